Source: an optimization exercise on an open RTL-to-GDS flow (aim: small area and a short achievable clock period). Production flows keep margins and buffers that such runs may drop.
At most, simulation tests tie the RTL to the original design; equivalence was not proved.
Order is by start time. A run may have started before the one above it ended, and the first run may already hold edits.
Not every run is shown, and edits may drop behaviour that the tests do not exercise.
Function not checked in runs 4, 14 to 16, 20, 33 and 36 to 40: the RTL went through the layout flow alone.
Power is estimated from default activity; no workload was simulated.

[design/flow/design.v]
module top_module (
    input wire clk,
    input wire reset,
    input wire signed [15:0] x_in,
    input wire signed [15:0] d_in,
    output wire signed [15:0] y_out
);
    reg [15:0] d0;                  
    reg [15:0] dl [1:15];           
    reg        p16, n16;            
    reg [15:0] rz, rp, rn;
    reg [15:0] y;
    reg [15:0] dr, yo;              
    reg        kp, kn;              
    reg [3:0]  cnt;                 
    integer i;
    wire        v15 = &cnt;
    wire [15:0] d15 = v15 ? dl[15] : 16'd0;
    wire [15:0] d1  = dl[1];
    wire        p1  = (|d1) & ~d1[15];
    wire        n1  = d1[15];
    wire        p15 = (|d15) & ~d15[15];
    wire        n15 = d15[15];
    wire [15:0] sp = p1 ? rp + d0 : rp - d0;
    wire [15:0] sn = n1 ? rn + d0 : rn - d0;
    wire [15:0] sz = rz - d0;
    wire [15:0] e  = dr - yo;
    wire        first = ~|cnt;
    always @(posedge clk or posedge reset) begin
        if (reset) begin
            d0  <= 16'd0;
            p16 <= 1'b0;
            n16 <= 1'b0;
            rz  <= 16'd0;
            rp  <= 16'd0;
            rn  <= 16'd0;
            y   <= 16'd0;
            kp  <= 1'b0;
            kn  <= 1'b0;
            cnt <= 4'd0;
        end else begin
            d0  <= x_in;
            p16 <= p15;
            n16 <= n15;
            rz  <= sz + d15;
            rp  <= p16 ? sp - d15 : sp + d15;
            rn  <= n16 ? sn - d15 : sn + d15;
            y   <= kp ? sp : (kn ? sn : sz);
            kp  <= ~first & (|e) & ~e[15];
            kn  <= ~first & e[15];
            if (!v15) cnt <= cnt + 4'd1;
        end
    end
    always @(posedge clk) begin
        dl[1] <= d0;
        for (i = 2; i < 16; i = i + 1)
            dl[i] <= dl[i-1];
        dr <= d_in;
        yo <= y;
    end
    assign y_out = y;
endmodule
[design/flow/run.sh]
#!/bin/bash
# synth_recipe.tcl (not shown) runs the flow's synth.tcl, then flattens the netlist and writes it again
# the make line also repeats each setting of config.mk as NAME=value (left out here)
make -C /OpenROAD-flow-scripts/flow DESIGN_CONFIG=/design/flow/config.mk WORK_HOME=/design/flow/orfs CLKGATE_MAP_FILE= SYNTH_SCRIPT=/design/flow/synth_recipe.tcl finish
[design/flow/config.mk]
export PLATFORM = sky130hd
export DESIGN_NAME = top_module
export DESIGN_NICKNAME = top_module
export VERILOG_FILES = /design/flow/design.v
export SDC_FILE = /design/flow/constraint.sdc
export NUM_CORES = 4
export LEC_CHECK = 0
export CAP_MARGIN = 20
export CORE_MARGIN = 2
export CORE_UTILIZATION = 45
export SLEW_MARGIN = 20
[design/flow/constraint.sdc]
create_clock -name core_clock -period 12.5 [get_ports {clk}]
set_input_delay 2.5000 -clock core_clock [delete_from_list [all_inputs] [get_ports {clk}]]
set_output_delay 2.5000 -clock core_clock [all_outputs]
set_load 0.01 [all_outputs]
==> metrics.yaml, run 1 <==
critical_path:
  path_delay_family: "compound AO/OA/AOI/OAI gates"
  worstPathCellList: "a41oi_1 > buf_4 > mux2_2 > inv_1 > fa_1 > nor2b_1 > o21ai_1 > a21boi_1 > o31ai_1 > a2111o_1 > nor2b_1 > xnor2_1 > ha_1 > or3_1 > o31ai_1 > o21bai_1 > a21oi_1 > xnor2_1"
  startpoint_type: "flip-flop"
  reg2regPathDepth: 18
  path_class: "reg2reg"
  r2r-end: "rp[14]$_DFF_PP0_"
  crit_buf_inv: 2
  slowest_stage: "dfxtp_1"
  cpPeakStageDelay_ns: 0.77
  path_depth: 18
  regToRegStartpoint: "dl[1][15]$_DFF_P_"
  startpoint: "dl[1][15]$_DFF_P_"
  path_max_fanout: 17
  regToRegSetupSlack_ns: 7.80
  cp.required_ns: 12.94
  crit_path_end: "rp[14]$_DFF_PP0_"
  setup.worst_path.end_class: "flip-flop"
  worstPathArrival_ns: 5.14
routing:
  drt_wl_total_um: 28200
  viasPerCell: 4.97
  drt-initial-drc-count: 623
  first_pass_iters: 7
  post-route-drc-count: 0
  wl_per_cell_um: 15.7
  via_count: 8939
  drtAntennaViolNets: 0
grt:
  antenna_found_initial: 0
  grt_max_degree: 58
  use_met2_pct: 27.8
  grt_pass1_vias: 9084
  overflow: 0
  grt_pass1_wl_um: 45600
  use_met3_pct: 2.83
  grt_use_total_pct: 17.5
  use_met1_pct: 24.5
  grt_busiest_layer: "met2"
floorplanning:
  io_pins: 50
  die_h_um: 181
  core-area_mm2: 0.0307
  num_rows: 64
  initial_utilization_pct: 45.8
  die_w_um: 181
  dieArea_mm2: 0.0326
layout:
  layout-drive-gt1-share_pct: 6.13
  fin_util_pct: 53.0
  final_net_count: 1526
  final_cell_mix: "dfxtp_1, xnor2_1, ha_1"
  antenna_cells: 0
  final_common_cell: "dfxtp_1"
  synthToLayoutAreaGrowth_pct: 15.8
synth:
  synth_top_cell_by_area: "dfxtp_1"
  synthCells: 1300
  synth-seq-cells: 360
  yosys-top-cells-area: "dfxtp_1, dfrtp_1, ha_1"
  synth_top_area_share_pct: 38.8
  yosysWarnings: 2
  ys_types: 66
  synthFlopType: "dfxtp_1"
  synth-seq-area-share_pct: 54.5
  synth_area_per_cell_um2: 10.8
  synthArstFlopShare_pct: 24.4
  synth_enable_flop_cells: 0
  synth_fp_nets: 1451
  synthesis.area_mm2: 0.0140
min_path:
  min_path_type: "reg2reg"
sta:
  fin_skew_ns: 0.0111
  report.final.slew_viol_count: 0
  rsz0062_at_grt: "false"
  setup-tns-final_ns: 0
  finalSetupViolations: 0
  max_clock_freq_mhz: 213
  fin_crit_sh_pct: 37.6
  worstMarginPinSlew_ns: 0.954
  setup_slack_ns: 7.80
  slew_headroom_pct: 36.4
  finalCriticalPeriod_ns: 4.70
  hold_viol_final: 0
pwr:
  vdd_drop_max_uv: 135
  p_leak_nw: 7.27
  p_per_area_mw_per_mm2: 312
  power_w: 0.00507
clock_tree:
  numCtsBuffers: 37
  cts_setup_buffers: 0
  clock_path_buffers: 3
  ctsResizeCount: 0
  cts.sinks: 360
  htree_num_levels: 2
  holdBufCountCts: 0
  clkSlewWorstSetupHoldPaths_ns: 0.06
  cts_tree: "built"
  clk_latency_ns: 0.52
  cts-root-buf: "clkbuf_16"
placed_design:
  hpwl_um: 21200
  port_buffers: 49
  globalplace.congestion: 0.899
  dp_slack_ns: 7.77
flow_run:
  maxCapViolCount: 0
status:
  status: "finished clean"
[cells by family (layout without fill, tap and decap cells)]
| kind of cell | after synthesis | after routing | share of synthesized area, % |
|---|---|---|---|
| flops | 360 | 360 | 54.5 |
| simple gates | 309 | 309 | 10.4 |
| compound gates | 250 | 250 | 11.5 |
| xor+xnor | 138 | 138 | 8.66 |
| fa+ha+maj | 117 | 117 | 10.8 |
| buf+inv | 109 | 211 | 2.92 |
| mux | 17 | 17 | 1.25 |
[area by class of cell]
cell class,count,area [um^2]
Fill cell,2676,14400
Sequential cell,360,7650
Multi-Input combinational cell,831,5980
Clock buffer,50,1100
Timing Repair Buffer,52,513
Tap cell,396,495
Inverter,93,352
Clock inverter,16,163
[routing by layer]
| layer | share of wire, % | vias to the layer above | wire length (um) |
|---|---|---|---|
| met2 | 44 | 181 | 12300 |
| li1 | - | 4602 | - |
| met3 | 4.8 | 45 | 1360 |
| met1 | 49 | 4111 | 13900 |
| met4 | 2.3 | 0 | 642 |
| met5 | 0 | - | 0 |
[power breakdown]
part	internal, W	switching [W]
Clock	0.000666	0.000450
Combinational	0.00111	0.00136
Sequential	0.00138	0.000109
[worst min path at each step]
stage                  startpoint                 end  slack [ns]  depth (start not counted)
6_report       dl[14][11]$_DFF_P_  dl[15][11]$_DFF_P_        0.32                          0
5_1_grt        dl[12][11]$_DFF_P_  dl[13][11]$_DFF_P_        0.32                          0
4_1_cts        dl[12][11]$_DFF_P_  dl[13][11]$_DFF_P_        0.31                          0
3_5_place_dp    dl[10][5]$_DFF_P_   dl[11][5]$_DFF_P_        0.31                          0
3_3_place_gp    dl[12][3]$_DFF_P_   dl[13][3]$_DFF_P_        0.31                          0
2_1_floorplan    dl[9][0]$_DFF_P_   dl[10][0]$_DFF_P_        0.31                          0
[synth_stat cells (11+ instances only)]
cell type    n
inv_1       93
xor2_1      23
nand2_1     72
o21ai_1     12
nor3_1      30
nor4_1      12
a31oi_1     11
and3_1      14
clkbuf_1    14
o21bai_1    14
ha_1       110
nor2_1     110
nand3_1     19
xnor2_1    114
o21ai_0     45
dfxtp_1    272
dfrtp_1     88
nor2b_1     16
mux2i_1     13
a21o_1      20
a21oi_1     67
o21a_1      18
[sequential cells by signal, summed over array words and instances (netlist names), 4 cells and up]
register,flops
d0,16
rz,16
dl,240
cnt,4
y,16
rp,16
yo,16
dr,16
rn,16
[stage by stage]
stage          area [um^2]  instances  hold slack (ns)
2_1_floorplan        14000       1300            0.310
6_report             16300       1798            0.317
5_1_grt              16300       1798            0.323
4_1_cts              16300       1798            0.310
3_5_place_dp         15000       1732            0.312
3_3_place_gp         15000       1732            0.309
[worst register-to-register path: stages (launching register included)]
cell	delay, ns
dfxtp_1	0.77
a41oi_1	0.10
buf_4	0.24
mux2_2	0.30
inv_1	0.07
fa_1	0.44
nor2b_1	0.13
o21ai_1	0.08
a21boi_1	0.22
o31ai_1	0.15
a2111o_1	0.41
nor2b_1	0.16
xnor2_1	0.15
ha_1	0.23
or3_1	0.40
o31ai_1	0.36
o21bai_1	0.11
a21oi_1	0.18
xnor2_1	0.13
==> run 2: changes to the inputs <==
==> design/flow/design.v (replaced) <==
module top_module (
    input wire clk,
    input wire reset,
    input wire signed [15:0] x_in,
    input wire signed [15:0] d_in,
    output wire signed [15:0] y_out
);
    reg [15:0] d0;                  
    reg [15:0] dl [1:15];           
    reg        p1, n1;              
    reg        p16, n16;            
    reg [15:0] rz;
    reg [15:1] rp, rn;
    reg [15:0] y;
    reg        ep, en;              
    reg        kp, kn;              
    reg [3:0]  cnt;                 
    integer i;
    wire        v15 = &cnt;
    wire [15:0] d15 = v15 ? dl[15] : 16'd0;
    wire        p15 = (|d15) & ~d15[15];
    wire        n15 = d15[15];
    function [15:0] upd(input [15:0] r, input [15:0] x0, input [15:0] x15,
                        input s0, input s15);
        reg [15:0] a, b, s, c;
        begin
            a = x0 ^ {16{s0}};
            b = x15 ^ {16{s15}};
            s = r ^ a ^ b;
            c = (r & a) | (r & b) | (a & b);
            upd = s + {c[14:0], s0} + s15;
        end
    endfunction
    wire [15:0] rpf = {rp, rz[0]};
    wire [15:0] rnf = {rn, rz[0]};
    wire [15:0] rpn = upd(rpf, d0, d15, ~p1, p16);
    wire [15:0] rnn = upd(rnf, d0, d15, ~n1, n16);
    wire [15:0] rzn = upd(rz, d0, d15, 1'b1, 1'b0);
    wire [15:0] rk = kp ? rpf : (kn ? rnf : rz);
    wire        m  = kp ? ~p1 : (kn ? ~n1 : 1'b1);
    wire [15:0] yn = rk + (d0 ^ {16{m}}) + m;
    wire [15:0] e = d_in - y;
    always @(posedge clk or posedge reset) begin
        if (reset) begin
            d0  <= 16'd0;
            p1  <= 1'b0;
            n1  <= 1'b0;
            p16 <= 1'b0;
            n16 <= 1'b0;
            rz  <= 16'd0;
            rp  <= 15'd0;
            rn  <= 15'd0;
            y   <= 16'd0;
            ep  <= 1'b0;
            en  <= 1'b0;
            kp  <= 1'b0;
            kn  <= 1'b0;
            cnt <= 4'd0;
        end else begin
            d0  <= x_in;
            p1  <= (|d0) & ~d0[15];
            n1  <= d0[15];
            p16 <= p15;
            n16 <= n15;
            rz  <= rzn;
            rp  <= rpn[15:1];
            rn  <= rnn[15:1];
            y   <= yn;
            ep  <= (|e) & ~e[15];
            en  <= e[15];
            kp  <= ep;
            kn  <= en;
            if (!v15) cnt <= cnt + 4'd1;
        end
    end
    always @(posedge clk) begin
        dl[1] <= d0;
        for (i = 2; i < 16; i = i + 1)
            dl[i] <= dl[i-1];
    end
    assign y_out = y;
endmodule
==> run 2 against run 1 <==
Global-route usage decreased by 1.0 points. Sequential share of layout area fell by 0.65 points. Cell count is 8.8% lower. Area after synthesis shrank 6.4%. Highest routed layer unchanged. Flip-flop and latch count is 30 lower. Routed wire length decreased by 15%. Clock-buffer cell count down 5. Non-clock buffer count increased by 5. Design area is 6.4% lower. Setup slack got worse by 0.23 ns. Hold slack improved by 0.0063 ns. Critical endpoint is now ep$_DFF_PP0_.
==> metrics.yaml, run 2 <==
clock_tree:
  clkSlewWorstSetupHoldPaths_ns: 0.05
  cts-root-buf: "clkbuf_16"
  holdBufCountCts: 0
  cts.sinks: 330
  cts_tree: "built"
  numCtsBuffers: 34
  cts_setup_buffers: 0
  clk_latency_ns: 0.50
  htree_num_levels: 2
  clock_path_buffers: 3
  ctsResizeCount: 0
sta:
  max_clock_freq_mhz: 203
  fin_skew_ns: 0.0121
  report.final.slew_viol_count: 0
  finalSetupViolations: 0
  rsz0062_at_grt: "false"
  worstMarginPinSlew_ns: 1.02
  fin_crit_sh_pct: 39.4
  slew_headroom_pct: 31.9
  setup-tns-final_ns: 0
  setup_slack_ns: 7.57
  hold_viol_final: 0
  finalCriticalPeriod_ns: 4.93
layout:
  final_net_count: 1389
  stdcell_area_mm2: 0.0152
  final_cell_mix: "dfxtp_1, inv_1, dfrtp_1"
  top_register: "dl"
  fillers: 2565
  final_common_cell: "dfxtp_1"
  antenna_cells: 0
  synthToLayoutAreaGrowth_pct: 15.7
  largest_reg_flops: 240
  fin_util_pct: 53.0
  layout-drive-gt1-share_pct: 6.29
placed_design:
  dp_slack_ns: 7.08
  dpl_cell_area_mm2: 0.0141
  globalplace.congestion: 0.833
  hpwl_um: 17800
  port_buffers: 49
floorplanning:
  die_h_um: 175
  initial_utilization_pct: 45.8
  num_rows: 62
  die_w_um: 175
  io_pins: 50
  dieArea_mm2: 0.0306
  core-area_mm2: 0.0287
critical_path:
  slowest_stage: "clkdlybuf4s50_1"
  path_max_fanout: 4
  path_class: "in2reg"
  worstPathCellList: "clkdlybuf4s50_1 > inv_1 > ha_1 > inv_1 > fa_1 > a21o_2 > a311oi_2 > o31ai_1 > a211o_1 > a211oi_2 > nand4b_1 > o32ai_2 > nand3_1"
  cp.required_ns: 12.87
  startpoint_type: "input pin"
  cpPeakStageDelay_ns: 0.41
  cpMostUsedCell: "inv_1"
  worstPathArrival_ns: 5.29
  setup.worst_path.end_class: "flip-flop"
synth:
  synth_top_area_share_pct: 36.6
  synth_top_cell_by_area: "dfxtp_1"
  yosys-top-cells-count: "dfxtp_1, inv_1, dfrtp_1"
  synth_enable_flop_cells: 0
  synth_fp_nets: 1313
  synthCells: 1154
  yosys-top-cells-area: "dfxtp_1, dfrtp_1, fa_1"
  ys_types: 61
  synth_area_per_cell_um2: 11.4
  synth-seq-cells: 330
  synthFlopType: "dfxtp_1"
  synthArstFlopShare_pct: 27.3
  synth-seq-area-share_pct: 53.7
  synthesis.area_mm2: 0.0131
  synth_most_common_cell: "dfxtp_1"
  yosysWarnings: 2
pwr:
  vdd_drop_max_uv: 119
  p_leak_nw: 6.89
  p_per_area_mw_per_mm2: 295
flow_run:
  maxCapViolCount: 0
routing:
  first_pass_iters: 5
  viasPerCell: 4.81
  post-route-drc-count: 0
  via_count: 7883
  wl_per_cell_um: 14.7
  drt-initial-drc-count: 375
  drt_wl_total_um: 24000
  drtAntennaViolNets: 0
grt:
  grt_pass1_wl_um: 40100
  antenna_found_initial: 0
  grt_pass1_vias: 8013
  overflow: 0
  grt_max_degree: 66
  grt_use_total_pct: 16.5
min_path:
  min_path_type: "reg2reg"
status:
  status: "finished clean"
## run 2: cell count changes in the layout (fill, tap and decap cells not counted), sizes merged, moves of 8 or more
cell / delta
a21oi: -28
dfxtp: -32
o21bai: -8
nor2: -57
xnor2: -31
inv: +39
xor2: +31
ha: -34
o21a: -9
fa: +42
nand2: -12
o21ai: -20
## run 2: final cells by class
class                      count  area, um^2  share of cell area (%)
clock buffer                  45         975                    6.41
clock inverter                16         128                   0.839
inverter                     136         513                    3.37
multi-input combinational    671        5500                    36.2
sequential                   330        7060                    46.4
tap                          384         480                    3.16
timing repair buffer          57         551                    3.62
## run 2: logic make-up after synthesis
logic type                 count (synthesis)  share of synthesized area, %
adders and majority gates                125                          14.7
buffers and inverters                    153                          4.44
xor gates and xnor gates                 138                          9.20
DFF                                      330                          53.7
AOI/OAI and AO/OA                        166                          8.30
muxes                                     18                          1.38
and+or+nand+nor                          224                          8.27
## run 2: through the flow
stage	instances	hold WS, ns	total power (W)
finish	1639	0.323	0.00449
global route	1639	0.327	0.00488
CTS	1639	0.323	0.00453
detailed placement	1578	0.312	0.00354
global placement	1578	0.310	0.00349
floorplan	1154	0.310	0.00306
## run 2: where the power goes
group | switching, W | internal, W | leakage [nW]
logic | 0.00119 | 0.000989 | 3.29
clock network | 0.000396 | 0.000575 | 0.550
registers | 0.0000935 | 0.00125 | 3.06
## run 2: path summary, 6_finish.rpt
kind	start	end	slack, ns	cells past startpoint
worst max-delay path	d_in[0]	ep$_DFF_PP0_	7.57	13
worst min-delay path	dl[1][10]$_DFF_P_	dl[2][10]$_DFF_P_	0.32	0
worst max register to register	cnt[0]$_DFFE_PP0P_	rn[12]$_DFF_PP0_	8.04	20
worst min register to register	dl[1][10]$_DFF_P_	dl[2][10]$_DFF_P_	0.32	0
max in group asynchronous	reset	d0[13]$_DFF_PP0_	8.96	3
min in group asynchronous	reset	y[2]$_DFF_PP0_	2.32	2
## run 2: per-layer routing
layer  global-route usage [%]  routed length (um)  vias up
li1                         -                   -     3939
met1                     22.2               11600     3746
met2                     26.7               10700      157
met3                     2.70                1050       41
met4                     6.46                 706        0
met5                        0                   0        -
## run 2: critical path: cells and delay by family
family | cells | cell delay [ns]
and+or+nand+nor | 2 | 0.24
AOI/OAI and AO/OA | 6 | 1.48
buffers and inverters | 3 | 0.52
adders and majority gates | 2 | 0.55
==> run 3: changes to the inputs <==
==> design/flow/flow/run.sh (new file) <==
#!/bin/bash
# Standard ORFS layout (standard.sh), with two changes to how it is made:
# - repair_timing aims for setup slack beyond the clock's own (SETUP_SLACK_MARGIN),
#   so the layout is optimised for a shorter achieved period;
# - port buffers are a plain buffer cell instead of the resizer's default pick.
# The clock period and constraints are the standard flow's, unchanged.
set -euo pipefail
export SETUP_SLACK_MARGIN=${SETUP_SLACK_MARGIN_OVERRIDE:-9.0}
export BUFFER_PORTS_ARGS="-buffer_cell sky130_fd_sc_hd__buf_2"
bash standard.sh > make_standard.log 2>&1
==> design/flow/standard.sh (new file) <==
#!/bin/bash
# synth_recipe.tcl (not shown) runs the flow's synth.tcl, then flattens the netlist and writes it again
# the make line also repeats each setting of config.mk as NAME=value (left out here)
make -C /OpenROAD-flow-scripts/flow DESIGN_CONFIG=/design/flow/config.mk WORK_HOME=/design/flow/orfs CLKGATE_MAP_FILE= SYNTH_SCRIPT=/design/flow/synth_recipe.tcl "${@:-finish}"
removed: design/flow/run.sh
==> run 3 against run 2 <==
Still clean. Combinational power rose by 26%. Routed wire length grew 6.6%. Clock skew up 0.0032 ns. Core utilization increased by 4.0 points. Non-clock buffer count increased by 55. Hold slack got worse by 0.00095 ns. Critical path depth stayed put. Cell count grew 3.4%.
==> metrics.yaml, run 3 <==
pwr:
  switchingPower_w: 0.00195
  p_comb_share_pct: 54.3
  p_int_w: 0.00311
  vdd_drop_max_uv: 127
  clockPowerShare_pct: 19.1
  power_w: 0.00505
  p_per_area_mw_per_mm2: 309
  p_seq_share_pct: 26.7
  p_leak_nw: 7.34
  p_sw_share_pct: 38.5
sta:
  hold_ws_ns: 0.322
  max_clock_freq_mhz: 235
  setup-tns-final_ns: 0
  fin_crit_sh_pct: 34.0
  slew_headroom_pct: 56.5
  rsz0062_at_grt: "true"
  hold_viol_final: 0
  setup_slack_ns: 8.25
  worstMarginPinSlew_ns: 0.652
  finalCriticalPeriod_ns: 4.25
  finalSetupViolations: 0
  fin_skew_ns: 0.0153
  report.final.slew_viol_count: 0
layout:
  fillers: 2398
  synthToLayoutAreaGrowth_pct: 24.5
  final_cell_mix: "dfxtp_1, inv_1, dfrtp_1"
  top_register: "dl"
  antenna_cells: 0
  largest_reg_flops: 240
  stdcell_area_mm2: 0.0164
  final_common_cell: "dfxtp_1"
  layout-drive-gt1-share_pct: 23.8
  final_net_count: 1444
placed_design:
  hpwl_um: 17500
  dpl_cell_area_mm2: 0.0139
  port_buffers: 49
  dp_slack_ns: 7.41
  globalplace.congestion: 0.845
critical_path:
  worstPathCellList: "buf_8 > inv_12 > ha_4 > inv_2 > fa_2 > a21o_4 > a311oi_4 > o31ai_1 > a211o_1 > a211oi_2 > nand4b_1 > o32ai_2 > nand3_1"
  worstPathArrival_ns: 4.63
  path_class: "in2reg"
  slowest_stage: "fa_2"
  setup.worst_path.end_class: "flip-flop"
  path_max_fanout: 2
  cp.required_ns: 12.88
  startpoint_type: "input pin"
  cpPeakStageDelay_ns: 0.34
synth:
  synth_most_common_cell: "dfxtp_1"
  yosysWarnings: 2
  synth_fp_nets: 1313
  synthFlopType: "dfxtp_1"
  yosys-top-cells-count: "dfxtp_1, inv_1, dfrtp_1"
  synth-seq-area-share_pct: 53.7
  synthArstFlopShare_pct: 27.3
  ys_types: 61
  yosys-top-cells-area: "dfxtp_1, dfrtp_1, fa_1"
  synthCells: 1154
  synth_top_cell_by_area: "dfxtp_1"
  synth_enable_flop_cells: 0
  synth_area_per_cell_um2: 11.4
  synth_top_area_share_pct: 36.6
  synthesis.area_mm2: 0.0131
  synth-seq-cells: 330
clock_tree:
  holdBufCountCts: 0
  cts-root-buf: "clkbuf_16"
  clock_path_buffers: 3
  cts.sinks: 330
  cts_tree: "built"
  htree_num_levels: 2
  clkSlewWorstSetupHoldPaths_ns: 0.06
  numCtsBuffers: 34
  clk_latency_ns: 0.52
floorplanning:
  dieArea_mm2: 0.0306
  num_rows: 62
  initial_utilization_pct: 45.8
  die_w_um: 175
  core-area_mm2: 0.0287
  io_pins: 50
  die_h_um: 175
routing:
  drt-initial-drc-count: 364
  viasPerCell: 4.82
  drtAntennaViolNets: 0
  via_count: 8171
  wl_per_cell_um: 15.1
  first_pass_iters: 4
  post-route-drc-count: 0
  drt_wl_total_um: 25600
grt:
  grt_pass1_vias: 8272
  grt_max_degree: 48
  grt_use_total_pct: 16.9
  antenna_found_initial: 0
  overflow: 0
  grt_pass1_wl_um: 41200
status:
  status: "finished clean"
min_path:
  min_path_type: "reg2reg"
flow_run:
  maxCapViolCount: 0
run 3: cell types whose count changed in the layout (fill, tap and decap cells not counted), moves of 12 or more:
cell	delta
clkdlybuf4s50_1	-49
buf_2	+48
buf_4	+44
a21oi_1	-18
ha_1	-18
ha_4	+16
a21oi_2	+14
nand2_1	-12
run 3: repair_timing:
action,4_1_cts,5_1_grt
buffers inserted,24,31
gates cloned,0,0
endpoints found under the setup margin,53,85
pin swaps,33,57
resized for setup,64,106
run 3: power groups by stage:
stage	logic (W)	registers [W]	clock network (W)
after global placement	0.00209	0.00137	0
after CTS	0.00234	0.00135	0.000990
after detailed placement	0.00214	0.00137	0
after floorplan	0.00172	0.00135	0
final	0.00274	0.00135	0.000963
after global routing	0.00304	0.00137	0.00104
run 3: cell type report:
type | count | area [um^2] | share of cell area, %
timing repair buffer | 112 | 803 | 4.91
tap | 384 | 480 | 2.94
clock inverter | 19 | 138 | 0.841
sequential | 330 | 7060 | 43.1
inverter | 136 | 527 | 3.22
clock buffer | 43 | 955 | 5.84
multi-input combinational | 671 | 6400 | 39.1
run 3: cells by family (layout without fill, tap and decap cells):
kind of cell | count (synthesis) | in the layout | share of synthesized area (%)
flip-flops | 330 | 330 | 53.7
buffers and inverters | 153 | 310 | 4.44
AND/OR/NAND/NOR | 224 | 224 | 8.27
multiplexers | 18 | 18 | 1.38
adder cells (fa/ha/maj) | 125 | 125 | 14.7
XOR/XNOR | 138 | 138 | 9.20
AO/OA/AOI/OAI | 166 | 166 | 8.30
run 3: per-stage QoR:
step,util (%),std cells
6_report,57.0,1695
4_1_cts,54.1,1664
2_1_floorplan,-,1154
3_5_place_dp,48.5,1578
5_1_grt,57.0,1695
3_3_place_gp,48.5,1578
run 3: final timing paths:
| path | startpoint | to | slack (ns) | depth (start not counted) |
|---|---|---|---|---|
| min in group asynchronous | reset | y[10]$_DFF_PP0_ | 2.18 | 3 |
| hold / removal | dl[7][1]$_DFF_P_ | dl[8][1]$_DFF_P_ | 0.32 | 0 |
| setup / recovery | d_in[0] | ep$_DFF_PP0_ | 8.25 | 13 |
| hold reg to reg | dl[7][1]$_DFF_P_ | dl[8][1]$_DFF_P_ | 0.32 | 0 |
| setup reg to reg | cnt[0]$_DFFE_PP0P_ | rn[12]$_DFF_PP0_ | 8.84 | 18 |
| max in group asynchronous | reset | rz[0]$_DFF_PP0_ | 9.42 | 4 |
run 3: critical path, delay by kind of cell:
family,cells,cell delay [ns]
AND/OR/NAND/NOR,2,0.25
AO/OA/AOI/OAI,6,1.23
adder cells (fa/ha/maj),2,0.46
buffers and inverters,3,0.18
run 3: layer usage:
layer | wire length [um] | track usage, % | up-vias
met5 | 0 | 0 | -
met4 | 691 | 5.21 | 0
met3 | 939 | 2.94 | 54
met2 | 11700 | 27.7 | 141
met1 | 12300 | 23.0 | 3912
li1 | - | - | 4064
==> run 4: changes to the inputs <==
--- a/design/flow/design.v
+++ b/design/flow/design.v
@@ -15,11 +15,33 @@
     reg        ep, en;              
     reg        kp, kn;              
     reg [3:0]  cnt;                 
+    reg        v15;                 
     integer i;
-    wire        v15 = &cnt;
     wire [15:0] d15 = v15 ? dl[15] : 16'd0;
     wire        p15 = (|d15) & ~d15[15];
     wire        n15 = d15[15];
+    function [15:0] add16(input [15:0] a, input [15:0] b, input ci);
+        reg [15:0] p, g, gg, pp;
+        integer k, st;
+        begin
+            p = a ^ b;
+            g = a & b;
+            gg = g;
+            pp = p;
+            gg[0] = g[0] | (p[0] & ci);
+            for (st = 1; st < 16; st = st * 2)
+                for (k = 2 * st - 1; k < 16; k = k + 2 * st) begin
+                    gg[k] = gg[k] | (pp[k] & gg[k-st]);
+                    pp[k] = pp[k] & pp[k-st];
+                end
+            for (st = 4; st >= 1; st = st / 2)
+                for (k = 3 * st - 1; k < 16; k = k + 2 * st) begin
+                    gg[k] = gg[k] | (pp[k] & gg[k-st]);
+                    pp[k] = pp[k] & pp[k-st];
+                end
+            add16 = p ^ {gg[14:0], ci};
+        end
+    endfunction
     function [15:0] upd(input [15:0] r, input [15:0] x0, input [15:0] x15,
                         input s0, input s15);
         reg [15:0] a, b, s, c;
@@ -28,7 +50,7 @@
             b = x15 ^ {16{s15}};
             s = r ^ a ^ b;
             c = (r & a) | (r & b) | (a & b);
-            upd = s + {c[14:0], s0} + s15;
+            upd = add16(s, {c[14:0], s0}, s15);
         end
     endfunction
     wire [15:0] rpf = {rp, rz[0]};
@@ -38,8 +60,9 @@
     wire [15:0] rzn = upd(rz, d0, d15, 1'b1, 1'b0);
     wire [15:0] rk = kp ? rpf : (kn ? rnf : rz);
     wire        m  = kp ? ~p1 : (kn ? ~n1 : 1'b1);
-    wire [15:0] yn = rk + (d0 ^ {16{m}}) + m;
-    wire [15:0] e = d_in - y;
+    wire [15:0] yn = add16(rk, d0 ^ {16{m}}, m);
+    wire        eneg = add16(d_in, ~y, 1'b1) >> 15;    
+    wire        enz  = |(d_in ^ y);                   
     always @(posedge clk or posedge reset) begin
         if (reset) begin
             d0  <= 16'd0;
@@ -56,6 +79,7 @@
             kp  <= 1'b0;
             kn  <= 1'b0;
             cnt <= 4'd0;
+            v15 <= 1'b0;
         end else begin
             d0  <= x_in;
             p1  <= (|d0) & ~d0[15];
@@ -66,11 +90,12 @@
             rp  <= rpn[15:1];
             rn  <= rnn[15:1];
             y   <= yn;
-            ep  <= (|e) & ~e[15];
-            en  <= e[15];
+            ep  <= enz & ~eneg;
+            en  <= eneg;
             kp  <= ep;
             kn  <= en;
             if (!v15) cnt <= cnt + 4'd1;
+            if (cnt == 4'd14) v15 <= 1'b1;
         end
     end
     always @(posedge clk) begin
==> run 4 against run 3 <==
Clock-buffer cell count down 1. Global-route usage fell by 0.99 points. Critical path depth increased by 4. Register-to-register slack worse by 0.21 ns. Critical endpoint is now rn[15]$_DFF_PP0_.
==> metrics.yaml, run 4 <==
status:
  status: "finished clean"
critical_path:
  setup.worst_path.end_class: "flip-flop"
  cpMostUsedCell: "xnor2_1"
  cp.required_ns: 12.93
  path_max_fanout: 2
  startpoint_type: "flip-flop"
  slowest_stage: "fa_1"
  crit_buf_inv: 2
  cpPeakStageDelay_ns: 0.50
  path_class: "reg2reg"
  worstPathCellList: "buf_12 > xor2_2 > fa_1 > inv_1 > ha_1 > a21o_1 > fa_2 > a21o_1 > a21oi_4 > o21ai_4 > a211oi_2 > o21bai_1 > fa_2 > xor2_1 > xnor2_1 > xnor2_1 > xnor2_1"
  worstPathArrival_ns: 4.29
  path_delay_family: "adder cells"
layout:
  final_cell_mix: "dfxtp_1, inv_1, dfrtp_1"
  stdcell_area_mm2: 0.0148
  layout-drive-gt1-share_pct: 20.8
  final_net_count: 1212
  final_common_cell: "dfxtp_1"
  antenna_cells: 0
  top_register: "dl"
  largest_reg_flops: 240
  synthToLayoutAreaGrowth_pct: 21.1
  fin_util_pct: 55.2
grt:
  overflow: 0
  grt_max_degree: 61
  grt_pass1_vias: 6786
  antenna_found_initial: 0
  grt_pass1_wl_um: 35100
  grt_use_total_pct: 15.9
routing:
  drt_wl_total_um: 21300
  wl_per_cell_um: 15.2
  drtAntennaViolNets: 0
  first_pass_iters: 4
  viasPerCell: 4.63
  post-route-drc-count: 0
  via_count: 6479
  drt-initial-drc-count: 292
synth:
  synthArstFlopShare_pct: 27.5
  synth_top_area_share_pct: 39.3
  synthesis.area_mm2: 0.0122
  synth-seq-cells: 331
  synthCells: 923
  yosys-top-cells-count: "dfxtp_1, inv_1, dfrtp_1"
  synth_area_per_cell_um2: 13.2
  synthFlopType: "dfxtp_1"
  synth-seq-area-share_pct: 58.0
  synth_most_common_cell: "dfxtp_1"
  yosys-top-cells-area: "dfxtp_1, dfrtp_1, fa_1"
  synth_fp_nets: 1102
  synth_enable_flop_cells: 0
  synth_top_cell_by_area: "dfxtp_1"
  yosysWarnings: 2
  ys_types: 46
min_path:
  min_path_type: "reg2reg"
placed_design:
  port_buffers: 49
  hpwl_um: 14800
  globalplace.congestion: 0.785
  dpl_cell_area_mm2: 0.0129
clock_tree:
  holdBufCountCts: 0
  clock_path_buffers: 3
  cts_tree: "built"
  clk_latency_ns: 0.51
  clkSlewWorstSetupHoldPaths_ns: 0.06
  cts-root-buf: "clkbuf_16"
  htree_num_levels: 2
  cts.sinks: 331
  numCtsBuffers: 34
sta:
  hold_ws_ns: 0.318
  slew_headroom_pct: 53.3
  fin_crit_sh_pct: 30.9
  fin_skew_ns: 0.0134
  rsz0062_at_grt: "true"
  hold_viol_final: 0
  setup-tns-final_ns: 0
  finalCriticalPeriod_ns: 3.87
  finalSetupViolations: 0
  report.final.slew_viol_count: 0
  worstMarginPinSlew_ns: 0.699
  max_clock_freq_mhz: 259
pwr:
  switchingPower_w: 0.00149
  power_w: 0.00429
  p_per_area_mw_per_mm2: 290
  p_int_w: 0.00280
  p_seq_share_pct: 32.0
  p_sw_share_pct: 34.7
  p_leak_nw: 6.71
  clockPowerShare_pct: 24.8
  p_comb_share_pct: 43.2
  vdd_drop_max_uv: 200
flow_run:
  maxCapViolCount: 0
floorplanning:
  num_rows: 60
  dieArea_mm2: 0.0285
  die_w_um: 169
  core-area_mm2: 0.0268
  io_pins: 50
  initial_utilization_pct: 45.6
  die_h_um: 169
==> run 4: cell types whose count changed after synthesis, sizes merged, moves of 16 or more <==
cell	delta
nor2	-38
a21oi	-17
o21ai	-16
nand2	-19
nor3	-30
fa	+28
xor2	-19
==> run 4: layout make-up <==
type	instances	area, um^2
multi-input combinational	455	4970
timing repair buffer	90	637
clock inverter	19	248
sequential	331	7100
fill	2227	12000
clock buffer	42	962
tap	341	427
inverter	121	458
==> run 4: cells by family after synthesis <==
kind of cell	count (synthesis)	synth area share, %
flops	331	58.0
buf+inv	137	4.34
simple gates	81	2.96
xor+xnor	120	8.60
compound gates	92	5.15
fa+ha+maj	145	19.6
mux	17	1.41
==> run 4: power groups by stage <==
stage	clock network, W	logic (W)	registers (W)
2_1_floorplan	0	0.00130	0.00136
3_3_place_gp	0	0.00159	0.00140
3_5_place_dp	0	0.00162	0.00141
4_1_cts	0.00109	0.00176	0.00137
5_1_grt	0.00114	0.00212	0.00140
6_report	0.00107	0.00186	0.00137
==> run 4: worst paths after layout <==
path,start,end,slack [ns],cells past startpoint
min in group asynchronous,reset,y[7]$_DFF_PP0_,2.10,2
worst max register to register,n16$_DFF_PP0_,rn[15]$_DFF_PP0_,8.63,17
worst min register to register,dl[3][0]$_DFF_P_,dl[4][0]$_DFF_P_,0.32,0
worst max-delay path,n16$_DFF_PP0_,rn[15]$_DFF_PP0_,8.63,17
max in group asynchronous,reset,v15$_DFFE_PP0N_,9.33,3
worst min-delay path,dl[3][0]$_DFF_P_,dl[4][0]$_DFF_P_,0.32,0
==> run 4: repair_timing <==
item | CTS | global route
buffers inserted | 25 | 12
setup endpoints to repair | 60 | 97
resized for setup | 52 | 31
pin swaps | 25 | 28
==> run 4: worst reg2reg max path, cell delays in order, from the launching register on <==
cell	delay, ns
dfrtp_1	0.40
buf_12	0.14
xor2_2	0.17
fa_1	0.50
inv_1	0.04
ha_1	0.26
a21o_1	0.17
fa_2	0.33
a21o_1	0.19
a21oi_4	0.17
o21ai_4	0.09
a211oi_2	0.23
o21bai_1	0.12
fa_2	0.34
xor2_1	0.17
xnor2_1	0.18
xnor2_1	0.15
xnor2_1	0.13
==> run 4: per-stage QoR <==
stage / std cells / setup slack [ns]
global route: 1399 / 8.46
CTS: 1387 / 8.67
global placement: 1301 / 7.94
finish: 1399 / 8.63
floorplan: 923 / 8.65
detailed placement: 1301 / 7.90
==> run 4: metal layers <==
layer	GRT usage, %	vias to the layer above	share of wire, %
met5	0	-	0
met4	5.58	0	2.8
met3	3.37	42	4.9
met2	24.8	134	44
met1	22.2	3164	48
li1	-	3139	-
==> run 5: changes to the inputs <==
--- a/design/flow/design.v
+++ b/design/flow/design.v
@@ -50,7 +50,7 @@
             b = x15 ^ {16{s15}};
             s = r ^ a ^ b;
             c = (r & a) | (r & b) | (a & b);
-            upd = add16(s, {c[14:0], s0}, s15);
+            upd = s + {c[14:0], s0} + s15;
         end
     endfunction
     wire [15:0] rpf = {rp, rz[0]};
@@ -60,7 +60,7 @@
     wire [15:0] rzn = upd(rz, d0, d15, 1'b1, 1'b0);
     wire [15:0] rk = kp ? rpf : (kn ? rnf : rz);
     wire        m  = kp ? ~p1 : (kn ? ~n1 : 1'b1);
-    wire [15:0] yn = add16(rk, d0 ^ {16{m}}, m);
+    wire [15:0] yn = rk + (d0 ^ {16{m}}) + m;
     wire        eneg = add16(d_in, ~y, 1'b1) >> 15;    
     wire        enz  = |(d_in ^ y);                   
     always @(posedge clk or posedge reset) begin
==> run 5 against run 4 <==
Synthesized cell count increased by 13%. Critical path depth is 16 lower. Still clean. Global-route usage grew 1.2 points. Largest cell class unchanged. Register-to-register slack better by 0.36 ns.
==> metrics.yaml, run 5 <==
status:
  status: "finished clean"
critical_path:
  path_class: "reg2out"
  slowest_stage: "dfrtp_1"
  crit_buf_inv: 1
  startpoint_type: "flip-flop"
  path_max_fanout: 2
  worstPathArrival_ns: 1.05
  setup.worst_path.end_class: "primary output"
  cp.required_ns: 10.00
  path_delay_family: "flip-flops"
  worstPathCellList: "buf_2"
  cpPeakStageDelay_ns: 0.39
synth:
  yosysWarnings: 2
  synthCells: 1046
  synth_top_cell_by_area: "dfxtp_1"
  synth_enable_flop_cells: 0
  synthArstFlopShare_pct: 27.5
  ys_types: 61
  synth-seq-cells: 331
  synth_most_common_cell: "dfxtp_1"
  synthFlopType: "dfxtp_1"
  synth_area_per_cell_um2: 12.1
  yosys-top-cells-area: "dfxtp_1, dfrtp_1, xnor2_1"
  synth_fp_nets: 1205
  synth_top_area_share_pct: 37.8
  synthesis.area_mm2: 0.0127
  yosys-top-cells-count: "dfxtp_1, xnor2_1, dfrtp_1"
  synth-seq-area-share_pct: 55.7
pwr:
  vdd_drop_max_uv: 136
  p_sw_share_pct: 37.9
  switchingPower_w: 0.00169
  p_per_area_mw_per_mm2: 304
  p_int_w: 0.00277
  p_leak_nw: 6.52
  p_seq_share_pct: 31.4
  p_comb_share_pct: 46.9
  clockPowerShare_pct: 21.7
clock_tree:
  htree_num_levels: 2
  clk_latency_ns: 0.52
  clock_path_buffers: 3
  clkSlewWorstSetupHoldPaths_ns: 0.06
  cts.sinks: 331
  holdBufCountCts: 0
  cts_tree: "built"
  numCtsBuffers: 34
  cts-root-buf: "clkbuf_16"
placed_design:
  hpwl_um: 17300
  port_buffers: 49
  globalplace.congestion: 0.884
  dp_slack_ns: 8.31
flow_run:
  maxCapViolCount: 0
floorplanning:
  dieArea_mm2: 0.0296
  num_rows: 61
  initial_utilization_pct: 45.7
  die_w_um: 172
  die_h_um: 172
  core-area_mm2: 0.0278
  io_pins: 50
grt:
  grt_pass1_vias: 7410
  grt_max_degree: 55
  grt_pass1_wl_um: 39000
  overflow: 0
  grt_use_total_pct: 17.2
  antenna_found_initial: 0
sta:
  finalSetupViolations: 0
  fin_crit_sh_pct: 28.4
  fin_skew_ns: 0.0195
  slew_headroom_pct: 37.2
  setup-tns-final_ns: 0
  worstMarginPinSlew_ns: 0.940
  finalCriticalPeriod_ns: 3.55
  report.final.slew_viol_count: 0
  rsz0062_at_grt: "true"
  hold_ws_ns: 0.312
  max_clock_freq_mhz: 282
  hold_viol_final: 0
  setup_slack_ns: 8.95
routing:
  wl_per_cell_um: 15.8
  drt-initial-drc-count: 401
  post-route-drc-count: 0
  drt_wl_total_um: 24200
  first_pass_iters: 5
  via_count: 7450
  viasPerCell: 4.87
  drtAntennaViolNets: 0
layout:
  largest_reg_flops: 240
  layout-drive-gt1-share_pct: 12.4
  final_cell_mix: "dfxtp_1, xnor2_1, dfrtp_1"
  synthToLayoutAreaGrowth_pct: 15.5
  top_register: "dl"
  final_common_cell: "dfxtp_1"
  antenna_cells: 0
  final_net_count: 1286
min_path:
  min_path_type: "reg2reg"
-- run 5: cell count changes in the layout (fill, tap and decap cells not counted), sizes merged, moves of 23 or more --
cell and delta:
fa -28, nor2 +24, inv -39, buf -27, xnor2 +29, a21oi +23
-- run 5: timing repair --
| item | in CTS | in global routing |
|---|---|---|
| resized for setup | 11 | 12 |
| setup buffers | 6 | 4 |
| setup endpoints to repair | 103 | 29 |
| pin swaps | 0 | 1 |
-- run 5: path summary, 6_finish.rpt --
| kind | start | endpoint | slack [ns] | cells past startpoint |
|---|---|---|---|---|
| setup / recovery | y[13]$_DFF_PP0_ | y_out[13] | 8.95 | 1 |
| hold / removal | dl[8][12]$_DFF_P_ | dl[9][12]$_DFF_P_ | 0.31 | 0 |
| setup reg to reg | v15$_DFFE_PP0N_ | rn[14]$_DFF_PP0_ | 8.99 | 12 |
| hold reg to reg | dl[8][12]$_DFF_P_ | dl[9][12]$_DFF_P_ | 0.31 | 0 |
| max in group asynchronous | reset | p1$_DFF_PP0_ | 9.26 | 3 |
| min in group asynchronous | reset | d0[8]$_DFF_PP0_ | 2.18 | 2 |
-- run 5: per-stage QoR --
| stage | util [%] | power [W] | area (um^2) | cells |
|---|---|---|---|---|
| finish | 52.8 | 0.00445 | 14700 | 1530 |
| global route | 52.8 | 0.00483 | 14700 | 1530 |
| CTS | 52.5 | 0.00446 | 14600 | 1526 |
| detailed placement | 48.3 | 0.00346 | 13400 | 1459 |
| global placement | 48.3 | 0.00342 | 13400 | 1459 |
| floorplan | - | 0.00301 | 12700 | 1046 |
-- run 5: cells by family (layout without fill, tap and decap cells) --
logic type,count (synthesis),after routing,share of synthesized area [%]
buffers and inverters,102,208,3.11
AND/OR/NAND/NOR,176,176,6.88
AO/OA/AOI/OAI,158,158,8.27
adder cells (fa/ha/maj),125,125,15.2
multiplexers,18,18,1.42
XOR/XNOR,136,136,9.37
flip-flops,331,331,55.7
-- run 5: power groups by stage --
stage | logic, W | registers, W | clock network (W)
after floorplan | 0.00165 | 0.00136 | 0
after global placement | 0.00200 | 0.00142 | 0
after detailed placement | 0.00204 | 0.00142 | 0
after CTS | 0.00207 | 0.00140 | 0.000997
after global routing | 0.00236 | 0.00142 | 0.00104
final | 0.00209 | 0.00140 | 0.000966
-- run 5: per-layer routing --
layer,vias up,wire length (um),GRT usage (%)
met5,-,0,0
met3,52,827,2.93
met1,3619,11500,23.8
li1,3672,-,-
met2,107,11200,27.6
met4,0,637,5.44
-- run 5: area by class of cell --
| class | instances | area (um^2) |
|---|---|---|
| Fill cell | 2441 | 13100 |
| Sequential cell | 331 | 7100 |
| Multi-Input combinational cell | 613 | 5310 |
| Clock buffer | 49 | 998 |
| Tap cell | 378 | 473 |
| Timing Repair Buffer | 63 | 374 |
| Inverter | 84 | 319 |
| Clock inverter | 12 | 95.1 |
==> run 6: changes to the inputs <==
--- a/design/flow/config.mk
+++ b/design/flow/config.mk
@@ -7,5 +7,5 @@
 export LEC_CHECK = 0
 export CAP_MARGIN = 20
 export CORE_MARGIN = 2
-export CORE_UTILIZATION = 45
+export CORE_UTILIZATION = 65
 export SLEW_MARGIN = 20
==> run 6 against run 5 <==
Synthesized cell count stayed put. Combinational power increased by 3%. Setup slack got worse by 0.040 ns. Area after synthesis is the same. Flip-flop and latch count is the same. Via count is 1.2% higher. Register-to-register slack gained 0.15 ns. First-iteration DRC count is 9.7% lower. Global-route usage increased by 7.4 points. Largest power group unchanged. Highest routed layer unchanged.
==> metrics.yaml, run 6 <==
sta:
  finalSetupViolations: 0
  fin_crit_sh_pct: 28.7
  setup-tns-final_ns: 0
  max_clock_freq_mhz: 279
  slew_headroom_pct: 53.7
  rsz0062_at_grt: "true"
  hold_viol_final: 0
  fin_skew_ns: 0.0163
  report.final.slew_viol_count: 0
  finalCriticalPeriod_ns: 3.59
  worstMarginPinSlew_ns: 0.694
critical_path:
  setup.worst_path.end_class: "primary output"
  cpPeakStageDelay_ns: 0.39
  slowest_stage: "dfrtp_1"
  startpoint_type: "flip-flop"
  worstPathArrival_ns: 1.09
  cp.required_ns: 10.00
  path_class: "reg2out"
  path_max_fanout: 2
  crit_buf_inv: 1
  path_delay_family: "flip-flops"
  worstPathCellList: "buf_2"
status:
  status: "finished clean"
pwr:
  vdd_drop_max_uv: 194
  p_per_area_mw_per_mm2: 308
  p_leak_nw: 6.52
floorplanning:
  dieArea_mm2: 0.0207
  io_pins: 50
  die_w_um: 144
  initial_utilization_pct: 65.7
  die_h_um: 144
  num_rows: 51
  core-area_mm2: 0.0193
synth:
  synth_enable_flop_cells: 0
  synth-seq-area-share_pct: 55.7
  synth_most_common_cell: "dfxtp_1"
  synth_fp_nets: 1205
  synthesis.area_mm2: 0.0127
  synth-seq-cells: 331
  synthFlopType: "dfxtp_1"
  synthArstFlopShare_pct: 27.5
  synthCells: 1046
  yosys-top-cells-area: "dfxtp_1, dfrtp_1, xnor2_1"
  synth_area_per_cell_um2: 12.1
  synth_top_cell_by_area: "dfxtp_1"
  yosysWarnings: 2
  synth_top_area_share_pct: 37.8
  yosys-top-cells-count: "dfxtp_1, xnor2_1, dfrtp_1"
  ys_types: 61
layout:
  fin_util_pct: 75.2
  final_common_cell: "dfxtp_1"
  synthToLayoutAreaGrowth_pct: 14.5
  layout-drive-gt1-share_pct: 13.1
  largest_reg_flops: 240
  antenna_cells: 0
  final_cell_mix: "dfxtp_1, xnor2_1, dfrtp_1"
  final_net_count: 1289
  top_register: "dl"
  fillers: 1343
clock_tree:
  cts.sinks: 331
  cts-root-buf: "clkbuf_16"
  clk_latency_ns: 0.55
  htree_num_levels: 1
  cts_tree: "built"
  numCtsBuffers: 30
  clkSlewWorstSetupHoldPaths_ns: 0.07
  clock_path_buffers: 3
placed_design:
  globalplace.congestion: 0.908
  port_buffers: 49
  hpwl_um: 16500
flow_run:
  maxCapViolCount: 0
grt:
  overflow: 0
  antenna_found_initial: 0
  grt_use_total_pct: 24.6
  grt_max_degree: 50
  grt_pass1_vias: 7675
  grt_pass1_wl_um: 39200
routing:
  wl_per_cell_um: 17.1
  drt_wl_total_um: 24300
  post-route-drc-count: 0
  via_count: 7543
  first_pass_iters: 5
  drtAntennaViolNets: 0
  viasPerCell: 5.32
  drt-initial-drc-count: 362
min_path:
  min_path_type: "reg2reg"
## run 6: worst paths after layout
check	slack [ns]	to	cells after the start	start
max reg2reg	9.14	rn[13]$_DFF_PP0_	11	v15$_DFFE_PP0N_
max	8.91	y_out[13]	1	y[13]$_DFF_PP0_
max in group asynchronous	9.79	v15$_DFFE_PP0N_	3	reset
min reg2reg	0.32	dl[14][7]$_DFF_P_	0	dl[13][7]$_DFF_P_
min	0.32	dl[14][7]$_DFF_P_	0	dl[13][7]$_DFF_P_
min in group asynchronous	2.13	d0[9]$_DFF_PP0_	3	reset
## run 6: layout make-up
| cell class | instances | area [um^2] | area share (%) |
|---|---|---|---|
| sequential | 331 | 7100 | 48.8 |
| multi-input combinational | 613 | 5330 | 36.7 |
| clock buffer | 43 | 905 | 6.22 |
| timing repair buffer | 70 | 419 | 2.88 |
| tap | 265 | 332 | 2.28 |
| inverter | 84 | 319 | 2.19 |
| clock inverter | 13 | 139 | 0.955 |
## run 6: routing by layer
metal  track usage (%)  vias up  wire (um)
met5                 0        -          0
met4              7.43        0        666
met3              3.30       46        760
met2              41.8      125      11900
met1              33.1     3697      10900
li1                  -     3675          -
## run 6: what timing repair did
action                                  4_1_cts  5_1_grt
hold buffers                                  0        0
setup buffers                                 4       13
pin swaps                                     0        3
endpoints found under the setup margin       49       29
gates resized for setup                      11       18
## run 6: cell families after synthesis
group           count (synthesis)  share of synthesized area, %
mux                            18                          1.42
simple gates                  176                          6.88
buf+inv                       102                          3.11
xor+xnor                      136                          9.37
fa+ha+maj                     125                          15.2
flops                         331                          55.7
compound gates                158                          8.27
## run 6: power breakdown
group	switching, W	internal [W]	total (W)
registers	0.000140	0.00126	0.00140
clock network	0.000390	0.000550	0.000940
logic	0.00118	0.000969	0.00215
## run 6: through the flow
step                hold WS [ns]  cell area [um^2]  cells  power, W  setup WS [ns]
floorplan                  0.310             12700   1046   0.00301           8.83
global route               0.330             14500   1419   0.00483           8.87
CTS                        0.324             14400   1406   0.00444           8.88
detailed placement         0.312             13300   1346   0.00345           8.38
global placement           0.310             13300   1346   0.00339           8.45
finish                     0.319             14500   1419   0.00448           8.91
==> run 7: changes to the inputs <==
--- a/design/flow/config.mk
+++ b/design/flow/config.mk
@@ -7,5 +7,8 @@
 export LEC_CHECK = 0
 export CAP_MARGIN = 20
 export CORE_MARGIN = 2
-export CORE_UTILIZATION = 65
+export CORE_UTILIZATION = 45
+export CTS_BUF_LIST = sky130_fd_sc_hd__clkbuf_8
+export CTS_CLUSTER_DIAMETER = 50
+export CTS_CLUSTER_SIZE = 16
 export SLEW_MARGIN = 20
==> run 7 against run 6 <==
Register-to-register slack got worse by 0.15 ns. Non-clock buffer count fell by 8. Highest routed layer unchanged. Sequential power about the same. Combinational power decreased by 3%. Die area increased by 43%. Routed wire length fell by 1.3%. Still clean. Clock power decreased by 33%. Synthesized cell count unchanged. Critical path depth unchanged. Hold slack improved by 0.00078 ns. First-iteration DRC count rose by 5.8%. Flip-flop and latch count is the same. Largest cell class unchanged.
==> metrics.yaml, run 7 <==
status:
  status: "finished clean"
placed_design:
  port_buffers: 49
  dpl_cell_area_mm2: 0.0134
  place_inst: 1459
  hpwl_um: 17300
  globalplace.congestion: 0.884
layout:
  layout-drive-gt1-share_pct: 11.6
  stdcell_area_mm2: 0.0142
  finalNonFillerCells: 1520
  top_register: "dl"
  largest_reg_flops: 240
  final_common_cell: "dfxtp_1"
  synthToLayoutAreaGrowth_pct: 11.6
  final_cell_mix: "dfxtp_1, xnor2_1, inv_1"
  final_net_count: 1280
  antenna_cells: 0
grt:
  antenna_found_initial: 0
  grt_max_degree: 55
  grt_use_total_pct: 16.8
  grt_pass1_vias: 7254
  overflow: 0
  grt_pass1_wl_um: 38500
critical_path:
  regToRegSetupSlack_ns: 8.99
  worstPathArrival_ns: 1.15
  setup.worst_path.end_class: "primary output"
  cp.required_ns: 10.00
  path_max_fanout: 2
  r2r-end: "rn[14]$_DFF_PP0_"
  worstPathCellList: "buf_2"
  crit_buf_inv: 1
  slowest_stage: "dfrtp_1"
  cpPeakStageDelay_ns: 0.41
  regToRegStartpoint: "v15$_DFFE_PP0N_"
  path_class: "reg2out"
  startpoint_type: "flip-flop"
  reg2regPathDepth: 12
  path_delay_family: "flip-flops"
routing:
  first_pass_iters: 5
  via_count: 7351
  post-route-drc-count: 0
  viasPerCell: 4.84
  drt-initial-drc-count: 383
  wl_per_cell_um: 15.8
  drt_wl_total_um: 24000
  drtAntennaViolNets: 0
synth:
  synth_enable_flop_cells: 0
  synthArstFlopShare_pct: 27.5
  synth_fp_nets: 1205
  synth_most_common_cell: "dfxtp_1"
  synth_top_area_share_pct: 37.8
  ys_types: 61
  synthCells: 1046
  synth_top_cell_by_area: "dfxtp_1"
  yosys-top-cells-count: "dfxtp_1, xnor2_1, dfrtp_1"
  yosysWarnings: 2
  yosys-top-cells-area: "dfxtp_1, dfrtp_1, xnor2_1"
  synth-seq-area-share_pct: 55.7
  synthesis.area_mm2: 0.0127
  synth-seq-cells: 331
  synth_area_per_cell_um2: 12.1
  synthFlopType: "dfxtp_1"
floorplanning:
  initial_utilization_pct: 45.7
  num_rows: 61
  core-area_mm2: 0.0278
  io_pins: 50
  dieArea_mm2: 0.0296
  die_h_um: 172
  die_w_um: 172
clock_tree:
  cts-root-buf: "clkbuf_8"
  htree_num_levels: 1
  cts.sinks: 331
  numCtsBuffers: 29
  clock_path_buffers: 3
  holdBufCountCts: 0
  clk_latency_ns: 0.61
  cts_tree: "built"
  clkSlewWorstSetupHoldPaths_ns: 0.10
min_path:
  worst_hold_startpoint: "dl[4][14]$_DFF_P_"
  whs_endpoint: "dl[5][14]$_DFF_P_"
  min_path_type: "reg2reg"
  hold_depth: 0
sta:
  rsz0062_at_grt: "true"
  max_clock_freq_mhz: 274
  slew_headroom_pct: 36.7
  finalCriticalPeriod_ns: 3.65
  fin_skew_ns: 0.0326
  setup-tns-final_ns: 0
  hold_viol_final: 0
  finalSetupViolations: 0
  report.final.slew_viol_count: 0
  fin_crit_sh_pct: 29.2
  worstMarginPinSlew_ns: 0.948
flow_run:
  maxCapViolCount: 0
pwr:
  p_leak_nw: 6.32
  p_per_area_mw_per_mm2: 291
  vdd_drop_max_uv: 115
## run 7: cell count changes in the layout (fill, tap and decap cells not counted), moves of 3 or more
cell       change
buf_4          -7
clkbuf_1       -7
clkbuf_16     -34
clkbuf_8      +30
clkinv_2       -3
inv_1         +10
## run 7: metrics by stage
stage               setup slack (ns)  power (W)  util (%)  hold slack [ns]
floorplan                       8.83    0.00301         -            0.310
global placement                8.44    0.00342      48.3            0.310
detailed placement              8.31    0.00346      48.3            0.312
CTS                             8.81    0.00412      50.7            0.327
global route                    8.79    0.00449      51.0            0.337
finish                          8.85    0.00412      51.0            0.320
## run 7: cell type report
type,count,area [um^2]
Tap cell,378,473
Inverter,84,319
Clock inverter,20,169
Fill cell,2501,13600
Clock buffer,32,440
Sequential cell,331,7100
Timing Repair Buffer,62,347
Multi-Input combinational cell,613,5330
## run 7: what timing repair did
action	CTS	global route
gates resized for setup	10	15
pin swaps	0	1
buffers inserted	6	3
endpoints found under the setup margin	49	82
## run 7: how the worst max path moves through the flow
stage	depth (start not counted)	to	from
finish	1	y_out[13]	y[13]$_DFF_PP0_
global route	1	y_out[0]	y[0]$_DFF_PP0_
CTS	1	y_out[13]	y[13]$_DFF_PP0_
detailed placement	12	rn[14]$_DFF_PP0_	v15$_DFFE_PP0N_
global placement	3	cnt[0]$_DFFE_PP0N_	reset
floorplan	7	ep$_DFF_PP0_	d_in[1]
## run 7: kinds of logic (layout without fill, tap and decap cells)
group / count (synthesis) / in the layout / synth area share, %
multiplexers: 18 / 18 / 1.42
flip-flops: 331 / 331 / 55.7
XOR/XNOR: 136 / 136 / 9.37
AND/OR/NAND/NOR: 176 / 176 / 6.88
AO/OA/AOI/OAI: 158 / 158 / 8.27
adder cells (fa/ha/maj): 125 / 125 / 15.2
buffers and inverters: 102 / 198 / 3.11
## run 7: power breakdown
part,internal (W),switching (W)
clock network,0.000271,0.000364
logic,0.000948,0.00114
registers,0.00125,0.000139
total,0.00247,0.00165
## run 7: metal layers
| layer | GRT usage [%] | up-vias | wire (um) |
|---|---|---|---|
| li1 | - | 3648 | - |
| met1 | 23.6 | 3563 | 11500 |
| met2 | 27.4 | 103 | 11100 |
| met3 | 2.52 | 37 | 816 |
| met4 | 4.46 | 0 | 532 |
| met5 | 0 | - | 0 |
==> run 8: changes to the inputs <==
--- a/design/flow/config.mk
+++ b/design/flow/config.mk
@@ -8,7 +8,6 @@
 export CAP_MARGIN = 20
 export CORE_MARGIN = 2
 export CORE_UTILIZATION = 45
-export CTS_BUF_LIST = sky130_fd_sc_hd__clkbuf_8
-export CTS_CLUSTER_DIAMETER = 50
-export CTS_CLUSTER_SIZE = 16
+export CTS_BUF_LIST = sky130_fd_sc_hd__clkbuf_16 sky130_fd_sc_hd__clkbuf_8
+export CTS_CLUSTER_SIZE = 22
 export SLEW_MARGIN = 20
==> run 8 against run 7 <==
Still clean. Via count increased by 1.3%. Die area did not move. Area after synthesis did not move. Power up 7.8%. Clock power grew about 50%. Register-to-register slack gained 0.05 ns. Critical path type unchanged. Critical endpoint unchanged.
==> metrics.yaml, run 8 <==
status:
  status: "finished clean"
synth:
  synth_fp_nets: 1205
  yosys-top-cells-count: "dfxtp_1, xnor2_1, dfrtp_1"
  synth-seq-cells: 331
  synth_most_common_cell: "dfxtp_1"
  synth_top_cell_by_area: "dfxtp_1"
  synthCells: 1046
  synth_area_per_cell_um2: 12.1
  ys_types: 61
  yosysWarnings: 2
  synth-seq-area-share_pct: 55.7
  synth_top_area_share_pct: 37.8
  yosys-top-cells-area: "dfxtp_1, dfrtp_1, xnor2_1"
  synth_enable_flop_cells: 0
  synthFlopType: "dfxtp_1"
  synthesis.area_mm2: 0.0127
  synthArstFlopShare_pct: 27.5
placed_design:
  port_buffers: 49
  place_inst: 1459
  dp_slack_ns: 8.31
  globalplace.congestion: 0.884
  hpwl_um: 17300
sta:
  worstMarginPinSlew_ns: 0.947
  slew_headroom_pct: 36.7
  max_clock_freq_mhz: 282
  setup_slack_ns: 8.96
  rsz0062_at_grt: "true"
  fin_skew_ns: 0.0232
  finalSetupViolations: 0
  setup-tns-final_ns: 0
  finalCriticalPeriod_ns: 3.54
  fin_crit_sh_pct: 28.3
  hold_viol_final: 0
  report.final.slew_viol_count: 0
  hold_ws_ns: 0.313
layout:
  top_register: "dl"
  final_common_cell: "dfxtp_1"
  final_net_count: 1293
  final_cell_mix: "dfxtp_1, xnor2_1, inv_1"
  layout-drive-gt1-share_pct: 12.7
  finalNonFillerCells: 1537
  synthToLayoutAreaGrowth_pct: 15.8
  antenna_cells: 0
  largest_reg_flops: 240
critical_path:
  worstPathArrival_ns: 1.04
  startpoint_type: "flip-flop"
  path_max_fanout: 2
  regToRegSetupSlack_ns: 9.04
  cp.required_ns: 10.00
  crit_buf_inv: 1
  path_class: "reg2out"
  setup.worst_path.end_class: "primary output"
  worstPathCellList: "buf_2"
  cpPeakStageDelay_ns: 0.40
  slowest_stage: "dfrtp_1"
  path_delay_family: "flip-flops"
clock_tree:
  cts_tree: "built"
  cts-root-buf: "clkbuf_16"
  htree_num_levels: 2
  clkSlewWorstSetupHoldPaths_ns: 0.06
  clk_latency_ns: 0.52
  clock_path_buffers: 3
  numCtsBuffers: 34
  holdBufCountCts: 0
  cts.sinks: 331
pwr:
  vdd_drop_max_uv: 137
  p_leak_nw: 6.59
  p_per_area_mw_per_mm2: 302
  power_w: 0.00444
routing:
  drtAntennaViolNets: 0
  via_count: 7447
  viasPerCell: 4.85
  drt_wl_total_um: 24200
  first_pass_iters: 4
  wl_per_cell_um: 15.8
  drt-initial-drc-count: 350
  post-route-drc-count: 0
floorplanning:
  core-area_mm2: 0.0278
  num_rows: 61
  initial_utilization_pct: 45.7
  dieArea_mm2: 0.0296
  die_w_um: 172
  io_pins: 50
  die_h_um: 172
flow_run:
  maxCapViolCount: 0
grt:
  overflow: 0
  grt_max_degree: 55
  grt_pass1_vias: 7460
  grt_pass1_wl_um: 39200
  grt_use_total_pct: 17.2
  antenna_found_initial: 0
min_path:
  min_path_type: "reg2reg"
[run 8: logic make-up (layout without fill, tap and decap cells)]
kind of cell / count (synthesis) / count (layout) / share of synthesized area, %
flops: 331 / 331 / 55.7
simple gates: 176 / 176 / 6.88
buf+inv: 102 / 215 / 3.11
compound gates: 158 / 158 / 8.27
xor+xnor: 136 / 136 / 9.37
fa+ha+maj: 125 / 125 / 15.2
mux: 18 / 18 / 1.42
[run 8: per-stage QoR]
step / area, um^2 / utilization, %
after floorplan: 12700 / -
after global placement: 13400 / 48.3
after detailed placement: 13400 / 48.3
after CTS: 14600 / 52.5
after global routing: 14700 / 53.0
final: 14700 / 53.0
[run 8: what timing repair did]
| action | 4_1_cts | 5_1_grt |
|---|---|---|
| setup endpoints to repair | 103 | 29 |
| hold endpoints to repair | 0 | 0 |
| resized for setup | 12 | 13 |
| buffers inserted | 6 | 11 |
| pin swaps | 0 | 1 |
[run 8: path summary, 6_finish.rpt]
| kind | startpoint | endpoint | cells after the start |
|---|---|---|---|
| worst max-delay path | y[13]$_DFF_PP0_ | y_out[13] | 1 |
| worst min-delay path | dl[8][12]$_DFF_P_ | dl[9][12]$_DFF_P_ | 0 |
| worst min register to register | dl[8][12]$_DFF_P_ | dl[9][12]$_DFF_P_ | 0 |
| worst max register to register | v15$_DFFE_PP0N_ | rn[14]$_DFF_PP0_ | 12 |
| min in group asynchronous | reset | d0[8]$_DFF_PP0_ | 2 |
| max in group asynchronous | reset | p1$_DFF_PP0_ | 3 |
[run 8: metal layers]
layer | vias to the layer above | wire [um] | global-route usage [%]
met3 | 49 | 899 | 3.18
met1 | 3603 | 11500 | 23.6
met4 | 0 | 654 | 5.77
met5 | - | 0 | 0
li1 | 3680 | - | -
met2 | 115 | 11200 | 27.5
[run 8: cell type report]
cell class / count / area [um^2]
Fill cell: 2442 / 13100
Tap cell: 378 / 473
Inverter: 84 / 319
Sequential cell: 331 / 7100
Timing Repair Buffer: 70 / 427
Multi-Input combinational cell: 613 / 5320
Clock buffer: 41 / 970
Clock inverter: 20 / 114
[run 8: where the power goes]
part	total [W]	switching (W)	internal (W)
combinational	0.00209	0.00114	0.000948
sequential	0.00140	0.000140	0.00126
clock	0.000953	0.000399	0.000555
total	0.00444	0.00168	0.00276
==> run 9: changes to the inputs <==
--- a/design/flow/flow/run.sh
+++ b/design/flow/flow/run.sh
@@ -7,4 +7,5 @@
 set -euo pipefail
 export SETUP_SLACK_MARGIN=${SETUP_SLACK_MARGIN_OVERRIDE:-9.0}
 export BUFFER_PORTS_ARGS="-buffer_cell sky130_fd_sc_hd__buf_2"
+export CTS_ARGS="-sink_clustering_enable -repair_clock_nets -dont_use_dummy_load -buf_list \"sky130_fd_sc_hd__clkbuf_16 sky130_fd_sc_hd__clkbuf_8\""
 bash standard.sh > make_standard.log 2>&1
--- a/design/flow/config.mk
+++ b/design/flow/config.mk
@@ -8,6 +8,4 @@
 export CAP_MARGIN = 20
 export CORE_MARGIN = 2
 export CORE_UTILIZATION = 45
-export CTS_BUF_LIST = sky130_fd_sc_hd__clkbuf_16 sky130_fd_sc_hd__clkbuf_8
-export CTS_CLUSTER_SIZE = 22
 export SLEW_MARGIN = 20
==> run 9 against run 8 <==
Maximum frequency increased by 0.88%. Power decreased by 3.0%. First-iteration DRC count decreased by 3.7%. Core utilization decreased by 1.1 points. Synthesized cell count unchanged. Critical path depth unchanged. Clock skew increased by 0.028 ns. Clock-buffer cell count decreased by 7. Sequential power about the same.
==> metrics.yaml, run 9 <==
critical_path:
  reg2regPathDepth: 12
  worstPathCellList: "buf_2"
  worstPathArrival_ns: 1.01
  cp.required_ns: 10.00
  r2r-end: "rn[14]$_DFF_PP0_"
  cpPeakStageDelay_ns: 0.39
  regToRegStartpoint: "v15$_DFFE_PP0N_"
  startpoint_type: "flip-flop"
  crit_buf_inv: 1
  regToRegSetupSlack_ns: 9.07
  slowest_stage: "dfrtp_1"
  path_max_fanout: 2
  setup.worst_path.end_class: "primary output"
  path_class: "reg2out"
  path_delay_family: "flip-flops"
clock_tree:
  clock_path_buffers: 3
  clk_latency_ns: 0.52
  clkSlewWorstSetupHoldPaths_ns: 0.06
  cts.sinks: 331
  cts-root-buf: "clkbuf_16"
  cts_tree: "built"
  numCtsBuffers: 34
  htree_num_levels: 2
sta:
  fin_skew_ns: 0.0517
  hold_viol_final: 0
  finalSetupViolations: 0
  slew_headroom_pct: 28.3
  rsz0062_at_grt: "true"
  finalCriticalPeriod_ns: 3.51
  worstMarginPinSlew_ns: 1.07
  setup_slack_ns: 8.99
  fin_crit_sh_pct: 28.1
  max_clock_freq_mhz: 285
  report.final.slew_viol_count: 0
  setup-tns-final_ns: 0
pwr:
  p_leak_nw: 6.39
  vdd_drop_max_uv: 137
  p_per_area_mw_per_mm2: 299
  power_w: 0.00431
floorplanning:
  num_rows: 61
  dieArea_mm2: 0.0296
  die_h_um: 172
  io_pins: 50
  core-area_mm2: 0.0278
  die_w_um: 172
  initial_utilization_pct: 45.7
synth:
  ys_types: 61
  yosys-top-cells-area: "dfxtp_1, dfrtp_1, xnor2_1"
  yosysWarnings: 2
  synth_top_cell_by_area: "dfxtp_1"
  synthFlopType: "dfxtp_1"
  synth_area_per_cell_um2: 12.1
  synth_fp_nets: 1205
  synthArstFlopShare_pct: 27.5
  synth-seq-area-share_pct: 55.7
  synth_most_common_cell: "dfxtp_1"
  synth_top_area_share_pct: 37.8
  synthesis.area_mm2: 0.0127
  synth_enable_flop_cells: 0
  synthCells: 1046
  synth-seq-cells: 331
  yosys-top-cells-count: "dfxtp_1, xnor2_1, dfrtp_1"
min_path:
  min_path_type: "reg2reg"
  hold_depth: 0
  worst_hold_startpoint: "dl[8][12]$_DFF_P_"
  whs_endpoint: "dl[9][12]$_DFF_P_"
routing:
  first_pass_iters: 5
  viasPerCell: 4.94
  drt_wl_total_um: 24200
  drt-initial-drc-count: 337
  wl_per_cell_um: 16.1
  post-route-drc-count: 0
  drtAntennaViolNets: 0
  via_count: 7428
placed_design:
  globalplace.congestion: 0.884
  hpwl_um: 17300
  dp_slack_ns: 8.31
  port_buffers: 49
layout:
  layout-drive-gt1-share_pct: 11.1
  top_register: "dl"
  synthToLayoutAreaGrowth_pct: 13.5
  antenna_cells: 0
  final_cell_mix: "dfxtp_1, xnor2_1, dfrtp_1"
  final_common_cell: "dfxtp_1"
  largest_reg_flops: 240
  final_net_count: 1286
status:
  status: "finished clean"
grt:
  grt_use_total_pct: 17.1
  grt_pass1_vias: 7449
  overflow: 0
  antenna_found_initial: 0
  grt_pass1_wl_um: 39000
  grt_max_degree: 55
flow_run:
  maxCapViolCount: 0
-- run 9: per-layer routing --
layer / vias to the layer above / part of all wire, % / GRT usage [%]
met4: 0 / 2.6 / 5.66
met2: 126 / 47 / 27.8
met5: - / 0 / 0
met3: 51 / 4.5 / 3.07
met1: 3608 / 46 / 23.3
li1: 3643 / - / -
-- run 9: worst max-delay path by stage --
stage                         start                 end  slack (ns)  cells after the start
floorplan                   d_in[1]        ep$_DFF_PP0_        8.83                      7
global placement              reset  cnt[0]$_DFFE_PP0N_        8.44                      3
detailed placement  v15$_DFFE_PP0N_    rn[14]$_DFF_PP0_        8.31                     12
CTS                 v15$_DFFE_PP0N_    rn[14]$_DFF_PP0_        8.86                     12
global route          p16$_DFF_PP0_    rp[14]$_DFF_PP0_        8.92                     12
finish               y[0]$_DFF_PP0_            y_out[0]        8.99                      1
-- run 9: timing repair --
action | CTS | global route
setup endpoints to repair | 102 | 31
pin swaps | 0 | 1
hold buffers | 0 | 0
gates cloned | 0 | 1
resized for setup | 11 | 14
buffers inserted | 6 | 3
-- run 9: final cells by class --
class / count / area (um^2)
fillers: 2463 / 13400
flip-flops and latches: 331 / 7100
multi-input cells: 613 / 5310
clock buffers: 34 / 851
well taps: 378 / 473
repair buffers: 62 / 367
inverters: 84 / 319
repair inverters: 1 / 5.00
-- run 9: per-stage QoR --
stage	instances	util [%]	instance area, um^2	hold WS (ns)
2_1_floorplan	1046	-	12700	0.310
3_3_place_gp	1459	48.3	13400	0.310
3_5_place_dp	1459	48.3	13400	0.312
4_1_cts	1499	51.6	14300	0.279
5_1_grt	1503	51.9	14400	0.286
6_report	1503	51.9	14400	0.279
-- run 9: cells by family after synthesis --
family	count (synthesis)	synth area share, %
adder cells (fa/ha/maj)	125	15.2
AND/OR/NAND/NOR	176	6.88
AO/OA/AOI/OAI	158	8.27
buffers and inverters	102	3.11
multiplexers	18	1.42
XOR/XNOR	136	9.37
flip-flops	331	55.7
-- run 9: power by group --
| part | total, W | switching, W | internal, W |
|---|---|---|---|
| logic | 0.00208 | 0.00114 | 0.000943 |
| clock network | 0.000826 | 0.000349 | 0.000477 |
| registers | 0.00140 | 0.000141 | 0.00126 |
| total | 0.00431 | 0.00163 | 0.00268 |
==> run 10: changes to the inputs <==
--- a/design/flow/flow/run.sh
+++ b/design/flow/flow/run.sh
@@ -7,5 +7,5 @@
 set -euo pipefail
 export SETUP_SLACK_MARGIN=${SETUP_SLACK_MARGIN_OVERRIDE:-9.0}
 export BUFFER_PORTS_ARGS="-buffer_cell sky130_fd_sc_hd__buf_2"
-export CTS_ARGS="-sink_clustering_enable -repair_clock_nets -dont_use_dummy_load -buf_list \"sky130_fd_sc_hd__clkbuf_16 sky130_fd_sc_hd__clkbuf_8\""
+export CTS_ARGS="-sink_clustering_enable -repair_clock_nets -dont_use_dummy_load -root_buf sky130_fd_sc_hd__clkbuf_16 -buf_list sky130_fd_sc_hd__clkbuf_8 -sink_clustering_size 16 -sink_clustering_max_diameter 50"
 bash standard.sh > make_standard.log 2>&1
==> run 10 against run 9 <==
Via count down 1.1%. Sequential share of layout area up 1.5 points. Die area unchanged. Clock skew up 0.010 ns. Sequential power about the same. Largest power group unchanged. Power down 6.4%. First-iteration DRC count up 36%. Critical path depth unchanged. Clock power down 35%. Area after synthesis unchanged.
==> metrics.yaml, run 10 <==
pwr:
  vdd_drop_max_uv: 118
  p_per_area_mw_per_mm2: 288
  p_leak_nw: 6.20
placed_design:
  globalplace.congestion: 0.884
  port_buffers: 49
  hpwl_um: 17300
routing:
  drt-initial-drc-count: 459
  drtAntennaViolNets: 0
  viasPerCell: 4.90
  first_pass_iters: 5
  via_count: 7346
  post-route-drc-count: 0
  wl_per_cell_um: 15.9
  drt_wl_total_um: 23900
synth:
  synthCells: 1046
  synth_fp_nets: 1205
  synthArstFlopShare_pct: 27.5
  yosysWarnings: 2
  synth_compound_area_share_pct: 8.27
  synth-simple-area-share_pct: 6.88
  synth_top_area_share_pct: 37.8
  yosys-top-cells-count: "dfxtp_1, xnor2_1, dfrtp_1"
  yosys-top-cells-area: "dfxtp_1, dfrtp_1, xnor2_1"
  synth_area_per_cell_um2: 12.1
  synth_enable_flop_cells: 0
  ys_types: 61
  synthFlopType: "dfxtp_1"
  synth-seq-cells: 331
  synth_fa_ha_area_share_pct: 15.2
  synth_xor_area_share_pct: 9.37
  synthMuxAreaShare_pct: 1.42
  synth_most_common_cell: "dfxtp_1"
  synthesis.area_mm2: 0.0127
  synth-seq-area-share_pct: 55.7
  synth_top_cell_by_area: "dfxtp_1"
  synth_top_family_by_area: "adder cells"
grt:
  grt_use_total_pct: 16.8
  grt_max_degree: 55
  grt_pass1_wl_um: 38500
  antenna_found_initial: 0
  overflow: 0
  grt_pass1_vias: 7300
critical_path:
  worstPathArrival_ns: 1.07
  path_class: "reg2out"
  startpoint_type: "flip-flop"
  setup.worst_path.end_class: "primary output"
  path_max_fanout: 2
  path_delay_family: "flip-flops"
  cpPeakStageDelay_ns: 0.40
  worstPathCellList: "buf_2"
  crit_buf_inv: 1
  slowest_stage: "dfrtp_1"
  cp.required_ns: 10.00
  startpoint: "y[13]$_DFF_PP0_"
  regToRegStartpoint: "v15$_DFFE_PP0N_"
clock_tree:
  htree_num_levels: 1
  numCtsBuffers: 29
  cts.sinks: 331
  cts_tree: "built"
  clock_path_buffers: 3
  clkSlewWorstSetupHoldPaths_ns: 0.09
  cts-root-buf: "clkbuf_16"
  clk_latency_ns: 0.52
sta:
  finalCriticalPeriod_ns: 3.57
  fin_crit_sh_pct: 28.5
  hold_viol_final: 0
  finalSetupViolations: 0
  rsz0062_at_grt: "true"
  max_clock_freq_mhz: 280
  worstMarginPinSlew_ns: 0.935
  fin_skew_ns: 0.0618
  slew_headroom_pct: 37.5
  hold_ws_ns: 0.322
  setup-tns-final_ns: 0
  report.final.slew_viol_count: 0
layout:
  final_cell_mix: "dfxtp_1, xnor2_1, dfrtp_1"
  layout-drive-gt1-share_pct: 10.6
  antenna_cells: 0
  synthToLayoutAreaGrowth_pct: 10.2
  largest_reg_flops: 240
  final_net_count: 1281
  final_common_cell: "dfxtp_1"
  fillers: 2506
  top_register: "dl"
floorplanning:
  initial_utilization_pct: 45.7
  dieArea_mm2: 0.0296
  die_h_um: 172
  die_w_um: 172
  num_rows: 61
  io_pins: 50
  core-area_mm2: 0.0278
min_path:
  worst_hold_startpoint: "dl[4][14]$_DFF_P_"
  min_path_type: "reg2reg"
flow_run:
  maxCapViolCount: 0
status:
  status: "finished clean"
[run 10: changes by cell type in the layout (fill, tap and decap cells not counted)]
cell	previous run	this run
buf_12	1	0
buf_4	9	11
clkbuf_16	34	3
clkbuf_8	0	26
clkinvlp_2	1	0
o21ai_0	30	32
o21ai_1	2	1
o21ai_2	1	0
o41ai_2	1	0
o41ai_4	0	1
[run 10: per-layer routing]
metal | part of all wire (%) | vias up | track usage, %
li1 | - | 3622 | -
met1 | 47 | 3560 | 23.5
met2 | 46 | 120 | 27.1
met3 | 4.2 | 44 | 2.54
met4 | 2.7 | 0 | 4.93
met5 | 0 | - | 0
[run 10: final cells by class]
class | instances | area [um^2] | area share, %
timing repair buffer | 63 | 362 | 2.58
sequential | 331 | 7100 | 50.7
clock buffer | 29 | 433 | 3.09
tap | 378 | 473 | 3.38
multi-input combinational | 613 | 5310 | 38.0
inverter | 84 | 319 | 2.28
[run 10: report_power, final]
part	internal, W	leakage (nW)	total (W)	switching (W)
registers	0.00126	3.06	0.00139	0.000139
logic	0.000952	2.91	0.00210	0.00115
clock network	0.000229	0.224	0.000541	0.000312
total	0.00244	6.20	0.00404	0.00160
[run 10: repair_timing]
action,CTS,global route
setup endpoints to repair,103,28
hold buffers,0,0
pin swaps,0,2
setup buffers,6,4
gates resized for setup,10,13
[run 10: final timing paths]
check                      cells past startpoint  slack (ns)           endpoint
max reg2reg                                   12        9.05   rn[14]$_DFF_PP0_
min in group asynchronous                      2        2.16   d0[12]$_DFF_PP0_
max in group asynchronous                      3        9.24    rn[9]$_DFF_PP0_
min reg2reg                                    0        0.32  dl[5][14]$_DFF_P_
min                                            0        0.32  dl[5][14]$_DFF_P_
max                                            1        8.93          y_out[13]
[run 10: cell families after synthesis]
| group | after synthesis |
|---|---|
| compound gates | 158 |
| flops | 331 |
| xor+xnor | 136 |
| buf+inv | 102 |
| simple gates | 176 |
| mux | 18 |
| fa+ha+maj | 125 |
[run 10: stage by stage]
step | total power, W | cell area (um^2) | cells | setup slack (ns) | util [%]
finish | 0.00404 | 14000 | 1498 | 8.93 | 50.4
global route | 0.00439 | 14000 | 1498 | 8.88 | 50.4
CTS | 0.00403 | 13900 | 1494 | 8.86 | 50.1
detailed placement | 0.00346 | 13400 | 1459 | 8.31 | 48.3
global placement | 0.00342 | 13400 | 1459 | 8.44 | 48.3
floorplan | 0.00301 | 12700 | 1046 | 8.83 | -
==> run 11: changes to the inputs <==
--- a/design/flow/design.v
+++ b/design/flow/design.v
@@ -11,6 +11,7 @@
     reg        p16, n16;            
     reg [15:0] rz;
     reg [15:1] rp, rn;
+    reg [3:1]  cz, cp, cn;          
     reg [15:0] y;
     reg        ep, en;              
     reg        kp, kn;              
@@ -42,25 +43,42 @@
             add16 = p ^ {gg[14:0], ci};
         end
     endfunction
-    function [15:0] upd(input [15:0] r, input [15:0] x0, input [15:0] x15,
-                        input s0, input s15);
-        reg [15:0] a, b, s, c;
+    function [4:0] rip4(input [3:0] a, input [3:0] b, input ci);
+        reg [4:0] c;
+        integer k;
+        begin
+            c[0] = ci;
+            for (k = 0; k < 4; k = k + 1)
+                c[k+1] = (a[k] & b[k]) | (a[k] & c[k]) | (b[k] & c[k]);
+            rip4 = {c[4], a ^ b ^ c[3:0]};
+        end
+    endfunction
+    function [18:0] upd(input [15:0] r, input [3:1] rc, input [15:0] x0,
+                        input [15:0] x15, input s0, input s15);
+        reg [15:0] a, b, s, c, c2;
+        reg [4:0]  b0, b1, b2, b3;
         begin
             a = x0 ^ {16{s0}};
             b = x15 ^ {16{s15}};
             s = r ^ a ^ b;
             c = (r & a) | (r & b) | (a & b);
-            upd = s + {c[14:0], s0} + s15;
+            c2 = {c[14:0], s0};
+            b0 = rip4(s[3:0], c2[3:0], s15);
+            b1 = rip4(s[7:4], c2[7:4], rc[1]);
+            b2 = rip4(s[11:8], c2[11:8], rc[2]);
+            b3 = rip4(s[15:12], c2[15:12], rc[3]);
+            upd = {b2[4], b1[4], b0[4], b3[3:0], b2[3:0], b1[3:0], b0[3:0]};
         end
     endfunction
     wire [15:0] rpf = {rp, rz[0]};
     wire [15:0] rnf = {rn, rz[0]};
-    wire [15:0] rpn = upd(rpf, d0, d15, ~p1, p16);
-    wire [15:0] rnn = upd(rnf, d0, d15, ~n1, n16);
-    wire [15:0] rzn = upd(rz, d0, d15, 1'b1, 1'b0);
+    wire [18:0] rpn = upd(rpf, cp, d0, d15, ~p1, p16);
+    wire [18:0] rnn = upd(rnf, cn, d0, d15, ~n1, n16);
+    wire [18:0] rzn = upd(rz, cz, d0, d15, 1'b1, 1'b0);
     wire [15:0] rk = kp ? rpf : (kn ? rnf : rz);
+    wire [3:1]  ck = kp ? cp : (kn ? cn : cz);
     wire        m  = kp ? ~p1 : (kn ? ~n1 : 1'b1);
-    wire [15:0] yn = rk + (d0 ^ {16{m}}) + m;
+    wire [15:0] yn = rk + (d0 ^ {16{m}}) + {3'd0, ck[3], 3'd0, ck[2], 3'd0, ck[1], 4'd0} + m;
     wire        eneg = add16(d_in, ~y, 1'b1) >> 15;    
     wire        enz  = |(d_in ^ y);                   
     always @(posedge clk or posedge reset) begin
@@ -73,6 +91,9 @@
             rz  <= 16'd0;
             rp  <= 15'd0;
             rn  <= 15'd0;
+            cz  <= 3'd0;
+            cp  <= 3'd0;
+            cn  <= 3'd0;
             y   <= 16'd0;
             ep  <= 1'b0;
             en  <= 1'b0;
@@ -86,9 +107,12 @@
             n1  <= d0[15];
             p16 <= p15;
             n16 <= n15;
-            rz  <= rzn;
+            rz  <= rzn[15:0];
             rp  <= rpn[15:1];
             rn  <= rnn[15:1];
+            cz  <= rzn[18:16];
+            cp  <= rpn[18:16];
+            cn  <= rnn[18:16];
             y   <= yn;
             ep  <= enz & ~eneg;
             en  <= eneg;
==> run 11 against run 10 <==
Register-to-register slack better by 0.12 ns. Synthesized cell count shrank 14%. Largest power group unchanged. Highest routed layer unchanged. Power fell by 7.9%. Largest cell class unchanged. Critical path depth unchanged. Area after synthesis fell by 3.7%. Clock skew decreased by 0.022 ns. Core utilization up 0.17 points. Design area down 3.2%. Setup slack better by 0.032 ns. Hold slack worse by 0.0079 ns.
==> metrics.yaml, run 11 <==
pwr:
  clockPowerShare_pct: 14.9
  switchingPower_w: 0.00137
  vdd_drop_max_uv: 141
  p_int_w: 0.00235
  p_per_area_mw_per_mm2: 274
  power_w: 0.00372
  p_seq_share_pct: 38.1
  p_leak_nw: 6.09
  p_comb_share_pct: 47.0
  p_sw_share_pct: 36.8
layout:
  top_register: "dl"
  layout-drive-gt1-share_pct: 12.7
  final_common_cell: "dfxtp_1"
  fillers: 2356
  final_cell_mix: "dfxtp_1, inv_1, dfrtp_1"
  final_net_count: 1152
  largest_reg_flops: 240
  synthToLayoutAreaGrowth_pct: 10.7
  seqCellArea_mm2: 0.00731
  multi_input_area_mm2: 0.00449
  antenna_cells: 0
synth:
  yosysWarnings: 2
  synthFlopType: "dfxtp_1"
  synth_top_area_share_pct: 39.3
  ys_types: 49
  synth_fp_nets: 1067
  synth_top_cell_by_area: "dfxtp_1"
  synth-seq-cells: 340
  synth-seq-area-share_pct: 59.7
  synth_area_per_cell_um2: 13.6
  synthArstFlopShare_pct: 29.4
  synthCells: 899
  synthesis.area_mm2: 0.0122
  yosys-top-cells-count: "dfxtp_1, inv_1, dfrtp_1"
  synth_most_common_cell: "dfxtp_1"
  yosys-top-cells-area: "dfxtp_1, dfrtp_1, fa_1"
  synth_enable_flop_cells: 0
floorplanning:
  io_pins: 50
  dieArea_mm2: 0.0285
  core-area_mm2: 0.0268
  die_w_um: 169
  die_h_um: 169
  num_rows: 60
  initial_utilization_pct: 45.6
sta:
  fin_crit_sh_pct: 28.3
  finalCriticalPeriod_ns: 3.53
  setup-tns-final_ns: 0
  worstMarginPinSlew_ns: 0.802
  finalSetupViolations: 0
  setup_slack_ns: 8.97
  hold_viol_final: 0
  report.final.slew_viol_count: 0
  max_clock_freq_mhz: 283
  rsz0062_at_grt: "true"
  fin_skew_ns: 0.0402
  slew_headroom_pct: 45.8
clock_tree:
  cts.sinks: 340
  numCtsBuffers: 30
  clock_path_buffers: 3
  clk_latency_ns: 0.51
  clkSlewWorstSetupHoldPaths_ns: 0.09
  htree_num_levels: 1
  holdBufCountCts: 0
  cts_tree: "built"
  cts-root-buf: "clkbuf_16"
grt:
  grt_max_degree: 69
  overflow: 0
  grt_pass1_vias: 6465
  grt_pass1_wl_um: 33700
  grt_use_total_pct: 15.0
  antenna_found_initial: 0
placed_design:
  dp_slack_ns: 8.35
  port_buffers: 49
  globalplace.congestion: 0.798
  hpwl_um: 14300
routing:
  via_count: 6087
  drt_wl_total_um: 20200
  first_pass_iters: 4
  drtAntennaViolNets: 0
  viasPerCell: 4.60
  drt-initial-drc-count: 283
  wl_per_cell_um: 15.2
  post-route-drc-count: 0
critical_path:
  path_max_fanout: 2
  worstPathCellList: "buf_2"
  slowest_stage: "dfrtp_1"
  crit_buf_inv: 1
  setup.worst_path.end_class: "primary output"
  path_class: "reg2out"
  path_delay_family: "flip-flops"
  cpPeakStageDelay_ns: 0.41
  worstPathArrival_ns: 1.03
  cp.required_ns: 10.00
  startpoint_type: "flip-flop"
status:
  status: "finished clean"
min_path:
  min_path_type: "reg2reg"
flow_run:
  maxCapViolCount: 0
## run 11: cell count changes in the layout (fill, tap and decap cells not counted), moves of 11 or more
cell | previous run | this run
a21o_1 | 15 | 4
a21oi_1 | 44 | 23
dfrtp_1 | 86 | 98
fa_1 | 49 | 89
ha_1 | 74 | 40
inv_1 | 82 | 110
nor2_1 | 39 | 19
nor3_1 | 17 | 2
o21ai_0 | 32 | 20
xnor2_1 | 113 | 90
## run 11: what timing repair did
action	in CTS	in global routing
pin swaps	0	4
setup buffers	10	8
resized for setup	2	17
cloned	0	0
setup endpoints to repair	110	38
## run 11: logic make-up (layout without fill, tap and decap cells)
| family | count (synthesis) | after routing | share of synthesized area (%) |
|---|---|---|---|
| AO/OA/AOI/OAI | 75 | 75 | 3.89 |
| XOR/XNOR | 109 | 109 | 7.80 |
| adder cells (fa/ha/maj) | 134 | 134 | 19.2 |
| buffers and inverters | 131 | 214 | 4.27 |
| flip-flops | 340 | 340 | 59.7 |
| multiplexers | 22 | 22 | 1.85 |
| AND/OR/NAND/NOR | 88 | 88 | 3.29 |
## run 11: power groups by stage
stage | combinational (W) | clock, W | sequential, W
global placement | 0.00166 | 0 | 0.00144
detailed placement | 0.00170 | 0 | 0.00144
global route | 0.00204 | 0.000620 | 0.00144
finish | 0.00175 | 0.000553 | 0.00142
CTS | 0.00173 | 0.000580 | 0.00142
floorplan | 0.00134 | 0 | 0.00142
## run 11: worst paths after layout
kind                                       start                to  slack, ns  depth (start not counted)
worst max-delay path             y[15]$_DFF_PP0_         y_out[15]       8.97                          1
worst min-delay path            dl[3][5]$_DFF_P_  dl[4][5]$_DFF_P_       0.31                          0
worst max register to register      kn$_DFF_PP0_   y[14]$_DFF_PP0_       9.17                         12
worst min register to register  dl[3][5]$_DFF_P_  dl[4][5]$_DFF_P_       0.31                          0
max in group asynchronous                  reset   v15$_DFFE_PP0N_       9.25                          3
min in group asynchronous                  reset  d0[13]$_DFF_PP0_       2.10                          2
## run 11: area by class of cell
| type | instances | share of cell area [%] |
|---|---|---|
| tap | 341 | 3.15 |
| inverter | 111 | 3.10 |
| sequential | 340 | 54.0 |
| timing repair buffer | 73 | 3.32 |
| clock buffer | 30 | 3.30 |
| multi-input combinational | 428 | 33.2 |
## run 11: stage by stage
stage	utilization, %	cell area (um^2)	hold WS, ns	instances
2_1_floorplan	-	12300	0.310	899
3_3_place_gp	48.1	12900	0.310	1275
3_5_place_dp	48.1	12900	0.312	1275
4_1_cts	50.1	13400	0.313	1315
5_1_grt	50.6	13500	0.318	1323
6_report	50.6	13500	0.314	1323
## run 11: per-layer routing
metal,vias up,track usage [%],share of wire [%]
met5,-,0,0
met4,0,3.79,2.4
met3,40,2.62,3.5
met2,82,24.6,48
met1,3010,21.0,46
li1,2955,-,-
==> run 12: changes to the inputs <==
==> design/flow/flow/run.sh (replaced) <==
#!/bin/bash
# The standard ORFS layout (standard.sh: standard synthesis, floorplan,
# placement, CTS, routing), with three changes to how the layout is made:
# - repair_timing aims for setup slack beyond the clock's own (SETUP_SLACK_MARGIN),
#   so the layout is optimised for a shorter achieved period;
# - port buffers are a plain buf_2 instead of the resizer's default pick;
# - CTS: clkbuf_16 root, clkbuf_8 leaf buffers, no dummy loads, smaller clusters.
# The clock period and constraints (constraint.sdc) are the standard flow's, unchanged.
# make's full output goes to make_standard.log; each ORFS step logs to orfs/logs.
set -euo pipefail
export SETUP_SLACK_MARGIN=9.0
export BUFFER_PORTS_ARGS="-buffer_cell sky130_fd_sc_hd__buf_2"
export CTS_ARGS="-sink_clustering_enable -repair_clock_nets -dont_use_dummy_load -root_buf sky130_fd_sc_hd__clkbuf_16 -buf_list sky130_fd_sc_hd__clkbuf_8 -sink_clustering_size 16 -sink_clustering_max_diameter 50"
bash standard.sh > make_standard.log 2>&1
==> run 12 against run 11 <==
Clock skew is the same. Flip-flop and latch count is the same. Hold slack stayed put. Power unchanged. Highest routed layer unchanged. Critical path depth unchanged. Synthesized cell count unchanged. Die area stayed put. Clock-buffer cell count unchanged. Non-clock buffer count did not move.
==> metrics.yaml, run 12 <==
status:
  status: "finished clean"
pwr:
  p_per_area_mw_per_mm2: 274
  p_leak_nw: 6.09
  vdd_drop_max_uv: 141
  power_w: 0.00372
critical_path:
  path_class: "reg2out"
  cp.required_ns: 10.00
  path_max_fanout: 2
  crit_buf_inv: 1
  setup.worst_path.end_class: "primary output"
  slowest_stage: "dfrtp_1"
  cpPeakStageDelay_ns: 0.41
  path_delay_family: "flip-flops"
  startpoint_type: "flip-flop"
  worstPathArrival_ns: 1.03
  worstPathCellList: "buf_2"
sta:
  hold_viol_final: 0
  fin_skew_ns: 0.0402
  fin_crit_sh_pct: 28.3
  max_clock_freq_mhz: 283
  slew_headroom_pct: 45.8
  worstMarginPinSlew_ns: 0.802
  report.final.slew_viol_count: 0
  rsz0062_at_grt: "true"
  hold_ws_ns: 0.314
  finalSetupViolations: 0
  finalCriticalPeriod_ns: 3.53
  setup-tns-final_ns: 0
layout:
  antenna_cells: 0
  fin_util_pct: 50.6
  final_cell_mix: "dfxtp_1, inv_1, dfrtp_1"
  synthToLayoutAreaGrowth_pct: 10.7
  top_register: "dl"
  layout-drive-gt1-share_pct: 12.7
  final_common_cell: "dfxtp_1"
  fillers: 2356
  final_net_count: 1152
  largest_reg_flops: 240
clock_tree:
  clk_latency_ns: 0.51
  clkSlewWorstSetupHoldPaths_ns: 0.09
  numCtsBuffers: 30
  cts_tree: "built"
  holdBufCountCts: 0
  clock_path_buffers: 3
  cts-root-buf: "clkbuf_16"
  cts.sinks: 340
  htree_num_levels: 1
placed_design:
  globalplace.congestion: 0.798
  hpwl_um: 14300
  port_buffers: 49
synth:
  synthCells: 899
  synthesis.area_mm2: 0.0122
  yosysWarnings: 2
  synth-seq-area-share_pct: 59.7
  yosys-top-cells-count: "dfxtp_1, inv_1, dfrtp_1"
  synth_most_common_cell: "dfxtp_1"
  synth_fp_nets: 1067
  yosys-top-cells-area: "dfxtp_1, dfrtp_1, fa_1"
  synth_enable_flop_cells: 0
  ys_types: 49
  synth-seq-cells: 340
  synth_top_area_share_pct: 39.3
  synth_top_cell_by_area: "dfxtp_1"
  synthArstFlopShare_pct: 29.4
  synth_area_per_cell_um2: 13.6
  synthFlopType: "dfxtp_1"
routing:
  drt_wl_total_um: 20200
  drtAntennaViolNets: 0
  wl_per_cell_um: 15.2
  post-route-drc-count: 0
  viasPerCell: 4.60
  via_count: 6087
  drt-initial-drc-count: 283
  first_pass_iters: 4
min_path:
  min_path_type: "reg2reg"
grt:
  overflow: 0
  grt_pass1_vias: 6465
  grt_use_total_pct: 15.0
  grt_max_degree: 69
  antenna_found_initial: 0
  grt_pass1_wl_um: 33700
floorplanning:
  initial_utilization_pct: 45.6
  num_rows: 60
  die_w_um: 169
  core-area_mm2: 0.0268
  die_h_um: 169
  dieArea_mm2: 0.0285
  io_pins: 50
flow_run:
  maxCapViolCount: 0
run 12: cell counts in the layout (fill, tap and decap cells not counted):
No cell type changed its count.
run 12: final timing paths:
| check | startpoint | slack [ns] | end | depth (start not counted) |
|---|---|---|---|---|
| min in group asynchronous | reset | 2.10 | d0[13]$_DFF_PP0_ | 2 |
| max in group asynchronous | reset | 9.25 | v15$_DFFE_PP0N_ | 3 |
| worst min-delay path | dl[3][5]$_DFF_P_ | 0.31 | dl[4][5]$_DFF_P_ | 0 |
| worst max register to register | kn$_DFF_PP0_ | 9.17 | y[14]$_DFF_PP0_ | 12 |
| worst max-delay path | y[15]$_DFF_PP0_ | 8.97 | y_out[15] | 1 |
| worst min register to register | dl[3][5]$_DFF_P_ | 0.31 | dl[4][5]$_DFF_P_ | 0 |
run 12: logic make-up (layout without fill, tap and decap cells):
logic type	Yosys count	after routing	share of synthesized area, %
adders and majority gates	134	134	19.2
AOI/OAI and AO/OA	75	75	3.89
xor gates and xnor gates	109	109	7.80
muxes	22	22	1.85
and+or+nand+nor	88	88	3.29
buffers and inverters	131	214	4.27
DFF	340	340	59.7
run 12: timing repair:
item,4_1_cts,5_1_grt
gates resized for setup,2,17
endpoints found under the setup margin,110,38
setup buffers,10,8
pin swaps,0,4
run 12: power breakdown:
part           switching (W)  internal (W)
Clock               0.000317      0.000236
Combinational       0.000938      0.000811
Sequential          0.000114       0.00130
run 12: metrics by stage:
step / instances / instance area, um^2 / setup WS (ns)
final: 1323 / 13500 / 8.97
after global routing: 1323 / 13500 / 8.92
after CTS: 1315 / 13400 / 8.87
after detailed placement: 1275 / 12900 / 8.35
after global placement: 1275 / 12900 / 8.35
after floorplan: 899 / 12300 / 8.69
run 12: cell type report:
cell class / count / area, um^2 / share of cell area [%]
Clock buffer: 30 / 447 / 3.30
Inverter: 111 / 420 / 3.10
Multi-Input combinational cell: 428 / 4490 / 33.2
Sequential cell: 340 / 7310 / 54.0
Tap cell: 341 / 427 / 3.15
Timing Repair Buffer: 73 / 449 / 3.32
run 12: per-layer routing:
| metal | share of wire, % | global-route usage (%) | up-vias |
|---|---|---|---|
| li1 | - | - | 2955 |
| met1 | 46 | 21.0 | 3010 |
| met2 | 48 | 24.6 | 82 |
| met3 | 3.5 | 2.62 | 40 |
| met4 | 2.4 | 3.79 | 0 |
| met5 | 0 | 0 | - |
==> run 13: changes to the inputs <==
--- a/design/flow/flow/run.sh
+++ b/design/flow/flow/run.sh
@@ -9,6 +9,6 @@
 # make's full output goes to make_standard.log; each ORFS step logs to orfs/logs.
 set -euo pipefail
 export SETUP_SLACK_MARGIN=9.0
-export BUFFER_PORTS_ARGS="-buffer_cell sky130_fd_sc_hd__buf_2"
-export CTS_ARGS="-sink_clustering_enable -repair_clock_nets -dont_use_dummy_load -root_buf sky130_fd_sc_hd__clkbuf_16 -buf_list sky130_fd_sc_hd__clkbuf_8 -sink_clustering_size 16 -sink_clustering_max_diameter 50"
+export BUFFER_PORTS_ARGS="-buffer_cell sky130_fd_sc_hd__buf_1"
+export CTS_ARGS="-sink_clustering_enable -repair_clock_nets -dont_use_dummy_load -root_buf sky130_fd_sc_hd__clkbuf_16 -buf_list sky130_fd_sc_hd__clkbuf_4 -sink_clustering_size 10 -sink_clustering_max_diameter 40"
 bash standard.sh > make_standard.log 2>&1
==> run 13 against run 12 <==
Clock-buffer cell count grew 19. Clock power grew 2%. Via count grew 2.6%. Highest routed layer unchanged.
==> metrics.yaml, run 13 <==
sta:
  slew_headroom_pct: 48.4
  finalSetupViolations: 0
  hold_viol_final: 0
  rsz0062_at_grt: "true"
  report.final.slew_viol_count: 0
  setup-tns-final_ns: 0
  finalCriticalPeriod_ns: 3.52
  worstMarginPinSlew_ns: 0.773
  fin_skew_ns: 0.0444
  setup_slack_ns: 8.98
  max_clock_freq_mhz: 284
  fin_crit_sh_pct: 28.1
synth:
  synth-seq-area-share_pct: 59.7
  synthArstFlopShare_pct: 29.4
  synthesis.area_mm2: 0.0122
  synthCells: 899
  synth_top_area_share_pct: 39.3
  yosys-top-cells-count: "dfxtp_1, inv_1, dfrtp_1"
  synth-seq-cells: 340
  synth_area_per_cell_um2: 13.6
  synth_most_common_cell: "dfxtp_1"
  yosys-top-cells-area: "dfxtp_1, dfrtp_1, fa_1"
  synthFlopType: "dfxtp_1"
  synth_enable_flop_cells: 0
  ys_types: 49
  yosysWarnings: 2
  synth_top_cell_by_area: "dfxtp_1"
  synth_fp_nets: 1067
grt:
  grt_use_total_pct: 15.7
  overflow: 0
  grt_pass1_wl_um: 34700
  antenna_found_initial: 0
  grt_max_degree: 69
  grt_pass1_vias: 6646
routing:
  drtAntennaViolNets: 0
  dr.max_layer_used: "met4"
  first_pass_iters: 4
  route.met3.wl_um: 923
  post-route-drc-count: 0
  via_count: 6247
  drt-initial-drc-count: 181
  wl_met2_um: 9950
  wl_per_cell_um: 15.6
  wirelength_met1_um: 9580
  viasPerCell: 4.66
  drt_wl_total_um: 20900
layout:
  antenna_cells: 0
  final_cell_mix: "dfxtp_1, inv_1, dfrtp_1"
  finalNonFillerCells: 1341
  largest_reg_flops: 240
  synthToLayoutAreaGrowth_pct: 10.6
  fin_util_pct: 50.5
  final_common_cell: "dfxtp_1"
  layout-drive-gt1-share_pct: 10.6
  final_net_count: 1170
  top_register: "dl"
clock_tree:
  clk_latency_ns: 0.50
  numCtsBuffers: 49
  htree_num_levels: 2
  cts_tree: "built"
  clkSlewWorstSetupHoldPaths_ns: 0.10
  holdBufCountCts: 0
  cts.sinks: 340
  cts-root-buf: "clkbuf_16"
  clock_path_buffers: 3
pwr:
  p_comb_share_pct: 46.9
  vdd_drop_max_uv: 131
  p_seq_share_pct: 37.9
  p_sw_share_pct: 37.1
  p_per_area_mw_per_mm2: 276
  power_w: 0.00373
  p_leak_nw: 6.04
  p_int_w: 0.00235
  clockPowerShare_pct: 15.1
  switchingPower_w: 0.00139
placed_design:
  dp_slack_ns: 8.33
  globalplace.congestion: 0.797
  port_buffers: 49
  place_inst: 1275
  hpwl_um: 14400
floorplanning:
  die_w_um: 169
  dieArea_mm2: 0.0285
  die_h_um: 169
  core-area_mm2: 0.0268
  initial_utilization_pct: 45.6
  num_rows: 60
  io_pins: 50
critical_path:
  slowest_stage: "dfrtp_1"
  worstPathArrival_ns: 1.02
  path_class: "reg2out"
  path_max_fanout: 2
  startpoint_type: "flip-flop"
  cpPeakStageDelay_ns: 0.40
  crit_buf_inv: 1
  worstPathCellList: "clkbuf_2"
  setup.worst_path.end_class: "primary output"
  path_delay_family: "flip-flops"
  cp.required_ns: 10.00
flow_run:
  maxCapViolCount: 0
min_path:
  min_path_type: "reg2reg"
status:
  status: "finished clean"
-- run 13: power by group through the flow --
stage	logic [W]	registers, W	clock network (W)
floorplan	0.00134	0.00142	0
global placement	0.00165	0.00144	0
detailed placement	0.00169	0.00144	0
CTS	0.00174	0.00142	0.000596
global route	0.00204	0.00144	0.000644
finish	0.00175	0.00142	0.000564
-- run 13: path summary, 6_finish.rpt --
check                                   start                  to  slack (ns)  depth (start not counted)
hold reg to reg            dl[14][13]$_DFF_P_  dl[15][13]$_DFF_P_        0.29                          0
setup reg to reg              v15$_DFFE_PP0N_    rn[15]$_DFF_PP0_        9.19                         11
min in group asynchronous               reset    d0[12]$_DFF_PP0_        2.12                          2
max in group asynchronous               reset       n16$_DFF_PP0_        9.21                          3
hold / removal             dl[14][13]$_DFF_P_  dl[15][13]$_DFF_P_        0.29                          0
setup / recovery               y[6]$_DFF_PP0_            y_out[6]        8.98                          1
-- run 13: cells by family (layout without fill, tap and decap cells) --
group	Yosys count	in the layout	synth area share [%]
AO/OA/AOI/OAI	75	75	3.89
XOR/XNOR	109	109	7.80
adder cells (fa/ha/maj)	134	134	19.2
buffers and inverters	131	232	4.27
flip-flops	340	340	59.7
multiplexers	22	22	1.85
AND/OR/NAND/NOR	88	88	3.29
-- run 13: repair_timing --
item	4_1_cts	5_1_grt
pin swaps	4	4
resized for setup	12	25
endpoints found under the setup margin	105	30
setup buffers	10	7
-- run 13: cell type report --
class	instances	area [um^2]
fill	2384	13300
sequential	340	7320
multi-input combinational	428	4470
clock buffer	49	455
timing repair buffer	72	435
tap	341	427
inverter	111	420
-- run 13: per-layer routing --
metal  GRT usage, %  vias up
met3           3.30       44
li1               -     3017
met2           25.1       99
met4           5.28        0
met5              0        -
met1           21.3     3087
-- run 13: per-stage QoR --
| step | hold slack [ns] | cell area [um^2] |
|---|---|---|
| after floorplan | 0.310 | 12300 |
| after global placement | 0.310 | 12800 |
| after detailed placement | 0.312 | 12800 |
| after CTS | 0.292 | 13400 |
| after global routing | 0.293 | 13500 |
| final | 0.289 | 13500 |
==> run 14: changes to the inputs <==
--- a/design/flow/design.v
+++ b/design/flow/design.v
@@ -53,32 +53,29 @@
             rip4 = {c[4], a ^ b ^ c[3:0]};
         end
     endfunction
-    function [18:0] upd(input [15:0] r, input [3:1] rc, input [15:0] x0,
-                        input [15:0] x15, input s0, input s15);
-        reg [15:0] a, b, s, c, c2;
+    function [18:0] acc(input [15:0] r, input [3:1] rc, input [15:0] x,
+                        input s);
+        reg [15:0] a;
         reg [4:0]  b0, b1, b2, b3;
         begin
-            a = x0 ^ {16{s0}};
-            b = x15 ^ {16{s15}};
-            s = r ^ a ^ b;
-            c = (r & a) | (r & b) | (a & b);
-            c2 = {c[14:0], s0};
-            b0 = rip4(s[3:0], c2[3:0], s15);
-            b1 = rip4(s[7:4], c2[7:4], rc[1]);
-            b2 = rip4(s[11:8], c2[11:8], rc[2]);
-            b3 = rip4(s[15:12], c2[15:12], rc[3]);
-            upd = {b2[4], b1[4], b0[4], b3[3:0], b2[3:0], b1[3:0], b0[3:0]};
+            a = x ^ {16{s}};
+            b0 = rip4(r[3:0], a[3:0], s);
+            b1 = rip4(r[7:4], a[7:4], rc[1]);
+            b2 = rip4(r[11:8], a[11:8], rc[2]);
+            b3 = rip4(r[15:12], a[15:12], rc[3]);
+            acc = {b2[4], b1[4], b0[4], b3[3:0], b2[3:0], b1[3:0], b0[3:0]};
         end
     endfunction
     wire [15:0] rpf = {rp, rz[0]};
     wire [15:0] rnf = {rn, rz[0]};
-    wire [18:0] rpn = upd(rpf, cp, d0, d15, ~p1, p16);
-    wire [18:0] rnn = upd(rnf, cn, d0, d15, ~n1, n16);
-    wire [18:0] rzn = upd(rz, cz, d0, d15, 1'b1, 1'b0);
-    wire [15:0] rk = kp ? rpf : (kn ? rnf : rz);
-    wire [3:1]  ck = kp ? cp : (kn ? cn : cz);
-    wire        m  = kp ? ~p1 : (kn ? ~n1 : 1'b1);
-    wire [15:0] yn = rk + (d0 ^ {16{m}}) + {3'd0, ck[3], 3'd0, ck[2], 3'd0, ck[1], 4'd0} + m;
+    wire [18:0] vp  = acc(rpf, cp, d0, ~p1);
+    wire [18:0] vn  = acc(rnf, cn, d0, ~n1);
+    wire [18:0] vz  = acc(rz, cz, d0, 1'b1);
+    wire [18:0] rpn = acc(vp[15:0], vp[18:16], d15, p16);
+    wire [18:0] rnn = acc(vn[15:0], vn[18:16], d15, n16);
+    wire [18:0] rzn = acc(vz[15:0], vz[18:16], d15, 1'b0);
+    wire [18:0] vk = kp ? vp : (kn ? vn : vz);
+    wire [15:0] yn = vk[15:0] + {3'd0, vk[18], 3'd0, vk[17], 3'd0, vk[16], 4'd0};
     wire        eneg = add16(d_in, ~y, 1'b1) >> 15;    
     wire        enz  = |(d_in ^ y);                   
     always @(posedge clk or posedge reset) begin
--- a/design/flow/flow/run.sh
+++ b/design/flow/flow/run.sh
@@ -9,6 +9,6 @@
 # make's full output goes to make_standard.log; each ORFS step logs to orfs/logs.
 set -euo pipefail
 export SETUP_SLACK_MARGIN=9.0
-export BUFFER_PORTS_ARGS="-buffer_cell sky130_fd_sc_hd__buf_1"
-export CTS_ARGS="-sink_clustering_enable -repair_clock_nets -dont_use_dummy_load -root_buf sky130_fd_sc_hd__clkbuf_16 -buf_list sky130_fd_sc_hd__clkbuf_4 -sink_clustering_size 10 -sink_clustering_max_diameter 40"
+export BUFFER_PORTS_ARGS="-buffer_cell sky130_fd_sc_hd__buf_2"
+export CTS_ARGS="-sink_clustering_enable -repair_clock_nets -dont_use_dummy_load -root_buf sky130_fd_sc_hd__clkbuf_16 -buf_list sky130_fd_sc_hd__clkbuf_8 -sink_clustering_size 16 -sink_clustering_max_diameter 50"
 bash standard.sh > make_standard.log 2>&1
==> run 14 against run 13 <==
Critical endpoint is now rn[15]$_DFF_PP0_. Still clean. Synthesized cell count shrank 8.6%. Design area decreased by 2.1%. Hold slack worse by 0.010 ns. Clock-buffer cell count fell by 18. Largest power group unchanged.
==> metrics.yaml, run 14 <==
placed_design:
  hpwl_um: 13100
  globalplace.congestion: 0.782
  place_inst: 1194
  port_buffers: 49
grt:
  grt_max_degree: 59
  grt_use_total_pct: 15.2
  overflow: 0
  grt_pass1_wl_um: 31100
  antenna_found_initial: 0
  grt_pass1_vias: 5876
sta:
  report.final.slew_viol_count: 0
  setup-tns-final_ns: 0
  worstMarginPinSlew_ns: 0.622
  finalSetupViolations: 0
  hold_viol_final: 0
  slew_headroom_pct: 58.6
  max_clock_freq_mhz: 282
  finalCriticalPeriod_ns: 3.55
  fin_crit_sh_pct: 28.4
  hold_ws_ns: 0.278
  rsz0062_at_grt: "true"
  fin_skew_ns: 0.0501
routing:
  first_pass_iters: 4
  drtAntennaViolNets: 0
  wl_per_cell_um: 15.2
  drt_wl_total_um: 19000
  post-route-drc-count: 0
  drt-initial-drc-count: 232
  viasPerCell: 4.45
  via_count: 5571
layout:
  finalNonFillerCells: 1252
  layout-drive-gt1-share_pct: 24.7
  final_net_count: 1065
  antenna_cells: 0
  final_cell_mix: "dfxtp_1, inv_1, dfrtp_1"
  largest_reg_flops: 240
  fin_util_pct: 52.6
  synthToLayoutAreaGrowth_pct: 14.8
  top_register: "dl"
  final_common_cell: "dfxtp_1"
clock_tree:
  numCtsBuffers: 31
  cts-root-buf: "clkbuf_16"
  clk_latency_ns: 0.52
  htree_num_levels: 1
  clock_path_buffers: 3
  clkSlewWorstSetupHoldPaths_ns: 0.09
  cts.sinks: 340
  cts_tree: "built"
pwr:
  p_int_w: 0.00231
  clockPowerShare_pct: 15.6
  p_per_area_mw_per_mm2: 271
  p_seq_share_pct: 38.7
  power_w: 0.00359
  p_leak_nw: 5.92
  vdd_drop_max_uv: 122
  p_sw_share_pct: 35.7
  switchingPower_w: 0.00128
  p_comb_share_pct: 45.7
flow_run:
  maxCapViolCount: 0
floorplanning:
  die_h_um: 164
  initial_utilization_pct: 45.8
  num_rows: 58
  dieArea_mm2: 0.0269
  io_pins: 50
  core-area_mm2: 0.0252
  die_w_um: 164
synth:
  synth_top_cell_by_area: "dfxtp_1"
  synth_top_area_share_pct: 41.6
  synth_enable_flop_cells: 0
  synthArstFlopShare_pct: 29.4
  ys_types: 46
  yosysWarnings: 2
  yosys-top-cells-area: "dfxtp_1, dfrtp_1, fa_1"
  synth_area_per_cell_um2: 14.0
  yosys-top-cells-count: "dfxtp_1, inv_1, dfrtp_1"
  synthesis.area_mm2: 0.0115
  synth_fp_nets: 963
  synthCells: 822
  synth-seq-area-share_pct: 63.3
  synth_most_common_cell: "dfxtp_1"
  synth-seq-cells: 340
  synthFlopType: "dfxtp_1"
critical_path:
  r2r-end: "rn[15]$_DFF_PP0_"
  worstPathArrival_ns: 3.91
  regToRegSetupSlack_ns: 8.95
  path_class: "reg2reg"
  path_max_fanout: 8
  setup.worst_path.end_class: "flip-flop"
  crit_buf_inv: 4
  worstPathCellList: "buf_6 > xor2_2 > fa_2 > inv_1 > fa_2 > fa_2 > inv_2 > fa_2 > fa_1 > inv_1 > fa_2 > fa_1 > xor2_1 > xnor2_1 > xnor2_1"
  path_delay_family: "adder cells"
  reg2regPathDepth: 15
  startpoint_type: "flip-flop"
  slowest_stage: "dfrtp_2"
  regToRegStartpoint: "n1$_DFF_PP0_"
  cp.required_ns: 12.86
  cpPeakStageDelay_ns: 0.43
  cpMostUsedCell: "fa_2"
min_path:
  worst_hold_startpoint: "dl[14][14]$_DFF_P_"
  whs_endpoint: "dl[15][14]$_DFF_P_"
  min_path_type: "reg2reg"
  hold_depth: 0
status:
  status: "finished clean"
==> run 14: changes by cell type in the layout (fill, tap and decap cells not counted), moves of 33 or more <==
cell,delta
buf_2,+43
xnor2_1,-37
buf_1,-33
clkbuf_4,-44
fa_2,+46
fa_1,-51
==> run 14: power by group through the flow <==
| stage | combinational, W | sequential, W | clock, W |
|---|---|---|---|
| 2_1_floorplan | 0.00113 | 0.00139 | 0 |
| 3_3_place_gp | 0.00146 | 0.00141 | 0 |
| 3_5_place_dp | 0.00149 | 0.00141 | 0 |
| 4_1_cts | 0.00161 | 0.00139 | 0.000590 |
| 5_1_grt | 0.00189 | 0.00141 | 0.000631 |
| 6_report | 0.00164 | 0.00139 | 0.000561 |
==> run 14: how the worst max path moves through the flow <==
stage                     from          endpoint  slack (ns)  depth (start not counted)
2_1_floorplan         d_in[11]      en$_DFF_PP0_        8.70                          6
3_3_place_gp          d_in[11]      en$_DFF_PP0_        8.47                          7
4_1_cts        d0[4]$_DFF_PP0_  rp[11]$_DFF_PP0_        8.85                         14
6_report          n1$_DFF_PP0_  rn[15]$_DFF_PP0_        8.95                         15
3_5_place_dp          d_in[13]      en$_DFF_PP0_        8.44                          7
5_1_grt           n1$_DFF_PP0_  rn[15]$_DFF_PP0_        8.80                         15
==> run 14: logic make-up after synthesis <==
kind of cell	share of synthesized area, %
flip-flops	63.3
XOR/XNOR	6.58
buffers and inverters	5.29
AO/OA/AOI/OAI	2.36
AND/OR/NAND/NOR	2.80
adder cells (fa/ha/maj)	17.1
multiplexers	2.60
==> run 14: area by class of cell <==
| class | count | area, um^2 |
|---|---|---|
| fillers | 2148 | 11900 |
| flip-flops and latches | 340 | 7320 |
| multi-input cells | 324 | 3940 |
| repair buffers | 84 | 571 |
| inverters | 143 | 541 |
| clock buffers | 31 | 460 |
| well taps | 330 | 413 |
==> run 14: routing by layer <==
metal / vias to the layer above / share of wire [%] / GRT usage (%)
met5: - / 0 / 0
met4: 0 / 3.3 / 5.10
met3: 48 / 5.4 / 2.60
met2: 127 / 45 / 24.0
met1: 2744 / 46 / 21.3
li1: 2652 / - / -
==> run 14: through the flow <==
step | instance area (um^2) | setup slack (ns)
floorplan | 11700 | 8.70
global placement | 12300 | 8.47
detailed placement | 12300 | 8.44
CTS | 13100 | 8.85
global route | 13200 | 8.80
finish | 13200 | 8.95
==> run 14: worst reg2reg max path, cell delays in order (launching register included) <==
cell and delay [ns]:
dfrtp_2 0.43, buf_6 0.16, xor2_2 0.16, fa_2 0.20, inv_1 0.05, fa_2 0.36, fa_2 0.36, inv_2 0.07
fa_2 0.21, fa_1 0.16, inv_1 0.05, fa_2 0.34, fa_1 0.43, xor2_1 0.16, xnor2_1 0.14, xnor2_1 0.14
==> run 14: timing repair <==
item                                    in CTS  in global routing
hold buffers                                 0                  0
pin swaps                                   35                 22
gates resized for setup                     47                 26
setup buffers                               22                  5
endpoints found under the setup margin      42                 94
==> run 15: changes to the inputs <==
--- a/design/flow/design.v
+++ b/design/flow/design.v
@@ -8,6 +8,7 @@
     reg [15:0] d0;                  
     reg [15:0] dl [1:15];           
     reg        p1, n1;              
+    reg        mp1, mn1;            
     reg        p16, n16;            
     reg [15:0] rz;
     reg [15:1] rp, rn;
@@ -54,11 +55,11 @@
         end
     endfunction
     function [18:0] acc(input [15:0] r, input [3:1] rc, input [15:0] x,
-                        input s);
+                        input s, input sh);
         reg [15:0] a;
         reg [4:0]  b0, b1, b2, b3;
         begin
-            a = x ^ {16{s}};
+            a = x ^ {{8{sh}}, {8{s}}};
             b0 = rip4(r[3:0], a[3:0], s);
             b1 = rip4(r[7:4], a[7:4], rc[1]);
             b2 = rip4(r[11:8], a[11:8], rc[2]);
@@ -68,12 +69,12 @@
     endfunction
     wire [15:0] rpf = {rp, rz[0]};
     wire [15:0] rnf = {rn, rz[0]};
-    wire [18:0] vp  = acc(rpf, cp, d0, ~p1);
-    wire [18:0] vn  = acc(rnf, cn, d0, ~n1);
-    wire [18:0] vz  = acc(rz, cz, d0, 1'b1);
-    wire [18:0] rpn = acc(vp[15:0], vp[18:16], d15, p16);
-    wire [18:0] rnn = acc(vn[15:0], vn[18:16], d15, n16);
-    wire [18:0] rzn = acc(vz[15:0], vz[18:16], d15, 1'b0);
+    wire [18:0] vp  = acc(rpf, cp, d0, ~p1, mp1);
+    wire [18:0] vn  = acc(rnf, cn, d0, ~n1, mn1);
+    wire [18:0] vz  = acc(rz, cz, d0, 1'b1, 1'b1);
+    wire [18:0] rpn = acc(vp[15:0], vp[18:16], d15, p16, p16);
+    wire [18:0] rnn = acc(vn[15:0], vn[18:16], d15, n16, n16);
+    wire [18:0] rzn = acc(vz[15:0], vz[18:16], d15, 1'b0, 1'b0);
     wire [18:0] vk = kp ? vp : (kn ? vn : vz);
     wire [15:0] yn = vk[15:0] + {3'd0, vk[18], 3'd0, vk[17], 3'd0, vk[16], 4'd0};
     wire        eneg = add16(d_in, ~y, 1'b1) >> 15;    
@@ -83,6 +84,8 @@
             d0  <= 16'd0;
             p1  <= 1'b0;
             n1  <= 1'b0;
+            mp1 <= 1'b1;
+            mn1 <= 1'b1;
             p16 <= 1'b0;
             n16 <= 1'b0;
             rz  <= 16'd0;
@@ -102,6 +105,8 @@
             d0  <= x_in;
             p1  <= (|d0) & ~d0[15];
             n1  <= d0[15];
+            mp1 <= ~((|d0) & ~d0[15]);
+            mn1 <= ~d0[15];
             p16 <= p15;
             n16 <= n15;
             rz  <= rzn[15:0];
==> run 15 against run 14 <==
Clock-buffer cell count unchanged. Clock power is 1% higher. First-iteration DRC count rose by 24%. Setup slack worse by 0.096 ns. Maximum frequency down 2.6%. Global-route usage increased by 0.57 points. Cell count grew 0.16%. Non-clock buffer count is 1 lower. Die area up 0.54%. Flip-flop and latch count is 2 higher. Core utilization shrank 0.082 points. Synthesized cell count rose by 0.36%. Critical endpoint is now rp[15]$_DFF_PP0_. Largest cell class unchanged. Highest routed layer unchanged.
==> metrics.yaml, run 15 <==
layout:
  final_common_cell: "dfxtp_1"
  seqCellArea_mm2: 0.00738
  top_register: "dl"
  antenna_cells: 0
  multi_input_area_mm2: 0.00394
  final_cell_mix: "dfxtp_1, inv_1, dfrtp_1"
  synthToLayoutAreaGrowth_pct: 14.3
  layout-drive-gt1-share_pct: 24.8
  final_net_count: 1067
  finalNonFillerCells: 1254
  fillers: 2204
  stdcell_area_mm2: 0.0133
  largest_reg_flops: 240
critical_path:
  worstPathCellList: "xnor2_2 > fa_2 > inv_1 > fa_2 > fa_2 > inv_2 > fa_2 > fa_1 > inv_1 > fa_2 > fa_2 > xor2_1 > xnor2_1 > xnor2_1"
  startpoint_type: "flip-flop"
  slowest_stage: "dfstp_4"
  path_max_fanout: 2
  cpPeakStageDelay_ns: 0.65
  setup.worst_path.end_class: "flip-flop"
  cpMostUsedCell: "fa_2"
  path_class: "reg2reg"
  cp.required_ns: 12.91
  worstPathArrival_ns: 4.06
pwr:
  p_leak_nw: 5.96
  p_seq_share_pct: 38.2
  p_int_w: 0.00235
  vdd_drop_max_uv: 112
  p_sw_share_pct: 35.9
  p_per_area_mw_per_mm2: 276
  clockPowerShare_pct: 15.5
  switchingPower_w: 0.00131
  p_comb_share_pct: 46.3
clock_tree:
  cts-root-buf: "clkbuf_16"
  cts_tree: "built"
  clock_path_buffers: 3
  htree_num_levels: 1
  numCtsBuffers: 31
  holdBufCountCts: 0
  clk_latency_ns: 0.52
  clkSlewWorstSetupHoldPaths_ns: 0.09
  cts.sinks: 342
synth:
  synth_area_per_cell_um2: 14.1
  synthesis.area_mm2: 0.0116
  yosys-top-cells-area: "dfxtp_1, dfrtp_1, fa_1"
  synth_top_cell_by_area: "dfxtp_1"
  yosys-top-cells-count: "dfxtp_1, inv_1, dfrtp_1"
  synthArstFlopShare_pct: 29.8
  ys_types: 49
  synth_top_area_share_pct: 41.4
  synthCells: 825
  yosysWarnings: 2
  synth_most_common_cell: "dfxtp_1"
  synth-seq-cells: 342
  synth_enable_flop_cells: 0
  synth_fp_nets: 966
  synth-seq-area-share_pct: 63.4
  synthFlopType: "dfxtp_1"
routing:
  drt_wl_total_um: 20000
  viasPerCell: 4.46
  via_count: 5589
  first_pass_iters: 4
  drt-initial-drc-count: 288
  wl_per_cell_um: 16.0
  drtAntennaViolNets: 0
  post-route-drc-count: 0
sta:
  max_clock_freq_mhz: 274
  slew_headroom_pct: 31.5
  finalCriticalPeriod_ns: 3.65
  setup-tns-final_ns: 0
  fin_skew_ns: 0.0556
  worstMarginPinSlew_ns: 1.03
  hold_ws_ns: 0.279
  finalSetupViolations: 0
  rsz0062_at_grt: "true"
  report.final.slew_viol_count: 0
  hold_viol_final: 0
  fin_crit_sh_pct: 29.2
grt:
  grt_pass1_wl_um: 32200
  antenna_found_initial: 1
  grt_pass1_vias: 5923
  grt_max_degree: 78
  overflow: 0
  grt_use_total_pct: 15.7
placed_design:
  place_inst: 1193
  port_buffers: 49
  globalplace.congestion: 0.773
  hpwl_um: 13600
  dpl_cell_area_mm2: 0.0123
min_path:
  min_path_type: "reg2reg"
floorplanning:
  io_pins: 50
  core-area_mm2: 0.0253
  num_rows: 58
  die_w_um: 165
  initial_utilization_pct: 46.0
  dieArea_mm2: 0.0271
  die_h_um: 165
status:
  status: "finished clean"
flow_run:
  maxCapViolCount: 0
-- run 15: cell families after synthesis --
| kind of cell | share of synthesized area [%] |
|---|---|
| XOR/XNOR | 6.54 |
| AO/OA/AOI/OAI | 2.43 |
| flip-flops | 63.4 |
| buffers and inverters | 5.35 |
| adder cells (fa/ha/maj) | 17.0 |
| AND/OR/NAND/NOR | 2.72 |
| multiplexers | 2.59 |
-- run 15: layout make-up --
class                      instances  area share, %
timing repair buffer              83           3.96
inverter                         146           4.16
clock buffer                      31           3.47
sequential                       342           55.6
tap                              330           3.11
multi-input combinational        322           29.7
-- run 15: stage by stage --
stage               utilization [%]  worst slack (ns)  power (W)
floorplan                         -              8.61    0.00254
global placement               48.9              8.35    0.00289
detailed placement             48.9              8.35    0.00294
CTS                            51.6              8.82    0.00362
global route                   52.5              8.70    0.00400
finish                         52.5              8.85    0.00367
-- run 15: critical path: cells and delay by family, from the launching register on --
family | cells | cell delay, ns
adders and majority gates | 7 | 2.11
buffers and inverters | 3 | 0.17
xor gates and xnor gates | 4 | 0.60
DFF | 1 | 0.65
-- run 15: path summary, 6_finish.rpt --
check                                  startpoint                end  slack, ns  depth (start not counted)
worst max-delay path                mp1$_DFF_PP1_   rp[15]$_DFF_PP0_       8.85                         14
worst min-delay path            dl[12][4]$_DFF_P_  dl[13][4]$_DFF_P_       0.28                          0
worst max register to register      mp1$_DFF_PP1_   rp[15]$_DFF_PP0_       8.85                         14
worst min register to register  dl[12][4]$_DFF_P_  dl[13][4]$_DFF_P_       0.28                          0
max in group asynchronous                   reset       p1$_DFF_PP0_       9.26                          3
min in group asynchronous                   reset    rz[0]$_DFF_PP0_       2.06                          2
-- run 15: metal layers --
layer	global-route usage, %	wire length (um)	vias to the layer above
met5	0	0	-
met2	23.9	8840	118
met3	2.89	1050	31
met1	23.1	9610	2764
met4	5.06	519	0
li1	-	-	2676
-- run 15: power by group through the flow --
stage | Clock, W | Combinational (W) | Sequential [W]
floorplan | 0 | 0.00114 | 0.00140
global placement | 0 | 0.00146 | 0.00142
detailed placement | 0 | 0.00151 | 0.00143
CTS | 0.000592 | 0.00162 | 0.00140
global route | 0.000633 | 0.00194 | 0.00142
finish | 0.000567 | 0.00170 | 0.00140
-- run 15: what timing repair did --
| action | 4_1_cts | 5_1_grt |
|---|---|---|
| pin swaps | 33 | 37 |
| endpoints found under the setup margin | 113 | 35 |
| gates resized for setup | 40 | 31 |
| endpoints found under the hold margin | 0 | 0 |
| buffers inserted | 15 | 15 |
==> run 16: changes to the inputs <==
==> design/flow/design.v (replaced) <==
module top_module (
    input wire clk,
    input wire reset,
    input wire signed [15:0] x_in,
    input wire signed [15:0] d_in,
    output wire signed [15:0] y_out
);
    reg [15:0] d0;                  
    reg [15:0] dl [1:15];           
    reg        p1, n1;              
    reg        p16, n16;            
    reg [15:0] rz;
    reg [15:1] rp, rn;
    reg [4:1]  cz, cp, cn;          
    reg [15:0] y;
    reg        ep, en;              
    reg        kp, kn;              
    reg [3:0]  cnt;                 
    reg        v15;                 
    integer i;
    wire [15:0] d15 = v15 ? dl[15] : 16'd0;
    wire        p15 = (|d15) & ~d15[15];
    wire        n15 = d15[15];
    function [15:0] add16(input [15:0] a, input [15:0] b, input ci);
        reg [15:0] p, g, gg, pp;
        integer k, st;
        begin
            p = a ^ b;
            g = a & b;
            gg = g;
            pp = p;
            gg[0] = g[0] | (p[0] & ci);
            for (st = 1; st < 16; st = st * 2)
                for (k = 2 * st - 1; k < 16; k = k + 2 * st) begin
                    gg[k] = gg[k] | (pp[k] & gg[k-st]);
                    pp[k] = pp[k] & pp[k-st];
                end
            for (st = 4; st >= 1; st = st / 2)
                for (k = 3 * st - 1; k < 16; k = k + 2 * st) begin
                    gg[k] = gg[k] | (pp[k] & gg[k-st]);
                    pp[k] = pp[k] & pp[k-st];
                end
            add16 = p ^ {gg[14:0], ci};
        end
    endfunction
    function [4:0] rip(input [3:0] a, input [3:0] b, input ci, input integer n);
        reg [4:0] c;
        integer k;
        begin
            c = 5'd0;
            c[0] = ci;
            for (k = 0; k < n; k = k + 1)
                c[k+1] = ({1'b0, a[k]} + {1'b0, b[k]} + {1'b0, c[k]}) >> 1;
            rip = {c[n], (a ^ b ^ c[3:0])};
        end
    endfunction
    function [19:0] acc(input [15:0] r, input [4:1] rc, input [15:0] x,
                        input s);
        reg [15:0] a;
        reg [4:0]  b0, b1, b2, b3, b4;
        begin
            a = x ^ {16{s}};
            b0 = rip({1'b0, r[2:0]}, {1'b0, a[2:0]}, s, 3);
            b1 = rip({1'b0, r[5:3]}, {1'b0, a[5:3]}, rc[1], 3);
            b2 = rip({1'b0, r[8:6]}, {1'b0, a[8:6]}, rc[2], 3);
            b3 = rip({1'b0, r[11:9]}, {1'b0, a[11:9]}, rc[3], 3);
            b4 = rip(r[15:12], a[15:12], rc[4], 4);
            acc = {b3[4], b2[4], b1[4], b0[4],
                   b4[3:0], b3[2:0], b2[2:0], b1[2:0], b0[2:0]};
        end
    endfunction
    wire [15:0] rpf = {rp, rz[0]};
    wire [15:0] rnf = {rn, rz[0]};
    wire [19:0] vp  = acc(rpf, cp, d0, ~p1);
    wire [19:0] vn  = acc(rnf, cn, d0, ~n1);
    wire [19:0] vz  = acc(rz, cz, d0, 1'b1);
    wire [19:0] rpn = acc(vp[15:0], vp[19:16], d15, p16);
    wire [19:0] rnn = acc(vn[15:0], vn[19:16], d15, n16);
    wire [19:0] rzn = acc(vz[15:0], vz[19:16], d15, 1'b0);
    wire [19:0] vk = kp ? vp : (kn ? vn : vz);
    wire [15:0] yn = vk[15:0] + {3'd0, vk[19], 2'd0, vk[18], 2'd0, vk[17], 2'd0, vk[16], 3'd0};
    wire        eneg = add16(d_in, ~y, 1'b1) >> 15;    
    wire        enz  = |(d_in ^ y);                   
    always @(posedge clk or posedge reset) begin
        if (reset) begin
            d0  <= 16'd0;
            p1  <= 1'b0;
            n1  <= 1'b0;
            p16 <= 1'b0;
            n16 <= 1'b0;
            rz  <= 16'd0;
            rp  <= 15'd0;
            rn  <= 15'd0;
            cz  <= 4'd0;
            cp  <= 4'd0;
            cn  <= 4'd0;
            y   <= 16'd0;
            ep  <= 1'b0;
            en  <= 1'b0;
            kp  <= 1'b0;
            kn  <= 1'b0;
            cnt <= 4'd0;
            v15 <= 1'b0;
        end else begin
            d0  <= x_in;
            p1  <= (|d0) & ~d0[15];
            n1  <= d0[15];
            p16 <= p15;
            n16 <= n15;
            rz  <= rzn[15:0];
            rp  <= rpn[15:1];
            rn  <= rnn[15:1];
            cz  <= rzn[19:16];
            cp  <= rpn[19:16];
            cn  <= rnn[19:16];
            y   <= yn;
            ep  <= enz & ~eneg;
            en  <= eneg;
            kp  <= ep;
            kn  <= en;
            if (!v15) cnt <= cnt + 4'd1;
            if (cnt == 4'd14) v15 <= 1'b1;
        end
    end
    always @(posedge clk) begin
        dl[1] <= d0;
        for (i = 2; i < 16; i = i + 1)
            dl[i] <= dl[i-1];
    end
    assign y_out = y;
endmodule
==> run 16 against run 15 <==
Routed wire length decreased by 0.18%. Register-to-register slack improved by 0.23 ns. First-iteration DRC count decreased by 0.69%. Setup slack improved by 0.093 ns. Clock skew increased by 0.0095 ns.
==> metrics.yaml, run 16 <==
status:
  status: "finished clean"
routing:
  drt_wl_total_um: 20000
  first_pass_iters: 5
  post-route-drc-count: 0
  drt-initial-drc-count: 286
  drtAntennaViolNets: 0
  via_count: 5800
  viasPerCell: 4.55
  wl_per_cell_um: 15.7
layout:
  final_common_cell: "dfxtp_1"
  largest_reg_flops: 240
  layout-drive-gt1-share_pct: 17.7
  multi_input_area_mm2: 0.00388
  synthToLayoutAreaGrowth_pct: 13.2
  seqCellArea_mm2: 0.00739
  final_net_count: 1089
  fin_util_pct: 52.2
  top_register: "dl"
  final_cell_mix: "dfxtp_1, inv_1, dfrtp_1"
  stdcell_area_mm2: 0.0132
  fillers: 2205
  finalNonFillerCells: 1275
  antenna_cells: 0
grt:
  grt_pass1_wl_um: 32500
  grt_busiest_layer: "met2"
  use_met3_pct: 3.05
  overflow: 0
  grt_use_total_pct: 15.7
  grt_max_degree: 54
  grt_pass1_vias: 6125
  use_met2_pct: 25.2
  use_met1_pct: 22.1
  antenna_found_initial: 0
sta:
  finalSetupViolations: 0
  max_clock_freq_mhz: 282
  fin_crit_sh_pct: 28.4
  rsz0062_at_grt: "true"
  finalCriticalPeriod_ns: 3.55
  slew_headroom_pct: 50.7
  hold_viol_final: 0
  setup-tns-final_ns: 0
  report.final.slew_viol_count: 0
  fin_skew_ns: 0.0651
  worstMarginPinSlew_ns: 0.729
critical_path:
  reg2regPathDepth: 13
  cpPeakStageDelay_ns: 0.41
  path_delay_family: "flip-flops"
  path_class: "reg2out"
  startpoint_type: "flip-flop"
  path_max_fanout: 2
  crit_buf_inv: 1
  slowest_stage: "dfrtp_1"
  worstPathArrival_ns: 1.05
  setup.worst_path.end_class: "primary output"
  cp.required_ns: 10.00
  worstPathCellList: "buf_2"
  path_depth: 1
pwr:
  p_leak_nw: 6.02
  vdd_drop_max_uv: 124
  p_per_area_mw_per_mm2: 278
synth:
  synthCells: 847
  synth_xor_area_share_pct: 6.53
  synth_top_cell_by_area: "dfxtp_1"
  synth_enable_flop_cells: 0
  yosys-top-cells-count: "dfxtp_1, inv_1, dfrtp_1"
  synthFlopType: "dfxtp_1"
  synth_top_area_share_pct: 41.2
  synth_top_family_by_area: "adder cells"
  synth-seq-cells: 343
  synth_fa_ha_area_share_pct: 17.0
  synthesis.area_mm2: 0.0117
  ys_types: 49
  yosysWarnings: 2
  synth_area_per_cell_um2: 13.8
  yosys-top-cells-area: "dfxtp_1, dfrtp_1, fa_1"
  synth-seq-area-share_pct: 63.2
  synth_fp_nets: 989
  synthMuxAreaShare_pct: 1.81
  synth_most_common_cell: "dfxtp_1"
  synthArstFlopShare_pct: 30.0
  synth-simple-area-share_pct: 2.95
  synth_compound_area_share_pct: 3.24
flow_run:
  maxCapViolCount: 0
clock_tree:
  holdBufCountCts: 0
  cts.sinks: 343
  clkSlewWorstSetupHoldPaths_ns: 0.09
  cts_tree: "built"
  numCtsBuffers: 31
  clk_latency_ns: 0.52
  cts-root-buf: "clkbuf_16"
  htree_num_levels: 1
  clock_path_buffers: 3
floorplanning:
  die_h_um: 165
  io_pins: 50
  dieArea_mm2: 0.0272
  die_w_um: 165
  num_rows: 58
  initial_utilization_pct: 46.1
  core-area_mm2: 0.0253
placed_design:
  port_buffers: 49
  globalplace.congestion: 0.795
  dpl_cell_area_mm2: 0.0123
  place_inst: 1218
  hpwl_um: 14100
min_path:
  hold_depth: 0
  min_path_type: "reg2reg"
==> run 16: through the flow <==
step | power, W | hold WS, ns | worst slack (ns)
6_report | 0.00368 | 0.295 | 8.95
5_1_grt | 0.00402 | 0.310 | 8.90
4_1_cts | 0.00360 | 0.296 | 8.92
3_3_place_gp | 0.00291 | 0.310 | 8.50
2_1_floorplan | 0.00254 | 0.310 | 8.77
3_5_place_dp | 0.00296 | 0.312 | 8.44
==> run 16: power breakdown <==
part / switching, W / total [W] / leakage [nW] / internal, W
clock network: 0.000322 / 0.000565 / 0.238 / 0.000243
registers: 0.0000843 / 0.00139 / 3.21 / 0.00131
logic: 0.000956 / 0.00172 / 2.57 / 0.000762
total: 0.00136 / 0.00368 / 6.02 / 0.00232
==> run 16: metal layers <==
layer	routed length, um	up-vias
met1	9340	2909
li1	-	2754
met3	900	35
met4	505	0
met5	0	-
met2	9230	102
==> run 16: cell families (layout without fill, tap and decap cells) <==
group,Yosys count,count (layout)
flip-flops,343,343
AO/OA/AOI/OAI,53,53
AND/OR/NAND/NOR,77,77
buffers and inverters,159,257
multiplexers,20,20
XOR/XNOR,87,87
adder cells (fa/ha/maj),108,108
==> run 16: worst paths after layout <==
kind                               startpoint                  to  slack [ns]
min                        dl[10][10]$_DFF_P_  dl[11][10]$_DFF_P_        0.29
min reg2reg                dl[10][10]$_DFF_P_  dl[11][10]$_DFF_P_        0.29
max reg2reg                      p1$_DFF_PP0_     y[13]$_DFF_PP0_        9.08
min in group asynchronous               reset     rz[8]$_DFF_PP0_        2.19
max                            y[4]$_DFF_PP0_            y_out[4]        8.95
max in group asynchronous               reset        p1$_DFF_PP0_        9.31
==> run 16: layout make-up <==
cell class                 count  area share, %
clock buffer                  31           3.48
tap                          330           3.12
timing repair buffer          82           3.98
inverter                     144           4.12
sequential                   343           56.0
multi-input combinational    345           29.3
==> run 16: timing repair <==
action,4_1_cts,5_1_grt
pin swaps,6,10
setup buffers,13,13
endpoints found under the setup margin,45,27
gates resized for setup,20,32
==> run 17: changes to the inputs <==
--- a/design/flow/design.v
+++ b/design/flow/design.v
@@ -50,7 +50,7 @@
             c = 5'd0;
             c[0] = ci;
             for (k = 0; k < n; k = k + 1)
-                c[k+1] = ({1'b0, a[k]} + {1'b0, b[k]} + {1'b0, c[k]}) >> 1;
+                c[k+1] = (a[k] & b[k]) | (a[k] & c[k]) | (b[k] & c[k]);
             rip = {c[n], (a ^ b ^ c[3:0])};
         end
     endfunction
==> run 17 against run 16 <==
First-iteration DRC count down 41%. Highest routed layer unchanged. Die area up 1.0%. Core utilization down 1.4 points. Largest cell class unchanged.
==> metrics.yaml, run 17 <==
status:
  status: "finished clean"
layout:
  final_net_count: 1094
  top_register: "dl"
  final_common_cell: "dfxtp_1"
  synthToLayoutAreaGrowth_pct: 11.5
  antenna_cells: 0
  layout-drive-gt1-share_pct: 15.2
  finalNonFillerCells: 1285
  largest_reg_flops: 240
  final_cell_mix: "dfxtp_1, inv_1, dfrtp_1"
  fillers: 2296
floorplanning:
  io_pins: 50
  num_rows: 59
  dieArea_mm2: 0.0275
  core-area_mm2: 0.0259
  initial_utilization_pct: 45.5
  die_h_um: 166
  die_w_um: 166
critical_path:
  worstPathCellList: "buf_2"
  crit_buf_inv: 1
  setup.worst_path.end_class: "primary output"
  path_delay_family: "flip-flops"
  worstPathArrival_ns: 1.03
  cpPeakStageDelay_ns: 0.40
  cp.required_ns: 10.00
  path_class: "reg2out"
  slowest_stage: "dfrtp_1"
  startpoint_type: "flip-flop"
  path_max_fanout: 2
clock_tree:
  clk_latency_ns: 0.50
  clock_path_buffers: 3
  htree_num_levels: 1
  cts-root-buf: "clkbuf_16"
  cts_tree: "built"
  clkSlewWorstSetupHoldPaths_ns: 0.09
  numCtsBuffers: 30
  cts.sinks: 343
placed_design:
  port_buffers: 49
  place_inst: 1241
  hpwl_um: 14000
  globalplace.congestion: 0.785
  dp_slack_ns: 8.49
flow_run:
  maxCapViolCount: 0
synth:
  synthArstFlopShare_pct: 30.0
  synth_area_per_cell_um2: 13.6
  synthesis.area_mm2: 0.0118
  synth_most_common_cell: "dfxtp_1"
  synth_enable_flop_cells: 0
  synth-seq-area-share_pct: 62.6
  synth_top_area_share_pct: 40.7
  synth_fp_nets: 1007
  yosysWarnings: 2
  ys_types: 53
  synthCells: 865
  synth-seq-cells: 343
  yosys-top-cells-count: "dfxtp_1, inv_1, dfrtp_1"
  synth_top_cell_by_area: "dfxtp_1"
  yosys-top-cells-area: "dfxtp_1, dfrtp_1, fa_1"
  synthFlopType: "dfxtp_1"
sta:
  finalSetupViolations: 0
  setup_slack_ns: 8.97
  fin_skew_ns: 0.0558
  setup-tns-final_ns: 0
  finalCriticalPeriod_ns: 3.53
  hold_ws_ns: 0.312
  worstMarginPinSlew_ns: 0.663
  report.final.slew_viol_count: 0
  rsz0062_at_grt: "true"
  max_clock_freq_mhz: 283
  hold_viol_final: 0
  fin_crit_sh_pct: 28.2
  slew_headroom_pct: 55.8
grt:
  antenna_found_initial: 0
  grt_pass1_wl_um: 32200
  grt_max_degree: 58
  overflow: 0
  grt_pass1_vias: 6065
  grt_use_total_pct: 14.8
pwr:
  switchingPower_w: 0.00132
  p_leak_nw: 5.98
  p_per_area_mw_per_mm2: 276
  p_sw_share_pct: 36.5
  vdd_drop_max_uv: 114
  p_int_w: 0.00231
  clockPowerShare_pct: 15.3
  p_seq_share_pct: 38.3
  p_comb_share_pct: 46.5
routing:
  route.met3.wl_um: 801
  wirelength_met1_um: 9880
  viasPerCell: 4.51
  wl_per_cell_um: 15.3
  post-route-drc-count: 0
  drtAntennaViolNets: 0
  via_count: 5798
  drt_wl_total_um: 19700
  first_pass_iters: 4
  wl_met2_um: 8660
  dr.max_layer_used: "met4"
  drt-initial-drc-count: 169
min_path:
  min_path_type: "reg2reg"
-- run 17: cell type report --
class / instances / area (um^2) / share of cell area (%)
clock buffers: 30 / 447 / 3.40
inverters: 140 / 529 / 4.02
multi-input cells: 366 / 3940 / 30.0
flip-flops and latches: 343 / 7390 / 56.2
well taps: 335 / 419 / 3.19
repair buffers: 71 / 424 / 3.23
-- run 17: power by group through the flow --
stage | Combinational [W] | Clock, W | Sequential [W]
2_1_floorplan | 0.00120 | 0 | 0.00141
3_3_place_gp | 0.00155 | 0 | 0.00141
3_5_place_dp | 0.00159 | 0 | 0.00142
4_1_cts | 0.00164 | 0.000580 | 0.00139
5_1_grt | 0.00194 | 0.000624 | 0.00141
6_report | 0.00169 | 0.000554 | 0.00139
-- run 17: through the flow --
step                area [um^2]  utilization, %  power (W)
floorplan                 11800               -    0.00261
global placement          12500            48.1    0.00296
detailed placement        12500            48.1    0.00301
CTS                       13000            50.2    0.00361
global route              13200            50.8    0.00397
finish                    13200            50.8    0.00363
-- run 17: path summary, 6_finish.rpt --
path	startpoint	end	slack, ns	depth (start not counted)
max in group asynchronous	reset	p1$_DFF_PP0_	9.27	4
worst min-delay path	dl[2][3]$_DFF_P_	dl[3][3]$_DFF_P_	0.31	0
worst max-delay path	y[10]$_DFF_PP0_	y_out[10]	8.97	1
worst max register to register	n1$_DFF_PP0_	y[14]$_DFF_PP0_	9.09	11
worst min register to register	dl[2][3]$_DFF_P_	dl[3][3]$_DFF_P_	0.31	0
min in group asynchronous	reset	v15$_DFFE_PP0N_	2.18	3
-- run 17: cells by family (layout without fill, tap and decap cells) --
| kind of cell | Yosys count | in the layout | share of synthesized area, % |
|---|---|---|---|
| AOI/OAI and AO/OA | 62 | 62 | 3.80 |
| xor gates and xnor gates | 91 | 91 | 6.76 |
| adders and majority gates | 108 | 108 | 16.5 |
| buffers and inverters | 156 | 241 | 5.08 |
| DFF | 343 | 343 | 62.6 |
| muxes | 21 | 21 | 1.93 |
| and+or+nand+nor | 84 | 84 | 3.36 |
-- run 17: routing by layer --
metal | vias up | GRT usage, %
li1 | 2805 | -
met2 | 103 | 22.5
met3 | 25 | 2.79
met1 | 2865 | 22.1
met4 | 0 | 3.74
met5 | - | 0
-- run 17: timing repair --
item | in CTS | in global routing
endpoints found under the setup margin | 33 | 25
resized for setup | 8 | 27
buffers inserted | 9 | 5
hold buffers | 0 | 0
pin swaps | 2 | 10
==> run 18: changes to the inputs <==
--- a/design/flow/flow/run.sh
+++ b/design/flow/flow/run.sh
@@ -8,7 +8,7 @@
 # The clock period and constraints (constraint.sdc) are the standard flow's, unchanged.
 # make's full output goes to make_standard.log; each ORFS step logs to orfs/logs.
 set -euo pipefail
-export SETUP_SLACK_MARGIN=9.0
+export SETUP_SLACK_MARGIN=8.8
 export BUFFER_PORTS_ARGS="-buffer_cell sky130_fd_sc_hd__buf_2"
 export CTS_ARGS="-sink_clustering_enable -repair_clock_nets -dont_use_dummy_load -root_buf sky130_fd_sc_hd__clkbuf_16 -buf_list sky130_fd_sc_hd__clkbuf_8 -sink_clustering_size 16 -sink_clustering_max_diameter 50"
 bash standard.sh > make_standard.log 2>&1
==> run 18 against run 17 <==
Critical path depth rose by 11. Sequential share of layout area grew 0.68 points. Die area unchanged. Cell count shrank 0.47%. Critical endpoint is now y[9]$_DFF_PP0_.
==> metrics.yaml, run 18 <==
synth:
  synthFlopType: "dfxtp_1"
  synth_area_per_cell_um2: 13.6
  yosys-top-cells-count: "dfxtp_1, inv_1, dfrtp_1"
  yosys-top-cells-area: "dfxtp_1, dfrtp_1, fa_1"
  synth_most_common_cell: "dfxtp_1"
  ys_types: 53
  synth-seq-area-share_pct: 62.6
  synth-seq-cells: 343
  synthesis.area_mm2: 0.0118
  synth_enable_flop_cells: 0
  synthCells: 865
  synth_top_cell_by_area: "dfxtp_1"
  synthArstFlopShare_pct: 30.0
  synth_fp_nets: 1007
  yosysWarnings: 2
  synth_top_area_share_pct: 40.7
clock_tree:
  cts.sinks: 343
  clock_path_buffers: 3
  htree_num_levels: 1
  clkSlewWorstSetupHoldPaths_ns: 0.09
  clk_latency_ns: 0.52
  holdBufCountCts: 0
  numCtsBuffers: 31
  cts-root-buf: "clkbuf_16"
  cts_tree: "built"
pwr:
  switchingPower_w: 0.00128
  p_per_area_mw_per_mm2: 271
  p_int_w: 0.00224
  p_comb_share_pct: 44.1
  vdd_drop_max_uv: 114
  p_sw_share_pct: 36.3
  p_seq_share_pct: 39.9
  p_leak_nw: 5.94
  clockPowerShare_pct: 16.0
  power_w: 0.00352
placed_design:
  hpwl_um: 13800
  globalplace.congestion: 0.788
  port_buffers: 49
floorplanning:
  die_w_um: 166
  dieArea_mm2: 0.0275
  initial_utilization_pct: 45.5
  core-area_mm2: 0.0259
  die_h_um: 166
  num_rows: 59
  io_pins: 50
grt:
  overflow: 0
  antenna_found_initial: 1
  grt_use_total_pct: 14.7
  grt_pass1_vias: 5959
  grt_pass1_wl_um: 32200
  grt_max_degree: 65
routing:
  drt_wl_total_um: 19300
  post-route-drc-count: 0
  wl_per_cell_um: 15.1
  viasPerCell: 4.50
  drt-initial-drc-count: 242
  via_count: 5761
  drtAntennaViolNets: 0
  first_pass_iters: 6
layout:
  layout-drive-gt1-share_pct: 12.2
  synthToLayoutAreaGrowth_pct: 10.2
  multi_input_area_mm2: 0.00384
  final_net_count: 1088
  seqCellArea_mm2: 0.00739
  fillers: 2288
  final_common_cell: "dfxtp_1"
  largest_reg_flops: 240
  top_register: "dl"
  final_cell_mix: "dfxtp_1, inv_1, dfrtp_1"
  antenna_cells: 0
critical_path:
  path_max_fanout: 6
  worstPathArrival_ns: 3.96
  startpoint_type: "flip-flop"
  path_class: "reg2reg"
  cpPeakStageDelay_ns: 0.56
  slowest_stage: "dfrtp_4"
  cp.required_ns: 12.85
  setup.worst_path.end_class: "flip-flop"
  worstPathCellList: "buf_2 > buf_4 > xnor2_1 > fa_1 > fa_1 > mux2i_1 > o21ai_0 > ha_1 > o2111a_1 > nor2_1 > or3_1 > xnor2_1"
  regToRegSetupSlack_ns: 8.90
sta:
  finalSetupViolations: 0
  hold_viol_final: 0
  fin_crit_sh_pct: 28.8
  fin_skew_ns: 0.0526
  rsz0062_at_grt: "true"
  worstMarginPinSlew_ns: 0.922
  finalCriticalPeriod_ns: 3.60
  setup-tns-final_ns: 0
  max_clock_freq_mhz: 278
  report.final.slew_viol_count: 0
  slew_headroom_pct: 38.4
flow_run:
  maxCapViolCount: 0
min_path:
  min_path_type: "reg2reg"
status:
  status: "finished clean"
==> run 18: changes by cell type in the layout (fill, tap and decap cells not counted), moves of 3 or more <==
cell | previous run | this run
ha_1 | 25 | 29
o21ai_0 | 14 | 17
fa_2 | 9 | 1
fa_1 | 70 | 78
buf_4 | 20 | 13
==> run 18: path summary, 6_finish.rpt <==
kind / startpoint / to / cells after the start
max: n1$_DFF_PP0_ / y[9]$_DFF_PP0_ / 12
min: dl[2][13]$_DFF_P_ / dl[3][13]$_DFF_P_ / 0
max reg2reg: n1$_DFF_PP0_ / y[9]$_DFF_PP0_ / 12
min reg2reg: dl[2][13]$_DFF_P_ / dl[3][13]$_DFF_P_ / 0
max in group asynchronous: reset / p1$_DFF_PP0_ / 3
min in group asynchronous: reset / cnt[0]$_DFFE_PP0N_ / 2
==> run 18: timing repair <==
action / in CTS / in global routing
gates resized for setup: 3 / 7
pin swaps: 0 / 3
setup endpoints to repair: 10 / 73
buffers inserted: 0 / 9
==> run 18: routing by layer <==
layer  share of wire [%]  routed length, um  vias up  track usage [%]
met5                   0                  0        -                0
met4                 2.2                425        0             3.71
met3                 4.9                942       35             2.98
met2                  44               8410      116             21.7
met1                  49               9490     2814             22.3
li1                    -                  -     2796                -
==> run 18: kinds of logic (layout without fill, tap and decap cells) <==
group                      after synthesis  in the layout  synth area share [%]
muxes                                   21             21                  1.93
AOI/OAI and AO/OA                       62             62                  3.80
and+or+nand+nor                         84             84                  3.36
DFF                                    343            343                  62.6
xor gates and xnor gates                91             91                  6.76
adders and majority gates              108            108                  16.5
buffers and inverters                  156            235                  5.08
==> run 18: power groups by stage <==
stage                     registers [W]  logic, W  clock network (W)
after floorplan                 0.00141   0.00120                  0
after global placement          0.00143   0.00152                  0
after detailed placement        0.00143   0.00156                  0
after CTS                       0.00141   0.00157           0.000593
after global routing            0.00143   0.00180           0.000633
final                           0.00141   0.00155           0.000565
==> run 18: layout make-up <==
| type | instances | area share [%] |
|---|---|---|
| flip-flops and latches | 343 | 56.9 |
| multi-input cells | 366 | 29.5 |
| inverters | 140 | 4.07 |
| clock buffers | 31 | 3.54 |
| well taps | 335 | 3.22 |
| repair buffers | 64 | 2.76 |
==> run 18: critical path, delay by kind of cell (launching register included) <==
kind	cells	cell delay, ns
adder cells (fa/ha/maj)	3	1.22
flip-flops	1	0.56
AO/OA/AOI/OAI	2	0.37
buffers and inverters	2	0.34
AND/OR/NAND/NOR	2	0.48
XOR/XNOR	2	0.26
multiplexers	1	0.21
==> run 18: stage by stage <==
stage | hold slack [ns] | utilization (%) | instances | setup WS (ns) | instance area, um^2
floorplan | 0.310 | - | 865 | 8.77 | 11800
global placement | 0.310 | 48.0 | 1239 | 8.33 | 12400
detailed placement | 0.312 | 48.0 | 1239 | 8.34 | 12400
CTS | 0.297 | 49.8 | 1270 | 8.81 | 12900
global route | 0.302 | 50.2 | 1279 | 8.75 | 13000
finish | 0.296 | 50.2 | 1279 | 8.90 | 13000
==> run 19: changes to the inputs <==
--- a/design/flow/flow/run.sh
+++ b/design/flow/flow/run.sh
@@ -8,7 +8,7 @@
 # The clock period and constraints (constraint.sdc) are the standard flow's, unchanged.
 # make's full output goes to make_standard.log; each ORFS step logs to orfs/logs.
 set -euo pipefail
-export SETUP_SLACK_MARGIN=8.8
+export SETUP_SLACK_MARGIN=9.0
 export BUFFER_PORTS_ARGS="-buffer_cell sky130_fd_sc_hd__buf_2"
-export CTS_ARGS="-sink_clustering_enable -repair_clock_nets -dont_use_dummy_load -root_buf sky130_fd_sc_hd__clkbuf_16 -buf_list sky130_fd_sc_hd__clkbuf_8 -sink_clustering_size 16 -sink_clustering_max_diameter 50"
+export CTS_ARGS="-sink_clustering_enable -repair_clock_nets -dont_use_dummy_load -root_buf sky130_fd_sc_hd__clkbuf_16 -buf_list sky130_fd_sc_hd__clkbuf_8 -sink_clustering_size 20 -sink_clustering_max_diameter 60"
 bash standard.sh > make_standard.log 2>&1
==> run 19 against run 18 <==
Still clean on timing, DRC and antenna. Design area increased by 0.56%. Power increased by 1.3%. Global-route usage increased by 0.11 points. Area after synthesis unchanged. Routed wire length increased by 1.2%. Sequential share of layout area decreased by 0.33 points. Flip-flop and latch count unchanged. Critical path type is now reg2out. Critical endpoint is now y_out[10].
==> metrics.yaml, run 19 <==
status:
  status: "finished clean"
critical_path:
  slowest_stage: "dfrtp_1"
  cpPeakStageDelay_ns: 0.40
  path_depth: 1
  path_class: "reg2out"
  cp.required_ns: 10.00
  path_delay_family: "flip-flops"
  worstPathArrival_ns: 1.02
  setup.worst_path.end_class: "primary output"
  reg2regPathDepth: 12
  path_max_fanout: 2
  worstPathCellList: "buf_2"
  startpoint_type: "flip-flop"
  crit_buf_inv: 1
clock_tree:
  numCtsBuffers: 24
  cts.sinks: 343
  cts-root-buf: "clkbuf_16"
  cts_tree: "built"
  clkSlewWorstSetupHoldPaths_ns: 0.10
  htree_num_levels: 1
  clock_path_buffers: 3
  clk_latency_ns: 0.50
layout:
  final_cell_mix: "dfxtp_1, inv_1, dfrtp_1"
  antenna_cells: 0
  top_register: "dl"
  synthToLayoutAreaGrowth_pct: 10.8
  multi_input_area_mm2: 0.00395
  final_common_cell: "dfxtp_1"
  seqCellArea_mm2: 0.00739
  largest_reg_flops: 240
  fillers: 2292
  final_net_count: 1087
  layout-drive-gt1-share_pct: 14.4
pwr:
  switchingPower_w: 0.00131
  p_seq_share_pct: 38.9
  p_per_area_mw_per_mm2: 273
  power_w: 0.00357
  p_leak_nw: 5.93
  p_int_w: 0.00226
  p_sw_share_pct: 36.7
  vdd_drop_max_uv: 130
  p_comb_share_pct: 47.0
  clockPowerShare_pct: 14.1
synth:
  synth_enable_flop_cells: 0
  synthFlopType: "dfxtp_1"
  synth-seq-cells: 343
  synthesis.area_mm2: 0.0118
  synthCells: 865
  synth-seq-area-share_pct: 62.6
  synthArstFlopShare_pct: 30.0
  yosys-top-cells-area: "dfxtp_1, dfrtp_1, fa_1"
  synth_top_area_share_pct: 40.7
  yosysWarnings: 2
  synth_fp_nets: 1007
  yosys-top-cells-count: "dfxtp_1, inv_1, dfrtp_1"
  ys_types: 53
  synth_area_per_cell_um2: 13.6
  synth_top_cell_by_area: "dfxtp_1"
  synth_most_common_cell: "dfxtp_1"
min_path:
  min_path_type: "reg2reg"
  hold_depth: 0
floorplanning:
  die_h_um: 166
  die_w_um: 166
  core-area_mm2: 0.0259
  io_pins: 50
  num_rows: 59
  dieArea_mm2: 0.0275
  initial_utilization_pct: 45.5
sta:
  rsz0062_at_grt: "true"
  setup-tns-final_ns: 0
  finalSetupViolations: 0
  slew_headroom_pct: 55.9
  worstMarginPinSlew_ns: 0.661
  finalCriticalPeriod_ns: 3.52
  fin_crit_sh_pct: 28.2
  hold_ws_ns: 0.302
  hold_viol_final: 0
  report.final.slew_viol_count: 0
  fin_skew_ns: 0.0529
  max_clock_freq_mhz: 284
routing:
  wl_per_cell_um: 15.3
  via_count: 5764
  first_pass_iters: 7
  post-route-drc-count: 0
  drt_wl_total_um: 19500
  drtAntennaViolNets: 0
  viasPerCell: 4.51
  drt-initial-drc-count: 211
grt:
  grt_pass1_vias: 6028
  overflow: 0
  grt_use_total_pct: 14.8
  antenna_found_initial: 0
  grt_pass1_wl_um: 32200
  grt_max_degree: 58
placed_design:
  globalplace.congestion: 0.785
  hpwl_um: 14000
  port_buffers: 49
flow_run:
  maxCapViolCount: 0
run 19: cell counts after synthesis:
No cell type changed its count.
run 19: metal layers:
metal | share of wire [%] | track usage [%] | vias to the layer above
met4 | 1.4 | 3.48 | 0
met3 | 3.9 | 2.31 | 23
met1 | 50 | 22.0 | 2856
met5 | 0 | 0 | -
li1 | - | - | 2788
met2 | 45 | 22.9 | 97
run 19: repair_timing:
| action | in CTS | in global routing |
|---|---|---|
| setup endpoints to repair | 39 | 26 |
| buffers inserted | 8 | 5 |
| pin swaps | 2 | 6 |
| gates resized for setup | 9 | 24 |
| hold buffers | 0 | 0 |
run 19: layout make-up:
cell class | count | share of cell area (%)
multi-input combinational | 366 | 30.2
inverter | 140 | 4.05
clock buffer | 24 | 2.79
sequential | 343 | 56.5
tap | 335 | 3.21
timing repair buffer | 70 | 3.19
run 19: path summary, 6_finish.rpt:
kind	to	start	slack [ns]
max	y_out[10]	y[10]$_DFF_PP0_	8.98
min	dl[10][7]$_DFF_P_	dl[9][7]$_DFF_P_	0.30
max reg2reg	rn[15]$_DFF_PP0_	n1$_DFF_PP0_	9.05
min reg2reg	dl[10][7]$_DFF_P_	dl[9][7]$_DFF_P_	0.30
max in group asynchronous	p1$_DFF_PP0_	reset	9.29
min in group asynchronous	cnt[3]$_DFFE_PP0N_	reset	2.17
run 19: stage by stage:
| stage | util, % | area [um^2] | cells | worst slack [ns] |
|---|---|---|---|---|
| after CTS | 49.9 | 12900 | 1273 | 8.93 |
| after floorplan | - | 11800 | 865 | 8.77 |
| after global routing | 50.4 | 13100 | 1278 | 8.92 |
| after detailed placement | 48.1 | 12500 | 1241 | 8.49 |
| after global placement | 48.1 | 12500 | 1241 | 8.49 |
| final | 50.4 | 13100 | 1278 | 8.98 |
run 19: cell families (layout without fill, tap and decap cells):
| kind of cell | count (synthesis) | in the layout | share of synthesized area [%] |
|---|---|---|---|
| flip-flops | 343 | 343 | 62.6 |
| buffers and inverters | 156 | 234 | 5.08 |
| adder cells (fa/ha/maj) | 108 | 108 | 16.5 |
| XOR/XNOR | 91 | 91 | 6.76 |
| AND/OR/NAND/NOR | 84 | 84 | 3.36 |
| AO/OA/AOI/OAI | 62 | 62 | 3.80 |
| multiplexers | 21 | 21 | 1.93 |
run 19: power by group through the flow:
stage	combinational (W)	clock (W)	sequential (W)
3_5_place_dp	0.00159	0	0.00142
6_report	0.00168	0.000502	0.00139
2_1_floorplan	0.00120	0	0.00141
5_1_grt	0.00193	0.000566	0.00141
4_1_cts	0.00164	0.000529	0.00139
3_3_place_gp	0.00155	0	0.00141
==> run 20: changes to the inputs <==
--- a/design/flow/design.v
+++ b/design/flow/design.v
@@ -21,26 +21,20 @@
     wire [15:0] d15 = v15 ? dl[15] : 16'd0;
     wire        p15 = (|d15) & ~d15[15];
     wire        n15 = d15[15];
-    function [15:0] add16(input [15:0] a, input [15:0] b, input ci);
-        reg [15:0] p, g, gg, pp;
+    function [1:0] eclass(input [15:0] a, input [15:0] b);
+        reg [15:0] lt, eq;
         integer k, st;
         begin
-            p = a ^ b;
-            g = a & b;
-            gg = g;
-            pp = p;
-            gg[0] = g[0] | (p[0] & ci);
+            lt = ~a & b;
+            eq = ~(a ^ b);
+            lt[15] = 1'b0;
+            eq[15] = 1'b1;
             for (st = 1; st < 16; st = st * 2)
                 for (k = 2 * st - 1; k < 16; k = k + 2 * st) begin
-                    gg[k] = gg[k] | (pp[k] & gg[k-st]);
-                    pp[k] = pp[k] & pp[k-st];
+                    lt[k] = lt[k] | (eq[k] & lt[k-st]);
+                    eq[k] = eq[k] & eq[k-st];
                 end
-            for (st = 4; st >= 1; st = st / 2)
-                for (k = 3 * st - 1; k < 16; k = k + 2 * st) begin
-                    gg[k] = gg[k] | (pp[k] & gg[k-st]);
-                    pp[k] = pp[k] & pp[k-st];
-                end
-            add16 = p ^ {gg[14:0], ci};
+            eclass = {a[15] ^ b[15] ^ lt[15], |(a ^ b)};
         end
     endfunction
     function [4:0] rip(input [3:0] a, input [3:0] b, input ci, input integer n);
@@ -79,8 +73,9 @@
     wire [19:0] rzn = acc(vz[15:0], vz[19:16], d15, 1'b0);
     wire [19:0] vk = kp ? vp : (kn ? vn : vz);
     wire [15:0] yn = vk[15:0] + {3'd0, vk[19], 2'd0, vk[18], 2'd0, vk[17], 2'd0, vk[16], 3'd0};
-    wire        eneg = add16(d_in, ~y, 1'b1) >> 15;    
-    wire        enz  = |(d_in ^ y);                   
+    wire [1:0]  ec   = eclass(d_in, y);
+    wire        eneg = ec[1];                         
+    wire        enz  = ec[0];                         
     always @(posedge clk or posedge reset) begin
         if (reset) begin
             d0  <= 16'd0;
--- a/design/flow/flow/run.sh
+++ b/design/flow/flow/run.sh
@@ -4,7 +4,8 @@
 # - repair_timing aims for setup slack beyond the clock's own (SETUP_SLACK_MARGIN),
 #   so the layout is optimised for a shorter achieved period;
 # - port buffers are a plain buf_2 instead of the resizer's default pick;
-# - CTS: clkbuf_16 root, clkbuf_8 leaf buffers, no dummy loads, smaller clusters.
+# - CTS: clkbuf_16 root, clkbuf_8 leaf buffers, no dummy loads, clusters of at most
+#   20 sinks within 60 um.
 # The clock period and constraints (constraint.sdc) are the standard flow's, unchanged.
 # make's full output goes to make_standard.log; each ORFS step logs to orfs/logs.
 set -euo pipefail
==> run 20 against run 19 <==
Clock skew increased by 0.0077 ns. Highest routed layer unchanged. Routed wire length decreased by 3.8%. Sequential share of layout area decreased by 0.20 points. Largest power group unchanged. Synthesized cell count decreased by 0.81%. Clock power increased by 2%. Largest cell class unchanged. Global-route usage decreased by 0.17 points. Setup slack got worse by 0.033 ns. Die area decreased by 0.42%. Still clean. Hold slack got worse by 0.036 ns.
==> metrics.yaml, run 20 <==
routing:
  via_count: 5697
  drt_wl_total_um: 18800
  drt-initial-drc-count: 194
  viasPerCell: 4.46
  wl_per_cell_um: 14.7
  drtAntennaViolNets: 0
  first_pass_iters: 4
  post-route-drc-count: 0
pwr:
  p_sw_share_pct: 35.8
  p_int_w: 0.00225
  p_seq_share_pct: 39.4
  p_comb_share_pct: 46.1
  switchingPower_w: 0.00126
  clockPowerShare_pct: 14.5
  p_leak_nw: 5.98
  p_per_area_mw_per_mm2: 268
  vdd_drop_max_uv: 124
layout:
  finalNonFillerCells: 1276
  seqCellArea_mm2: 0.00739
  fillers: 2287
  antenna_cells: 0
  layout-drive-gt1-share_pct: 15.4
  largest_reg_flops: 240
  final_net_count: 1085
  synthToLayoutAreaGrowth_pct: 11.7
  stdcell_area_mm2: 0.0131
  top_register: "dl"
  multi_input_area_mm2: 0.00389
  final_cell_mix: "dfxtp_1, inv_1, dfrtp_1"
  final_common_cell: "dfxtp_1"
synth:
  synthFlopType: "dfxtp_1"
  synth_fp_nets: 1000
  yosys-top-cells-count: "dfxtp_1, inv_1, dfrtp_1"
  synth_fa_ha_area_share_pct: 16.6
  synthCells: 858
  synth_enable_flop_cells: 0
  yosys-top-cells-area: "dfxtp_1, dfrtp_1, fa_1"
  synth-simple-area-share_pct: 3.08
  synth_compound_area_share_pct: 3.43
  synth-seq-cells: 343
  synth-seq-area-share_pct: 62.9
  synth_most_common_cell: "dfxtp_1"
  synth_top_family_by_area: "adder cells"
  synthMuxAreaShare_pct: 2.07
  synthesis.area_mm2: 0.0117
  ys_types: 51
  synth_xor_area_share_pct: 6.71
  synth_area_per_cell_um2: 13.7
  synth_top_area_share_pct: 40.9
  synthArstFlopShare_pct: 30.0
  synth_top_cell_by_area: "dfxtp_1"
  yosysWarnings: 2
critical_path:
  startpoint: "y[15]$_DFF_PP0_"
  path_max_fanout: 2
  startpoint_type: "flip-flop"
  path_class: "reg2out"
  path_delay_family: "flip-flops"
  slowest_stage: "dfrtp_1"
  crit_buf_inv: 1
  worstPathCellList: "buf_2"
  cp.required_ns: 10.00
  worstPathArrival_ns: 1.06
  cpPeakStageDelay_ns: 0.41
  setup.worst_path.end_class: "primary output"
  regToRegStartpoint: "n1$_DFF_PP0_"
grt:
  grt_use_total_pct: 14.6
  grt_max_degree: 66
  grt_pass1_wl_um: 30600
  grt_pass1_vias: 5898
  antenna_found_initial: 1
  overflow: 0
floorplanning:
  initial_utilization_pct: 45.5
  die_h_um: 166
  io_pins: 50
  die_w_um: 166
  core-area_mm2: 0.0258
  num_rows: 59
  dieArea_mm2: 0.0274
status:
  status: "finished clean"
placed_design:
  place_inst: 1234
  globalplace.congestion: 0.768
  dpl_cell_area_mm2: 0.0125
  hpwl_um: 13400
  port_buffers: 49
clock_tree:
  cts-root-buf: "clkbuf_16"
  cts.sinks: 343
  clock_path_buffers: 3
  htree_num_levels: 1
  numCtsBuffers: 25
  clk_latency_ns: 0.51
  holdBufCountCts: 0
  cts_tree: "built"
  clkSlewWorstSetupHoldPaths_ns: 0.11
sta:
  setup-tns-final_ns: 0
  fin_skew_ns: 0.0606
  fin_crit_sh_pct: 28.5
  worstMarginPinSlew_ns: 0.918
  max_clock_freq_mhz: 281
  finalSetupViolations: 0
  report.final.slew_viol_count: 0
  finalCriticalPeriod_ns: 3.56
  rsz0062_at_grt: "true"
  slew_headroom_pct: 38.5
  hold_viol_final: 0
  hold_ws_ns: 0.266
min_path:
  min_path_type: "reg2reg"
  worst_hold_startpoint: "dl[13][7]$_DFF_P_"
flow_run:
  maxCapViolCount: 0
-- run 20: changes by cell type in the layout (fill, tap and decap cells not counted), sizes merged, moves of 3 or more --
cell,before,now
nor2,15,12
a21o,1,4
nand2b,10,7
inv,139,144
xor2,28,31
xnor2,63,59
buf,70,73
o21ai,21,17
-- run 20: final timing paths --
path	to	slack, ns	cells past startpoint
max	y_out[15]	8.94	1
min	dl[14][7]$_DFF_P_	0.27	0
max reg2reg	y[14]$_DFF_PP0_	9.04	13
min reg2reg	dl[14][7]$_DFF_P_	0.27	0
max in group asynchronous	d0[6]$_DFF_PP0_	9.39	3
min in group asynchronous	d0[1]$_DFF_PP0_	2.10	2
-- run 20: area by class of cell --
class | count | area share, %
sequential | 343 | 56.3
multi-input combinational | 354 | 29.7
inverter | 145 | 4.25
timing repair buffer | 73 | 3.61
tap | 335 | 3.20
clock buffer | 25 | 2.88
timing repair inverter | 1 | 0.0382
-- run 20: timing repair --
item	in CTS	in global routing
gates cloned	0	1
pin swaps	4	4
buffers inserted	13	3
gates resized for setup	17	20
setup endpoints to repair	93	49
-- run 20: kinds of logic (layout without fill, tap and decap cells) --
family                     count (synthesis)  after routing
and+or+nand+nor                           75             75
xor gates and xnor gates                  90             90
muxes                                     22             22
AOI/OAI and AO/OA                         59             59
DFF                                      343            343
buffers and inverters                    161            244
adders and majority gates                108            108
-- run 20: routing by layer --
layer	track usage [%]	vias to the layer above	part of all wire, %
met5	0	-	0
met4	3.64	0	1.9
met3	2.30	25	4.5
met2	22.7	101	43
met1	21.6	2795	50
li1	-	2776	-
-- run 20: through the flow --
stage | total power (W) | worst slack [ns] | util (%)
3_3_place_gp | 0.00288 | 8.34 | 48.3
5_1_grt | 0.00386 | 8.89 | 50.8
3_5_place_dp | 0.00293 | 8.32 | 48.3
4_1_cts | 0.00352 | 8.91 | 50.4
6_report | 0.00351 | 8.94 | 50.8
2_1_floorplan | 0.00255 | 8.77 | -
-- run 20: power by group through the flow --
stage / registers, W / logic, W / clock network (W)
6_report: 0.00138 / 0.00162 / 0.000510
5_1_grt: 0.00141 / 0.00187 / 0.000578
4_1_cts: 0.00139 / 0.00159 / 0.000539
3_5_place_dp: 0.00141 / 0.00151 / 0
3_3_place_gp: 0.00141 / 0.00147 / 0
2_1_floorplan: 0.00141 / 0.00114 / 0
==> run 21: changes to the inputs <==
--- a/design/flow/design.v
+++ b/design/flow/design.v
@@ -21,20 +21,26 @@
     wire [15:0] d15 = v15 ? dl[15] : 16'd0;
     wire        p15 = (|d15) & ~d15[15];
     wire        n15 = d15[15];
-    function [1:0] eclass(input [15:0] a, input [15:0] b);
-        reg [15:0] lt, eq;
+    function [15:0] add16(input [15:0] a, input [15:0] b, input ci);
+        reg [15:0] p, g, gg, pp;
         integer k, st;
         begin
-            lt = ~a & b;
-            eq = ~(a ^ b);
-            lt[15] = 1'b0;
-            eq[15] = 1'b1;
+            p = a ^ b;
+            g = a & b;
+            gg = g;
+            pp = p;
+            gg[0] = g[0] | (p[0] & ci);
             for (st = 1; st < 16; st = st * 2)
                 for (k = 2 * st - 1; k < 16; k = k + 2 * st) begin
-                    lt[k] = lt[k] | (eq[k] & lt[k-st]);
-                    eq[k] = eq[k] & eq[k-st];
+                    gg[k] = gg[k] | (pp[k] & gg[k-st]);
+                    pp[k] = pp[k] & pp[k-st];
                 end
-            eclass = {a[15] ^ b[15] ^ lt[15], |(a ^ b)};
+            for (st = 4; st >= 1; st = st / 2)
+                for (k = 3 * st - 1; k < 16; k = k + 2 * st) begin
+                    gg[k] = gg[k] | (pp[k] & gg[k-st]);
+                    pp[k] = pp[k] & pp[k-st];
+                end
+            add16 = p ^ {gg[14:0], ci};
         end
     endfunction
     function [4:0] rip(input [3:0] a, input [3:0] b, input ci, input integer n);
@@ -73,9 +79,8 @@
     wire [19:0] rzn = acc(vz[15:0], vz[19:16], d15, 1'b0);
     wire [19:0] vk = kp ? vp : (kn ? vn : vz);
     wire [15:0] yn = vk[15:0] + {3'd0, vk[19], 2'd0, vk[18], 2'd0, vk[17], 2'd0, vk[16], 3'd0};
-    wire [1:0]  ec   = eclass(d_in, y);
-    wire        eneg = ec[1];                         
-    wire        enz  = ec[0];                         
+    wire        eneg = add16(d_in, ~y, 1'b1) >> 15;    
+    wire        enz  = |(d_in ^ y);                   
     always @(posedge clk or posedge reset) begin
         if (reset) begin
             d0  <= 16'd0;
--- a/design/flow/flow/run.sh
+++ b/design/flow/flow/run.sh
@@ -4,8 +4,7 @@
 # - repair_timing aims for setup slack beyond the clock's own (SETUP_SLACK_MARGIN),
 #   so the layout is optimised for a shorter achieved period;
 # - port buffers are a plain buf_2 instead of the resizer's default pick;
-# - CTS: clkbuf_16 root, clkbuf_8 leaf buffers, no dummy loads, clusters of at most
-#   20 sinks within 60 um.
+# - CTS: clkbuf_16 root, clkbuf_8 leaf buffers, no dummy loads, smaller clusters.
 # The clock period and constraints (constraint.sdc) are the standard flow's, unchanged.
 # make's full output goes to make_standard.log; each ORFS step logs to orfs/logs.
 set -euo pipefail
--- a/design/flow/config.mk
+++ b/design/flow/config.mk
@@ -7,5 +7,5 @@
 export LEC_CHECK = 0
 export CAP_MARGIN = 20
 export CORE_MARGIN = 2
-export CORE_UTILIZATION = 45
+export CORE_UTILIZATION = 55
 export SLEW_MARGIN = 20
==> run 21 against run 20 <==
Clock power increased by 2%. Critical path depth is the same. Synthesized cell count grew 0.82%. Maximum frequency rose by 0.70%. Clock skew grew 0.013 ns. Sequential power about the same. Global-route usage is 4.4 points higher. Setup slack better by 0.025 ns. Combinational power is 6% higher. Routed wire length grew 7.1%. Die area decreased by 17%. Highest routed layer unchanged.
==> metrics.yaml, run 21 <==
pwr:
  vdd_drop_max_uv: 133
  p_per_area_mw_per_mm2: 276
  p_leak_nw: 6.01
min_path:
  min_path_type: "reg2reg"
  worst_hold_startpoint: "dl[1][12]$_DFF_P_"
layout:
  fillers: 1644
  largest_reg_flops: 240
  final_net_count: 1099
  synthToLayoutAreaGrowth_pct: 11.0
  finalNonFillerCells: 1230
  seqCellArea_mm2: 0.00739
  antenna_cells: 0
  final_cell_mix: "dfxtp_1, inv_1, dfrtp_1"
  top_register: "dl"
  multi_input_area_mm2: 0.00395
  layout-drive-gt1-share_pct: 15.7
  stdcell_area_mm2: 0.0131
  final_common_cell: "dfxtp_1"
critical_path:
  crit_buf_inv: 1
  worstPathArrival_ns: 1.03
  setup.worst_path.end_class: "primary output"
  path_delay_family: "flip-flops"
  path_max_fanout: 2
  regToRegStartpoint: "n1$_DFF_PP0_"
  worstPathCellList: "buf_2"
  cp.required_ns: 10.00
  startpoint: "y[15]$_DFF_PP0_"
  slowest_stage: "dfrtp_1"
  path_class: "reg2out"
  cpPeakStageDelay_ns: 0.40
  startpoint_type: "flip-flop"
clock_tree:
  cts_tree: "built"
  numCtsBuffers: 26
  clkSlewWorstSetupHoldPaths_ns: 0.11
  cts.sinks: 343
  holdBufCountCts: 0
  cts-root-buf: "clkbuf_16"
  clk_latency_ns: 0.51
  clock_path_buffers: 3
  htree_num_levels: 1
grt:
  grt_max_degree: 66
  grt_pass1_vias: 6503
  grt_pass1_wl_um: 33100
  antenna_found_initial: 0
  grt_use_total_pct: 19.0
  overflow: 0
synth:
  synthesis.area_mm2: 0.0118
  synthArstFlopShare_pct: 30.0
  synth_fp_nets: 1007
  synthFlopType: "dfxtp_1"
  synth-seq-area-share_pct: 62.6
  synth-seq-cells: 343
  yosysWarnings: 2
  synth_top_area_share_pct: 40.7
  synth_enable_flop_cells: 0
  ys_types: 53
  synth_most_common_cell: "dfxtp_1"
  synthCells: 865
  synth_area_per_cell_um2: 13.6
  yosys-top-cells-area: "dfxtp_1, dfrtp_1, fa_1"
  synth_top_cell_by_area: "dfxtp_1"
  yosys-top-cells-count: "dfxtp_1, inv_1, dfrtp_1"
placed_design:
  hpwl_um: 14600
  place_inst: 1179
  dpl_cell_area_mm2: 0.0124
  port_buffers: 49
  globalplace.congestion: 0.827
sta:
  finalCriticalPeriod_ns: 3.53
  max_clock_freq_mhz: 283
  hold_viol_final: 0
  fin_crit_sh_pct: 28.3
  setup-tns-final_ns: 0
  worstMarginPinSlew_ns: 0.871
  rsz0062_at_grt: "true"
  slew_headroom_pct: 41.8
  fin_skew_ns: 0.0734
  finalSetupViolations: 0
  report.final.slew_viol_count: 0
routing:
  first_pass_iters: 5
  wl_per_cell_um: 16.3
  via_count: 5900
  post-route-drc-count: 0
  drt_wl_total_um: 20100
  drtAntennaViolNets: 0
  drt-initial-drc-count: 197
  viasPerCell: 4.80
floorplanning:
  die_h_um: 150
  core-area_mm2: 0.0210
  die_w_um: 150
  num_rows: 53
  initial_utilization_pct: 56.1
  io_pins: 50
  dieArea_mm2: 0.0226
status:
  status: "finished clean"
flow_run:
  maxCapViolCount: 0
run 21: changes by cell type in the layout (fill, tap and decap cells not counted), moves of 3 or more:
cell | before | now
ha_4 | 6 | 1
a21o_1 | 4 | 1
nand2b_1 | 7 | 10
buf_6 | 6 | 1
ha_1 | 22 | 26
inv_2 | 4 | 0
buf_2 | 44 | 48
xor2_1 | 28 | 23
dfrtp_2 | 6 | 3
xnor2_2 | 0 | 4
buf_4 | 22 | 30
run 21: path summary, 6_finish.rpt:
kind | endpoint | cells after the start | slack [ns]
worst min register to register | dl[2][12]$_DFF_P_ | 0 | 0.27
worst max register to register | y[9]$_DFF_PP0_ | 12 | 9.09
worst max-delay path | y_out[15] | 1 | 8.97
max in group asynchronous | rp[10]$_DFF_PP0_ | 3 | 9.29
worst min-delay path | dl[2][12]$_DFF_P_ | 0 | 0.27
min in group asynchronous | cz[1]$_DFF_PP0_ | 2 | 2.18
run 21: kinds of logic (layout without fill, tap and decap cells):
logic type | Yosys count | in the layout | synth area share (%)
flip-flops | 343 | 343 | 62.6
buffers and inverters | 156 | 246 | 5.08
adder cells (fa/ha/maj) | 108 | 108 | 16.5
XOR/XNOR | 91 | 91 | 6.76
AND/OR/NAND/NOR | 84 | 84 | 3.36
AO/OA/AOI/OAI | 62 | 62 | 3.80
multiplexers | 21 | 21 | 1.93
run 21: area by class of cell:
type	instances	area share, %
Multi-Input combinational cell	366	30.1
Inverter	140	4.04
Sequential cell	343	56.4
Timing Repair Buffer	80	3.75
Tap cell	275	2.63
Clock buffer	26	2.99
run 21: timing repair:
action | CTS | global route
resized for setup | 9 | 27
pin swaps | 0 | 10
buffers inserted | 16 | 9
endpoints found under the setup margin | 99 | 32
run 21: power by group:
group	total, W	switching [W]	internal [W]
Combinational	0.00171	0.000932	0.000774
Sequential	0.00139	0.0000811	0.00131
Clock	0.000518	0.000309	0.000209
run 21: metal layers:
metal | GRT usage [%] | vias up | part of all wire (%)
met2 | 33.1 | 100 | 50
met5 | 0 | - | 0
met1 | 25.2 | 2953 | 43
met4 | 4.72 | 0 | 2.2
li1 | - | 2813 | -
met3 | 2.82 | 34 | 4.1
run 21: per-stage QoR:
stage                     setup WS [ns]  utilization (%)  hold WS [ns]  total power (W)
after CTS                          8.92             61.4         0.272          0.00359
final                              8.97             62.3         0.273          0.00362
after global placement             8.37             58.9         0.309          0.00295
after global routing               8.91             62.3         0.259          0.00396
after floorplan                    8.77                -         0.310          0.00261
after detailed placement           8.34             58.9         0.312          0.00303
==> run 22: changes to the inputs <==
--- a/design/flow/flow/run.sh
+++ b/design/flow/flow/run.sh
@@ -4,7 +4,8 @@
 # - repair_timing aims for setup slack beyond the clock's own (SETUP_SLACK_MARGIN),
 #   so the layout is optimised for a shorter achieved period;
 # - port buffers are a plain buf_2 instead of the resizer's default pick;
-# - CTS: clkbuf_16 root, clkbuf_8 leaf buffers, no dummy loads, smaller clusters.
+# - CTS: clkbuf_16 root, clkbuf_8 leaf buffers, no dummy loads, clusters of at most
+#   20 sinks within 60 um.
 # The clock period and constraints (constraint.sdc) are the standard flow's, unchanged.
 # make's full output goes to make_standard.log; each ORFS step logs to orfs/logs.
 set -euo pipefail
--- a/design/flow/config.mk
+++ b/design/flow/config.mk
@@ -7,5 +7,5 @@
 export LEC_CHECK = 0
 export CAP_MARGIN = 20
 export CORE_MARGIN = 2
-export CORE_UTILIZATION = 55
+export CORE_UTILIZATION = 45
 export SLEW_MARGIN = 20
==> run 22 against run 21 <==
Critical path type unchanged. Sequential power barely moved. Critical endpoint is now y_out[10]. Routed wire length fell by 3.0%. Design area fell by 0.21%. Area after synthesis did not move. Cell count rose by 3.9%. Setup slack improved by 0.0082 ns. Flip-flop and latch count did not move. Critical path depth did not move. Clock skew fell by 0.021 ns. Non-clock buffer count fell by 10. Via count fell by 2.3%.
==> metrics.yaml, run 22 <==
sta:
  hold_viol_final: 0
  fin_skew_ns: 0.0529
  setup-tns-final_ns: 0
  worstMarginPinSlew_ns: 0.661
  finalCriticalPeriod_ns: 3.52
  fin_crit_sh_pct: 28.2
  finalSetupViolations: 0
  report.final.slew_viol_count: 0
  slew_headroom_pct: 55.9
  max_clock_freq_mhz: 284
  hold_ws_ns: 0.302
  rsz0062_at_grt: "true"
synth:
  ys_types: 53
  synthMuxAreaShare_pct: 1.93
  synth-seq-area-share_pct: 62.6
  synth_fp_nets: 1007
  synth_top_cell_by_area: "dfxtp_1"
  synthesis.area_mm2: 0.0118
  synth_top_area_share_pct: 40.7
  yosys-top-cells-count: "dfxtp_1, inv_1, dfrtp_1"
  synth_enable_flop_cells: 0
  synth_area_per_cell_um2: 13.6
  synth_fa_ha_area_share_pct: 16.5
  synth_top_family_by_area: "adder cells"
  synth_compound_area_share_pct: 3.80
  synthArstFlopShare_pct: 30.0
  yosys-top-cells-area: "dfxtp_1, dfrtp_1, fa_1"
  synth_most_common_cell: "dfxtp_1"
  yosysWarnings: 2
  synthFlopType: "dfxtp_1"
  synth-simple-area-share_pct: 3.36
  synthCells: 865
  synth_xor_area_share_pct: 6.76
  synth-seq-cells: 343
critical_path:
  path_class: "reg2out"
  path_max_fanout: 2
  crit_buf_inv: 1
  setup.worst_path.end_class: "primary output"
  cp.required_ns: 10.00
  path_delay_family: "flip-flops"
  cpPeakStageDelay_ns: 0.40
  worstPathArrival_ns: 1.02
  slowest_stage: "dfrtp_1"
  regToRegSetupSlack_ns: 9.05
  worstPathCellList: "buf_2"
  startpoint_type: "flip-flop"
routing:
  drt_wl_total_um: 19500
  via_count: 5764
  first_pass_iters: 7
  drtAntennaViolNets: 0
  viasPerCell: 4.51
  wl_per_cell_um: 15.3
  post-route-drc-count: 0
  drt-initial-drc-count: 211
placed_design:
  globalplace.congestion: 0.785
  hpwl_um: 14000
  place_inst: 1241
  port_buffers: 49
grt:
  grt_pass1_wl_um: 32200
  grt_pass1_vias: 6028
  overflow: 0
  grt_use_total_pct: 14.8
  grt_max_degree: 58
  antenna_found_initial: 0
clock_tree:
  clk_latency_ns: 0.50
  cts.sinks: 343
  numCtsBuffers: 24
  cts-root-buf: "clkbuf_16"
  clock_path_buffers: 3
  cts_tree: "built"
  clkSlewWorstSetupHoldPaths_ns: 0.10
  htree_num_levels: 1
pwr:
  p_per_area_mw_per_mm2: 273
  p_leak_nw: 5.93
  power_w: 0.00357
  vdd_drop_max_uv: 130
layout:
  final_common_cell: "dfxtp_1"
  antenna_cells: 0
  largest_reg_flops: 240
  top_register: "dl"
  layout-drive-gt1-share_pct: 14.4
  finalNonFillerCells: 1278
  final_cell_mix: "dfxtp_1, inv_1, dfrtp_1"
  synthToLayoutAreaGrowth_pct: 10.8
  final_net_count: 1087
floorplanning:
  dieArea_mm2: 0.0275
  num_rows: 59
  io_pins: 50
  die_w_um: 166
  die_h_um: 166
  core-area_mm2: 0.0259
  initial_utilization_pct: 45.5
flow_run:
  maxCapViolCount: 0
min_path:
  min_path_type: "reg2reg"
status:
  status: "finished clean"
run 22: metal layers:
| layer | wire length, um | track usage [%] | vias up | part of all wire [%] |
|---|---|---|---|---|
| li1 | - | - | 2788 | - |
| met1 | 9740 | 22.0 | 2856 | 50 |
| met2 | 8720 | 22.9 | 97 | 45 |
| met3 | 763 | 2.31 | 23 | 3.9 |
| met4 | 280 | 3.48 | 0 | 1.4 |
| met5 | 0 | 0 | - | 0 |
run 22: final timing paths:
check,start,to,cells after the start
setup / recovery,y[10]$_DFF_PP0_,y_out[10],1
hold / removal,dl[9][7]$_DFF_P_,dl[10][7]$_DFF_P_,0
setup reg to reg,n1$_DFF_PP0_,rn[15]$_DFF_PP0_,12
hold reg to reg,dl[9][7]$_DFF_P_,dl[10][7]$_DFF_P_,0
max in group asynchronous,reset,p1$_DFF_PP0_,4
min in group asynchronous,reset,cnt[3]$_DFFE_PP0N_,3
run 22: logic make-up (layout without fill, tap and decap cells):
kind of cell | count (synthesis) | in the layout
simple gates | 84 | 84
buf+inv | 156 | 234
compound gates | 62 | 62
fa+ha+maj | 108 | 108
xor+xnor | 91 | 91
mux | 21 | 21
flops | 343 | 343
run 22: power breakdown:
part / switching (W) / internal, W
clock network: 0.000307 / 0.000195
registers: 0.0000789 / 0.00131
logic: 0.000926 / 0.000752
run 22: cell type report:
class / count / area, um^2
Timing Repair Buffer: 70 / 417
Fill cell: 2292 / 12800
Sequential cell: 343 / 7390
Clock buffer: 24 / 364
Multi-Input combinational cell: 366 / 3950
Inverter: 140 / 529
Tap cell: 335 / 419
run 22: repair_timing:
action	CTS	global route
resized for setup	9	24
setup buffers	8	5
hold buffers	0	0
endpoints found under the setup margin	39	26
pin swaps	2	6
run 22: per-stage QoR:
stage               worst slack, ns  cell area (um^2)  util (%)
floorplan                      8.77             11800         -
global placement               8.49             12500      48.1
detailed placement             8.49             12500      48.1
CTS                            8.93             12900      49.9
global route                   8.92             13100      50.4
finish                         8.98             13100      50.4
==> run 23: changes to the inputs <==
==> design/flow/flow/run.sh (replaced) <==
#!/bin/bash
# The standard ORFS layout (standard.sh), with these changes to how the
# layout is made:
# - after the standard synthesis, flow/polarity.py picks the polarity of each
#   full adder and xor cell so that fewer inverters are needed (full adders are
#   self-dual; xor2 and xnor2 absorb inversions). Registers, ports and other
#   cells are untouched. Yosys proves the result equivalent to the standard
#   netlist (flow/equiv.ys); if it cannot, the standard netlist is used as is;
# - repair_timing aims for setup slack beyond the clock's own (SETUP_SLACK_MARGIN),
#   so the layout is optimised for a shorter achieved period;
# - port buffers are a plain buf_2 instead of the resizer's default pick;
# - CTS: clkbuf_16 root, clkbuf_8 leaf buffers, no dummy loads, clusters of at most
#   20 sinks within 60 um.
# The clock period and constraints (constraint.sdc) are the standard flow's, unchanged.
# Logs: make_synth.log, polarity.log, equiv.log, make_standard.log here, and
# each ORFS step's log under orfs/logs.
set -euo pipefail
export SETUP_SLACK_MARGIN=9.0
export BUFFER_PORTS_ARGS="-buffer_cell sky130_fd_sc_hd__buf_2"
export CTS_ARGS="-sink_clustering_enable -repair_clock_nets -dont_use_dummy_load -root_buf sky130_fd_sc_hd__clkbuf_16 -buf_list sky130_fd_sc_hd__clkbuf_8 -sink_clustering_size 20 -sink_clustering_max_diameter 60"
RES="$PWD/orfs/results/$FLOW_PLATFORM/top_module/base"
YOSYS="$FLOW_HOME/../tools/install/yosys/bin/yosys"
LIB="$FLOW_HOME/platforms/$FLOW_PLATFORM/lib/sky130_fd_sc_hd__tt_025C_1v80.lib"

bash standard.sh "$RES/1_2_yosys.v" > make_synth.log 2>&1
mkdir -p pol
cp "$RES/1_2_yosys.v" pol/standard.v
cp "$LIB" pol/lib.lib
if python3 flow/polarity.py pol/standard.v pol/polarity.v > polarity.log 2>&1 &&
   (cd pol && "$YOSYS" -s ../flow/equiv.ys) > equiv.log 2>&1; then
  cp pol/polarity.v "$RES/1_2_yosys.v"
  echo "using the polarity netlist" >> polarity.log
else
  echo "using the standard netlist" >> polarity.log
fi
rm -f pol/lib.lib
touch "$RES/1_2_yosys.v"
bash standard.sh > make_standard.log 2>&1
==> design/flow/flow/equiv.ys (new file) <==
# Proves flow/polarity.py's netlist equivalent to the standard synthesis's:
# registers and ports are paired by name, everything else is internal.
read_liberty -ignore_miss_func lib.lib
read_verilog standard.v
rename top_module gold
read_verilog polarity.v
rename top_module gate
flatten gold gate
async2sync
rename -hide gold/w:_*
rename -hide gate/w:_*
equiv_make gold gate equiv
equiv_simple -seq 1
equiv_induct
equiv_status -assert equiv
==> design/flow/flow/polarity.py (new file) <==
#!/usr/bin/env python3
"""Choose the polarity of each full-adder cell in a Yosys gate netlist so
that the netlist needs as few inverters as possible.

A full adder is self-dual: FA(~a, ~b, ~c) = (~sum, ~cout). The pass removes
every inverter, picks for each full adder whether it computes the true or the
complemented function (local search on the number of inverters needed), then
puts back one inverter for each signal that some load needs in the other
polarity. Only full adders and inverters change: registers, ports and all other
cells stay as they are, so the netlist's function does not change.

usage: polarity.py IN.v OUT.v
"""
import random
import re
import sys

OUTPINS = {"X", "Y", "Q", "Q_N", "SUM", "COUT", "HI", "LO"}
INV = "sky130_fd_sc_hd__inv_1"

src = open(sys.argv[1]).read()
ports = set()
for d in re.finditer(r"^\s*(input|output)\s+(\[(\d+):(\d+)\]\s*)?(\S+?);", src, re.M):
    name = d.group(5)
    if d.group(2):
        hi, lo = int(d.group(3)), int(d.group(4))
        for i in range(min(hi, lo), max(hi, lo) + 1):
            ports.add(f"{name}[{i}]")
    else:
        ports.add(name)

inst_re = re.compile(r"(\(\*[^\n]*\*\)\s*\n\s*)?(sky130_fd_sc_hd__\w+)\s+(\S+)\s*\((.*?)\);\n", re.S)
pin_re = re.compile(r"\.(\w+)\((\\\S+ |[^()]*)\)")
cells, order = {}, []
first = last = None
for mm in inst_re.finditer(src):
    typ, name, body = mm.group(2), mm.group(3), mm.group(4)
    pins = {}
    for p, n in pin_re.findall(body):
        n = n.strip()
        pins[p] = n if n else None
    cells[name] = [typ, pins]
    order.append(name)
    if first is None:
        first = mm.start()
    last = mm.end()
head = re.sub(r"\(\*[^\n]*\*\)\s*\n\s*$", "", src[:first])
tail = src[last:]

def is_inv(c):
    return "__inv_" in cells[c][0]

def is_fa(c):
    return re.search(r"__fa_\d+$", cells[c][0]) is not None

def is_xor(c):
    return re.search(r"__x(n)?or2_\d+$", cells[c][0]) is not None

drv = {}
for c, (t, pins) in cells.items():
    for p, n in pins.items():
        if n is not None and p in OUTPINS:
            drv[n] = (c, p)

def root(n):
    """(root net, parity) of net n through inverter chains."""
    par = 0
    while n in drv and is_inv(drv[n][0]):
        n = cells[drv[n][0]][1]["A"]
        par ^= 1
    return n, par

# loads: (cell, pin, root, parity needed relative to the root's true value)
loads = []
for c, (t, pins) in cells.items():
    if is_inv(c):
        continue
    for p, n in pins.items():
        if n is None or p in OUTPINS:
            continue
        r, q = root(n)
        loads.append((c, p, r, q))
# output ports read from nets: a port net driven through inverters
port_loads = []
for n in ports:
    if n in drv and is_inv(drv[n][0]):
        r, q = root(n)
        port_loads.append((n, r, q))

fas = [c for c in cells if is_fa(c) or is_xor(c)]
fa_idx = {c: i for i, c in enumerate(fas)}
roots = {}
for (c, p, r, q) in loads:
    roots.setdefault(r, []).append((c, p, q))
for (n, r, q) in port_loads:
    roots.setdefault(r, []).append((None, n, q))

def provided(r, flip):
    d = drv.get(r)
    if d and d[0] in fa_idx:
        return flip[fa_idx[d[0]]]
    return 0

def need(c, p, q, flip):
    if c is not None and c in fa_idx:
        if is_xor(c):
            return None          # an xor absorbs either polarity
        if p in ("A", "B", "CIN"):
            return q ^ flip[fa_idx[c]]
    return q

def rcost(r, flip):
    pi = provided(r, flip)
    for (c, p, q) in roots[r]:
        nd = need(c, p, q, flip)
        if nd is not None and nd != pi:
            return 1
    return 0

# roots touched by each fa (its outputs and its inputs' roots)
touch = [set() for _ in fas]
for r, ls in roots.items():
    d = drv.get(r)
    if d and d[0] in fa_idx:
        touch[fa_idx[d[0]]].add(r)
    for (c, p, q) in ls:
        if c is not None and c in fa_idx:
            touch[fa_idx[c]].add(r)

def total(flip):
    return sum(rcost(r, flip) for r in roots)

def local(flip):
    improved = True
    while improved:
        improved = False
        for i in range(len(fas)):
            before = sum(rcost(r, flip) for r in touch[i])
            flip[i] ^= 1
            after = sum(rcost(r, flip) for r in touch[i])
            if after < before:
                improved = True
            elif after > before:
                flip[i] ^= 1
            # equal: keep the flip to move along plateaus only sometimes
            elif random.random() < 0.5:
                flip[i] ^= 1
    return flip

random.seed(1)
n_inv0 = sum(1 for c in cells if is_inv(c))
best = [0] * len(fas)
best_cost = total(best)
start_cost = best_cost
for it in range(200):
    flip = list(best)
    for _ in range(random.randint(1, 6)):
        flip[random.randrange(len(fas))] ^= 1
    flip = local(flip)
    cst = total(flip)
    if cst < best_cost:
        best, best_cost = flip, cst

# rebuild: drop all inverters, re-add one per root that needs it
for c in [c for c in cells if is_inv(c)]:
    del cells[c]
k = [0]
def fresh(prefix):
    k[0] += 1
    return f"_pol{prefix}{k[0]}_"
newnets = []
for i, f in enumerate(fas):
    if best[i]:
        pins = cells[f][1]
        for p in ("SUM", "COUT"):
            pass  # outputs keep their nets; the nets now carry the complement
xor_d = {}
for r, ls in roots.items():
    pi = provided(r, best)
    inv_net = None
    for (c, p, q) in ls:
        nd = need(c, p, q, best)
        if nd is None:
            xor_d[c] = xor_d.get(c, 0) ^ pi ^ q
            nd = pi
        if nd == pi:
            net = r
        else:
            if inv_net is None:
                inv_net = fresh("n")
                newnets.append(inv_net)
                name = fresh("i")
                cells[name] = [INV, {"A": r, "Y": inv_net}]
                order.append(name)
            net = inv_net
        if c is None:
            # an output port read through inverters: drive the port net itself
            pass
        else:
            cells[c][1][p] = net
# output ports that were driven by inverters: make the port net the inverter's output
for (n, r, q) in port_loads:
    pi = provided(r, best)
    if q == pi:
        name = fresh("b")
        cells[name] = ["sky130_fd_sc_hd__buf_1", {"A": r, "X": n}]
    else:
        name = fresh("i")
        cells[name] = [INV, {"A": r, "Y": n}]
    order.append(name)

for c in fas:
    if is_xor(c):
        t = cells[c][0]
        t0 = 1 if "__xnor2_" in t else 0
        tn = t0 ^ best[fa_idx[c]] ^ xor_d.get(c, 0)
        size = t.rsplit("_", 1)[1]
        cells[c][0] = f"sky130_fd_sc_hd__{'xnor2' if tn else 'xor2'}_{size}"
        pins = cells[c][1]
        outnet = pins.pop("X", None) or pins.pop("Y", None)
        pins["Y" if tn else "X"] = outnet

wires = "".join(f"  wire {n};\n" for n in newnets)
idx = head.find("  wire ")
head = head[:idx] + wires + head[idx:]
def fmt(n):
    if n is None:
        return ""
    return n + " " if n.startswith("\\") else n
out = [head]
for c in order:
    if c not in cells:
        continue
    t, pins = cells[c]
    body = ",\n".join(f"    .{p}({fmt(n)})" for p, n in pins.items())
    out.append(f"  {t} {c} (\n{body}\n  );\n")
out.append(tail)
open(sys.argv[2], "w").write("".join(out))
n_inv1 = sum(1 for c in cells if is_inv(c))
print(f"polarity: {len(fas)} full adders and xors, inverters {n_inv0} -> {n_inv1} "
      f"(cost {start_cost} -> {best_cost})", file=sys.stderr)
==> run 23 against run 22 <==
Still clean. Area after synthesis decreased by 2.2%. Setup slack got worse by 0.012 ns. Sequential share of layout area rose by 0.87 points. Routed wire length fell by 0.68%. Register-to-register slack better by 0.02 ns. Hold slack worse by 0.029 ns. Global-route usage rose by 0.72 points. Clock skew rose by 0.014 ns. Clock power grew 2%. Via count is 4.6% lower. Critical path type unchanged. Largest power group unchanged.
==> metrics.yaml, run 23 <==
sta:
  slew_headroom_pct: 54.9
  fin_crit_sh_pct: 28.3
  worstMarginPinSlew_ns: 0.676
  finalSetupViolations: 0
  report.final.slew_viol_count: 0
  fin_skew_ns: 0.0671
  hold_viol_final: 0
  setup_slack_ns: 8.96
  hold_ws_ns: 0.274
  max_clock_freq_mhz: 283
  finalCriticalPeriod_ns: 3.54
  setup-tns-final_ns: 0
  rsz0062_at_grt: "true"
clock_tree:
  clock_path_buffers: 3
  cts.sinks: 343
  clkSlewWorstSetupHoldPaths_ns: 0.10
  holdBufCountCts: 0
  numCtsBuffers: 25
  cts-root-buf: "clkbuf_16"
  cts_tree: "built"
  clk_latency_ns: 0.51
  htree_num_levels: 1
placed_design:
  hpwl_um: 13800
  port_buffers: 49
  globalplace.congestion: 0.793
  dp_slack_ns: 8.34
  dpl_cell_area_mm2: 0.0122
layout:
  final_net_count: 1021
  final_common_cell: "dfxtp_1"
  synthToLayoutAreaGrowth_pct: 11.6
  seqCellArea_mm2: 0.00739
  layout-drive-gt1-share_pct: 17.8
  antenna_cells: 0
  multi_input_area_mm2: 0.00397
  top_register: "dl"
  stdcell_area_mm2: 0.0129
  largest_reg_flops: 240
  final_cell_mix: "dfxtp_1, dfrtp_1, xnor2_1"
  fillers: 2152
routing:
  drt-initial-drc-count: 257
  wl_per_cell_um: 16.0
  viasPerCell: 4.55
  via_count: 5497
  drtAntennaViolNets: 0
  first_pass_iters: 4
  drt_wl_total_um: 19400
  post-route-drc-count: 0
status:
  status: "finished clean"
grt:
  antenna_found_initial: 2
  grt_pass1_wl_um: 31900
  grt_use_total_pct: 15.5
  grt_pass1_vias: 5878
  grt_max_degree: 57
  overflow: 0
critical_path:
  crit_buf_inv: 1
  path_class: "reg2out"
  worstPathArrival_ns: 1.04
  setup.worst_path.end_class: "primary output"
  worstPathCellList: "buf_2"
  path_delay_family: "flip-flops"
  cpPeakStageDelay_ns: 0.40
  slowest_stage: "dfrtp_1"
  path_max_fanout: 2
  startpoint_type: "flip-flop"
  cp.required_ns: 10.00
synth:
  synthesis.area_mm2: 0.0115
  synth_area_per_cell_um2: 14.5
  yosysWarnings: 2
  synth_fp_nets: 938
  synthCells: 796
floorplanning:
  dieArea_mm2: 0.0269
  initial_utilization_pct: 45.8
  core-area_mm2: 0.0252
  die_w_um: 164
  io_pins: 50
  die_h_um: 164
  num_rows: 58
flow_run:
  maxCapViolCount: 0
pwr:
  vdd_drop_max_uv: 133
  power_w: 0.00356
  p_leak_nw: 5.54
  p_per_area_mw_per_mm2: 276
min_path:
  min_path_type: "reg2reg"
-- run 23: metrics by stage --
step                      std cells  utilization (%)
final                          1207             51.1
after detailed placement       1166             48.5
after global placement         1166             48.5
after global routing           1207             51.1
after CTS                      1204             50.7
after floorplan                 796                -
-- run 23: power breakdown --
part           switching (W)  internal, W
Sequential          0.000101      0.00131
Clock               0.000311     0.000202
Combinational       0.000865     0.000768
Total                0.00128      0.00228
-- run 23: repair_timing --
| item | 4_1_cts | 5_1_grt |
|---|---|---|
| endpoints found under the hold margin | 0 | 0 |
| pin swaps | 12 | 11 |
| setup buffers | 13 | 3 |
| resized for setup | 22 | 26 |
| endpoints found under the setup margin | 47 | 27 |
-- run 23: final cells by class --
| type | instances | area share (%) |
|---|---|---|
| clock buffers | 25 | 2.93 |
| well taps | 330 | 3.21 |
| multi-input cells | 366 | 30.8 |
| repair buffers | 72 | 3.52 |
| flip-flops and latches | 343 | 57.4 |
| inverters | 71 | 2.10 |
-- run 23: final timing paths --
| kind | startpoint | to | slack [ns] | depth (start not counted) |
|---|---|---|---|---|
| setup / recovery | y[14]$_DFF_PP0_ | y_out[14] | 8.96 | 1 |
| hold / removal | dl[13][8]$_DFF_P_ | dl[14][8]$_DFF_P_ | 0.27 | 0 |
| setup reg to reg | p1$_DFF_PP0_ | rp[15]$_DFF_PP0_ | 9.07 | 10 |
| hold reg to reg | dl[13][8]$_DFF_P_ | dl[14][8]$_DFF_P_ | 0.27 | 0 |
| max in group asynchronous | reset | rn[5]$_DFF_PP0_ | 9.31 | 4 |
| min in group asynchronous | reset | rp[11]$_DFF_PP0_ | 2.20 | 3 |
-- run 23: metal layers --
metal / track usage, % / wire length, um / vias up
met2: 24.4 / 8730 / 103
met3: 2.58 / 913 / 17
met5: 0 / 0 / -
met4: 3.35 / 210 / 0
met1: 22.7 / 9510 / 2724
li1: - / - / 2653
==> run 24: changes to the inputs <==
--- a/design/flow/flow/run.sh
+++ b/design/flow/flow/run.sh
@@ -4,15 +4,17 @@
 # - after the standard synthesis, flow/polarity.py picks the polarity of each
 #   full adder and xor cell so that fewer inverters are needed (full adders are
 #   self-dual; xor2 and xnor2 absorb inversions). Registers, ports and other
-#   cells are untouched. Yosys proves the result equivalent to the standard
-#   netlist (flow/equiv.ys); if it cannot, the standard netlist is used as is;
+#   cells are untouched. Then Yosys re-maps the other combinational cells with
+#   ABC (flow/remap.ys), so leftover inverters merge into gates; registers and
+#   adders stay. Yosys proves the result equivalent to the standard netlist
+#   (flow/equiv.ys); if it cannot, the standard netlist is used as is;
 # - repair_timing aims for setup slack beyond the clock's own (SETUP_SLACK_MARGIN),
 #   so the layout is optimised for a shorter achieved period;
 # - port buffers are a plain buf_2 instead of the resizer's default pick;
 # - CTS: clkbuf_16 root, clkbuf_8 leaf buffers, no dummy loads, clusters of at most
 #   20 sinks within 60 um.
 # The clock period and constraints (constraint.sdc) are the standard flow's, unchanged.
-# Logs: make_synth.log, polarity.log, equiv.log, make_standard.log here, and
+# Logs: make_synth.log, polarity.log, remap.log, equiv.log, make_standard.log here, and
 # each ORFS step's log under orfs/logs.
 set -euo pipefail
 export SETUP_SLACK_MARGIN=9.0
@@ -26,10 +28,13 @@
 mkdir -p pol
 cp "$RES/1_2_yosys.v" pol/standard.v
 cp "$LIB" pol/lib.lib
+cp "$FLOW_HOME/scripts/abc_speed.script" flow/abc.constr pol/ 2>/dev/null || cp "$FLOW_HOME/scripts/abc_speed.script" pol/
 if python3 flow/polarity.py pol/standard.v pol/polarity.v > polarity.log 2>&1 &&
+   (cd pol && "$YOSYS" -s ../flow/remap.ys) > remap.log 2>&1 &&
+   cp pol/remap.v pol/netlist.v &&
    (cd pol && "$YOSYS" -s ../flow/equiv.ys) > equiv.log 2>&1; then
-  cp pol/polarity.v "$RES/1_2_yosys.v"
-  echo "using the polarity netlist" >> polarity.log
+  cp pol/netlist.v "$RES/1_2_yosys.v"
+  echo "using the optimised netlist" >> polarity.log
 else
   echo "using the standard netlist" >> polarity.log
 fi
==> design/flow/flow/abc.constr (new file) <==
set_driving_cell sky130_fd_sc_hd__buf_1
set_load 5
==> design/flow/flow/equiv.ys (replaced) <==
# Proves the optimised netlist (netlist.v) equivalent to the standard synthesis's:
# registers and ports are paired by name, everything else is internal.
read_liberty -ignore_miss_func lib.lib
read_verilog standard.v
rename top_module gold
read_verilog netlist.v
rename top_module gate
flatten gold gate
async2sync
rename -hide gold/w:_*
rename -hide gate/w:_*
equiv_make gold gate equiv
equiv_simple -seq 1
equiv_induct
equiv_status -assert equiv
==> design/flow/flow/remap.ys (new file) <==
# Re-maps the combinational cells of flow/polarity.py's netlist with ABC, so
# the inverters left next to the full adders can merge into other gates.
# Registers, full and half adders stay as they are.
read_liberty -ignore_miss_func lib.lib
read_verilog polarity.v
hierarchy -top top_module
blackbox sky130_fd_sc_hd__fa_* sky130_fd_sc_hd__ha_* sky130_fd_sc_hd__df*
flatten
rename -hide w:*.*
opt_clean -purge
abc -script abc_speed.script -liberty lib.lib -D 12.5 -constr abc.constr -dont_use sky130_fd_sc_hd__probe_p_8 -dont_use sky130_fd_sc_hd__probec_p_8 -dont_use sky130_fd_sc_hd__lpflow_*
opt_clean -purge
splitnets
opt_clean -purge
stat -liberty lib.lib
write_verilog -noattr -noexpr -nohex -nodec remap.v
==> run 24 against run 23 <==
Still clean on timing, DRC and antenna. Non-clock buffer count is 4 higher. Critical path depth stayed put. First-iteration DRC count is 1.9% higher.
==> metrics.yaml, run 24 <==
pwr:
  clockPowerShare_pct: 14.7
  p_comb_share_pct: 44.6
  p_int_w: 0.00225
  vdd_drop_max_uv: 107
  switchingPower_w: 0.00122
  p_sw_share_pct: 35.2
  p_seq_share_pct: 40.7
  p_leak_nw: 5.44
  p_per_area_mw_per_mm2: 272
layout:
  final_net_count: 989
  largest_reg_flops: 240
  fin_util_pct: 51.0
  layout-drive-gt1-share_pct: 18.9
  top_register: "dl"
  multi_input_area_mm2: 0.00392
  final_common_cell: "dfxtp_1"
  seqCellArea_mm2: 0.00739
  antenna_cells: 0
  synthToLayoutAreaGrowth_pct: 11.8
  fillers: 2134
  final_cell_mix: "dfxtp_1, dfrtp_1, xnor2_1"
placed_design:
  hpwl_um: 13900
  port_buffers: 49
  globalplace.congestion: 0.863
critical_path:
  path_class: "reg2out"
  worstPathCellList: "buf_2"
  path_max_fanout: 2
  reg2regPathDepth: 11
  cp.required_ns: 10.00
  startpoint_type: "flip-flop"
  path_depth: 1
  slowest_stage: "dfrtp_1"
  setup.worst_path.end_class: "primary output"
  cpPeakStageDelay_ns: 0.41
  path_delay_family: "flip-flops"
  worstPathArrival_ns: 1.07
  crit_buf_inv: 1
routing:
  wl_per_cell_um: 17.1
  first_pass_iters: 4
  via_count: 5448
  drtAntennaViolNets: 0
  drt_wl_total_um: 20100
  post-route-drc-count: 0
  viasPerCell: 4.64
  drt-initial-drc-count: 262
clock_tree:
  numCtsBuffers: 25
  clkSlewWorstSetupHoldPaths_ns: 0.11
  holdBufCountCts: 0
  clk_latency_ns: 0.51
  clock_path_buffers: 3
  cts-root-buf: "clkbuf_16"
  htree_num_levels: 1
  cts_tree: "built"
  cts.sinks: 343
sta:
  hold_viol_final: 0
  finalCriticalPeriod_ns: 3.57
  slew_headroom_pct: 41.5
  fin_skew_ns: 0.0501
  report.final.slew_viol_count: 0
  worstMarginPinSlew_ns: 0.872
  max_clock_freq_mhz: 280
  setup-tns-final_ns: 0
  finalSetupViolations: 0
  rsz0062_at_grt: "true"
  fin_crit_sh_pct: 28.5
floorplanning:
  initial_utilization_pct: 45.7
  die_w_um: 163
  io_pins: 50
  die_h_um: 163
  num_rows: 58
  dieArea_mm2: 0.0267
  core-area_mm2: 0.0250
grt:
  grt_pass1_vias: 6168
  grt_use_total_pct: 16.0
  overflow: 0
  antenna_found_initial: 0
  grt_max_degree: 64
  grt_pass1_wl_um: 32900
min_path:
  min_path_type: "reg2reg"
  hold_depth: 0
synth:
  synthCells: 760
  synthesis.area_mm2: 0.0114
  synth_area_per_cell_um2: 15.0
  yosysWarnings: 2
  synth_fp_nets: 902
flow_run:
  maxCapViolCount: 0
status:
  status: "finished clean"
[run 24: cell types whose count changed in the layout (fill, tap and decap cells not counted), sizes merged, moves of 3 or more]
| cell | before | now |
|---|---|---|
| xnor2 | 76 | 79 |
| buf | 72 | 76 |
| o21a | 5 | 1 |
| mux2i | 16 | 20 |
| o2111a | 3 | 0 |
| inv | 70 | 51 |
| nor2 | 15 | 6 |
[run 24: power groups by stage]
stage          Sequential (W)  Clock (W)  Combinational (W)
6_report              0.00141   0.000512            0.00155
5_1_grt               0.00144   0.000583            0.00175
4_1_cts               0.00141   0.000540            0.00151
3_5_place_dp          0.00144          0            0.00147
3_3_place_gp          0.00143          0            0.00139
2_1_floorplan         0.00142          0            0.00108
[run 24: final timing paths]
kind / startpoint / to / slack, ns
worst max-delay path: y[15]$_DFF_PP0_ / y_out[15] / 8.93
max in group asynchronous: reset / p1$_DFF_PP0_ / 9.40
worst max register to register: d0[9]$_DFF_PP0_ / rp[15]$_DFF_PP0_ / 8.95
min in group asynchronous: reset / cnt[3]$_DFFE_PP0N_ / 2.08
worst min-delay path: dl[4][0]$_DFF_P_ / dl[5][0]$_DFF_P_ / 0.28
worst min register to register: dl[4][0]$_DFF_P_ / dl[5][0]$_DFF_P_ / 0.28
[run 24: repair_timing]
action	CTS	global route
resized for setup	13	22
endpoints found under the setup margin	108	39
buffers inserted	12	9
gates cloned	0	1
hold endpoints to repair	0	0
pin swaps	3	9
[run 24: per-stage QoR]
step           total power [W]  hold slack (ns)  setup slack (ns)  area [um^2]  instances
2_1_floorplan          0.00250            0.310              8.77        11500        760
3_3_place_gp           0.00282            0.310              8.42        12100       1128
3_5_place_dp           0.00290            0.312              8.36        12100       1128
4_1_cts                0.00346            0.281              8.83        12600       1165
5_1_grt                0.00377            0.281              8.80        12800       1175
6_report               0.00347            0.282              8.93        12800       1175
[run 24: area by class of cell]
cell class / count / area share (%)
multi-input combinational: 348 / 30.7
timing repair buffer: 76 / 3.66
sequential: 343 / 57.9
tap: 330 / 3.23
inverter: 52 / 1.56
clock buffer: 25 / 2.96
timing repair inverter: 1 / 0.0392
[run 24: per-layer routing]
metal  track usage [%]  wire (um)  up-vias
met1              22.2       8920     2744
met4              5.23        550        0
met2              25.8       9540      128
met3              2.67       1090       38
met5                 0          0        -
li1                  -          -     2538
==> run 25: changes to the inputs <==
--- a/design/flow/flow/remap.ys
+++ b/design/flow/flow/remap.ys
@@ -8,7 +8,7 @@
 flatten
 rename -hide w:*.*
 opt_clean -purge
-abc -script abc_speed.script -liberty lib.lib -D 12.5 -constr abc.constr -dont_use sky130_fd_sc_hd__probe_p_8 -dont_use sky130_fd_sc_hd__probec_p_8 -dont_use sky130_fd_sc_hd__lpflow_*
+abc -script abc_speed.script -liberty lib.lib -D 3000 -dont_use sky130_fd_sc_hd__probe_p_8 -dont_use sky130_fd_sc_hd__probec_p_8 -dont_use sky130_fd_sc_hd__lpflow_*
 opt_clean -purge
 splitnets
 opt_clean -purge
removed: design/flow/flow/abc.constr
==> run 25 against run 24 <==
Still clean on timing, DRC and antenna. Critical path depth did not move. Register-to-register slack barely moved. Non-clock buffer count rose by 7. Clock skew rose by 0.0041 ns. Core utilization rose by 0.50 points. Routed wire length fell by 1.2%. Sequential share of layout area fell by 0.40 points. Die area fell by 0.87%. Largest power group unchanged.
==> metrics.yaml, run 25 <==
status:
  status: "finished clean"
flow_run:
  maxCapViolCount: 0
floorplanning:
  dieArea_mm2: 0.0265
  die_w_um: 163
  num_rows: 58
  initial_utilization_pct: 45.4
  io_pins: 50
  die_h_um: 163
  core-area_mm2: 0.0250
layout:
  fin_util_pct: 51.5
  layout-drive-gt1-share_pct: 20.4
  final_net_count: 995
  final_common_cell: "dfxtp_1"
  synthToLayoutAreaGrowth_pct: 13.6
  antenna_cells: 0
  largest_reg_flops: 240
  final_cell_mix: "dfxtp_1, dfrtp_1, xnor2_1"
  top_register: "dl"
clock_tree:
  cts-root-buf: "clkbuf_16"
  cts_tree: "built"
  clock_path_buffers: 3
  cts.sinks: 343
  htree_num_levels: 1
  clk_latency_ns: 0.50
  numCtsBuffers: 24
  holdBufCountCts: 0
  clkSlewWorstSetupHoldPaths_ns: 0.11
routing:
  drt-initial-drc-count: 213
  wl_per_cell_um: 16.8
  viasPerCell: 4.60
  drt_wl_total_um: 19900
  via_count: 5434
  drtAntennaViolNets: 0
  first_pass_iters: 4
  post-route-drc-count: 0
sta:
  hold_viol_final: 0
  finalSetupViolations: 0
  report.final.slew_viol_count: 0
  hold_ws_ns: 0.299
  max_clock_freq_mhz: 282
  worstMarginPinSlew_ns: 1.01
  setup_slack_ns: 8.96
  fin_crit_sh_pct: 28.4
  rsz0062_at_grt: "true"
  setup-tns-final_ns: 0
  finalCriticalPeriod_ns: 3.54
  slew_headroom_pct: 32.5
  fin_skew_ns: 0.0542
pwr:
  p_sw_share_pct: 34.8
  clockPowerShare_pct: 14.4
  vdd_drop_max_uv: 126
  p_comb_share_pct: 45.3
  switchingPower_w: 0.00122
  p_per_area_mw_per_mm2: 272
  p_int_w: 0.00228
  p_seq_share_pct: 40.4
  p_leak_nw: 5.48
min_path:
  worst_hold_startpoint: "dl[14][2]$_DFF_P_"
  whs_endpoint: "dl[15][2]$_DFF_P_"
  min_path_type: "reg2reg"
  hold_depth: 0
grt:
  antenna_found_initial: 0
  grt_pass1_wl_um: 32500
  grt_pass1_vias: 6216
  grt_use_total_pct: 16.0
  overflow: 0
  grt_max_degree: 65
critical_path:
  worstPathArrival_ns: 1.04
  reg2regPathDepth: 13
  cpPeakStageDelay_ns: 0.41
  crit_buf_inv: 1
  regToRegSetupSlack_ns: 8.96
  startpoint_type: "flip-flop"
  worstPathCellList: "buf_2"
  setup.worst_path.end_class: "primary output"
  path_max_fanout: 2
  regToRegStartpoint: "n1$_DFF_PP0_"
  cp.required_ns: 10.00
  r2r-end: "y[15]$_DFF_PP0_"
  slowest_stage: "dfrtp_1"
  path_class: "reg2out"
  path_delay_family: "flip-flops"
placed_design:
  port_buffers: 49
  globalplace.congestion: 0.874
  dp_slack_ns: 8.28
  hpwl_um: 14000
synth:
  synth_fp_nets: 885
  yosysWarnings: 2
  synthCells: 743
  synthesis.area_mm2: 0.0113
  synth_area_per_cell_um2: 15.2
==> run 25: power by group through the flow <==
stage	clock network, W	registers (W)	logic, W
after CTS	0.000530	0.00142	0.00154
after floorplan	0	0.00145	0.00102
after global placement	0	0.00143	0.00136
after detailed placement	0	0.00144	0.00143
final	0.000504	0.00141	0.00159
after global routing	0.000570	0.00144	0.00178
==> run 25: area by class of cell <==
cell class                 count  area [um^2]
timing repair buffer          83          552
fill                        2136        12100
multi-input combinational    348         3940
timing repair inverter         1         5.00
inverter                      52          199
sequential                   343         7390
clock buffer                  24          364
tap                          330          413
==> run 25: layer usage <==
| metal | up-vias | track usage [%] | part of all wire (%) |
|---|---|---|---|
| li1 | 2551 | - | - |
| met1 | 2739 | 21.6 | 45 |
| met2 | 110 | 27.0 | 48 |
| met3 | 34 | 2.52 | 4.2 |
| met4 | 0 | 4.34 | 2.0 |
| met5 | - | 0 | 0 |
==> run 25: through the flow <==
stage | area (um^2) | power [W] | instances
final | 12900 | 0.00350 | 1181
after CTS | 12700 | 0.00348 | 1168
after detailed placement | 12100 | 0.00287 | 1127
after floorplan | 11400 | 0.00247 | 743
after global routing | 12900 | 0.00379 | 1181
after global placement | 12100 | 0.00279 | 1127
==> run 25: worst max-delay path by stage <==
stage | end | cells past startpoint | slack, ns | start
2_1_floorplan | n1$_DFF_PP0_ | 1 | 8.66 | reset
3_3_place_gp | n1$_DFF_PP0_ | 3 | 8.37 | reset
3_5_place_dp | n1$_DFF_PP0_ | 3 | 8.28 | reset
4_1_cts | y[15]$_DFF_PP0_ | 13 | 8.85 | n1$_DFF_PP0_
5_1_grt | y[15]$_DFF_PP0_ | 13 | 8.82 | n1$_DFF_PP0_
6_report | y_out[5] | 1 | 8.96 | y[5]$_DFF_PP0_
==> run 25: what timing repair did <==
item | 4_1_cts | 5_1_grt
endpoints found under the hold margin | 0 | 0
cloned | 0 | 1
buffers inserted | 17 | 12
setup endpoints to repair | 101 | 56
gates resized for setup | 21 | 21
pin swaps | 14 | 20
==> run 26: changes to the inputs <==
==> design/flow/flow/run.sh (replaced) <==
#!/bin/bash
# The standard ORFS layout (standard.sh), with these changes to how the
# layout is made:
# - after the standard synthesis, flow/polarity.py picks the polarity of each
#   full adder and xor cell so that fewer inverters are needed (full adders are
#   self-dual; xor2 and xnor2 absorb inversions). Registers, ports and other
#   cells are untouched. Yosys proves the result equivalent to the standard
#   netlist (flow/equiv.ys); if it cannot, the standard netlist is used as is;
# - repair_timing aims for setup slack beyond the clock's own (SETUP_SLACK_MARGIN),
#   so the layout is optimised for a shorter achieved period;
# - port buffers are a plain buf_2 instead of the resizer's default pick;
# - CTS: clkbuf_16 root, clkbuf_8 leaf buffers, no dummy loads, clusters of at most
#   20 sinks within 60 um.
# The clock period and constraints (constraint.sdc) are the standard flow's, unchanged.
# Logs: make_synth.log, polarity.log, equiv.log, make_standard.log here, and
# each ORFS step's log under orfs/logs.
set -euo pipefail
export SETUP_SLACK_MARGIN=9.0
export BUFFER_PORTS_ARGS="-buffer_cell sky130_fd_sc_hd__buf_2"
export CTS_ARGS="-sink_clustering_enable -repair_clock_nets -dont_use_dummy_load -root_buf sky130_fd_sc_hd__clkbuf_16 -buf_list sky130_fd_sc_hd__clkbuf_16 -sink_clustering_size 30 -sink_clustering_max_diameter 80"
RES="$PWD/orfs/results/$FLOW_PLATFORM/top_module/base"
YOSYS="$FLOW_HOME/../tools/install/yosys/bin/yosys"
LIB="$FLOW_HOME/platforms/$FLOW_PLATFORM/lib/sky130_fd_sc_hd__tt_025C_1v80.lib"

bash standard.sh "$RES/1_2_yosys.v" > make_synth.log 2>&1
mkdir -p pol
cp "$RES/1_2_yosys.v" pol/standard.v
cp "$LIB" pol/lib.lib
if python3 flow/polarity.py pol/standard.v pol/polarity.v > polarity.log 2>&1 &&
   (cd pol && "$YOSYS" -s ../flow/equiv.ys) > equiv.log 2>&1; then
  cp pol/polarity.v "$RES/1_2_yosys.v"
  echo "using the polarity netlist" >> polarity.log
else
  echo "using the standard netlist" >> polarity.log
fi
rm -f pol/lib.lib
touch "$RES/1_2_yosys.v"
bash standard.sh > make_standard.log 2>&1
==> design/flow/flow/equiv.ys (replaced) <==
# Proves flow/polarity.py's netlist equivalent to the standard synthesis's:
# registers and ports are paired by name, everything else is internal.
read_liberty -ignore_miss_func lib.lib
read_verilog standard.v
rename top_module gold
read_verilog polarity.v
rename top_module gate
flatten gold gate
async2sync
rename -hide gold/w:_*
rename -hide gate/w:_*
equiv_make gold gate equiv
equiv_simple -seq 1
equiv_induct
equiv_status -assert equiv
removed: design/flow/flow/remap.ys
==> run 26 against run 25 <==
Sequential share of layout area shrank 0.50 points. Setup slack improved by 0.023 ns. Register-to-register slack better by 0.08 ns. Die area rose by 1.8%. Area after synthesis is 1.8% higher. First-iteration DRC count rose by 38%. Hold slack better by 0.0021 ns. Clock skew increased by 0.015 ns. Clock power grew 6.5%. Largest cell class unchanged. Largest power group unchanged.
==> metrics.yaml, run 26 <==
floorplanning:
  io_pins: 50
  die_w_um: 164
  num_rows: 58
  initial_utilization_pct: 45.8
  dieArea_mm2: 0.0269
  core-area_mm2: 0.0252
  die_h_um: 164
routing:
  via_count: 5504
  dr.max_layer_used: "met4"
  route.met3.wl_um: 731
  wirelength_met1_um: 9470
  drtAntennaViolNets: 0
  first_pass_iters: 5
  wl_met2_um: 8780
  viasPerCell: 4.58
  drt_wl_total_um: 19400
  wl_per_cell_um: 16.1
  drt-initial-drc-count: 294
  post-route-drc-count: 0
sta:
  hold_ws_ns: 0.302
  finalCriticalPeriod_ns: 3.52
  hold_viol_final: 0
  fin_crit_sh_pct: 28.2
  setup-tns-final_ns: 0
  rsz0062_at_grt: "true"
  finalSetupViolations: 0
  setup_slack_ns: 8.98
  worstMarginPinSlew_ns: 0.689
  report.final.slew_viol_count: 0
  slew_headroom_pct: 54.1
  max_clock_freq_mhz: 284
  fin_skew_ns: 0.0688
grt:
  grt_max_degree: 57
  overflow: 0
  grt_pass1_wl_um: 31800
  antenna_found_initial: 2
  grt_use_total_pct: 15.5
  grt_pass1_vias: 5833
critical_path:
  worstPathCellList: "buf_2"
  path_class: "reg2out"
  setup.worst_path.end_class: "primary output"
  path_max_fanout: 2
  cp.required_ns: 10.00
  cpPeakStageDelay_ns: 0.41
  path_delay_family: "flip-flops"
  slowest_stage: "dfrtp_1"
  worstPathArrival_ns: 1.02
  startpoint_type: "flip-flop"
  crit_buf_inv: 1
layout:
  final_cell_mix: "dfxtp_1, dfrtp_1, xnor2_1"
  finalNonFillerCells: 1203
  fillers: 2143
  final_net_count: 1017
  layout-drive-gt1-share_pct: 18.7
  final_common_cell: "dfxtp_1"
  antenna_cells: 0
  top_register: "dl"
  synthToLayoutAreaGrowth_pct: 12.5
  largest_reg_flops: 240
pwr:
  p_sw_share_pct: 35.5
  p_per_area_mw_per_mm2: 278
  clockPowerShare_pct: 14.9
  vdd_drop_max_uv: 138
  p_leak_nw: 5.57
  p_seq_share_pct: 39.1
  p_comb_share_pct: 46.1
  switchingPower_w: 0.00128
  p_int_w: 0.00233
synth:
  synthCells: 796
  synth_fp_nets: 938
  yosysWarnings: 2
  synthesis.area_mm2: 0.0115
  synth_area_per_cell_um2: 14.5
clock_tree:
  cts_tree: "built"
  numCtsBuffers: 16
  clk_latency_ns: 0.52
  clock_path_buffers: 3
  clkSlewWorstSetupHoldPaths_ns: 0.11
  htree_num_levels: 1
  holdBufCountCts: 0
  cts.sinks: 343
  cts-root-buf: "clkbuf_16"
min_path:
  min_path_type: "reg2reg"
placed_design:
  globalplace.congestion: 0.793
  place_inst: 1166
  hpwl_um: 13800
  dp_slack_ns: 8.34
  port_buffers: 49
flow_run:
  maxCapViolCount: 0
status:
  status: "finished clean"
-- run 26: through the flow --
step / cell area (um^2) / total power (W) / utilization (%)
5_1_grt: 13000 / 0.00395 / 51.5
2_1_floorplan: 11600 / 0.00255 / -
4_1_cts: 12800 / 0.00359 / 50.8
3_3_place_gp: 12200 / 0.00291 / 48.5
6_report: 13000 / 0.00361 / 51.5
3_5_place_dp: 12200 / 0.00296 / 48.5
-- run 26: cell type report --
type,instances,area (um^2),share of cell area [%]
clock buffers,16,400,3.08
repair buffers,77,485,3.74
multi-input cells,366,4020,31.0
inverters,71,270,2.08
flip-flops and latches,343,7390,57.0
well taps,330,413,3.18
-- run 26: path summary, 6_finish.rpt --
path	from	end	slack, ns	cells after the start
max	y[15]$_DFF_PP0_	y_out[15]	8.98	1
min	dl[7][13]$_DFF_P_	dl[8][13]$_DFF_P_	0.30	0
max reg2reg	d0[9]$_DFF_PP0_	rp[15]$_DFF_PP0_	9.04	10
min reg2reg	dl[7][13]$_DFF_P_	dl[8][13]$_DFF_P_	0.30	0
max in group asynchronous	reset	rz[4]$_DFF_PP0_	9.32	4
min in group asynchronous	reset	d0[5]$_DFF_PP0_	2.20	3
-- run 26: timing repair --
action	4_1_cts	5_1_grt
gates resized for setup	28	34
setup buffers	15	6
endpoints found under the setup margin	56	28
pin swaps	17	19
-- run 26: power groups by stage --
stage | sequential, W | combinational (W) | clock (W)
after floorplan | 0.00142 | 0.00113 | 0
after global placement | 0.00144 | 0.00148 | 0
after detailed placement | 0.00144 | 0.00152 | 0
after CTS | 0.00141 | 0.00161 | 0.000566
after global routing | 0.00143 | 0.00191 | 0.000605
final | 0.00141 | 0.00166 | 0.000537
-- run 26: layer usage --
metal,global-route usage (%),vias to the layer above
met2,24.6,90
met5,0,-
met3,2.27,24
li1,-,2643
met1,22.6,2747
met4,3.83,0
==> run 27: changes to the inputs <==
--- a/design/flow/flow/run.sh
+++ b/design/flow/flow/run.sh
@@ -15,9 +15,9 @@
 # Logs: make_synth.log, polarity.log, equiv.log, make_standard.log here, and
 # each ORFS step's log under orfs/logs.
 set -euo pipefail
-export SETUP_SLACK_MARGIN=9.0
+export SETUP_SLACK_MARGIN=9.3
 export BUFFER_PORTS_ARGS="-buffer_cell sky130_fd_sc_hd__buf_2"
-export CTS_ARGS="-sink_clustering_enable -repair_clock_nets -dont_use_dummy_load -root_buf sky130_fd_sc_hd__clkbuf_16 -buf_list sky130_fd_sc_hd__clkbuf_16 -sink_clustering_size 30 -sink_clustering_max_diameter 80"
+export CTS_ARGS="-sink_clustering_enable -repair_clock_nets -dont_use_dummy_load -root_buf sky130_fd_sc_hd__clkbuf_16 -buf_list sky130_fd_sc_hd__clkbuf_8 -sink_clustering_size 20 -sink_clustering_max_diameter 60"
 RES="$PWD/orfs/results/$FLOW_PLATFORM/top_module/base"
 YOSYS="$FLOW_HOME/../tools/install/yosys/bin/yosys"
 LIB="$FLOW_HOME/platforms/$FLOW_PLATFORM/lib/sky130_fd_sc_hd__tt_025C_1v80.lib"
==> run 27 against run 26 <==
Flip-flop and latch count unchanged. Die area unchanged. Non-clock buffer count increased by 25. Core utilization increased by 1.2 points. Synthesized cell count did not move. Sequential power barely moved. Cell count rose by 2.8%. Global-route usage down 0.41 points. Power increased by 0.63%. Critical path type unchanged. Critical endpoint is now y_out[10].
==> metrics.yaml, run 27 <==
critical_path:
  worstPathArrival_ns: 1.03
  startpoint_type: "flip-flop"
  worstPathCellList: "buf_2"
  slowest_stage: "dfrtp_1"
  cpPeakStageDelay_ns: 0.39
  crit_buf_inv: 1
  setup.worst_path.end_class: "primary output"
  path_max_fanout: 2
  cp.required_ns: 10.00
  path_class: "reg2out"
  regToRegSetupSlack_ns: 8.97
  path_delay_family: "flip-flops"
layout:
  synthToLayoutAreaGrowth_pct: 15.2
  fin_util_pct: 52.8
  final_net_count: 1051
  final_cell_mix: "dfxtp_1, dfrtp_1, xnor2_1, inv_1, fa_2"
  top_register: "dl"
  layout-drive-gt1-share_pct: 24.7
  largest_reg_flops: 240
  final_common_cell: "dfxtp_1"
  antenna_cells: 0
grt:
  grt_pass1_vias: 5981
  use_met2_pct: 24.9
  overflow: 0
  grt_use_total_pct: 15.1
  grt_pass1_wl_um: 31000
  grt_max_degree: 74
  use_met3_pct: 3.74
  antenna_found_initial: 0
  use_met1_pct: 20.0
  grt_busiest_layer: "met2"
routing:
  wl_per_cell_um: 15.7
  post-route-drc-count: 0
  first_pass_iters: 4
  drt-initial-drc-count: 176
  via_count: 5624
  drt_wl_total_um: 19400
  viasPerCell: 4.55
  drtAntennaViolNets: 0
clock_tree:
  clkSlewWorstSetupHoldPaths_ns: 0.11
  cts.sinks: 343
  htree_num_levels: 1
  cts_tree: "built"
  holdBufCountCts: 0
  clk_latency_ns: 0.51
  numCtsBuffers: 24
  cts-root-buf: "clkbuf_16"
  clock_path_buffers: 3
sta:
  rsz0062_at_grt: "true"
  fin_crit_sh_pct: 28.3
  report.final.slew_viol_count: 0
  slew_headroom_pct: 39.1
  hold_ws_ns: 0.303
  fin_skew_ns: 0.0624
  hold_viol_final: 0
  worstMarginPinSlew_ns: 0.905
  finalCriticalPeriod_ns: 3.53
  finalSetupViolations: 0
  max_clock_freq_mhz: 283
  setup-tns-final_ns: 0
pwr:
  p_leak_nw: 5.70
  p_comb_share_pct: 47.5
  p_per_area_mw_per_mm2: 274
  p_sw_share_pct: 35.3
  vdd_drop_max_uv: 147
  p_int_w: 0.00235
  p_seq_share_pct: 38.7
  clockPowerShare_pct: 13.8
  switchingPower_w: 0.00128
synth:
  yosysWarnings: 2
  synthCells: 796
  synth_area_per_cell_um2: 14.5
  synth_fp_nets: 938
  synthesis.area_mm2: 0.0115
floorplanning:
  io_pins: 50
  dieArea_mm2: 0.0269
  die_w_um: 164
  core-area_mm2: 0.0252
  die_h_um: 164
  initial_utilization_pct: 45.8
  num_rows: 58
status:
  status: "finished clean"
placed_design:
  globalplace.congestion: 0.770
  hpwl_um: 13500
  port_buffers: 49
min_path:
  min_path_type: "reg2reg"
flow_run:
  maxCapViolCount: 0
[run 27: final cells by class]
| type | count | area, um^2 |
|---|---|---|
| well taps | 330 | 413 |
| repair buffers | 102 | 699 |
| fillers | 2110 | 11900 |
| inverters | 71 | 270 |
| repair inverters | 1 | 5.00 |
| clock buffers | 24 | 364 |
| flip-flops and latches | 343 | 7390 |
| multi-input cells | 366 | 4140 |
[run 27: power by group through the flow]
stage	Clock (W)	Combinational [W]	Sequential (W)
finish	0.000501	0.00173	0.00141
detailed placement	0	0.00151	0.00143
global placement	0	0.00146	0.00143
CTS	0.000527	0.00169	0.00141
floorplan	0	0.00114	0.00142
global route	0.000562	0.00196	0.00143
[run 27: path summary, 6_finish.rpt]
| path | from | to | depth (start not counted) |
|---|---|---|---|
| hold reg to reg | dl[5][2]$_DFF_P_ | dl[6][2]$_DFF_P_ | 0 |
| setup reg to reg | p1$_DFF_PP0_ | rp[15]$_DFF_PP0_ | 10 |
| max in group asynchronous | reset | n1$_DFF_PP0_ | 3 |
| min in group asynchronous | reset | d0[1]$_DFF_PP0_ | 2 |
| setup / recovery | y[10]$_DFF_PP0_ | y_out[10] | 1 |
| hold / removal | dl[5][2]$_DFF_P_ | dl[6][2]$_DFF_P_ | 0 |
[run 27: per-layer routing]
layer | vias to the layer above | wire length [um] | part of all wire, %
met2 | 85 | 9320 | 48
met4 | 0 | 478 | 2.5
li1 | 2716 | - | -
met1 | 2791 | 8690 | 45
met5 | - | 0 | 0
met3 | 32 | 908 | 4.7
[run 27: stage by stage]
step	setup slack [ns]	power, W	std cells	cell area (um^2)
floorplan	8.77	0.00256	796	11600
global placement	8.39	0.00290	1165	12200
detailed placement	8.41	0.00294	1165	12200
CTS	8.93	0.00363	1224	13100
global route	8.83	0.00396	1237	13300
finish	8.97	0.00364	1237	13300
[run 27: what timing repair did]
action,4_1_cts,5_1_grt
buffers inserted,35,12
cloned,0,1
pin swaps,34,30
endpoints found under the setup margin,131,116
gates resized for setup,72,16
==> run 28: changes to the inputs <==
--- a/design/flow/flow/run.sh
+++ b/design/flow/flow/run.sh
@@ -15,7 +15,7 @@
 # Logs: make_synth.log, polarity.log, equiv.log, make_standard.log here, and
 # each ORFS step's log under orfs/logs.
 set -euo pipefail
-export SETUP_SLACK_MARGIN=9.3
+export SETUP_SLACK_MARGIN=9.0
 export BUFFER_PORTS_ARGS="-buffer_cell sky130_fd_sc_hd__buf_2"
 export CTS_ARGS="-sink_clustering_enable -repair_clock_nets -dont_use_dummy_load -root_buf sky130_fd_sc_hd__clkbuf_16 -buf_list sky130_fd_sc_hd__clkbuf_8 -sink_clustering_size 20 -sink_clustering_max_diameter 60"
 RES="$PWD/orfs/results/$FLOW_PLATFORM/top_module/base"
--- a/design/flow/config.mk
+++ b/design/flow/config.mk
@@ -8,4 +8,5 @@
 export CAP_MARGIN = 20
 export CORE_MARGIN = 2
 export CORE_UTILIZATION = 45
+export PLACE_DENSITY = 0.75
 export SLEW_MARGIN = 20
==> run 28 against run 27 <==
Global-route usage is 0.60 points lower. Cell count is 2.0% lower. Clock skew is 0.022 ns lower. Largest cell class unchanged.
==> metrics.yaml, run 28 <==
status:
  status: "finished clean"
pwr:
  vdd_drop_max_uv: 122
  clockPowerShare_pct: 13.7
  p_sw_share_pct: 35.9
  p_seq_share_pct: 38.8
  p_int_w: 0.00232
  p_per_area_mw_per_mm2: 279
  p_leak_nw: 5.59
  switchingPower_w: 0.00130
  p_comb_share_pct: 47.5
sta:
  max_clock_freq_mhz: 284
  rsz0062_at_grt: "true"
  slew_headroom_pct: 36.5
  worstMarginPinSlew_ns: 0.947
  report.final.slew_viol_count: 0
  fin_skew_ns: 0.0404
  finalCriticalPeriod_ns: 3.53
  fin_crit_sh_pct: 28.2
  setup-tns-final_ns: 0
  finalSetupViolations: 0
  hold_viol_final: 0
critical_path:
  path_class: "reg2out"
  cpPeakStageDelay_ns: 0.39
  startpoint_type: "flip-flop"
  slowest_stage: "dfrtp_1"
  reg2regPathDepth: 10
  worstPathCellList: "buf_2"
  path_depth: 1
  worstPathArrival_ns: 1.03
  crit_buf_inv: 1
  cp.required_ns: 10.00
  setup.worst_path.end_class: "primary output"
  path_max_fanout: 2
  path_delay_family: "flip-flops"
clock_tree:
  clkSlewWorstSetupHoldPaths_ns: 0.12
  numCtsBuffers: 23
  holdBufCountCts: 0
  clk_latency_ns: 0.51
  cts-root-buf: "clkbuf_16"
  cts.sinks: 343
  htree_num_levels: 1
  cts_tree: "built"
  clock_path_buffers: 3
synth:
  synth_area_per_cell_um2: 14.5
  synth_fp_nets: 938
  yosysWarnings: 2
  synthesis.area_mm2: 0.0115
  synthCells: 796
floorplanning:
  dieArea_mm2: 0.0269
  initial_utilization_pct: 45.8
  io_pins: 50
  num_rows: 58
  core-area_mm2: 0.0252
  die_h_um: 164
  die_w_um: 164
layout:
  top_register: "dl"
  fillers: 2071
  fin_util_pct: 51.6
  synthToLayoutAreaGrowth_pct: 12.7
  antenna_cells: 0
  layout-drive-gt1-share_pct: 19.5
  final_net_count: 1026
  largest_reg_flops: 240
  final_common_cell: "dfxtp_1"
  final_cell_mix: "dfxtp_1, dfrtp_1, xnor2_1, inv_1, fa_1"
  finalNonFillerCells: 1212
grt:
  grt_max_degree: 66
  grt_pass1_wl_um: 30300
  overflow: 0
  grt_use_total_pct: 14.5
  grt_pass1_vias: 5854
  antenna_found_initial: 1
routing:
  wl_met2_um: 8470
  wl_per_cell_um: 15.7
  via_count: 5636
  wirelength_met1_um: 8990
  first_pass_iters: 4
  drt_wl_total_um: 19000
  post-route-drc-count: 0
  dr.max_layer_used: "met4"
  route.met3.wl_um: 1130
  drt-initial-drc-count: 230
  drtAntennaViolNets: 0
  viasPerCell: 4.65
placed_design:
  globalplace.congestion: 0.842
  place_inst: 1163
  port_buffers: 49
  hpwl_um: 13100
flow_run:
  maxCapViolCount: 0
min_path:
  hold_depth: 0
  min_path_type: "reg2reg"
-- run 28: per-stage QoR --
step	hold WS, ns	power (W)	setup WS [ns]	area [um^2]
after CTS	0.309	0.00351	8.87	12700
after floorplan	0.310	0.00255	8.77	11600
after global placement	0.310	0.00285	8.43	12200
after global routing	0.306	0.00393	8.86	13000
after detailed placement	0.312	0.00294	8.41	12200
final	0.306	0.00363	8.97	13000
-- run 28: layout make-up --
type                            count  area [um^2]  area share, %
Sequential cell                   343         7390           56.9
Multi-Input combinational cell    366         4070           31.3
Timing Repair Buffer               78          503           3.87
Tap cell                          330          413           3.18
Clock buffer                       23          350           2.69
Inverter                           71          270           2.08
Timing Repair inverter              1         5.00         0.0385
-- run 28: what timing repair did --
| item | CTS | global route |
|---|---|---|
| setup buffers | 12 | 13 |
| setup endpoints to repair | 107 | 31 |
| pin swaps | 6 | 28 |
| endpoints found under the hold margin | 0 | 0 |
| gates cloned | 0 | 1 |
| resized for setup | 25 | 42 |
-- run 28: final timing paths --
path,start,endpoint,slack (ns)
worst max-delay path,y[14]$_DFF_PP0_,y_out[14],8.97
worst max register to register,d0[9]$_DFF_PP0_,rp[15]$_DFF_PP0_,8.97
min in group asynchronous,reset,d0[1]$_DFF_PP0_,2.09
max in group asynchronous,reset,p1$_DFF_PP0_,9.45
worst min register to register,dl[13][10]$_DFF_P_,dl[14][10]$_DFF_P_,0.31
worst min-delay path,dl[13][10]$_DFF_P_,dl[14][10]$_DFF_P_,0.31
-- run 28: power groups by stage --
| stage | Combinational [W] | Clock (W) | Sequential (W) |
|---|---|---|---|
| 6_report | 0.00172 | 0.000498 | 0.00141 |
| 5_1_grt | 0.00195 | 0.000556 | 0.00143 |
| 4_1_cts | 0.00158 | 0.000519 | 0.00141 |
| 3_5_place_dp | 0.00150 | 0 | 0.00143 |
| 3_3_place_gp | 0.00142 | 0 | 0.00143 |
| 2_1_floorplan | 0.00113 | 0 | 0.00142 |
-- run 28: routing by layer --
metal	track usage (%)	vias to the layer above
met4	4.27	0
met1	20.9	2789
met5	0	-
met3	2.78	28
met2	22.4	147
li1	-	2672
==> run 29: changes to the inputs <==
--- a/design/flow/flow/run.sh
+++ b/design/flow/flow/run.sh
@@ -15,7 +15,7 @@
 # Logs: make_synth.log, polarity.log, equiv.log, make_standard.log here, and
 # each ORFS step's log under orfs/logs.
 set -euo pipefail
-export SETUP_SLACK_MARGIN=9.0
+export SETUP_SLACK_MARGIN=8.95
 export BUFFER_PORTS_ARGS="-buffer_cell sky130_fd_sc_hd__buf_2"
 export CTS_ARGS="-sink_clustering_enable -repair_clock_nets -dont_use_dummy_load -root_buf sky130_fd_sc_hd__clkbuf_16 -buf_list sky130_fd_sc_hd__clkbuf_8 -sink_clustering_size 20 -sink_clustering_max_diameter 60"
 RES="$PWD/orfs/results/$FLOW_PLATFORM/top_module/base"
--- a/design/flow/config.mk
+++ b/design/flow/config.mk
@@ -8,5 +8,4 @@
 export CAP_MARGIN = 20
 export CORE_MARGIN = 2
 export CORE_UTILIZATION = 45
-export PLACE_DENSITY = 0.75
 export SLEW_MARGIN = 20
==> run 29 against run 28 <==
Clock power rose by 1%. Flip-flop and latch count stayed put. Critical path type unchanged. Hold slack lost 0.025 ns. Combinational power shrank 4%. Sequential power hardly changed. Area after synthesis stayed put. Global-route usage increased by 1.3 points. Power down 1.6%. Core utilization fell by 0.37 points. Still clean.
==> metrics.yaml, run 29 <==
status:
  status: "finished clean"
critical_path:
  reg2regPathDepth: 10
  worstPathArrival_ns: 1.06
  cp.required_ns: 10.00
  path_delay_family: "flip-flops"
  path_depth: 1
  path_class: "reg2out"
  crit_buf_inv: 1
  slowest_stage: "dfrtp_1"
  path_max_fanout: 2
  cpPeakStageDelay_ns: 0.42
  startpoint_type: "flip-flop"
  regToRegSetupSlack_ns: 8.96
  worstPathCellList: "buf_6"
  r2r-end: "rp[15]$_DFF_PP0_"
  setup.worst_path.end_class: "primary output"
  regToRegStartpoint: "p1$_DFF_PP0_"
layout:
  largest_reg_flops: 240
  finalNonFillerCells: 1208
  layout-drive-gt1-share_pct: 18.1
  synthToLayoutAreaGrowth_pct: 11.9
  final_net_count: 1022
  top_register: "dl"
  final_common_cell: "dfxtp_1"
  final_cell_mix: "dfxtp_1, dfrtp_1, xnor2_1"
  antenna_cells: 0
pwr:
  p_per_area_mw_per_mm2: 276
  power_w: 0.00357
  vdd_drop_max_uv: 118
  p_leak_nw: 5.56
sta:
  report.final.slew_viol_count: 0
  hold_viol_final: 0
  hold_ws_ns: 0.280
  max_clock_freq_mhz: 281
  finalSetupViolations: 0
  finalCriticalPeriod_ns: 3.56
  fin_crit_sh_pct: 28.5
  worstMarginPinSlew_ns: 0.820
  setup-tns-final_ns: 0
  rsz0062_at_grt: "true"
  slew_headroom_pct: 45.2
  fin_skew_ns: 0.0562
routing:
  wl_per_cell_um: 16.4
  drtAntennaViolNets: 0
  drt-initial-drc-count: 221
  viasPerCell: 4.63
  post-route-drc-count: 0
  drt_wl_total_um: 19800
  via_count: 5599
  first_pass_iters: 4
clock_tree:
  clk_latency_ns: 0.51
  numCtsBuffers: 24
  cts-root-buf: "clkbuf_16"
  cts_tree: "built"
  holdBufCountCts: 0
  cts.sinks: 343
  clock_path_buffers: 3
  htree_num_levels: 1
  clkSlewWorstSetupHoldPaths_ns: 0.12
placed_design:
  hpwl_um: 13700
  place_inst: 1165
  globalplace.congestion: 0.787
  port_buffers: 49
grt:
  overflow: 0
  antenna_found_initial: 0
  grt_pass1_wl_um: 32300
  grt_pass1_vias: 5959
  grt_max_degree: 71
  grt_use_total_pct: 15.8
floorplanning:
  num_rows: 58
  io_pins: 50
  initial_utilization_pct: 45.8
  core-area_mm2: 0.0252
  dieArea_mm2: 0.0269
  die_h_um: 164
  die_w_um: 164
synth:
  synth_area_per_cell_um2: 14.5
  synthCells: 796
  synthesis.area_mm2: 0.0115
  yosysWarnings: 2
  synth_fp_nets: 938
min_path:
  whs_endpoint: "dl[2][5]$_DFF_P_"
  min_path_type: "reg2reg"
  worst_hold_startpoint: "dl[1][5]$_DFF_P_"
  hold_depth: 0
flow_run:
  maxCapViolCount: 0
## run 29: how the worst max path moves through the flow
stage | start | end | slack (ns)
2_1_floorplan | reset | cn[1]$_DFF_PP0_ | 8.77
3_3_place_gp | reset | d0[12]$_DFF_PP0_ | 8.31
3_5_place_dp | reset | rz[12]$_DFF_PP0_ | 8.29
4_1_cts | p1$_DFF_PP0_ | rp[15]$_DFF_PP0_ | 8.81
5_1_grt | p1$_DFF_PP0_ | rp[15]$_DFF_PP0_ | 8.84
6_report | y[0]$_DFF_PP0_ | y_out[0] | 8.94
## run 29: layout make-up
cell class                 instances  area (um^2)
tap                              330          413
multi-input combinational        366         3980
fill                            2169        12300
clock buffer                      24          364
inverter                          71          270
sequential                       343         7390
timing repair buffer              74          484
## run 29: report_power, final
group	leakage [nW]	total, W	internal, W	switching (W)
Combinational	2.17	0.00165	0.000777	0.000876
Sequential	3.21	0.00141	0.00131	0.0000996
Clock	0.188	0.000503	0.000195	0.000308
## run 29: layer usage
metal | vias to the layer above | part of all wire, % | track usage [%]
met3 | 31 | 4.5 | 2.45
met2 | 120 | 45 | 24.6
met5 | - | 0 | 0
met1 | 2788 | 48 | 22.8
met4 | 0 | 2.4 | 5.14
li1 | 2660 | - | -
## run 29: what timing repair did
action,in CTS,in global routing
setup buffers,11,8
pin swaps,6,23
gates resized for setup,19,35
endpoints found under the setup margin,104,27
## run 29: per-stage QoR
stage                     worst slack [ns]  area, um^2  util, %
after floorplan                       8.77       11600        -
after global placement                8.31       12200     48.5
after detailed placement              8.29       12200     48.5
after CTS                             8.81       12700     50.5
after global routing                  8.84       12900     51.3
final                                 8.94       12900     51.3
==> run 30: changes to the inputs <==
--- a/design/flow/flow/run.sh
+++ b/design/flow/flow/run.sh
@@ -15,7 +15,7 @@
 # Logs: make_synth.log, polarity.log, equiv.log, make_standard.log here, and
 # each ORFS step's log under orfs/logs.
 set -euo pipefail
-export SETUP_SLACK_MARGIN=8.95
+export SETUP_SLACK_MARGIN=8.9
 export BUFFER_PORTS_ARGS="-buffer_cell sky130_fd_sc_hd__buf_2"
 export CTS_ARGS="-sink_clustering_enable -repair_clock_nets -dont_use_dummy_load -root_buf sky130_fd_sc_hd__clkbuf_16 -buf_list sky130_fd_sc_hd__clkbuf_8 -sink_clustering_size 20 -sink_clustering_max_diameter 60"
 RES="$PWD/orfs/results/$FLOW_PLATFORM/top_module/base"
==> run 30 against run 29 <==
Sequential power hardly changed. Highest routed layer unchanged. Still clean on timing, DRC and antenna. Critical endpoint unchanged. First-iteration DRC count is 25% higher. Flip-flop and latch count stayed put. Design area is 1.1% lower.
==> metrics.yaml, run 30 <==
status:
  status: "finished clean"
layout:
  fin_util_pct: 50.7
  top_register: "dl"
  synthToLayoutAreaGrowth_pct: 10.7
  multi_input_area_mm2: 0.00392
  fillers: 2181
  final_net_count: 1018
  layout-drive-gt1-share_pct: 16.5
  antenna_cells: 0
  seqCellArea_mm2: 0.00739
  final_cell_mix: "dfxtp_1, dfrtp_1, xnor2_1"
  largest_reg_flops: 240
  final_common_cell: "dfxtp_1"
sta:
  rsz0062_at_grt: "true"
  finalSetupViolations: 0
  report.final.slew_viol_count: 0
  worstMarginPinSlew_ns: 0.720
  fin_crit_sh_pct: 28.4
  hold_viol_final: 0
  fin_skew_ns: 0.0552
  slew_headroom_pct: 51.9
  finalCriticalPeriod_ns: 3.55
  max_clock_freq_mhz: 282
  setup-tns-final_ns: 0
floorplanning:
  dieArea_mm2: 0.0269
  num_rows: 58
  die_w_um: 164
  core-area_mm2: 0.0252
  io_pins: 50
  die_h_um: 164
  initial_utilization_pct: 45.8
min_path:
  min_path_type: "reg2reg"
critical_path:
  cpPeakStageDelay_ns: 0.41
  crit_buf_inv: 1
  setup.worst_path.end_class: "primary output"
  worstPathArrival_ns: 1.05
  cp.required_ns: 10.00
  startpoint_type: "flip-flop"
  slowest_stage: "dfrtp_1"
  path_class: "reg2out"
  path_delay_family: "flip-flops"
  path_max_fanout: 2
  worstPathCellList: "buf_2"
grt:
  grt_pass1_vias: 5700
  grt_pass1_wl_um: 31000
  grt_max_degree: 73
  grt_use_total_pct: 15.1
  overflow: 0
  antenna_found_initial: 0
routing:
  first_pass_iters: 6
  wl_per_cell_um: 16.0
  drt-initial-drc-count: 277
  drt_wl_total_um: 19200
  post-route-drc-count: 0
  drtAntennaViolNets: 0
  via_count: 5504
  viasPerCell: 4.57
flow_run:
  maxCapViolCount: 0
synth:
  yosysWarnings: 2
  synth_area_per_cell_um2: 14.5
  synthesis.area_mm2: 0.0115
  synth_fp_nets: 938
  synthCells: 796
clock_tree:
  cts.sinks: 343
  holdBufCountCts: 0
  htree_num_levels: 1
  cts_tree: "built"
  clkSlewWorstSetupHoldPaths_ns: 0.11
  clk_latency_ns: 0.50
  numCtsBuffers: 24
  cts-root-buf: "clkbuf_16"
  clock_path_buffers: 3
pwr:
  p_leak_nw: 5.51
  p_per_area_mw_per_mm2: 275
  vdd_drop_max_uv: 113
placed_design:
  globalplace.congestion: 0.790
  port_buffers: 49
  hpwl_um: 13600
run 30: changes by cell type in the layout (fill, tap and decap cells not counted), moves of 3 or more:
cell,change
buf_2,+5
xnor2_1,+3
buf_6,-5
buf_4,-3
xnor2_2,-3
run 30: per-stage QoR:
stage	std cells	cell area, um^2	worst slack (ns)	power (W)	hold slack, ns
floorplan	796	11600	8.77	0.00255	0.310
global placement	1165	12200	8.36	0.00291	0.310
detailed placement	1165	12200	8.31	0.00295	0.312
CTS	1197	12700	8.78	0.00348	0.302
global route	1204	12800	8.84	0.00383	0.301
finish	1204	12800	8.95	0.00351	0.300
run 30: final cells by class:
type | instances | share of cell area, %
well taps | 330 | 3.23
clock buffers | 24 | 2.85
repair buffers | 70 | 3.20
multi-input cells | 366 | 30.7
flip-flops and latches | 343 | 57.9
inverters | 71 | 2.12
run 30: worst paths after layout:
path,from,end,slack (ns),depth (start not counted)
worst max-delay path,y[0]$_DFF_PP0_,y_out[0],8.95,1
worst min-delay path,dl[8][13]$_DFF_P_,dl[9][13]$_DFF_P_,0.30,0
worst max register to register,p1$_DFF_PP0_,rp[15]$_DFF_PP0_,8.98,10
worst min register to register,dl[8][13]$_DFF_P_,dl[9][13]$_DFF_P_,0.30,0
max in group asynchronous,reset,n1$_DFF_PP0_,9.23,3
min in group asynchronous,reset,y[14]$_DFF_PP0_,2.12,2
run 30: report_power, final:
group | total (W) | switching, W | leakage (nW) | internal, W
combinational | 0.00161 | 0.000855 | 2.12 | 0.000752
clock | 0.000498 | 0.000303 | 0.188 | 0.000195
sequential | 0.00141 | 0.0000969 | 3.21 | 0.00131
run 30: per-layer routing:
layer / vias to the layer above / share of wire, % / GRT usage [%]
met5: - / 0 / 0
met3: 19 / 4.2 / 2.65
met2: 93 / 45 / 23.4
li1: 2653 / - / -
met1: 2739 / 49 / 22.5
met4: 0 / 1.3 / 3.39
run 30: timing repair:
action,4_1_cts,5_1_grt
setup buffers,8,7
pin swaps,4,20
endpoints found under the setup margin,95,13
resized for setup,12,25
gates cloned,0,0
==> run 31: changes to the inputs <==
--- a/design/flow/flow/run.sh
+++ b/design/flow/flow/run.sh
@@ -15,7 +15,7 @@
 # Logs: make_synth.log, polarity.log, equiv.log, make_standard.log here, and
 # each ORFS step's log under orfs/logs.
 set -euo pipefail
-export SETUP_SLACK_MARGIN=8.9
+export SETUP_SLACK_MARGIN=8.85
 export BUFFER_PORTS_ARGS="-buffer_cell sky130_fd_sc_hd__buf_2"
 export CTS_ARGS="-sink_clustering_enable -repair_clock_nets -dont_use_dummy_load -root_buf sky130_fd_sc_hd__clkbuf_16 -buf_list sky130_fd_sc_hd__clkbuf_8 -sink_clustering_size 20 -sink_clustering_max_diameter 60"
 RES="$PWD/orfs/results/$FLOW_PLATFORM/top_module/base"
==> run 31 against run 30 <==
Still clean on timing, DRC and antenna. First-iteration DRC count decreased by 18%. Global-route usage up 0.29 points. Synthesized cell count stayed put. Flip-flop and latch count unchanged. Core utilization fell by 0.22 points. Critical path type is now reg2reg. Largest power group unchanged. Highest routed layer unchanged.
==> metrics.yaml, run 31 <==
layout:
  final_net_count: 1014
  antenna_cells: 0
  final_common_cell: "dfxtp_1"
  finalNonFillerCells: 1200
  final_cell_mix: "dfxtp_1, dfrtp_1, xnor2_1"
  synthToLayoutAreaGrowth_pct: 10.2
  top_register: "dl"
  largest_reg_flops: 240
  layout-drive-gt1-share_pct: 14.9
status:
  status: "finished clean"
sta:
  rsz0062_at_grt: "true"
  finalCriticalPeriod_ns: 3.60
  max_clock_freq_mhz: 278
  finalSetupViolations: 0
  setup_slack_ns: 8.90
  slew_headroom_pct: 54.7
  setup-tns-final_ns: 0
  hold_viol_final: 0
  report.final.slew_viol_count: 0
  fin_crit_sh_pct: 28.8
  worstMarginPinSlew_ns: 0.679
  fin_skew_ns: 0.0502
critical_path:
  startpoint_type: "flip-flop"
  cpMostUsedCell: "fa_2"
  path_delay_family: "adder cells"
  cp.required_ns: 12.90
  worstPathCellList: "xnor2_2 > fa_2 > fa_2 > fa_2 > fa_2 > fa_2 > fa_1 > xnor2_1 > xor2_1 > xor2_1"
  worstPathArrival_ns: 4.00
  crit_buf_inv: 0
  cpPeakStageDelay_ns: 0.52
  setup.worst_path.end_class: "flip-flop"
  path_class: "reg2reg"
  slowest_stage: "dfrtp_4"
  path_max_fanout: 2
floorplanning:
  die_w_um: 164
  io_pins: 50
  core-area_mm2: 0.0252
  dieArea_mm2: 0.0269
  initial_utilization_pct: 45.8
  num_rows: 58
  die_h_um: 164
grt:
  overflow: 0
  grt_max_degree: 58
  antenna_found_initial: 0
  grt_pass1_wl_um: 31500
  grt_use_total_pct: 15.4
  grt_pass1_vias: 5860
clock_tree:
  cts-root-buf: "clkbuf_16"
  htree_num_levels: 1
  holdBufCountCts: 0
  numCtsBuffers: 24
  clk_latency_ns: 0.51
  clock_path_buffers: 3
  clkSlewWorstSetupHoldPaths_ns: 0.10
  cts_tree: "built"
  cts.sinks: 343
pwr:
  vdd_drop_max_uv: 119
  p_leak_nw: 5.50
  p_per_area_mw_per_mm2: 271
placed_design:
  port_buffers: 49
  place_inst: 1167
  hpwl_um: 13700
  dp_slack_ns: 8.28
  globalplace.congestion: 0.831
synth:
  synth_area_per_cell_um2: 14.5
  synth_fp_nets: 938
  yosysWarnings: 2
  synthCells: 796
  synthesis.area_mm2: 0.0115
min_path:
  min_path_type: "reg2reg"
routing:
  via_count: 5502
  first_pass_iters: 4
  drt-initial-drc-count: 227
  post-route-drc-count: 0
  viasPerCell: 4.59
  drtAntennaViolNets: 0
  wl_per_cell_um: 16.1
  drt_wl_total_um: 19400
flow_run:
  maxCapViolCount: 0
-- run 31: worst register-to-register path, stage by stage (launching register included) --
cell and delay (ns):
dfrtp_4 0.52, xnor2_2 0.15, fa_2 0.35, fa_2 0.37, fa_2 0.38, fa_2 0.36
fa_2 0.41, fa_1 0.44, xnor2_1 0.18, xor2_1 0.20, xor2_1 0.16
-- run 31: through the flow --
step	util (%)	cell area [um^2]	hold slack, ns	power (W)
floorplan	-	11600	0.310	0.00255
global placement	48.5	12200	0.310	0.00290
detailed placement	48.5	12200	0.312	0.00294
CTS	50.2	12600	0.302	0.00348
global route	50.5	12700	0.299	0.00377
finish	50.5	12700	0.302	0.00345
-- run 31: per-layer routing --
| metal | track usage (%) | vias to the layer above | share of wire [%] |
|---|---|---|---|
| li1 | - | 2644 | - |
| met1 | 22.0 | 2711 | 48 |
| met2 | 24.1 | 114 | 45 |
| met5 | 0 | - | 0 |
| met3 | 2.58 | 33 | 4.1 |
| met4 | 5.42 | 0 | 3.3 |
-- run 31: layout make-up --
cell class,count,area (um^2)
clock buffer,24,364
timing repair buffer,66,384
sequential,343,7390
inverter,71,270
multi-input combinational,366,3900
fill,2174,12500
tap,330,413
-- run 31: power by group --
| part | switching, W | total, W | internal [W] |
|---|---|---|---|
| Sequential | 0.0000954 | 0.00141 | 0.00131 |
| Clock | 0.000309 | 0.000505 | 0.000195 |
| Combinational | 0.000833 | 0.00154 | 0.000708 |
| Total | 0.00124 | 0.00345 | 0.00221 |
-- run 31: final timing paths --
kind | from | to | slack, ns | depth (start not counted)
worst max-delay path | p1$_DFF_PP0_ | rp[15]$_DFF_PP0_ | 8.90 | 10
worst min-delay path | dl[5][13]$_DFF_P_ | dl[6][13]$_DFF_P_ | 0.30 | 0
worst max register to register | p1$_DFF_PP0_ | rp[15]$_DFF_PP0_ | 8.90 | 10
worst min register to register | dl[5][13]$_DFF_P_ | dl[6][13]$_DFF_P_ | 0.30 | 0
max in group asynchronous | reset | rz[4]$_DFF_PP0_ | 9.32 | 4
min in group asynchronous | reset | y[10]$_DFF_PP0_ | 2.17 | 3
-- run 31: what timing repair did --
action | CTS | global route
buffers inserted | 5 | 4
endpoints found under the setup margin | 15 | 15
gates resized for setup | 13 | 14
pin swaps | 4 | 12
==> run 32: changes to the inputs <==
--- a/design/flow/flow/run.sh
+++ b/design/flow/flow/run.sh
@@ -8,15 +8,15 @@
 #   netlist (flow/equiv.ys); if it cannot, the standard netlist is used as is;
 # - repair_timing aims for setup slack beyond the clock's own (SETUP_SLACK_MARGIN),
 #   so the layout is optimised for a shorter achieved period;
-# - port buffers are a plain buf_2 instead of the resizer's default pick;
+# - port buffers are a plain buf_1 instead of the resizer's default pick;
 # - CTS: clkbuf_16 root, clkbuf_8 leaf buffers, no dummy loads, clusters of at most
 #   20 sinks within 60 um.
 # The clock period and constraints (constraint.sdc) are the standard flow's, unchanged.
 # Logs: make_synth.log, polarity.log, equiv.log, make_standard.log here, and
 # each ORFS step's log under orfs/logs.
 set -euo pipefail
-export SETUP_SLACK_MARGIN=8.85
-export BUFFER_PORTS_ARGS="-buffer_cell sky130_fd_sc_hd__buf_2"
+export SETUP_SLACK_MARGIN=8.9
+export BUFFER_PORTS_ARGS="-buffer_cell sky130_fd_sc_hd__buf_1"
 export CTS_ARGS="-sink_clustering_enable -repair_clock_nets -dont_use_dummy_load -root_buf sky130_fd_sc_hd__clkbuf_16 -buf_list sky130_fd_sc_hd__clkbuf_8 -sink_clustering_size 20 -sink_clustering_max_diameter 60"
 RES="$PWD/orfs/results/$FLOW_PLATFORM/top_module/base"
 YOSYS="$FLOW_HOME/../tools/install/yosys/bin/yosys"
==> run 32 against run 31 <==
Clock skew increased by 0.020 ns. Combinational power increased by 3%. Still clean. First-iteration DRC count is 7.9% higher. Area after synthesis unchanged. Largest cell class unchanged. Non-clock buffer count up 7. Flip-flop and latch count stayed put. Maximum frequency grew 1.4%.
==> metrics.yaml, run 32 <==
status:
  status: "finished clean"
layout:
  fillers: 2186
  final_common_cell: "dfxtp_1"
  antenna_cells: 0
  multi_input_area_mm2: 0.00394
  synthToLayoutAreaGrowth_pct: 10.7
  largest_reg_flops: 240
  finalNonFillerCells: 1208
  top_register: "dl"
  layout-drive-gt1-share_pct: 11.5
  fin_util_pct: 50.7
  seqCellArea_mm2: 0.00739
  final_cell_mix: "dfxtp_1, dfrtp_1, xnor2_1"
  final_net_count: 1022
grt:
  grt_max_degree: 74
  use_met3_pct: 2.58
  use_met1_pct: 22.4
  antenna_found_initial: 0
  grt_busiest_layer: "met2"
  grt_pass1_wl_um: 31700
  use_met2_pct: 24.6
  overflow: 0
  grt_pass1_vias: 5861
  grt_use_total_pct: 15.5
floorplanning:
  die_h_um: 164
  die_w_um: 164
  num_rows: 58
  core-area_mm2: 0.0252
  io_pins: 50
  dieArea_mm2: 0.0269
  initial_utilization_pct: 45.8
routing:
  first_pass_iters: 4
  via_count: 5496
  drt-initial-drc-count: 245
  drt_wl_total_um: 19300
  wl_per_cell_um: 16.0
  drtAntennaViolNets: 0
  viasPerCell: 4.55
  post-route-drc-count: 0
critical_path:
  startpoint_type: "flip-flop"
  cp.required_ns: 12.85
  setup.worst_path.end_class: "flip-flop"
  reg2regPathDepth: 11
  path_class: "reg2reg"
  worstPathArrival_ns: 3.90
  regToRegStartpoint: "p1$_DFF_PP0_"
  path_max_fanout: 6
  r2r-end: "y[14]$_DFF_PP0_"
  regToRegSetupSlack_ns: 8.95
synth:
  yosysWarnings: 2
  synth_fp_nets: 938
  synthCells: 796
  synthesis.area_mm2: 0.0115
  synth_area_per_cell_um2: 14.5
flow_run:
  maxCapViolCount: 0
sta:
  finalSetupViolations: 0
  rsz0062_at_grt: "true"
  slew_headroom_pct: 51.6
  report.final.slew_viol_count: 0
  setup-tns-final_ns: 0
  fin_crit_sh_pct: 28.4
  fin_skew_ns: 0.0705
  worstMarginPinSlew_ns: 0.725
  hold_viol_final: 0
  finalCriticalPeriod_ns: 3.55
  max_clock_freq_mhz: 282
placed_design:
  globalplace.congestion: 0.781
  hpwl_um: 13700
  port_buffers: 49
  place_inst: 1166
pwr:
  p_comb_share_pct: 45.2
  vdd_drop_max_uv: 125
  clockPowerShare_pct: 14.6
  p_sw_share_pct: 35.9
  switchingPower_w: 0.00126
  p_leak_nw: 5.41
  p_seq_share_pct: 40.2
  p_per_area_mw_per_mm2: 274
  p_int_w: 0.00224
clock_tree:
  clk_latency_ns: 0.51
  cts.sinks: 343
  numCtsBuffers: 25
  cts-root-buf: "clkbuf_16"
  clock_path_buffers: 3
  clkSlewWorstSetupHoldPaths_ns: 0.10
  cts_tree: "built"
  htree_num_levels: 1
  holdBufCountCts: 0
min_path:
  min_path_type: "reg2reg"
  whs_endpoint: "dl[15][4]$_DFF_P_"
  worst_hold_startpoint: "dl[14][4]$_DFF_P_"
  hold_depth: 0
-- run 32: cell count changes in the layout (fill, tap and decap cells not counted), sizes merged --
cell | before | now
buf | 66 | 73
clkbuf | 24 | 25
-- run 32: timing repair --
action	in CTS	in global routing
setup buffers	11	6
resized for setup	12	27
pin swaps	4	23
endpoints found under the setup margin	80	10
-- run 32: worst max path at each step --
stage | depth (start not counted) | endpoint | startpoint | slack [ns]
after floorplan | 1 | cn[1]$_DFF_PP0_ | reset | 8.77
after global placement | 3 | rz[12]$_DFF_PP0_ | reset | 8.35
after detailed placement | 10 | rp[15]$_DFF_PP0_ | p1$_DFF_PP0_ | 8.31
after CTS | 10 | rp[15]$_DFF_PP0_ | d0[9]$_DFF_PP0_ | 8.76
after global routing | 10 | rp[15]$_DFF_PP0_ | d0[9]$_DFF_PP0_ | 8.83
final | 11 | y[14]$_DFF_PP0_ | p1$_DFF_PP0_ | 8.95
-- run 32: per-layer routing --
layer	vias up	part of all wire, %
li1	2659	-
met1	2710	49
met2	97	45
met3	30	3.8
met4	0	2.2
met5	-	0
-- run 32: stage by stage --
| step | power [W] | hold slack, ns | setup slack [ns] | area, um^2 |
|---|---|---|---|---|
| 6_report | 0.00350 | 0.298 | 8.95 | 12800 |
| 3_5_place_dp | 0.00294 | 0.312 | 8.31 | 12100 |
| 3_3_place_gp | 0.00289 | 0.310 | 8.35 | 12100 |
| 2_1_floorplan | 0.00255 | 0.310 | 8.77 | 11600 |
| 5_1_grt | 0.00381 | 0.301 | 8.83 | 12800 |
| 4_1_cts | 0.00350 | 0.298 | 8.76 | 12600 |
-- run 32: final cells by class --
type | count | share of cell area [%]
timing repair buffer | 73 | 3.01
inverter | 71 | 2.12
clock buffer | 25 | 2.96
tap | 330 | 3.23
sequential | 343 | 57.8
multi-input combinational | 366 | 30.8
-- run 32: power groups by stage --
| stage | combinational [W] | sequential [W] | clock [W] |
|---|---|---|---|
| after floorplan | 0.00113 | 0.00142 | 0 |
| after global placement | 0.00146 | 0.00143 | 0 |
| after detailed placement | 0.00151 | 0.00143 | 0 |
| after CTS | 0.00155 | 0.00141 | 0.000540 |
| after global routing | 0.00180 | 0.00143 | 0.000582 |
| final | 0.00158 | 0.00141 | 0.000513 |
-- run 32: worst max-delay path, stage by stage (launching register included) --
cell	delay [ns]
dfrtp_4	0.51
buf_4	0.17
buf_4	0.17
xnor2_1	0.15
fa_1	0.41
fa_1	0.45
fa_1	0.54
nand2_1	0.11
o21ai_2	0.13
nor2b_1	0.20
a221o_1	0.30
a211o_1	0.27
==> run 33: changes to the inputs <==
--- a/design/flow/design.v
+++ b/design/flow/design.v
@@ -9,7 +9,7 @@
     reg [15:0] dl [1:15];           
     reg        p1, n1;              
     reg        p16, n16;            
-    reg [15:0] rz;
+    reg [15:0] nrz;                 
     reg [15:1] rp, rn;
     reg [4:1]  cz, cp, cn;          
     reg [15:0] y;
@@ -69,6 +69,7 @@
                    b4[3:0], b3[2:0], b2[2:0], b1[2:0], b0[2:0]};
         end
     endfunction
+    wire [15:0] rz  = ~nrz;
     wire [15:0] rpf = {rp, rz[0]};
     wire [15:0] rnf = {rn, rz[0]};
     wire [19:0] vp  = acc(rpf, cp, d0, ~p1);
@@ -88,7 +89,7 @@
             n1  <= 1'b0;
             p16 <= 1'b0;
             n16 <= 1'b0;
-            rz  <= 16'd0;
+            nrz <= 16'hffff;
             rp  <= 15'd0;
             rn  <= 15'd0;
             cz  <= 4'd0;
@@ -107,7 +108,7 @@
             n1  <= d0[15];
             p16 <= p15;
             n16 <= n15;
-            rz  <= rzn[15:0];
+            nrz <= ~rzn[15:0];
             rp  <= rpn[15:1];
             rn  <= rnn[15:1];
             cz  <= rzn[19:16];
--- a/design/flow/flow/run.sh
+++ b/design/flow/flow/run.sh
@@ -8,7 +8,7 @@
 #   netlist (flow/equiv.ys); if it cannot, the standard netlist is used as is;
 # - repair_timing aims for setup slack beyond the clock's own (SETUP_SLACK_MARGIN),
 #   so the layout is optimised for a shorter achieved period;
-# - port buffers are a plain buf_1 instead of the resizer's default pick;
+# - port buffers are a plain buf_2 instead of the resizer's default pick;
 # - CTS: clkbuf_16 root, clkbuf_8 leaf buffers, no dummy loads, clusters of at most
 #   20 sinks within 60 um.
 # The clock period and constraints (constraint.sdc) are the standard flow's, unchanged.
@@ -16,7 +16,7 @@
 # each ORFS step's log under orfs/logs.
 set -euo pipefail
 export SETUP_SLACK_MARGIN=8.9
-export BUFFER_PORTS_ARGS="-buffer_cell sky130_fd_sc_hd__buf_1"
+export BUFFER_PORTS_ARGS="-buffer_cell sky130_fd_sc_hd__buf_2"
 export CTS_ARGS="-sink_clustering_enable -repair_clock_nets -dont_use_dummy_load -root_buf sky130_fd_sc_hd__clkbuf_16 -buf_list sky130_fd_sc_hd__clkbuf_8 -sink_clustering_size 20 -sink_clustering_max_diameter 60"
 RES="$PWD/orfs/results/$FLOW_PLATFORM/top_module/base"
 YOSYS="$FLOW_HOME/../tools/install/yosys/bin/yosys"
==> run 33 against run 32 <==
Routed wire length is 5.1% higher. Global-route usage up 0.43 points. Sequential power barely moved. Clock-buffer cell count up 1. Largest cell class unchanged. Still clean on timing, DRC and antenna. Design area increased by 2.7%. Hold slack got worse by 0.0026 ns. Cell count grew 0.50%. Highest routed layer unchanged.
==> metrics.yaml, run 33 <==
status:
  status: "finished clean"
layout:
  finalNonFillerCells: 1214
  fin_util_pct: 52.2
  top_register: "dl"
  stdcell_area_mm2: 0.0131
  final_cell_mix: "dfxtp_1, dfrtp_1, xnor2_1"
  multi_input_area_mm2: 0.00409
  seqCellArea_mm2: 0.00741
  final_common_cell: "dfxtp_1"
  synthToLayoutAreaGrowth_pct: 14.0
  fillers: 2136
  layout-drive-gt1-share_pct: 22.6
  largest_reg_flops: 240
  final_net_count: 1028
  antenna_cells: 0
routing:
  first_pass_iters: 4
  drt_wl_total_um: 20300
  drtAntennaViolNets: 0
  wl_per_cell_um: 16.7
  via_count: 5566
  viasPerCell: 4.58
  post-route-drc-count: 0
  drt-initial-drc-count: 234
sta:
  rsz0062_at_grt: "true"
  slew_headroom_pct: 39.0
  worstMarginPinSlew_ns: 0.916
  max_clock_freq_mhz: 274
  finalCriticalPeriod_ns: 3.65
  fin_skew_ns: 0.0907
  hold_viol_final: 0
  fin_crit_sh_pct: 29.2
  report.final.slew_viol_count: 0
  finalSetupViolations: 0
  setup_slack_ns: 8.85
  setup-tns-final_ns: 0
placed_design:
  globalplace.congestion: 0.802
  place_inst: 1154
  dp_slack_ns: 8.33
  dpl_cell_area_mm2: 0.0122
  hpwl_um: 13900
  port_buffers: 49
min_path:
  min_path_type: "reg2reg"
  hold_depth: 0
critical_path:
  cpMostUsedCell: "fa_2"
  reg2regPathDepth: 13
  startpoint_type: "flip-flop"
  worstPathCellList: "buf_4 > buf_12 > xnor2_2 > fa_2 > fa_2 > fa_2 > nand2_2 > o21ai_2 > mux2_4 > ha_4 > a31oi_1 > or4b_4 > o311ai_2"
  slowest_stage: "or4b_4"
  path_delay_family: "adder cells"
  worstPathArrival_ns: 4.01
  cp.required_ns: 12.86
  cpPeakStageDelay_ns: 0.52
  path_depth: 13
  crit_buf_inv: 2
  path_class: "reg2reg"
  path_max_fanout: 8
  setup.worst_path.end_class: "flip-flop"
grt:
  overflow: 0
  grt_max_degree: 69
  grt_pass1_wl_um: 32300
  antenna_found_initial: 0
  grt_pass1_vias: 5836
  grt_use_total_pct: 15.9
pwr:
  p_int_w: 0.00234
  p_comb_share_pct: 46.4
  p_sw_share_pct: 36.0
  clockPowerShare_pct: 14.4
  switchingPower_w: 0.00131
  vdd_drop_max_uv: 121
  p_leak_nw: 5.57
  p_seq_share_pct: 39.2
  p_per_area_mw_per_mm2: 278
synth:
  synth_fp_nets: 927
  synthesis.area_mm2: 0.0115
  synth_area_per_cell_um2: 14.7
  synthCells: 785
  yosysWarnings: 2
floorplanning:
  num_rows: 58
  core-area_mm2: 0.0251
  dieArea_mm2: 0.0269
  initial_utilization_pct: 45.8
  die_h_um: 164
  io_pins: 50
  die_w_um: 164
flow_run:
  maxCapViolCount: 0
clock_tree:
  clk_latency_ns: 0.53
  cts_tree: "built"
  cts-root-buf: "clkbuf_16"
  cts.sinks: 343
  numCtsBuffers: 26
  clock_path_buffers: 3
  clkSlewWorstSetupHoldPaths_ns: 0.10
  htree_num_levels: 1
run 33: power groups by stage:
stage,logic (W),registers [W],clock network (W)
global route,0.00192,0.00146,0.000593
detailed placement,0.00150,0.00146,0
floorplan,0.00112,0.00144,0
finish,0.00169,0.00143,0.000527
global placement,0.00146,0.00145,0
CTS,0.00157,0.00143,0.000552
run 33: through the flow:
stage	hold WS (ns)	power, W
after CTS	0.294	0.00356
after floorplan	0.310	0.00256
after global placement	0.309	0.00292
after global routing	0.312	0.00397
final	0.296	0.00365
after detailed placement	0.312	0.00296
run 33: layer usage:
layer  part of all wire, %  vias to the layer above  track usage (%)
met2                    44                       89             24.6
met4                   2.0                        0             3.79
met1                    50                     2769             23.7
met5                     0                        -                0
li1                      -                     2678                -
met3                   3.8                       30             2.58
run 33: path summary, 6_finish.rpt:
check | end | slack, ns | startpoint
worst max-delay path | y[14]$_DFF_PP0_ | 8.85 | n1$_DFF_PP0_
worst min-delay path | dl[14][5]$_DFF_P_ | 0.30 | dl[13][5]$_DFF_P_
worst max register to register | y[14]$_DFF_PP0_ | 8.85 | n1$_DFF_PP0_
worst min register to register | dl[14][5]$_DFF_P_ | 0.30 | dl[13][5]$_DFF_P_
max in group asynchronous | p1$_DFF_PP0_ | 9.16 | reset
min in group asynchronous | d0[1]$_DFF_PP0_ | 2.13 | reset
run 33: what timing repair did:
action | in CTS | in global routing
setup endpoints to repair | 44 | 12
pin swaps | 9 | 31
hold buffers | 0 | 0
resized for setup | 26 | 35
setup buffers | 11 | 23
run 33: area by class of cell:
type                    instances  area share, %
well taps                     330           3.15
inverters                      56           1.63
multi-input cells             370           31.2
flip-flops and latches        343           56.5
clock buffers                  26           2.99
repair buffers                 89           4.53
==> run 34: changes to the inputs <==
--- a/design/flow/design.v
+++ b/design/flow/design.v
@@ -9,7 +9,7 @@
     reg [15:0] dl [1:15];           
     reg        p1, n1;              
     reg        p16, n16;            
-    reg [15:0] nrz;                 
+    reg [15:0] rz;
     reg [15:1] rp, rn;
     reg [4:1]  cz, cp, cn;          
     reg [15:0] y;
@@ -69,7 +69,6 @@
                    b4[3:0], b3[2:0], b2[2:0], b1[2:0], b0[2:0]};
         end
     endfunction
-    wire [15:0] rz  = ~nrz;
     wire [15:0] rpf = {rp, rz[0]};
     wire [15:0] rnf = {rn, rz[0]};
     wire [19:0] vp  = acc(rpf, cp, d0, ~p1);
@@ -89,7 +88,7 @@
             n1  <= 1'b0;
             p16 <= 1'b0;
             n16 <= 1'b0;
-            nrz <= 16'hffff;
+            rz  <= 16'd0;
             rp  <= 15'd0;
             rn  <= 15'd0;
             cz  <= 4'd0;
@@ -108,7 +107,7 @@
             n1  <= d0[15];
             p16 <= p15;
             n16 <= n15;
-            nrz <= ~rzn[15:0];
+            rz  <= rzn[15:0];
             rp  <= rpn[15:1];
             rn  <= rnn[15:1];
             cz  <= rzn[19:16];
--- a/design/flow/config.mk
+++ b/design/flow/config.mk
@@ -7,5 +7,5 @@
 export LEC_CHECK = 0
 export CAP_MARGIN = 20
 export CORE_MARGIN = 2
-export CORE_UTILIZATION = 45
+export CORE_UTILIZATION = 52
 export SLEW_MARGIN = 20
==> run 34 against run 33 <==
Clock power is 4.0% lower. Sequential power hardly changed. Sequential share of layout area is 1.7 points higher. Cell count is 5.3% lower.
==> metrics.yaml, run 34 <==
status:
  status: "finished clean"
sta:
  rsz0062_at_grt: "true"
  max_clock_freq_mhz: 283
  finalCriticalPeriod_ns: 3.53
  slew_headroom_pct: 48.9
  setup-tns-final_ns: 0
  worstMarginPinSlew_ns: 0.760
  finalSetupViolations: 0
  hold_viol_final: 0
  fin_skew_ns: 0.0546
  report.final.slew_viol_count: 0
  fin_crit_sh_pct: 28.3
routing:
  wl_per_cell_um: 17.2
  drt-initial-drc-count: 199
  post-route-drc-count: 0
  first_pass_iters: 4
  drtAntennaViolNets: 0
  drt_wl_total_um: 19800
  via_count: 5655
  viasPerCell: 4.92
placed_design:
  port_buffers: 49
  globalplace.congestion: 0.795
  place_inst: 1116
  dpl_cell_area_mm2: 0.0121
  hpwl_um: 14300
layout:
  multi_input_area_mm2: 0.00392
  fillers: 1747
  synthToLayoutAreaGrowth_pct: 10.0
  stdcell_area_mm2: 0.0127
  largest_reg_flops: 240
  final_cell_mix: "dfxtp_1, dfrtp_1, xnor2_1"
  final_common_cell: "dfxtp_1"
  layout-drive-gt1-share_pct: 15.9
  finalNonFillerCells: 1150
  top_register: "dl"
  antenna_cells: 0
  seqCellArea_mm2: 0.00739
  final_net_count: 1014
min_path:
  min_path_type: "reg2reg"
  whs_endpoint: "dl[14][8]$_DFF_P_"
  worst_hold_startpoint: "dl[13][8]$_DFF_P_"
  hold_depth: 0
synth:
  synthesis.area_mm2: 0.0115
  synthCells: 796
  synth_area_per_cell_um2: 14.5
  synth_fp_nets: 938
  yosysWarnings: 2
critical_path:
  regToRegStartpoint: "n1$_DFF_PP0_"
  path_class: "reg2reg"
  startpoint_type: "flip-flop"
  cpPeakStageDelay_ns: 0.56
  path_max_fanout: 16
  cp.required_ns: 12.86
  r2r-end: "y[14]$_DFF_PP0_"
  worstPathCellList: "buf_8 > xnor2_1 > fa_1 > fa_1 > fa_1 > mux2i_1 > o21ai_1 > nor3b_1 > a221o_1 > a211o_1"
  reg2regPathDepth: 10
  regToRegSetupSlack_ns: 8.97
  setup.worst_path.end_class: "flip-flop"
  startpoint: "n1$_DFF_PP0_"
  cpMostUsedCell: "fa_1"
  slowest_stage: "fa_1"
  worstPathArrival_ns: 3.89
flow_run:
  maxCapViolCount: 0
floorplanning:
  dieArea_mm2: 0.0234
  core-area_mm2: 0.0218
  die_h_um: 153
  io_pins: 50
  die_w_um: 153
  initial_utilization_pct: 52.9
  num_rows: 54
grt:
  overflow: 0
  grt_max_degree: 61
  grt_use_total_pct: 17.9
  antenna_found_initial: 0
  grt_pass1_vias: 6236
  grt_pass1_wl_um: 33100
clock_tree:
  clk_latency_ns: 0.51
  numCtsBuffers: 24
  clock_path_buffers: 3
  holdBufCountCts: 0
  cts-root-buf: "clkbuf_16"
  cts.sinks: 343
  clkSlewWorstSetupHoldPaths_ns: 0.12
  htree_num_levels: 1
  cts_tree: "built"
pwr:
  p_leak_nw: 5.51
  vdd_drop_max_uv: 115
  p_per_area_mw_per_mm2: 277
run 34: changes by cell type in the layout (fill, tap and decap cells not counted), moves of 5 or more:
| cell | change |
|---|---|
| dfstp_2 | -16 |
| buf_4 | -20 |
| fa_1 | +5 |
| fa_2 | -5 |
| inv_1 | +15 |
| o21a_1 | +5 |
| nor2b_1 | -5 |
| xnor2_1 | +8 |
| mux2i_1 | +7 |
| dfrtp_1 | +18 |
run 34: layout make-up:
cell class                 count  area share [%]
clock buffer                  24            2.87
tap                          280            2.76
timing repair buffer          66            3.12
inverter                      71            2.13
sequential                   343            58.2
multi-input combinational    366            30.9
run 34: worst max-delay path by stage:
| stage | cells after the start | end |
|---|---|---|
| global placement | 3 | d0[5]$_DFF_PP0_ |
| detailed placement | 3 | d0[8]$_DFF_PP0_ |
| floorplan | 1 | cn[1]$_DFF_PP0_ |
| global route | 10 | rp[15]$_DFF_PP0_ |
| CTS | 10 | rp[15]$_DFF_PP0_ |
| finish | 10 | y[14]$_DFF_PP0_ |
run 34: worst max-delay path, delay by kind of cell (launching register included):
kind,cells,cell delay [ns]
mux,1,0.11
flops,1,0.40
fa+ha+maj,3,1.41
compound gates,3,1.01
buf+inv,1,0.18
simple gates,1,0.10
xor+xnor,1,0.16
run 34: power by group:
group	switching [W]	internal, W
Sequential	0.0000962	0.00131
Clock	0.000311	0.000195
Combinational	0.000863	0.000743
Total	0.00127	0.00225
run 34: metrics by stage:
stage	util (%)	setup slack (ns)	hold slack (ns)	total power (W)
global placement	55.7	8.40	0.310	0.00291
global route	58.2	8.80	0.280	0.00383
floorplan	-	8.77	0.310	0.00255
detailed placement	55.7	8.35	0.312	0.00297
CTS	57.7	8.88	0.285	0.00353
finish	58.2	8.97	0.283	0.00352
run 34: per-layer routing:
layer,routed length (um),global-route usage (%),vias to the layer above
li1,-,-,2642
met1,8770,25.0,2880
met2,9640,29.2,97
met3,830,2.95,36
met4,516,5.42,0
met5,0,0,-
run 34: timing repair:
action / CTS / global route
gates resized for setup: 15 / 20
pin swaps: 6 / 14
setup endpoints to repair: 31 / 10
gates cloned: 0 / 0
buffers inserted: 6 / 3
==> run 35: changes to the inputs <==
--- a/design/flow/config.mk
+++ b/design/flow/config.mk
@@ -7,5 +7,5 @@
 export LEC_CHECK = 0
 export CAP_MARGIN = 20
 export CORE_MARGIN = 2
-export CORE_UTILIZATION = 52
+export CORE_UTILIZATION = 40
 export SLEW_MARGIN = 20
==> run 35 against run 34 <==
Largest cell class unchanged. Sequential power about the same. Area after synthesis unchanged. Via count down 3.4%. Sequential share of layout area down 0.62 points. Clock power about the same.
==> metrics.yaml, run 35 <==
pwr:
  p_leak_nw: 5.50
  vdd_drop_max_uv: 96.4
  p_per_area_mw_per_mm2: 273
critical_path:
  reg2regPathDepth: 10
  setup.worst_path.end_class: "primary output"
  slowest_stage: "dfrtp_1"
  path_delay_family: "flip-flops"
  worstPathArrival_ns: 1.05
  path_class: "reg2out"
  path_max_fanout: 2
  worstPathCellList: "buf_2"
  crit_buf_inv: 1
  cp.required_ns: 10.00
  regToRegStartpoint: "d0[9]$_DFF_PP0_"
  startpoint_type: "flip-flop"
  regToRegSetupSlack_ns: 8.95
  cpPeakStageDelay_ns: 0.40
  r2r-end: "rp[15]$_DFF_PP0_"
clock_tree:
  cts-root-buf: "clkbuf_16"
  clk_latency_ns: 0.53
  cts.sinks: 343
  holdBufCountCts: 0
  cts_tree: "built"
  clock_path_buffers: 3
  numCtsBuffers: 24
  htree_num_levels: 1
  clkSlewWorstSetupHoldPaths_ns: 0.10
routing:
  viasPerCell: 4.36
  post-route-drc-count: 0
  drt-initial-drc-count: 243
  via_count: 5464
  drt_wl_total_um: 18400
  drtAntennaViolNets: 0
  wl_per_cell_um: 14.6
  first_pass_iters: 4
layout:
  final_net_count: 1014
  antenna_cells: 0
  final_common_cell: "dfxtp_1"
  largest_reg_flops: 240
  synthToLayoutAreaGrowth_pct: 11.3
  fin_util_pct: 45.0
  top_register: "dl"
  layout-drive-gt1-share_pct: 16.4
  final_cell_mix: "dfxtp_1, dfrtp_1, xnor2_1"
sta:
  fin_crit_sh_pct: 28.4
  fin_skew_ns: 0.0755
  setup-tns-final_ns: 0
  max_clock_freq_mhz: 282
  report.final.slew_viol_count: 0
  rsz0062_at_grt: "true"
  finalCriticalPeriod_ns: 3.55
  hold_viol_final: 0
  setup_slack_ns: 8.95
  slew_headroom_pct: 41.3
  finalSetupViolations: 0
  worstMarginPinSlew_ns: 0.880
floorplanning:
  initial_utilization_pct: 40.4
  core-area_mm2: 0.0285
  num_rows: 62
  dieArea_mm2: 0.0302
  io_pins: 50
  die_h_um: 174
  die_w_um: 174
synth:
  synthCells: 796
  synth_fp_nets: 938
  synth_area_per_cell_um2: 14.5
  synthesis.area_mm2: 0.0115
  yosysWarnings: 2
grt:
  grt_use_total_pct: 12.7
  use_met3_pct: 1.84
  use_met2_pct: 19.4
  grt_pass1_vias: 5714
  grt_busiest_layer: "met2"
  use_met1_pct: 18.8
  overflow: 0
  grt_max_degree: 71
  grt_pass1_wl_um: 30300
  antenna_found_initial: 0
placed_design:
  dp_slack_ns: 8.35
  port_buffers: 49
  globalplace.congestion: 0.794
  hpwl_um: 13300
min_path:
  hold_depth: 0
  min_path_type: "reg2reg"
  worst_hold_startpoint: "dl[2][13]$_DFF_P_"
  whs_endpoint: "dl[3][13]$_DFF_P_"
status:
  status: "finished clean"
flow_run:
  maxCapViolCount: 0
## run 35: cell count changes in the layout (fill, tap and decap cells not counted), moves of 2 or more
cell and change:
fa_1 -4, buf_4 +2, mux2i_1 -2, mux2i_2 +2, fa_2 +4
## run 35: how the worst max path moves through the flow
stage / startpoint / to / slack (ns) / depth (start not counted)
2_1_floorplan: reset / cn[1]$_DFF_PP0_ / 8.77 / 1
3_3_place_gp: reset / d0[15]$_DFF_PP0_ / 8.35 / 3
3_5_place_dp: reset / d0[15]$_DFF_PP0_ / 8.35 / 3
4_1_cts: d0[9]$_DFF_PP0_ / rp[15]$_DFF_PP0_ / 8.78 / 10
5_1_grt: d0[9]$_DFF_PP0_ / rp[15]$_DFF_PP0_ / 8.81 / 10
6_report: y[15]$_DFF_PP0_ / y_out[15] / 8.95 / 1
## run 35: worst reg2reg max path: cells and delay by family (launching register included)
family / cells / cell delay [ns]
xor+xnor: 4 / 0.63
flops: 1 / 0.49
fa+ha+maj: 6 / 2.28
## run 35: per-layer routing
metal / share of wire [%] / vias up / wire, um
li1: - / 2637 / -
met4: 2.3 / 0 / 420
met5: 0 / - / 0
met2: 43 / 85 / 7960
met3: 3.6 / 30 / 663
met1: 51 / 2712 / 9320
## run 35: what timing repair did
item	CTS	global route
pin swaps	5	12
setup buffers	10	3
resized for setup	12	28
setup endpoints to repair	39	12
hold endpoints to repair	0	0
## run 35: layout make-up
cell class | count | area [um^2]
flip-flops and latches | 343 | 7390
multi-input cells | 366 | 3950
clock buffers | 24 | 364
fillers | 2644 | 15700
inverters | 71 | 270
well taps | 384 | 480
repair buffers | 66 | 377
## run 35: per-stage QoR
step                      instances  power, W  area (um^2)  hold slack, ns
after global placement         1217   0.00288        12300           0.310
final                          1254   0.00350        12800           0.246
after global routing           1254   0.00383        12800           0.241
after detailed placement       1217   0.00293        12300           0.312
after CTS                      1251   0.00348        12700           0.242
after floorplan                 796   0.00255        11600           0.310
## run 35: power by group
group	switching (W)	internal [W]	total, W
Combinational	0.000846	0.000748	0.00159
Clock	0.000309	0.000195	0.000504
Sequential	0.0000948	0.00131	0.00141
Total	0.00125	0.00225	0.00350
==> run 36: changes to the inputs <==
--- a/design/flow/design.v
+++ b/design/flow/design.v
@@ -78,7 +78,18 @@
     wire [19:0] rnn = acc(vn[15:0], vn[19:16], d15, n16);
     wire [19:0] rzn = acc(vz[15:0], vz[19:16], d15, 1'b0);
     wire [19:0] vk = kp ? vp : (kn ? vn : vz);
-    wire [15:0] yn = vk[15:0] + {3'd0, vk[19], 2'd0, vk[18], 2'd0, vk[17], 2'd0, vk[16], 3'd0};
+    wire [15:0] vs = vk[15:0];
+    wire [4:1]  vc = vk[19:16];
+    wire        a1 = &vs[5:3], a2 = &vs[8:6], a3 = &vs[11:9];
+    wire        b2 = vs[8:6] == 3'b110, b3 = vs[11:9] == 3'b110;
+    wire        k2 = a1 & vc[1];
+    wire        k3 = (a2 & (vc[2] | k2)) | (b2 & vc[2] & k2);
+    wire        k4 = (a3 & (vc[3] | k3)) | (b3 & vc[3] & k3);
+    wire [2:0]  t1 = vs[5:3] + vc[1];
+    wire [2:0]  t2 = vs[8:6] + vc[2] + k2;
+    wire [2:0]  t3 = vs[11:9] + vc[3] + k3;
+    wire [3:0]  t4 = vs[15:12] + vc[4] + k4;
+    wire [15:0] yn = {t4, t3, t2, t1, vs[2:0]};
     wire        eneg = add16(d_in, ~y, 1'b1) >> 15;    
     wire        enz  = |(d_in ^ y);                   
     always @(posedge clk or posedge reset) begin
--- a/design/flow/config.mk
+++ b/design/flow/config.mk
@@ -7,5 +7,5 @@
 export LEC_CHECK = 0
 export CAP_MARGIN = 20
 export CORE_MARGIN = 2
-export CORE_UTILIZATION = 40
+export CORE_UTILIZATION = 45
 export SLEW_MARGIN = 20
==> run 36 against run 35 <==
Highest routed layer unchanged. Setup slack worse by 0.17 ns. Power is 0.44% higher. Via count is 2.5% lower. Critical endpoint is now y[15]$_DFF_PP0_. Still clean.
==> metrics.yaml, run 36 <==
sta:
  fin_crit_sh_pct: 29.8
  setup-tns-final_ns: 0
  max_clock_freq_mhz: 269
  worstMarginPinSlew_ns: 1.04
  fin_skew_ns: 0.0790
  setup_slack_ns: 8.78
  hold_viol_final: 0
  hold_ws_ns: 0.281
  rsz0062_at_grt: "true"
  finalCriticalPeriod_ns: 3.72
  finalSetupViolations: 0
  report.final.slew_viol_count: 0
  slew_headroom_pct: 30.6
routing:
  drtAntennaViolNets: 0
  wl_met2_um: 9340
  via_count: 5326
  dr.max_layer_used: "met4"
  drt-initial-drc-count: 210
  first_pass_iters: 4
  drt_wl_total_um: 19500
  route.met3.wl_um: 897
  wl_per_cell_um: 16.6
  post-route-drc-count: 0
  wirelength_met1_um: 8770
  viasPerCell: 4.53
clock_tree:
  cts-root-buf: "clkbuf_16"
  htree_num_levels: 1
  cts.sinks: 343
  clk_latency_ns: 0.52
  clock_path_buffers: 3
  cts_tree: "built"
  clkSlewWorstSetupHoldPaths_ns: 0.12
  numCtsBuffers: 25
critical_path:
  path_max_fanout: 4
  cpMostUsedCell: "fa_2"
  path_class: "reg2reg"
  path_delay_family: "adder cells"
  worstPathArrival_ns: 4.18
  setup.worst_path.end_class: "flip-flop"
  cp.required_ns: 12.96
  cpPeakStageDelay_ns: 0.55
  startpoint_type: "flip-flop"
  slowest_stage: "fa_2"
  worstPathCellList: "buf_12 > xnor2_4 > fa_2 > fa_2 > fa_2 > mux2_4 > mux2i_4 > a211oi_2 > a31o_1 > a31oi_4 > fa_2 > nor3b_2 > xor2_1"
  crit_buf_inv: 1
pwr:
  p_leak_nw: 5.60
  p_sw_share_pct: 34.8
  vdd_drop_max_uv: 123
  clockPowerShare_pct: 14.6
  p_seq_share_pct: 40.1
  p_per_area_mw_per_mm2: 271
  p_int_w: 0.00229
  switchingPower_w: 0.00122
  p_comb_share_pct: 45.3
grt:
  antenna_found_initial: 0
  grt_max_degree: 59
  overflow: 0
  grt_pass1_vias: 6060
  grt_use_total_pct: 15.6
  grt_pass1_wl_um: 32000
floorplanning:
  die_w_um: 163
  core-area_mm2: 0.0250
  dieArea_mm2: 0.0266
  die_h_um: 163
  io_pins: 50
  num_rows: 58
  initial_utilization_pct: 45.6
placed_design:
  hpwl_um: 13500
  globalplace.congestion: 0.832
  port_buffers: 49
  dp_slack_ns: 8.03
layout:
  top_register: "dl"
  synthToLayoutAreaGrowth_pct: 13.8
  final_common_cell: "dfxtp_1"
  final_net_count: 993
  layout-drive-gt1-share_pct: 22.0
  seqCellArea_mm2: 0.00739
  antenna_cells: 0
  final_cell_mix: "dfxtp_1, dfrtp_1, inv_1"
  fillers: 2138
  largest_reg_flops: 240
  multi_input_area_mm2: 0.00394
synth:
  synthesis.area_mm2: 0.0114
  yosysWarnings: 2
  synthCells: 752
  synth_area_per_cell_um2: 15.2
  synth_fp_nets: 897
flow_run:
  maxCapViolCount: 0
min_path:
  min_path_type: "reg2reg"
status:
  status: "finished clean"
## run 36: changes by cell type in the layout (fill, tap and decap cells not counted), sizes merged, moves of 5 or more
cell | previous run | this run
buf | 66 | 85
o21ai | 21 | 9
nand2 | 35 | 25
nand2b | 10 | 1
fa | 79 | 87
inv | 70 | 77
nor2 | 15 | 8
xnor2 | 76 | 70
ha | 29 | 24
xor2 | 15 | 10
## run 36: worst reg2reg max path, stage by stage, from the launching register on
cell      delay [ns]
dfrtp_4         0.53
buf_12          0.16
xnor2_4         0.12
fa_2            0.35
fa_2            0.38
fa_2            0.55
mux2_4          0.16
mux2i_4         0.09
a211oi_2        0.29
a31o_1          0.23
a31oi_4         0.05
fa_2            0.40
nor3b_2         0.20
xor2_1          0.15
## run 36: power groups by stage
stage                     Sequential, W  Clock, W  Combinational, W
after floorplan                 0.00142         0           0.00104
after CTS                       0.00142  0.000537           0.00157
final                           0.00141  0.000513           0.00159
after global routing            0.00144  0.000580           0.00179
after detailed placement        0.00144         0           0.00142
after global placement          0.00143         0           0.00135
## run 36: path summary, 6_finish.rpt
| path | startpoint | endpoint | slack (ns) | cells after the start |
|---|---|---|---|---|
| setup / recovery | n1$_DFF_PP0_ | y[15]$_DFF_PP0_ | 8.78 | 13 |
| hold reg to reg | dl[4][8]$_DFF_P_ | dl[5][8]$_DFF_P_ | 0.28 | 0 |
| setup reg to reg | n1$_DFF_PP0_ | y[15]$_DFF_PP0_ | 8.78 | 13 |
| hold / removal | dl[4][8]$_DFF_P_ | dl[5][8]$_DFF_P_ | 0.28 | 0 |
| max in group asynchronous | reset | rp[13]$_DFF_PP0_ | 9.30 | 4 |
| min in group asynchronous | reset | y[0]$_DFF_PP0_ | 2.00 | 2 |
## run 36: routing by layer
metal	track usage, %	vias to the layer above
li1	-	2508
met1	21.0	2657
met2	26.2	118
met3	2.54	43
met4	4.95	0
met5	0	-
## run 36: final cells by class
cell class / instances / area share (%)
Sequential cell: 343 / 56.9
Multi-Input combinational cell: 315 / 30.3
Timing Repair Buffer: 85 / 4.36
Tap cell: 330 / 3.18
Clock buffer: 25 / 2.91
Inverter: 78 / 2.28
## run 36: stage by stage
step	util [%]	cell area [um^2]	total power (W)	cells
finish	51.9	13000	0.00352	1176
global route	51.9	13000	0.00381	1176
floorplan	-	11600	0.00246	752
CTS	51.4	12900	0.00352	1168
detailed placement	48.5	12100	0.00286	1120
global placement	48.5	12100	0.00279	1120
## run 36: what timing repair did
item                       in CTS  in global routing
pin swaps                      31                 16
cloned                          0                  0
hold buffers                    0                  0
setup buffers                  23                  7
gates resized for setup        37                 13
setup endpoints to repair      90                 26
==> run 37: changes to the inputs <==
--- a/design/flow/design.v
+++ b/design/flow/design.v
@@ -21,26 +21,20 @@
     wire [15:0] d15 = v15 ? dl[15] : 16'd0;
     wire        p15 = (|d15) & ~d15[15];
     wire        n15 = d15[15];
-    function [15:0] add16(input [15:0] a, input [15:0] b, input ci);
-        reg [15:0] p, g, gg, pp;
+    function [1:0] eclass(input [15:0] a, input [15:0] b);
+        reg [15:0] lt, eq;
         integer k, st;
         begin
-            p = a ^ b;
-            g = a & b;
-            gg = g;
-            pp = p;
-            gg[0] = g[0] | (p[0] & ci);
+            lt = ~a & b;
+            eq = ~(a ^ b);
+            lt[15] = 1'b0;
+            eq[15] = 1'b1;
             for (st = 1; st < 16; st = st * 2)
                 for (k = 2 * st - 1; k < 16; k = k + 2 * st) begin
-                    gg[k] = gg[k] | (pp[k] & gg[k-st]);
-                    pp[k] = pp[k] & pp[k-st];
+                    lt[k] = lt[k] | (eq[k] & lt[k-st]);
+                    eq[k] = eq[k] & eq[k-st];
                 end
-            for (st = 4; st >= 1; st = st / 2)
-                for (k = 3 * st - 1; k < 16; k = k + 2 * st) begin
-                    gg[k] = gg[k] | (pp[k] & gg[k-st]);
-                    pp[k] = pp[k] & pp[k-st];
-                end
-            add16 = p ^ {gg[14:0], ci};
+            eclass = {a[15] ^ b[15] ^ lt[15], |(a ^ b)};
         end
     endfunction
     function [4:0] rip(input [3:0] a, input [3:0] b, input ci, input integer n);
@@ -90,8 +84,9 @@
     wire [2:0]  t3 = vs[11:9] + vc[3] + k3;
     wire [3:0]  t4 = vs[15:12] + vc[4] + k4;
     wire [15:0] yn = {t4, t3, t2, t1, vs[2:0]};
-    wire        eneg = add16(d_in, ~y, 1'b1) >> 15;    
-    wire        enz  = |(d_in ^ y);                   
+    wire [1:0]  ec   = eclass(d_in, y);
+    wire        eneg = ec[1];                         
+    wire        enz  = ec[0];                         
     always @(posedge clk or posedge reset) begin
         if (reset) begin
             d0  <= 16'd0;
==> run 37 against run 36 <==
Hold slack improved by 0.027 ns. Die area shrank 0.71%. Sequential power about the same. Flip-flop and latch count did not move. Clock power down 5.3%. Register-to-register slack hardly changed. Synthesized cell count increased by 1.1%. Setup slack improved by 0.014 ns. Clock-buffer cell count fell by 3. Sequential share of layout area increased by 1.7 points.
==> metrics.yaml, run 37 <==
critical_path:
  cpPeakStageDelay_ns: 0.52
  worstPathCellList: "buf_6 > xnor2_4 > fa_2 > fa_2 > fa_2 > fa_2 > fa_2 > fa_2 > xor2_2 > xor2_1 > xnor2_1"
  slowest_stage: "dfrtp_4"
  path_max_fanout: 4
  reg2regPathDepth: 11
  cpMostUsedCell: "fa_2"
  startpoint_type: "flip-flop"
  worstPathArrival_ns: 4.09
  setup.worst_path.end_class: "flip-flop"
  path_class: "reg2reg"
  cp.required_ns: 12.89
routing:
  wl_per_cell_um: 16.5
  via_count: 5302
  drt-initial-drc-count: 194
  drtAntennaViolNets: 0
  viasPerCell: 4.53
  first_pass_iters: 4
  post-route-drc-count: 0
  drt_wl_total_um: 19300
pwr:
  clockPowerShare_pct: 15.1
  p_int_w: 0.00210
  p_sw_share_pct: 34.7
  vdd_drop_max_uv: 126
  p_per_area_mw_per_mm2: 255
  p_comb_share_pct: 40.9
  p_seq_share_pct: 44.0
  switchingPower_w: 0.00112
  p_leak_nw: 5.49
grt:
  overflow: 0
  grt_pass1_vias: 5764
  grt_pass1_wl_um: 30900
  antenna_found_initial: 0
  grt_use_total_pct: 15.2
  grt_max_degree: 64
layout:
  fillers: 2187
  layout-drive-gt1-share_pct: 17.9
  final_cell_mix: "dfxtp_1, dfrtp_1, inv_1"
  largest_reg_flops: 240
  final_common_cell: "dfxtp_1"
  top_register: "dl"
  synthToLayoutAreaGrowth_pct: 11.3
  antenna_cells: 0
  final_net_count: 987
clock_tree:
  clk_latency_ns: 0.50
  cts-root-buf: "clkbuf_16"
  holdBufCountCts: 0
  cts.sinks: 343
  clock_path_buffers: 3
  cts_tree: "built"
  htree_num_levels: 1
  numCtsBuffers: 22
  clkSlewWorstSetupHoldPaths_ns: 0.11
min_path:
  min_path_type: "reg2reg"
  hold_depth: 0
sta:
  setup-tns-final_ns: 0
  max_clock_freq_mhz: 270
  slew_headroom_pct: 34.6
  hold_ws_ns: 0.308
  rsz0062_at_grt: "true"
  report.final.slew_viol_count: 0
  hold_viol_final: 0
  finalCriticalPeriod_ns: 3.71
  finalSetupViolations: 0
  worstMarginPinSlew_ns: 0.982
  fin_crit_sh_pct: 29.6
  fin_skew_ns: 0.0442
floorplanning:
  die_h_um: 163
  num_rows: 58
  core-area_mm2: 0.0250
  io_pins: 50
  die_w_um: 163
  dieArea_mm2: 0.0265
  initial_utilization_pct: 45.4
flow_run:
  maxCapViolCount: 0
synth:
  synth_area_per_cell_um2: 14.9
  synthesis.area_mm2: 0.0113
  synthCells: 760
  yosysWarnings: 2
  synth_fp_nets: 905
placed_design:
  hpwl_um: 13800
  globalplace.congestion: 0.877
  port_buffers: 49
status:
  status: "finished clean"
==> run 37: changes by cell type in the layout (fill, tap and decap cells not counted), sizes merged, moves of 3 or more <==
cell,change
clkbuf,-3
buf,-10
nand2,+12
xor2,+5
inv,-5
o21ai,+7
a211oi,-3
xnor2,-3
a21oi,+3
mux2,-7
==> run 37: final cells by class <==
| type | count | area (um^2) | area share [%] |
|---|---|---|---|
| Clock buffer | 22 | 337 | 2.67 |
| Inverter | 73 | 278 | 2.20 |
| Multi-Input combinational cell | 327 | 3730 | 29.6 |
| Sequential cell | 343 | 7390 | 58.6 |
| Tap cell | 330 | 413 | 3.27 |
| Timing Repair Buffer | 75 | 458 | 3.63 |
==> run 37: what timing repair did <==
action | 4_1_cts | 5_1_grt
setup endpoints to repair | 26 | 18
pin swaps | 15 | 12
setup buffers | 12 | 9
gates resized for setup | 17 | 21
==> run 37: worst max-delay path, delay by kind of cell (launching register included) <==
| kind | cells | cell delay, ns |
|---|---|---|
| XOR/XNOR | 4 | 0.60 |
| adder cells (fa/ha/maj) | 6 | 2.32 |
| buffers and inverters | 1 | 0.15 |
| flip-flops | 1 | 0.52 |
==> run 37: worst paths after layout <==
kind | start | to | slack [ns]
max in group asynchronous | reset | n1$_DFF_PP0_ | 9.33
worst min register to register | dl[6][4]$_DFF_P_ | dl[7][4]$_DFF_P_ | 0.31
min in group asynchronous | reset | cp[2]$_DFF_PP0_ | 2.15
worst max register to register | n1$_DFF_PP0_ | rn[15]$_DFF_PP0_ | 8.79
worst min-delay path | dl[6][4]$_DFF_P_ | dl[7][4]$_DFF_P_ | 0.31
worst max-delay path | n1$_DFF_PP0_ | rn[15]$_DFF_PP0_ | 8.79
==> run 37: per-layer routing <==
| metal | track usage [%] | up-vias | share of wire [%] |
|---|---|---|---|
| li1 | - | 2498 | - |
| met1 | 22.1 | 2644 | 48 |
| met2 | 24.2 | 130 | 45 |
| met3 | 2.44 | 30 | 5.4 |
| met4 | 3.74 | 0 | 1.8 |
| met5 | 0 | - | 0 |
==> run 37: metrics by stage <==
stage          instances  setup slack, ns  area [um^2]  util [%]  total power (W)
6_report            1170             8.79        12600      50.5          0.00322
3_5_place_dp        1127             8.30        12000      48.0          0.00269
4_1_cts             1161             8.79        12500      49.9          0.00322
5_1_grt             1170             8.69        12600      50.5          0.00350
3_3_place_gp        1127             8.37        12000      48.0          0.00261
2_1_floorplan        760             8.77        11400         -          0.00232
==> run 37: power by group through the flow <==
stage	combinational, W	clock (W)	sequential [W]
after floorplan	0.000902	0	0.00142
after global placement	0.00117	0	0.00143
after detailed placement	0.00125	0	0.00144
after CTS	0.00130	0.000511	0.00142
after global routing	0.00151	0.000550	0.00144
final	0.00132	0.000486	0.00142
==> run 38: changes to the inputs <==
--- a/design/flow/design.v
+++ b/design/flow/design.v
@@ -14,7 +14,7 @@
     reg [4:1]  cz, cp, cn;          
     reg [15:0] y;
     reg        ep, en;              
-    reg        kp, kn;              
+    reg        kp, kn, kz;          
     reg [3:0]  cnt;                 
     reg        v15;                 
     integer i;
@@ -71,7 +71,7 @@
     wire [19:0] rpn = acc(vp[15:0], vp[19:16], d15, p16);
     wire [19:0] rnn = acc(vn[15:0], vn[19:16], d15, n16);
     wire [19:0] rzn = acc(vz[15:0], vz[19:16], d15, 1'b0);
-    wire [19:0] vk = kp ? vp : (kn ? vn : vz);
+    wire [19:0] vk = (vp & {20{kp}}) | (vn & {20{kn}}) | (vz & {20{kz}});
     wire [15:0] vs = vk[15:0];
     wire [4:1]  vc = vk[19:16];
     wire        a1 = &vs[5:3], a2 = &vs[8:6], a3 = &vs[11:9];
@@ -105,6 +105,7 @@
             en  <= 1'b0;
             kp  <= 1'b0;
             kn  <= 1'b0;
+            kz  <= 1'b1;
             cnt <= 4'd0;
             v15 <= 1'b0;
         end else begin
@@ -124,6 +125,7 @@
             en  <= eneg;
             kp  <= ep;
             kn  <= en;
+            kz  <= ~ep & ~en;
             if (!v15) cnt <= cnt + 4'd1;
             if (cnt == 4'd14) v15 <= 1'b1;
         end
==> run 38 against run 37 <==
Clock power rose by 6.0%. Sequential power barely moved. Sequential share of layout area rose by 0.078 points. Critical path depth rose by 2. Area after synthesis fell by 1.1%. Synthesized cell count fell by 3.3%. Critical endpoint is now y[15]$_DFF_PP0_. Largest cell class unchanged. Largest power group unchanged. Highest routed layer unchanged.
==> metrics.yaml, run 38 <==
critical_path:
  path_class: "reg2reg"
  worstPathArrival_ns: 4.02
  path_max_fanout: 7
  cp.required_ns: 12.88
  startpoint_type: "flip-flop"
  setup.worst_path.end_class: "flip-flop"
synth:
  synth_area_per_cell_um2: 15.2
  yosysWarnings: 2
  synth_fp_nets: 880
  synthesis.area_mm2: 0.0112
  synthCells: 735
routing:
  dr.max_layer_used: "met4"
  drtAntennaViolNets: 0
  route.met3.wl_um: 711
  wirelength_met1_um: 8920
  wl_met2_um: 9600
  drt_wl_total_um: 19900
  viasPerCell: 4.65
  first_pass_iters: 5
  drt-initial-drc-count: 303
  via_count: 5378
  post-route-drc-count: 0
  wl_per_cell_um: 17.2
floorplanning:
  initial_utilization_pct: 45.9
  io_pins: 50
  dieArea_mm2: 0.0262
  die_h_um: 162
  core-area_mm2: 0.0244
  num_rows: 57
  die_w_um: 162
sta:
  worstMarginPinSlew_ns: 0.754
  hold_ws_ns: 0.299
  fin_crit_sh_pct: 29.1
  max_clock_freq_mhz: 275
  report.final.slew_viol_count: 0
  rsz0062_at_grt: "true"
  finalSetupViolations: 0
  hold_viol_final: 0
  fin_skew_ns: 0.0535
  setup_slack_ns: 8.86
  slew_headroom_pct: 49.8
  setup-tns-final_ns: 0
  finalCriticalPeriod_ns: 3.64
placed_design:
  hpwl_um: 14000
  port_buffers: 49
  globalplace.congestion: 0.808
  dp_slack_ns: 8.10
clock_tree:
  holdBufCountCts: 0
  cts_tree: "built"
  clock_path_buffers: 3
  clk_latency_ns: 0.51
  cts.sinks: 344
  numCtsBuffers: 25
  clkSlewWorstSetupHoldPaths_ns: 0.11
  cts-root-buf: "clkbuf_16"
  htree_num_levels: 1
status:
  status: "finished clean"
layout:
  synthToLayoutAreaGrowth_pct: 12.9
  top_register: "dl"
  final_cell_mix: "dfxtp_1, dfrtp_1, inv_1"
  final_net_count: 979
  largest_reg_flops: 240
  fillers: 2123
  layout-drive-gt1-share_pct: 20.1
  antenna_cells: 0
  final_common_cell: "dfxtp_1"
pwr:
  vdd_drop_max_uv: 150
  p_per_area_mw_per_mm2: 262
  p_leak_nw: 5.48
grt:
  grt_pass1_vias: 6033
  grt_max_degree: 45
  grt_pass1_wl_um: 32500
  overflow: 0
  grt_use_total_pct: 16.0
  antenna_found_initial: 0
min_path:
  min_path_type: "reg2reg"
flow_run:
  maxCapViolCount: 0
[run 38: per-stage QoR]
stage | util (%) | std cells | total power, W | instance area, um^2
2_1_floorplan | - | 735 | 0.00231 | 11300
3_3_place_gp | 48.6 | 1097 | 0.00264 | 11900
3_5_place_dp | 48.8 | 1098 | 0.00270 | 11900
4_1_cts | 51.2 | 1143 | 0.00330 | 12500
5_1_grt | 51.8 | 1156 | 0.00359 | 12600
6_report | 51.8 | 1156 | 0.00331 | 12600
[run 38: worst max-delay path, cell delays in order, from the launching register on]
cell and delay [ns]:
dfrtp_4 0.57, xnor2_2 0.17, fa_2 0.35, fa_2 0.37, fa_1 0.48, a222oi_1 0.41
nor2_1 0.09, nand3_2 0.11, a2111oi_4 0.09, o21a_1 0.21, fa_2 0.36, nand2_1 0.08
nor2_1 0.05, xnor2_1 0.16
[run 38: final timing paths]
kind | startpoint | to | slack (ns) | cells past startpoint
max | p1$_DFF_PP0_ | y[15]$_DFF_PP0_ | 8.86 | 13
min | dl[8][2]$_DFF_P_ | dl[9][2]$_DFF_P_ | 0.30 | 0
max reg2reg | p1$_DFF_PP0_ | y[15]$_DFF_PP0_ | 8.86 | 13
min reg2reg | dl[8][2]$_DFF_P_ | dl[9][2]$_DFF_P_ | 0.30 | 0
max in group asynchronous | reset | rz[7]$_DFF_PP0_ | 9.27 | 4
min in group asynchronous | reset | y[13]$_DFF_PP0_ | 2.01 | 2
[run 38: cell type report]
class	instances	area (um^2)	area share, %
sequential	344	7420	58.7
tap	324	405	3.21
multi-input combinational	298	3590	28.4
timing repair buffer	87	551	4.36
clock buffer	25	378	2.99
inverter	78	297	2.35
[run 38: layer usage]
layer / vias up / track usage, %
li1: 2469 / -
met1: 2762 / 21.9
met4: 0 / 5.63
met3: 46 / 2.45
met5: - / 0
met2: 101 / 26.3
[run 38: what timing repair did]
item                                    4_1_cts  5_1_grt
resized for setup                            21       11
pin swaps                                    20       12
endpoints found under the setup margin       33       25
cloned                                        0        0
setup buffers                                20       13
[run 38: power by group]
part / switching [W] / internal, W / leakage (nW) / total, W
combinational: 0.000692 / 0.000659 / 2.07 / 0.00135
sequential: 0.000129 / 0.00132 / 3.22 / 0.00145
clock: 0.000313 / 0.000202 / 0.195 / 0.000515
total: 0.00113 / 0.00218 / 5.48 / 0.00331
==> run 39: changes to the inputs <==
==> design/flow/design.v (replaced) <==
module top_module (
    input wire clk,
    input wire reset,
    input wire signed [15:0] x_in,
    input wire signed [15:0] d_in,
    output wire signed [15:0] y_out
);
    reg [15:0] d0;                  
    reg [15:0] dl [1:15];           
    reg        p1, n1;              
    reg        p16, n16;            
    reg [15:0] rz;
    reg [15:1] rp, rn;
    reg [5:1]  cz, cp, cn;          
    reg [15:0] y;
    reg        ep, en;              
    reg        kp, kn;              
    reg [3:0]  cnt;                 
    reg        v15;                 
    integer i;
    wire [15:0] d15 = v15 ? dl[15] : 16'd0;
    wire        p15 = (|d15) & ~d15[15];
    wire        n15 = d15[15];
    function [15:0] add16(input [15:0] a, input [15:0] b, input ci);
        reg [15:0] p, g, gg, pp;
        integer k, st;
        begin
            p = a ^ b;
            g = a & b;
            gg = g;
            pp = p;
            gg[0] = g[0] | (p[0] & ci);
            for (st = 1; st < 16; st = st * 2)
                for (k = 2 * st - 1; k < 16; k = k + 2 * st) begin
                    gg[k] = gg[k] | (pp[k] & gg[k-st]);
                    pp[k] = pp[k] & pp[k-st];
                end
            for (st = 4; st >= 1; st = st / 2)
                for (k = 3 * st - 1; k < 16; k = k + 2 * st) begin
                    gg[k] = gg[k] | (pp[k] & gg[k-st]);
                    pp[k] = pp[k] & pp[k-st];
                end
            add16 = p ^ {gg[14:0], ci};
        end
    endfunction
    function [4:0] rip(input [3:0] a, input [3:0] b, input ci, input integer n);
        reg [4:0] c;
        integer k;
        begin
            c = 5'd0;
            c[0] = ci;
            for (k = 0; k < n; k = k + 1)
                c[k+1] = (a[k] & b[k]) | (a[k] & c[k]) | (b[k] & c[k]);
            rip = {c[n], (a ^ b ^ c[3:0])};
        end
    endfunction
    function [20:0] acc(input [15:0] r, input [5:1] rc, input [15:0] x,
                        input s);
        reg [15:0] a;
        reg [4:0]  b0, b1, b2, b3, b4, b5;
        begin
            a = x ^ {16{s}};
            b0 = rip({1'b0, r[2:0]}, {1'b0, a[2:0]}, s, 3);
            b1 = rip({1'b0, r[5:3]}, {1'b0, a[5:3]}, rc[1], 3);
            b2 = rip({1'b0, r[8:6]}, {1'b0, a[8:6]}, rc[2], 3);
            b3 = rip({1'b0, r[11:9]}, {1'b0, a[11:9]}, rc[3], 3);
            b4 = rip({2'b0, r[13:12]}, {2'b0, a[13:12]}, rc[4], 2);
            b5 = rip({2'b0, r[15:14]}, {2'b0, a[15:14]}, rc[5], 2);
            acc = {b4[2], b3[3], b2[3], b1[3], b0[3],
                   b5[1:0], b4[1:0], b3[2:0], b2[2:0], b1[2:0], b0[2:0]};
        end
    endfunction
    wire [15:0] rpf = {rp, rz[0]};
    wire [15:0] rnf = {rn, rz[0]};
    wire [20:0] vp  = acc(rpf, cp, d0, ~p1);
    wire [20:0] vn  = acc(rnf, cn, d0, ~n1);
    wire [20:0] vz  = acc(rz, cz, d0, 1'b1);
    wire [20:0] rpn = acc(vp[15:0], vp[20:16], d15, p16);
    wire [20:0] rnn = acc(vn[15:0], vn[20:16], d15, n16);
    wire [20:0] rzn = acc(vz[15:0], vz[20:16], d15, 1'b0);
    wire [20:0] vk = kp ? vp : (kn ? vn : vz);
    wire [15:0] yn = vk[15:0] + {1'd0, vk[20], 1'd0, vk[19], 2'd0, vk[18], 2'd0, vk[17], 2'd0, vk[16], 3'd0};
    wire        eneg = add16(d_in, ~y, 1'b1) >> 15;    
    wire        enz  = |(d_in ^ y);                   
    always @(posedge clk or posedge reset) begin
        if (reset) begin
            d0  <= 16'd0;
            p1  <= 1'b0;
            n1  <= 1'b0;
            p16 <= 1'b0;
            n16 <= 1'b0;
            rz  <= 16'd0;
            rp  <= 15'd0;
            rn  <= 15'd0;
            cz  <= 5'd0;
            cp  <= 5'd0;
            cn  <= 5'd0;
            y   <= 16'd0;
            ep  <= 1'b0;
            en  <= 1'b0;
            kp  <= 1'b0;
            kn  <= 1'b0;
            cnt <= 4'd0;
            v15 <= 1'b0;
        end else begin
            d0  <= x_in;
            p1  <= (|d0) & ~d0[15];
            n1  <= d0[15];
            p16 <= p15;
            n16 <= n15;
            rz  <= rzn[15:0];
            rp  <= rpn[15:1];
            rn  <= rnn[15:1];
            cz  <= rzn[20:16];
            cp  <= rpn[20:16];
            cn  <= rnn[20:16];
            y   <= yn;
            ep  <= enz & ~eneg;
            en  <= eneg;
            kp  <= ep;
            kn  <= en;
            if (!v15) cnt <= cnt + 4'd1;
            if (cnt == 4'd14) v15 <= 1'b1;
        end
    end
    always @(posedge clk) begin
        dl[1] <= d0;
        for (i = 2; i < 16; i = i + 1)
            dl[i] <= dl[i-1];
    end
    assign y_out = y;
endmodule
==> run 39 against run 38 <==
Global-route usage down 1.0 points. First-iteration DRC count decreased by 42%. Clock power about the same. Setup slack better by 0.073 ns. Cell count up 4.3%. Largest cell class unchanged. Still clean on timing, DRC and antenna. Maximum frequency rose by 2.0%. Sequential power about the same. Clock skew is 0.0022 ns higher. Die area increased by 3.1%. Core utilization shrank 0.82 points.
==> metrics.yaml, run 39 <==
clock_tree:
  htree_num_levels: 1
  cts.sinks: 346
  numCtsBuffers: 25
  clk_latency_ns: 0.51
  clock_path_buffers: 3
  cts-root-buf: "clkbuf_16"
  holdBufCountCts: 0
  cts_tree: "built"
  clkSlewWorstSetupHoldPaths_ns: 0.11
layout:
  largest_reg_flops: 240
  fillers: 2182
  top_register: "dl"
  layout-drive-gt1-share_pct: 15.3
  synthToLayoutAreaGrowth_pct: 11.2
  final_common_cell: "dfxtp_1"
  fin_util_pct: 51.0
  final_net_count: 1021
  antenna_cells: 0
  finalNonFillerCells: 1206
  final_cell_mix: "dfxtp_1, dfrtp_1, inv_1"
critical_path:
  path_class: "reg2reg"
  setup.worst_path.end_class: "flip-flop"
  path_delay_family: "adder cells"
  worstPathCellList: "buf_12 > xnor2_4 > fa_2 > fa_2 > fa_2 > mux2i_2 > o21ai_2 > ha_4 > nand2_1 > o31a_1 > or3_4 > a21oi_2 > xor2_1"
  startpoint: "n1$_DFF_PP0_"
  path_max_fanout: 7
  cpPeakStageDelay_ns: 0.40
  cpMostUsedCell: "fa_2"
  worstPathArrival_ns: 3.98
  crit_buf_inv: 1
  slowest_stage: "dfrtp_1"
  startpoint_type: "flip-flop"
  regToRegStartpoint: "n1$_DFF_PP0_"
  cp.required_ns: 12.91
sta:
  fin_crit_sh_pct: 28.6
  slew_headroom_pct: 40.3
  setup_slack_ns: 8.93
  finalCriticalPeriod_ns: 3.57
  worstMarginPinSlew_ns: 0.894
  hold_viol_final: 0
  max_clock_freq_mhz: 280
  rsz0062_at_grt: "true"
  fin_skew_ns: 0.0557
  report.final.slew_viol_count: 0
  setup-tns-final_ns: 0
  finalSetupViolations: 0
grt:
  overflow: 0
  grt_pass1_wl_um: 31100
  grt_use_total_pct: 15.0
  grt_pass1_vias: 5698
  grt_max_degree: 66
  antenna_found_initial: 0
pwr:
  switchingPower_w: 0.00121
  p_seq_share_pct: 41.4
  clockPowerShare_pct: 15.0
  p_per_area_mw_per_mm2: 268
  p_sw_share_pct: 35.1
  vdd_drop_max_uv: 111
  p_int_w: 0.00224
  p_comb_share_pct: 43.7
  p_leak_nw: 5.62
routing:
  viasPerCell: 4.50
  drt-initial-drc-count: 175
  via_count: 5431
  post-route-drc-count: 0
  drt_wl_total_um: 19000
  drtAntennaViolNets: 0
  first_pass_iters: 6
  wl_per_cell_um: 15.7
floorplanning:
  initial_utilization_pct: 45.9
  core-area_mm2: 0.0252
  num_rows: 58
  dieArea_mm2: 0.0270
  die_w_um: 164
  io_pins: 50
  die_h_um: 164
flow_run:
  maxCapViolCount: 0
status:
  status: "finished clean"
placed_design:
  place_inst: 1164
  port_buffers: 49
  hpwl_um: 12900
  dp_slack_ns: 8.26
  globalplace.congestion: 0.805
synth:
  yosysWarnings: 2
  synthCells: 797
  synthesis.area_mm2: 0.0116
  synth_area_per_cell_um2: 14.5
  synth_fp_nets: 940
min_path:
  worst_hold_startpoint: "dl[12][2]$_DFF_P_"
  min_path_type: "reg2reg"
-- run 39: cell types whose count changed in the layout (fill, tap and decap cells not counted), sizes merged, moves of 5 or more --
cell / before / now
fa: 87 / 80
xor2: 11 / 18
a222oi: 12 / 0
ha: 24 / 29
o21ai: 4 / 18
mux2i: 1 / 18
buf: 87 / 73
-- run 39: path summary, 6_finish.rpt --
| path | to | slack (ns) | cells after the start |
|---|---|---|---|
| max | y[14]$_DFF_PP0_ | 8.93 | 13 |
| min | dl[13][2]$_DFF_P_ | 0.30 | 0 |
| max reg2reg | y[14]$_DFF_PP0_ | 8.93 | 13 |
| min reg2reg | dl[13][2]$_DFF_P_ | 0.30 | 0 |
| max in group asynchronous | p1$_DFF_PP0_ | 9.17 | 3 |
| min in group asynchronous | n16$_DFF_PP0_ | 2.16 | 2 |
-- run 39: timing repair --
item,CTS,global route
pin swaps,4,13
resized for setup,13,22
setup buffers,8,9
setup endpoints to repair,79,7
-- run 39: power by group through the flow --
stage | Sequential [W] | Combinational [W] | Clock (W)
2_1_floorplan | 0.00144 | 0.00104 | 0
3_3_place_gp | 0.00145 | 0.00136 | 0
3_5_place_dp | 0.00145 | 0.00139 | 0
4_1_cts | 0.00143 | 0.00143 | 0.000544
5_1_grt | 0.00145 | 0.00171 | 0.000587
6_report | 0.00143 | 0.00150 | 0.000516
-- run 39: through the flow --
| step | hold WS [ns] | cell area (um^2) | power, W |
|---|---|---|---|
| 6_report | 0.297 | 12800 | 0.00345 |
| 5_1_grt | 0.297 | 12800 | 0.00375 |
| 4_1_cts | 0.300 | 12700 | 0.00340 |
| 3_5_place_dp | 0.312 | 12200 | 0.00285 |
| 3_3_place_gp | 0.310 | 12200 | 0.00281 |
| 2_1_floorplan | 0.310 | 11600 | 0.00248 |
-- run 39: cell type report --
| type | instances | area, um^2 | share of cell area (%) |
|---|---|---|---|
| inverter | 80 | 304 | 2.37 |
| sequential | 346 | 7470 | 58.1 |
| timing repair buffer | 73 | 458 | 3.57 |
| clock buffer | 25 | 378 | 2.94 |
| multi-input combinational | 352 | 3820 | 29.8 |
| tap | 330 | 413 | 3.22 |
-- run 39: routing by layer --
metal	up-vias	GRT usage [%]	routed length, um
li1	2625	-	-
met1	2681	22.6	9620
met2	93	22.7	8160
met3	32	2.73	830
met4	0	3.51	362
met5	-	0	0
==> run 40: changes to the inputs <==
==> design/flow/design.v: back to that of run 38 <==
--- a/design/flow/flow/run.sh
+++ b/design/flow/flow/run.sh
@@ -15,7 +15,7 @@
 # Logs: make_synth.log, polarity.log, equiv.log, make_standard.log here, and
 # each ORFS step's log under orfs/logs.
 set -euo pipefail
-export SETUP_SLACK_MARGIN=8.9
+export SETUP_SLACK_MARGIN=9.0
 export BUFFER_PORTS_ARGS="-buffer_cell sky130_fd_sc_hd__buf_2"
 export CTS_ARGS="-sink_clustering_enable -repair_clock_nets -dont_use_dummy_load -root_buf sky130_fd_sc_hd__clkbuf_16 -buf_list sky130_fd_sc_hd__clkbuf_8 -sink_clustering_size 20 -sink_clustering_max_diameter 60"
 RES="$PWD/orfs/results/$FLOW_PLATFORM/top_module/base"
==> run 40 against run 39 <==
Combinational power shrank 7%. Design area shrank 0.81%. Highest routed layer unchanged. Cell count shrank 3.9%. Still clean on timing, DRC and antenna. Sequential share of layout area grew 0.11 points. Clock power is essentially flat.
==> metrics.yaml, run 40 <==
pwr:
  vdd_drop_max_uv: 126
  p_leak_nw: 5.49
  p_per_area_mw_per_mm2: 264
layout:
  largest_reg_flops: 240
  stdcell_area_mm2: 0.0127
  top_register: "dl"
  antenna_cells: 0
  final_cell_mix: "dfxtp_1, dfrtp_1, inv_1"
  final_common_cell: "dfxtp_1"
  layout-drive-gt1-share_pct: 21.7
  final_net_count: 982
  synthToLayoutAreaGrowth_pct: 13.8
clock_tree:
  holdBufCountCts: 0
  cts-root-buf: "clkbuf_16"
  htree_num_levels: 1
  numCtsBuffers: 25
  cts_tree: "built"
  clk_latency_ns: 0.52
  cts.sinks: 344
  clock_path_buffers: 3
  clkSlewWorstSetupHoldPaths_ns: 0.10
routing:
  viasPerCell: 4.62
  dr.max_layer_used: "met4"
  route.met3.wl_um: 665
  wl_met2_um: 10000
  drt_wl_total_um: 19900
  drt-initial-drc-count: 331
  first_pass_iters: 4
  wirelength_met1_um: 8650
  drtAntennaViolNets: 0
  wl_per_cell_um: 17.2
  via_count: 5354
  post-route-drc-count: 0
sta:
  hold_viol_final: 0
  fin_crit_sh_pct: 29.3
  fin_skew_ns: 0.0536
  setup-tns-final_ns: 0
  max_clock_freq_mhz: 273
  finalSetupViolations: 0
  rsz0062_at_grt: "true"
  finalCriticalPeriod_ns: 3.66
  worstMarginPinSlew_ns: 0.795
  report.final.slew_viol_count: 0
  slew_headroom_pct: 46.9
floorplanning:
  die_h_um: 162
  initial_utilization_pct: 45.9
  num_rows: 57
  die_w_um: 162
  dieArea_mm2: 0.0262
  core-area_mm2: 0.0244
  io_pins: 50
critical_path:
  regToRegStartpoint: "p1$_DFF_PP0_"
  startpoint_type: "flip-flop"
  setup.worst_path.end_class: "flip-flop"
  worstPathArrival_ns: 4.05
  path_class: "reg2reg"
  path_max_fanout: 6
  regToRegSetupSlack_ns: 8.84
  reg2regPathDepth: 11
  r2r-end: "rp[15]$_DFF_PP0_"
  cp.required_ns: 12.89
synth:
  synthCells: 735
  synthesis.area_mm2: 0.0112
  synth_area_per_cell_um2: 15.2
  yosysWarnings: 2
  synth_fp_nets: 880
placed_design:
  dpl_cell_area_mm2: 0.0119
  globalplace.congestion: 0.854
  port_buffers: 49
  hpwl_um: 14000
status:
  status: "finished clean"
grt:
  antenna_found_initial: 0
  grt_use_total_pct: 16.2
  grt_pass1_wl_um: 32500
  overflow: 0
  grt_pass1_vias: 6030
  grt_max_degree: 72
flow_run:
  maxCapViolCount: 0
min_path:
  whs_endpoint: "dl[15][12]$_DFF_P_"
  min_path_type: "reg2reg"
  hold_depth: 0
  worst_hold_startpoint: "dl[14][12]$_DFF_P_"
-- run 40: worst max-delay path by stage --
| stage | from | endpoint | slack, ns |
|---|---|---|---|
| after floorplan | reset | cn[1]$_DFF_PP0_ | 8.76 |
| after global placement | p1$_DFF_PP0_ | y[14]$_DFF_PP0_ | 8.30 |
| after detailed placement | p1$_DFF_PP0_ | y[14]$_DFF_PP0_ | 8.21 |
| after CTS | p1$_DFF_PP0_ | y[15]$_DFF_PP0_ | 8.84 |
| after global routing | p1$_DFF_PP0_ | y[15]$_DFF_PP0_ | 8.73 |
| final | p1$_DFF_PP0_ | rp[15]$_DFF_PP0_ | 8.84 |
-- run 40: through the flow --
step                      total power (W)  std cells  util, %  worst slack (ns)  hold slack [ns]
final                             0.00336       1159     52.2              8.84            0.280
after global routing              0.00365       1159     52.2              8.73            0.286
after CTS                         0.00335       1154     51.8              8.84            0.277
after detailed placement          0.00271       1097     48.9              8.21            0.312
after global placement            0.00265       1097     48.9              8.30            0.310
after floorplan                   0.00232        735        -              8.76            0.310
-- run 40: timing repair --
item | CTS | global route
buffers inserted | 32 | 5
resized for setup | 20 | 16
endpoints found under the setup margin | 117 | 35
pin swaps | 20 | 5
-- run 40: final cells by class --
cell class | instances | area (um^2)
multi-input combinational | 298 | 3650
clock buffer | 25 | 378
timing repair buffer | 90 | 573
inverter | 78 | 309
sequential | 344 | 7420
tap | 324 | 405
fill | 2111 | 11700
-- run 40: critical path, cell delays in order (launching register included) --
cell and delay, ns:
dfrtp_4 0.54, buf_12 0.15, xnor2_2 0.13, fa_2 0.37, fa_2 0.40, fa_2 0.40
fa_2 0.40, fa_2 0.35, fa_2 0.36, xnor2_2 0.14, xor2_1 0.17, xor2_1 0.16
-- run 40: where the power goes --
group	switching [W]	internal [W]
combinational	0.000709	0.000690
sequential	0.000128	0.00132
clock	0.000314	0.000202
-- run 40: routing by layer --
layer | global-route usage, % | vias to the layer above
li1 | - | 2479
met1 | 21.4 | 2747
met2 | 27.8 | 89
met3 | 2.53 | 39
met4 | 5.03 | 0
met5 | 0 | -

## port drivers added, routing unchanged
The results above use ideal ports. As a check the final layouts listed here were re-extracted and re-timed, cells and wires unchanged.
Step 1 (the two cells are an assumption about what drives the block):
set clk [get_ports {clk}]
set_driving_cell -lib_cell sky130_fd_sc_hd__clkbuf_16 $clk
set_driving_cell -lib_cell sky130_fd_sc_hd__buf_2 [delete_from_list [all_inputs] $clk]
Step 2 times the ports against the registers' clock, not the clock port: input delays grow and output delays shrink by t, the midpoint of the rising clock arrivals with the driver on.
Three values: ideal, step 1, step 2; two values: the first two.
run	t, ns	slack for setup (ns)	worst data-port slew with drivers (ns)	cell pins on the clock port's net
run 1	0.567	7.800 / 7.800 / 7.800	0.04	1
run 2	0.542	7.574 / 7.589 / 7.047	0.04	1
run 3	0.560	8.246 / 8.256 / 7.696	0.05	1
run 4	0.550	8.633 / 8.633 / 8.414	0.04	1
run 5	0.559	8.955 / 8.908 / 8.595	0.04	1
run 6	0.590	8.915 / 8.867 / 8.532	0.03	1
run 7	0.635	8.848 / 8.805 / 8.607	0.05	1
run 8	0.558	8.957 / 8.910 / 8.592	0.04	1
run 9	0.538	8.988 / 8.941 / 8.615	0.05	1
run 10	0.539	8.934 / 8.884 / 8.607	0.05	1
run 11	0.534	8.965 / 8.917 / 8.505	0.05	1
run 12	0.534	8.965 / 8.917 / 8.505	0.05	1
run 13	0.523	8.982 / 8.933 / 8.534	0.05	1
run 14	0.543	8.951 / 8.920 / 8.564	0.04	1
run 15	0.545	8.855 / 8.855 / 8.501	0.05	1
run 16	0.532	8.948 / 8.903 / 8.594	0.04	1
run 17	0.523	8.969 / 8.923 / 8.588	0.04	1
run 18	0.538	8.897 / 8.887 / 8.526	0.05	1
run 19	0.522	8.976 / 8.929 / 8.590	0.04	1
run 20	0.526	8.943 / 8.895 / 8.477	0.03	1
run 21	0.522	8.967 / 8.921 / 8.538	0.04	1
run 22	0.522	8.976 / 8.929 / 8.590	0.04	1
run 23	0.522	8.963 / 8.919 / 8.601	0.04	1
run 24	0.528	8.934 / 8.888 / 8.530	0.03	1
run 25	0.518	8.955 / 8.911 / 8.626	0.03	1
run 26	0.537	8.978 / 8.928 / 8.587	0.04	1
run 27	0.526	8.967 / 8.923 / 8.587	0.04	1
run 28	0.532	8.973 / 8.929 / 8.534	0.03	1
run 29	0.524	8.939 / 8.892 / 8.626	0.03	1
run 30	0.521	8.952 / 8.902 / 8.557	0.04	1
run 31	0.532	8.903 / 8.894 / 8.591	0.03	1
run 32	0.521	8.954 / 8.918 / 8.578	0.04	1
run 33	0.532	8.849 / 8.849 / 8.551	0.03	1
run 34	0.528	8.967 / 8.933 / 8.574	0.04	1
run 35	0.534	8.952 / 8.906 / 8.512	0.03	1
run 36	0.528	8.780 / 8.780 / 8.554	0.03	1
run 37	0.528	8.794 / 8.794 / 8.622	0.03	1
run 38	0.531	8.858 / 8.858 / 8.513	0.03	1
run 39	0.527	8.931 / 8.920 / 8.497	0.03	1
run 40	0.537	8.842 / 8.842 / 8.645	0.03	1
After both steps setup and hold are still met in every run listed. The setup slack of run 3, which loses most, moves by +0.010 ns with the drivers and by -0.550 ns with both steps.
